Context: an optimization exercise on an open-source flow, tuned for small area, a short achievable clock period and few clock cycles. The choices shown serve that exercise and are no tape-out recipe.
At most, simulation tests tie the RTL to the original design; equivalence was not proved.
Runs are listed by start time; runs that overlapped did not see each other's results, and the first one shown may already differ from the original design.
The series may have gaps, and a smaller design here may also do less where the tests do not look.
For runs 18, 19 and 25 to 27, only the layout was checked, not whether the RTL still works.

**design/flow/config.mk**
```make
export PLATFORM = sky130hd
export DESIGN_NAME = fmultiplier
export DESIGN_NICKNAME = fmultiplier
export VERILOG_FILES = /design/flow/design.v
export SDC_FILE = /design/flow/constraint.sdc
export NUM_CORES = 4
export LEC_CHECK = 0
export CAP_MARGIN = 20
export CORE_MARGIN = 2
export CORE_UTILIZATION = 40
export PLACE_DENSITY = 0.6
export SLEW_MARGIN = 20
```
**design/flow/design.v**
```verilog
`timescale 1ns / 1ps
module fmultiplier(
    input  wire        clk,
    input  wire        rst,
    input  wire        valid,       
    input  wire [31:0] a,
    input  wire [31:0] b,
    output reg  [31:0] z,
    output reg         out_valid    
);
    function automatic [4:0] lz24(input [23:0] x);
        integer i;
        reg found;
        begin
            lz24 = 5'd24;
            found = 1'b0;
            for (i = 23; i >= 0; i = i - 1)
                if (!found && x[i]) begin
                    lz24 = 5'd23 - i[4:0];
                    found = 1'b1;
                end
        end
    endfunction
    function automatic [4:0] tz24(input [23:0] x);
        integer i;
        reg found;
        begin
            tz24 = 5'd24;
            found = 1'b0;
            for (i = 0; i < 24; i = i + 1)
                if (!found && x[i]) begin
                    tz24 = i[4:0];
                    found = 1'b1;
                end
        end
    endfunction
    wire        sa = a[31], sb = b[31];
    wire [7:0]  ea = a[30:23], eb = b[30:23];
    wire [22:0] fa = a[22:0], fb = b[22:0];
    wire        sz = sa ^ sb;
    wire a_ez = (ea == 8'h00), b_ez = (eb == 8'h00);
    wire a_eo = (ea == 8'hFF), b_eo = (eb == 8'hFF);
    wire a_fz = (fa == 23'd0), b_fz = (fb == 23'd0);
    wire a_nan  = a_eo & ~a_fz, b_nan  = b_eo & ~b_fz;
    wire a_inf  = a_eo &  a_fz, b_inf  = b_eo &  b_fz;
    wire a_zero = a_ez &  a_fz, b_zero = b_ez &  b_fz;
    wire is_nan  = a_nan | b_nan | (a_inf & b_zero) | (b_inf & a_zero);
    wire is_inf  = a_inf | b_inf;
    wire is_zero = a_zero | b_zero;
    wire [23:0] ma = {~a_ez, fa};
    wire [23:0] mb = {~b_ez, fb};
    wire [7:0]  xa = {ea[7:1], ea[0] | a_ez};
    wire [7:0]  xb = {eb[7:1], eb[0] | b_ez};
    wire [47:0] p = ma * mb;
    wire [5:0] lzs = lz24(ma) + lz24(mb);           
    wire [5:0] tzs = tz24(ma) + tz24(mb);           
    wire signed [10:0] e0  = $signed({3'b000, xa}) + $signed({3'b000, xb}) - 11'sd127;
    wire signed [10:0] t1  = 11'sd23 - $signed({5'd0, lzs});
    wire signed [10:0] t2  = 11'sd24 - e0;
    wire signed [10:0] t   = (t1 > t2) ? t1 : t2;   
    wire [5:0]  tsh  = (t > 11'sd63) ? 6'd63 : t[5:0];
    wire signed [10:0] eadj = e0 - 11'sd24 + t;      
    wire        st1  = ({5'd0, tzs} < t);             
    wire        st0  = ({5'd0, tzs} < t - 11'sd1);    
    wire        ovf_hi = (eadj >= 11'sd254);
    wire        ovf_eq = (eadj == 11'sd253);
    wire [7:0]  e_0 = eadj[7:0];
    wire [7:0]  e_1 = eadj[7:0] + 8'd1;
    wire [7:0]  e_2 = eadj[7:0] + 8'd2;
    wire [70:0] x = {p, 23'd0};
    wire [70:0] qx = x >> tsh;
    wire [47:22] q = qx[47:22];
    wire [23:0] m  = q[47] ? q[47:24] : q[46:23];
    wire        g  = q[47] ? q[23] : q[22];
    wire        st = q[47] ? st1 : st0;
    wire [7:0]  ef = q[47] ? e_2 : (q[46] ? e_1 : e_0);
    wire        inc = g & (st | m[0]);
    wire [30:0] pk = {ef, m[22:0]} + {30'd0, inc};
    wire        ovf = ovf_hi | (ovf_eq & q[47]);
    reg [31:0] res;
    always @(*) begin
        if (is_nan)
            res = 32'h7FC0_0000;
        else if (is_inf | ovf)
            res = {sz, 8'hFF, 23'd0};
        else if (is_zero)
            res = {sz, 31'd0};
        else
            res = {sz, pk};
    end
    always @(posedge clk or posedge rst) begin
        if (rst)
            out_valid <= 1'b0;
        else
            out_valid <= valid;
    end
    always @(posedge clk) begin
        z <= res;
    end
endmodule
```
**design/flow/constraint.sdc**
```tcl
create_clock -name core_clock -period 10.0 [get_ports {clk}]
set_input_delay 2.0000 -clock core_clock [delete_from_list [all_inputs] [get_ports {clk}]]
set_output_delay 2.0000 -clock core_clock [all_outputs]
set_load 0.01 [all_outputs]
```
**design/flow/run.sh**
```bash
#!/bin/bash
# synth_recipe.tcl (not shown) runs the flow's synth.tcl, then flattens the netlist and writes it again
# the make line also repeats each setting of config.mk as NAME=value (left out here)
make -C /OpenROAD-flow-scripts/flow DESIGN_CONFIG=/design/flow/config.mk WORK_HOME=/design/flow/orfs CLKGATE_MAP_FILE= SYNTH_SCRIPT=/design/flow/synth_recipe.tcl finish
```
==> impl_metrics.toml, run 1 <==
[timing]
worst_pin_slew_ns = 0.934
relSlewSlack_pct = 36.9
setup_violations = 31
fmax_ghz = 0.0903
drv_slew = 0
worst_slack_ns = -1.07
hold_viol_final = 0
finalCriticalPeriod_ns = 11.07
fin_crit_sh_pct = 111
rsz0062_at_grt = "true"
fin_setup_tns_ns = -20.85

[grt]
busiest_layer = "met2"
grt_use_total_pct = 29.8
grt_max_degree = 46
gr-usage-met2_pct = 49.6
grtUsageMet1_pct = 41.0
grt_antenna_before_repair = 0
use_met3_pct = 2.04
overflow = 0
grt_pass1_wl_mm = 183
grt_pass1_vias = 32900

[finish]
antennaDiodeCount = 0
utilization_pct = 58.1
drive_gt1_share_pct = 33.1
instances_no_fill = 5714
final_area_mm2 = 0.0432
synthToLayoutAreaGrowth_pct = 43.8
final_nets = 5547

[critical_path]
startpoint_type = "primary input"
critical_path.most_common_cell = "fa_1"
critPathKind = "primary input to flop"
required_ns = 10.21
slowest_delay_ns = 0.55
path_delay_family = "adder cells"
critical_path_arrival_ns = 11.28
cp_num_buf_inv = 9
crit_path_max_fanout = 10
cp-end-kind = "flop"
critPathSlowestCell = "fa_1"

[hold_path]
hold_class = "primary input to asynchronous set/reset pin"

[synth]
synth_edf_count = 0
netlist_area_mm2 = 0.0300
synth_seq_cells = 33
ys_seq_area_share_pct = 2.22
yosys.area.top_type = "fa_1"
async_reset_ff_share_pct = 3.03
yosys_warnings = 1
synth_area_leaders = "fa_1 (32%), ha_1 (10%), and2_1 (9.0%)"
synth.distinct_cells = 111
synth_top_flop_cell = "dfxtp_1"
synth_top_area_share_pct = 32.4
synth_cells = 3791
avgSynthCellArea_um2 = 7.92

[clock_tree]
root_buffer = "clkbuf_16"
clock_tree.buffer_depth = 2
cts_tree = "done"
clkSinkCount = 33
cts_buffers = 5
cts_max_level = 2
path_clk_slew_ns = 0.06

[route]
viasPerCell = 5.55
drcViolationCount = 0
via_count = 31700
post_drt_wl_per_cell_um = 20.3
ant_nets = 0
first_pass_iters = 6
wl_mm = 116
drt-initial-drc-count = 2357

[placed_design]
port_buffers = 99
globalplace.congestion = 1.02
dpl_cell_area_mm2 = 0.0393
hpwl_mm = 93.7
dp.cells = 5584

[floorplan]
ios = 100
die_x_um = 278
num_rows = 100
initial_utilization_pct = 40.4
dieArea_mm2 = 0.0772
die_h_um = 278
core_mm2 = 0.0743

[status]
status = "failed layout checks"
check.faults = "negative setup slack"

[flow_run]
max_cap_violations = 0
-- repair_timing --
action / CTS / global route
gates cloned: 12 / 3
hold buffers: 0 / 0
setup buffers: 61 / 53
resized for setup: 420 / 265
pin swaps: 167 / 160
endpoints found under the setup margin: 31 / 31
-- cells in the mapped netlist (37+ instances only) --
master / n
fa_1: 486
a31oi_1: 37
inv_1: 590
nand2_1: 339
and2_1: 430
clkbuf_1: 188
ha_1: 250
xnor2_1: 62
o21ai_0: 117
nand3_1: 84
nor2_1: 208
nor3_1: 61
nand4_1: 41
a21oi_1: 164
-- how the worst max path moves through the flow --
stage / startpoint / to / depth (start not counted)
4_1_cts: a[30] / z[30] / 36
5_1_grt: b[29] / z[30] / 38
3_5_place_dp: b[25] / z[30] / 36
6_report: a[12] / z[30] / 37
2_1_floorplan: b[26] / z[30] / 33
3_3_place_gp: b[25] / z[28] / 36
-- cell families after synthesis --
kind of cell,count (synthesis),share of synthesized area (%)
flip-flops,33,2.22
buffers and inverters,827,10.6
adder cells (fa/ha/maj),736,42.8
AND/OR/NAND/NOR,1336,23.3
XOR/XNOR,89,2.60
multiplexers,43,1.48
AO/OA/AOI/OAI,727,17.0
-- cell usage in the layout, fill, tap and decap left out, types with 30 or more instances in the layout --
cell type	instances
and2_1	414
nor2_1	184
buf_4	923
nand4_1	41
ha_1	216
nand2_1	322
fa_1	460
clkdlybuf4s50_1	45
nand3_1	71
buf_6	86
buf_12	53
o211ai_1	34
inv_1	574
nor3_1	46
xnor2_1	53
o21ai_0	87
a21oi_2	30
a21oi_1	129
dfxtp_1	32
-- sequential cells by signal, summed over array words and instances (netlist names) --
name       count
out_valid      1
z             32
-- per-layer routing --
| metal | vias to the layer above | part of all wire, % |
|---|---|---|
| li1 | 14500 | - |
| met1 | 15800 | 43 |
| met2 | 1174 | 47 |
| met3 | 245 | 6.1 |
| met4 | 0 | 3.8 |
| met5 | - | 0 |
-- through the flow --
| stage | setup slack (ns) | hold WS [ns] |
|---|---|---|
| CTS | -0.855 | 1.83 |
| global placement | -1.74 | 2.14 |
| global route | -1.37 | 1.84 |
| floorplan | -0.904 | 1.73 |
| detailed placement | -1.84 | 2.14 |
| finish | -1.07 | 1.83 |
-- area by class of cell --
type	count	area, µm²
well taps	969	1210
multi-input cells	2932	28600
fillers	6728	31200
repair buffers	1174	10300
flip-flops and latches	33	666
clock buffers	5	125
inverters	598	2260
clock inverters	3	46.3
Testbench counts, summed over its fixed seeds: cycles 16,000.
Power of run 1 is left out: the tool's default activity adds up to more than one toggle a clock period on the data nets, which glitch-free logic cannot reach.
==> run 2, diff against run 1 <==
==> design/flow/design.v (replaced) <==
`timescale 1ns / 1ps
module fmultiplier(
    input  wire        clk,
    input  wire        rst,
    input  wire        valid,       
    input  wire [31:0] a,
    input  wire [31:0] b,
    output reg  [31:0] z,
    output reg         out_valid    
);
    function automatic [4:0] lz24(input [23:0] x);
        integer i;
        reg found;
        begin
            lz24 = 5'd24;
            found = 1'b0;
            for (i = 23; i >= 0; i = i - 1)
                if (!found && x[i]) begin
                    lz24 = 5'd23 - i[4:0];
                    found = 1'b1;
                end
        end
    endfunction
    function automatic [4:0] tz24(input [23:0] x);
        integer i;
        reg found;
        begin
            tz24 = 5'd24;
            found = 1'b0;
            for (i = 0; i < 24; i = i + 1)
                if (!found && x[i]) begin
                    tz24 = i[4:0];
                    found = 1'b1;
                end
        end
    endfunction
    wire        sa = a[31], sb = b[31];
    wire [7:0]  ea = a[30:23], eb = b[30:23];
    wire [22:0] fa = a[22:0], fb = b[22:0];
    wire a_ez = (ea == 8'h00), b_ez = (eb == 8'h00);
    wire a_eo = (ea == 8'hFF), b_eo = (eb == 8'hFF);
    wire a_fz = (fa == 23'd0), b_fz = (fb == 23'd0);
    wire a_nan  = a_eo & ~a_fz, b_nan  = b_eo & ~b_fz;
    wire a_inf  = a_eo &  a_fz, b_inf  = b_eo &  b_fz;
    wire a_zero = a_ez &  a_fz, b_zero = b_ez &  b_fz;
    wire is_nan  = a_nan | b_nan | (a_inf & b_zero) | (b_inf & a_zero);
    wire is_inf  = a_inf | b_inf;
    wire is_zero = a_zero | b_zero;
    wire [23:0] ma = {~a_ez, fa};
    wire [23:0] mb = {~b_ez, fb};
    wire [7:0]  xa = {ea[7:1], ea[0] | a_ez};
    wire [7:0]  xb = {eb[7:1], eb[0] | b_ez};
    wire [26:0] yb = {2'b00, mb, 1'b0};
    wire [12:0] bn;               
    wire [24:0] bm0, bm1, bm2, bm3, bm4, bm5, bm6, bm7, bm8, bm9, bm10, bm11, bm12;
    wire [24:0] bmx [0:12];
    genvar gi;
    generate
        for (gi = 0; gi < 13; gi = gi + 1) begin : g_booth
            wire d2 = yb[2*gi+2], d1 = yb[2*gi+1], d0 = yb[2*gi];
            wire one = d1 ^ d0;
            wire two = (d2 & ~d1 & ~d0) | (~d2 & d1 & d0);
            assign bn[gi] = d2 & ~(d1 & d0);
            assign bmx[gi] = (({25{one}} & {1'b0, ma}) | ({25{two}} & {ma, 1'b0})) ^ {25{bn[gi]}};
        end
    endgenerate
    assign bm0 = bmx[0];   assign bm1 = bmx[1];   assign bm2 = bmx[2];
    assign bm3 = bmx[3];   assign bm4 = bmx[4];   assign bm5 = bmx[5];
    assign bm6 = bmx[6];   assign bm7 = bmx[7];   assign bm8 = bmx[8];
    assign bm9 = bmx[9];   assign bm10 = bmx[10]; assign bm11 = bmx[11];
    assign bm12 = bmx[12];
    wire hs0 = bn[1] ^ bm0[2];
    wire hc0 = bn[1] & bm0[2];
    wire hs1 = bm0[3] ^ bm1[1];
    wire hc1 = bm0[3] & bm1[1];
    wire fs0 = bn[2] ^ bm0[4] ^ bm1[2];
    wire fc0 = (bn[2] & bm0[4]) | (bn[2] & bm1[2]) | (bm0[4] & bm1[2]);
    wire hs2 = bm2[0] ^ hc1;
    wire hc2 = bm2[0] & hc1;
    wire fs1 = bm0[5] ^ bm1[3] ^ bm2[1];
    wire fc1 = (bm0[5] & bm1[3]) | (bm0[5] & bm2[1]) | (bm1[3] & bm2[1]);
    wire hs3 = fc0 ^ fs1;
    wire hc3 = fc0 & fs1;
    wire fs2 = bn[3] ^ bm0[6] ^ bm1[4];
    wire fc2 = (bn[3] & bm0[6]) | (bn[3] & bm1[4]) | (bm0[6] & bm1[4]);
    wire fs3 = bm2[2] ^ bm3[0] ^ fc1;
    wire fc3 = (bm2[2] & bm3[0]) | (bm2[2] & fc1) | (bm3[0] & fc1);
    wire hs4 = fs2 ^ hc3;
    wire hc4 = fs2 & hc3;
    wire fs4 = bm0[7] ^ bm1[5] ^ bm2[3];
    wire fc4 = (bm0[7] & bm1[5]) | (bm0[7] & bm2[3]) | (bm1[5] & bm2[3]);
    wire fs5 = bm3[1] ^ fc2 ^ fs4;
    wire fc5 = (bm3[1] & fc2) | (bm3[1] & fs4) | (fc2 & fs4);
    wire hs5 = fc3 ^ fs5;
    wire hc5 = fc3 & fs5;
    wire fs6 = bn[4] ^ bm0[8] ^ bm1[6];
    wire fc6 = (bn[4] & bm0[8]) | (bn[4] & bm1[6]) | (bm0[8] & bm1[6]);
    wire fs7 = bm2[4] ^ bm3[2] ^ bm4[0];
    wire fc7 = (bm2[4] & bm3[2]) | (bm2[4] & bm4[0]) | (bm3[2] & bm4[0]);
    wire fs8 = fc4 ^ fs6 ^ fs7;
    wire fc8 = (fc4 & fs6) | (fc4 & fs7) | (fs6 & fs7);
    wire hs6 = fc5 ^ fs8;
    wire hc6 = fc5 & fs8;
    wire fs9 = bm0[9] ^ bm1[7] ^ bm2[5];
    wire fc9 = (bm0[9] & bm1[7]) | (bm0[9] & bm2[5]) | (bm1[7] & bm2[5]);
    wire fs10 = bm3[3] ^ bm4[1] ^ fc6;
    wire fc10 = (bm3[3] & bm4[1]) | (bm3[3] & fc6) | (bm4[1] & fc6);
    wire fs11 = fc7 ^ fs9 ^ fc8;
    wire fc11 = (fc7 & fs9) | (fc7 & fc8) | (fs9 & fc8);
    wire hs7 = fs10 ^ hc6;
    wire hc7 = fs10 & hc6;
    wire fs12 = bn[5] ^ bm0[10] ^ bm1[8];
    wire fc12 = (bn[5] & bm0[10]) | (bn[5] & bm1[8]) | (bm0[10] & bm1[8]);
    wire fs13 = bm2[6] ^ bm3[4] ^ bm4[2];
    wire fc13 = (bm2[6] & bm3[4]) | (bm2[6] & bm4[2]) | (bm3[4] & bm4[2]);
    wire fs14 = bm5[0] ^ fc9 ^ fs12;
    wire fc14 = (bm5[0] & fc9) | (bm5[0] & fs12) | (fc9 & fs12);
    wire fs15 = fs13 ^ fc10 ^ fs14;
    wire fc15 = (fs13 & fc10) | (fs13 & fs14) | (fc10 & fs14);
    wire hs8 = fc11 ^ fs15;
    wire hc8 = fc11 & fs15;
    wire fs16 = bm0[11] ^ bm1[9] ^ bm2[7];
    wire fc16 = (bm0[11] & bm1[9]) | (bm0[11] & bm2[7]) | (bm1[9] & bm2[7]);
    wire fs17 = bm3[5] ^ bm4[3] ^ bm5[1];
    wire fc17 = (bm3[5] & bm4[3]) | (bm3[5] & bm5[1]) | (bm4[3] & bm5[1]);
    wire fs18 = fc12 ^ fc13 ^ fs16;
    wire fc18 = (fc12 & fc13) | (fc12 & fs16) | (fc13 & fs16);
    wire fs19 = fs17 ^ fc14 ^ fs18;
    wire fc19 = (fs17 & fc14) | (fs17 & fs18) | (fc14 & fs18);
    wire hs9 = fc15 ^ fs19;
    wire hc9 = fc15 & fs19;
    wire fs20 = bn[6] ^ bm0[12] ^ bm1[10];
    wire fc20 = (bn[6] & bm0[12]) | (bn[6] & bm1[10]) | (bm0[12] & bm1[10]);
    wire fs21 = bm2[8] ^ bm3[6] ^ bm4[4];
    wire fc21 = (bm2[8] & bm3[6]) | (bm2[8] & bm4[4]) | (bm3[6] & bm4[4]);
    wire fs22 = bm5[2] ^ bm6[0] ^ fc16;
    wire fc22 = (bm5[2] & bm6[0]) | (bm5[2] & fc16) | (bm6[0] & fc16);
    wire fs23 = fc17 ^ fs20 ^ fs21;
    wire fc23 = (fc17 & fs20) | (fc17 & fs21) | (fs20 & fs21);
    wire fs24 = fc18 ^ fs22 ^ fs23;
    wire fc24 = (fc18 & fs22) | (fc18 & fs23) | (fs22 & fs23);
    wire hs10 = fc19 ^ fs24;
    wire hc10 = fc19 & fs24;
    wire fs25 = bm0[13] ^ bm1[11] ^ bm2[9];
    wire fc25 = (bm0[13] & bm1[11]) | (bm0[13] & bm2[9]) | (bm1[11] & bm2[9]);
    wire fs26 = bm3[7] ^ bm4[5] ^ bm5[3];
    wire fc26 = (bm3[7] & bm4[5]) | (bm3[7] & bm5[3]) | (bm4[5] & bm5[3]);
    wire fs27 = bm6[1] ^ fc20 ^ fc21;
    wire fc27 = (bm6[1] & fc20) | (bm6[1] & fc21) | (fc20 & fc21);
    wire fs28 = fs25 ^ fs26 ^ fc22;
    wire fc28 = (fs25 & fs26) | (fs25 & fc22) | (fs26 & fc22);
    wire fs29 = fc23 ^ fs27 ^ fs28;
    wire fc29 = (fc23 & fs27) | (fc23 & fs28) | (fs27 & fs28);
    wire hs11 = fc24 ^ hc10;
    wire hc11 = fc24 & hc10;
    wire fs30 = bn[7] ^ bm0[14] ^ bm1[12];
    wire fc30 = (bn[7] & bm0[14]) | (bn[7] & bm1[12]) | (bm0[14] & bm1[12]);
    wire fs31 = bm2[10] ^ bm3[8] ^ bm4[6];
    wire fc31 = (bm2[10] & bm3[8]) | (bm2[10] & bm4[6]) | (bm3[8] & bm4[6]);
    wire fs32 = bm5[4] ^ bm6[2] ^ bm7[0];
    wire fc32 = (bm5[4] & bm6[2]) | (bm5[4] & bm7[0]) | (bm6[2] & bm7[0]);
    wire fs33 = fc25 ^ fc26 ^ fs30;
    wire fc33 = (fc25 & fc26) | (fc25 & fs30) | (fc26 & fs30);
    wire fs34 = fs31 ^ fs32 ^ fc27;
    wire fc34 = (fs31 & fs32) | (fs31 & fc27) | (fs32 & fc27);
    wire fs35 = fs33 ^ fc28 ^ fs34;
    wire fc35 = (fs33 & fc28) | (fs33 & fs34) | (fc28 & fs34);
    wire hs12 = fc29 ^ fs35;
    wire hc12 = fc29 & fs35;
    wire fs36 = bm0[15] ^ bm1[13] ^ bm2[11];
    wire fc36 = (bm0[15] & bm1[13]) | (bm0[15] & bm2[11]) | (bm1[13] & bm2[11]);
    wire fs37 = bm3[9] ^ bm4[7] ^ bm5[5];
    wire fc37 = (bm3[9] & bm4[7]) | (bm3[9] & bm5[5]) | (bm4[7] & bm5[5]);
    wire fs38 = bm6[3] ^ bm7[1] ^ fc30;
    wire fc38 = (bm6[3] & bm7[1]) | (bm6[3] & fc30) | (bm7[1] & fc30);
    wire fs39 = fc31 ^ fc32 ^ fs36;
    wire fc39 = (fc31 & fc32) | (fc31 & fs36) | (fc32 & fs36);
    wire fs40 = fs37 ^ fc33 ^ fs38;
    wire fc40 = (fs37 & fc33) | (fs37 & fs38) | (fc33 & fs38);
    wire fs41 = fs39 ^ fc34 ^ fs40;
    wire fc41 = (fs39 & fc34) | (fs39 & fs40) | (fc34 & fs40);
    wire hs13 = fc35 ^ fs41;
    wire hc13 = fc35 & fs41;
    wire fs42 = bn[8] ^ bm0[16] ^ bm1[14];
    wire fc42 = (bn[8] & bm0[16]) | (bn[8] & bm1[14]) | (bm0[16] & bm1[14]);
    wire fs43 = bm2[12] ^ bm3[10] ^ bm4[8];
    wire fc43 = (bm2[12] & bm3[10]) | (bm2[12] & bm4[8]) | (bm3[10] & bm4[8]);
    wire fs44 = bm5[6] ^ bm6[4] ^ bm7[2];
    wire fc44 = (bm5[6] & bm6[4]) | (bm5[6] & bm7[2]) | (bm6[4] & bm7[2]);
    wire fs45 = bm8[0] ^ fc36 ^ fc37;
    wire fc45 = (bm8[0] & fc36) | (bm8[0] & fc37) | (fc36 & fc37);
    wire fs46 = fs42 ^ fs43 ^ fs44;
    wire fc46 = (fs42 & fs43) | (fs42 & fs44) | (fs43 & fs44);
    wire fs47 = fc38 ^ fc39 ^ fs45;
    wire fc47 = (fc38 & fc39) | (fc38 & fs45) | (fc39 & fs45);
    wire fs48 = fs46 ^ fc40 ^ fs47;
    wire fc48 = (fs46 & fc40) | (fs46 & fs47) | (fc40 & fs47);
    wire hs14 = fc41 ^ fs48;
    wire hc14 = fc41 & fs48;
    wire fs49 = bm0[17] ^ bm1[15] ^ bm2[13];
    wire fc49 = (bm0[17] & bm1[15]) | (bm0[17] & bm2[13]) | (bm1[15] & bm2[13]);
    wire fs50 = bm3[11] ^ bm4[9] ^ bm5[7];
    wire fc50 = (bm3[11] & bm4[9]) | (bm3[11] & bm5[7]) | (bm4[9] & bm5[7]);
    wire fs51 = bm6[5] ^ bm7[3] ^ bm8[1];
    wire fc51 = (bm6[5] & bm7[3]) | (bm6[5] & bm8[1]) | (bm7[3] & bm8[1]);
    wire fs52 = fc42 ^ fc43 ^ fc44;
    wire fc52 = (fc42 & fc43) | (fc42 & fc44) | (fc43 & fc44);
    wire fs53 = fs49 ^ fs50 ^ fs51;
    wire fc53 = (fs49 & fs50) | (fs49 & fs51) | (fs50 & fs51);
    wire fs54 = fc45 ^ fc46 ^ fs52;
    wire fc54 = (fc45 & fc46) | (fc45 & fs52) | (fc46 & fs52);
    wire fs55 = fs53 ^ fc47 ^ fs54;
    wire fc55 = (fs53 & fc47) | (fs53 & fs54) | (fc47 & fs54);
    wire hs15 = fc48 ^ fs55;
    wire hc15 = fc48 & fs55;
    wire fs56 = bn[9] ^ bm0[18] ^ bm1[16];
    wire fc56 = (bn[9] & bm0[18]) | (bn[9] & bm1[16]) | (bm0[18] & bm1[16]);
    wire fs57 = bm2[14] ^ bm3[12] ^ bm4[10];
    wire fc57 = (bm2[14] & bm3[12]) | (bm2[14] & bm4[10]) | (bm3[12] & bm4[10]);
    wire fs58 = bm5[8] ^ bm6[6] ^ bm7[4];
    wire fc58 = (bm5[8] & bm6[6]) | (bm5[8] & bm7[4]) | (bm6[6] & bm7[4]);
    wire fs59 = bm8[2] ^ bm9[0] ^ fc49;
    wire fc59 = (bm8[2] & bm9[0]) | (bm8[2] & fc49) | (bm9[0] & fc49);
    wire fs60 = fc50 ^ fc51 ^ fs56;
    wire fc60 = (fc50 & fc51) | (fc50 & fs56) | (fc51 & fs56);
    wire fs61 = fs57 ^ fs58 ^ fc52;
    wire fc61 = (fs57 & fs58) | (fs57 & fc52) | (fs58 & fc52);
    wire fs62 = fc53 ^ fs59 ^ fs60;
    wire fc62 = (fc53 & fs59) | (fc53 & fs60) | (fs59 & fs60);
    wire fs63 = fc54 ^ fs61 ^ fs62;
    wire fc63 = (fc54 & fs61) | (fc54 & fs62) | (fs61 & fs62);
    wire hs16 = fc55 ^ fs63;
    wire hc16 = fc55 & fs63;
    wire fs64 = bm0[19] ^ bm1[17] ^ bm2[15];
    wire fc64 = (bm0[19] & bm1[17]) | (bm0[19] & bm2[15]) | (bm1[17] & bm2[15]);
    wire fs65 = bm3[13] ^ bm4[11] ^ bm5[9];
    wire fc65 = (bm3[13] & bm4[11]) | (bm3[13] & bm5[9]) | (bm4[11] & bm5[9]);
    wire fs66 = bm6[7] ^ bm7[5] ^ bm8[3];
    wire fc66 = (bm6[7] & bm7[5]) | (bm6[7] & bm8[3]) | (bm7[5] & bm8[3]);
    wire fs67 = bm9[1] ^ fc56 ^ fc57;
    wire fc67 = (bm9[1] & fc56) | (bm9[1] & fc57) | (fc56 & fc57);
    wire fs68 = fc58 ^ fs64 ^ fs65;
    wire fc68 = (fc58 & fs64) | (fc58 & fs65) | (fs64 & fs65);
    wire fs69 = fs66 ^ fc59 ^ fc60;
    wire fc69 = (fs66 & fc59) | (fs66 & fc60) | (fc59 & fc60);
    wire fs70 = fs67 ^ fs68 ^ fc61;
    wire fc70 = (fs67 & fs68) | (fs67 & fc61) | (fs68 & fc61);
    wire fs71 = fc62 ^ fs69 ^ fs70;
    wire fc71 = (fc62 & fs69) | (fc62 & fs70) | (fs69 & fs70);
    wire hs17 = fc63 ^ hc16;
    wire hc17 = fc63 & hc16;
    wire fs72 = bn[10] ^ bm0[20] ^ bm1[18];
    wire fc72 = (bn[10] & bm0[20]) | (bn[10] & bm1[18]) | (bm0[20] & bm1[18]);
    wire fs73 = bm2[16] ^ bm3[14] ^ bm4[12];
    wire fc73 = (bm2[16] & bm3[14]) | (bm2[16] & bm4[12]) | (bm3[14] & bm4[12]);
    wire fs74 = bm5[10] ^ bm6[8] ^ bm7[6];
    wire fc74 = (bm5[10] & bm6[8]) | (bm5[10] & bm7[6]) | (bm6[8] & bm7[6]);
    wire fs75 = bm8[4] ^ bm9[2] ^ bm10[0];
    wire fc75 = (bm8[4] & bm9[2]) | (bm8[4] & bm10[0]) | (bm9[2] & bm10[0]);
    wire fs76 = fc64 ^ fc65 ^ fc66;
    wire fc76 = (fc64 & fc65) | (fc64 & fc66) | (fc65 & fc66);
    wire fs77 = fs72 ^ fs73 ^ fs74;
    wire fc77 = (fs72 & fs73) | (fs72 & fs74) | (fs73 & fs74);
    wire fs78 = fs75 ^ fc67 ^ fc68;
    wire fc78 = (fs75 & fc67) | (fs75 & fc68) | (fc67 & fc68);
    wire fs79 = fs76 ^ fs77 ^ fc69;
    wire fc79 = (fs76 & fs77) | (fs76 & fc69) | (fs77 & fc69);
    wire fs80 = fs78 ^ fc70 ^ fs79;
    wire fc80 = (fs78 & fc70) | (fs78 & fs79) | (fc70 & fs79);
    wire hs18 = fc71 ^ fs80;
    wire hc18 = fc71 & fs80;
    wire fs81 = bm0[21] ^ bm1[19] ^ bm2[17];
    wire fc81 = (bm0[21] & bm1[19]) | (bm0[21] & bm2[17]) | (bm1[19] & bm2[17]);
    wire fs82 = bm3[15] ^ bm4[13] ^ bm5[11];
    wire fc82 = (bm3[15] & bm4[13]) | (bm3[15] & bm5[11]) | (bm4[13] & bm5[11]);
    wire fs83 = bm6[9] ^ bm7[7] ^ bm8[5];
    wire fc83 = (bm6[9] & bm7[7]) | (bm6[9] & bm8[5]) | (bm7[7] & bm8[5]);
    wire fs84 = bm9[3] ^ bm10[1] ^ fc72;
    wire fc84 = (bm9[3] & bm10[1]) | (bm9[3] & fc72) | (bm10[1] & fc72);
    wire fs85 = fc73 ^ fc74 ^ fc75;
    wire fc85 = (fc73 & fc74) | (fc73 & fc75) | (fc74 & fc75);
    wire fs86 = fs81 ^ fs82 ^ fs83;
    wire fc86 = (fs81 & fs82) | (fs81 & fs83) | (fs82 & fs83);
    wire fs87 = fc76 ^ fc77 ^ fs84;
    wire fc87 = (fc76 & fc77) | (fc76 & fs84) | (fc77 & fs84);
    wire fs88 = fs85 ^ fs86 ^ fc78;
    wire fc88 = (fs85 & fs86) | (fs85 & fc78) | (fs86 & fc78);
    wire fs89 = fs87 ^ fc79 ^ fs88;
    wire fc89 = (fs87 & fc79) | (fs87 & fs88) | (fc79 & fs88);
    wire hs19 = fc80 ^ fs89;
    wire hc19 = fc80 & fs89;
    wire fs90 = bn[11] ^ bm0[22] ^ bm1[20];
    wire fc90 = (bn[11] & bm0[22]) | (bn[11] & bm1[20]) | (bm0[22] & bm1[20]);
    wire fs91 = bm2[18] ^ bm3[16] ^ bm4[14];
    wire fc91 = (bm2[18] & bm3[16]) | (bm2[18] & bm4[14]) | (bm3[16] & bm4[14]);
    wire fs92 = bm5[12] ^ bm6[10] ^ bm7[8];
    wire fc92 = (bm5[12] & bm6[10]) | (bm5[12] & bm7[8]) | (bm6[10] & bm7[8]);
    wire fs93 = bm8[6] ^ bm9[4] ^ bm10[2];
    wire fc93 = (bm8[6] & bm9[4]) | (bm8[6] & bm10[2]) | (bm9[4] & bm10[2]);
    wire fs94 = bm11[0] ^ fc81 ^ fc82;
    wire fc94 = (bm11[0] & fc81) | (bm11[0] & fc82) | (fc81 & fc82);
    wire fs95 = fc83 ^ fs90 ^ fs91;
    wire fc95 = (fc83 & fs90) | (fc83 & fs91) | (fs90 & fs91);
    wire fs96 = fs92 ^ fs93 ^ fc84;
    wire fc96 = (fs92 & fs93) | (fs92 & fc84) | (fs93 & fc84);
    wire fs97 = fc85 ^ fc86 ^ fs94;
    wire fc97 = (fc85 & fc86) | (fc85 & fs94) | (fc86 & fs94);
    wire fs98 = fs95 ^ fc87 ^ fs96;
    wire fc98 = (fs95 & fc87) | (fs95 & fs96) | (fc87 & fs96);
    wire fs99 = fs97 ^ fc88 ^ fs98;
    wire fc99 = (fs97 & fc88) | (fs97 & fs98) | (fc88 & fs98);
    wire hs20 = fc89 ^ fs99;
    wire hc20 = fc89 & fs99;
    wire fs100 = bm0[23] ^ bm1[21] ^ bm2[19];
    wire fc100 = (bm0[23] & bm1[21]) | (bm0[23] & bm2[19]) | (bm1[21] & bm2[19]);
    wire fs101 = bm3[17] ^ bm4[15] ^ bm5[13];
    wire fc101 = (bm3[17] & bm4[15]) | (bm3[17] & bm5[13]) | (bm4[15] & bm5[13]);
    wire fs102 = bm6[11] ^ bm7[9] ^ bm8[7];
    wire fc102 = (bm6[11] & bm7[9]) | (bm6[11] & bm8[7]) | (bm7[9] & bm8[7]);
    wire fs103 = bm9[5] ^ bm10[3] ^ bm11[1];
    wire fc103 = (bm9[5] & bm10[3]) | (bm9[5] & bm11[1]) | (bm10[3] & bm11[1]);
    wire fs104 = fc90 ^ fc91 ^ fc92;
    wire fc104 = (fc90 & fc91) | (fc90 & fc92) | (fc91 & fc92);
    wire fs105 = fc93 ^ fs100 ^ fs101;
    wire fc105 = (fc93 & fs100) | (fc93 & fs101) | (fs100 & fs101);
    wire fs106 = fs102 ^ fs103 ^ fc94;
    wire fc106 = (fs102 & fs103) | (fs102 & fc94) | (fs103 & fc94);
    wire fs107 = fc95 ^ fs104 ^ fs105;
    wire fc107 = (fc95 & fs104) | (fc95 & fs105) | (fs104 & fs105);
    wire fs108 = fc96 ^ fc97 ^ fs106;
    wire fc108 = (fc96 & fc97) | (fc96 & fs106) | (fc97 & fs106);
    wire fs109 = fs107 ^ fc98 ^ fs108;
    wire fc109 = (fs107 & fc98) | (fs107 & fs108) | (fc98 & fs108);
    wire hs21 = fc99 ^ fs109;
    wire hc21 = fc99 & fs109;
    wire fs110 = bn[12] ^ bm0[24] ^ bm1[22];
    wire fc110 = (bn[12] & bm0[24]) | (bn[12] & bm1[22]) | (bm0[24] & bm1[22]);
    wire fs111 = bm2[20] ^ bm3[18] ^ bm4[16];
    wire fc111 = (bm2[20] & bm3[18]) | (bm2[20] & bm4[16]) | (bm3[18] & bm4[16]);
    wire fs112 = bm5[14] ^ bm6[12] ^ bm7[10];
    wire fc112 = (bm5[14] & bm6[12]) | (bm5[14] & bm7[10]) | (bm6[12] & bm7[10]);
    wire fs113 = bm8[8] ^ bm9[6] ^ bm10[4];
    wire fc113 = (bm8[8] & bm9[6]) | (bm8[8] & bm10[4]) | (bm9[6] & bm10[4]);
    wire fs114 = bm11[2] ^ bm12[0] ^ fc100;
    wire fc114 = (bm11[2] & bm12[0]) | (bm11[2] & fc100) | (bm12[0] & fc100);
    wire fs115 = fc101 ^ fc102 ^ fc103;
    wire fc115 = (fc101 & fc102) | (fc101 & fc103) | (fc102 & fc103);
    wire fs116 = fs110 ^ fs111 ^ fs112;
    wire fc116 = (fs110 & fs111) | (fs110 & fs112) | (fs111 & fs112);
    wire fs117 = fs113 ^ fc104 ^ fc105;
    wire fc117 = (fs113 & fc104) | (fs113 & fc105) | (fc104 & fc105);
    wire fs118 = fs114 ^ fs115 ^ fs116;
    wire fc118 = (fs114 & fs115) | (fs114 & fs116) | (fs115 & fs116);
    wire fs119 = fc106 ^ fc107 ^ fs117;
    wire fc119 = (fc106 & fc107) | (fc106 & fs117) | (fc107 & fs117);
    wire fs120 = fs118 ^ fc108 ^ fs119;
    wire fc120 = (fs118 & fc108) | (fs118 & fs119) | (fc108 & fs119);
    wire hs22 = fc109 ^ fs120;
    wire hc22 = fc109 & fs120;
    wire fs121 = 1'b1 ^ ~bn[0] ^ bm1[23];
    wire fc121 = (1'b1 & ~bn[0]) | (1'b1 & bm1[23]) | (~bn[0] & bm1[23]);
    wire fs122 = bm2[21] ^ bm3[19] ^ bm4[17];
    wire fc122 = (bm2[21] & bm3[19]) | (bm2[21] & bm4[17]) | (bm3[19] & bm4[17]);
    wire fs123 = bm5[15] ^ bm6[13] ^ bm7[11];
    wire fc123 = (bm5[15] & bm6[13]) | (bm5[15] & bm7[11]) | (bm6[13] & bm7[11]);
    wire fs124 = bm8[9] ^ bm9[7] ^ bm10[5];
    wire fc124 = (bm8[9] & bm9[7]) | (bm8[9] & bm10[5]) | (bm9[7] & bm10[5]);
    wire fs125 = bm11[3] ^ bm12[1] ^ fc110;
    wire fc125 = (bm11[3] & bm12[1]) | (bm11[3] & fc110) | (bm12[1] & fc110);
    wire fs126 = fc111 ^ fc112 ^ fc113;
    wire fc126 = (fc111 & fc112) | (fc111 & fc113) | (fc112 & fc113);
    wire fs127 = fs121 ^ fs122 ^ fs123;
    wire fc127 = (fs121 & fs122) | (fs121 & fs123) | (fs122 & fs123);
    wire fs128 = fs124 ^ fc114 ^ fc115;
    wire fc128 = (fs124 & fc114) | (fs124 & fc115) | (fc114 & fc115);
    wire fs129 = fc116 ^ fs125 ^ fs126;
    wire fc129 = (fc116 & fs125) | (fc116 & fs126) | (fs125 & fs126);
    wire fs130 = fs127 ^ fc117 ^ fs128;
    wire fc130 = (fs127 & fc117) | (fs127 & fs128) | (fc117 & fs128);
    wire fs131 = fc118 ^ fs129 ^ fs130;
    wire fc131 = (fc118 & fs129) | (fc118 & fs130) | (fs129 & fs130);
    wire fs132 = fc119 ^ fs131 ^ fc120;
    wire fc132 = (fc119 & fs131) | (fc119 & fc120) | (fs131 & fc120);
    wire fs133 = 1'b1 ^ bm1[24] ^ bm2[22];
    wire fc133 = (1'b1 & bm1[24]) | (1'b1 & bm2[22]) | (bm1[24] & bm2[22]);
    wire fs134 = bm3[20] ^ bm4[18] ^ bm5[16];
    wire fc134 = (bm3[20] & bm4[18]) | (bm3[20] & bm5[16]) | (bm4[18] & bm5[16]);
    wire fs135 = bm6[14] ^ bm7[12] ^ bm8[10];
    wire fc135 = (bm6[14] & bm7[12]) | (bm6[14] & bm8[10]) | (bm7[12] & bm8[10]);
    wire fs136 = bm9[8] ^ bm10[6] ^ bm11[4];
    wire fc136 = (bm9[8] & bm10[6]) | (bm9[8] & bm11[4]) | (bm10[6] & bm11[4]);
    wire fs137 = bm12[2] ^ fc121 ^ fc122;
    wire fc137 = (bm12[2] & fc121) | (bm12[2] & fc122) | (fc121 & fc122);
    wire fs138 = fc123 ^ fc124 ^ fs133;
    wire fc138 = (fc123 & fc124) | (fc123 & fs133) | (fc124 & fs133);
    wire fs139 = fs134 ^ fs135 ^ fs136;
    wire fc139 = (fs134 & fs135) | (fs134 & fs136) | (fs135 & fs136);
    wire fs140 = fc125 ^ fc126 ^ fc127;
    wire fc140 = (fc125 & fc126) | (fc125 & fc127) | (fc126 & fc127);
    wire fs141 = fs137 ^ fs138 ^ fs139;
    wire fc141 = (fs137 & fs138) | (fs137 & fs139) | (fs138 & fs139);
    wire fs142 = fc128 ^ fc129 ^ fs140;
    wire fc142 = (fc128 & fc129) | (fc128 & fs140) | (fc129 & fs140);
    wire fs143 = fs141 ^ fc130 ^ fs142;
    wire fc143 = (fs141 & fc130) | (fs141 & fs142) | (fc130 & fs142);
    wire hs23 = fc131 ^ fs143;
    wire hc23 = fc131 & fs143;
    wire fs144 = ~bn[1] ^ bm2[23] ^ bm3[21];
    wire fc144 = (~bn[1] & bm2[23]) | (~bn[1] & bm3[21]) | (bm2[23] & bm3[21]);
    wire fs145 = bm4[19] ^ bm5[17] ^ bm6[15];
    wire fc145 = (bm4[19] & bm5[17]) | (bm4[19] & bm6[15]) | (bm5[17] & bm6[15]);
    wire fs146 = bm7[13] ^ bm8[11] ^ bm9[9];
    wire fc146 = (bm7[13] & bm8[11]) | (bm7[13] & bm9[9]) | (bm8[11] & bm9[9]);
    wire fs147 = bm10[7] ^ bm11[5] ^ bm12[3];
    wire fc147 = (bm10[7] & bm11[5]) | (bm10[7] & bm12[3]) | (bm11[5] & bm12[3]);
    wire fs148 = fc133 ^ fc134 ^ fc135;
    wire fc148 = (fc133 & fc134) | (fc133 & fc135) | (fc134 & fc135);
    wire fs149 = fc136 ^ fs144 ^ fs145;
    wire fc149 = (fc136 & fs144) | (fc136 & fs145) | (fs144 & fs145);
    wire fs150 = fs146 ^ fs147 ^ fc137;
    wire fc150 = (fs146 & fs147) | (fs146 & fc137) | (fs147 & fc137);
    wire fs151 = fc138 ^ fc139 ^ fs148;
    wire fc151 = (fc138 & fc139) | (fc138 & fs148) | (fc139 & fs148);
    wire fs152 = fs149 ^ fc140 ^ fs150;
    wire fc152 = (fs149 & fc140) | (fs149 & fs150) | (fc140 & fs150);
    wire fs153 = fc141 ^ fs151 ^ fs152;
    wire fc153 = (fc141 & fs151) | (fc141 & fs152) | (fs151 & fs152);
    wire fs154 = fc142 ^ fs153 ^ fc143;
    wire fc154 = (fc142 & fs153) | (fc142 & fc143) | (fs153 & fc143);
    wire fs155 = 1'b1 ^ bm2[24] ^ bm3[22];
    wire fc155 = (1'b1 & bm2[24]) | (1'b1 & bm3[22]) | (bm2[24] & bm3[22]);
    wire fs156 = bm4[20] ^ bm5[18] ^ bm6[16];
    wire fc156 = (bm4[20] & bm5[18]) | (bm4[20] & bm6[16]) | (bm5[18] & bm6[16]);
    wire fs157 = bm7[14] ^ bm8[12] ^ bm9[10];
    wire fc157 = (bm7[14] & bm8[12]) | (bm7[14] & bm9[10]) | (bm8[12] & bm9[10]);
    wire fs158 = bm10[8] ^ bm11[6] ^ bm12[4];
    wire fc158 = (bm10[8] & bm11[6]) | (bm10[8] & bm12[4]) | (bm11[6] & bm12[4]);
    wire fs159 = fc144 ^ fc145 ^ fc146;
    wire fc159 = (fc144 & fc145) | (fc144 & fc146) | (fc145 & fc146);
    wire fs160 = fc147 ^ fs155 ^ fs156;
    wire fc160 = (fc147 & fs155) | (fc147 & fs156) | (fs155 & fs156);
    wire fs161 = fs157 ^ fs158 ^ fc148;
    wire fc161 = (fs157 & fs158) | (fs157 & fc148) | (fs158 & fc148);
    wire fs162 = fc149 ^ fs159 ^ fs160;
    wire fc162 = (fc149 & fs159) | (fc149 & fs160) | (fs159 & fs160);
    wire fs163 = fc150 ^ fc151 ^ fs161;
    wire fc163 = (fc150 & fc151) | (fc150 & fs161) | (fc151 & fs161);
    wire fs164 = fs162 ^ fc152 ^ fs163;
    wire fc164 = (fs162 & fc152) | (fs162 & fs163) | (fc152 & fs163);
    wire hs24 = fc153 ^ fs164;
    wire hc24 = fc153 & fs164;
    wire fs165 = ~bn[2] ^ bm3[23] ^ bm4[21];
    wire fc165 = (~bn[2] & bm3[23]) | (~bn[2] & bm4[21]) | (bm3[23] & bm4[21]);
    wire fs166 = bm5[19] ^ bm6[17] ^ bm7[15];
    wire fc166 = (bm5[19] & bm6[17]) | (bm5[19] & bm7[15]) | (bm6[17] & bm7[15]);
    wire fs167 = bm8[13] ^ bm9[11] ^ bm10[9];
    wire fc167 = (bm8[13] & bm9[11]) | (bm8[13] & bm10[9]) | (bm9[11] & bm10[9]);
    wire fs168 = bm11[7] ^ bm12[5] ^ fc155;
    wire fc168 = (bm11[7] & bm12[5]) | (bm11[7] & fc155) | (bm12[5] & fc155);
    wire fs169 = fc156 ^ fc157 ^ fc158;
    wire fc169 = (fc156 & fc157) | (fc156 & fc158) | (fc157 & fc158);
    wire fs170 = fs165 ^ fs166 ^ fs167;
    wire fc170 = (fs165 & fs166) | (fs165 & fs167) | (fs166 & fs167);
    wire fs171 = fc159 ^ fc160 ^ fs168;
    wire fc171 = (fc159 & fc160) | (fc159 & fs168) | (fc160 & fs168);
    wire fs172 = fs169 ^ fs170 ^ fc161;
    wire fc172 = (fs169 & fs170) | (fs169 & fc161) | (fs170 & fc161);
    wire fs173 = fc162 ^ fs171 ^ fc163;
    wire fc173 = (fc162 & fs171) | (fc162 & fc163) | (fs171 & fc163);
    wire fs174 = fs172 ^ fc164 ^ fs173;
    wire fc174 = (fs172 & fc164) | (fs172 & fs173) | (fc164 & fs173);
    wire fs175 = 1'b1 ^ bm3[24] ^ bm4[22];
    wire fc175 = (1'b1 & bm3[24]) | (1'b1 & bm4[22]) | (bm3[24] & bm4[22]);
    wire fs176 = bm5[20] ^ bm6[18] ^ bm7[16];
    wire fc176 = (bm5[20] & bm6[18]) | (bm5[20] & bm7[16]) | (bm6[18] & bm7[16]);
    wire fs177 = bm8[14] ^ bm9[12] ^ bm10[10];
    wire fc177 = (bm8[14] & bm9[12]) | (bm8[14] & bm10[10]) | (bm9[12] & bm10[10]);
    wire fs178 = bm11[8] ^ bm12[6] ^ fc165;
    wire fc178 = (bm11[8] & bm12[6]) | (bm11[8] & fc165) | (bm12[6] & fc165);
    wire fs179 = fc166 ^ fc167 ^ fs175;
    wire fc179 = (fc166 & fc167) | (fc166 & fs175) | (fc167 & fs175);
    wire fs180 = fs176 ^ fs177 ^ fc168;
    wire fc180 = (fs176 & fs177) | (fs176 & fc168) | (fs177 & fc168);
    wire fs181 = fc169 ^ fc170 ^ fs178;
    wire fc181 = (fc169 & fc170) | (fc169 & fs178) | (fc170 & fs178);
    wire fs182 = fs179 ^ fc171 ^ fs180;
    wire fc182 = (fs179 & fc171) | (fs179 & fs180) | (fc171 & fs180);
    wire fs183 = fs181 ^ fc172 ^ fs182;
    wire fc183 = (fs181 & fc172) | (fs181 & fs182) | (fc172 & fs182);
    wire hs25 = fc173 ^ fs183;
    wire hc25 = fc173 & fs183;
    wire fs184 = ~bn[3] ^ bm4[23] ^ bm5[21];
    wire fc184 = (~bn[3] & bm4[23]) | (~bn[3] & bm5[21]) | (bm4[23] & bm5[21]);
    wire fs185 = bm6[19] ^ bm7[17] ^ bm8[15];
    wire fc185 = (bm6[19] & bm7[17]) | (bm6[19] & bm8[15]) | (bm7[17] & bm8[15]);
    wire fs186 = bm9[13] ^ bm10[11] ^ bm11[9];
    wire fc186 = (bm9[13] & bm10[11]) | (bm9[13] & bm11[9]) | (bm10[11] & bm11[9]);
    wire fs187 = bm12[7] ^ fc175 ^ fc176;
    wire fc187 = (bm12[7] & fc175) | (bm12[7] & fc176) | (fc175 & fc176);
    wire fs188 = fc177 ^ fs184 ^ fs185;
    wire fc188 = (fc177 & fs184) | (fc177 & fs185) | (fs184 & fs185);
    wire fs189 = fs186 ^ fc178 ^ fc179;
    wire fc189 = (fs186 & fc178) | (fs186 & fc179) | (fc178 & fc179);
    wire fs190 = fs187 ^ fs188 ^ fc180;
    wire fc190 = (fs187 & fs188) | (fs187 & fc180) | (fs188 & fc180);
    wire fs191 = fc181 ^ fs189 ^ fc182;
    wire fc191 = (fc181 & fs189) | (fc181 & fc182) | (fs189 & fc182);
    wire fs192 = fs190 ^ fc183 ^ fs191;
    wire fc192 = (fs190 & fc183) | (fs190 & fs191) | (fc183 & fs191);
    wire fs193 = 1'b1 ^ bm4[24] ^ bm5[22];
    wire fc193 = (1'b1 & bm4[24]) | (1'b1 & bm5[22]) | (bm4[24] & bm5[22]);
    wire fs194 = bm6[20] ^ bm7[18] ^ bm8[16];
    wire fc194 = (bm6[20] & bm7[18]) | (bm6[20] & bm8[16]) | (bm7[18] & bm8[16]);
    wire fs195 = bm9[14] ^ bm10[12] ^ bm11[10];
    wire fc195 = (bm9[14] & bm10[12]) | (bm9[14] & bm11[10]) | (bm10[12] & bm11[10]);
    wire fs196 = bm12[8] ^ fc184 ^ fc185;
    wire fc196 = (bm12[8] & fc184) | (bm12[8] & fc185) | (fc184 & fc185);
    wire fs197 = fc186 ^ fs193 ^ fs194;
    wire fc197 = (fc186 & fs193) | (fc186 & fs194) | (fs193 & fs194);
    wire fs198 = fs195 ^ fc187 ^ fc188;
    wire fc198 = (fs195 & fc187) | (fs195 & fc188) | (fc187 & fc188);
    wire fs199 = fs196 ^ fs197 ^ fc189;
    wire fc199 = (fs196 & fs197) | (fs196 & fc189) | (fs197 & fc189);
    wire fs200 = fs198 ^ fc190 ^ fs199;
    wire fc200 = (fs198 & fc190) | (fs198 & fs199) | (fc190 & fs199);
    wire hs26 = fc191 ^ fs200;
    wire hc26 = fc191 & fs200;
    wire fs201 = ~bn[4] ^ bm5[23] ^ bm6[21];
    wire fc201 = (~bn[4] & bm5[23]) | (~bn[4] & bm6[21]) | (bm5[23] & bm6[21]);
    wire fs202 = bm7[19] ^ bm8[17] ^ bm9[15];
    wire fc202 = (bm7[19] & bm8[17]) | (bm7[19] & bm9[15]) | (bm8[17] & bm9[15]);
    wire fs203 = bm10[13] ^ bm11[11] ^ bm12[9];
    wire fc203 = (bm10[13] & bm11[11]) | (bm10[13] & bm12[9]) | (bm11[11] & bm12[9]);
    wire fs204 = fc193 ^ fc194 ^ fc195;
    wire fc204 = (fc193 & fc194) | (fc193 & fc195) | (fc194 & fc195);
    wire fs205 = fs201 ^ fs202 ^ fs203;
    wire fc205 = (fs201 & fs202) | (fs201 & fs203) | (fs202 & fs203);
    wire fs206 = fc196 ^ fc197 ^ fs204;
    wire fc206 = (fc196 & fc197) | (fc196 & fs204) | (fc197 & fs204);
    wire fs207 = fs205 ^ fc198 ^ fs206;
    wire fc207 = (fs205 & fc198) | (fs205 & fs206) | (fc198 & fs206);
    wire fs208 = fc199 ^ fs207 ^ fc200;
    wire fc208 = (fc199 & fs207) | (fc199 & fc200) | (fs207 & fc200);
    wire fs209 = 1'b1 ^ bm5[24] ^ bm6[22];
    wire fc209 = (1'b1 & bm5[24]) | (1'b1 & bm6[22]) | (bm5[24] & bm6[22]);
    wire fs210 = bm7[20] ^ bm8[18] ^ bm9[16];
    wire fc210 = (bm7[20] & bm8[18]) | (bm7[20] & bm9[16]) | (bm8[18] & bm9[16]);
    wire fs211 = bm10[14] ^ bm11[12] ^ bm12[10];
    wire fc211 = (bm10[14] & bm11[12]) | (bm10[14] & bm12[10]) | (bm11[12] & bm12[10]);
    wire fs212 = fc201 ^ fc202 ^ fc203;
    wire fc212 = (fc201 & fc202) | (fc201 & fc203) | (fc202 & fc203);
    wire fs213 = fs209 ^ fs210 ^ fs211;
    wire fc213 = (fs209 & fs210) | (fs209 & fs211) | (fs210 & fs211);
    wire fs214 = fc204 ^ fc205 ^ fs212;
    wire fc214 = (fc204 & fc205) | (fc204 & fs212) | (fc205 & fs212);
    wire fs215 = fs213 ^ fc206 ^ fs214;
    wire fc215 = (fs213 & fc206) | (fs213 & fs214) | (fc206 & fs214);
    wire hs27 = fc207 ^ fs215;
    wire hc27 = fc207 & fs215;
    wire fs216 = ~bn[5] ^ bm6[23] ^ bm7[21];
    wire fc216 = (~bn[5] & bm6[23]) | (~bn[5] & bm7[21]) | (bm6[23] & bm7[21]);
    wire fs217 = bm8[19] ^ bm9[17] ^ bm10[15];
    wire fc217 = (bm8[19] & bm9[17]) | (bm8[19] & bm10[15]) | (bm9[17] & bm10[15]);
    wire fs218 = bm11[13] ^ bm12[11] ^ fc209;
    wire fc218 = (bm11[13] & bm12[11]) | (bm11[13] & fc209) | (bm12[11] & fc209);
    wire fs219 = fc210 ^ fc211 ^ fs216;
    wire fc219 = (fc210 & fc211) | (fc210 & fs216) | (fc211 & fs216);
    wire fs220 = fs217 ^ fc212 ^ fc213;
    wire fc220 = (fs217 & fc212) | (fs217 & fc213) | (fc212 & fc213);
    wire fs221 = fs218 ^ fs219 ^ fc214;
    wire fc221 = (fs218 & fs219) | (fs218 & fc214) | (fs219 & fc214);
    wire fs222 = fs220 ^ fs221 ^ fc215;
    wire fc222 = (fs220 & fs221) | (fs220 & fc215) | (fs221 & fc215);
    wire fs223 = 1'b1 ^ bm6[24] ^ bm7[22];
    wire fc223 = (1'b1 & bm6[24]) | (1'b1 & bm7[22]) | (bm6[24] & bm7[22]);
    wire fs224 = bm8[20] ^ bm9[18] ^ bm10[16];
    wire fc224 = (bm8[20] & bm9[18]) | (bm8[20] & bm10[16]) | (bm9[18] & bm10[16]);
    wire fs225 = bm11[14] ^ bm12[12] ^ fc216;
    wire fc225 = (bm11[14] & bm12[12]) | (bm11[14] & fc216) | (bm12[12] & fc216);
    wire fs226 = fc217 ^ fs223 ^ fs224;
    wire fc226 = (fc217 & fs223) | (fc217 & fs224) | (fs223 & fs224);
    wire fs227 = fc218 ^ fc219 ^ fs225;
    wire fc227 = (fc218 & fc219) | (fc218 & fs225) | (fc219 & fs225);
    wire fs228 = fs226 ^ fc220 ^ fs227;
    wire fc228 = (fs226 & fc220) | (fs226 & fs227) | (fc220 & fs227);
    wire hs28 = fc221 ^ fs228;
    wire hc28 = fc221 & fs228;
    wire fs229 = ~bn[6] ^ bm7[23] ^ bm8[21];
    wire fc229 = (~bn[6] & bm7[23]) | (~bn[6] & bm8[21]) | (bm7[23] & bm8[21]);
    wire fs230 = bm9[19] ^ bm10[17] ^ bm11[15];
    wire fc230 = (bm9[19] & bm10[17]) | (bm9[19] & bm11[15]) | (bm10[17] & bm11[15]);
    wire fs231 = bm12[13] ^ fc223 ^ fc224;
    wire fc231 = (bm12[13] & fc223) | (bm12[13] & fc224) | (fc223 & fc224);
    wire fs232 = fs229 ^ fs230 ^ fc225;
    wire fc232 = (fs229 & fs230) | (fs229 & fc225) | (fs230 & fc225);
    wire fs233 = fc226 ^ fs231 ^ fc227;
    wire fc233 = (fc226 & fs231) | (fc226 & fc227) | (fs231 & fc227);
    wire fs234 = fs232 ^ fs233 ^ fc228;
    wire fc234 = (fs232 & fs233) | (fs232 & fc228) | (fs233 & fc228);
    wire fs235 = 1'b1 ^ bm7[24] ^ bm8[22];
    wire fc235 = (1'b1 & bm7[24]) | (1'b1 & bm8[22]) | (bm7[24] & bm8[22]);
    wire fs236 = bm9[20] ^ bm10[18] ^ bm11[16];
    wire fc236 = (bm9[20] & bm10[18]) | (bm9[20] & bm11[16]) | (bm10[18] & bm11[16]);
    wire fs237 = bm12[14] ^ fc229 ^ fc230;
    wire fc237 = (bm12[14] & fc229) | (bm12[14] & fc230) | (fc229 & fc230);
    wire fs238 = fs235 ^ fs236 ^ fc231;
    wire fc238 = (fs235 & fs236) | (fs235 & fc231) | (fs236 & fc231);
    wire fs239 = fs237 ^ fc232 ^ fs238;
    wire fc239 = (fs237 & fc232) | (fs237 & fs238) | (fc232 & fs238);
    wire hs29 = fc233 ^ fs239;
    wire hc29 = fc233 & fs239;
    wire fs240 = ~bn[7] ^ bm8[23] ^ bm9[21];
    wire fc240 = (~bn[7] & bm8[23]) | (~bn[7] & bm9[21]) | (bm8[23] & bm9[21]);
    wire fs241 = bm10[19] ^ bm11[17] ^ bm12[15];
    wire fc241 = (bm10[19] & bm11[17]) | (bm10[19] & bm12[15]) | (bm11[17] & bm12[15]);
    wire fs242 = fc235 ^ fc236 ^ fs240;
    wire fc242 = (fc235 & fc236) | (fc235 & fs240) | (fc236 & fs240);
    wire fs243 = fs241 ^ fc237 ^ fs242;
    wire fc243 = (fs241 & fc237) | (fs241 & fs242) | (fc237 & fs242);
    wire fs244 = fc238 ^ fs243 ^ fc239;
    wire fc244 = (fc238 & fs243) | (fc238 & fc239) | (fs243 & fc239);
    wire fs245 = 1'b1 ^ bm8[24] ^ bm9[22];
    wire fc245 = (1'b1 & bm8[24]) | (1'b1 & bm9[22]) | (bm8[24] & bm9[22]);
    wire fs246 = bm10[20] ^ bm11[18] ^ bm12[16];
    wire fc246 = (bm10[20] & bm11[18]) | (bm10[20] & bm12[16]) | (bm11[18] & bm12[16]);
    wire fs247 = fc240 ^ fc241 ^ fs245;
    wire fc247 = (fc240 & fc241) | (fc240 & fs245) | (fc241 & fs245);
    wire fs248 = fs246 ^ fc242 ^ fs247;
    wire fc248 = (fs246 & fc242) | (fs246 & fs247) | (fc242 & fs247);
    wire hs30 = fc243 ^ fs248;
    wire hc30 = fc243 & fs248;
    wire fs249 = ~bn[8] ^ bm9[23] ^ bm10[21];
    wire fc249 = (~bn[8] & bm9[23]) | (~bn[8] & bm10[21]) | (bm9[23] & bm10[21]);
    wire fs250 = bm11[19] ^ bm12[17] ^ fc245;
    wire fc250 = (bm11[19] & bm12[17]) | (bm11[19] & fc245) | (bm12[17] & fc245);
    wire fs251 = fc246 ^ fs249 ^ fc247;
    wire fc251 = (fc246 & fs249) | (fc246 & fc247) | (fs249 & fc247);
    wire fs252 = fs250 ^ fc248 ^ fs251;
    wire fc252 = (fs250 & fc248) | (fs250 & fs251) | (fc248 & fs251);
    wire fs253 = 1'b1 ^ bm9[24] ^ bm10[22];
    wire fc253 = (1'b1 & bm9[24]) | (1'b1 & bm10[22]) | (bm9[24] & bm10[22]);
    wire fs254 = bm11[20] ^ bm12[18] ^ fc249;
    wire fc254 = (bm11[20] & bm12[18]) | (bm11[20] & fc249) | (bm12[18] & fc249);
    wire fs255 = fs253 ^ fc250 ^ fs254;
    wire fc255 = (fs253 & fc250) | (fs253 & fs254) | (fc250 & fs254);
    wire hs31 = fc251 ^ fs255;
    wire hc31 = fc251 & fs255;
    wire fs256 = ~bn[9] ^ bm10[23] ^ bm11[21];
    wire fc256 = (~bn[9] & bm10[23]) | (~bn[9] & bm11[21]) | (bm10[23] & bm11[21]);
    wire fs257 = bm12[19] ^ fc253 ^ fs256;
    wire fc257 = (bm12[19] & fc253) | (bm12[19] & fs256) | (fc253 & fs256);
    wire fs258 = fc254 ^ fs257 ^ fc255;
    wire fc258 = (fc254 & fs257) | (fc254 & fc255) | (fs257 & fc255);
    wire fs259 = 1'b1 ^ bm10[24] ^ bm11[22];
    wire fc259 = (1'b1 & bm10[24]) | (1'b1 & bm11[22]) | (bm10[24] & bm11[22]);
    wire fs260 = bm12[20] ^ fc256 ^ fs259;
    wire fc260 = (bm12[20] & fc256) | (bm12[20] & fs259) | (fc256 & fs259);
    wire hs32 = fc257 ^ fs260;
    wire hc32 = fc257 & fs260;
    wire fs261 = ~bn[10] ^ bm11[23] ^ bm12[21];
    wire fc261 = (~bn[10] & bm11[23]) | (~bn[10] & bm12[21]) | (bm11[23] & bm12[21]);
    wire fs262 = fc259 ^ fs261 ^ fc260;
    wire fc262 = (fc259 & fs261) | (fc259 & fc260) | (fs261 & fc260);
    wire fs263 = 1'b1 ^ bm11[24] ^ bm12[22];
    wire fc263 = (1'b1 & bm11[24]) | (1'b1 & bm12[22]) | (bm11[24] & bm12[22]);
    wire hs33 = fc261 ^ fs263;
    wire hc33 = fc261 & fs263;
    wire fs264 = ~bn[11] ^ bm12[23] ^ fc263;
    wire fc264 = (~bn[11] & bm12[23]) | (~bn[11] & fc263) | (bm12[23] & fc263);
    wire [47:0] s_row = {hc33, hs33, hc32, hs32, hc31, hs31, hc30, hs30, hc29, hs29, hc28, hs28, hc27, hs27, hc26, hs26, hc25, hs25, hc24, hs24, hc23, hs23, hc22, hc21, hc20, hc19, hc18, hc17, fs71, hc15, hc14, hc13, hc12, hc11, fs29, hc9, hc8, hc7, fs11, hc5, hc4, fs3, hc2, fs0, hc0, bm1[0], bm0[1], bn[0]};
    wire [47:0] c_row = {fs264, fc262, fs262, fc258, fs258, fc252, fs252, fc244, fs244, fc234, fs234, fc222, fs222, fc208, fs208, fc192, fs192, fc174, fs174, fc154, fs154, fc132, fs132, hs22, hs21, hs20, hs19, hs18, hs17, hs16, hs15, hs14, hs13, hs12, hs11, hs10, hs9, hs8, hs7, hs6, hs5, hs4, hs3, hs2, hs1, hs0, 1'b0, bm0[0]};
    wire [23:0] mn  = a_ez ? ma : mb;
    wire [4:0]  lzs = lz24(mn);                     
    wire [5:0]  tzs = tz24(ma) + tz24(mb);          
    wire [8:0]  xs  = {1'b0, xa} + {1'b0, xb};
    wire signed [10:0] u  = $signed({2'b00, xs}) - $signed({6'd0, lzs}) - 11'sd128;
    wire        nrm = ~u[10];                       
    wire [4:0]  t1  = 5'd23 - lzs;                  
    wire signed [10:0] t2 = 11'sd151 - $signed({2'b00, xs});    
    wire [5:0]  t2c = (t2 > 11'sd63) ? 6'd63 : t2[5:0];
    wire [5:0]  tsh = nrm ? {1'b0, t1} : t2c;       
    wire [7:0]  e_0 = nrm ? u[7:0] : 8'd0;          
    wire [5:0]  tzl = tzs + {1'b0, lzs};
    wire        st1 = nrm ? (tzl < 6'd23) : ($signed({5'd0, tzs}) < t2);
    wire        st0 = nrm ? (tzl < 6'd22) : ($signed({5'd0, tzs}) + 11'sd1 < t2);
    wire        ovf_hi = nrm & (u >= 11'sd254);
    wire        ovf_eq = nrm & (u == 11'sd253);
    reg [47:0] r_s, r_c;
    reg [5:0]  r_tsh;
    reg [7:0]  r_e0;
    reg        r_st1, r_st0, r_ovh, r_ove, r_sz, r_nan, r_inf, r_zero;
    always @(posedge clk) begin
        r_s    <= s_row;
        r_c    <= c_row;
        r_tsh  <= tsh;
        r_e0   <= e_0;
        r_st1  <= st1;
        r_st0  <= st0;
        r_ovh  <= ovf_hi & ~is_zero;
        r_ove  <= ovf_eq & ~is_zero;
        r_sz   <= sa ^ sb;
        r_nan  <= is_nan;
        r_inf  <= is_inf;
        r_zero <= is_zero;
    end
    always @(posedge clk or posedge rst) begin
        if (rst)
            out_valid <= 1'b0;
        else
            out_valid <= valid;
    end
    wire [47:0] p = r_s + r_c;
    wire [70:0] x  = {p, 23'd0};
    wire [70:0] qx = x >> r_tsh;
    wire [47:22] q = qx[47:22];
    wire [7:0]  e_1 = r_e0 + 8'd1;
    wire [7:0]  e_2 = r_e0 + 8'd2;
    wire [23:0] m  = q[47] ? q[47:24] : q[46:23];
    wire        g  = q[47] ? q[23] : q[22];
    wire        st = q[47] ? r_st1 : r_st0;
    wire [7:0]  ef = q[47] ? e_2 : (q[46] ? e_1 : r_e0);
    wire        inc = g & (st | m[0]);
    wire [30:0] pk0 = {ef, m[22:0]};
    wire [30:0] pk1 = pk0 + 31'd1;
    wire [30:0] pk  = inc ? pk1 : pk0;
    wire        ovf = r_ovh | (r_ove & q[47]);
    always @(*) begin
        if (r_nan)
            z = 32'h7FC0_0000;
        else if (r_inf | ovf)
            z = {r_sz, 8'hFF, 23'd0};
        else if (r_zero)
            z = {r_sz, 31'd0};
        else
            z = {r_sz, pk};
    end
endmodule
==> run 2 against run 1 <==
  * The run now finishes clean
  * Sequential cell count is 85 higher
  * Final area is 31% lower
  * Utilization is 14 points lower
  * Critical path depth is 20 lower
  * Worst hold slack worse by 0.13 ns
  * Sequential share of layout area is 6.4 points higher
==> impl_metrics.toml, run 2 <==
[hold_path]
hold_class = "primary input to asynchronous set/reset pin"

[synth]
synth.distinct_cells = 106
avgSynthCellArea_um2 = 7.83
synth_top_flop_cell = "dfxtp_1"
synth_most_common_cell = "inv_1"
ys_seq_area_share_pct = 8.60
yosys.area.top_type = "fa_1"
async_reset_ff_share_pct = 0.847
synth_area_leaders = "fa_1 (19%), dfxtp_1 (8.5%), a22oi_1 (7.5%)"
synth_cells = 3514
synth_edf_count = 0
synth_top_area_share_pct = 18.5
synth_seq_cells = 118
netlist_area_mm2 = 0.0275
synth_common_cells = "inv_1 (307), a22oi_1 (274), fa_1 (255)"
yosys_warnings = 1

[placed_design]
hpwl_mm = 81.6
dp.cells = 4306
port_buffers = 99
globalplace.congestion = 1.02

[clock_tree]
cts_max_level = 4
cts_tree = "done"
clkSinkCount = 118
path_clk_slew_ns = 0.06
root_buffer = "clkbuf_16"
cts_buffers = 17
clock_tree.buffer_depth = 2

[grt]
grt_pass1_wl_mm = 169
overflow = 0
grt_max_degree = 59
grt_use_total_pct = 30.9
grt_antenna_before_repair = 0
grt_pass1_vias = 27600

[floorplan]
dieArea_mm2 = 0.0709
num_rows = 96
die_x_um = 266
die_h_um = 266
ios = 100
initial_utilization_pct = 40.3
core_mm2 = 0.0683

[timing]
rsz0062_at_grt = "false"
relSlewSlack_pct = 18.1
hold_viol_final = 0
worst_pin_slew_ns = 1.23
fin_crit_sh_pct = 94.0
finalCriticalPeriod_ns = 9.40
setup_violations = 0
fmax_ghz = 0.106
fin_setup_tns_ns = 0
drv_slew = 0

[critical_path]
crit_path_max_fanout = 16
required_ns = 8.00
cp_num_buf_inv = 1
slowest_delay_ns = 0.61
path_delay_family = "simple AND/OR/NAND/NOR gates"
critical_path_arrival_ns = 7.40
critPathSlowestCell = "ha_1"
critPathKind = "flop to output pin"
critical_path.most_common_cell = "nor3_2"
startpoint_type = "flop"
worstPathCellList = "ha_1 -> nand4_1 -> or4_4 -> a21oi_2 -> nor3_2 -> nor2_1 -> o221ai_1 -> a2111oi_2 -> or4b_1 -> o221a_4 -> nor3b_1 -> nor3_2 -> nand3_1 -> nor4_1 -> mux2i_1 -> a211oi_1 -> clkdlybuf4s50_1"
cp-end-kind = "output pin"

[route]
drt-initial-drc-count = 3018
wl_mm = 111
post_drt_wl_per_cell_um = 25.6
first_pass_iters = 6
drcViolationCount = 0
viasPerCell = 6.42
ant_nets = 0
via_count = 27800

[finish]
largest_reg_flops = 48
antennaDiodeCount = 0
drive_gt1_share_pct = 6.74
regMostFlops = "r_s"
instances_no_fill = 4338
fillers = 6957
synthToLayoutAreaGrowth_pct = 8.78
final_nets = 3911
final_common_cell = "inv_1"
top_regs = "r_s (48), r_c (47), r_e0 (8)"
mostFrequentLayoutCells = "inv_1 (307), a22oi_1 (274), fa_1 (255)"

[flow_run]
max_cap_violations = 0

[status]
status = "complete, no violations"
run 2: cell count changes in the layout (fill, tap and decap cells not counted), sizes merged, moves of 35 or more:
cell           delta
inv             -283
xnor2           +150
buf             -979
nand2            -98
dfxtp            +85
clkdlybuf4s50    +49
nor3             +35
ha              -104
and2            -399
a22oi           +261
fa              -231
xor2            +144
run 2: per-stage QoR:
stage               setup slack [ns]  util, %  hold slack [ns]  cell area (µm²)
floorplan                       2.35        -             1.73            27500
detailed placement             0.913     42.9             2.15            29300
global route                  0.0188     43.8             1.71            29900
finish                         0.598     43.8             1.70            29900
CTS                            0.447     43.8             1.68            29900
global placement                1.05     42.9             2.14            29300
run 2: repair_timing:
item,CTS,global route
hold buffers,0,0
setup buffers,0,0
resized for setup,0,2
endpoints found under the setup margin,0,11
run 2: routing by layer:
metal | wire [µm] | up-vias | share of wire (%) | track usage, %
li1 | - | 12400 | - | -
met1 | 45500 | 13400 | 41 | 40.6
met2 | 48300 | 1633 | 44 | 47.9
met3 | 10400 | 371 | 9.3 | 5.55
met4 | 6770 | 0 | 6.1 | 17.3
met5 | 0 | - | 0 | 0
run 2: final cells by class:
class	count	area (µm²)	area share (%)
timing repair buffer	192	1660	5.56
tap	882	1100	3.69
multi-input combinational	2800	23000	76.8
clock inverter	11	148	0.493
clock buffer	21	470	1.57
sequential	118	2370	7.92
inverter	314	1180	3.94
run 2: worst max path at each step:
stage / cells after the start / from / to / slack (ns)
global route: 18 / r_s[22] / z[15] / 0.02
global placement: 20 / r_s[2] / z[30] / 1.05
finish: 17 / r_s[26] / z[15] / 0.60
detailed placement: 18 / r_c[7] / z[15] / 0.91
CTS: 18 / r_s[2] / z[15] / 0.45
floorplan: 24 / b[23] / r_tsh[0] / 2.35
run 2: cells by family after synthesis:
kind of cell / share of synthesized area (%)
buffers and inverters: 8.33
adders and majority gates: 25.2
AOI/OAI and AO/OA: 25.9
and+or+nand+nor: 17.0
muxes: 2.74
xor gates and xnor gates: 12.2
DFF: 8.60
Testbench counts for the RTL of run 2, summed over its fixed seeds: cycles 16,000.
Power of run 2 is not shown: the default activity estimate is doubtful for this run.
==> run 3, diff against run 2 <==
--- a/design/flow/design.v
+++ b/design/flow/design.v
@@ -686,11 +686,17 @@
     wire        ovf_hi = nrm & (u >= 11'sd254);
     wire        ovf_eq = nrm & (u == 11'sd253);
-    reg [47:0] r_s, r_c;
+    localparam K = 24;
+    wire [K:0]  p_lo = {1'b0, s_row[K-1:0]} + {1'b0, c_row[K-1:0]};
+    reg [47:K] r_s, r_c;
+    reg [K-1:0] r_plo;
+    reg        r_cy;
     reg [5:0]  r_tsh;
     reg [7:0]  r_e0;
     reg        r_st1, r_st0, r_ovh, r_ove, r_sz, r_nan, r_inf, r_zero;
     always @(posedge clk) begin
-        r_s    <= s_row;
-        r_c    <= c_row;
+        r_s    <= s_row[47:K];
+        r_c    <= c_row[47:K];
+        r_plo  <= p_lo[K-1:0];
+        r_cy   <= p_lo[K];
         r_tsh  <= tsh;
         r_e0   <= e_0;
@@ -710,5 +716,6 @@
             out_valid <= valid;
     end
-    wire [47:0] p = r_s + r_c;
+    wire [47:K] p_hi = r_s + r_c + {{(47-K){1'b0}}, r_cy};
+    wire [47:0] p = {p_hi, r_plo};
     wire [70:0] x  = {p, 23'd0};
     wire [70:0] qx = x >> r_tsh;
@@ -716,13 +723,14 @@
     wire [7:0]  e_1 = r_e0 + 8'd1;
     wire [7:0]  e_2 = r_e0 + 8'd2;
-    wire [23:0] m  = q[47] ? q[47:24] : q[46:23];
-    wire        g  = q[47] ? q[23] : q[22];
-    wire        st = q[47] ? r_st1 : r_st0;
-    wire [7:0]  ef = q[47] ? e_2 : (q[46] ? e_1 : r_e0);
-    wire        inc = g & (st | m[0]);
-    wire [30:0] pk0 = {ef, m[22:0]};
-    wire [30:0] pk1 = pk0 + 31'd1;
-    wire [30:0] pk  = inc ? pk1 : pk0;
-    wire        ovf = r_ovh | (r_ove & q[47]);
+    wire        inc_h = q[23] & (r_st1 | q[24]);
+    wire [30:0] pk_h0 = {e_2, q[46:24]};
+    wire [30:0] pk_h1 = pk_h0 + 31'd1;
+    wire [30:0] pk_h  = inc_h ? pk_h1 : pk_h0;
+    wire        inc_l = q[22] & (r_st0 | q[23]);
+    wire [30:0] pk_l0 = {(q[46] ? e_1 : r_e0), q[45:23]};
+    wire [30:0] pk_l1 = pk_l0 + 31'd1;
+    wire [30:0] pk_l  = inc_l ? pk_l1 : pk_l0;
+    wire [30:0] pk    = q[47] ? pk_h : pk_l;
+    wire        ovf   = r_ovh | (r_ove & q[47]);
     always @(*) begin
         if (r_nan)
==> run 3 against run 2 <==
  * First-iteration DRC count down 6.5%
  * Setup slack better by 0.60 ns
  * Wire length down 16%
  * Critical path type is now primary input to flop
  * Die area down 5.9%
  * Global-route usage down 3.4 points
  * Via count down 13%
  * Synthesized cell count down 8.9%
  * Sequential cell count down 22
==> impl_metrics.toml, run 3 <==
[status]
status = "complete, no violations"

[synth]
yosys.area.top_type = "fa_1"
synth_seq_cells = 96
synth_most_common_cell = "inv_1"
synth_top_area_share_pct = 19.9
synth_common_cells = "inv_1 (336), a22oi_1 (263), fa_1 (257)"
synth_area_leaders = "fa_1 (20%), xnor2_1 (8.6%), a22oi_1 (7.6%)"
synth_edf_count = 0
netlist_area_mm2 = 0.0259
yosys_warnings = 1
ys_seq_area_share_pct = 7.45
synth_top_flop_cell = "dfxtp_1"
avgSynthCellArea_um2 = 8.08
synth.distinct_cells = 114
async_reset_ff_share_pct = 1.04
synth_cells = 3202

[grt]
grt_use_total_pct = 27.5
overflow = 0
grt_pass1_wl_mm = 144
grt_max_degree = 54
grt_antenna_before_repair = 2
grt_pass1_vias = 23400

[timing]
hold_viol_final = 0
fin_setup_tns_ns = 0
finalCriticalPeriod_ns = 8.80
rsz0062_at_grt = "false"
drv_slew = 0
worst_pin_slew_ns = 1.06
relSlewSlack_pct = 29.2
fmax_ghz = 0.114
fin_crit_sh_pct = 88.0
setup_violations = 0

[clock_tree]
clkSinkCount = 96
cts_resized = 0
clock_tree.buffer_depth = 2
cts_buffers = 9
path_clk_slew_ns = 0.08
cts_tree = "done"
root_buffer = "clkbuf_16"
post-cts-setup-buffer-count = 0
cts_max_level = 3
hold_buffers = 0

[finish]
final_nets = 3627
top_regs = "r_c (24), r_plo (24), r_s (24)"
final_common_cell = "inv_1"
synthToLayoutAreaGrowth_pct = 8.22
mostFrequentLayoutCells = "inv_1 (336), a22oi_1 (263), fa_1 (257)"
drive_gt1_share_pct = 7.38

[route]
via_count = 24200
drt-initial-drc-count = 2821
first_pass_iters = 6
viasPerCell = 6.04
wl_mm = 93.2
drcViolationCount = 0
ant_nets = 0
post_drt_wl_per_cell_um = 23.2

[floorplan]
initial_utilization_pct = 40.3
die_h_um = 258
dieArea_mm2 = 0.0667
core_mm2 = 0.0642
ios = 100
num_rows = 93
die_x_um = 258

[placed_design]
globalplace.congestion = 1.02
hpwl_mm = 71.5
port_buffers = 99

[critical_path]
cp-end-kind = "flop"
critPathSlowestCell = "a22oi_1"
critPathKind = "primary input to flop"
required_ns = 10.27
slowest_delay_ns = 0.75
crit_path_max_fanout = 21
startpoint_type = "primary input"
critical_path.most_common_cell = "nor2_1"
critical_path_arrival_ns = 9.07

[hold_path]
hold_class = "primary input to asynchronous set/reset pin"

[flow_run]
max_cap_violations = 0
## run 3: cell count changes in the layout (fill, tap and decap cells not counted), moves of 21 or more
cell	previous run	this run
nand2_1	241	197
nor2_1	234	192
xnor2_1	211	253
a21oi_1	182	150
inv_1	307	336
o21ai_1	35	11
dfxtp_1	115	92
nand3_1	77	56
## run 3: stage by stage
stage / cell area [µm²] / util, % / worst slack [ns] / hold WS [ns] / std cells
after floorplan: 25900 / - / 2.46 / 1.73 / 3202
after CTS: 28000 / 43.6 / 1.34 / 1.76 / 4014
after detailed placement: 27700 / 43.1 / 0.992 / 2.15 / 3998
final: 28000 / 43.6 / 1.20 / 1.78 / 4016
after global placement: 27700 / 43.1 / 1.09 / 2.15 / 3998
after global routing: 28000 / 43.6 / 0.378 / 1.78 / 4016
## run 3: metal layers
layer,up-vias,GRT usage [%],part of all wire (%)
li1,11100,-,-
met1,11700,38.5,44
met2,1222,42.6,43
met3,246,3.69,7.9
met4,0,11.7,4.6
met5,-,0,0
## run 3: worst max path at each step
stage	from	endpoint	slack, ns	cells after the start
2_1_floorplan	b[15]	r_plo[23]	2.46	22
5_1_grt	a[27]	r_tsh[0]	0.38	25
6_report	a[27]	r_tsh[0]	1.20	25
4_1_cts	r_s[24]	z[26]	1.34	20
3_5_place_dp	a[27]	r_tsh[0]	0.99	25
3_3_place_gp	a[27]	r_tsh[0]	1.09	25
## run 3: area by class of cell
class,instances,area (µm²)
diodes,2,5.00
flip-flops and latches,96,1930
clock inverters,7,91.3
inverters,340,1280
well taps,855,1070
fillers,6576,36200
clock buffers,9,225
repair buffers,187,1660
multi-input cells,2520,21700
## run 3: critical path: cells and delay by family
family	cells	cell delay [ns]
adders and majority gates	1	0.46
buffers and inverters	2	0.66
and+or+nand+nor	11	2.82
AOI/OAI and AO/OA	10	2.94
xor gates and xnor gates	1	0.17
## run 3: logic make-up after synthesis
logic type | synth area share, %
AOI/OAI and AO/OA | 23.4
DFF | 7.45
muxes | 3.55
and+or+nand+nor | 15.6
buffers and inverters | 8.83
xor gates and xnor gates | 14.1
adders and majority gates | 27.1
Testbench counts for the RTL of run 3, summed over its fixed seeds: cycles 16,000.
Power of run 3 is not shown: the default activity estimate is doubtful for this run.
==> run 4, diff against run 3 <==
--- a/design/flow/design.v
+++ b/design/flow/design.v
@@ -9,15 +9,10 @@
     output reg         out_valid    
 );
-    function automatic [4:0] lz24(input [23:0] x);
+    function automatic [4:0] msb23(input [22:0] x);
         integer i;
-        reg found;
         begin
-            lz24 = 5'd24;
-            found = 1'b0;
-            for (i = 23; i >= 0; i = i - 1)
-                if (!found && x[i]) begin
-                    lz24 = 5'd23 - i[4:0];
-                    found = 1'b1;
-                end
+            msb23 = 5'd0;
+            for (i = 0; i < 23; i = i + 1)
+                if (x[i]) msb23 = i[4:0];
         end
     endfunction
@@ -670,18 +665,20 @@
     wire [47:0] s_row = {hc33, hs33, hc32, hs32, hc31, hs31, hc30, hs30, hc29, hs29, hc28, hs28, hc27, hs27, hc26, hs26, hc25, hs25, hc24, hs24, hc23, hs23, hc22, hc21, hc20, hc19, hc18, hc17, fs71, hc15, hc14, hc13, hc12, hc11, fs29, hc9, hc8, hc7, fs11, hc5, hc4, fs3, hc2, fs0, hc0, bm1[0], bm0[1], bn[0]};
     wire [47:0] c_row = {fs264, fc262, fs262, fc258, fs258, fc252, fs252, fc244, fs244, fc234, fs234, fc222, fs222, fc208, fs208, fc192, fs192, fc174, fs174, fc154, fs154, fc132, fs132, hs22, hs21, hs20, hs19, hs18, hs17, hs16, hs15, hs14, hs13, hs12, hs11, hs10, hs9, hs8, hs7, hs6, hs5, hs4, hs3, hs2, hs1, hs0, 1'b0, bm0[0]};
-    wire [23:0] mn  = a_ez ? ma : mb;
-    wire [4:0]  lzs = lz24(mn);                     
+    wire [4:0]  ka  = msb23(fa), kb = msb23(fb);    
     wire [5:0]  tzs = tz24(ma) + tz24(mb);          
     wire [8:0]  xs  = {1'b0, xa} + {1'b0, xb};
-    wire signed [10:0] u  = $signed({2'b00, xs}) - $signed({6'd0, lzs}) - 11'sd128;
+    wire signed [10:0] u_nn = $signed({2'b00, xs}) - 11'sd128;
+    wire signed [10:0] u_an = $signed({3'b000, xb}) + $signed({6'd0, ka}) - 11'sd150;
+    wire signed [10:0] u_bn = $signed({3'b000, xa}) + $signed({6'd0, kb}) - 11'sd150;
+    wire signed [10:0] u  = a_ez ? u_an : (b_ez ? u_bn : u_nn);
     wire        nrm = ~u[10];                       
-    wire [4:0]  t1  = 5'd23 - lzs;                  
+    wire [4:0]  t1  = a_ez ? ka : (b_ez ? kb : 5'd23);    
     wire signed [10:0] t2 = 11'sd151 - $signed({2'b00, xs});    
-    wire [5:0]  t2c = (t2 > 11'sd63) ? 6'd63 : t2[5:0];
+    wire        t2big = (xs < 9'd88);               
+    wire [5:0]  t2c = t2big ? 6'd63 : t2[5:0];
     wire [5:0]  tsh = nrm ? {1'b0, t1} : t2c;       
     wire [7:0]  e_0 = nrm ? u[7:0] : 8'd0;          
-    wire [5:0]  tzl = tzs + {1'b0, lzs};
-    wire        st1 = nrm ? (tzl < 6'd23) : ($signed({5'd0, tzs}) < t2);
-    wire        st0 = nrm ? (tzl < 6'd22) : ($signed({5'd0, tzs}) + 11'sd1 < t2);
+    wire        st1 = nrm ? (tzs < {1'b0, t1}) : (t2big | (tzs < t2[5:0]));
+    wire        st0 = nrm ? (tzs + 6'd1 < {1'b0, t1}) : (t2big | (tzs + 6'd1 < t2[5:0]));
     wire        ovf_hi = nrm & (u >= 11'sd254);
     wire        ovf_eq = nrm & (u == 11'sd253);
==> design/flow/flow/run.sh (new file) <==
#!/bin/bash
# Standard layout, with the ports buffered by buf cells instead of the delay
# buffer that buffer_ports picks by default.
export BUFFER_PORTS_ARGS="-buffer_cell sky130_fd_sc_hd__buf_2"
bash standard.sh > standard.log 2>&1
==> design/flow/standard.sh (new file) <==
#!/bin/bash
# synth_recipe.tcl (not shown) runs the flow's synth.tcl, then flattens the netlist and writes it again
# the make line also repeats each setting of config.mk as NAME=value (left out here)
make -C /OpenROAD-flow-scripts/flow DESIGN_CONFIG=/design/flow/config.mk WORK_HOME=/design/flow/orfs CLKGATE_MAP_FILE= SYNTH_SCRIPT=/design/flow/synth_recipe.tcl "${@:-finish}"
removed: design/flow/run.sh
==> run 4 against run 3 <==
  * Still clean on timing, DRC and antenna
  * Cell count is 3.0% higher
  * First-iteration DRC count shrank 9.3%
  * Non-clock buffer count shrank 11
  * Worst hold slack got worse by 0.33 ns
  * Sequential share of layout area hardly changed
  * Area after synthesis increased by 1.9%
  * Via count increased by 3.3%
  * Global-route usage decreased by 0.16 points
  * Maximum frequency up 8.2%
  * Wire length increased by 0.89%
  * Synthesized cell count rose by 3.9%
  * Critical path type is now flop to output pin
==> impl_metrics.toml, run 4 <==
[synth]
avgSynthCellArea_um2 = 7.92
synth_top_area_share_pct = 19.5
synth_most_common_cell = "inv_1"
yosys.area.top_type = "fa_1"
synth_area_leaders = "fa_1 (20%), ha_1 (8.2%), xnor2_1 (8.2%)"
synth_cells = 3328
synth.distinct_cells = 103
synth_edf_count = 0
ys_seq_area_share_pct = 7.31
synth_common_cells = "inv_1 (360), fa_1 (257), xnor2_1 (246)"
netlist_area_mm2 = 0.0264
yosys_warnings = 1
synth_seq_cells = 96
async_reset_ff_share_pct = 1.04
synth_top_flop_cell = "dfxtp_1"

[timing]
worst_pin_slew_ns = 1.18
relSlewSlack_pct = 20.7
drv_slew = 0
setup_violations = 0
hold_viol_final = 0
rsz0062_at_grt = "false"
whs_ns = 1.45
fin_crit_sh_pct = 81.4
fmax_ghz = 0.123
finalCriticalPeriod_ns = 8.14
fin_setup_tns_ns = 0

[status]
status = "complete, no violations"

[floorplan]
num_rows = 94
initial_utilization_pct = 40.2
core_mm2 = 0.0655
die_h_um = 261
die_x_um = 261
ios = 100
dieArea_mm2 = 0.0680

[finish]
synthToLayoutAreaGrowth_pct = 6.04
utilization_pct = 42.7
instances_no_fill = 4135
drive_gt1_share_pct = 9.17
final_nets = 3762
top_regs = "r_c (24), r_plo (24), r_s (24)"
mostFrequentLayoutCells = "inv_1 (360), fa_1 (257), xnor2_1 (246)"
final_common_cell = "inv_1"
fillers = 6628

[critical_path]
cp-end-kind = "output pin"
startpoint_type = "flop"
critical_path_arrival_ns = 6.14
crit_path_max_fanout = 10
required_ns = 8.00
critPathKind = "flop to output pin"

[grt]
grt_pass1_wl_mm = 145
overflow = 0
grt_max_degree = 57
grt_use_total_pct = 27.4
grt_pass1_vias = 24000
grt_antenna_before_repair = 0

[clock_tree]
cts_tree = "done"
clock_tree.buffer_depth = 2
post-cts-setup-buffer-count = 0
path_clk_slew_ns = 0.07
hold_buffers = 0
root_buffer = "clkbuf_16"
cts_max_level = 3
clkSinkCount = 96
cts_buffers = 9
cts_resized = 0

[route]
top_layer_used = "met4"
route.met2.wl_mm = 40.2
via_count = 25000
drcViolationCount = 0
drt-met1-wl_mm = 40.0
viasPerCell = 6.06
drt-initial-drc-count = 2560
wl_mm = 94.0
post_drt_wl_per_cell_um = 22.7
ant_nets = 0
wl_met3_mm = 8.68
first_pass_iters = 7

[placed_design]
globalplace.congestion = 0.997
port_buffers = 99
dp.cells = 4117
hpwl_mm = 70.9

[flow_run]
max_cap_violations = 0

[hold_path]
hold_class = "primary input to asynchronous set/reset pin"
## run 4: cell count changes after synthesis, moves of 21 or more
| cell | change |
|---|---|
| nor3_1 | -29 |
| inv_1 | +24 |
| ha_1 | +24 |
| nand2_1 | +24 |
| clkbuf_1 | +30 |
| a21oi_1 | +28 |
| nor2b_1 | +21 |
| a22oi_1 | -27 |
| o21ai_0 | +23 |
## run 4: worst max-delay path by stage
stage | from | endpoint | slack (ns) | cells past startpoint
finish | r_cy | z[24] | 1.86 | 20
detailed placement | b[3] | r_plo[23] | 2.28 | 19
global placement | b[3] | r_plo[23] | 2.32 | 19
floorplan | b[3] | r_plo[23] | 2.55 | 23
CTS | r_cy | z[26] | 2.09 | 20
global route | r_cy | z[26] | 1.43 | 19
## run 4: worst max-delay path: stages, from the launching register on
cell	delay, ns
dfxtp_1	0.35
fa_1	0.26
inv_1	0.07
fa_1	0.41
nand2b_1	0.21
a21o_1	0.22
o211ai_1	0.34
nand2_1	0.17
xnor2_1	0.44
o22ai_1	0.15
nor3_1	0.34
a2bb2oi_1	0.34
o211a_1	0.22
a21o_1	0.18
ha_1	0.23
o2111ai_2	0.33
nor4_1	0.71
nand3_1	0.18
xnor2_1	0.27
o221ai_1	0.16
buf_2	0.20
## run 4: area by class of cell
| cell class | instances | area [µm²] | share of cell area [%] |
|---|---|---|---|
| repair buffers | 176 | 1070 | 3.83 |
| multi-input cells | 2616 | 22200 | 79.4 |
| clock inverters | 7 | 86.3 | 0.309 |
| flip-flops and latches | 96 | 1930 | 6.91 |
| well taps | 864 | 1080 | 3.87 |
| diodes | 1 | 2.50 | 0.00895 |
| inverters | 366 | 1370 | 4.92 |
| clock buffers | 9 | 225 | 0.806 |
## run 4: kinds of logic after synthesis
group | share of synthesized area (%)
xor+xnor | 12.9
mux | 3.68
buf+inv | 8.89
compound gates | 23.6
fa+ha+maj | 27.7
simple gates | 15.8
flops | 7.31
## run 4: layer usage
| metal | global-route usage, % | vias up |
|---|---|---|
| met5 | 0 | - |
| met4 | 13.3 | 0 |
| met3 | 4.82 | 278 |
| met2 | 41.8 | 1313 |
| met1 | 37.3 | 12000 |
| li1 | - | 11500 |
## run 4: metrics by stage
stage                     setup slack, ns  area [µm²]
after global placement               2.32       27600
after floorplan                      2.55       26400
after detailed placement             2.28       27600
after CTS                            2.09       27900
after global routing                 1.43       27900
final                                1.86       27900
Testbench counts for the RTL of run 4, summed over its fixed seeds: cycles 16,000.
Power of run 4 is not shown: the default activity estimate is doubtful for this run.
==> run 5, diff against run 4 <==
==> design/flow/run.sh (new file) <==
#!/bin/bash
# synth_recipe.tcl (not shown) runs the flow's synth.tcl, then flattens the netlist and writes it again
# the make line also repeats each setting of config.mk as NAME=value (left out here)
make -C /OpenROAD-flow-scripts/flow DESIGN_CONFIG=/design/flow/config.mk WORK_HOME=/design/flow/orfs CLKGATE_MAP_FILE= SYNTH_SCRIPT=/design/flow/synth_recipe.tcl finish
removed: design/flow/flow/run.sh
removed: design/flow/standard.sh
==> run 5 against run 4 <==
  * Still clean on timing, DRC and antenna
  * Sequential cell count unchanged
  * Die area unchanged
  * First-iteration DRC count increased by 3.9%
  * Wire length decreased by 0.54%
  * Area after synthesis unchanged
  * Setup slack got worse by 0.34 ns
  * Critical path depth decreased by 5
  * Utilization increased by 0.85 points
  * Maximum frequency decreased by 4.0%
  * Final area increased by 2.0%
  * Non-clock buffer count increased by 8
  * Highest routed layer unchanged
==> impl_metrics.toml, run 5 <==
[timing]
fmax_ghz = 0.118
finalCriticalPeriod_ns = 8.48
hold_viol_final = 0
worst_pin_slew_ns = 1.21
setup_violations = 0
fin_crit_sh_pct = 84.8
drv_slew = 0
fin_setup_tns_ns = 0
rsz0062_at_grt = "false"
relSlewSlack_pct = 18.6

[synth]
synth_mux_area_share_pct = 3.68
ys_seq_area_share_pct = 7.31
synth_most_common_cell = "inv_1"
yosys_warnings = 1
synth_cells = 3328
synth_area_leaders = "fa_1 (20%), ha_1 (8.2%), xnor2_1 (8.2%)"
yosys.area.top_type = "fa_1"
synth_compound_area_share_pct = 23.6
synth_top_area_share_pct = 19.5
synth_seq_cells = 96
yosys.area_share.simple_pct = 15.8
synthXorXnorAreaFrac_pct = 12.9
netlist_area_mm2 = 0.0264
synth_top_flop_cell = "dfxtp_1"
synth.distinct_cells = 103
synth_common_cells = "inv_1 (360), fa_1 (257), xnor2_1 (246)"
yosys.area_share.adder_pct = 27.7
async_reset_ff_share_pct = 1.04
synth_top_family_by_area = "adder cells"
synth_edf_count = 0
avgSynthCellArea_um2 = 7.92

[floorplan]
die_x_um = 261
initial_utilization_pct = 40.2
dieArea_mm2 = 0.0680
ios = 100
die_h_um = 261
core_mm2 = 0.0655
num_rows = 94

[clock_tree]
cts_max_level = 3
cts_tree = "done"
post-cts-setup-buffer-count = 0
clkSinkCount = 96
clock_tree.buffer_depth = 2
root_buffer = "clkbuf_16"
cts_buffers = 9
cts_resized = 0
hold_buffers = 0
path_clk_slew_ns = 0.07

[finish]
synthToLayoutAreaGrowth_pct = 8.15
fillers = 6610
final_nets = 3770
mostFrequentLayoutCells = "inv_1 (360), fa_1 (257), xnor2_1 (246)"
drive_gt1_share_pct = 6.44
antennaDiodeCount = 0
final_common_cell = "inv_1"
top_regs = "r_c (24), r_plo (24), r_s (24)"

[hold_path]
hold_class = "primary input to asynchronous set/reset pin"

[status]
status = "complete, no violations"

[grt]
grt_pass1_vias = 23600
overflow = 0
grt_max_degree = 51
grt_use_total_pct = 27.3
grt_pass1_wl_mm = 144
grt_antenna_before_repair = 0

[placed_design]
globalplace.congestion = 0.984
port_buffers = 99
hpwl_mm = 72.3

[critical_path]
worstPathCellList = "clkinv_1 -> nand2_1 -> buf_4 -> nor4_1 -> nor4_1 -> o2111ai_1 -> a32oi_1 -> nor2_1 -> a211oi_1 -> nand2_1 -> nor4_1 -> nand4_1 -> xor2_1 -> o211ai_1 -> clkdlybuf4s50_1"
startpoint_type = "flop"
path_delay_family = "simple AND/OR/NAND/NOR gates"
slowest_delay_ns = 0.72
critical_path.most_common_cell = "nor4_1"
cp_num_buf_inv = 3
critPathKind = "flop to output pin"
crit_path_max_fanout = 27
cp-end-kind = "output pin"
critical_path_arrival_ns = 6.48
critPathSlowestCell = "clkinv_1"
required_ns = 8.00

[route]
wl_mm = 93.5
ant_nets = 0
first_pass_iters = 6
via_count = 24900
viasPerCell = 6.01
drcViolationCount = 0
drt-initial-drc-count = 2660
post_drt_wl_per_cell_um = 22.6

[flow_run]
max_cap_violations = 0
[run 5: cell counts after synthesis]
Identical to the previous run, type by type.
[run 5: layer usage]
metal	wire length [µm]	part of all wire, %	global-route usage [%]
met1	41200	44	38.5
met2	40700	43	41.8
met3	7410	7.9	3.12
met4	4210	4.5	11.8
met5	0	0	0
[run 5: area by class of cell]
type / instances / area [µm²] / share of cell area [%]
repair buffers: 184 / 1620 / 5.70
inverters: 366 / 1370 / 4.82
well taps: 864 / 1080 / 3.79
clock buffers: 9 / 225 / 0.790
clock inverters: 7 / 86.3 / 0.303
multi-input cells: 2616 / 22200 / 77.8
flip-flops and latches: 96 / 1930 / 6.77
[run 5: through the flow]
| stage | instances | cell area [µm²] | utilization (%) | setup slack [ns] | hold WS (ns) |
|---|---|---|---|---|---|
| floorplan | 3328 | 26400 | - | 2.55 | 1.73 |
| global placement | 4125 | 28200 | 43.0 | 1.73 | 2.14 |
| detailed placement | 4125 | 28200 | 43.0 | 1.77 | 2.15 |
| CTS | 4141 | 28500 | 43.5 | 1.69 | 1.75 |
| global route | 4142 | 28500 | 43.5 | 1.09 | 1.78 |
| finish | 4142 | 28500 | 43.5 | 1.52 | 1.77 |
[run 5: path summary, 6_finish.rpt]
kind / slack, ns / cells past startpoint / endpoint / from
setup / recovery: 1.52 / 15 / z[25] / r_tsh[1]
hold / removal: 1.77 / 2 / out_valid / rst
max in group asynchronous: 8.15 / 2 / out_valid / rst
min in group core_clock: 2.08 / 1 / out_valid / valid
[run 5: cells by family after synthesis]
| logic type | Yosys count |
|---|---|
| AO/OA/AOI/OAI | 892 |
| flip-flops | 96 |
| buffers and inverters | 616 |
| AND/OR/NAND/NOR | 827 |
| adder cells (fa/ha/maj) | 430 |
| multiplexers | 79 |
| XOR/XNOR | 388 |
Power of run 5 is not shown: the default activity estimate is doubtful for this run.
==> run 6, diff against run 5 <==
==> design/flow/flow/run.sh (new file) <==
#!/bin/bash
# Standard layout, with the ports buffered by buf cells instead of the delay
# buffer that buffer_ports picks by default.
export BUFFER_PORTS_ARGS="-buffer_cell sky130_fd_sc_hd__buf_2"
bash standard.sh > standard.log 2>&1
==> design/flow/standard.sh (new file) <==
#!/bin/bash
# synth_recipe.tcl (not shown) runs the flow's synth.tcl, then flattens the netlist and writes it again
# the make line also repeats each setting of config.mk as NAME=value (left out here)
make -C /OpenROAD-flow-scripts/flow DESIGN_CONFIG=/design/flow/config.mk WORK_HOME=/design/flow/orfs CLKGATE_MAP_FILE= SYNTH_SCRIPT=/design/flow/synth_recipe.tcl "${@:-finish}"
--- a/design/flow/config.mk
+++ b/design/flow/config.mk
@@ -8,5 +8,5 @@
 export CAP_MARGIN = 20
 export CORE_MARGIN = 2
-export CORE_UTILIZATION = 40
-export PLACE_DENSITY = 0.6
+export CORE_UTILIZATION = 60
+export PLACE_DENSITY = 0.75
 export SLEW_MARGIN = 20
removed: design/flow/run.sh
==> run 6 against run 5 <==
  * Sequential share of layout area is 0.25 points higher
  * Worst hold slack worse by 0.32 ns
  * Area after synthesis stayed put
  * Largest cell class unchanged
  * Highest routed layer unchanged
==> impl_metrics.toml, run 6 <==
[finish]
synthToLayoutAreaGrowth_pct = 4.23
final_common_cell = "inv_1"
mostFrequentLayoutCells = "inv_1 (360), fa_1 (257), xnor2_1 (246)"
final_nets = 3752
top_regs = "r_c (24), r_plo (24), r_s (24)"
drive_gt1_share_pct = 8.56
final_area_mm2 = 0.0275

[clock_tree]
clkSinkCount = 96
post-cts-setup-buffer-count = 0
root_buffer = "clkbuf_16"
cts_tree = "done"
path_clk_slew_ns = 0.07
cts_buffers = 9
clock_tree.buffer_depth = 2
hold_buffers = 0
cts_resized = 0
cts_max_level = 3

[timing]
hold_viol_final = 0
relSlewSlack_pct = 26.8
fin_crit_sh_pct = 82.6
drv_slew = 0
setup_violations = 0
fmax_ghz = 0.121
fin_setup_tns_ns = 0
finalCriticalPeriod_ns = 8.26
rsz0062_at_grt = "false"
worst_slack_ns = 1.74
worst_pin_slew_ns = 1.10

[hold_path]
hold_class = "primary input to asynchronous set/reset pin"

[critical_path]
cp-startpoint = "r_s[24]"
required_ns = 8.00
path_delay_family = "compound AO/OA/AOI/OAI gates"
cp_num_buf_inv = 1
cp.depth = 16
critical_path_arrival_ns = 6.26
startpoint_type = "flop"
setup.worst_path.end = "z[20]"
critPathSlowestCell = "o41ai_1"
worstPathCellList = "fa_1 -> a211oi_2 -> nor3_1 -> o21ai_1 -> o21ai_1 -> and4b_1 -> o41ai_1 -> mux4_2 -> nor2_1 -> a31oi_2 -> a21oi_1 -> nand4_1 -> nor3_1 -> xnor2_1 -> a211oi_1 -> buf_2"
critPathKind = "flop to output pin"
slowest_delay_ns = 0.88
crit_path_max_fanout = 13
cp-end-kind = "output pin"

[synth]
synth_top_flop_cell = "dfxtp_1"
synth_top_area_share_pct = 19.5
netlist_area_mm2 = 0.0264
async_reset_ff_share_pct = 1.04
avgSynthCellArea_um2 = 7.92
yosys_warnings = 1
synth_seq_cells = 96
synth_edf_count = 0
ys_seq_area_share_pct = 7.31
synth_area_leaders = "fa_1 (20%), ha_1 (8.2%), xnor2_1 (8.2%)"
synth.distinct_cells = 103
synth_common_cells = "inv_1 (360), fa_1 (257), xnor2_1 (246)"
synth_cells = 3328
yosys.area.top_type = "fa_1"
synth_most_common_cell = "inv_1"

[grt]
grt_antenna_before_repair = 2
grt_pass1_wl_mm = 148
grt_use_total_pct = 42.2
grt_pass1_vias = 25800
overflow = 0
grt_max_degree = 56

[floorplan]
num_rows = 76
die_x_um = 214
ios = 100
initial_utilization_pct = 61.0
die_h_um = 214
dieArea_mm2 = 0.0456
core_mm2 = 0.0432

[route]
wl_mm = 96.2
post_drt_wl_per_cell_um = 25.0
first_pass_iters = 9
drcViolationCount = 0
via_count = 26200
drt-initial-drc-count = 3305
ant_nets = 0
viasPerCell = 6.81

[placed_design]
dpl_cell_area_mm2 = 0.0272
hpwl_mm = 71.2
port_buffers = 99
pre_cts_ws_ns = 2.03
globalplace.congestion = 1.07

[flow_run]
max_cap_violations = 0

[status]
status = "complete, no violations"
[run 6: cell counts after synthesis]
Identical to the previous run, type by type.
[run 6: cell families (layout without fill, tap and decap cells)]
kind of cell	count (synthesis)	after routing	synth area share [%]
buffers and inverters	616	548	8.89
xor gates and xnor gates	388	388	12.9
muxes	79	79	3.68
other	0	1	0
and+or+nand+nor	827	827	15.8
DFF	96	96	7.31
adders and majority gates	430	430	27.7
AOI/OAI and AO/OA	892	892	23.6
[run 6: how the worst min path moves through the flow]
stage	from	end	slack [ns]	cells past startpoint
after floorplan	rst	out_valid	1.73	1
after global placement	rst	out_valid	1.83	2
after detailed placement	rst	out_valid	1.83	2
after CTS	rst	out_valid	1.43	2
after global routing	rst	out_valid	1.46	2
final	rst	out_valid	1.45	2
[run 6: per-stage QoR]
step | instances | utilization (%) | hold WS (ns)
final | 3846 | 63.6 | 1.45
after CTS | 3845 | 63.6 | 1.43
after global routing | 3845 | 63.6 | 1.46
after floorplan | 3328 | - | 1.73
after global placement | 3829 | 62.9 | 1.83
after detailed placement | 3829 | 62.9 | 1.83
[run 6: metal layers]
metal | vias to the layer above | global-route usage [%] | wire length (µm)
met5 | - | 0 | 0
met4 | 0 | 23.8 | 6360
met3 | 408 | 10.4 | 11800
met2 | 1878 | 64.2 | 41200
met1 | 12500 | 55.0 | 36900
li1 | 11400 | - | -
[run 6: cell type report]
type,count,area (µm²)
Sequential cell,96,1930
Antenna cell,1,2.50
Multi-Input combinational cell,2616,22100
Timing Repair Buffer,166,998
Clock buffer,10,229
Clock inverter,6,62.6
Tap cell,585,732
Inverter,366,1370
Fill cell,3845,15700
Power of run 6 is not shown: the default activity estimate is doubtful for this run.
==> run 7, diff against run 6 <==
--- a/design/flow/config.mk
+++ b/design/flow/config.mk
@@ -6,7 +6,8 @@
 export NUM_CORES = 4
 export LEC_CHECK = 0
+export ABC_AREA = 1
 export CAP_MARGIN = 20
 export CORE_MARGIN = 2
-export CORE_UTILIZATION = 60
-export PLACE_DENSITY = 0.75
+export CORE_UTILIZATION = 40
+export PLACE_DENSITY = 0.6
 export SLEW_MARGIN = 20
==> run 7 against run 6 <==
  * Still clean
  * Setup slack better by 0.82 ns
  * Die area grew 46%
  * Synthesized cell count grew 13%
  * Cell count up 20%
==> impl_metrics.toml, run 7 <==
[status]
status = "complete, no violations"

[timing]
fin_crit_sh_pct = 74.4
fmax_ghz = 0.134
relSlewSlack_pct = 37.5
worst_pin_slew_ns = 0.935
fin_setup_tns_ns = 0
finalCriticalPeriod_ns = 7.44
setup_violations = 0
drv_slew = 0
rsz0062_at_grt = "false"
hold_viol_final = 0

[synth]
synth_most_common_cell = "nand2_1"
synth_cells = 3763
synth_common_cells = "nand2_1 (623), inv_1 (620), xor2_1 (337)"
avgSynthCellArea_um2 = 6.87
yosys.area_share.simple_pct = 24.6
synth_edf_count = 0
synth_top_flop_cell = "dfxtp_1"
synth_top_family_by_area = "adder cells"
synthXorXnorAreaFrac_pct = 12.0
async_reset_ff_share_pct = 1.04
synth_area_leaders = "fa_1 (20%), xor2_1 (11%), nand2_1 (9.0%)"
synth.distinct_cells = 60
synth_mux_area_share_pct = 0.426
yosys.area_share.adder_pct = 28.3
yosys.area.top_type = "fa_1"
netlist_area_mm2 = 0.0259
yosys_warnings = 1
synth_compound_area_share_pct = 14.7
synth_seq_cells = 96
ys_seq_area_share_pct = 7.45
synth_top_area_share_pct = 19.9

[route]
wl_mm = 90.9
drt-initial-drc-count = 2572
viasPerCell = 5.54
ant_nets = 0
wl_met3_mm = 8.03
drcViolationCount = 0
post_drt_wl_per_cell_um = 19.6
route.met2.wl_mm = 39.5
first_pass_iters = 6
drt-met1-wl_mm = 39.4
via_count = 25600
top_layer_used = "met5"

[grt]
grt_pass1_wl_mm = 142
grt_antenna_before_repair = 5
grt_pass1_vias = 24700
overflow = 0
grt_max_degree = 58
grt_use_total_pct = 26.8

[floorplan]
dieArea_mm2 = 0.0667
num_rows = 93
ios = 100
core_mm2 = 0.0642
die_x_um = 258
initial_utilization_pct = 40.3
die_h_um = 258

[clock_tree]
path_clk_slew_ns = 0.07
cts_resized = 0
clock_tree.buffer_depth = 2
root_buffer = "clkbuf_16"
cts_tree = "done"
cts_max_level = 3
clkSinkCount = 96
hold_buffers = 0
cts_buffers = 9
post-cts-setup-buffer-count = 0

[critical_path]
worstPathCellList = "buf_2 -> nand2_1 -> o22ai_1 -> xor2_1 -> fa_1 -> inv_1 -> fa_1 -> inv_1 -> fa_1 -> inv_1 -> fa_1 -> inv_1 -> ha_1 -> ha_1 -> nand4_1 -> o221ai_1 -> a21boi_0 -> o21ai_0 -> nand3_1 -> nand2_1 -> xor2_1"
required_ns = 10.29
critPathSlowestCell = "nand2_1"
slowest_delay_ns = 0.73
path_delay_family = "adder cells"
critical_path_arrival_ns = 7.73
cp_num_buf_inv = 5
cp-end-kind = "flop"
startpoint_type = "primary input"
critPathKind = "primary input to flop"
cp-startpoint = "b[1]"
crit_path_max_fanout = 22

[finish]
synthToLayoutAreaGrowth_pct = 6.60
drive_gt1_share_pct = 9.81
utilization_pct = 42.9
final_nets = 4264
top_regs = "r_c (24), r_plo (24), r_s (24)"
final_common_cell = "nand2_1"
mostFrequentLayoutCells = "nand2_1 (623), inv_1 (620), xor2_1 (337)"

[flow_run]
max_cap_violations = 0

[placed_design]
hpwl_mm = 70.1
globalplace.congestion = 0.961
port_buffers = 99

[hold_path]
hold_class = "primary input to asynchronous set/reset pin"
-- run 7: cell count changes after synthesis, moves of 75 or more --
| cell | before | now |
|---|---|---|
| clkbuf_1 | 196 | 121 |
| a22oi_1 | 236 | 5 |
| nand2_1 | 222 | 623 |
| inv_1 | 360 | 620 |
| o22ai_1 | 19 | 280 |
| xnor2_1 | 246 | 16 |
| nand3_1 | 76 | 306 |
| xor2_1 | 142 | 337 |
-- run 7: cells by family after synthesis --
kind of cell               count (synthesis)
AOI/OAI and AO/OA                        638
xor gates and xnor gates                 353
adders and majority gates                430
buffers and inverters                    854
DFF                                       96
muxes                                     11
and+or+nand+nor                         1381
-- run 7: how the worst max path moves through the flow --
stage / to / slack (ns) / cells after the start
after floorplan: r_plo[22] / 2.85 / 20
after global placement: r_plo[22] / 2.34 / 21
after detailed placement: r_plo[22] / 2.31 / 21
after global routing: r_plo[22] / 2.17 / 21
after CTS: r_plo[22] / 2.67 / 21
final: r_plo[22] / 2.56 / 21
-- run 7: stage by stage --
stage	instances	hold WS, ns	worst slack [ns]	area [µm²]
3_5_place_dp	4611	1.83	2.31	27300
2_1_floorplan	3763	1.73	2.85	25900
3_3_place_gp	4611	1.83	2.34	27300
6_report	4628	1.46	2.56	27600
4_1_cts	4627	1.44	2.67	27600
5_1_grt	4628	1.45	2.17	27600
-- run 7: area by class of cell --
cell class | instances | area [µm²]
repair buffers | 172 | 1040
well taps | 855 | 1070
fillers | 6880 | 36700
multi-input cells | 2813 | 20700
inverters | 675 | 2530
diodes | 1 | 2.50
flip-flops and latches | 96 | 1930
clock inverters | 7 | 86.3
clock buffers | 9 | 225
-- run 7: metal layers --
layer | GRT usage (%) | up-vias
li1 | - | 12200
met1 | 36.5 | 12000
met2 | 41.9 | 1228
met3 | 4.76 | 225
met4 | 11.4 | 8
met5 | 0 | -
Power of run 7 is not shown: the default activity estimate is doubtful for this run.
==> run 8, diff against run 7 <==
==> design/flow/design.v (replaced) <==
`timescale 1ns / 1ps
module fmultiplier(
    input  wire        clk,
    input  wire        rst,
    input  wire        valid,       
    input  wire [31:0] a,
    input  wire [31:0] b,
    output reg  [31:0] z,
    output reg         out_valid    
);
    function automatic [4:0] msb23(input [22:0] x);
        integer i;
        begin
            msb23 = 5'd0;
            for (i = 0; i < 23; i = i + 1)
                if (x[i]) msb23 = i[4:0];
        end
    endfunction
    function automatic [4:0] tz24(input [23:0] x);
        integer i;
        reg found;
        begin
            tz24 = 5'd24;
            found = 1'b0;
            for (i = 0; i < 24; i = i + 1)
                if (!found && x[i]) begin
                    tz24 = i[4:0];
                    found = 1'b1;
                end
        end
    endfunction
    wire        sa = a[31], sb = b[31];
    wire [7:0]  ea = a[30:23], eb = b[30:23];
    wire [22:0] fa = a[22:0], fb = b[22:0];
    wire a_ez = (ea == 8'h00), b_ez = (eb == 8'h00);
    wire a_eo = (ea == 8'hFF), b_eo = (eb == 8'hFF);
    wire a_fz = (fa == 23'd0), b_fz = (fb == 23'd0);
    wire a_nan  = a_eo & ~a_fz, b_nan  = b_eo & ~b_fz;
    wire a_inf  = a_eo &  a_fz, b_inf  = b_eo &  b_fz;
    wire a_zero = a_ez &  a_fz, b_zero = b_ez &  b_fz;
    wire is_nan  = a_nan | b_nan | (a_inf & b_zero) | (b_inf & a_zero);
    wire is_inf  = a_inf | b_inf;
    wire is_zero = a_zero | b_zero;
    wire [23:0] ma = {~a_ez, fa};
    wire [23:0] mb = {~b_ez, fb};
    wire [7:0]  xa = {ea[7:1], ea[0] | a_ez};
    wire [7:0]  xb = {eb[7:1], eb[0] | b_ez};
    wire [26:0] yb = {2'b00, mb, 1'b0};
    wire [12:0] bn;               
    wire [24:0] bm0, bm1, bm2, bm3, bm4, bm5, bm6, bm7, bm8, bm9, bm10, bm11, bm12;
    wire [24:0] bmx [0:12];
    genvar gi;
    generate
        for (gi = 0; gi < 13; gi = gi + 1) begin : g_booth
            wire d2 = yb[2*gi+2], d1 = yb[2*gi+1], d0 = yb[2*gi];
            wire one = d1 ^ d0;
            wire two = (d2 & ~d1 & ~d0) | (~d2 & d1 & d0);
            assign bn[gi] = d2 & ~(d1 & d0);
            assign bmx[gi] = (({25{one}} & {1'b0, ma}) | ({25{two}} & {ma, 1'b0})) ^ {25{bn[gi]}};
        end
    endgenerate
    assign bm0 = bmx[0];   assign bm1 = bmx[1];   assign bm2 = bmx[2];
    assign bm3 = bmx[3];   assign bm4 = bmx[4];   assign bm5 = bmx[5];
    assign bm6 = bmx[6];   assign bm7 = bmx[7];   assign bm8 = bmx[8];
    assign bm9 = bmx[9];   assign bm10 = bmx[10]; assign bm11 = bmx[11];
    assign bm12 = bmx[12];
    wire hs0 = bn[8] ^ bm0[16];
    wire hc0 = bn[8] & bm0[16];
    wire hs1 = bm0[17] ^ bm1[15];
    wire hc1 = bm0[17] & bm1[15];
    wire fs0 = bn[9] ^ bm0[18] ^ bm1[16];
    wire fc0 = (bn[9] & bm0[18]) | (bn[9] & bm1[16]) | (bm0[18] & bm1[16]);
    wire hs2 = bm2[14] ^ bm3[12];
    wire hc2 = bm2[14] & bm3[12];
    wire fs1 = bm0[19] ^ bm1[17] ^ bm2[15];
    wire fc1 = (bm0[19] & bm1[17]) | (bm0[19] & bm2[15]) | (bm1[17] & bm2[15]);
    wire hs3 = bm3[13] ^ bm4[11];
    wire hc3 = bm3[13] & bm4[11];
    wire fs2 = bn[10] ^ bm0[20] ^ bm1[18];
    wire fc2 = (bn[10] & bm0[20]) | (bn[10] & bm1[18]) | (bm0[20] & bm1[18]);
    wire fs3 = bm2[16] ^ bm3[14] ^ bm4[12];
    wire fc3 = (bm2[16] & bm3[14]) | (bm2[16] & bm4[12]) | (bm3[14] & bm4[12]);
    wire hs4 = bm5[10] ^ bm6[8];
    wire hc4 = bm5[10] & bm6[8];
    wire fs4 = bm0[21] ^ bm1[19] ^ bm2[17];
    wire fc4 = (bm0[21] & bm1[19]) | (bm0[21] & bm2[17]) | (bm1[19] & bm2[17]);
    wire fs5 = bm3[15] ^ bm4[13] ^ bm5[11];
    wire fc5 = (bm3[15] & bm4[13]) | (bm3[15] & bm5[11]) | (bm4[13] & bm5[11]);
    wire hs5 = bm6[9] ^ bm7[7];
    wire hc5 = bm6[9] & bm7[7];
    wire fs6 = bn[11] ^ bm0[22] ^ bm1[20];
    wire fc6 = (bn[11] & bm0[22]) | (bn[11] & bm1[20]) | (bm0[22] & bm1[20]);
    wire fs7 = bm2[18] ^ bm3[16] ^ bm4[14];
    wire fc7 = (bm2[18] & bm3[16]) | (bm2[18] & bm4[14]) | (bm3[16] & bm4[14]);
    wire fs8 = bm5[12] ^ bm6[10] ^ bm7[8];
    wire fc8 = (bm5[12] & bm6[10]) | (bm5[12] & bm7[8]) | (bm6[10] & bm7[8]);
    wire hs6 = bm8[6] ^ bm9[4];
    wire hc6 = bm8[6] & bm9[4];
    wire fs9 = bm0[23] ^ bm1[21] ^ bm2[19];
    wire fc9 = (bm0[23] & bm1[21]) | (bm0[23] & bm2[19]) | (bm1[21] & bm2[19]);
    wire fs10 = bm3[17] ^ bm4[15] ^ bm5[13];
    wire fc10 = (bm3[17] & bm4[15]) | (bm3[17] & bm5[13]) | (bm4[15] & bm5[13]);
    wire fs11 = bm6[11] ^ bm7[9] ^ bm8[7];
    wire fc11 = (bm6[11] & bm7[9]) | (bm6[11] & bm8[7]) | (bm7[9] & bm8[7]);
    wire hs7 = bm9[5] ^ bm10[3];
    wire hc7 = bm9[5] & bm10[3];
    wire fs12 = bm0[24] ^ bm1[22] ^ bm2[20];
    wire fc12 = (bm0[24] & bm1[22]) | (bm0[24] & bm2[20]) | (bm1[22] & bm2[20]);
    wire fs13 = bm3[18] ^ bm4[16] ^ bm5[14];
    wire fc13 = (bm3[18] & bm4[16]) | (bm3[18] & bm5[14]) | (bm4[16] & bm5[14]);
    wire fs14 = bm6[12] ^ bm7[10] ^ bm8[8];
    wire fc14 = (bm6[12] & bm7[10]) | (bm6[12] & bm8[8]) | (bm7[10] & bm8[8]);
    wire fs15 = bm9[6] ^ bm10[4] ^ bm11[2];
    wire fc15 = (bm9[6] & bm10[4]) | (bm9[6] & bm11[2]) | (bm10[4] & bm11[2]);
    wire fs16 = bn[0] ^ bm1[23] ^ bm2[21];
    wire fc16 = (bn[0] & bm1[23]) | (bn[0] & bm2[21]) | (bm1[23] & bm2[21]);
    wire fs17 = bm3[19] ^ bm4[17] ^ bm5[15];
    wire fc17 = (bm3[19] & bm4[17]) | (bm3[19] & bm5[15]) | (bm4[17] & bm5[15]);
    wire fs18 = bm6[13] ^ bm7[11] ^ bm8[9];
    wire fc18 = (bm6[13] & bm7[11]) | (bm6[13] & bm8[9]) | (bm7[11] & bm8[9]);
    wire fs19 = bm9[7] ^ bm10[5] ^ bm11[3];
    wire fc19 = (bm9[7] & bm10[5]) | (bm9[7] & bm11[3]) | (bm10[5] & bm11[3]);
    wire fs20 = bn[0] ^ bm1[24] ^ bm2[22];
    wire fc20 = (bn[0] & bm1[24]) | (bn[0] & bm2[22]) | (bm1[24] & bm2[22]);
    wire fs21 = bm3[20] ^ bm4[18] ^ bm5[16];
    wire fc21 = (bm3[20] & bm4[18]) | (bm3[20] & bm5[16]) | (bm4[18] & bm5[16]);
    wire fs22 = bm6[14] ^ bm7[12] ^ bm8[10];
    wire fc22 = (bm6[14] & bm7[12]) | (bm6[14] & bm8[10]) | (bm7[12] & bm8[10]);
    wire fs23 = bm9[8] ^ bm10[6] ^ bm11[4];
    wire fc23 = (bm9[8] & bm10[6]) | (bm9[8] & bm11[4]) | (bm10[6] & bm11[4]);
    wire fs24 = ~bn[0] ^ ~bn[1] ^ bm2[23];
    wire fc24 = (~bn[0] & ~bn[1]) | (~bn[0] & bm2[23]) | (~bn[1] & bm2[23]);
    wire fs25 = bm3[21] ^ bm4[19] ^ bm5[17];
    wire fc25 = (bm3[21] & bm4[19]) | (bm3[21] & bm5[17]) | (bm4[19] & bm5[17]);
    wire fs26 = bm6[15] ^ bm7[13] ^ bm8[11];
    wire fc26 = (bm6[15] & bm7[13]) | (bm6[15] & bm8[11]) | (bm7[13] & bm8[11]);
    wire fs27 = bm9[9] ^ bm10[7] ^ bm11[5];
    wire fc27 = (bm9[9] & bm10[7]) | (bm9[9] & bm11[5]) | (bm10[7] & bm11[5]);
    wire fs28 = 1'b1 ^ bm2[24] ^ bm3[22];
    wire fc28 = (1'b1 & bm2[24]) | (1'b1 & bm3[22]) | (bm2[24] & bm3[22]);
    wire fs29 = bm4[20] ^ bm5[18] ^ bm6[16];
    wire fc29 = (bm4[20] & bm5[18]) | (bm4[20] & bm6[16]) | (bm5[18] & bm6[16]);
    wire fs30 = bm7[14] ^ bm8[12] ^ bm9[10];
    wire fc30 = (bm7[14] & bm8[12]) | (bm7[14] & bm9[10]) | (bm8[12] & bm9[10]);
    wire hs8 = bm10[8] ^ bm11[6];
    wire hc8 = bm10[8] & bm11[6];
    wire fs31 = ~bn[2] ^ bm3[23] ^ bm4[21];
    wire fc31 = (~bn[2] & bm3[23]) | (~bn[2] & bm4[21]) | (bm3[23] & bm4[21]);
    wire fs32 = bm5[19] ^ bm6[17] ^ bm7[15];
    wire fc32 = (bm5[19] & bm6[17]) | (bm5[19] & bm7[15]) | (bm6[17] & bm7[15]);
    wire fs33 = bm8[13] ^ bm9[11] ^ bm10[9];
    wire fc33 = (bm8[13] & bm9[11]) | (bm8[13] & bm10[9]) | (bm9[11] & bm10[9]);
    wire fs34 = 1'b1 ^ bm3[24] ^ bm4[22];
    wire fc34 = (1'b1 & bm3[24]) | (1'b1 & bm4[22]) | (bm3[24] & bm4[22]);
    wire fs35 = bm5[20] ^ bm6[18] ^ bm7[16];
    wire fc35 = (bm5[20] & bm6[18]) | (bm5[20] & bm7[16]) | (bm6[18] & bm7[16]);
    wire hs9 = bm8[14] ^ bm9[12];
    wire hc9 = bm8[14] & bm9[12];
    wire fs36 = ~bn[3] ^ bm4[23] ^ bm5[21];
    wire fc36 = (~bn[3] & bm4[23]) | (~bn[3] & bm5[21]) | (bm4[23] & bm5[21]);
    wire fs37 = bm6[19] ^ bm7[17] ^ bm8[15];
    wire fc37 = (bm6[19] & bm7[17]) | (bm6[19] & bm8[15]) | (bm7[17] & bm8[15]);
    wire fs38 = 1'b1 ^ bm4[24] ^ bm5[22];
    wire fc38 = (1'b1 & bm4[24]) | (1'b1 & bm5[22]) | (bm4[24] & bm5[22]);
    wire hs10 = bm6[20] ^ bm7[18];
    wire hc10 = bm6[20] & bm7[18];
    wire fs39 = ~bn[4] ^ bm5[23] ^ bm6[21];
    wire fc39 = (~bn[4] & bm5[23]) | (~bn[4] & bm6[21]) | (bm5[23] & bm6[21]);
    wire hs11 = 1'b1 ^ bm5[24];
    wire hc11 = 1'b1 & bm5[24];
    wire hs12 = bn[5] ^ bm0[10];
    wire hc12 = bn[5] & bm0[10];
    wire hs13 = bm0[11] ^ bm1[9];
    wire hc13 = bm0[11] & bm1[9];
    wire fs40 = bn[6] ^ bm0[12] ^ bm1[10];
    wire fc40 = (bn[6] & bm0[12]) | (bn[6] & bm1[10]) | (bm0[12] & bm1[10]);
    wire hs14 = bm2[8] ^ bm3[6];
    wire hc14 = bm2[8] & bm3[6];
    wire fs41 = bm0[13] ^ bm1[11] ^ bm2[9];
    wire fc41 = (bm0[13] & bm1[11]) | (bm0[13] & bm2[9]) | (bm1[11] & bm2[9]);
    wire hs15 = bm3[7] ^ bm4[5];
    wire hc15 = bm3[7] & bm4[5];
    wire fs42 = bn[7] ^ bm0[14] ^ bm1[12];
    wire fc42 = (bn[7] & bm0[14]) | (bn[7] & bm1[12]) | (bm0[14] & bm1[12]);
    wire fs43 = bm2[10] ^ bm3[8] ^ bm4[6];
    wire fc43 = (bm2[10] & bm3[8]) | (bm2[10] & bm4[6]) | (bm3[8] & bm4[6]);
    wire hs16 = bm5[4] ^ bm6[2];
    wire hc16 = bm5[4] & bm6[2];
    wire fs44 = bm0[15] ^ bm1[13] ^ bm2[11];
    wire fc44 = (bm0[15] & bm1[13]) | (bm0[15] & bm2[11]) | (bm1[13] & bm2[11]);
    wire fs45 = bm3[9] ^ bm4[7] ^ bm5[5];
    wire fc45 = (bm3[9] & bm4[7]) | (bm3[9] & bm5[5]) | (bm4[7] & bm5[5]);
    wire hs17 = bm6[3] ^ bm7[1];
    wire hc17 = bm6[3] & bm7[1];
    wire fs46 = bm1[14] ^ bm2[12] ^ bm3[10];
    wire fc46 = (bm1[14] & bm2[12]) | (bm1[14] & bm3[10]) | (bm2[12] & bm3[10]);
    wire fs47 = bm4[8] ^ bm5[6] ^ bm6[4];
    wire fc47 = (bm4[8] & bm5[6]) | (bm4[8] & bm6[4]) | (bm5[6] & bm6[4]);
    wire fs48 = bm7[2] ^ bm8[0] ^ hs0;
    wire fc48 = (bm7[2] & bm8[0]) | (bm7[2] & hs0) | (bm8[0] & hs0);
    wire fs49 = bm2[13] ^ bm3[11] ^ bm4[9];
    wire fc49 = (bm2[13] & bm3[11]) | (bm2[13] & bm4[9]) | (bm3[11] & bm4[9]);
    wire fs50 = bm5[7] ^ bm6[5] ^ bm7[3];
    wire fc50 = (bm5[7] & bm6[5]) | (bm5[7] & bm7[3]) | (bm6[5] & bm7[3]);
    wire fs51 = bm8[1] ^ hc0 ^ hs1;
    wire fc51 = (bm8[1] & hc0) | (bm8[1] & hs1) | (hc0 & hs1);
    wire fs52 = bm4[10] ^ bm5[8] ^ bm6[6];
    wire fc52 = (bm4[10] & bm5[8]) | (bm4[10] & bm6[6]) | (bm5[8] & bm6[6]);
    wire fs53 = bm7[4] ^ bm8[2] ^ bm9[0];
    wire fc53 = (bm7[4] & bm8[2]) | (bm7[4] & bm9[0]) | (bm8[2] & bm9[0]);
    wire fs54 = hc1 ^ hs2 ^ fs0;
    wire fc54 = (hc1 & hs2) | (hc1 & fs0) | (hs2 & fs0);
    wire fs55 = bm5[9] ^ bm6[7] ^ bm7[5];
    wire fc55 = (bm5[9] & bm6[7]) | (bm5[9] & bm7[5]) | (bm6[7] & bm7[5]);
    wire fs56 = bm8[3] ^ bm9[1] ^ hc2;
    wire fc56 = (bm8[3] & bm9[1]) | (bm8[3] & hc2) | (bm9[1] & hc2);
    wire fs57 = hs3 ^ fc0 ^ fs1;
    wire fc57 = (hs3 & fc0) | (hs3 & fs1) | (fc0 & fs1);
    wire fs58 = bm7[6] ^ bm8[4] ^ bm9[2];
    wire fc58 = (bm7[6] & bm8[4]) | (bm7[6] & bm9[2]) | (bm8[4] & bm9[2]);
    wire fs59 = bm10[0] ^ hc3 ^ hs4;
    wire fc59 = (bm10[0] & hc3) | (bm10[0] & hs4) | (hc3 & hs4);
    wire fs60 = fc1 ^ fs2 ^ fs3;
    wire fc60 = (fc1 & fs2) | (fc1 & fs3) | (fs2 & fs3);
    wire fs61 = bm8[5] ^ bm9[3] ^ bm10[1];
    wire fc61 = (bm8[5] & bm9[3]) | (bm8[5] & bm10[1]) | (bm9[3] & bm10[1]);
    wire fs62 = hc4 ^ hs5 ^ fc2;
    wire fc62 = (hc4 & hs5) | (hc4 & fc2) | (hs5 & fc2);
    wire fs63 = fc3 ^ fs4 ^ fs5;
    wire fc63 = (fc3 & fs4) | (fc3 & fs5) | (fs4 & fs5);
    wire fs64 = bm10[2] ^ bm11[0] ^ hc5;
    wire fc64 = (bm10[2] & bm11[0]) | (bm10[2] & hc5) | (bm11[0] & hc5);
    wire fs65 = hs6 ^ fc4 ^ fc5;
    wire fc65 = (hs6 & fc4) | (hs6 & fc5) | (fc4 & fc5);
    wire fs66 = fs6 ^ fs7 ^ fs8;
    wire fc66 = (fs6 & fs7) | (fs6 & fs8) | (fs7 & fs8);
    wire fs67 = bm11[1] ^ hc6 ^ hs7;
    wire fc67 = (bm11[1] & hc6) | (bm11[1] & hs7) | (hc6 & hs7);
    wire fs68 = fc6 ^ fc7 ^ fc8;
    wire fc68 = (fc6 & fc7) | (fc6 & fc8) | (fc7 & fc8);
    wire fs69 = fs9 ^ fs10 ^ fs11;
    wire fc69 = (fs9 & fs10) | (fs9 & fs11) | (fs10 & fs11);
    wire fs70 = bm12[0] ^ hc7 ^ fc9;
    wire fc70 = (bm12[0] & hc7) | (bm12[0] & fc9) | (hc7 & fc9);
    wire fs71 = fc10 ^ fc11 ^ fs12;
    wire fc71 = (fc10 & fc11) | (fc10 & fs12) | (fc11 & fs12);
    wire fs72 = fs13 ^ fs14 ^ fs15;
    wire fc72 = (fs13 & fs14) | (fs13 & fs15) | (fs14 & fs15);
    wire fs73 = bm12[1] ^ fc12 ^ fc13;
    wire fc73 = (bm12[1] & fc12) | (bm12[1] & fc13) | (fc12 & fc13);
    wire fs74 = fc14 ^ fc15 ^ fs16;
    wire fc74 = (fc14 & fc15) | (fc14 & fs16) | (fc15 & fs16);
    wire fs75 = fs17 ^ fs18 ^ fs19;
    wire fc75 = (fs17 & fs18) | (fs17 & fs19) | (fs18 & fs19);
    wire fs76 = bm12[2] ^ fc16 ^ fc17;
    wire fc76 = (bm12[2] & fc16) | (bm12[2] & fc17) | (fc16 & fc17);
    wire fs77 = fc18 ^ fc19 ^ fs20;
    wire fc77 = (fc18 & fc19) | (fc18 & fs20) | (fc19 & fs20);
    wire fs78 = fs21 ^ fs22 ^ fs23;
    wire fc78 = (fs21 & fs22) | (fs21 & fs23) | (fs22 & fs23);
    wire fs79 = bm12[3] ^ fc20 ^ fc21;
    wire fc79 = (bm12[3] & fc20) | (bm12[3] & fc21) | (fc20 & fc21);
    wire fs80 = fc22 ^ fc23 ^ fs24;
    wire fc80 = (fc22 & fc23) | (fc22 & fs24) | (fc23 & fs24);
    wire fs81 = fs25 ^ fs26 ^ fs27;
    wire fc81 = (fs25 & fs26) | (fs25 & fs27) | (fs26 & fs27);
    wire fs82 = bm12[4] ^ hs8 ^ fc24;
    wire fc82 = (bm12[4] & hs8) | (bm12[4] & fc24) | (hs8 & fc24);
    wire fs83 = fc25 ^ fc26 ^ fc27;
    wire fc83 = (fc25 & fc26) | (fc25 & fc27) | (fc26 & fc27);
    wire fs84 = fs28 ^ fs29 ^ fs30;
    wire fc84 = (fs28 & fs29) | (fs28 & fs30) | (fs29 & fs30);
    wire fs85 = bm11[7] ^ bm12[5] ^ hc8;
    wire fc85 = (bm11[7] & bm12[5]) | (bm11[7] & hc8) | (bm12[5] & hc8);
    wire fs86 = fc28 ^ fc29 ^ fc30;
    wire fc86 = (fc28 & fc29) | (fc28 & fc30) | (fc29 & fc30);
    wire fs87 = fs31 ^ fs32 ^ fs33;
    wire fc87 = (fs31 & fs32) | (fs31 & fs33) | (fs32 & fs33);
    wire fs88 = bm10[10] ^ bm11[8] ^ bm12[6];
    wire fc88 = (bm10[10] & bm11[8]) | (bm10[10] & bm12[6]) | (bm11[8] & bm12[6]);
    wire fs89 = hs9 ^ fc31 ^ fc32;
    wire fc89 = (hs9 & fc31) | (hs9 & fc32) | (fc31 & fc32);
    wire fs90 = fc33 ^ fs34 ^ fs35;
    wire fc90 = (fc33 & fs34) | (fc33 & fs35) | (fs34 & fs35);
    wire fs91 = bm9[13] ^ bm10[11] ^ bm11[9];
    wire fc91 = (bm9[13] & bm10[11]) | (bm9[13] & bm11[9]) | (bm10[11] & bm11[9]);
    wire fs92 = bm12[7] ^ hc9 ^ fc34;
    wire fc92 = (bm12[7] & hc9) | (bm12[7] & fc34) | (hc9 & fc34);
    wire fs93 = fc35 ^ fs36 ^ fs37;
    wire fc93 = (fc35 & fs36) | (fc35 & fs37) | (fs36 & fs37);
    wire fs94 = bm8[16] ^ bm9[14] ^ bm10[12];
    wire fc94 = (bm8[16] & bm9[14]) | (bm8[16] & bm10[12]) | (bm9[14] & bm10[12]);
    wire fs95 = bm11[10] ^ bm12[8] ^ hs10;
    wire fc95 = (bm11[10] & bm12[8]) | (bm11[10] & hs10) | (bm12[8] & hs10);
    wire fs96 = fc36 ^ fc37 ^ fs38;
    wire fc96 = (fc36 & fc37) | (fc36 & fs38) | (fc37 & fs38);
    wire fs97 = bm7[19] ^ bm8[17] ^ bm9[15];
    wire fc97 = (bm7[19] & bm8[17]) | (bm7[19] & bm9[15]) | (bm8[17] & bm9[15]);
    wire fs98 = bm10[13] ^ bm11[11] ^ bm12[9];
    wire fc98 = (bm10[13] & bm11[11]) | (bm10[13] & bm12[9]) | (bm11[11] & bm12[9]);
    wire fs99 = hc10 ^ fc38 ^ fs39;
    wire fc99 = (hc10 & fc38) | (hc10 & fs39) | (fc38 & fs39);
    wire fs100 = bm6[22] ^ bm7[20] ^ bm8[18];
    wire fc100 = (bm6[22] & bm7[20]) | (bm6[22] & bm8[18]) | (bm7[20] & bm8[18]);
    wire fs101 = bm9[16] ^ bm10[14] ^ bm11[12];
    wire fc101 = (bm9[16] & bm10[14]) | (bm9[16] & bm11[12]) | (bm10[14] & bm11[12]);
    wire fs102 = bm12[10] ^ hs11 ^ fc39;
    wire fc102 = (bm12[10] & hs11) | (bm12[10] & fc39) | (hs11 & fc39);
    wire fs103 = ~bn[5] ^ bm6[23] ^ bm7[21];
    wire fc103 = (~bn[5] & bm6[23]) | (~bn[5] & bm7[21]) | (bm6[23] & bm7[21]);
    wire fs104 = bm8[19] ^ bm9[17] ^ bm10[15];
    wire fc104 = (bm8[19] & bm9[17]) | (bm8[19] & bm10[15]) | (bm9[17] & bm10[15]);
    wire fs105 = bm11[13] ^ bm12[11] ^ hc11;
    wire fc105 = (bm11[13] & bm12[11]) | (bm11[13] & hc11) | (bm12[11] & hc11);
    wire fs106 = 1'b1 ^ bm6[24] ^ bm7[22];
    wire fc106 = (1'b1 & bm6[24]) | (1'b1 & bm7[22]) | (bm6[24] & bm7[22]);
    wire fs107 = bm8[20] ^ bm9[18] ^ bm10[16];
    wire fc107 = (bm8[20] & bm9[18]) | (bm8[20] & bm10[16]) | (bm9[18] & bm10[16]);
    wire hs18 = bm11[14] ^ bm12[12];
    wire hc18 = bm11[14] & bm12[12];
    wire fs108 = ~bn[6] ^ bm7[23] ^ bm8[21];
    wire fc108 = (~bn[6] & bm7[23]) | (~bn[6] & bm8[21]) | (bm7[23] & bm8[21]);
    wire fs109 = bm9[19] ^ bm10[17] ^ bm11[15];
    wire fc109 = (bm9[19] & bm10[17]) | (bm9[19] & bm11[15]) | (bm10[17] & bm11[15]);
    wire fs110 = 1'b1 ^ bm7[24] ^ bm8[22];
    wire fc110 = (1'b1 & bm7[24]) | (1'b1 & bm8[22]) | (bm7[24] & bm8[22]);
    wire hs19 = bm9[20] ^ bm10[18];
    wire hc19 = bm9[20] & bm10[18];
    wire fs111 = ~bn[7] ^ bm8[23] ^ bm9[21];
    wire fc111 = (~bn[7] & bm8[23]) | (~bn[7] & bm9[21]) | (bm8[23] & bm9[21]);
    wire hs20 = 1'b1 ^ bm8[24];
    wire hc20 = 1'b1 & bm8[24];
    wire hs21 = bn[3] ^ bm0[6];
    wire hc21 = bn[3] & bm0[6];
    wire hs22 = bm0[7] ^ bm1[5];
    wire hc22 = bm0[7] & bm1[5];
    wire fs112 = bn[4] ^ bm0[8] ^ bm1[6];
    wire fc112 = (bn[4] & bm0[8]) | (bn[4] & bm1[6]) | (bm0[8] & bm1[6]);
    wire hs23 = bm2[4] ^ bm3[2];
    wire hc23 = bm2[4] & bm3[2];
    wire fs113 = bm0[9] ^ bm1[7] ^ bm2[5];
    wire fc113 = (bm0[9] & bm1[7]) | (bm0[9] & bm2[5]) | (bm1[7] & bm2[5]);
    wire hs24 = bm3[3] ^ bm4[1];
    wire hc24 = bm3[3] & bm4[1];
    wire fs114 = bm1[8] ^ bm2[6] ^ bm3[4];
    wire fc114 = (bm1[8] & bm2[6]) | (bm1[8] & bm3[4]) | (bm2[6] & bm3[4]);
    wire fs115 = bm4[2] ^ bm5[0] ^ hs12;
    wire fc115 = (bm4[2] & bm5[0]) | (bm4[2] & hs12) | (bm5[0] & hs12);
    wire fs116 = bm2[7] ^ bm3[5] ^ bm4[3];
    wire fc116 = (bm2[7] & bm3[5]) | (bm2[7] & bm4[3]) | (bm3[5] & bm4[3]);
    wire fs117 = bm5[1] ^ hc12 ^ hs13;
    wire fc117 = (bm5[1] & hc12) | (bm5[1] & hs13) | (hc12 & hs13);
    wire fs118 = bm4[4] ^ bm5[2] ^ bm6[0];
    wire fc118 = (bm4[4] & bm5[2]) | (bm4[4] & bm6[0]) | (bm5[2] & bm6[0]);
    wire fs119 = hc13 ^ hs14 ^ fs40;
    wire fc119 = (hc13 & hs14) | (hc13 & fs40) | (hs14 & fs40);
    wire fs120 = bm5[3] ^ bm6[1] ^ hc14;
    wire fc120 = (bm5[3] & bm6[1]) | (bm5[3] & hc14) | (bm6[1] & hc14);
    wire fs121 = hs15 ^ fc40 ^ fs41;
    wire fc121 = (hs15 & fc40) | (hs15 & fs41) | (fc40 & fs41);
    wire fs122 = bm7[0] ^ hc15 ^ hs16;
    wire fc122 = (bm7[0] & hc15) | (bm7[0] & hs16) | (hc15 & hs16);
    wire fs123 = fc41 ^ fs42 ^ fs43;
    wire fc123 = (fc41 & fs42) | (fc41 & fs43) | (fs42 & fs43);
    wire fs124 = hc16 ^ hs17 ^ fc42;
    wire fc124 = (hc16 & hs17) | (hc16 & fc42) | (hs17 & fc42);
    wire fs125 = fc43 ^ fs44 ^ fs45;
    wire fc125 = (fc43 & fs44) | (fc43 & fs45) | (fs44 & fs45);
    wire fs126 = hc17 ^ fc44 ^ fc45;
    wire fc126 = (hc17 & fc44) | (hc17 & fc45) | (fc44 & fc45);
    wire fs127 = fs46 ^ fs47 ^ fs48;
    wire fc127 = (fs46 & fs47) | (fs46 & fs48) | (fs47 & fs48);
    wire fs128 = fc46 ^ fc47 ^ fs49;
    wire fc128 = (fc46 & fc47) | (fc46 & fs49) | (fc47 & fs49);
    wire fs129 = fs50 ^ fc48 ^ fs51;
    wire fc129 = (fs50 & fc48) | (fs50 & fs51) | (fc48 & fs51);
    wire fs130 = fc49 ^ fc50 ^ fs52;
    wire fc130 = (fc49 & fc50) | (fc49 & fs52) | (fc50 & fs52);
    wire fs131 = fs53 ^ fc51 ^ fs54;
    wire fc131 = (fs53 & fc51) | (fs53 & fs54) | (fc51 & fs54);
    wire fs132 = fc52 ^ fc53 ^ fs55;
    wire fc132 = (fc52 & fc53) | (fc52 & fs55) | (fc53 & fs55);
    wire fs133 = fs56 ^ fc54 ^ fs57;
    wire fc133 = (fs56 & fc54) | (fs56 & fs57) | (fc54 & fs57);
    wire fs134 = fc55 ^ fs58 ^ fc56;
    wire fc134 = (fc55 & fs58) | (fc55 & fc56) | (fs58 & fc56);
    wire fs135 = fs59 ^ fc57 ^ fs60;
    wire fc135 = (fs59 & fc57) | (fs59 & fs60) | (fc57 & fs60);
    wire fs136 = fc58 ^ fs61 ^ fc59;
    wire fc136 = (fc58 & fs61) | (fc58 & fc59) | (fs61 & fc59);
    wire fs137 = fc60 ^ fs62 ^ fs63;
    wire fc137 = (fc60 & fs62) | (fc60 & fs63) | (fs62 & fs63);
    wire fs138 = fc61 ^ fs64 ^ fc62;
    wire fc138 = (fc61 & fs64) | (fc61 & fc62) | (fs64 & fc62);
    wire fs139 = fc63 ^ fs65 ^ fs66;
    wire fc139 = (fc63 & fs65) | (fc63 & fs66) | (fs65 & fs66);
    wire fs140 = fc64 ^ fs67 ^ fc65;
    wire fc140 = (fc64 & fs67) | (fc64 & fc65) | (fs67 & fc65);
    wire fs141 = fc66 ^ fs68 ^ fs69;
    wire fc141 = (fc66 & fs68) | (fc66 & fs69) | (fs68 & fs69);
    wire fs142 = fc67 ^ fc68 ^ fc69;
    wire fc142 = (fc67 & fc68) | (fc67 & fc69) | (fc68 & fc69);
    wire fs143 = fs70 ^ fs71 ^ fs72;
    wire fc143 = (fs70 & fs71) | (fs70 & fs72) | (fs71 & fs72);
    wire fs144 = fc70 ^ fc71 ^ fc72;
    wire fc144 = (fc70 & fc71) | (fc70 & fc72) | (fc71 & fc72);
    wire fs145 = fs73 ^ fs74 ^ fs75;
    wire fc145 = (fs73 & fs74) | (fs73 & fs75) | (fs74 & fs75);
    wire fs146 = fc73 ^ fc74 ^ fc75;
    wire fc146 = (fc73 & fc74) | (fc73 & fc75) | (fc74 & fc75);
    wire fs147 = fs76 ^ fs77 ^ fs78;
    wire fc147 = (fs76 & fs77) | (fs76 & fs78) | (fs77 & fs78);
    wire fs148 = fc76 ^ fc77 ^ fc78;
    wire fc148 = (fc76 & fc77) | (fc76 & fc78) | (fc77 & fc78);
    wire fs149 = fs79 ^ fs80 ^ fs81;
    wire fc149 = (fs79 & fs80) | (fs79 & fs81) | (fs80 & fs81);
    wire fs150 = fc79 ^ fc80 ^ fc81;
    wire fc150 = (fc79 & fc80) | (fc79 & fc81) | (fc80 & fc81);
    wire fs151 = fs82 ^ fs83 ^ fs84;
    wire fc151 = (fs82 & fs83) | (fs82 & fs84) | (fs83 & fs84);
    wire fs152 = fs85 ^ fc82 ^ fc83;
    wire fc152 = (fs85 & fc82) | (fs85 & fc83) | (fc82 & fc83);
    wire fs153 = fc84 ^ fs86 ^ fs87;
    wire fc153 = (fc84 & fs86) | (fc84 & fs87) | (fs86 & fs87);
    wire fs154 = fs88 ^ fc85 ^ fc86;
    wire fc154 = (fs88 & fc85) | (fs88 & fc86) | (fc85 & fc86);
    wire fs155 = fc87 ^ fs89 ^ fs90;
    wire fc155 = (fc87 & fs89) | (fc87 & fs90) | (fs89 & fs90);
    wire fs156 = fc88 ^ fs91 ^ fc89;
    wire fc156 = (fc88 & fs91) | (fc88 & fc89) | (fs91 & fc89);
    wire fs157 = fc90 ^ fs92 ^ fs93;
    wire fc157 = (fc90 & fs92) | (fc90 & fs93) | (fs92 & fs93);
    wire fs158 = fc91 ^ fs94 ^ fs95;
    wire fc158 = (fc91 & fs94) | (fc91 & fs95) | (fs94 & fs95);
    wire fs159 = fc92 ^ fc93 ^ fs96;
    wire fc159 = (fc92 & fc93) | (fc92 & fs96) | (fc93 & fs96);
    wire fs160 = fc94 ^ fs97 ^ fs98;
    wire fc160 = (fc94 & fs97) | (fc94 & fs98) | (fs97 & fs98);
    wire fs161 = fc95 ^ fc96 ^ fs99;
    wire fc161 = (fc95 & fc96) | (fc95 & fs99) | (fc96 & fs99);
    wire fs162 = fc97 ^ fc98 ^ fs100;
    wire fc162 = (fc97 & fc98) | (fc97 & fs100) | (fc98 & fs100);
    wire fs163 = fs101 ^ fc99 ^ fs102;
    wire fc163 = (fs101 & fc99) | (fs101 & fs102) | (fc99 & fs102);
    wire fs164 = fc100 ^ fc101 ^ fs103;
    wire fc164 = (fc100 & fc101) | (fc100 & fs103) | (fc101 & fs103);
    wire fs165 = fs104 ^ fs105 ^ fc102;
    wire fc165 = (fs104 & fs105) | (fs104 & fc102) | (fs105 & fc102);
    wire fs166 = hs18 ^ fc103 ^ fc104;
    wire fc166 = (hs18 & fc103) | (hs18 & fc104) | (fc103 & fc104);
    wire fs167 = fs106 ^ fs107 ^ fc105;
    wire fc167 = (fs106 & fs107) | (fs106 & fc105) | (fs107 & fc105);
    wire fs168 = bm12[13] ^ hc18 ^ fc106;
    wire fc168 = (bm12[13] & hc18) | (bm12[13] & fc106) | (hc18 & fc106);
    wire fs169 = fc107 ^ fs108 ^ fs109;
    wire fc169 = (fc107 & fs108) | (fc107 & fs109) | (fs108 & fs109);
    wire fs170 = bm11[16] ^ bm12[14] ^ hs19;
    wire fc170 = (bm11[16] & bm12[14]) | (bm11[16] & hs19) | (bm12[14] & hs19);
    wire fs171 = fc108 ^ fc109 ^ fs110;
    wire fc171 = (fc108 & fc109) | (fc108 & fs110) | (fc109 & fs110);
    wire fs172 = bm10[19] ^ bm11[17] ^ bm12[15];
    wire fc172 = (bm10[19] & bm11[17]) | (bm10[19] & bm12[15]) | (bm11[17] & bm12[15]);
    wire fs173 = hc19 ^ fc110 ^ fs111;
    wire fc173 = (hc19 & fc110) | (hc19 & fs111) | (fc110 & fs111);
    wire fs174 = bm9[22] ^ bm10[20] ^ bm11[18];
    wire fc174 = (bm9[22] & bm10[20]) | (bm9[22] & bm11[18]) | (bm10[20] & bm11[18]);
    wire fs175 = bm12[16] ^ hs20 ^ fc111;
    wire fc175 = (bm12[16] & hs20) | (bm12[16] & fc111) | (hs20 & fc111);
    wire fs176 = ~bn[8] ^ bm9[23] ^ bm10[21];
    wire fc176 = (~bn[8] & bm9[23]) | (~bn[8] & bm10[21]) | (bm9[23] & bm10[21]);
    wire fs177 = bm11[19] ^ bm12[17] ^ hc20;
    wire fc177 = (bm11[19] & bm12[17]) | (bm11[19] & hc20) | (bm12[17] & hc20);
    wire fs178 = 1'b1 ^ bm9[24] ^ bm10[22];
    wire fc178 = (1'b1 & bm9[24]) | (1'b1 & bm10[22]) | (bm9[24] & bm10[22]);
    wire hs25 = bm11[20] ^ bm12[18];
    wire hc25 = bm11[20] & bm12[18];
    wire fs179 = ~bn[9] ^ bm10[23] ^ bm11[21];
    wire fc179 = (~bn[9] & bm10[23]) | (~bn[9] & bm11[21]) | (bm10[23] & bm11[21]);
    wire hs26 = 1'b1 ^ bm10[24];
    wire hc26 = 1'b1 & bm10[24];
    wire hs27 = bn[2] ^ bm0[4];
    wire hc27 = bn[2] & bm0[4];
    wire hs28 = bm0[5] ^ bm1[3];
    wire hc28 = bm0[5] & bm1[3];
    wire fs180 = bm1[4] ^ bm2[2] ^ bm3[0];
    wire fc180 = (bm1[4] & bm2[2]) | (bm1[4] & bm3[0]) | (bm2[2] & bm3[0]);
    wire fs181 = bm2[3] ^ bm3[1] ^ hc21;
    wire fc181 = (bm2[3] & bm3[1]) | (bm2[3] & hc21) | (bm3[1] & hc21);
    wire fs182 = bm4[0] ^ hc22 ^ hs23;
    wire fc182 = (bm4[0] & hc22) | (bm4[0] & hs23) | (hc22 & hs23);
    wire fs183 = hc23 ^ hs24 ^ fc112;
    wire fc183 = (hc23 & hs24) | (hc23 & fc112) | (hs24 & fc112);
    wire fs184 = hc24 ^ fc113 ^ fs114;
    wire fc184 = (hc24 & fc113) | (hc24 & fs114) | (fc113 & fs114);
    wire fs185 = fc114 ^ fs116 ^ fc115;
    wire fc185 = (fc114 & fs116) | (fc114 & fc115) | (fs116 & fc115);
    wire fs186 = fc116 ^ fs118 ^ fc117;
    wire fc186 = (fc116 & fs118) | (fc116 & fc117) | (fs118 & fc117);
    wire fs187 = fc118 ^ fs120 ^ fc119;
    wire fc187 = (fc118 & fs120) | (fc118 & fc119) | (fs120 & fc119);
    wire fs188 = fc120 ^ fs122 ^ fc121;
    wire fc188 = (fc120 & fs122) | (fc120 & fc121) | (fs122 & fc121);
    wire fs189 = fc122 ^ fc123 ^ fs124;
    wire fc189 = (fc122 & fc123) | (fc122 & fs124) | (fc123 & fs124);
    wire fs190 = fc124 ^ fc125 ^ fs126;
    wire fc190 = (fc124 & fc125) | (fc124 & fs126) | (fc125 & fs126);
    wire fs191 = fc126 ^ fs128 ^ fc127;
    wire fc191 = (fc126 & fs128) | (fc126 & fc127) | (fs128 & fc127);
    wire fs192 = fc128 ^ fs130 ^ fc129;
    wire fc192 = (fc128 & fs130) | (fc128 & fc129) | (fs130 & fc129);
    wire fs193 = fc130 ^ fs132 ^ fc131;
    wire fc193 = (fc130 & fs132) | (fc130 & fc131) | (fs132 & fc131);
    wire fs194 = fc132 ^ fs134 ^ fc133;
    wire fc194 = (fc132 & fs134) | (fc132 & fc133) | (fs134 & fc133);
    wire fs195 = fc134 ^ fs136 ^ fc135;
    wire fc195 = (fc134 & fs136) | (fc134 & fc135) | (fs136 & fc135);
    wire fs196 = fc136 ^ fs138 ^ fc137;
    wire fc196 = (fc136 & fs138) | (fc136 & fc137) | (fs138 & fc137);
    wire fs197 = fc138 ^ fs140 ^ fc139;
    wire fc197 = (fc138 & fs140) | (fc138 & fc139) | (fs140 & fc139);
    wire fs198 = fc140 ^ fc141 ^ fs142;
    wire fc198 = (fc140 & fc141) | (fc140 & fs142) | (fc141 & fs142);
    wire fs199 = fc142 ^ fc143 ^ fs144;
    wire fc199 = (fc142 & fc143) | (fc142 & fs144) | (fc143 & fs144);
    wire fs200 = fc144 ^ fc145 ^ fs146;
    wire fc200 = (fc144 & fc145) | (fc144 & fs146) | (fc145 & fs146);
    wire fs201 = fc146 ^ fc147 ^ fs148;
    wire fc201 = (fc146 & fc147) | (fc146 & fs148) | (fc147 & fs148);
    wire fs202 = fc148 ^ fc149 ^ fs150;
    wire fc202 = (fc148 & fc149) | (fc148 & fs150) | (fc149 & fs150);
    wire fs203 = fc150 ^ fs152 ^ fc151;
    wire fc203 = (fc150 & fs152) | (fc150 & fc151) | (fs152 & fc151);
    wire fs204 = fc152 ^ fs154 ^ fc153;
    wire fc204 = (fc152 & fs154) | (fc152 & fc153) | (fs154 & fc153);
    wire fs205 = fc154 ^ fs156 ^ fc155;
    wire fc205 = (fc154 & fs156) | (fc154 & fc155) | (fs156 & fc155);
    wire fs206 = fs158 ^ fc156 ^ fc157;
    wire fc206 = (fs158 & fc156) | (fs158 & fc157) | (fc156 & fc157);
    wire fs207 = fs160 ^ fc158 ^ fc159;
    wire fc207 = (fs160 & fc158) | (fs160 & fc159) | (fc158 & fc159);
    wire fs208 = fc160 ^ fs162 ^ fc161;
    wire fc208 = (fc160 & fs162) | (fc160 & fc161) | (fs162 & fc161);
    wire fs209 = fc162 ^ fs164 ^ fc163;
    wire fc209 = (fc162 & fs164) | (fc162 & fc163) | (fs164 & fc163);
    wire fs210 = fc164 ^ fs166 ^ fs167;
    wire fc210 = (fc164 & fs166) | (fc164 & fs167) | (fs166 & fs167);
    wire fs211 = fc166 ^ fs168 ^ fs169;
    wire fc211 = (fc166 & fs168) | (fc166 & fs169) | (fs168 & fs169);
    wire fs212 = fs170 ^ fc168 ^ fc169;
    wire fc212 = (fs170 & fc168) | (fs170 & fc169) | (fc168 & fc169);
    wire fs213 = fs172 ^ fc170 ^ fc171;
    wire fc213 = (fs172 & fc170) | (fs172 & fc171) | (fc170 & fc171);
    wire fs214 = fc172 ^ fs174 ^ fc173;
    wire fc214 = (fc172 & fs174) | (fc172 & fc173) | (fs174 & fc173);
    wire fs215 = fc174 ^ fs176 ^ fs177;
    wire fc215 = (fc174 & fs176) | (fc174 & fs177) | (fs176 & fs177);
    wire fs216 = hs25 ^ fc176 ^ fs178;
    wire fc216 = (hs25 & fc176) | (hs25 & fs178) | (fc176 & fs178);
    wire fs217 = bm12[19] ^ hc25 ^ fc178;
    wire fc217 = (bm12[19] & hc25) | (bm12[19] & fc178) | (hc25 & fc178);
    wire fs218 = bm11[22] ^ bm12[20] ^ hs26;
    wire fc218 = (bm11[22] & bm12[20]) | (bm11[22] & hs26) | (bm12[20] & hs26);
    wire fs219 = ~bn[10] ^ bm11[23] ^ bm12[21];
    wire fc219 = (~bn[10] & bm11[23]) | (~bn[10] & bm12[21]) | (bm11[23] & bm12[21]);
    wire hs29 = 1'b1 ^ bm11[24];
    wire hc29 = 1'b1 & bm11[24];
    wire hs30 = bn[1] ^ bm0[2];
    wire hc30 = bn[1] & bm0[2];
    wire hs31 = bm0[3] ^ bm1[1];
    wire hc31 = bm0[3] & bm1[1];
    wire fs220 = bm1[2] ^ bm2[0] ^ hs27;
    wire fc220 = (bm1[2] & bm2[0]) | (bm1[2] & hs27) | (bm2[0] & hs27);
    wire fs221 = bm2[1] ^ hc27 ^ hs28;
    wire fc221 = (bm2[1] & hc27) | (bm2[1] & hs28) | (hc27 & hs28);
    wire fs222 = hc28 ^ hs21 ^ fs180;
    wire fc222 = (hc28 & hs21) | (hc28 & fs180) | (hs21 & fs180);
    wire fs223 = hs22 ^ fc180 ^ fs181;
    wire fc223 = (hs22 & fc180) | (hs22 & fs181) | (fc180 & fs181);
    wire fs224 = fs112 ^ fc181 ^ fs182;
    wire fc224 = (fs112 & fc181) | (fs112 & fs182) | (fc181 & fs182);
    wire fs225 = fs113 ^ fc182 ^ fs183;
    wire fc225 = (fs113 & fc182) | (fs113 & fs183) | (fc182 & fs183);
    wire fs226 = fs115 ^ fc183 ^ fs184;
    wire fc226 = (fs115 & fc183) | (fs115 & fs184) | (fc183 & fs184);
    wire fs227 = fs117 ^ fc184 ^ fs185;
    wire fc227 = (fs117 & fc184) | (fs117 & fs185) | (fc184 & fs185);
    wire fs228 = fs119 ^ fc185 ^ fs186;
    wire fc228 = (fs119 & fc185) | (fs119 & fs186) | (fc185 & fs186);
    wire fs229 = fs121 ^ fc186 ^ fs187;
    wire fc229 = (fs121 & fc186) | (fs121 & fs187) | (fc186 & fs187);
    wire fs230 = fs123 ^ fc187 ^ fs188;
    wire fc230 = (fs123 & fc187) | (fs123 & fs188) | (fc187 & fs188);
    wire fs231 = fs125 ^ fc188 ^ fs189;
    wire fc231 = (fs125 & fc188) | (fs125 & fs189) | (fc188 & fs189);
    wire fs232 = fs127 ^ fc189 ^ fs190;
    wire fc232 = (fs127 & fc189) | (fs127 & fs190) | (fc189 & fs190);
    wire fs233 = fs129 ^ fc190 ^ fs191;
    wire fc233 = (fs129 & fc190) | (fs129 & fs191) | (fc190 & fs191);
    wire fs234 = fs131 ^ fc191 ^ fs192;
    wire fc234 = (fs131 & fc191) | (fs131 & fs192) | (fc191 & fs192);
    wire fs235 = fs133 ^ fc192 ^ fs193;
    wire fc235 = (fs133 & fc192) | (fs133 & fs193) | (fc192 & fs193);
    wire fs236 = fs135 ^ fc193 ^ fs194;
    wire fc236 = (fs135 & fc193) | (fs135 & fs194) | (fc193 & fs194);
    wire fs237 = fs137 ^ fc194 ^ fs195;
    wire fc237 = (fs137 & fc194) | (fs137 & fs195) | (fc194 & fs195);
    wire fs238 = fs139 ^ fc195 ^ fs196;
    wire fc238 = (fs139 & fc195) | (fs139 & fs196) | (fc195 & fs196);
    wire fs239 = fs141 ^ fc196 ^ fs197;
    wire fc239 = (fs141 & fc196) | (fs141 & fs197) | (fc196 & fs197);
    wire fs240 = fs143 ^ fc197 ^ fs198;
    wire fc240 = (fs143 & fc197) | (fs143 & fs198) | (fc197 & fs198);
    wire fs241 = fs145 ^ fc198 ^ fs199;
    wire fc241 = (fs145 & fc198) | (fs145 & fs199) | (fc198 & fs199);
    wire fs242 = fs147 ^ fc199 ^ fs200;
    wire fc242 = (fs147 & fc199) | (fs147 & fs200) | (fc199 & fs200);
    wire fs243 = fs149 ^ fc200 ^ fs201;
    wire fc243 = (fs149 & fc200) | (fs149 & fs201) | (fc200 & fs201);
    wire fs244 = fs151 ^ fc201 ^ fs202;
    wire fc244 = (fs151 & fc201) | (fs151 & fs202) | (fc201 & fs202);
    wire fs245 = fs153 ^ fc202 ^ fs203;
    wire fc245 = (fs153 & fc202) | (fs153 & fs203) | (fc202 & fs203);
    wire fs246 = fs155 ^ fc203 ^ fs204;
    wire fc246 = (fs155 & fc203) | (fs155 & fs204) | (fc203 & fs204);
    wire fs247 = fs157 ^ fc204 ^ fs205;
    wire fc247 = (fs157 & fc204) | (fs157 & fs205) | (fc204 & fs205);
    wire fs248 = fs159 ^ fc205 ^ fs206;
    wire fc248 = (fs159 & fc205) | (fs159 & fs206) | (fc205 & fs206);
    wire fs249 = fs161 ^ fc206 ^ fs207;
    wire fc249 = (fs161 & fc206) | (fs161 & fs207) | (fc206 & fs207);
    wire fs250 = fs163 ^ fc207 ^ fs208;
    wire fc250 = (fs163 & fc207) | (fs163 & fs208) | (fc207 & fs208);
    wire fs251 = fs165 ^ fs209 ^ fc208;
    wire fc251 = (fs165 & fs209) | (fs165 & fc208) | (fs209 & fc208);
    wire fs252 = fc165 ^ fs210 ^ fc209;
    wire fc252 = (fc165 & fs210) | (fc165 & fc209) | (fs210 & fc209);
    wire fs253 = fc167 ^ fs211 ^ fc210;
    wire fc253 = (fc167 & fs211) | (fc167 & fc210) | (fs211 & fc210);
    wire fs254 = fs171 ^ fc211 ^ fs212;
    wire fc254 = (fs171 & fc211) | (fs171 & fs212) | (fc211 & fs212);
    wire fs255 = fs173 ^ fc212 ^ fs213;
    wire fc255 = (fs173 & fc212) | (fs173 & fs213) | (fc212 & fs213);
    wire fs256 = fs175 ^ fc213 ^ fs214;
    wire fc256 = (fs175 & fc213) | (fs175 & fs214) | (fc213 & fs214);
    wire fs257 = fc175 ^ fs215 ^ fc214;
    wire fc257 = (fc175 & fs215) | (fc175 & fc214) | (fs215 & fc214);
    wire fs258 = fc177 ^ fs216 ^ fc215;
    wire fc258 = (fc177 & fs216) | (fc177 & fc215) | (fs216 & fc215);
    wire fs259 = fs179 ^ fc216 ^ fs217;
    wire fc259 = (fs179 & fc216) | (fs179 & fs217) | (fc216 & fs217);
    wire fs260 = fc179 ^ fs218 ^ fc217;
    wire fc260 = (fc179 & fs218) | (fc179 & fc217) | (fs218 & fc217);
    wire fs261 = hc26 ^ fs219 ^ fc218;
    wire fc261 = (hc26 & fs219) | (hc26 & fc218) | (fs219 & fc218);
    wire fs262 = bm12[22] ^ hs29 ^ fc219;
    wire fc262 = (bm12[22] & hs29) | (bm12[22] & fc219) | (hs29 & fc219);
    wire fs263 = ~bn[11] ^ bm12[23] ^ hc29;
    wire fc263 = (~bn[11] & bm12[23]) | (~bn[11] & hc29) | (bm12[23] & hc29);
    wire [47:0] s_row = {fs263, fs262, fs261, fc259, fs259, fs258, fs257, fc255, fc254, fs254, fs253, fs252, fc250, fc249, fc248, fc247, fc246, fc245, fc244, fc243, fc242, fc241, fc240, fc239, fc238, fc237, fc236, fc235, fc234, fc233, fc232, fc231, fc230, fc229, fc228, fc227, fc226, fc225, fc224, fc223, fc222, fc221, fc220, hc31, hc30, bm1[0], bm0[1], bn[0]};
    wire [47:0] c_row = {fc262, fc261, fc260, fs260, fc258, fc257, fc256, fs256, fs255, fc253, fc252, fc251, fs251, fs250, fs249, fs248, fs247, fs246, fs245, fs244, fs243, fs242, fs241, fs240, fs239, fs238, fs237, fs236, fs235, fs234, fs233, fs232, fs231, fs230, fs229, fs228, fs227, fs226, fs225, fs224, fs223, fs222, fs221, fs220, hs31, hs30, 1'b0, bm0[0]};
    wire [4:0]  ka  = msb23(fa), kb = msb23(fb);    
    wire [5:0]  tzs = tz24(ma) + tz24(mb);          
    wire [8:0]  xs  = {1'b0, xa} + {1'b0, xb};
    wire signed [10:0] u_nn = $signed({2'b00, xs}) - 11'sd128;
    wire signed [10:0] u_an = $signed({3'b000, xb}) + $signed({6'd0, ka}) - 11'sd150;
    wire signed [10:0] u_bn = $signed({3'b000, xa}) + $signed({6'd0, kb}) - 11'sd150;
    wire signed [10:0] u  = a_ez ? u_an : (b_ez ? u_bn : u_nn);
    wire        nrm = ~u[10];                       
    wire [4:0]  t1  = a_ez ? ka : (b_ez ? kb : 5'd23);    
    wire signed [10:0] t2 = 11'sd151 - $signed({2'b00, xs});    
    wire        t2big = (xs < 9'd88);               
    wire [5:0]  t2c = t2big ? 6'd63 : t2[5:0];
    wire [5:0]  tsh = nrm ? {1'b0, t1} : t2c;       
    wire [7:0]  e_0 = nrm ? u[7:0] : 8'd0;          
    wire        st1 = nrm ? (tzs < {1'b0, t1}) : (t2big | (tzs < t2[5:0]));
    wire        st0 = nrm ? (tzs + 6'd1 < {1'b0, t1}) : (t2big | (tzs + 6'd1 < t2[5:0]));
    wire        ovf_hi = nrm & (u >= 11'sd254);
    wire        ovf_eq = nrm & (u == 11'sd253);
    wire        special = is_nan | is_inf | is_zero;
    wire        slow = ~special & (a_ez | b_ez | u_nn[10]);
    localparam K = 16;
    wire [K:0]  p_lo = {1'b0, s_row[K-1:0]} + {1'b0, c_row[K-1:0]};
    reg [47:K] r_s, r_c;
    reg [K-1:0] r_plo;
    reg        r_cy;
    reg [5:0]  r_tsh;
    reg [7:0]  r_e0;
    reg        r_st1, r_st0, r_ovh, r_ove, r_sz, r_nan, r_inf, r_zero, r_slow;
    reg        r_v1;              
    reg        r_v2;              
    reg [47:22] r_q;              
    wire        hold = r_v1 & r_slow;
    always @(posedge clk) begin
        r_s    <= s_row[47:K];
        r_c    <= c_row[47:K];
        r_plo  <= p_lo[K-1:0];
        r_cy   <= p_lo[K];
        r_tsh  <= tsh;
    end
    always @(posedge clk) begin
        if (!hold) begin
            r_e0   <= e_0;
            r_st1  <= st1;
            r_st0  <= st0;
            r_ovh  <= ovf_hi & ~is_zero;
            r_ove  <= ovf_eq & ~is_zero;
            r_sz   <= sa ^ sb;
            r_nan  <= is_nan;
            r_inf  <= is_inf;
            r_zero <= is_zero;
            r_slow <= slow;
        end
    end
    always @(posedge clk or posedge rst) begin
        if (rst) begin
            r_v1 <= 1'b0;
            r_v2 <= 1'b0;
        end else begin
            r_v1 <= valid;
            r_v2 <= r_v1 & r_slow;
        end
    end
    wire [47:K] p_hi = r_s + r_c + {{(47-K){1'b0}}, r_cy};
    wire [47:0] p = {p_hi, r_plo};
    wire [70:0] x  = {p, 23'd0};
    wire [70:0] qx = x >> r_tsh;
    always @(posedge clk) r_q <= qx[47:22];
    wire [47:22] q = r_v2 ? r_q : p[47:22];
    wire [7:0]  e_1 = r_e0 + 8'd1;
    wire [7:0]  e_2 = r_e0 + 8'd2;
    wire        inc_h = q[23] & (r_st1 | q[24]);
    wire [30:0] pk_h0 = {e_2, q[46:24]};
    wire [30:0] pk_h1 = pk_h0 + 31'd1;
    wire [30:0] pk_h  = inc_h ? pk_h1 : pk_h0;
    wire        inc_l = q[22] & (r_st0 | q[23]);
    wire [30:0] pk_l0 = {(q[46] ? e_1 : r_e0), q[45:23]};
    wire [30:0] pk_l1 = pk_l0 + 31'd1;
    wire [30:0] pk_l  = inc_l ? pk_l1 : pk_l0;
    wire [30:0] pk    = q[47] ? pk_h : pk_l;
    wire        ovf   = r_ovh | (r_ove & q[47]);
    always @(*) out_valid = (r_v1 & ~r_slow) | r_v2;
    always @(*) begin
        if (r_nan)
            z = 32'h7FC0_0000;
        else if (r_inf | ovf)
            z = {r_sz, 8'hFF, 23'd0};
        else if (r_zero)
            z = {r_sz, 31'd0};
        else
            z = {r_sz, pk};
    end
endmodule
==> run 8 against run 7 <==
  * Synthesized cell count increased by 4.3%
  * Wire length up 6.0%
  * Critical path depth down 2
  * Worst hold slack worse by 0.81 ns
  * Critical endpoint is now r_plo[15]
==> impl_metrics.toml, run 8 <==
[timing]
fmax_ghz = 0.149
setup_violations = 0
clock_skew_ns = 0.0177
rsz0062_at_grt = "false"
whs_ns = 0.645
finalCriticalPeriod_ns = 6.71
relSlewSlack_pct = 21.2
hold_viol_final = 0
fin_setup_tns_ns = 0
drv_slew = 0
fin_crit_sh_pct = 67.1
worst_pin_slew_ns = 1.18

[synth]
synth_top_family_by_area = "adder cells"
synth_cells = 3925
synth_area_leaders = "fa_1 (19%), xor2_1 (11%), nand2_1 (11%)"
yosys.area_share.simple_pct = 25.6
yosys.area.top_type = "fa_1"
synth_common_cells = "nand2_1 (770), inv_1 (595), xor2_1 (333)"
async_reset_ff_share_pct = 1.52
netlist_area_mm2 = 0.0272
synthXorXnorAreaFrac_pct = 11.4
synth_compound_area_share_pct = 14.0
synth_most_common_cell = "nand2_1"
synth_top_flop_cell = "dfxtp_1"
synth_mux_area_share_pct = 0.335
yosys.area_share.adder_pct = 26.7
synth_seq_cells = 132
avgSynthCellArea_um2 = 6.94
yosys_warnings = 1
ys_seq_area_share_pct = 10.4
synth.distinct_cells = 66
synth_top_area_share_pct = 19.3
synth_edf_count = 17

[route]
viasPerCell = 5.54
drt-initial-drc-count = 2859
drcViolationCount = 0
first_pass_iters = 6
post_drt_wl_per_cell_um = 20.1
via_count = 26500
wl_mm = 96.3
ant_nets = 0

[finish]
final_area_mm2 = 0.0291
mostFrequentLayoutCells = "nand2_1 (770), inv_1 (594), xor2_1 (333)"
synthToLayoutAreaGrowth_pct = 6.75
drive_gt1_share_pct = 9.48
fillers = 7086
final_nets = 4390
antennaDiodeCount = 0
utilization_pct = 43.2
final_common_cell = "nand2_1"
top_regs = "r_c (32), r_s (32), r_q (26)"

[clock_tree]
cts_buffers = 17
clkSinkCount = 132
cts_max_level = 4
cts_tree = "done"
clock_tree.buffer_depth = 2
post-cts-setup-buffer-count = 0
path_clk_slew_ns = 0.07
root_buffer = "clkbuf_16"
clk_latency_ns = 0.44
cts_resized = 0
hold_buffers = 0

[critical_path]
required_ns = 10.33
critical_path_arrival_ns = 7.04
critPathKind = "primary input to flop"
crit_path_max_fanout = 30
startpoint_type = "primary input"
cp-end-kind = "flop"

[grt]
grt_antenna_before_repair = 1
grtUsageMet1_pct = 37.5
grt_pass1_vias = 25100
use_met3_pct = 5.11
grt_pass1_wl_mm = 147
grt_max_degree = 56
busiest_layer = "met2"
grt_use_total_pct = 27.0
gr-usage-met2_pct = 41.5
overflow = 0

[floorplan]
die_x_um = 265
die_h_um = 265
num_rows = 95
core_mm2 = 0.0673
dieArea_mm2 = 0.0702
ios = 100
initial_utilization_pct = 40.5

[status]
status = "complete, no violations"

[placed_design]
port_buffers = 99
hpwl_mm = 74.5
dpl_cell_area_mm2 = 0.0285
globalplace.congestion = 0.958

[hold_path]
hold_class = "flop to flop"

[flow_run]
max_cap_violations = 0
-- run 8: final timing paths --
check / slack, ns / depth (start not counted) / endpoint / from
max reg2reg: 6.28 / 17 / r_q[46] / r_cy
min: 0.64 / 2 / r_q[22] / r_tsh[5]
max in group asynchronous: 8.50 / 2 / r_v2 / rst
max: 3.29 / 19 / r_plo[15] / b[1]
min in group asynchronous: 1.39 / 2 / r_v1 / rst
min reg2reg: 0.64 / 2 / r_q[22] / r_tsh[5]
-- run 8: cell families after synthesis --
family | after synthesis
AND/OR/NAND/NOR | 1533
buffers and inverters | 841
AO/OA/AOI/OAI | 634
adder cells (fa/ha/maj) | 423
XOR/XNOR | 353
flip-flops | 132
multiplexers | 9
-- run 8: layer usage --
layer | up-vias | share of wire [%]
met2 | 1220 | 43
met1 | 12500 | 44
met4 | 0 | 4.0
li1 | 12600 | -
met3 | 193 | 8.8
met5 | - | 0
-- run 8: layout make-up --
| type | count | area [µm²] | area share, % |
|---|---|---|---|
| clock buffers | 17 | 425 | 1.46 |
| clock inverters | 15 | 189 | 0.649 |
| inverters | 652 | 2450 | 8.42 |
| multi-input cells | 2952 | 21300 | 73.1 |
| flip-flops and latches | 132 | 2820 | 9.71 |
| well taps | 873 | 1090 | 3.76 |
| repair buffers | 145 | 841 | 2.89 |
-- run 8: critical path: stages --
cell      delay, ns
buf_2          0.61
inv_2          0.24
o21ai_0        0.17
nand2_1        0.58
o22ai_1        0.37
xor2_1         0.14
fa_1           0.54
inv_1          0.05
fa_1           0.40
inv_1          0.08
fa_1           0.41
fa_1           0.50
ha_1           0.36
nand2_1        0.09
nor2_1         0.05
a211oi_1       0.23
nand2_1        0.09
nand2_1        0.06
nand2_1        0.06
-- run 8: per-stage QoR --
step	cells	worst slack, ns
finish	4786	3.29
global route	4786	2.94
CTS	4786	3.36
detailed placement	4754	2.90
global placement	4754	2.96
floorplan	3925	3.76
Testbench counts for the RTL of run 8, summed over its fixed seeds: cycles 16,137.
Power of run 8 is not shown: the default activity estimate is doubtful for this run.
==> run 9, diff against run 8 <==
--- a/design/flow/design.v
+++ b/design/flow/design.v
@@ -679,5 +679,5 @@
     wire        special = is_nan | is_inf | is_zero;
     wire        slow = ~special & (a_ez | b_ez | u_nn[10]);
-    localparam K = 16;
+    localparam K = 24;
     wire [K:0]  p_lo = {1'b0, s_row[K-1:0]} + {1'b0, c_row[K-1:0]};
     reg [47:K] r_s, r_c;
==> run 9 against run 8 <==
  * Still clean on timing, DRC and antenna
  * Final area fell by 4.4%
  * Non-clock buffer count grew 15
  * Die area down 4.9%
  * Maximum frequency down 11%
  * Wire length is 7.5% lower
  * Worst hold slack got worse by 0.027 ns
  * Cell count shrank 6.5%
  * Synthesized cell count is 7.9% lower
  * Setup slack worse by 0.83 ns
  * Clock skew down 0.0047 ns
  * Utilization increased by 0.057 points
==> impl_metrics.toml, run 9 <==
[clock_tree]
path_clk_slew_ns = 0.06
cts_resized = 0
root_buffer = "clkbuf_16"
clk_latency_ns = 0.44
hold_buffers = 0
clock_tree.buffer_depth = 2
post-cts-setup-buffer-count = 0
cts_tree = "done"
cts_buffers = 17
cts_max_level = 4
clkSinkCount = 124

[timing]
hold_viol_final = 0
worst_pin_slew_ns = 1.09
relSlewSlack_pct = 26.6
fin_setup_tns_ns = 0
drv_slew = 0
setup_violations = 0
rsz0062_at_grt = "false"
finalCriticalPeriod_ns = 7.53
fmax_ghz = 0.133
fin_crit_sh_pct = 75.3
clock_skew_ns = 0.0131

[hold_path]
hold_class = "flop to flop"

[floorplan]
dieArea_mm2 = 0.0668
die_h_um = 258
num_rows = 93
ios = 100
core_mm2 = 0.0642
die_x_um = 258
initial_utilization_pct = 40.3

[critical_path]
cp_num_buf_inv = 4
reg2reg_depth = 23
timing.rr.start = "r_s[24]"
critPathSlowestCell = "buf_2"
critPathKind = "primary input to flop"
startpoint_type = "primary input"
reg2reg_slack_ns = 6.55
required_ns = 10.32
setup.worst_path.end = "r_plo[22]"
rr_endpoint = "r_q[39]"
cp.depth = 21
cp-startpoint = "b[1]"
slowest_delay_ns = 0.65
cp-end-kind = "flop"
crit_path_max_fanout = 29
critical_path.most_common_cell = "fa_1"
critical_path_arrival_ns = 7.85
worstPathCellList = "buf_2 -> inv_2 -> o21ai_0 -> nand2_1 -> o22ai_1 -> xor2_1 -> fa_1 -> inv_1 -> fa_1 -> inv_1 -> fa_1 -> fa_1 -> ha_1 -> nand3_1 -> o221ai_1 -> a21oi_1 -> nor3_1 -> nor2_1 -> o21ai_0 -> a31oi_1 -> xor2_1"
path_delay_family = "adder cells"

[route]
first_pass_iters = 6
drcViolationCount = 0
post_drt_wl_per_cell_um = 19.9
viasPerCell = 5.52
drt-initial-drc-count = 2250
wl_mm = 89.1
ant_nets = 0
via_count = 24700

[placed_design]
globalplace.congestion = 0.972
port_buffers = 99
hpwl_mm = 67.9

[finish]
drive_gt1_share_pct = 9.83
final_nets = 4098
synthToLayoutAreaGrowth_pct = 7.43
largest_reg_flops = 26
regMostFlops = "r_q"
antennaDiodeCount = 0
mostFrequentLayoutCells = "nand2_1 (616), inv_1 (526), xor2_1 (348)"
fillers = 6695
final_common_cell = "nand2_1"

[synth]
synth_top_flop_cell = "dfxtp_1"
async_reset_ff_share_pct = 1.61
synth_common_cells = "nand2_1 (616), inv_1 (526), xor2_1 (348)"
synth_edf_count = 17
netlist_area_mm2 = 0.0259
ys_seq_area_share_pct = 10.3
synth_cells = 3616
synth_top_area_share_pct = 20.3
synth_area_leaders = "fa_1 (20%), xor2_1 (12%), nand2_1 (8.9%)"
synth_most_common_cell = "nand2_1"
yosys.area.top_type = "fa_1"
avgSynthCellArea_um2 = 7.16
synth.distinct_cells = 68
synth_seq_cells = 124
yosys_warnings = 1

[grt]
grt_antenna_before_repair = 0
grt_pass1_wl_mm = 139
grt_use_total_pct = 26.6
grt_pass1_vias = 24400
grt_max_degree = 55
overflow = 0

[flow_run]
max_cap_violations = 0

[status]
status = "complete, no violations"
## run 9: cell count changes after synthesis, sizes merged, moves of 14 or more
| cell | delta |
|---|---|
| buf | -14 |
| inv | -64 |
| nand2 | -195 |
| nand3 | -96 |
| nor2 | -31 |
| o21ai | +48 |
## run 9: area by class of cell
class                      instances  area (µm²)  area share (%)
sequential                       124        2660            9.58
multi-input combinational       2721       20300            73.1
timing repair buffer             160         953            3.43
tap                              855        1070            3.85
clock buffer                      17         425            1.53
inverter                         584        2190            7.89
clock inverter                    15         178           0.639
## run 9: how the worst min path moves through the flow
stage,start,endpoint,slack [ns],depth (start not counted)
2_1_floorplan,r_tsh[5],r_q[47],0.42,1
3_3_place_gp,r_tsh[5],r_q[25],0.61,1
3_5_place_dp,r_tsh[5],r_q[25],0.62,1
4_1_cts,r_tsh[5],r_q[25],0.63,1
5_1_grt,r_tsh[5],r_q[25],0.63,1
6_report,r_tsh[5],r_q[25],0.62,1
## run 9: through the flow
step	setup WS [ns]	instance area, µm²	cells	hold slack [ns]	util, %
final	2.47	27800	4476	0.618	43.3
after global placement	2.13	27200	4444	0.608	42.4
after detailed placement	2.11	27200	4444	0.616	42.4
after CTS	2.56	27800	4476	0.627	43.3
after floorplan	2.96	25900	3616	0.418	-
after global routing	2.07	27800	4476	0.627	43.3
## run 9: kinds of logic (layout without fill, tap and decap cells)
logic type,Yosys count,count (layout),synth area share (%)
buffers and inverters,771,776,11.3
XOR/XNOR,372,372,12.6
multiplexers,5,5,0.193
AO/OA/AOI/OAI,712,712,16.5
flip-flops,124,124,10.3
adder cells (fa/ha/maj),423,423,28.1
AND/OR/NAND/NOR,1209,1209,21.0
## run 9: worst register-to-register path, delay by kind of cell, from the launching register on
family | cells | cell delay [ns]
AO/OA/AOI/OAI | 6 | 0.97
AND/OR/NAND/NOR | 10 | 0.96
adder cells (fa/ha/maj) | 2 | 0.66
buffers and inverters | 5 | 0.43
flip-flops | 1 | 0.30
## run 9: per-layer routing
layer	part of all wire [%]	routed length (µm)	GRT usage, %	vias to the layer above
met1	43	38400	35.6	11600
met2	43	38600	41.3	1148
met5	0	0	0	-
met3	9.6	8510	5.96	220
li1	-	-	-	11700
met4	4.1	3620	11.0	0
Testbench counts for the RTL of run 9, summed over its fixed seeds: cycles 16,137.
Power of run 9 is not shown: the default activity estimate is doubtful for this run.
==> run 10, diff against run 9 <==
--- a/design/flow/design.v
+++ b/design/flow/design.v
@@ -679,5 +679,5 @@
     wire        special = is_nan | is_inf | is_zero;
     wire        slow = ~special & (a_ez | b_ez | u_nn[10]);
-    localparam K = 24;
+    localparam K = 16;
     wire [K:0]  p_lo = {1'b0, s_row[K-1:0]} + {1'b0, c_row[K-1:0]};
     reg [47:K] r_s, r_c;
--- a/design/flow/config.mk
+++ b/design/flow/config.mk
@@ -11,3 +11,4 @@
 export CORE_UTILIZATION = 40
 export PLACE_DENSITY = 0.6
+export SETUP_SLACK_MARGIN = 4.5
 export SLEW_MARGIN = 20
==> run 10 against run 9 <==
  * Final area grew 24%
  * Synthesized cell count rose by 8.5%
  * Still clean on timing, DRC and antenna
  * Via count grew 17%
  * Global-route usage up 3.1 points
  * Sequential cell count rose by 8
  * Maximum frequency is 31% higher
==> impl_metrics.toml, run 10 <==
[floorplan]
num_rows = 95
initial_utilization_pct = 40.5
ios = 100
die_x_um = 265
core_mm2 = 0.0673
die_h_um = 265
dieArea_mm2 = 0.0702

[placed_design]
dp.cells = 4761
hpwl_mm = 75.4
port_buffers = 99
dpl_cell_area_mm2 = 0.0289
globalplace.congestion = 0.956

[synth]
synthXorXnorAreaFrac_pct = 11.4
synth_cells = 3925
async_reset_ff_share_pct = 1.52
synth_area_leaders = "fa_1 (19%), xor2_1 (11%), nand2_1 (11%)"
synth_top_flop_cell = "dfxtp_1"
yosys.area_share.adder_pct = 26.7
yosys.area.top_type = "fa_1"
synth.distinct_cells = 66
synth_compound_area_share_pct = 14.0
synth_mux_area_share_pct = 0.335
synth_most_common_cell = "nand2_1"
synth_edf_count = 17
yosys_warnings = 1
synth_top_area_share_pct = 19.3
netlist_area_mm2 = 0.0272
synth_top_family_by_area = "adder cells"
synth_seq_cells = 132
yosys.area_share.simple_pct = 25.6
avgSynthCellArea_um2 = 6.94
ys_seq_area_share_pct = 10.4
synth_common_cells = "nand2_1 (770), inv_1 (595), xor2_1 (333)"

[grt]
grt_pass1_vias = 27300
grt_use_total_pct = 29.6
grt_pass1_wl_mm = 161
overflow = 0
grt_antenna_before_repair = 3
grt_max_degree = 56

[clock_tree]
cts_buffers = 17
cts_max_level = 4
root_buffer = "clkbuf_16"
path_clk_slew_ns = 0.07
cts_tree = "done"
clk_latency_ns = 0.45
clock_tree.buffer_depth = 2
clkSinkCount = 132
hold_buffers = 0

[hold_path]
hold_class = "flop to flop"
hold_depth = 2
whs_endpoint = "r_q[22]"
min_from = "r_tsh[5]"

[critical_path]
critical_path_arrival_ns = 3.76
cp-end-kind = "output pin"
cp_num_buf_inv = 6
required_ns = 8.00
cp.depth = 20
path_delay_family = "buffers and inverters"
worstPathCellList = "inv_2 -> fa_2 -> inv_2 -> fa_2 -> nand2_2 -> nand2_4 -> nand3_4 -> nand2_4 -> nand2_4 -> a31oi_4 -> buf_6 -> ha_4 -> nand3_4 -> nor2_4 -> nand3_4 -> buf_4 -> buf_4 -> xor2_1 -> a211oi_2 -> buf_2"
slowest_delay_ns = 0.36
reg2reg_slack_ns = 4.56
startpoint_type = "flop"
reg2reg_depth = 43
timing.rr.start = "r_cy"
crit_path_max_fanout = 3
rr_endpoint = "r_q[36]"
critPathKind = "flop to output pin"
critPathSlowestCell = "fa_2"

[finish]
top_regs = "r_c (32), r_s (32), r_q (26)"
final_nets = 4658
instances_no_fill = 5058
drive_gt1_share_pct = 25.8
utilization_pct = 51.3
final_area_mm2 = 0.0345
synthToLayoutAreaGrowth_pct = 26.6
final_common_cell = "nand2_1"
mostFrequentLayoutCells = "nand2_1 (705), inv_1 (524), xor2_1 (322)"

[timing]
fin_setup_tns_ns = 0
drv_slew = 0
finalCriticalPeriod_ns = 5.76
rsz0062_at_grt = "true"
fin_crit_sh_pct = 57.6
worst_pin_slew_ns = 0.799
setup_violations = 0
fmax_ghz = 0.174
clock_skew_ns = 0.0122
hold_viol_final = 0
relSlewSlack_pct = 46.5

[status]
status = "complete, no violations"

[route]
drcViolationCount = 0
viasPerCell = 5.70
wl_mm = 110
ant_nets = 0
first_pass_iters = 9
via_count = 28800
drt-initial-drc-count = 3392
post_drt_wl_per_cell_um = 21.7

[flow_run]
max_cap_violations = 0
run 10: what timing repair did:
action | CTS | global route
setup buffers | 158 | 77
pin swaps | 153 | 180
gates cloned | 16 | 10
gates resized for setup | 373 | 316
endpoints found under the setup margin | 111 | 91
run 10: logic make-up after synthesis:
family          Yosys count
fa+ha+maj               423
compound gates          634
xor+xnor                353
buf+inv                 841
flops                   132
simple gates           1533
mux                       9
run 10: worst max path at each step:
stage,start,to
after floorplan,b[29],r_c[25]
after global placement,b[1],r_st0
after detailed placement,b[1],r_st0
after CTS,r_s[16],z[26]
after global routing,r_c[16],z[28]
final,r_cy,z[8]
run 10: tightest hold or removal path, stage by stage (launching register included):
cell	delay (ns)
dfxtp_1	0.40
nand3_1	0.13
nand2_1	0.05
run 10: through the flow:
| stage | hold slack, ns | setup WS [ns] |
|---|---|---|
| after detailed placement | 0.601 | 2.90 |
| after floorplan | 0.459 | 4.29 |
| after global placement | 0.624 | 3.07 |
| after global routing | 0.624 | 4.08 |
| after CTS | 0.606 | 4.21 |
| final | 0.612 | 4.24 |
run 10: final cells by class:
cell class              count  area, µm²
inverters                 652       2650
repair inverters            9       67.6
clock buffers              18        429
fillers                  6464      32800
diodes                      4       10.0
flip-flops and latches    132       2830
clock inverters            14        145
multi-input cells        2954      23600
well taps                 873       1090
repair buffers            402       3630
run 10: routing by layer:
layer  wire [µm]  vias up  GRT usage, %
met5         110        -             0
met4        6260        2          13.2
met3       11900      420          6.10
met2       47000     1744          45.5
met1       44500    13500          40.2
li1            -    13200             -
Testbench counts for the RTL of run 10, summed over its fixed seeds: cycles 16,137.
Power of run 10 is not shown: the default activity estimate is doubtful for this run.
==> run 11, diff against run 10 <==
--- a/design/flow/config.mk
+++ b/design/flow/config.mk
@@ -11,4 +11,4 @@
 export CORE_UTILIZATION = 40
 export PLACE_DENSITY = 0.6
-export SETUP_SLACK_MARGIN = 4.5
+export SETUP_SLACK_MARGIN = 3.5
 export SLEW_MARGIN = 20
==> run 11 against run 10 <==
  * Critical path depth decreased by 1
  * Non-clock buffer count decreased by 249
  * Sequential share of layout area increased by 1.5 points
  * Wire length decreased by 12%
  * Die area unchanged
  * Clock skew increased by 0.0035 ns
  * Synthesized cell count unchanged
==> impl_metrics.toml, run 11 <==
[route]
top_layer_used = "met4"
wl_met3_mm = 8.64
route.met2.wl_mm = 41.5
drcViolationCount = 0
drt-initial-drc-count = 2870
ant_nets = 0
drt-met1-wl_mm = 42.4
via_count = 26600
viasPerCell = 5.54
wl_mm = 96.5
first_pass_iters = 7
post_drt_wl_per_cell_um = 20.1

[critical_path]
critPathKind = "primary input to flop"
path_delay_family = "adder cells"
reg2reg_slack_ns = 6.38
cp_num_buf_inv = 8
rr_endpoint = "r_q[46]"
crit_path_max_fanout = 26
worstPathCellList = "buf_2 -> inv_1 -> ha_1 -> inv_1 -> nor4_4 -> buf_4 -> nand3_1 -> nand2_1 -> clkinvlp_4 -> o22ai_1 -> xor2_1 -> fa_1 -> fa_1 -> inv_1 -> fa_1 -> inv_1 -> fa_1 -> inv_1 -> fa_1"
timing.rr.start = "r_cy"
slowest_delay_ns = 0.52
critPathSlowestCell = "fa_1"
cp-end-kind = "flop"
required_ns = 10.31
reg2reg_depth = 21
startpoint_type = "primary input"
critical_path_arrival_ns = 6.61

[timing]
fin_crit_sh_pct = 62.9
relSlewSlack_pct = 20.6
rsz0062_at_grt = "false"
drv_slew = 0
finalCriticalPeriod_ns = 6.29
hold_viol_final = 0
fin_setup_tns_ns = 0
worst_pin_slew_ns = 1.19
clock_skew_ns = 0.0158
fmax_ghz = 0.159
setup_violations = 0

[grt]
grt_max_degree = 56
grt_antenna_before_repair = 1
overflow = 0
grt_use_total_pct = 27.0
grt_pass1_vias = 25100
grt_pass1_wl_mm = 147

[flow_run]
max_cap_violations = 0

[floorplan]
num_rows = 95
initial_utilization_pct = 40.5
core_mm2 = 0.0673
dieArea_mm2 = 0.0702
ios = 100
die_h_um = 265
die_x_um = 265

[clock_tree]
clk_latency_ns = 0.44
hold_buffers = 0
path_clk_slew_ns = 0.07
clkSinkCount = 132
cts_max_level = 4
root_buffer = "clkbuf_16"
clock_tree.buffer_depth = 2
cts_buffers = 17
cts_tree = "done"

[finish]
final_common_cell = "nand2_1"
mostFrequentLayoutCells = "nand2_1 (768), inv_1 (591), xor2_1 (333)"
synthToLayoutAreaGrowth_pct = 7.36
drive_gt1_share_pct = 10.1
top_regs = "r_c (32), r_s (32), r_q (26)"
antennaDiodeCount = 0
final_nets = 4400

[placed_design]
port_buffers = 99
hpwl_mm = 74.5
globalplace.congestion = 0.958

[synth]
async_reset_ff_share_pct = 1.52
synth.distinct_cells = 66
avgSynthCellArea_um2 = 6.94
synth_seq_cells = 132
synth_area_leaders = "fa_1 (19%), xor2_1 (11%), nand2_1 (11%)"
synth_most_common_cell = "nand2_1"
ys_seq_area_share_pct = 10.4
synth_common_cells = "nand2_1 (770), inv_1 (595), xor2_1 (333)"
synth_edf_count = 17
synth_cells = 3925
yosys.area.top_type = "fa_1"
synth_top_area_share_pct = 19.3
yosys_warnings = 1
synth_top_flop_cell = "dfxtp_1"
netlist_area_mm2 = 0.0272

[hold_path]
hold_depth = 2
hold_class = "flop to flop"
min_from = "r_tsh[5]"
whs_endpoint = "r_q[22]"

[status]
status = "complete, no violations"
==> run 11: cell counts after synthesis <==
No cell type changed its count.
==> run 11: per-stage QoR <==
stage	hold slack (ns)	cell area (µm²)	setup slack (ns)	instances	util (%)
finish	0.646	29300	3.71	4796	43.5
global route	0.673	29300	3.51	4796	43.5
CTS	0.657	29100	3.50	4786	43.2
detailed placement	0.636	28500	2.90	4754	42.3
global placement	0.643	28500	2.96	4754	42.3
floorplan	0.459	27200	3.76	3925	-
==> run 11: per-layer routing <==
layer	up-vias	track usage, %
met5	-	0
met2	1264	41.5
met3	194	5.11
li1	12600	-
met4	0	10.2
met1	12500	37.5
==> run 11: worst max path at each step <==
stage           from        end  slack (ns)  depth (start not counted)
2_1_floorplan   b[1]  r_plo[15]        3.76                         17
3_3_place_gp    b[1]  r_plo[15]        2.96                         19
3_5_place_dp    b[1]  r_plo[15]        2.90                         19
4_1_cts         r_cy      z[17]        3.50                         20
5_1_grt        b[29]    r_c[27]        3.51                         19
6_report       b[29]    r_c[26]        3.71                         19
==> run 11: worst reg2reg max path, stage by stage, from the launching register on <==
cell and delay [ns]:
dfxtp_1 0.36, inv_1 0.09, fa_1 0.38, inv_2 0.13, fa_2 0.25, nand2_1 0.06, nand2_1 0.11, nand3_1 0.13
nand2_2 0.13, nand2_2 0.08, nand2_2 0.10, nand2_1 0.07, nand2_1 0.06, inv_1 0.06, nand2_1 0.05, o21ai_0 0.21
or2_2 0.37, nand3_1 0.09, nand3_1 0.11, nand3_1 0.09, nand2_1 0.07, a31oi_1 0.44
==> run 11: repair_timing <==
| item | 4_1_cts | 5_1_grt |
|---|---|---|
| pin swaps | 1 | 5 |
| buffers inserted | 0 | 8 |
| setup endpoints to repair | 8 | 38 |
| cloned | 0 | 2 |
| endpoints found under the hold margin | 0 | 0 |
| gates resized for setup | 3 | 23 |
==> run 11: cells by family after synthesis <==
family / count (synthesis) / synth area share (%)
buffers and inverters: 841 / 11.7
AND/OR/NAND/NOR: 1533 / 25.6
flip-flops: 132 / 10.4
AO/OA/AOI/OAI: 634 / 14.0
adder cells (fa/ha/maj): 423 / 26.7
XOR/XNOR: 353 / 11.4
multiplexers: 9 / 0.335
==> run 11: cell type report <==
type,instances,area (µm²)
clock buffers,17,425
clock inverters,15,189
fillers,7076,38000
inverters,652,2460
multi-input cells,2953,21400
flip-flops and latches,132,2820
well taps,873,1090
repair buffers,153,907
repair inverters,1,5.00
Power of run 11 is not shown: the default activity estimate is doubtful for this run.
==> run 12, diff against run 11 <==
==> design/flow/design.v (replaced) <==
`timescale 1ns / 1ps
module fmultiplier(
    input  wire        clk,
    input  wire        rst,
    input  wire        valid,       
    input  wire [31:0] a,
    input  wire [31:0] b,
    output reg  [31:0] z,
    output reg         out_valid    
);
    function automatic [4:0] msb23(input [22:0] x);
        integer i;
        begin
            msb23 = 5'd0;
            for (i = 0; i < 23; i = i + 1)
                if (x[i]) msb23 = i[4:0];
        end
    endfunction
    function automatic [4:0] tz24(input [23:0] x);
        integer i;
        reg found;
        begin
            tz24 = 5'd24;
            found = 1'b0;
            for (i = 0; i < 24; i = i + 1)
                if (!found && x[i]) begin
                    tz24 = i[4:0];
                    found = 1'b1;
                end
        end
    endfunction
    wire        sa = a[31], sb = b[31];
    wire [7:0]  ea = a[30:23], eb = b[30:23];
    wire [22:0] fa = a[22:0], fb = b[22:0];
    wire a_ez = (ea == 8'h00), b_ez = (eb == 8'h00);
    wire a_eo = (ea == 8'hFF), b_eo = (eb == 8'hFF);
    wire a_fz = (fa == 23'd0), b_fz = (fb == 23'd0);
    wire a_nan  = a_eo & ~a_fz, b_nan  = b_eo & ~b_fz;
    wire a_inf  = a_eo &  a_fz, b_inf  = b_eo &  b_fz;
    wire a_zero = a_ez &  a_fz, b_zero = b_ez &  b_fz;
    wire is_nan  = a_nan | b_nan | (a_inf & b_zero) | (b_inf & a_zero);
    wire is_inf  = a_inf | b_inf;
    wire is_zero = a_zero | b_zero;
    wire [23:0] ma = {~a_ez, fa};
    wire [23:0] mb = {~b_ez, fb};
    wire [7:0]  xa = {ea[7:1], ea[0] | a_ez};
    wire [7:0]  xb = {eb[7:1], eb[0] | b_ez};
    wire [26:0] yb = {2'b00, mb, 1'b0};
    wire [12:0] bn;               
    wire [24:0] bm0, bm1, bm2, bm3, bm4, bm5, bm6, bm7, bm8, bm9, bm10, bm11, bm12;
    wire [24:0] bmx [0:12];
    genvar gi;
    generate
        for (gi = 0; gi < 13; gi = gi + 1) begin : g_booth
            wire d2 = yb[2*gi+2], d1 = yb[2*gi+1], d0 = yb[2*gi];
            wire one = d1 ^ d0;
            wire two = (d2 & ~d1 & ~d0) | (~d2 & d1 & d0);
            assign bn[gi] = d2 & ~(d1 & d0);
            assign bmx[gi] = (({25{one}} & {1'b0, ma}) | ({25{two}} & {ma, 1'b0})) ^ {25{bn[gi]}};
        end
    endgenerate
    assign bm0 = bmx[0];   assign bm1 = bmx[1];   assign bm2 = bmx[2];
    assign bm3 = bmx[3];   assign bm4 = bmx[4];   assign bm5 = bmx[5];
    assign bm6 = bmx[6];   assign bm7 = bmx[7];   assign bm8 = bmx[8];
    assign bm9 = bmx[9];   assign bm10 = bmx[10]; assign bm11 = bmx[11];
    assign bm12 = bmx[12];
    wire hs0, hc0;
    fmul_ha u_ha0 (.a(bn[8]), .b(bm0[16]), .s(hs0), .co(hc0));
    wire hs1, hc1;
    fmul_ha u_ha1 (.a(bm0[17]), .b(bm1[15]), .s(hs1), .co(hc1));
    wire fs0, fc0;
    fmul_fa u_fa0 (.a(bn[9]), .b(bm0[18]), .c(bm1[16]), .s(fs0), .co(fc0));
    wire hs2, hc2;
    fmul_ha u_ha2 (.a(bm2[14]), .b(bm3[12]), .s(hs2), .co(hc2));
    wire fs1, fc1;
    fmul_fa u_fa1 (.a(bm0[19]), .b(bm1[17]), .c(bm2[15]), .s(fs1), .co(fc1));
    wire hs3, hc3;
    fmul_ha u_ha3 (.a(bm3[13]), .b(bm4[11]), .s(hs3), .co(hc3));
    wire fs2, fc2;
    fmul_fa u_fa2 (.a(bn[10]), .b(bm0[20]), .c(bm1[18]), .s(fs2), .co(fc2));
    wire fs3, fc3;
    fmul_fa u_fa3 (.a(bm2[16]), .b(bm3[14]), .c(bm4[12]), .s(fs3), .co(fc3));
    wire hs4, hc4;
    fmul_ha u_ha4 (.a(bm5[10]), .b(bm6[8]), .s(hs4), .co(hc4));
    wire fs4, fc4;
    fmul_fa u_fa4 (.a(bm0[21]), .b(bm1[19]), .c(bm2[17]), .s(fs4), .co(fc4));
    wire fs5, fc5;
    fmul_fa u_fa5 (.a(bm3[15]), .b(bm4[13]), .c(bm5[11]), .s(fs5), .co(fc5));
    wire hs5, hc5;
    fmul_ha u_ha5 (.a(bm6[9]), .b(bm7[7]), .s(hs5), .co(hc5));
    wire fs6, fc6;
    fmul_fa u_fa6 (.a(bn[11]), .b(bm0[22]), .c(bm1[20]), .s(fs6), .co(fc6));
    wire fs7, fc7;
    fmul_fa u_fa7 (.a(bm2[18]), .b(bm3[16]), .c(bm4[14]), .s(fs7), .co(fc7));
    wire fs8, fc8;
    fmul_fa u_fa8 (.a(bm5[12]), .b(bm6[10]), .c(bm7[8]), .s(fs8), .co(fc8));
    wire hs6, hc6;
    fmul_ha u_ha6 (.a(bm8[6]), .b(bm9[4]), .s(hs6), .co(hc6));
    wire fs9, fc9;
    fmul_fa u_fa9 (.a(bm0[23]), .b(bm1[21]), .c(bm2[19]), .s(fs9), .co(fc9));
    wire fs10, fc10;
    fmul_fa u_fa10 (.a(bm3[17]), .b(bm4[15]), .c(bm5[13]), .s(fs10), .co(fc10));
    wire fs11, fc11;
    fmul_fa u_fa11 (.a(bm6[11]), .b(bm7[9]), .c(bm8[7]), .s(fs11), .co(fc11));
    wire hs7, hc7;
    fmul_ha u_ha7 (.a(bm9[5]), .b(bm10[3]), .s(hs7), .co(hc7));
    wire fs12, fc12;
    fmul_fa u_fa12 (.a(bm0[24]), .b(bm1[22]), .c(bm2[20]), .s(fs12), .co(fc12));
    wire fs13, fc13;
    fmul_fa u_fa13 (.a(bm3[18]), .b(bm4[16]), .c(bm5[14]), .s(fs13), .co(fc13));
    wire fs14, fc14;
    fmul_fa u_fa14 (.a(bm6[12]), .b(bm7[10]), .c(bm8[8]), .s(fs14), .co(fc14));
    wire fs15, fc15;
    fmul_fa u_fa15 (.a(bm9[6]), .b(bm10[4]), .c(bm11[2]), .s(fs15), .co(fc15));
    wire fs16, fc16;
    fmul_fa u_fa16 (.a(bn[0]), .b(bm1[23]), .c(bm2[21]), .s(fs16), .co(fc16));
    wire fs17, fc17;
    fmul_fa u_fa17 (.a(bm3[19]), .b(bm4[17]), .c(bm5[15]), .s(fs17), .co(fc17));
    wire fs18, fc18;
    fmul_fa u_fa18 (.a(bm6[13]), .b(bm7[11]), .c(bm8[9]), .s(fs18), .co(fc18));
    wire fs19, fc19;
    fmul_fa u_fa19 (.a(bm9[7]), .b(bm10[5]), .c(bm11[3]), .s(fs19), .co(fc19));
    wire fs20, fc20;
    fmul_fa u_fa20 (.a(bn[0]), .b(bm1[24]), .c(bm2[22]), .s(fs20), .co(fc20));
    wire fs21, fc21;
    fmul_fa u_fa21 (.a(bm3[20]), .b(bm4[18]), .c(bm5[16]), .s(fs21), .co(fc21));
    wire fs22, fc22;
    fmul_fa u_fa22 (.a(bm6[14]), .b(bm7[12]), .c(bm8[10]), .s(fs22), .co(fc22));
    wire fs23, fc23;
    fmul_fa u_fa23 (.a(bm9[8]), .b(bm10[6]), .c(bm11[4]), .s(fs23), .co(fc23));
    wire fs24, fc24;
    fmul_fa u_fa24 (.a(~bn[0]), .b(~bn[1]), .c(bm2[23]), .s(fs24), .co(fc24));
    wire fs25, fc25;
    fmul_fa u_fa25 (.a(bm3[21]), .b(bm4[19]), .c(bm5[17]), .s(fs25), .co(fc25));
    wire fs26, fc26;
    fmul_fa u_fa26 (.a(bm6[15]), .b(bm7[13]), .c(bm8[11]), .s(fs26), .co(fc26));
    wire fs27, fc27;
    fmul_fa u_fa27 (.a(bm9[9]), .b(bm10[7]), .c(bm11[5]), .s(fs27), .co(fc27));
    wire fs28, fc28;
    fmul_fa u_fa28 (.a(1'b1), .b(bm2[24]), .c(bm3[22]), .s(fs28), .co(fc28));
    wire fs29, fc29;
    fmul_fa u_fa29 (.a(bm4[20]), .b(bm5[18]), .c(bm6[16]), .s(fs29), .co(fc29));
    wire fs30, fc30;
    fmul_fa u_fa30 (.a(bm7[14]), .b(bm8[12]), .c(bm9[10]), .s(fs30), .co(fc30));
    wire hs8, hc8;
    fmul_ha u_ha8 (.a(bm10[8]), .b(bm11[6]), .s(hs8), .co(hc8));
    wire fs31, fc31;
    fmul_fa u_fa31 (.a(~bn[2]), .b(bm3[23]), .c(bm4[21]), .s(fs31), .co(fc31));
    wire fs32, fc32;
    fmul_fa u_fa32 (.a(bm5[19]), .b(bm6[17]), .c(bm7[15]), .s(fs32), .co(fc32));
    wire fs33, fc33;
    fmul_fa u_fa33 (.a(bm8[13]), .b(bm9[11]), .c(bm10[9]), .s(fs33), .co(fc33));
    wire fs34, fc34;
    fmul_fa u_fa34 (.a(1'b1), .b(bm3[24]), .c(bm4[22]), .s(fs34), .co(fc34));
    wire fs35, fc35;
    fmul_fa u_fa35 (.a(bm5[20]), .b(bm6[18]), .c(bm7[16]), .s(fs35), .co(fc35));
    wire hs9, hc9;
    fmul_ha u_ha9 (.a(bm8[14]), .b(bm9[12]), .s(hs9), .co(hc9));
    wire fs36, fc36;
    fmul_fa u_fa36 (.a(~bn[3]), .b(bm4[23]), .c(bm5[21]), .s(fs36), .co(fc36));
    wire fs37, fc37;
    fmul_fa u_fa37 (.a(bm6[19]), .b(bm7[17]), .c(bm8[15]), .s(fs37), .co(fc37));
    wire fs38, fc38;
    fmul_fa u_fa38 (.a(1'b1), .b(bm4[24]), .c(bm5[22]), .s(fs38), .co(fc38));
    wire hs10, hc10;
    fmul_ha u_ha10 (.a(bm6[20]), .b(bm7[18]), .s(hs10), .co(hc10));
    wire fs39, fc39;
    fmul_fa u_fa39 (.a(~bn[4]), .b(bm5[23]), .c(bm6[21]), .s(fs39), .co(fc39));
    wire hs11, hc11;
    fmul_ha u_ha11 (.a(1'b1), .b(bm5[24]), .s(hs11), .co(hc11));
    wire hs12, hc12;
    fmul_ha u_ha12 (.a(bn[5]), .b(bm0[10]), .s(hs12), .co(hc12));
    wire hs13, hc13;
    fmul_ha u_ha13 (.a(bm0[11]), .b(bm1[9]), .s(hs13), .co(hc13));
    wire fs40, fc40;
    fmul_fa u_fa40 (.a(bn[6]), .b(bm0[12]), .c(bm1[10]), .s(fs40), .co(fc40));
    wire hs14, hc14;
    fmul_ha u_ha14 (.a(bm2[8]), .b(bm3[6]), .s(hs14), .co(hc14));
    wire fs41, fc41;
    fmul_fa u_fa41 (.a(bm0[13]), .b(bm1[11]), .c(bm2[9]), .s(fs41), .co(fc41));
    wire hs15, hc15;
    fmul_ha u_ha15 (.a(bm3[7]), .b(bm4[5]), .s(hs15), .co(hc15));
    wire fs42, fc42;
    fmul_fa u_fa42 (.a(bn[7]), .b(bm0[14]), .c(bm1[12]), .s(fs42), .co(fc42));
    wire fs43, fc43;
    fmul_fa u_fa43 (.a(bm2[10]), .b(bm3[8]), .c(bm4[6]), .s(fs43), .co(fc43));
    wire hs16, hc16;
    fmul_ha u_ha16 (.a(bm5[4]), .b(bm6[2]), .s(hs16), .co(hc16));
    wire fs44, fc44;
    fmul_fa u_fa44 (.a(bm0[15]), .b(bm1[13]), .c(bm2[11]), .s(fs44), .co(fc44));
    wire fs45, fc45;
    fmul_fa u_fa45 (.a(bm3[9]), .b(bm4[7]), .c(bm5[5]), .s(fs45), .co(fc45));
    wire hs17, hc17;
    fmul_ha u_ha17 (.a(bm6[3]), .b(bm7[1]), .s(hs17), .co(hc17));
    wire fs46, fc46;
    fmul_fa u_fa46 (.a(bm1[14]), .b(bm2[12]), .c(bm3[10]), .s(fs46), .co(fc46));
    wire fs47, fc47;
    fmul_fa u_fa47 (.a(bm4[8]), .b(bm5[6]), .c(bm6[4]), .s(fs47), .co(fc47));
    wire fs48, fc48;
    fmul_fa u_fa48 (.a(bm7[2]), .b(bm8[0]), .c(hs0), .s(fs48), .co(fc48));
    wire fs49, fc49;
    fmul_fa u_fa49 (.a(bm2[13]), .b(bm3[11]), .c(bm4[9]), .s(fs49), .co(fc49));
    wire fs50, fc50;
    fmul_fa u_fa50 (.a(bm5[7]), .b(bm6[5]), .c(bm7[3]), .s(fs50), .co(fc50));
    wire fs51, fc51;
    fmul_fa u_fa51 (.a(bm8[1]), .b(hc0), .c(hs1), .s(fs51), .co(fc51));
    wire fs52, fc52;
    fmul_fa u_fa52 (.a(bm4[10]), .b(bm5[8]), .c(bm6[6]), .s(fs52), .co(fc52));
    wire fs53, fc53;
    fmul_fa u_fa53 (.a(bm7[4]), .b(bm8[2]), .c(bm9[0]), .s(fs53), .co(fc53));
    wire fs54, fc54;
    fmul_fa u_fa54 (.a(hc1), .b(hs2), .c(fs0), .s(fs54), .co(fc54));
    wire fs55, fc55;
    fmul_fa u_fa55 (.a(bm5[9]), .b(bm6[7]), .c(bm7[5]), .s(fs55), .co(fc55));
    wire fs56, fc56;
    fmul_fa u_fa56 (.a(bm8[3]), .b(bm9[1]), .c(hc2), .s(fs56), .co(fc56));
    wire fs57, fc57;
    fmul_fa u_fa57 (.a(hs3), .b(fc0), .c(fs1), .s(fs57), .co(fc57));
    wire fs58, fc58;
    fmul_fa u_fa58 (.a(bm7[6]), .b(bm8[4]), .c(bm9[2]), .s(fs58), .co(fc58));
    wire fs59, fc59;
    fmul_fa u_fa59 (.a(bm10[0]), .b(hc3), .c(hs4), .s(fs59), .co(fc59));
    wire fs60, fc60;
    fmul_fa u_fa60 (.a(fc1), .b(fs2), .c(fs3), .s(fs60), .co(fc60));
    wire fs61, fc61;
    fmul_fa u_fa61 (.a(bm8[5]), .b(bm9[3]), .c(bm10[1]), .s(fs61), .co(fc61));
    wire fs62, fc62;
    fmul_fa u_fa62 (.a(hc4), .b(hs5), .c(fc2), .s(fs62), .co(fc62));
    wire fs63, fc63;
    fmul_fa u_fa63 (.a(fc3), .b(fs4), .c(fs5), .s(fs63), .co(fc63));
    wire fs64, fc64;
    fmul_fa u_fa64 (.a(bm10[2]), .b(bm11[0]), .c(hc5), .s(fs64), .co(fc64));
    wire fs65, fc65;
    fmul_fa u_fa65 (.a(hs6), .b(fc4), .c(fc5), .s(fs65), .co(fc65));
    wire fs66, fc66;
    fmul_fa u_fa66 (.a(fs6), .b(fs7), .c(fs8), .s(fs66), .co(fc66));
    wire fs67, fc67;
    fmul_fa u_fa67 (.a(bm11[1]), .b(hc6), .c(hs7), .s(fs67), .co(fc67));
    wire fs68, fc68;
    fmul_fa u_fa68 (.a(fc6), .b(fc7), .c(fc8), .s(fs68), .co(fc68));
    wire fs69, fc69;
    fmul_fa u_fa69 (.a(fs9), .b(fs10), .c(fs11), .s(fs69), .co(fc69));
    wire fs70, fc70;
    fmul_fa u_fa70 (.a(bm12[0]), .b(hc7), .c(fc9), .s(fs70), .co(fc70));
    wire fs71, fc71;
    fmul_fa u_fa71 (.a(fc10), .b(fc11), .c(fs12), .s(fs71), .co(fc71));
    wire fs72, fc72;
    fmul_fa u_fa72 (.a(fs13), .b(fs14), .c(fs15), .s(fs72), .co(fc72));
    wire fs73, fc73;
    fmul_fa u_fa73 (.a(bm12[1]), .b(fc12), .c(fc13), .s(fs73), .co(fc73));
    wire fs74, fc74;
    fmul_fa u_fa74 (.a(fc14), .b(fc15), .c(fs16), .s(fs74), .co(fc74));
    wire fs75, fc75;
    fmul_fa u_fa75 (.a(fs17), .b(fs18), .c(fs19), .s(fs75), .co(fc75));
    wire fs76, fc76;
    fmul_fa u_fa76 (.a(bm12[2]), .b(fc16), .c(fc17), .s(fs76), .co(fc76));
    wire fs77, fc77;
    fmul_fa u_fa77 (.a(fc18), .b(fc19), .c(fs20), .s(fs77), .co(fc77));
    wire fs78, fc78;
    fmul_fa u_fa78 (.a(fs21), .b(fs22), .c(fs23), .s(fs78), .co(fc78));
    wire fs79, fc79;
    fmul_fa u_fa79 (.a(bm12[3]), .b(fc20), .c(fc21), .s(fs79), .co(fc79));
    wire fs80, fc80;
    fmul_fa u_fa80 (.a(fc22), .b(fc23), .c(fs24), .s(fs80), .co(fc80));
    wire fs81, fc81;
    fmul_fa u_fa81 (.a(fs25), .b(fs26), .c(fs27), .s(fs81), .co(fc81));
    wire fs82, fc82;
    fmul_fa u_fa82 (.a(bm12[4]), .b(hs8), .c(fc24), .s(fs82), .co(fc82));
    wire fs83, fc83;
    fmul_fa u_fa83 (.a(fc25), .b(fc26), .c(fc27), .s(fs83), .co(fc83));
    wire fs84, fc84;
    fmul_fa u_fa84 (.a(fs28), .b(fs29), .c(fs30), .s(fs84), .co(fc84));
    wire fs85, fc85;
    fmul_fa u_fa85 (.a(bm11[7]), .b(bm12[5]), .c(hc8), .s(fs85), .co(fc85));
    wire fs86, fc86;
    fmul_fa u_fa86 (.a(fc28), .b(fc29), .c(fc30), .s(fs86), .co(fc86));
    wire fs87, fc87;
    fmul_fa u_fa87 (.a(fs31), .b(fs32), .c(fs33), .s(fs87), .co(fc87));
    wire fs88, fc88;
    fmul_fa u_fa88 (.a(bm10[10]), .b(bm11[8]), .c(bm12[6]), .s(fs88), .co(fc88));
    wire fs89, fc89;
    fmul_fa u_fa89 (.a(hs9), .b(fc31), .c(fc32), .s(fs89), .co(fc89));
    wire fs90, fc90;
    fmul_fa u_fa90 (.a(fc33), .b(fs34), .c(fs35), .s(fs90), .co(fc90));
    wire fs91, fc91;
    fmul_fa u_fa91 (.a(bm9[13]), .b(bm10[11]), .c(bm11[9]), .s(fs91), .co(fc91));
    wire fs92, fc92;
    fmul_fa u_fa92 (.a(bm12[7]), .b(hc9), .c(fc34), .s(fs92), .co(fc92));
    wire fs93, fc93;
    fmul_fa u_fa93 (.a(fc35), .b(fs36), .c(fs37), .s(fs93), .co(fc93));
    wire fs94, fc94;
    fmul_fa u_fa94 (.a(bm8[16]), .b(bm9[14]), .c(bm10[12]), .s(fs94), .co(fc94));
    wire fs95, fc95;
    fmul_fa u_fa95 (.a(bm11[10]), .b(bm12[8]), .c(hs10), .s(fs95), .co(fc95));
    wire fs96, fc96;
    fmul_fa u_fa96 (.a(fc36), .b(fc37), .c(fs38), .s(fs96), .co(fc96));
    wire fs97, fc97;
    fmul_fa u_fa97 (.a(bm7[19]), .b(bm8[17]), .c(bm9[15]), .s(fs97), .co(fc97));
    wire fs98, fc98;
    fmul_fa u_fa98 (.a(bm10[13]), .b(bm11[11]), .c(bm12[9]), .s(fs98), .co(fc98));
    wire fs99, fc99;
    fmul_fa u_fa99 (.a(hc10), .b(fc38), .c(fs39), .s(fs99), .co(fc99));
    wire fs100, fc100;
    fmul_fa u_fa100 (.a(bm6[22]), .b(bm7[20]), .c(bm8[18]), .s(fs100), .co(fc100));
    wire fs101, fc101;
    fmul_fa u_fa101 (.a(bm9[16]), .b(bm10[14]), .c(bm11[12]), .s(fs101), .co(fc101));
    wire fs102, fc102;
    fmul_fa u_fa102 (.a(bm12[10]), .b(hs11), .c(fc39), .s(fs102), .co(fc102));
    wire fs103, fc103;
    fmul_fa u_fa103 (.a(~bn[5]), .b(bm6[23]), .c(bm7[21]), .s(fs103), .co(fc103));
    wire fs104, fc104;
    fmul_fa u_fa104 (.a(bm8[19]), .b(bm9[17]), .c(bm10[15]), .s(fs104), .co(fc104));
    wire fs105, fc105;
    fmul_fa u_fa105 (.a(bm11[13]), .b(bm12[11]), .c(hc11), .s(fs105), .co(fc105));
    wire fs106, fc106;
    fmul_fa u_fa106 (.a(1'b1), .b(bm6[24]), .c(bm7[22]), .s(fs106), .co(fc106));
    wire fs107, fc107;
    fmul_fa u_fa107 (.a(bm8[20]), .b(bm9[18]), .c(bm10[16]), .s(fs107), .co(fc107));
    wire hs18, hc18;
    fmul_ha u_ha18 (.a(bm11[14]), .b(bm12[12]), .s(hs18), .co(hc18));
    wire fs108, fc108;
    fmul_fa u_fa108 (.a(~bn[6]), .b(bm7[23]), .c(bm8[21]), .s(fs108), .co(fc108));
    wire fs109, fc109;
    fmul_fa u_fa109 (.a(bm9[19]), .b(bm10[17]), .c(bm11[15]), .s(fs109), .co(fc109));
    wire fs110, fc110;
    fmul_fa u_fa110 (.a(1'b1), .b(bm7[24]), .c(bm8[22]), .s(fs110), .co(fc110));
    wire hs19, hc19;
    fmul_ha u_ha19 (.a(bm9[20]), .b(bm10[18]), .s(hs19), .co(hc19));
    wire fs111, fc111;
    fmul_fa u_fa111 (.a(~bn[7]), .b(bm8[23]), .c(bm9[21]), .s(fs111), .co(fc111));
    wire hs20, hc20;
    fmul_ha u_ha20 (.a(1'b1), .b(bm8[24]), .s(hs20), .co(hc20));
    wire hs21, hc21;
    fmul_ha u_ha21 (.a(bn[3]), .b(bm0[6]), .s(hs21), .co(hc21));
    wire hs22, hc22;
    fmul_ha u_ha22 (.a(bm0[7]), .b(bm1[5]), .s(hs22), .co(hc22));
    wire fs112, fc112;
    fmul_fa u_fa112 (.a(bn[4]), .b(bm0[8]), .c(bm1[6]), .s(fs112), .co(fc112));
    wire hs23, hc23;
    fmul_ha u_ha23 (.a(bm2[4]), .b(bm3[2]), .s(hs23), .co(hc23));
    wire fs113, fc113;
    fmul_fa u_fa113 (.a(bm0[9]), .b(bm1[7]), .c(bm2[5]), .s(fs113), .co(fc113));
    wire hs24, hc24;
    fmul_ha u_ha24 (.a(bm3[3]), .b(bm4[1]), .s(hs24), .co(hc24));
    wire fs114, fc114;
    fmul_fa u_fa114 (.a(bm1[8]), .b(bm2[6]), .c(bm3[4]), .s(fs114), .co(fc114));
    wire fs115, fc115;
    fmul_fa u_fa115 (.a(bm4[2]), .b(bm5[0]), .c(hs12), .s(fs115), .co(fc115));
    wire fs116, fc116;
    fmul_fa u_fa116 (.a(bm2[7]), .b(bm3[5]), .c(bm4[3]), .s(fs116), .co(fc116));
    wire fs117, fc117;
    fmul_fa u_fa117 (.a(bm5[1]), .b(hc12), .c(hs13), .s(fs117), .co(fc117));
    wire fs118, fc118;
    fmul_fa u_fa118 (.a(bm4[4]), .b(bm5[2]), .c(bm6[0]), .s(fs118), .co(fc118));
    wire fs119, fc119;
    fmul_fa u_fa119 (.a(hc13), .b(hs14), .c(fs40), .s(fs119), .co(fc119));
    wire fs120, fc120;
    fmul_fa u_fa120 (.a(bm5[3]), .b(bm6[1]), .c(hc14), .s(fs120), .co(fc120));
    wire fs121, fc121;
    fmul_fa u_fa121 (.a(hs15), .b(fc40), .c(fs41), .s(fs121), .co(fc121));
    wire fs122, fc122;
    fmul_fa u_fa122 (.a(bm7[0]), .b(hc15), .c(hs16), .s(fs122), .co(fc122));
    wire fs123, fc123;
    fmul_fa u_fa123 (.a(fc41), .b(fs42), .c(fs43), .s(fs123), .co(fc123));
    wire fs124, fc124;
    fmul_fa u_fa124 (.a(hc16), .b(hs17), .c(fc42), .s(fs124), .co(fc124));
    wire fs125, fc125;
    fmul_fa u_fa125 (.a(fc43), .b(fs44), .c(fs45), .s(fs125), .co(fc125));
    wire fs126, fc126;
    fmul_fa u_fa126 (.a(hc17), .b(fc44), .c(fc45), .s(fs126), .co(fc126));
    wire fs127, fc127;
    fmul_fa u_fa127 (.a(fs46), .b(fs47), .c(fs48), .s(fs127), .co(fc127));
    wire fs128, fc128;
    fmul_fa u_fa128 (.a(fc46), .b(fc47), .c(fs49), .s(fs128), .co(fc128));
    wire fs129, fc129;
    fmul_fa u_fa129 (.a(fs50), .b(fc48), .c(fs51), .s(fs129), .co(fc129));
    wire fs130, fc130;
    fmul_fa u_fa130 (.a(fc49), .b(fc50), .c(fs52), .s(fs130), .co(fc130));
    wire fs131, fc131;
    fmul_fa u_fa131 (.a(fs53), .b(fc51), .c(fs54), .s(fs131), .co(fc131));
    wire fs132, fc132;
    fmul_fa u_fa132 (.a(fc52), .b(fc53), .c(fs55), .s(fs132), .co(fc132));
    wire fs133, fc133;
    fmul_fa u_fa133 (.a(fs56), .b(fc54), .c(fs57), .s(fs133), .co(fc133));
    wire fs134, fc134;
    fmul_fa u_fa134 (.a(fc55), .b(fs58), .c(fc56), .s(fs134), .co(fc134));
    wire fs135, fc135;
    fmul_fa u_fa135 (.a(fs59), .b(fc57), .c(fs60), .s(fs135), .co(fc135));
    wire fs136, fc136;
    fmul_fa u_fa136 (.a(fc58), .b(fs61), .c(fc59), .s(fs136), .co(fc136));
    wire fs137, fc137;
    fmul_fa u_fa137 (.a(fc60), .b(fs62), .c(fs63), .s(fs137), .co(fc137));
    wire fs138, fc138;
    fmul_fa u_fa138 (.a(fc61), .b(fs64), .c(fc62), .s(fs138), .co(fc138));
    wire fs139, fc139;
    fmul_fa u_fa139 (.a(fc63), .b(fs65), .c(fs66), .s(fs139), .co(fc139));
    wire fs140, fc140;
    fmul_fa u_fa140 (.a(fc64), .b(fs67), .c(fc65), .s(fs140), .co(fc140));
    wire fs141, fc141;
    fmul_fa u_fa141 (.a(fc66), .b(fs68), .c(fs69), .s(fs141), .co(fc141));
    wire fs142, fc142;
    fmul_fa u_fa142 (.a(fc67), .b(fc68), .c(fc69), .s(fs142), .co(fc142));
    wire fs143, fc143;
    fmul_fa u_fa143 (.a(fs70), .b(fs71), .c(fs72), .s(fs143), .co(fc143));
    wire fs144, fc144;
    fmul_fa u_fa144 (.a(fc70), .b(fc71), .c(fc72), .s(fs144), .co(fc144));
    wire fs145, fc145;
    fmul_fa u_fa145 (.a(fs73), .b(fs74), .c(fs75), .s(fs145), .co(fc145));
    wire fs146, fc146;
    fmul_fa u_fa146 (.a(fc73), .b(fc74), .c(fc75), .s(fs146), .co(fc146));
    wire fs147, fc147;
    fmul_fa u_fa147 (.a(fs76), .b(fs77), .c(fs78), .s(fs147), .co(fc147));
    wire fs148, fc148;
    fmul_fa u_fa148 (.a(fc76), .b(fc77), .c(fc78), .s(fs148), .co(fc148));
    wire fs149, fc149;
    fmul_fa u_fa149 (.a(fs79), .b(fs80), .c(fs81), .s(fs149), .co(fc149));
    wire fs150, fc150;
    fmul_fa u_fa150 (.a(fc79), .b(fc80), .c(fc81), .s(fs150), .co(fc150));
    wire fs151, fc151;
    fmul_fa u_fa151 (.a(fs82), .b(fs83), .c(fs84), .s(fs151), .co(fc151));
    wire fs152, fc152;
    fmul_fa u_fa152 (.a(fs85), .b(fc82), .c(fc83), .s(fs152), .co(fc152));
    wire fs153, fc153;
    fmul_fa u_fa153 (.a(fc84), .b(fs86), .c(fs87), .s(fs153), .co(fc153));
    wire fs154, fc154;
    fmul_fa u_fa154 (.a(fs88), .b(fc85), .c(fc86), .s(fs154), .co(fc154));
    wire fs155, fc155;
    fmul_fa u_fa155 (.a(fc87), .b(fs89), .c(fs90), .s(fs155), .co(fc155));
    wire fs156, fc156;
    fmul_fa u_fa156 (.a(fc88), .b(fs91), .c(fc89), .s(fs156), .co(fc156));
    wire fs157, fc157;
    fmul_fa u_fa157 (.a(fc90), .b(fs92), .c(fs93), .s(fs157), .co(fc157));
    wire fs158, fc158;
    fmul_fa u_fa158 (.a(fc91), .b(fs94), .c(fs95), .s(fs158), .co(fc158));
    wire fs159, fc159;
    fmul_fa u_fa159 (.a(fc92), .b(fc93), .c(fs96), .s(fs159), .co(fc159));
    wire fs160, fc160;
    fmul_fa u_fa160 (.a(fc94), .b(fs97), .c(fs98), .s(fs160), .co(fc160));
    wire fs161, fc161;
    fmul_fa u_fa161 (.a(fc95), .b(fc96), .c(fs99), .s(fs161), .co(fc161));
    wire fs162, fc162;
    fmul_fa u_fa162 (.a(fc97), .b(fc98), .c(fs100), .s(fs162), .co(fc162));
    wire fs163, fc163;
    fmul_fa u_fa163 (.a(fs101), .b(fc99), .c(fs102), .s(fs163), .co(fc163));
    wire fs164, fc164;
    fmul_fa u_fa164 (.a(fc100), .b(fc101), .c(fs103), .s(fs164), .co(fc164));
    wire fs165, fc165;
    fmul_fa u_fa165 (.a(fs104), .b(fs105), .c(fc102), .s(fs165), .co(fc165));
    wire fs166, fc166;
    fmul_fa u_fa166 (.a(hs18), .b(fc103), .c(fc104), .s(fs166), .co(fc166));
    wire fs167, fc167;
    fmul_fa u_fa167 (.a(fs106), .b(fs107), .c(fc105), .s(fs167), .co(fc167));
    wire fs168, fc168;
    fmul_fa u_fa168 (.a(bm12[13]), .b(hc18), .c(fc106), .s(fs168), .co(fc168));
    wire fs169, fc169;
    fmul_fa u_fa169 (.a(fc107), .b(fs108), .c(fs109), .s(fs169), .co(fc169));
    wire fs170, fc170;
    fmul_fa u_fa170 (.a(bm11[16]), .b(bm12[14]), .c(hs19), .s(fs170), .co(fc170));
    wire fs171, fc171;
    fmul_fa u_fa171 (.a(fc108), .b(fc109), .c(fs110), .s(fs171), .co(fc171));
    wire fs172, fc172;
    fmul_fa u_fa172 (.a(bm10[19]), .b(bm11[17]), .c(bm12[15]), .s(fs172), .co(fc172));
    wire fs173, fc173;
    fmul_fa u_fa173 (.a(hc19), .b(fc110), .c(fs111), .s(fs173), .co(fc173));
    wire fs174, fc174;
    fmul_fa u_fa174 (.a(bm9[22]), .b(bm10[20]), .c(bm11[18]), .s(fs174), .co(fc174));
    wire fs175, fc175;
    fmul_fa u_fa175 (.a(bm12[16]), .b(hs20), .c(fc111), .s(fs175), .co(fc175));
    wire fs176, fc176;
    fmul_fa u_fa176 (.a(~bn[8]), .b(bm9[23]), .c(bm10[21]), .s(fs176), .co(fc176));
    wire fs177, fc177;
    fmul_fa u_fa177 (.a(bm11[19]), .b(bm12[17]), .c(hc20), .s(fs177), .co(fc177));
    wire fs178, fc178;
    fmul_fa u_fa178 (.a(1'b1), .b(bm9[24]), .c(bm10[22]), .s(fs178), .co(fc178));
    wire hs25, hc25;
    fmul_ha u_ha25 (.a(bm11[20]), .b(bm12[18]), .s(hs25), .co(hc25));
    wire fs179, fc179;
    fmul_fa u_fa179 (.a(~bn[9]), .b(bm10[23]), .c(bm11[21]), .s(fs179), .co(fc179));
    wire hs26, hc26;
    fmul_ha u_ha26 (.a(1'b1), .b(bm10[24]), .s(hs26), .co(hc26));
    wire hs27, hc27;
    fmul_ha u_ha27 (.a(bn[2]), .b(bm0[4]), .s(hs27), .co(hc27));
    wire hs28, hc28;
    fmul_ha u_ha28 (.a(bm0[5]), .b(bm1[3]), .s(hs28), .co(hc28));
    wire fs180, fc180;
    fmul_fa u_fa180 (.a(bm1[4]), .b(bm2[2]), .c(bm3[0]), .s(fs180), .co(fc180));
    wire fs181, fc181;
    fmul_fa u_fa181 (.a(bm2[3]), .b(bm3[1]), .c(hc21), .s(fs181), .co(fc181));
    wire fs182, fc182;
    fmul_fa u_fa182 (.a(bm4[0]), .b(hc22), .c(hs23), .s(fs182), .co(fc182));
    wire fs183, fc183;
    fmul_fa u_fa183 (.a(hc23), .b(hs24), .c(fc112), .s(fs183), .co(fc183));
    wire fs184, fc184;
    fmul_fa u_fa184 (.a(hc24), .b(fc113), .c(fs114), .s(fs184), .co(fc184));
    wire fs185, fc185;
    fmul_fa u_fa185 (.a(fc114), .b(fs116), .c(fc115), .s(fs185), .co(fc185));
    wire fs186, fc186;
    fmul_fa u_fa186 (.a(fc116), .b(fs118), .c(fc117), .s(fs186), .co(fc186));
    wire fs187, fc187;
    fmul_fa u_fa187 (.a(fc118), .b(fs120), .c(fc119), .s(fs187), .co(fc187));
    wire fs188, fc188;
    fmul_fa u_fa188 (.a(fc120), .b(fs122), .c(fc121), .s(fs188), .co(fc188));
    wire fs189, fc189;
    fmul_fa u_fa189 (.a(fc122), .b(fc123), .c(fs124), .s(fs189), .co(fc189));
    wire fs190, fc190;
    fmul_fa u_fa190 (.a(fc124), .b(fc125), .c(fs126), .s(fs190), .co(fc190));
    wire fs191, fc191;
    fmul_fa u_fa191 (.a(fc126), .b(fs128), .c(fc127), .s(fs191), .co(fc191));
    wire fs192, fc192;
    fmul_fa u_fa192 (.a(fc128), .b(fs130), .c(fc129), .s(fs192), .co(fc192));
    wire fs193, fc193;
    fmul_fa u_fa193 (.a(fc130), .b(fs132), .c(fc131), .s(fs193), .co(fc193));
    wire fs194, fc194;
    fmul_fa u_fa194 (.a(fc132), .b(fs134), .c(fc133), .s(fs194), .co(fc194));
    wire fs195, fc195;
    fmul_fa u_fa195 (.a(fc134), .b(fs136), .c(fc135), .s(fs195), .co(fc195));
    wire fs196, fc196;
    fmul_fa u_fa196 (.a(fc136), .b(fs138), .c(fc137), .s(fs196), .co(fc196));
    wire fs197, fc197;
    fmul_fa u_fa197 (.a(fc138), .b(fs140), .c(fc139), .s(fs197), .co(fc197));
    wire fs198, fc198;
    fmul_fa u_fa198 (.a(fc140), .b(fc141), .c(fs142), .s(fs198), .co(fc198));
    wire fs199, fc199;
    fmul_fa u_fa199 (.a(fc142), .b(fc143), .c(fs144), .s(fs199), .co(fc199));
    wire fs200, fc200;
    fmul_fa u_fa200 (.a(fc144), .b(fc145), .c(fs146), .s(fs200), .co(fc200));
    wire fs201, fc201;
    fmul_fa u_fa201 (.a(fc146), .b(fc147), .c(fs148), .s(fs201), .co(fc201));
    wire fs202, fc202;
    fmul_fa u_fa202 (.a(fc148), .b(fc149), .c(fs150), .s(fs202), .co(fc202));
    wire fs203, fc203;
    fmul_fa u_fa203 (.a(fc150), .b(fs152), .c(fc151), .s(fs203), .co(fc203));
    wire fs204, fc204;
    fmul_fa u_fa204 (.a(fc152), .b(fs154), .c(fc153), .s(fs204), .co(fc204));
    wire fs205, fc205;
    fmul_fa u_fa205 (.a(fc154), .b(fs156), .c(fc155), .s(fs205), .co(fc205));
    wire fs206, fc206;
    fmul_fa u_fa206 (.a(fs158), .b(fc156), .c(fc157), .s(fs206), .co(fc206));
    wire fs207, fc207;
    fmul_fa u_fa207 (.a(fs160), .b(fc158), .c(fc159), .s(fs207), .co(fc207));
    wire fs208, fc208;
    fmul_fa u_fa208 (.a(fc160), .b(fs162), .c(fc161), .s(fs208), .co(fc208));
    wire fs209, fc209;
    fmul_fa u_fa209 (.a(fc162), .b(fs164), .c(fc163), .s(fs209), .co(fc209));
    wire fs210, fc210;
    fmul_fa u_fa210 (.a(fc164), .b(fs166), .c(fs167), .s(fs210), .co(fc210));
    wire fs211, fc211;
    fmul_fa u_fa211 (.a(fc166), .b(fs168), .c(fs169), .s(fs211), .co(fc211));
    wire fs212, fc212;
    fmul_fa u_fa212 (.a(fs170), .b(fc168), .c(fc169), .s(fs212), .co(fc212));
    wire fs213, fc213;
    fmul_fa u_fa213 (.a(fs172), .b(fc170), .c(fc171), .s(fs213), .co(fc213));
    wire fs214, fc214;
    fmul_fa u_fa214 (.a(fc172), .b(fs174), .c(fc173), .s(fs214), .co(fc214));
    wire fs215, fc215;
    fmul_fa u_fa215 (.a(fc174), .b(fs176), .c(fs177), .s(fs215), .co(fc215));
    wire fs216, fc216;
    fmul_fa u_fa216 (.a(hs25), .b(fc176), .c(fs178), .s(fs216), .co(fc216));
    wire fs217, fc217;
    fmul_fa u_fa217 (.a(bm12[19]), .b(hc25), .c(fc178), .s(fs217), .co(fc217));
    wire fs218, fc218;
    fmul_fa u_fa218 (.a(bm11[22]), .b(bm12[20]), .c(hs26), .s(fs218), .co(fc218));
    wire fs219, fc219;
    fmul_fa u_fa219 (.a(~bn[10]), .b(bm11[23]), .c(bm12[21]), .s(fs219), .co(fc219));
    wire hs29, hc29;
    fmul_ha u_ha29 (.a(1'b1), .b(bm11[24]), .s(hs29), .co(hc29));
    wire hs30, hc30;
    fmul_ha u_ha30 (.a(bn[1]), .b(bm0[2]), .s(hs30), .co(hc30));
    wire hs31, hc31;
    fmul_ha u_ha31 (.a(bm0[3]), .b(bm1[1]), .s(hs31), .co(hc31));
    wire fs220, fc220;
    fmul_fa u_fa220 (.a(bm1[2]), .b(bm2[0]), .c(hs27), .s(fs220), .co(fc220));
    wire fs221, fc221;
    fmul_fa u_fa221 (.a(bm2[1]), .b(hc27), .c(hs28), .s(fs221), .co(fc221));
    wire fs222, fc222;
    fmul_fa u_fa222 (.a(hc28), .b(hs21), .c(fs180), .s(fs222), .co(fc222));
    wire fs223, fc223;
    fmul_fa u_fa223 (.a(hs22), .b(fc180), .c(fs181), .s(fs223), .co(fc223));
    wire fs224, fc224;
    fmul_fa u_fa224 (.a(fs112), .b(fc181), .c(fs182), .s(fs224), .co(fc224));
    wire fs225, fc225;
    fmul_fa u_fa225 (.a(fs113), .b(fc182), .c(fs183), .s(fs225), .co(fc225));
    wire fs226, fc226;
    fmul_fa u_fa226 (.a(fs115), .b(fc183), .c(fs184), .s(fs226), .co(fc226));
    wire fs227, fc227;
    fmul_fa u_fa227 (.a(fs117), .b(fc184), .c(fs185), .s(fs227), .co(fc227));
    wire fs228, fc228;
    fmul_fa u_fa228 (.a(fs119), .b(fc185), .c(fs186), .s(fs228), .co(fc228));
    wire fs229, fc229;
    fmul_fa u_fa229 (.a(fs121), .b(fc186), .c(fs187), .s(fs229), .co(fc229));
    wire fs230, fc230;
    fmul_fa u_fa230 (.a(fs123), .b(fc187), .c(fs188), .s(fs230), .co(fc230));
    wire fs231, fc231;
    fmul_fa u_fa231 (.a(fs125), .b(fc188), .c(fs189), .s(fs231), .co(fc231));
    wire fs232, fc232;
    fmul_fa u_fa232 (.a(fs127), .b(fc189), .c(fs190), .s(fs232), .co(fc232));
    wire fs233, fc233;
    fmul_fa u_fa233 (.a(fs129), .b(fc190), .c(fs191), .s(fs233), .co(fc233));
    wire fs234, fc234;
    fmul_fa u_fa234 (.a(fs131), .b(fc191), .c(fs192), .s(fs234), .co(fc234));
    wire fs235, fc235;
    fmul_fa u_fa235 (.a(fs133), .b(fc192), .c(fs193), .s(fs235), .co(fc235));
    wire fs236, fc236;
    fmul_fa u_fa236 (.a(fs135), .b(fc193), .c(fs194), .s(fs236), .co(fc236));
    wire fs237, fc237;
    fmul_fa u_fa237 (.a(fs137), .b(fc194), .c(fs195), .s(fs237), .co(fc237));
    wire fs238, fc238;
    fmul_fa u_fa238 (.a(fs139), .b(fc195), .c(fs196), .s(fs238), .co(fc238));
    wire fs239, fc239;
    fmul_fa u_fa239 (.a(fs141), .b(fc196), .c(fs197), .s(fs239), .co(fc239));
    wire fs240, fc240;
    fmul_fa u_fa240 (.a(fs143), .b(fc197), .c(fs198), .s(fs240), .co(fc240));
    wire fs241, fc241;
    fmul_fa u_fa241 (.a(fs145), .b(fc198), .c(fs199), .s(fs241), .co(fc241));
    wire fs242, fc242;
    fmul_fa u_fa242 (.a(fs147), .b(fc199), .c(fs200), .s(fs242), .co(fc242));
    wire fs243, fc243;
    fmul_fa u_fa243 (.a(fs149), .b(fc200), .c(fs201), .s(fs243), .co(fc243));
    wire fs244, fc244;
    fmul_fa u_fa244 (.a(fs151), .b(fc201), .c(fs202), .s(fs244), .co(fc244));
    wire fs245, fc245;
    fmul_fa u_fa245 (.a(fs153), .b(fc202), .c(fs203), .s(fs245), .co(fc245));
    wire fs246, fc246;
    fmul_fa u_fa246 (.a(fs155), .b(fc203), .c(fs204), .s(fs246), .co(fc246));
    wire fs247, fc247;
    fmul_fa u_fa247 (.a(fs157), .b(fc204), .c(fs205), .s(fs247), .co(fc247));
    wire fs248, fc248;
    fmul_fa u_fa248 (.a(fs159), .b(fc205), .c(fs206), .s(fs248), .co(fc248));
    wire fs249, fc249;
    fmul_fa u_fa249 (.a(fs161), .b(fc206), .c(fs207), .s(fs249), .co(fc249));
    wire fs250, fc250;
    fmul_fa u_fa250 (.a(fs163), .b(fc207), .c(fs208), .s(fs250), .co(fc250));
    wire fs251, fc251;
    fmul_fa u_fa251 (.a(fs165), .b(fs209), .c(fc208), .s(fs251), .co(fc251));
    wire fs252, fc252;
    fmul_fa u_fa252 (.a(fc165), .b(fs210), .c(fc209), .s(fs252), .co(fc252));
    wire fs253, fc253;
    fmul_fa u_fa253 (.a(fc167), .b(fs211), .c(fc210), .s(fs253), .co(fc253));
    wire fs254, fc254;
    fmul_fa u_fa254 (.a(fs171), .b(fc211), .c(fs212), .s(fs254), .co(fc254));
    wire fs255, fc255;
    fmul_fa u_fa255 (.a(fs173), .b(fc212), .c(fs213), .s(fs255), .co(fc255));
    wire fs256, fc256;
    fmul_fa u_fa256 (.a(fs175), .b(fc213), .c(fs214), .s(fs256), .co(fc256));
    wire fs257, fc257;
    fmul_fa u_fa257 (.a(fc175), .b(fs215), .c(fc214), .s(fs257), .co(fc257));
    wire fs258, fc258;
    fmul_fa u_fa258 (.a(fc177), .b(fs216), .c(fc215), .s(fs258), .co(fc258));
    wire fs259, fc259;
    fmul_fa u_fa259 (.a(fs179), .b(fc216), .c(fs217), .s(fs259), .co(fc259));
    wire fs260, fc260;
    fmul_fa u_fa260 (.a(fc179), .b(fs218), .c(fc217), .s(fs260), .co(fc260));
    wire fs261, fc261;
    fmul_fa u_fa261 (.a(hc26), .b(fs219), .c(fc218), .s(fs261), .co(fc261));
    wire fs262, fc262;
    fmul_fa u_fa262 (.a(bm12[22]), .b(hs29), .c(fc219), .s(fs262), .co(fc262));
    wire fs263, fc263;
    fmul_fa u_fa263 (.a(~bn[11]), .b(bm12[23]), .c(hc29), .s(fs263), .co(fc263));
    wire [47:0] s_row = {fs263, fs262, fs261, fc259, fs259, fs258, fs257, fc255, fc254, fs254, fs253, fs252, fc250, fc249, fc248, fc247, fc246, fc245, fc244, fc243, fc242, fc241, fc240, fc239, fc238, fc237, fc236, fc235, fc234, fc233, fc232, fc231, fc230, fc229, fc228, fc227, fc226, fc225, fc224, fc223, fc222, fc221, fc220, hc31, hc30, bm1[0], bm0[1], bn[0]};
    wire [47:0] c_row = {fc262, fc261, fc260, fs260, fc258, fc257, fc256, fs256, fs255, fc253, fc252, fc251, fs251, fs250, fs249, fs248, fs247, fs246, fs245, fs244, fs243, fs242, fs241, fs240, fs239, fs238, fs237, fs236, fs235, fs234, fs233, fs232, fs231, fs230, fs229, fs228, fs227, fs226, fs225, fs224, fs223, fs222, fs221, fs220, hs31, hs30, 1'b0, bm0[0]};
    wire [4:0]  ka  = msb23(fa), kb = msb23(fb);    
    wire [5:0]  tzs = tz24(ma) + tz24(mb);          
    wire [8:0]  xs  = {1'b0, xa} + {1'b0, xb};
    wire signed [10:0] u_nn = $signed({2'b00, xs}) - 11'sd128;
    wire signed [10:0] u_an = $signed({3'b000, xb}) + $signed({6'd0, ka}) - 11'sd150;
    wire signed [10:0] u_bn = $signed({3'b000, xa}) + $signed({6'd0, kb}) - 11'sd150;
    wire signed [10:0] u  = a_ez ? u_an : (b_ez ? u_bn : u_nn);
    wire        nrm = ~u[10];                       
    wire [4:0]  t1  = a_ez ? ka : (b_ez ? kb : 5'd23);    
    wire signed [10:0] t2 = 11'sd151 - $signed({2'b00, xs});    
    wire        t2big = (xs < 9'd88);               
    wire [5:0]  t2c = t2big ? 6'd63 : t2[5:0];
    wire [5:0]  tsh = nrm ? {1'b0, t1} : t2c;       
    wire [7:0]  e_0 = nrm ? u[7:0] : 8'd0;          
    wire        st1 = nrm ? (tzs < {1'b0, t1}) : (t2big | (tzs < t2[5:0]));
    wire        st0 = nrm ? (tzs + 6'd1 < {1'b0, t1}) : (t2big | (tzs + 6'd1 < t2[5:0]));
    wire        ovf_hi = nrm & (u >= 11'sd254);
    wire        ovf_eq = nrm & (u == 11'sd253);
    wire        special = is_nan | is_inf | is_zero;
    wire        slow = ~special & (a_ez | b_ez | u_nn[10]);
    localparam K = 16;
    wire [K:0]  p_lo = {1'b0, s_row[K-1:0]} + {1'b0, c_row[K-1:0]};
    reg [47:K] r_s, r_c;
    reg [K-1:0] r_plo;
    reg        r_cy;
    reg [5:0]  r_tsh;
    reg [7:0]  r_e0;
    reg        r_st1, r_st0, r_ovh, r_ove, r_sz, r_nan, r_inf, r_zero, r_slow;
    reg        r_v1;              
    reg        r_v2;              
    reg [47:22] r_q;              
    wire        hold = r_v1 & r_slow;
    always @(posedge clk) begin
        r_s    <= s_row[47:K];
        r_c    <= c_row[47:K];
        r_plo  <= p_lo[K-1:0];
        r_cy   <= p_lo[K];
        r_tsh  <= tsh;
    end
    always @(posedge clk) begin
        if (!hold) begin
            r_e0   <= e_0;
            r_st1  <= st1;
            r_st0  <= st0;
            r_ovh  <= ovf_hi & ~is_zero;
            r_ove  <= ovf_eq & ~is_zero;
            r_sz   <= sa ^ sb;
            r_nan  <= is_nan;
            r_inf  <= is_inf;
            r_zero <= is_zero;
            r_slow <= slow;
        end
    end
    always @(posedge clk or posedge rst) begin
        if (rst) begin
            r_v1 <= 1'b0;
            r_v2 <= 1'b0;
        end else begin
            r_v1 <= valid;
            r_v2 <= r_v1 & r_slow;
        end
    end
    wire [47:K] p_hi = r_s + r_c + {{(47-K){1'b0}}, r_cy};
    wire [47:0] p = {p_hi, r_plo};
    wire [70:0] x  = {p, 23'd0};
    wire [70:0] qx = x >> r_tsh;
    always @(posedge clk) r_q <= qx[47:22];
    wire [47:22] q = r_v2 ? r_q : p[47:22];
    wire [7:0]  e_1 = r_e0 + 8'd1;
    wire [7:0]  e_2 = r_e0 + 8'd2;
    wire        inc_h = q[23] & (r_st1 | q[24]);
    wire [30:0] pk_h0 = {e_2, q[46:24]};
    wire [30:0] pk_h1 = pk_h0 + 31'd1;
    wire [30:0] pk_h  = inc_h ? pk_h1 : pk_h0;
    wire        inc_l = q[22] & (r_st0 | q[23]);
    wire [30:0] pk_l0 = {(q[46] ? e_1 : r_e0), q[45:23]};
    wire [30:0] pk_l1 = pk_l0 + 31'd1;
    wire [30:0] pk_l  = inc_l ? pk_l1 : pk_l0;
    wire [30:0] pk    = q[47] ? pk_h : pk_l;
    wire        ovf   = r_ovh | (r_ove & q[47]);
    always @(*) out_valid = (r_v1 & ~r_slow) | r_v2;
    always @(*) begin
        if (r_nan)
            z = 32'h7FC0_0000;
        else if (r_inf | ovf)
            z = {r_sz, 8'hFF, 23'd0};
        else if (r_zero)
            z = {r_sz, 31'd0};
        else
            z = {r_sz, pk};
    end
endmodule
module fmul_fa(input wire a, input wire b, input wire c, output wire s, output wire co);
    assign s  = a ^ b ^ c;
    assign co = (a & b) | (a & c) | (b & c);
endmodule
module fmul_ha(input wire a, input wire b, output wire s, output wire co);
    assign s  = a ^ b;
    assign co = a & b;
endmodule
--- a/design/flow/config.mk
+++ b/design/flow/config.mk
@@ -13,2 +13,3 @@
 export SETUP_SLACK_MARGIN = 3.5
 export SLEW_MARGIN = 20
+export SYNTH_HIERARCHICAL = 1
==> run 12 against run 11 <==
  * Still clean on timing, DRC and antenna
  * Area after synthesis decreased by 5.6%
  * First-iteration DRC count decreased by 9.1%
  * Worst hold slack improved by 0.12 ns
  * Cell count down 7.4%
  * Via count shrank 5.3%
  * Final area down 4.6%
  * Critical path depth grew 5
  * Non-clock buffer count up 9
  * Sequential cell count is the same
  * Utilization rose by 0.61 points
  * Die area decreased by 5.5%
  * Global-route usage is 0.63 points higher
  * Critical endpoint is now z[10]
==> impl_metrics.toml, run 12 <==
[synth]
synth_seq_cells = 132
synth_cells = 3572
yosys.area.top_type = "fa_1"
avgSynthCellArea_um2 = 7.20
synth.distinct_cells = 63
yosys.area_share.simple_pct = 23.6
synth_top_area_share_pct = 21.0
synth_top_flop_cell = "dfxtp_1"
synth_common_cells = "nand2_1 (664), xor2_1 (337), inv_1 (323)"
netlist_area_mm2 = 0.0257
synth_top_family_by_area = "adder cells"
synthXorXnorAreaFrac_pct = 12.1
ys_seq_area_share_pct = 11.0
synth_compound_area_share_pct = 16.0
yosys_warnings = 7
synth_mux_area_share_pct = 0.394
synth_edf_count = 17
synth_most_common_cell = "nand2_1"
async_reset_ff_share_pct = 1.52
synth_area_leaders = "fa_1 (21%), xor2_1 (11%), nand2_1 (9.7%)"
yosys.area_share.adder_pct = 28.7

[status]
status = "complete, no violations"

[route]
wl_mm = 92.8
via_count = 25100
drt-met1-wl_mm = 40.3
ant_nets = 0
wl_met3_mm = 7.80
viasPerCell = 5.66
top_layer_used = "met4"
drt-initial-drc-count = 2608
route.met2.wl_mm = 41.0
first_pass_iters = 6
drcViolationCount = 0
post_drt_wl_per_cell_um = 20.9

[grt]
grt_antenna_before_repair = 3
overflow = 0
grt_pass1_vias = 24500
grt_use_total_pct = 27.6
grt_pass1_wl_mm = 143
grt_max_degree = 55

[finish]
final_common_cell = "nand2_1"
mostFrequentLayoutCells = "nand2_1 (662), xor2_1 (337), inv_1 (319)"
drive_gt1_share_pct = 10.6
fillers = 6624
synthToLayoutAreaGrowth_pct = 8.56
final_nets = 4073
top_regs = "r_c (32), r_s (32), r_q (26)"

[clock_tree]
cts_tree = "done"
cts_buffers = 17
hold_buffers = 0
clk_latency_ns = 0.46
clkSinkCount = 132
clock_tree.buffer_depth = 2
cts_max_level = 4
path_clk_slew_ns = 0.07
root_buffer = "clkbuf_16"

[critical_path]
cp-end-kind = "output pin"
worstPathCellList = "inv_1 -> fa_1 -> inv_2 -> fa_2 -> nand2_1 -> o21ai_2 -> nand2_1 -> nand2_2 -> nand2_1 -> nand3_2 -> o21ai_4 -> inv_2 -> ha_2 -> inv_1 -> nor2_1 -> inv_2 -> a21oi_4 -> nand2_4 -> nor2_2 -> a21oi_1 -> o21ai_0 -> o21ai_0 -> nor2_1 -> buf_2"
critPathKind = "flop to output pin"
critical_path_arrival_ns = 4.25
required_ns = 8.00
slowest_delay_ns = 0.39
reg2reg_depth = 22
timing.rr.start = "r_cy"
reg2reg_slack_ns = 6.45
crit_path_max_fanout = 5
rr_endpoint = "r_q[41]"
startpoint_type = "flop"
critPathSlowestCell = "fa_1"

[hold_path]
min_from = "r_tsh[5]"
hold_depth = 1
whs_endpoint = "r_q[23]"
hold_class = "flop to flop"

[timing]
fin_crit_sh_pct = 62.5
rsz0062_at_grt = "true"
setup_violations = 0
fmax_ghz = 0.160
clock_skew_ns = 0.0161
whs_ns = 0.763
drv_slew = 0
worst_pin_slew_ns = 1.16
fin_setup_tns_ns = 0
hold_viol_final = 0
finalCriticalPeriod_ns = 6.25
relSlewSlack_pct = 22.2

[placed_design]
hpwl_mm = 68.9
port_buffers = 99
globalplace.congestion = 0.963

[flow_run]
max_cap_violations = 0

[floorplan]
initial_utilization_pct = 40.6
die_x_um = 258
num_rows = 92
dieArea_mm2 = 0.0663
die_h_um = 258
ios = 100
core_mm2 = 0.0633
-- run 12: cell count changes in the layout (fill, tap and decap cells not counted), sizes merged, moves of 10 or more --
cell   change
a21oi     +21
o21ai     +37
conb      +10
inv      -277
nor2      +41
nand3     -37
nand2    -136
-- run 12: final cells by class --
| type | count | area [µm²] | area share [%] |
|---|---|---|---|
| multi-input combinational | 2891 | 21000 | 75.3 |
| sequential | 132 | 2830 | 10.1 |
| inverter | 371 | 1420 | 5.09 |
| tap | 846 | 1060 | 3.79 |
| timing repair buffer | 162 | 1000 | 3.59 |
| clock buffer | 17 | 425 | 1.52 |
| clock inverter | 15 | 156 | 0.560 |
| timing repair inverter | 3 | 15.0 | 0.0538 |
| antenna | 2 | 5.00 | 0.0179 |
-- run 12: worst max path at each step --
stage,depth (start not counted),end,slack [ns],start
after global routing,24,r_st0,3.45,a[8]
after global placement,37,r_st0,2.89,a[2]
after CTS,27,z[24],3.49,r_cy
after detailed placement,37,r_st0,2.85,a[2]
after floorplan,13,r_cy,4.05,b[1]
final,24,z[10],3.75,r_cy
-- run 12: cells by family (layout without fill, tap and decap cells) --
family	Yosys count	count (layout)
adder cells (fa/ha/maj)	428	428
XOR/XNOR	355	355
buffers and inverters	558	568
multiplexers	10	10
AO/OA/AOI/OAI	696	696
flip-flops	132	132
other	1	12
AND/OR/NAND/NOR	1392	1392
-- run 12: per-stage QoR --
stage               setup slack, ns  cell area (µm²)  instances  util (%)
CTS                            3.49            27600       4420      43.6
finish                         3.75            27900       4439      44.1
global placement               2.89            27000       4385      42.6
floorplan                      4.05            25800       3581         -
global route                   3.45            27900       4439      44.1
detailed placement             2.85            27000       4385      42.6
-- run 12: worst max-delay path, delay by kind of cell, from the launching register on --
family | cells | cell delay [ns]
flip-flops | 1 | 0.35
AND/OR/NAND/NOR | 9 | 1.10
buffers and inverters | 6 | 0.55
AO/OA/AOI/OAI | 6 | 0.96
adder cells (fa/ha/maj) | 3 | 0.82
-- run 12: Yosys stat by module, one instance, submodules excluded --
module | copies in the design | flops+latches | cells inside | cell area [µm²]
fmul_fa | 264 | 0 | 1 | 20.0
fmultiplier | 1 | 132 | 3276 | 20000
fmul_ha | 32 | 0 | 1 | 12.5
-- run 12: repair_timing --
item                       in CTS  in global routing
resized for setup               9                 36
buffers inserted                3                 12
pin swaps                       0                  5
setup endpoints to repair      23                 49
gates cloned                    0                  3
-- run 12: metal layers --
metal / global-route usage [%] / vias up
met4: 11.7 / 0
met1: 37.7 / 11900
li1: - / 11900
met5: 0 / -
met3: 4.85 / 205
met2: 43.1 / 1210
Testbench counts for the RTL of run 12, summed over its fixed seeds: cycles 16,137.
Power of run 12 is not shown: the default activity estimate is doubtful for this run.
==> run 13, diff against run 12 <==
==> design/flow/design.v: back to that of run 8 <==
--- a/design/flow/config.mk
+++ b/design/flow/config.mk
@@ -11,5 +11,4 @@
 export CORE_UTILIZATION = 40
 export PLACE_DENSITY = 0.6
-export SETUP_SLACK_MARGIN = 3.5
+export SETUP_SLACK_MARGIN = 4.0
 export SLEW_MARGIN = 20
-export SYNTH_HIERARCHICAL = 1
==> run 13 against run 12 <==
  * Still clean on timing, DRC and antenna
  * Maximum frequency up 5.2%
  * Global-route usage up 0.19 points
  * Die area up 5.9%
  * Cell count up 9.5%
  * Largest cell class unchanged
==> impl_metrics.toml, run 13 <==
[route]
post_drt_wl_per_cell_um = 20.5
first_pass_iters = 6
ant_nets = 0
wl_mm = 99.6
drcViolationCount = 0
viasPerCell = 5.56
via_count = 27000
drt-initial-drc-count = 3205

[clock_tree]
clk_latency_ns = 0.45
cts_buffers = 17
clock_tree.buffer_depth = 2
root_buffer = "clkbuf_16"
path_clk_slew_ns = 0.07
cts_max_level = 4
clkSinkCount = 132
cts_tree = "done"

[timing]
rsz0062_at_grt = "true"
fin_setup_tns_ns = 0
drv_slew = 0
worst_pin_slew_ns = 1.08
finalCriticalPeriod_ns = 5.93
hold_viol_final = 0
fin_crit_sh_pct = 59.3
setup_violations = 0
clock_skew_ns = 0.0118
fmax_ghz = 0.169
relSlewSlack_pct = 28.1

[critical_path]
cp-end-kind = "flop"
startpoint_type = "primary input"
critPathKind = "primary input to flop"
critical_path_arrival_ns = 6.26
required_ns = 10.33
crit_path_max_fanout = 11

[synth]
ys_seq_area_share_pct = 10.4
synth_area_leaders = "fa_1 (19%), xor2_1 (11%), nand2_1 (11%)"
netlist_area_mm2 = 0.0272
synth_seq_cells = 132
synth_top_flop_cell = "dfxtp_1"
async_reset_ff_share_pct = 1.52
avgSynthCellArea_um2 = 6.94
yosys.area.top_type = "fa_1"
synth_cells = 3925
yosys_warnings = 1
synth.distinct_cells = 66
synth_edf_count = 17
synth_most_common_cell = "nand2_1"
synth_top_area_share_pct = 19.3
synth_common_cells = "nand2_1 (770), inv_1 (595), xor2_1 (333)"

[grt]
overflow = 0
grt_antenna_before_repair = 2
grt_max_degree = 56
grt_use_total_pct = 27.8
grt_pass1_wl_mm = 151
grt_pass1_vias = 25500

[finish]
top_regs = "r_c (32), r_s (32), r_q (26)"
synthToLayoutAreaGrowth_pct = 11.4
drive_gt1_share_pct = 13.9
multiInputGateArea_mm2 = 0.0218
mostFrequentLayoutCells = "nand2_1 (753), inv_1 (577), xor2_1 (332)"
seq_area_mm2 = 0.00283
final_area_mm2 = 0.0303
final_common_cell = "nand2_1"
final_nets = 4463
utilization_pct = 45.1
fillers = 7054

[floorplan]
core_mm2 = 0.0673
initial_utilization_pct = 40.5
num_rows = 95
die_h_um = 265
die_x_um = 265
dieArea_mm2 = 0.0702
ios = 100

[placed_design]
hpwl_mm = 74.2
dpl_cell_area_mm2 = 0.0285
port_buffers = 99
globalplace.congestion = 0.946

[flow_run]
max_cap_violations = 0

[hold_path]
hold_class = "flop to flop"

[status]
status = "complete, no violations"
==> run 13: layout make-up <==
class / count / area share (%)
multi-input cells: 2953 / 71.8
flip-flops and latches: 132 / 9.31
inverters: 652 / 8.34
repair buffers: 208 / 4.82
well taps: 873 / 3.60
clock buffers: 18 / 1.41
clock inverters: 14 / 0.466
repair inverters: 9 / 0.190
diodes: 1 / 0.00825
==> run 13: cell families after synthesis <==
logic type | Yosys count | synth area share (%)
compound gates | 634 | 14.0
flops | 132 | 10.4
mux | 9 | 0.335
xor+xnor | 353 | 11.4
buf+inv | 841 | 11.7
fa+ha+maj | 423 | 26.7
simple gates | 1533 | 25.6
==> run 13: through the flow <==
step	cells	setup slack, ns	hold WS, ns
finish	4860	4.07	0.637
global route	4860	3.93	0.648
CTS	4813	3.99	0.625
detailed placement	4754	2.95	0.609
global placement	4754	2.98	0.630
floorplan	3925	3.98	0.459
==> run 13: metal layers <==
| metal | global-route usage [%] | vias to the layer above | share of wire [%] |
|---|---|---|---|
| li1 | - | 12800 | - |
| met1 | 38.6 | 12700 | 43 |
| met2 | 42.3 | 1346 | 43 |
| met3 | 5.46 | 206 | 9.9 |
| met4 | 11.1 | 0 | 3.9 |
| met5 | 0 | - | 0 |
==> run 13: final timing paths <==
check,startpoint,end,slack [ns],cells past startpoint
max,b[3],r_c[25],4.07,13
min,r_tsh[5],r_q[22],0.64,2
max reg2reg,r_cy,r_q[46],6.58,18
min reg2reg,r_tsh[5],r_q[22],0.64,2
max in group asynchronous,rst,r_v2,8.51,2
min in group asynchronous,rst,r_v1,1.38,2
==> run 13: worst max-delay path, cell delays in order <==
cell        delay, ns
clkbuf_4         0.17
ha_2             0.47
clkinvlp_2       0.59
o22ai_1          0.42
xor2_1           0.22
fa_1             0.43
inv_1            0.10
fa_1             0.46
fa_1             0.40
inv_1            0.09
fa_1             0.42
inv_1            0.08
fa_1             0.40
==> run 13: repair_timing <==
action / in CTS / in global routing
buffers inserted: 19 / 42
gates cloned: 8 / 4
endpoints found under the hold margin: 0 / 0
endpoints found under the setup margin: 84 / 67
pin swaps: 8 / 25
hold buffers: 0 / 0
resized for setup: 55 / 130
Testbench counts for the RTL of run 13, summed over its fixed seeds: cycles 16,137.
Power of run 13 is not shown: the default activity estimate is doubtful for this run.
==> run 14, diff against run 13 <==
==> design/flow/design.v: back to that of run 12 <==
--- a/design/flow/config.mk
+++ b/design/flow/config.mk
@@ -13,2 +13,3 @@
 export SETUP_SLACK_MARGIN = 4.0
 export SLEW_MARGIN = 20
+export SYNTH_HIERARCHICAL = 1
==> run 14 against run 13 <==
  * Register-to-register slack gained 0.02 ns
  * Worst hold slack better by 0.12 ns
  * Setup slack worse by 0.068 ns
  * Critical path type unchanged
  * Critical endpoint is now r_c[28]
  * Largest cell class unchanged
==> impl_metrics.toml, run 14 <==
[floorplan]
die_x_um = 258
dieArea_mm2 = 0.0663
num_rows = 92
initial_utilization_pct = 40.6
core_mm2 = 0.0633
ios = 100
die_h_um = 258

[critical_path]
critical_path_arrival_ns = 6.31
crit_path_max_fanout = 11
cp-end-kind = "flop"
reg2reg_depth = 22
startpoint_type = "primary input"
critPathKind = "primary input to flop"
required_ns = 10.31
rr_endpoint = "r_q[41]"
timing.rr.start = "r_cy"
reg2reg_slack_ns = 6.60

[timing]
hold_viol_final = 0
finalCriticalPeriod_ns = 6.00
worst_slack_ns = 4.00
setup_violations = 0
relSlewSlack_pct = 25.5
worst_pin_slew_ns = 1.12
fmax_ghz = 0.167
fin_setup_tns_ns = 0
clock_skew_ns = 0.0156
fin_crit_sh_pct = 60.0
rsz0062_at_grt = "true"
drv_slew = 0

[route]
route.met2.wl_mm = 41.6
wl_mm = 95.7
post_drt_wl_per_cell_um = 21.3
drcViolationCount = 0
via_count = 25600
first_pass_iters = 6
top_layer_used = "met4"
ant_nets = 0
drt-initial-drc-count = 2743
drt-met1-wl_mm = 40.7
viasPerCell = 5.71
wl_met3_mm = 9.07

[placed_design]
port_buffers = 99
hpwl_mm = 68.9
pre_cts_ws_ns = 2.85
globalplace.congestion = 0.963

[grt]
grt_pass1_vias = 24600
grt_antenna_before_repair = 3
grt_pass1_wl_mm = 143
overflow = 0
grt_use_total_pct = 27.7
grt_max_degree = 55

[hold_path]
whs_endpoint = "r_q[23]"
min_from = "r_tsh[5]"
hold_depth = 1
hold_class = "flop to flop"

[clock_tree]
cts_max_level = 4
path_clk_slew_ns = 0.07
cts_buffers = 17
root_buffer = "clkbuf_16"
clk_latency_ns = 0.46
clkSinkCount = 132
clock_tree.buffer_depth = 2
cts_tree = "done"

[finish]
drive_gt1_share_pct = 14.8
seq_area_mm2 = 0.00283
multiInputGateArea_mm2 = 0.0215
top_regs = "r_c (32), r_s (32), r_q (26)"
fillers = 6535
final_nets = 4127
mostFrequentLayoutCells = "nand2_1 (639), xor2_1 (336), inv_1 (301)"
synthToLayoutAreaGrowth_pct = 12.6
final_common_cell = "nand2_1"

[synth]
synth_area_leaders = "fa_1 (21%), xor2_1 (11%), nand2_1 (9.7%)"
synth_most_common_cell = "nand2_1"
synth_top_flop_cell = "dfxtp_1"
yosys.area.top_type = "fa_1"
yosys_warnings = 7
avgSynthCellArea_um2 = 7.20
synth_cells = 3572
synth_top_area_share_pct = 21.0
synth_common_cells = "nand2_1 (664), xor2_1 (337), inv_1 (323)"
async_reset_ff_share_pct = 1.52
netlist_area_mm2 = 0.0257
synth.distinct_cells = 63
synth_edf_count = 17
ys_seq_area_share_pct = 11.0
synth_seq_cells = 132

[status]
status = "complete, no violations"

[flow_run]
max_cap_violations = 0
[run 14: area by class of cell]
| class | instances | share of cell area [%] |
|---|---|---|
| repair inverters | 8 | 0.173 |
| diodes | 2 | 0.0173 |
| flip-flops and latches | 132 | 9.76 |
| clock inverters | 15 | 0.540 |
| clock buffers | 17 | 1.47 |
| inverters | 371 | 5.02 |
| well taps | 846 | 3.66 |
| multi-input cells | 2893 | 74.4 |
| repair buffers | 209 | 4.92 |
[run 14: worst max path at each step]
stage / start / to / slack (ns) / cells past startpoint
global placement: a[2] / r_st0 / 2.89 / 37
CTS: r_cy / z[20] / 3.95 / 21
global route: r_s[16] / z[30] / 3.88 / 27
floorplan: b[1] / r_cy / 4.05 / 13
finish: b[3] / r_c[28] / 4.00 / 10
detailed placement: a[2] / r_st0 / 2.85 / 37
[run 14: critical path, stage by stage]
cell	delay, ns
buf_2	0.16
ha_1	0.47
clkinvlp_2	0.67
o22ai_1	0.43
xor2_1	0.20
fa_1	0.45
fa_1	0.43
fa_1	0.45
fa_1	0.57
fa_1	0.48
[run 14: cell families (layout without fill, tap and decap cells)]
logic type,count (synthesis),in the layout,share of synthesized area [%]
DFF,132,132,11.0
other,1,12,0.0146
adders and majority gates,428,428,28.7
buffers and inverters,558,620,8.26
muxes,10,10,0.394
and+or+nand+nor,1392,1394,23.6
AOI/OAI and AO/OA,696,696,16.0
xor gates and xnor gates,355,355,12.1
[run 14: Yosys stat by module (local to each module, per instance)]
module / times used / cells / cell area, µm² / flops+latches
fmul_fa: 264 / 1 / 20.0 / 0
fmul_ha: 32 / 1 / 12.5 / 0
fmultiplier: 1 / 3276 / 20000 / 132
[run 14: through the flow]
step	hold WS [ns]	std cells	utilization, %	instance area [µm²]
2_1_floorplan	0.490	3581	-	25800
3_5_place_dp	0.750	4385	42.6	27000
3_3_place_gp	0.750	4385	42.6	27000
5_1_grt	0.798	4493	45.7	28900
6_report	0.754	4493	45.7	28900
4_1_cts	0.758	4438	44.1	27900
[run 14: per-layer routing]
layer | track usage (%) | vias to the layer above
met1 | 37.7 | 12100
li1 | - | 12000
met4 | 11.5 | 0
met5 | 0 | -
met2 | 43.4 | 1319
met3 | 5.05 | 251
[run 14: what timing repair did]
action                                  CTS  global route
buffers inserted                         21            40
gates resized for setup                  55           172
endpoints found under the hold margin     0             0
hold buffers                              0             0
pin swaps                                11            47
gates cloned                              0            11
endpoints found under the setup margin   72            66
Testbench counts for the RTL of run 14, summed over its fixed seeds: cycles 16,137.
Power of run 14 is not shown: the default activity estimate is doubtful for this run.
==> run 15, diff against run 14 <==
--- a/design/flow/config.mk
+++ b/design/flow/config.mk
@@ -14,2 +14,3 @@
 export SLEW_MARGIN = 20
 export SYNTH_HIERARCHICAL = 1
+export TNS_END_PERCENT = 100
==> run 15 against run 14 <==
  * Utilization is the same
  * Cell count stayed put
  * Non-clock buffer count did not move
  * Die area is the same
  * Maximum frequency is the same
  * Global-route usage unchanged
  * Largest cell class unchanged
  * Still clean
  * Final area is the same
  * Area after synthesis stayed put
  * Sequential cell count is the same
  * Register-to-register slack is essentially flat
==> impl_metrics.toml, run 15 <==
[finish]
final_nets = 4127
top_regs = "r_c (32), r_s (32), r_q (26)"
final_common_cell = "nand2_1"
synthToLayoutAreaGrowth_pct = 12.6
drive_gt1_share_pct = 14.8
mostFrequentLayoutCells = "nand2_1 (639), xor2_1 (336), inv_1 (301)"

[clock_tree]
root_buffer = "clkbuf_16"
path_clk_slew_ns = 0.07
cts_tree = "done"
cts_max_level = 4
cts_buffers = 17
hold_buffers = 0
clk_latency_ns = 0.46
clkSinkCount = 132
clock_tree.buffer_depth = 2

[route]
via_count = 25600
first_pass_iters = 6
drt-initial-drc-count = 2743
viasPerCell = 5.71
wl_mm = 95.7
ant_nets = 0
drcViolationCount = 0
post_drt_wl_per_cell_um = 21.3

[status]
status = "complete, no violations"

[floorplan]
die_x_um = 258
dieArea_mm2 = 0.0663
die_h_um = 258
initial_utilization_pct = 40.6
num_rows = 92
core_mm2 = 0.0633
ios = 100

[timing]
fmax_ghz = 0.167
relSlewSlack_pct = 25.5
finalCriticalPeriod_ns = 6.00
clock_skew_ns = 0.0156
hold_viol_final = 0
rsz0062_at_grt = "true"
worst_pin_slew_ns = 1.12
fin_setup_tns_ns = 0
fin_crit_sh_pct = 60.0
drv_slew = 0
setup_violations = 0

[synth]
async_reset_ff_share_pct = 1.52
synth_most_common_cell = "nand2_1"
ys_seq_area_share_pct = 11.0
synth_seq_cells = 132
avgSynthCellArea_um2 = 7.20
yosys_warnings = 7
netlist_area_mm2 = 0.0257
synth_cells = 3572
synth_top_area_share_pct = 21.0
synth_top_flop_cell = "dfxtp_1"
synth_edf_count = 17
synth_area_leaders = "fa_1 (21%), xor2_1 (11%), nand2_1 (9.7%)"
yosys.area.top_type = "fa_1"
synth.distinct_cells = 63
synth_common_cells = "nand2_1 (664), xor2_1 (337), inv_1 (323)"

[placed_design]
hpwl_mm = 68.9
globalplace.congestion = 0.963
port_buffers = 99

[grt]
grt_use_total_pct = 27.7
grt_antenna_before_repair = 3
grt_max_degree = 55
overflow = 0
grt_pass1_vias = 24600
grt_pass1_wl_mm = 143

[critical_path]
cp-end-kind = "flop"
cp-startpoint = "b[3]"
timing.rr.start = "r_cy"
critical_path_arrival_ns = 6.31
critPathKind = "primary input to flop"
required_ns = 10.31
startpoint_type = "primary input"
crit_path_max_fanout = 11

[hold_path]
hold_class = "flop to flop"
min_from = "r_tsh[5]"

[flow_run]
max_cap_violations = 0
==> run 15: Yosys stat by module, one instance, submodules excluded <==
module	cells	cell area (µm²)
fmul_ha	1	12.5
fmultiplier	3276	20000
fmul_fa	1	20.0
==> run 15: cell type report <==
cell class                      instances  area, µm²
Timing Repair Buffer                  209       1420
Sequential cell                       132       2830
Clock buffer                           17        425
Inverter                              371       1450
Fill cell                            6535      34400
Tap cell                              846       1060
Antenna cell                            2       5.00
Multi-Input combinational cell       2893      21500
Clock inverter                         15        156
Timing Repair inverter                  8       50.0
==> run 15: timing repair <==
item | CTS | global route
pin swaps | 11 | 47
cloned | 0 | 11
resized for setup | 55 | 172
setup buffers | 21 | 40
endpoints found under the setup margin | 72 | 66
==> run 15: logic make-up (layout without fill, tap and decap cells) <==
family / after synthesis / in the layout / share of synthesized area (%)
xor gates and xnor gates: 355 / 355 / 12.1
muxes: 10 / 10 / 0.394
and+or+nand+nor: 1392 / 1394 / 23.6
other: 1 / 12 / 0.0146
AOI/OAI and AO/OA: 696 / 696 / 16.0
buffers and inverters: 558 / 620 / 8.26
adders and majority gates: 428 / 428 / 28.7
DFF: 132 / 132 / 11.0
==> run 15: path summary, 6_finish.rpt <==
| check | slack, ns | to | cells past startpoint |
|---|---|---|---|
| min | 0.75 | r_q[23] | 1 |
| min in group asynchronous | 1.38 | r_v2 | 2 |
| min reg2reg | 0.75 | r_q[23] | 1 |
| max in group asynchronous | 8.51 | r_v1 | 2 |
| max reg2reg | 6.60 | r_q[41] | 22 |
| max | 4.00 | r_c[28] | 10 |
==> run 15: worst max-delay path: stages <==
cell and delay, ns:
buf_2 0.16, ha_1 0.47, clkinvlp_2 0.67, o22ai_1 0.43, xor2_1 0.20, fa_1 0.45, fa_1 0.43, fa_1 0.45
fa_1 0.57, fa_1 0.48
==> run 15: per-stage QoR <==
step / hold slack (ns) / util (%) / cells / setup WS (ns) / area (µm²)
global route: 0.798 / 45.7 / 4493 / 3.88 / 28900
finish: 0.754 / 45.7 / 4493 / 4.00 / 28900
CTS: 0.758 / 44.1 / 4438 / 3.95 / 27900
floorplan: 0.490 / - / 3581 / 4.05 / 25800
detailed placement: 0.750 / 42.6 / 4385 / 2.85 / 27000
global placement: 0.750 / 42.6 / 4385 / 2.89 / 27000
==> run 15: layer usage <==
metal	part of all wire [%]	vias up	GRT usage (%)	wire length, µm
met3	9.5	251	5.05	9070
met5	0	-	0	0
met1	43	12100	37.7	40700
met4	4.5	0	11.5	4270
met2	44	1319	43.4	41600
li1	-	12000	-	-
Power of run 15 is not shown: the default activity estimate is doubtful for this run.
==> run 16, diff against run 15 <==
--- a/design/flow/design.v
+++ b/design/flow/design.v
@@ -673,6 +673,4 @@
     wire [5:0]  tsh = nrm ? {1'b0, t1} : t2c;       
     wire [7:0]  e_0 = nrm ? u[7:0] : 8'd0;          
-    wire        st1 = nrm ? (tzs < {1'b0, t1}) : (t2big | (tzs < t2[5:0]));
-    wire        st0 = nrm ? (tzs + 6'd1 < {1'b0, t1}) : (t2big | (tzs + 6'd1 < t2[5:0]));
     wire        ovf_hi = nrm & (u >= 11'sd254);
     wire        ovf_eq = nrm & (u == 11'sd253);
@@ -685,6 +683,7 @@
     reg        r_cy;
     reg [5:0]  r_tsh;
+    reg [5:0]  r_tzs;
     reg [7:0]  r_e0;
-    reg        r_st1, r_st0, r_ovh, r_ove, r_sz, r_nan, r_inf, r_zero, r_slow;
+    reg        r_ovh, r_ove, r_sz, r_nan, r_inf, r_zero, r_slow;
     reg        r_v1;              
     reg        r_v2;              
@@ -696,11 +695,10 @@
         r_plo  <= p_lo[K-1:0];
         r_cy   <= p_lo[K];
-        r_tsh  <= tsh;
     end
     always @(posedge clk) begin
         if (!hold) begin
             r_e0   <= e_0;
-            r_st1  <= st1;
-            r_st0  <= st0;
+            r_tsh  <= tsh;
+            r_tzs  <= tzs;
             r_ovh  <= ovf_hi & ~is_zero;
             r_ove  <= ovf_eq & ~is_zero;
@@ -729,9 +727,11 @@
     wire [7:0]  e_1 = r_e0 + 8'd1;
     wire [7:0]  e_2 = r_e0 + 8'd2;
-    wire        inc_h = q[23] & (r_st1 | q[24]);
+    wire        st1 = (r_tzs < r_tsh);
+    wire        st0 = (r_tzs + 6'd1 < r_tsh);
+    wire        inc_h = q[23] & (st1 | q[24]);
     wire [30:0] pk_h0 = {e_2, q[46:24]};
     wire [30:0] pk_h1 = pk_h0 + 31'd1;
     wire [30:0] pk_h  = inc_h ? pk_h1 : pk_h0;
-    wire        inc_l = q[22] & (r_st0 | q[23]);
+    wire        inc_l = q[22] & (st0 | q[23]);
     wire [30:0] pk_l0 = {(q[46] ? e_1 : r_e0), q[45:23]};
     wire [30:0] pk_l1 = pk_l0 + 31'd1;
--- a/design/flow/config.mk
+++ b/design/flow/config.mk
@@ -14,3 +14,2 @@
 export SLEW_MARGIN = 20
 export SYNTH_HIERARCHICAL = 1
-export TNS_END_PERCENT = 100
==> run 16 against run 15 <==
  * Via count increased by 1.8%
  * Clock skew increased by 0.0020 ns
  * Non-clock buffer count unchanged
  * Critical path type unchanged
  * Largest cell class unchanged
  * Highest routed layer is now met5
==> impl_metrics.toml, run 16 <==
[status]
status = "complete, no violations"

[flow_run]
max_cap_violations = 0

[clock_tree]
clkSinkCount = 136
root_buffer = "clkbuf_16"
cts_buffers = 17
clk_latency_ns = 0.45
cts_tree = "done"
clock_tree.buffer_depth = 2
cts_max_level = 4
path_clk_slew_ns = 0.07

[grt]
grt_pass1_wl_mm = 146
grt_pass1_vias = 24800
overflow = 0
grt_max_degree = 54
grt_antenna_before_repair = 4
grt_use_total_pct = 28.1

[synth]
ys_seq_area_share_pct = 11.5
netlist_area_mm2 = 0.0262
synth.distinct_cells = 60
synth_cells = 3663
synth_area_leaders = "fa_1 (21%), xor2_1 (11%), nand2_1 (11%)"
avgSynthCellArea_um2 = 7.14
synth_mux_area_share_pct = 0.306
synthXorXnorAreaFrac_pct = 11.9
yosys_warnings = 7
yosys.area_share.adder_pct = 27.8
synth_common_cells = "nand2_1 (740), inv_1 (370), xor2_1 (331)"
synth_top_area_share_pct = 20.7
synth_seq_cells = 136
synth_top_family_by_area = "adder cells"
yosys.area_share.simple_pct = 25.7
async_reset_ff_share_pct = 1.47
synth_top_flop_cell = "dfxtp_1"
synth_edf_count = 27
synth_most_common_cell = "nand2_1"
synth_compound_area_share_pct = 13.9
yosys.area.top_type = "fa_1"

[route]
first_pass_iters = 6
via_count = 26100
ant_nets = 0
drcViolationCount = 0
wl_mm = 97.5
viasPerCell = 5.68
drt-initial-drc-count = 2832
post_drt_wl_per_cell_um = 21.2

[floorplan]
initial_utilization_pct = 40.5
num_rows = 93
core_mm2 = 0.0646
die_x_um = 260
dieArea_mm2 = 0.0675
die_h_um = 260
ios = 100

[finish]
drive_gt1_share_pct = 13.6
top_regs = "r_c (32), r_s (32), r_q (26)"
final_nets = 4211
final_common_cell = "nand2_1"
fillers = 6636
mostFrequentLayoutCells = "nand2_1 (712), inv_1 (357), xor2_1 (330)"
synthToLayoutAreaGrowth_pct = 11.9

[timing]
fin_setup_tns_ns = 0
worst_pin_slew_ns = 1.18
fin_crit_sh_pct = 59.5
relSlewSlack_pct = 21.0
rsz0062_at_grt = "true"
finalCriticalPeriod_ns = 5.95
clock_skew_ns = 0.0176
setup_violations = 0
drv_slew = 0
fmax_ghz = 0.168
hold_viol_final = 0

[critical_path]
slowest_delay_ns = 0.67
critPathSlowestCell = "clkinvlp_2"
worstPathCellList = "buf_2 -> ha_1 -> clkinvlp_2 -> o22ai_1 -> xor2_1 -> fa_1 -> fa_1 -> fa_1 -> fa_1 -> fa_1"
cp-end-kind = "flop"
critical_path.most_common_cell = "fa_1"
critical_path_arrival_ns = 6.27
critPathKind = "primary input to flop"
startpoint_type = "primary input"
required_ns = 10.32
crit_path_max_fanout = 11

[placed_design]
globalplace.congestion = 0.956
hpwl_mm = 71.6
port_buffers = 99

[hold_path]
hold_class = "flop to flop"
-- run 16: cell count changes after synthesis, moves of 17 or more --
cell	before	now
a21oi_1	127	103
nor3_1	32	15
nand3_1	268	327
nor2_1	285	260
nand2_1	664	740
o211ai_1	7	25
o21ai_0	171	142
inv_1	323	370
-- run 16: through the flow --
stage | instances | hold WS [ns] | setup slack [ns] | util, % | instance area [µm²]
floorplan | 3672 | 0.459 | 4.00 | - | 26200
global placement | 4495 | 0.776 | 2.75 | 42.6 | 27500
detailed placement | 4495 | 0.781 | 2.67 | 42.6 | 27500
CTS | 4538 | 0.796 | 3.96 | 43.9 | 28300
global route | 4592 | 0.803 | 3.95 | 45.3 | 29300
finish | 4593 | 0.807 | 4.05 | 45.3 | 29300
-- run 16: repair_timing --
item	4_1_cts	5_1_grt
pin swaps	9	29
cloned	1	12
resized for setup	41	131
setup endpoints to repair	56	72
setup buffers	10	42
hold buffers	0	0
-- run 16: worst max-delay path, delay by kind of cell --
kind,cells,cell delay [ns]
buf+inv,2,0.80
compound gates,1,0.41
fa+ha+maj,6,2.84
xor+xnor,1,0.22
-- run 16: cell type report --
type,count,area (µm²),share of cell area (%)
clock buffer,17,425,1.45
clock inverter,15,195,0.667
tap,855,1070,3.65
antenna,1,2.50,0.00855
timing repair buffer,209,1440,4.92
multi-input combinational,2925,21400,73.2
sequential,136,3000,10.3
timing repair inverter,8,52.6,0.180
inverter,427,1660,5.68
-- run 16: worst paths after layout --
path	startpoint	to	slack (ns)	cells after the start
setup / recovery	b[11]	r_c[34]	4.05	10
hold / removal	r_tsh[5]	r_q[47]	0.81	1
setup reg to reg	r_s[16]	r_q[38]	6.80	19
hold reg to reg	r_tsh[5]	r_q[47]	0.81	1
max in group asynchronous	rst	r_v1	8.46	2
min in group asynchronous	rst	r_v2	1.40	2
-- run 16: kinds of logic after synthesis --
family | count (synthesis)
AOI/OAI and AO/OA | 615
xor gates and xnor gates | 354
adders and majority gates | 420
buffers and inverters | 614
DFF | 136
muxes | 8
other | 1
and+or+nand+nor | 1515
-- run 16: per-module statistics from Yosys, one instance, submodules excluded --
module | area [µm²] | cells
fmul_ha | 12.5 | 1
fmul_fa | 20.0 | 1
fmultiplier | 20500 | 3367
-- run 16: routing by layer --
layer / GRT usage (%) / share of wire (%) / vias to the layer above / wire, µm
met3: 5.87 / 9.4 / 257 / 9190
li1: - / - / 12200 / -
met5: 0 / 0.013 / - / 13
met2: 44.5 / 44 / 1331 / 43100
met1: 37.6 / 42 / 12300 / 40800
met4: 10.2 / 4.5 / 2 / 4380
Testbench counts for the RTL of run 16, summed over its fixed seeds: cycles 16,137.
Power of run 16 is not shown: the default activity estimate is doubtful for this run.
==> run 17, diff against run 16 <==
--- a/design/flow/config.mk
+++ b/design/flow/config.mk
@@ -9,6 +9,6 @@
 export CAP_MARGIN = 20
 export CORE_MARGIN = 2
-export CORE_UTILIZATION = 40
-export PLACE_DENSITY = 0.6
+export CORE_UTILIZATION = 55
+export PLACE_DENSITY = 0.7
 export SETUP_SLACK_MARGIN = 4.0
 export SLEW_MARGIN = 20
==> run 17 against run 16 <==
  * Global-route usage rose by 11 points
  * Synthesized cell count stayed put
  * Register-to-register slack lost 0.31 ns
  * Wire length grew 3.7%
  * Worst hold slack got worse by 0.097 ns
  * Sequential share of layout area rose by 0.11 points
  * Cell count decreased by 5.2%
  * Die area fell by 27%
  * Clock-buffer cell count grew 1
==> impl_metrics.toml, run 17 <==
[status]
status = "complete, no violations"

[timing]
fin_setup_tns_ns = 0
worst_pin_slew_ns = 1.16
setup_violations = 0
drv_slew = 0
fmax_ghz = 0.168
whs_ns = 0.710
relSlewSlack_pct = 22.2
hold_viol_final = 0
finalCriticalPeriod_ns = 5.97
fin_crit_sh_pct = 59.7
clock_skew_ns = 0.0201
rsz0062_at_grt = "true"

[floorplan]
initial_utilization_pct = 55.9
ios = 100
die_h_um = 222
core_mm2 = 0.0468
die_x_um = 222
dieArea_mm2 = 0.0493
num_rows = 79

[critical_path]
slowest_delay_ns = 0.71
cp-end-kind = "flop"
cp-startpoint = "b[19]"
path_delay_family = "adder cells"
cp_num_buf_inv = 4
required_ns = 10.32
critical_path_arrival_ns = 6.29
startpoint_type = "primary input"
crit_path_max_fanout = 11
critPathSlowestCell = "clkinvlp_2"
critPathKind = "primary input to flop"
critical_path.most_common_cell = "fa_1"
timing.rr.start = "r_cy"
worstPathCellList = "buf_2 -> inv_1 -> nor2_1 -> inv_1 -> o21ai_1 -> clkinvlp_2 -> o22ai_1 -> xor2_1 -> fa_1 -> fa_1 -> fa_1 -> fa_1"

[grt]
grt_max_degree = 54
grt_use_total_pct = 39.3
grt_pass1_vias = 25400
overflow = 0
grt_antenna_before_repair = 5
grt_pass1_wl_mm = 149

[synth]
ys_seq_area_share_pct = 11.5
synth_top_flop_cell = "dfxtp_1"
synth_common_cells = "nand2_1 (740), inv_1 (370), xor2_1 (331)"
yosys.area.top_type = "fa_1"
async_reset_ff_share_pct = 1.47
yosys.area_share.simple_pct = 25.7
synth_compound_area_share_pct = 13.9
netlist_area_mm2 = 0.0262
synth_most_common_cell = "nand2_1"
synth_mux_area_share_pct = 0.306
synth_seq_cells = 136
synth_top_family_by_area = "adder cells"
synth_edf_count = 27
synth_area_leaders = "fa_1 (21%), xor2_1 (11%), nand2_1 (11%)"
yosys.area_share.adder_pct = 27.8
synthXorXnorAreaFrac_pct = 11.9
avgSynthCellArea_um2 = 7.14
synth_top_area_share_pct = 20.7
yosys_warnings = 7
synth.distinct_cells = 60
synth_cells = 3663

[clock_tree]
clk_latency_ns = 0.46
clkSinkCount = 136
cts_max_level = 4
path_clk_slew_ns = 0.06
root_buffer = "clkbuf_16"
clock_tree.buffer_depth = 2
cts_buffers = 17
hold_buffers = 0
cts_tree = "done"

[route]
wl_met3_mm = 11.9
top_layer_used = "met5"
post_drt_wl_per_cell_um = 23.2
first_pass_iters = 8
drt-initial-drc-count = 3247
wl_mm = 101
ant_nets = 0
via_count = 27300
viasPerCell = 6.28
drt-met1-wl_mm = 38.9
drcViolationCount = 0
route.met2.wl_mm = 44.2

[finish]
drive_gt1_share_pct = 14.3
mostFrequentLayoutCells = "nand2_1 (708), inv_1 (355), xor2_1 (331)"
utilization_pct = 62.0
top_regs = "r_c (32), r_s (32), r_q (26)"
multiInputGateArea_mm2 = 0.0214
seq_area_mm2 = 0.00301
fillers = 4376
final_nets = 4218
synthToLayoutAreaGrowth_pct = 10.9
final_common_cell = "nand2_1"

[hold_path]
hold_class = "flop to flop"
min_from = "r_tsh[5]"

[placed_design]
globalplace.congestion = 0.998
port_buffers = 99
hpwl_mm = 73.4

[flow_run]
max_cap_violations = 0
[run 17: cell counts after synthesis]
No cell type changed its count.
[run 17: path summary, 6_finish.rpt]
check / to / slack, ns / cells after the start
max reg2reg: r_q[38] / 6.49 / 19
min: r_q[47] / 0.71 / 2
max: r_c[22] / 4.03 / 12
max in group asynchronous: r_v2 / 8.50 / 2
min in group asynchronous: r_v1 / 1.38 / 2
min reg2reg: r_q[47] / 0.71 / 2
[run 17: logic make-up after synthesis]
| group | count (synthesis) |
|---|---|
| DFF | 136 |
| adders and majority gates | 420 |
| and+or+nand+nor | 1515 |
| AOI/OAI and AO/OA | 615 |
| other | 1 |
| muxes | 8 |
| xor gates and xnor gates | 354 |
| buffers and inverters | 614 |
[run 17: metrics by stage]
stage	instances	setup WS, ns	cell area, µm²
2_1_floorplan	3672	4.00	26200
3_3_place_gp	4233	2.71	27100
3_5_place_dp	4233	2.61	27100
4_1_cts	4274	3.96	27900
5_1_grt	4351	3.91	29000
6_report	4352	4.03	29000
[run 17: final cells by class]
type                    instances  area share (%)
diodes                          1         0.00863
clock buffers                  18            1.55
clock inverters                14           0.462
inverters                     427            5.78
multi-input cells            2925            73.9
flip-flops and latches        136            10.4
well taps                     607            2.62
repair buffers                214            5.13
repair inverters               10           0.216
[run 17: timing repair]
action	CTS	global route
buffers inserted	8	62
pin swaps	9	32
gates cloned	1	14
endpoints found under the setup margin	80	71
resized for setup	39	148
[run 17: worst reg2reg max path, delay by kind of cell, from the launching register on]
kind / cells / cell delay [ns]
compound gates: 6 / 1.23
fa+ha+maj: 2 / 0.54
buf+inv: 3 / 0.30
flops: 1 / 0.34
simple gates: 8 / 0.88
[run 17: modules after synthesis (local to each module, per instance)]
module       cells inside  flip-flops and latches  times used
fmul_ha                 1                       0          32
fmul_fa                 1                       0         264
fmultiplier          3367                     136           1
[run 17: routing by layer]
metal  vias up  GRT usage (%)
li1      12200              -
met1     12900           52.0
met2      1810           61.7
met3       410           9.33
met4         2           16.6
met5         -              0
Power of run 17 is not shown: the default activity estimate is doubtful for this run.
==> run 18, diff against run 17 <==
--- a/design/flow/design.v
+++ b/design/flow/design.v
@@ -55,6 +55,6 @@
             wire d2 = yb[2*gi+2], d1 = yb[2*gi+1], d0 = yb[2*gi];
             wire one = d1 ^ d0;
-            wire two = (d2 & ~d1 & ~d0) | (~d2 & d1 & d0);
-            assign bn[gi] = d2 & ~(d1 & d0);
+            wire two = ~one & (d2 ^ d1);
+            assign bn[gi] = d2;
             assign bmx[gi] = (({25{one}} & {1'b0, ma}) | ({25{two}} & {ma, 1'b0})) ^ {25{bn[gi]}};
         end
--- a/design/flow/config.mk
+++ b/design/flow/config.mk
@@ -9,6 +9,6 @@
 export CAP_MARGIN = 20
 export CORE_MARGIN = 2
-export CORE_UTILIZATION = 55
-export PLACE_DENSITY = 0.7
+export CORE_UTILIZATION = 40
+export PLACE_DENSITY = 0.6
 export SETUP_SLACK_MARGIN = 4.0
 export SLEW_MARGIN = 20
==> run 18 against run 17 <==
  * Final area barely moved
  * Critical path depth rose by 5
  * Clock-buffer cell count rose by 1
  * Sequential cell count did not move
  * Die area rose by 35%
  * Area after synthesis fell by 1.3%
  * Maximum frequency rose by 1.0%
  * Via count fell by 5.8%
  * Global-route usage fell by 11 points
  * First-iteration DRC count fell by 17%
  * Register-to-register slack improved by 0.34 ns
  * Highest routed layer unchanged
==> impl_metrics.toml, run 18 <==
[finish]
final_area_mm2 = 0.0290
mostFrequentLayoutCells = "nand2_1 (775), xor2_1 (340), inv_1 (334)"
final_nets = 4146
fillers = 6501
top_regs = "r_c (32), r_s (32), r_q (26)"
final_common_cell = "nand2_1"
synthToLayoutAreaGrowth_pct = 12.2
utilization_pct = 45.2
drive_gt1_share_pct = 12.1

[timing]
rsz0062_at_grt = "true"
fmax_ghz = 0.169
whs_ns = 0.829
relSlewSlack_pct = 23.2
drv_slew = 0
finalCriticalPeriod_ns = 5.91
clock_skew_ns = 0.0177
hold_viol_final = 0
fin_setup_tns_ns = 0
fin_crit_sh_pct = 59.1
worst_pin_slew_ns = 1.14
setup_violations = 0

[synth]
synth_edf_count = 27
synth_cells = 3618
synth_common_cells = "nand2_1 (807), inv_1 (342), xor2_1 (341)"
synth_most_common_cell = "nand2_1"
synth.distinct_cells = 59
yosys_warnings = 7
yosys.area.top_type = "fa_1"
synth_top_flop_cell = "dfxtp_1"
synth_top_area_share_pct = 20.9
avgSynthCellArea_um2 = 7.13
async_reset_ff_share_pct = 1.47
synth_seq_cells = 136
synth_area_leaders = "fa_1 (21%), nand2_1 (12%), xor2_1 (12%)"
netlist_area_mm2 = 0.0258
ys_seq_area_share_pct = 11.6

[clock_tree]
cts_buffers = 17
clkSinkCount = 136
cts_tree = "done"
path_clk_slew_ns = 0.06
cts_max_level = 4
root_buffer = "clkbuf_16"
clk_latency_ns = 0.47
clock_tree.buffer_depth = 2

[grt]
grt_antenna_before_repair = 2
grt_pass1_wl_mm = 146
grt_pass1_vias = 24500
grt_max_degree = 57
grt_use_total_pct = 28.6
overflow = 0

[route]
first_pass_iters = 6
viasPerCell = 5.69
ant_nets = 0
via_count = 25700
drcViolationCount = 0
post_drt_wl_per_cell_um = 21.3
drt-initial-drc-count = 2707
wl_mm = 96.4

[hold_path]
hold_class = "flop to flop"

[placed_design]
port_buffers = 99
dpl_cell_area_mm2 = 0.0272
globalplace.congestion = 1.00
hpwl_mm = 72.2

[floorplan]
die_h_um = 258
die_x_um = 258
num_rows = 93
ios = 100
initial_utilization_pct = 40.3
dieArea_mm2 = 0.0666
core_mm2 = 0.0641

[critical_path]
required_ns = 10.34
critical_path_arrival_ns = 6.25
crit_path_max_fanout = 16
reg2reg_slack_ns = 6.83
cp-end-kind = "flop"
critPathKind = "primary input to flop"
startpoint_type = "primary input"

[status]
status = "complete, no violations"

[flow_run]
max_cap_violations = 0
## run 18: worst paths after layout
check,from,to,depth (start not counted)
setup reg to reg,r_s[24],r_q[44],19
max in group asynchronous,rst,r_v2,2
hold reg to reg,r_tsh[4],r_q[47],2
setup / recovery,b[9],r_plo[15],17
min in group asynchronous,rst,r_v1,2
hold / removal,r_tsh[4],r_q[47],2
## run 18: cell families after synthesis
| group | share of synthesized area [%] |
|---|---|
| other | 0.0145 |
| adders and majority gates | 28.2 |
| xor gates and xnor gates | 12.2 |
| muxes | 0.504 |
| DFF | 11.6 |
| AOI/OAI and AO/OA | 13.8 |
| and+or+nand+nor | 25.1 |
| buffers and inverters | 8.51 |
## run 18: metal layers
| metal | share of wire, % | up-vias | GRT usage [%] |
|---|---|---|---|
| li1 | - | 12000 | - |
| met4 | 5.5 | 2 | 13.7 |
| met1 | 42 | 12200 | 38.3 |
| met3 | 8.7 | 263 | 4.87 |
| met5 | 0.013 | - | 0 |
| met2 | 44 | 1283 | 44.8 |
## run 18: what timing repair did
action                                 in CTS  in global routing
buffers inserted                            5                 35
gates cloned                                0                  6
hold buffers                                0                  0
pin swaps                                   6                 27
resized for setup                          59                152
endpoints found under the hold margin       0                  0
setup endpoints to repair                  95                 66
## run 18: area by class of cell
| type | instances | area, µm² | area share, % |
|---|---|---|---|
| Inverter | 377 | 1460 | 5.04 |
| Clock inverter | 13 | 136 | 0.471 |
| Clock buffer | 19 | 443 | 1.53 |
| Timing Repair Buffer | 212 | 1610 | 5.54 |
| Timing Repair inverter | 1 | 5.00 | 0.0173 |
| Tap cell | 855 | 1070 | 3.69 |
| Sequential cell | 136 | 3000 | 10.4 |
| Antenna cell | 1 | 2.50 | 0.00864 |
| Multi-Input combinational cell | 2914 | 21300 | 73.3 |
## run 18: per-module statistics from Yosys, one instance, submodules excluded
module / cells inside / flops+latches
fmul_fa: 1 / 0
fmul_ha: 1 / 0
fmultiplier: 3322 / 136
## run 18: stage by stage
stage | cells | worst slack [ns]
3_3_place_gp | 4449 | 2.62
2_1_floorplan | 3627 | 4.02
4_1_cts | 4486 | 3.97
3_5_place_dp | 4449 | 2.60
5_1_grt | 4527 | 3.96
6_report | 4528 | 4.09
## run 18: worst max-delay path: stages
cell and delay, ns:
clkbuf_4 0.27, inv_1 0.22, ha_1 0.33, nand2_2 0.22, buf_6 0.24, o22ai_1 0.10, xor2_1 0.17, ha_1 0.34
fa_1 0.45, fa_1 0.51, fa_1 0.44, ha_1 0.35, nand2_1 0.10, nor2_1 0.05, a211oi_1 0.15, o21ai_0 0.13
xor2_1 0.16
Power of run 18 is not shown: the default activity estimate is doubtful for this run.
==> run 19, diff against run 18 <==
--- a/design/flow/design.v
+++ b/design/flow/design.v
@@ -55,6 +55,6 @@
             wire d2 = yb[2*gi+2], d1 = yb[2*gi+1], d0 = yb[2*gi];
             wire one = d1 ^ d0;
-            wire two = ~one & (d2 ^ d1);
-            assign bn[gi] = d2;
+            wire two = (d2 & ~d1 & ~d0) | (~d2 & d1 & d0);
+            assign bn[gi] = d2 & ~(d1 & d0);
             assign bmx[gi] = (({25{one}} & {1'b0, ma}) | ({25{two}} & {ma, 1'b0})) ^ {25{bn[gi]}};
         end
@@ -677,5 +677,5 @@
     wire        special = is_nan | is_inf | is_zero;
     wire        slow = ~special & (a_ez | b_ez | u_nn[10]);
-    localparam K = 16;
+    localparam K = 12;
     wire [K:0]  p_lo = {1'b0, s_row[K-1:0]} + {1'b0, c_row[K-1:0]};
     reg [47:K] r_s, r_c;
==> run 19 against run 18 <==
  * Still clean
  * Clock skew decreased by 0.0049 ns
  * First-iteration DRC count grew 2.3%
  * Critical path depth is 7 lower
  * Setup slack improved by 0.039 ns
  * Area after synthesis up 2.8%
  * Highest routed layer is now met4
==> impl_metrics.toml, run 19 <==
[route]
ant_nets = 0
drt-met1-wl_mm = 42.6
via_count = 26300
viasPerCell = 5.66
wl_met3_mm = 8.45
route.met2.wl_mm = 43.0
drt-initial-drc-count = 2768
wl_mm = 99.4
drcViolationCount = 0
first_pass_iters = 5
top_layer_used = "met4"
post_drt_wl_per_cell_um = 21.4

[synth]
synth_top_area_share_pct = 20.4
synth_common_cells = "nand2_1 (807), inv_1 (355), xor2_1 (331)"
synth_cells = 3723
synth_top_flop_cell = "dfxtp_1"
yosys_warnings = 7
synth_edf_count = 27
ys_seq_area_share_pct = 11.6
netlist_area_mm2 = 0.0265
yosys.area.top_type = "fa_1"
synth_seq_cells = 140
async_reset_ff_share_pct = 1.43
synth_most_common_cell = "nand2_1"
synth_area_leaders = "fa_1 (20%), nand2_1 (11%), xor2_1 (11%)"
avgSynthCellArea_um2 = 7.13
synth.distinct_cells = 64

[clock_tree]
cts_tree = "done"
clk_latency_ns = 0.48
cts_buffers = 17
hold_buffers = 0
cts_max_level = 4
clkSinkCount = 140
path_clk_slew_ns = 0.07
clock_tree.buffer_depth = 2
root_buffer = "clkbuf_16"

[finish]
mostFrequentLayoutCells = "nand2_1 (777), inv_1 (348), xor2_1 (331)"
multiInputGateArea_mm2 = 0.0218
final_nets = 4255
final_area_mm2 = 0.0296
fillers = 6712
top_regs = "r_c (36), r_s (36), r_q (26)"
final_common_cell = "nand2_1"
drive_gt1_share_pct = 14.0
seq_area_mm2 = 0.00309
synthToLayoutAreaGrowth_pct = 11.5

[timing]
fin_setup_tns_ns = 0
fin_crit_sh_pct = 58.7
setup_violations = 0
fmax_ghz = 0.170
drv_slew = 0
clock_skew_ns = 0.0128
rsz0062_at_grt = "true"
relSlewSlack_pct = 21.3
finalCriticalPeriod_ns = 5.87
worst_pin_slew_ns = 1.18
hold_viol_final = 0

[critical_path]
critPathKind = "primary input to flop"
cp_num_buf_inv = 2
crit_path_max_fanout = 23
required_ns = 10.36
slowest_delay_ns = 0.84
critPathSlowestCell = "inv_1"
startpoint_type = "primary input"
critical_path_arrival_ns = 6.23
critical_path.most_common_cell = "fa_1"
worstPathCellList = "buf_2 -> ha_1 -> inv_1 -> o22ai_1 -> xor2_1 -> fa_1 -> fa_1 -> fa_1 -> fa_1 -> fa_1"
cp-end-kind = "flop"
path_delay_family = "adder cells"

[floorplan]
ios = 100
core_mm2 = 0.0657
dieArea_mm2 = 0.0684
num_rows = 94
die_h_um = 262
initial_utilization_pct = 40.4
die_x_um = 262

[hold_path]
hold_class = "flop to flop"

[flow_run]
max_cap_violations = 0

[grt]
grt_use_total_pct = 28.8
grt_pass1_wl_mm = 150
overflow = 0
grt_antenna_before_repair = 6
grt_pass1_vias = 25100
grt_max_degree = 59

[placed_design]
port_buffers = 99
hpwl_mm = 73.9
dpl_cell_area_mm2 = 0.0279
globalplace.congestion = 0.946

[status]
status = "complete, no violations"
-- run 19: cell types whose count changed after synthesis, sizes merged, moves of 4 or more --
cell	delta
inv	+40
xor2	-10
nand3b	-5
o21ai	+31
dfxtp	+4
clkbuf	-12
nor2	+24
nand2	+28
or2	+9
xnor2	+4
mux2i	-5
nand3	+8
-- run 19: area by class of cell --
type | instances | share of cell area [%]
Inverter | 420 | 5.46
Clock buffer | 17 | 1.44
Timing Repair Buffer | 205 | 4.84
Tap cell | 864 | 3.65
Antenna cell | 2 | 0.0169
Sequential cell | 140 | 10.4
Multi-Input combinational cell | 2984 | 73.6
Clock inverter | 15 | 0.609
-- run 19: path summary, 6_finish.rpt --
kind,start,end,cells past startpoint,slack [ns]
setup / recovery,b[13],r_c[28],10,4.13
hold / removal,r_v1,r_v2,2,0.61
setup reg to reg,r_cy,r_q[24],15,6.66
hold reg to reg,r_v1,r_v2,2,0.61
max in group asynchronous,rst,r_v2,2,8.49
min in group asynchronous,rst,r_v1,2,1.36
-- run 19: worst min-delay path, cell delays in order, from the launching register on --
cell	delay [ns]
dfrtp_1	0.35
nand2_1	0.13
inv_1	0.09
-- run 19: what timing repair did --
item                                   CTS  global route
pin swaps                               19            51
setup endpoints to repair               54            48
resized for setup                       46           131
gates cloned                             0             3
setup buffers                           13            35
endpoints found under the hold margin    0             0
-- run 19: through the flow --
step,hold slack [ns],setup WS [ns],std cells,utilization (%)
floorplan,0.522,4.00,3732,-
global placement,0.562,3.01,4562,42.5
detailed placement,0.564,2.91,4562,42.5
CTS,0.597,4.00,4607,43.8
global route,0.641,3.94,4647,45.0
finish,0.612,4.13,4647,45.0
-- run 19: kinds of logic (layout without fill, tap and decap cells) --
family / Yosys count / after routing / synth area share (%)
compound gates: 624 / 624 / 13.9
xor+xnor: 353 / 353 / 11.7
fa+ha+maj: 420 / 420 / 27.4
buf+inv: 608 / 657 / 8.71
flops: 140 / 140 / 11.6
mux: 8 / 8 / 0.302
other cells: 1 / 12 / 0.0141
simple gates: 1569 / 1569 / 26.4
-- run 19: layer usage --
metal | track usage [%] | vias up
met4 | 14.0 | 0
met3 | 6.14 | 271
met2 | 43.9 | 1307
met1 | 38.8 | 12400
li1 | - | 12300
met5 | 0 | -
-- run 19: per-module statistics from Yosys (local to each module, per instance) --
module / flip-flops and latches / times used / cell area, µm²
fmultiplier: 140 / 1 / 20900
fmul_fa: 0 / 264 / 20.0
fmul_ha: 0 / 32 / 12.5
Power of run 19 is not shown: the default activity estimate is doubtful for this run.
==> run 20, diff against run 19 <==
--- a/design/flow/design.v
+++ b/design/flow/design.v
@@ -55,6 +55,6 @@
             wire d2 = yb[2*gi+2], d1 = yb[2*gi+1], d0 = yb[2*gi];
             wire one = d1 ^ d0;
-            wire two = (d2 & ~d1 & ~d0) | (~d2 & d1 & d0);
-            assign bn[gi] = d2 & ~(d1 & d0);
+            wire two = ~one & (d2 ^ d1);
+            assign bn[gi] = d2;
             assign bmx[gi] = (({25{one}} & {1'b0, ma}) | ({25{two}} & {ma, 1'b0})) ^ {25{bn[gi]}};
         end
@@ -676,6 +676,7 @@
     wire        ovf_eq = nrm & (u == 11'sd253);
     wire        special = is_nan | is_inf | is_zero;
-    wire        slow = ~special & (a_ez | b_ez | u_nn[10]);
-    localparam K = 12;
+    wire        uf = (xs < 9'd103);                 
+    wire        slow = ~special & ~uf & (a_ez | b_ez | u_nn[10]);
+    localparam K = 16;
     wire [K:0]  p_lo = {1'b0, s_row[K-1:0]} + {1'b0, c_row[K-1:0]};
     reg [47:K] r_s, r_c;
@@ -706,5 +707,5 @@
             r_nan  <= is_nan;
             r_inf  <= is_inf;
-            r_zero <= is_zero;
+            r_zero <= is_zero | uf;
             r_slow <= slow;
         end
==> run 20 against run 19 <==
  * Clock-buffer cell count increased by 1
  * Cell count decreased by 1.4%
  * Die area decreased by 1.3%
  * Non-clock buffer count increased by 18
  * First-iteration DRC count increased by 9.0%
  * Via count decreased by 0.22%
  * Setup slack got worse by 0.046 ns
==> impl_metrics.toml, run 20 <==
[synth]
yosys.area.top_type = "fa_1"
netlist_area_mm2 = 0.0262
synth_cells = 3663
synth_area_leaders = "fa_1 (21%), xor2_1 (11%), nand2_1 (11%)"
async_reset_ff_share_pct = 1.47
ys_seq_area_share_pct = 11.5
avgSynthCellArea_um2 = 7.15
yosys_warnings = 7
synth_seq_cells = 136
synth_common_cells = "nand2_1 (796), inv_1 (347), xor2_1 (342)"
synth_top_flop_cell = "dfxtp_1"
synth_edf_count = 27
synth_most_common_cell = "nand2_1"
synth.distinct_cells = 67
synth_top_area_share_pct = 20.6

[grt]
overflow = 0
grtUsageMet1_pct = 38.9
use_met3_pct = 6.42
grt_max_degree = 60
grt_pass1_vias = 25000
busiest_layer = "met2"
grt_pass1_wl_mm = 149
grt_antenna_before_repair = 4
gr-usage-met2_pct = 43.4
grt_use_total_pct = 29.0

[route]
drcViolationCount = 0
drt-initial-drc-count = 3016
wl_mm = 99.5
viasPerCell = 5.73
ant_nets = 0
via_count = 26200
post_drt_wl_per_cell_um = 21.7
first_pass_iters = 6

[clock_tree]
cts_max_level = 4
clock_tree.buffer_depth = 2
cts_buffers = 17
root_buffer = "clkbuf_16"
clkSinkCount = 136
cts_tree = "done"
clk_latency_ns = 0.48
path_clk_slew_ns = 0.07

[floorplan]
core_mm2 = 0.0646
num_rows = 93
ios = 100
dieArea_mm2 = 0.0675
die_x_um = 260
initial_utilization_pct = 40.6
die_h_um = 260

[critical_path]
critPathKind = "primary input to flop"
cp-end-kind = "flop"
crit_path_max_fanout = 4
reg2reg_depth = 21
startpoint_type = "primary input"
timing.rr.start = "r_s[16]"
required_ns = 10.26
critical_path_arrival_ns = 6.17
cp-startpoint = "a[1]"

[timing]
worst_pin_slew_ns = 0.941
clock_skew_ns = 0.0206
hold_viol_final = 0
setup_violations = 0
rsz0062_at_grt = "true"
fin_crit_sh_pct = 59.1
fmax_ghz = 0.169
fin_setup_tns_ns = 0
relSlewSlack_pct = 36.9
drv_slew = 0
finalCriticalPeriod_ns = 5.91

[finish]
top_regs = "r_c (32), r_s (32), r_q (26)"
antennaDiodeCount = 0
synthToLayoutAreaGrowth_pct = 12.4
final_nets = 4201
final_common_cell = "nand2_1"
mostFrequentLayoutCells = "nand2_1 (763), xor2_1 (342), inv_1 (340)"
drive_gt1_share_pct = 13.3
instances_no_fill = 4580

[status]
status = "complete, no violations"

[hold_path]
min_from = "r_v1"
hold_depth = 2
hold_class = "flop to flop"

[placed_design]
dp.cells = 4494
globalplace.congestion = 1.01
hpwl_mm = 72.6
port_buffers = 99

[flow_run]
max_cap_violations = 0
## run 20: final cells by class
type,count,area (µm²)
Timing Repair Buffer,223,1780
Multi-Input combinational cell,2941,21500
Sequential cell,136,3010
Clock buffer,18,429
Clock inverter,14,164
Tap cell,855,1070
Fill cell,6634,35100
Inverter,393,1510
## run 20: cells by family after synthesis
family | count (synthesis) | synth area share [%]
other | 1 | 0.0143
xor gates and xnor gates | 362 | 12.1
adders and majority gates | 422 | 27.9
DFF | 136 | 11.5
AOI/OAI and AO/OA | 619 | 14.1
buffers and inverters | 596 | 8.66
muxes | 9 | 0.344
and+or+nand+nor | 1518 | 25.4
## run 20: Yosys stat by module (local to each module, per instance)
module	flops+latches	copies in the design	cell area (µm²)
fmultiplier	136	1	20500
fmul_ha	0	32	12.5
fmul_fa	0	264	20.0
## run 20: worst max-delay path: stages
cell      delay, ns
buf_2          0.16
nor2_1         0.43
inv_1          0.08
nor2_1         0.14
nand4_1        0.08
nor2_1         0.41
inv_1          0.13
nor2_1         0.28
nand2_1        0.22
o31ai_1        0.70
nor3_1         0.13
o211ai_1       0.18
ha_1           0.19
inv_1          0.06
fa_1           0.40
o21ai_0        0.24
xor2_1         0.33
## run 20: per-layer routing
metal	up-vias	routed length [µm]	share of wire, %
met4	2	5530	5.6
met2	1390	42600	43
met1	12400	41800	42
met5	-	13	0.013
li1	12200	-	-
met3	292	9550	9.6
## run 20: timing repair
action / in CTS / in global routing
gates resized for setup: 55 / 151
hold buffers: 0 / 0
endpoints found under the setup margin: 83 / 76
pin swaps: 6 / 25
gates cloned: 1 / 7
buffers inserted: 6 / 40
## run 20: path summary, 6_finish.rpt
kind                       slack [ns]        to
max                              4.09  r_tzs[4]
min in group asynchronous        1.38      r_v1
max reg2reg                      6.74   r_q[46]
max in group asynchronous        8.48      r_v2
min                              0.55      r_v2
min reg2reg                      0.55      r_v2
## run 20: per-stage QoR
stage	cell area [µm²]	worst slack, ns	hold slack [ns]	util, %
final	29400	4.09	0.554	45.6
after global routing	29400	3.95	0.604	45.6
after CTS	28400	3.94	0.568	44.0
after detailed placement	27600	2.97	0.536	42.7
after global placement	27600	3.04	0.550	42.7
after floorplan	26200	4.00	0.609	-
Testbench counts for the RTL of run 20, summed over its fixed seeds: cycles 16,082.
Power of run 20 is not shown: the default activity estimate is doubtful for this run.
==> run 21, diff against run 20 <==
--- a/design/flow/config.mk
+++ b/design/flow/config.mk
@@ -11,5 +11,5 @@
 export CORE_UTILIZATION = 40
 export PLACE_DENSITY = 0.6
-export SETUP_SLACK_MARGIN = 4.0
+export SETUP_SLACK_MARGIN = 3.7
 export SLEW_MARGIN = 20
 export SYNTH_HIERARCHICAL = 1
==> run 21 against run 20 <==
  * Highest routed layer is now met4
  * Register-to-register slack lost 0.12 ns
  * Utilization shrank 1.4 points
  * Via count shrank 1.2%
  * Non-clock buffer count shrank 42
  * First-iteration DRC count shrank 5.1%
  * Die area is the same
  * Synthesized cell count is the same
  * Critical endpoint is now r_plo[15]
  * Global-route usage grew 0.14 points
  * Wire length shrank 0.39%
  * Area after synthesis is the same
  * Maximum frequency shrank 5.1%
  * Clock skew shrank 0.0029 ns
==> impl_metrics.toml, run 21 <==
[critical_path]
path_delay_family = "adder cells"
setup.worst_path.end = "r_plo[15]"
cp-end-kind = "flop"
required_ns = 10.34
reg2reg_slack_ns = 6.62
worstPathCellList = "clkbuf_4 -> inv_1 -> ha_1 -> nand2_1 -> buf_4 -> o22ai_1 -> xor2_1 -> ha_1 -> fa_1 -> fa_1 -> fa_1 -> ha_1 -> nand2_1 -> nor2_1 -> a211oi_1 -> o21ai_0 -> xor2_1"
cp_num_buf_inv = 3
critPathKind = "primary input to flop"
critPathSlowestCell = "fa_1"
startpoint_type = "primary input"
critical_path_arrival_ns = 6.57
crit_path_max_fanout = 24
cp.depth = 17
timing.rr.start = "r_s[16]"
slowest_delay_ns = 0.53
cp-startpoint = "b[11]"
reg2reg_depth = 21
rr_endpoint = "r_q[46]"

[synth]
synth_common_cells = "nand2_1 (796), inv_1 (347), xor2_1 (342)"
synth_top_flop_cell = "dfxtp_1"
netlist_area_mm2 = 0.0262
synth_cells = 3663
yosys.area.top_type = "fa_1"
synth.distinct_cells = 67
synth_top_area_share_pct = 20.6
synth_area_leaders = "fa_1 (21%), xor2_1 (11%), nand2_1 (11%)"
async_reset_ff_share_pct = 1.47
avgSynthCellArea_um2 = 7.15
ys_seq_area_share_pct = 11.5
synth_seq_cells = 136
synth_edf_count = 27
synth_most_common_cell = "nand2_1"
yosys_warnings = 7

[route]
drcViolationCount = 0
route.met2.wl_mm = 42.6
wl_mm = 99.1
first_pass_iters = 6
drt-initial-drc-count = 2861
viasPerCell = 5.71
top_layer_used = "met4"
wl_met3_mm = 9.13
via_count = 25900
drt-met1-wl_mm = 41.8
post_drt_wl_per_cell_um = 21.8
ant_nets = 0

[clock_tree]
cts_tree = "done"
path_clk_slew_ns = 0.08
cts_buffers = 17
hold_buffers = 0
cts_max_level = 4
clk_latency_ns = 0.46
clock_tree.buffer_depth = 2
clkSinkCount = 136
root_buffer = "clkbuf_16"

[timing]
rsz0062_at_grt = "true"
finalCriticalPeriod_ns = 6.24
setup_violations = 0
relSlewSlack_pct = 27.6
whs_ns = 0.609
fin_setup_tns_ns = 0
drv_slew = 0
fin_crit_sh_pct = 62.4
worst_pin_slew_ns = 1.09
fmax_ghz = 0.160
hold_viol_final = 0
clock_skew_ns = 0.0176

[grt]
grt_max_degree = 60
grt_pass1_vias = 24800
grt_use_total_pct = 29.2
grt_pass1_wl_mm = 150
grt_antenna_before_repair = 1
overflow = 0

[finish]
drive_gt1_share_pct = 10.2
top_regs = "r_c (32), r_s (32), r_q (26)"
final_area_mm2 = 0.0285
utilization_pct = 44.2
mostFrequentLayoutCells = "nand2_1 (786), inv_1 (344), xor2_1 (342)"
final_nets = 4160
synthToLayoutAreaGrowth_pct = 8.98
final_common_cell = "nand2_1"

[floorplan]
ios = 100
initial_utilization_pct = 40.6
die_x_um = 260
dieArea_mm2 = 0.0675
num_rows = 93
core_mm2 = 0.0646
die_h_um = 260

[placed_design]
dpl_cell_area_mm2 = 0.0276
globalplace.congestion = 0.989
port_buffers = 99
hpwl_mm = 73.5

[status]
status = "complete, no violations"

[hold_path]
hold_class = "flop to flop"
min_from = "r_v1"

[flow_run]
max_cap_violations = 0
[run 21: cell counts after synthesis]
Identical to the previous run, type by type.
[run 21: Yosys stat by module (local to each module, per instance)]
module       copies in the design  cells inside  cell area (µm²)
fmul_ha                        32             1             12.5
fmul_fa                       264             1             20.0
fmultiplier                     1          3367            20500
[run 21: cell families after synthesis]
logic type | count (synthesis) | share of synthesized area [%]
multiplexers | 9 | 0.344
flip-flops | 136 | 11.5
other | 1 | 0.0143
adder cells (fa/ha/maj) | 422 | 27.9
AND/OR/NAND/NOR | 1518 | 25.4
XOR/XNOR | 362 | 12.1
AO/OA/AOI/OAI | 619 | 14.1
buffers and inverters | 596 | 8.66
[run 21: layout make-up]
class	count	area, µm²
clock buffers	17	425
clock inverters	15	179
fillers	6745	36000
multi-input cells	2941	21200
repair buffers	181	1210
well taps	855	1070
flip-flops and latches	136	3000
inverters	393	1500
repair inverters	1	5.00
diodes	1	2.50
[run 21: how the worst min path moves through the flow]
stage / slack (ns) / depth (start not counted) / end
final: 0.61 / 2 / r_v2
after global routing: 0.63 / 2 / r_v2
after CTS: 0.61 / 2 / r_v2
after detailed placement: 0.57 / 2 / r_v2
after global placement: 0.57 / 2 / r_v2
after floorplan: 0.61 / 3 / r_q[23]
[run 21: worst reg2reg max path, stage by stage, from the launching register on]
cell and delay [ns]:
dfxtp_1 0.32, inv_1 0.05, fa_1 0.42, inv_2 0.10
fa_2 0.22, nand2_1 0.08, nand2_1 0.12, nand3_1 0.09
nand2_2 0.13, nand2_1 0.08, nand2_1 0.12, nand2_1 0.08
nand2_1 0.14, inv_1 0.06, nand2_1 0.05, o21ai_0 0.10
or2_2 0.33, nand3_1 0.10, nand3_1 0.11, nand3_1 0.10
nand2_1 0.05, nor2_1 0.38
[run 21: what timing repair did]
action | in CTS | in global routing
endpoints found under the setup margin | 59 | 63
cloned | 2 | 0
setup buffers | 3 | 12
gates resized for setup | 17 | 52
pin swaps | 3 | 5
[run 21: metal layers]
metal	up-vias	global-route usage [%]
li1	12100	-
met1	12200	39.3
met2	1339	44.3
met3	312	5.51
met4	0	15.0
met5	-	0
[run 21: metrics by stage]
stage	setup slack [ns]	cells
global placement	2.65	4489
floorplan	3.76	3672
global route	3.61	4539
finish	3.76	4540
detailed placement	2.52	4489
CTS	3.70	4526
Power of run 21 is not shown: the default activity estimate is doubtful for this run.
==> run 22, diff against run 21 <==
--- a/design/flow/config.mk
+++ b/design/flow/config.mk
@@ -11,5 +11,5 @@
 export CORE_UTILIZATION = 40
 export PLACE_DENSITY = 0.6
-export SETUP_SLACK_MARGIN = 3.7
+export SETUP_SLACK_MARGIN = 4.3
 export SLEW_MARGIN = 20
 export SYNTH_HIERARCHICAL = 1
==> run 22 against run 21 <==
  * Die area stayed put
  * Sequential cell count stayed put
  * Largest cell class unchanged
  * Via count is 5.7% higher
  * Synthesized cell count stayed put
  * Clock skew hardly changed
  * Utilization is 5.5 points higher
  * Still clean on timing, DRC and antenna
  * Sequential share of layout area is 1.1 points lower
==> impl_metrics.toml, run 22 <==
[status]
status = "complete, no violations"

[critical_path]
worstPathCellList = "inv_2 -> fa_2 -> inv_4 -> fa_2 -> nand2_4 -> nand2_4 -> nand3_4 -> nand3b_1 -> nand3_4 -> nand2_4 -> ha_4 -> inv_4 -> nor2_4 -> buf_4 -> nand4_1 -> buf_4 -> inv_1 -> nand2_2 -> o21ai_2 -> nand2_1 -> nor2_1 -> buf_2"
cp_num_buf_inv = 7
critical_path.most_common_cell = "nand2_4"
required_ns = 8.00
cp-end-kind = "output pin"
crit_path_max_fanout = 5
reg2reg_depth = 17
cp.depth = 22
critPathKind = "flop to output pin"
critPathSlowestCell = "fa_2"
critical_path_arrival_ns = 3.73
path_delay_family = "simple AND/OR/NAND/NOR gates"
startpoint_type = "flop"
slowest_delay_ns = 0.39

[timing]
clock_skew_ns = 0.0180
fin_setup_tns_ns = 0
hold_viol_final = 0
worst_pin_slew_ns = 0.988
relSlewSlack_pct = 33.8
rsz0062_at_grt = "true"
whs_ns = 0.600
worst_slack_ns = 4.27
finalCriticalPeriod_ns = 5.73
fin_crit_sh_pct = 57.3
drv_slew = 0
setup_violations = 0
fmax_ghz = 0.175

[grt]
grt_use_total_pct = 29.3
grt_pass1_wl_mm = 151
grt_pass1_vias = 25200
grt_max_degree = 60
overflow = 0
grt_antenna_before_repair = 1

[route]
ant_nets = 0
viasPerCell = 5.82
drcViolationCount = 0
drt-initial-drc-count = 3105
wl_mm = 106
via_count = 27400
post_drt_wl_per_cell_um = 22.6
first_pass_iters = 6

[synth]
yosys.area_share.adder_pct = 27.9
synth_most_common_cell = "nand2_1"
synth_seq_cells = 136
synth_top_family_by_area = "adder cells"
async_reset_ff_share_pct = 1.47
ys_seq_area_share_pct = 11.5
synth_top_area_share_pct = 20.6
synth_compound_area_share_pct = 14.1
synth_edf_count = 27
synth_mux_area_share_pct = 0.344
netlist_area_mm2 = 0.0262
yosys.area.top_type = "fa_1"
yosys_warnings = 7
synthXorXnorAreaFrac_pct = 12.1
synth.distinct_cells = 67
synth_top_flop_cell = "dfxtp_1"
synth_area_leaders = "fa_1 (21%), xor2_1 (11%), nand2_1 (11%)"
avgSynthCellArea_um2 = 7.15
synth_cells = 3663
yosys.area_share.simple_pct = 25.4
synth_common_cells = "nand2_1 (796), inv_1 (347), xor2_1 (342)"

[clock_tree]
clkSinkCount = 136
clk_latency_ns = 0.46
root_buffer = "clkbuf_16"
cts_tree = "done"
cts_max_level = 4
path_clk_slew_ns = 0.07
clock_tree.buffer_depth = 2
cts_buffers = 17
hold_buffers = 0

[floorplan]
dieArea_mm2 = 0.0675
core_mm2 = 0.0646
die_h_um = 260
die_x_um = 260
initial_utilization_pct = 40.6
ios = 100
num_rows = 93

[hold_path]
hold_class = "flop to flop"
hold_depth = 2

[finish]
top_regs = "r_c (32), r_s (32), r_q (26)"
final_nets = 4329
drive_gt1_share_pct = 20.6
synthToLayoutAreaGrowth_pct = 22.5
mostFrequentLayoutCells = "nand2_1 (724), xor2_1 (339), inv_1 (324)"
final_common_cell = "nand2_1"

[placed_design]
globalplace.congestion = 0.973
hpwl_mm = 72.5
pre_cts_ws_ns = 2.35
port_buffers = 99

[flow_run]
max_cap_violations = 0
## run 22: cell counts after synthesis
Identical to the previous run, type by type.
## run 22: worst register-to-register path, stage by stage, from the launching register on
cell	delay [ns]
dfxtp_2	0.33
inv_2	0.04
fa_2	0.39
inv_4	0.08
fa_2	0.23
nand2_4	0.08
nand2_4	0.09
nand3_4	0.07
nand3b_1	0.18
nand2_1	0.10
o21ai_0	0.21
nand2_1	0.07
o21ai_0	0.09
or2_0	0.15
o21ai_0	0.18
o21ai_0	0.38
nor2_1	0.07
o21ai_0	0.31
## run 22: modules after synthesis, one instance, submodules excluded
module / times used / cells inside
fmultiplier: 1 / 3367
fmul_fa: 264 / 1
fmul_ha: 32 / 1
## run 22: layer usage
layer  GRT usage, %  share of wire [%]  vias to the layer above
li1               -                  -                    12400
met1           39.3                 41                    13000
met2           44.1                 43                     1612
met3           5.54                 10                      388
met4           16.5                6.6                        0
met5              0                  0                        -
## run 22: metrics by stage
stage | instances | cell area, µm² | utilization (%)
final | 4709 | 32100 | 49.7
after global routing | 4708 | 32100 | 49.7
after CTS | 4572 | 29400 | 45.6
after detailed placement | 4490 | 27600 | 42.7
after global placement | 4490 | 27600 | 42.7
after floorplan | 3672 | 26300 | -
## run 22: logic make-up after synthesis
kind of cell | Yosys count
buffers and inverters | 596
AO/OA/AOI/OAI | 619
other | 1
adder cells (fa/ha/maj) | 422
flip-flops | 136
XOR/XNOR | 362
AND/OR/NAND/NOR | 1518
multiplexers | 9
## run 22: path summary, 6_finish.rpt
path	start	to	slack, ns
worst max-delay path	r_cy	z[19]	4.27
worst min register to register	r_v1	r_v2	0.60
min in group asynchronous	rst	r_v1	1.39
max in group asynchronous	rst	r_v2	8.47
worst max register to register	r_cy	r_q[29]	6.82
worst min-delay path	r_v1	r_v2	0.60
## run 22: area by class of cell
cell class                      count  area [µm²]
Fill cell                        6294       32500
Multi-Input combinational cell   2942       22700
Timing Repair Buffer              347        3160
Sequential cell                   136        3020
Inverter                          393        1560
Tap cell                          855        1070
Clock buffer                       17         425
Clock inverter                     15         159
Timing Repair inverter              3        22.5
Antenna cell                        1        2.50
## run 22: repair_timing
item                       CTS  global route
pin swaps                   51           112
cloned                       9            17
setup endpoints to repair  109            77
setup buffers               41           119
gates resized for setup    197           313
Power of run 22 is not shown: the default activity estimate is doubtful for this run.
==> run 23, diff against run 22 <==
--- a/design/flow/config.mk
+++ b/design/flow/config.mk
@@ -6,10 +6,10 @@
 export NUM_CORES = 4
 export LEC_CHECK = 0
-export ABC_AREA = 1
+export ABC_AREA = 0
 export CAP_MARGIN = 20
 export CORE_MARGIN = 2
 export CORE_UTILIZATION = 40
 export PLACE_DENSITY = 0.6
-export SETUP_SLACK_MARGIN = 4.3
+export SETUP_SLACK_MARGIN = 4.0
 export SLEW_MARGIN = 20
 export SYNTH_HIERARCHICAL = 1
==> run 23 against run 22 <==
  * Still clean
  * Area after synthesis increased by 3.1%
  * Final area fell by 1.1%
  * Clock skew fell by 0.00081 ns
  * Register-to-register slack lost 1.2 ns
  * Critical path type unchanged
==> impl_metrics.toml, run 23 <==
[status]
status = "complete, no violations"

[critical_path]
critPathSlowestCell = "fa_2"
cp-end-kind = "output pin"
critical_path_arrival_ns = 4.38
slowest_delay_ns = 0.38
worstPathCellList = "inv_2 -> fa_2 -> inv_2 -> fa_2 -> a211oi_4 -> o21ai_4 -> a221oi_4 -> buf_12 -> buf_6 -> a2111oi_4 -> a211oi_2 -> xor2_2 -> a21oi_4 -> nand4_1 -> buf_6 -> buf_4 -> nor2_2 -> xor2_1 -> nor4_1 -> a211o_1 -> buf_2"
cp_num_buf_inv = 7
startpoint_type = "flop"
critPathKind = "flop to output pin"
crit_path_max_fanout = 7
required_ns = 8.00
path_delay_family = "compound AO/OA/AOI/OAI gates"

[hold_path]
hold_class = "flop to flop"

[timing]
fmax_ghz = 0.157
rsz0062_at_grt = "true"
clock_skew_ns = 0.0171
hold_viol_final = 0
drv_slew = 0
fin_setup_tns_ns = 0
setup_violations = 0
relSlewSlack_pct = 30.9
worst_pin_slew_ns = 1.03
finalCriticalPeriod_ns = 6.38
fin_crit_sh_pct = 63.8

[clock_tree]
hold_buffers = 0
root_buffer = "clkbuf_16"
clk_latency_ns = 0.45
cts_tree = "done"
cts_buffers = 17
cts_max_level = 4
clkSinkCount = 136
path_clk_slew_ns = 0.06
clock_tree.buffer_depth = 2

[finish]
synthToLayoutAreaGrowth_pct = 17.5
final_nets = 3818
final_common_cell = "xnor2_1"
instances_no_fill = 4216
utilization_pct = 47.3
mostFrequentLayoutCells = "xnor2_1 (325), a21oi_1 (305), nor2_1 (272)"
top_regs = "r_c (32), r_s (32), r_q (26)"
drive_gt1_share_pct = 19.5

[synth]
synth_area_leaders = "fa_1 (20%), xnor2_1 (11%), dfxtp_1 (7.9%)"
yosys_warnings = 7
synth_seq_cells = 136
synth_common_cells = "xnor2_1 (338), a21oi_1 (332), nor2_1 (295)"
synth_top_area_share_pct = 20.0
synth_cells = 3280
yosys.area.top_type = "fa_1"
synth.distinct_cells = 107
avgSynthCellArea_um2 = 8.23
async_reset_ff_share_pct = 1.47
synth_edf_count = 27
synth_most_common_cell = "xnor2_1"
ys_seq_area_share_pct = 11.1
netlist_area_mm2 = 0.0270
synth_top_flop_cell = "dfxtp_1"

[route]
drt-initial-drc-count = 3247
via_count = 26200
viasPerCell = 6.20
drcViolationCount = 0
ant_nets = 0
post_drt_wl_per_cell_um = 25.1
wl_mm = 106
first_pass_iters = 8

[grt]
grt_pass1_wl_mm = 157
grt_pass1_vias = 24700
overflow = 0
grt_antenna_before_repair = 3
grt_max_degree = 54
grt_use_total_pct = 29.5

[placed_design]
dp.cells = 4036
globalplace.congestion = 0.942
port_buffers = 99
hpwl_mm = 73.0

[floorplan]
initial_utilization_pct = 40.3
die_x_um = 264
die_h_um = 264
dieArea_mm2 = 0.0696
num_rows = 95
core_mm2 = 0.0670
ios = 100

[flow_run]
max_cap_violations = 0
-- run 23: cell types whose count changed in the layout (fill, tap and decap cells not counted), sizes merged, moves of 125 or more --
cell	previous run	this run
nand3	307	83
nand2	835	186
xor2	342	68
o22ai	281	19
xnor2	22	341
and3	1	126
inv	367	101
a21oi	106	336
-- run 23: worst register-to-register path: stages (launching register included) --
cell and delay, ns:
dfxtp_1 0.30, inv_2 0.05, fa_2 0.21, inv_2 0.04
fa_2 0.38, a211oi_4 0.29, o21ai_4 0.14, a221oi_4 0.33
buf_12 0.17, buf_6 0.10, a2111oi_4 0.07, a211oi_2 0.25
xor2_2 0.17, buf_4 0.18, mux4_2 0.54, mux4_2 0.54
o21ai_1 0.42
-- run 23: area by class of cell --
| cell class | instances | area, µm² |
|---|---|---|
| tap | 873 | 1090 |
| fill | 6492 | 35300 |
| clock inverter | 15 | 163 |
| sequential | 136 | 3010 |
| timing repair buffer | 301 | 2420 |
| clock buffer | 17 | 425 |
| antenna | 1 | 2.50 |
| inverter | 103 | 442 |
| multi-input combinational | 2770 | 24200 |
-- run 23: path summary, 6_finish.rpt --
check	startpoint	to	slack, ns	depth (start not counted)
max	r_cy	z[22]	3.62	21
min	r_tsh[4]	r_q[45]	0.88	3
max reg2reg	r_cy	r_q[39]	5.67	16
min reg2reg	r_tsh[4]	r_q[45]	0.88	3
max in group asynchronous	rst	r_v2	8.47	2
min in group asynchronous	rst	r_v1	1.40	2
-- run 23: per-module statistics from Yosys, one instance, submodules excluded --
module / cell area [µm²] / flip-flops and latches / times used / cells inside
fmul_fa: 20.0 / 0 / 264 / 1
fmul_ha: 12.5 / 0 / 32 / 1
fmultiplier: 21300 / 136 / 1 / 2984
-- run 23: what timing repair did --
item / 4_1_cts / 5_1_grt
gates resized for setup: 197 / 166
cloned: 5 / 5
setup buffers: 69 / 68
setup endpoints to repair: 91 / 72
pin swaps: 60 / 85
-- run 23: cell families (layout without fill, tap and decap cells) --
logic type / after synthesis / count (layout) / synth area share (%)
other cells: 1 / 11 / 0.0139
xor+xnor: 406 / 409 / 13.2
fa+ha+maj: 430 / 430 / 27.3
buf+inv: 390 / 436 / 5.53
simple gates: 920 / 923 / 16.7
compound gates: 883 / 884 / 20.5
flops: 136 / 136 / 11.1
mux: 114 / 114 / 5.53
-- run 23: metrics by stage --
stage / hold WS, ns / setup slack [ns] / area (µm²)
6_report: 0.876 / 3.62 / 31700
5_1_grt: 0.906 / 3.41 / 31700
4_1_cts: 0.862 / 3.58 / 30400
3_5_place_dp: 0.849 / 2.57 / 28200
3_3_place_gp: 0.851 / 2.62 / 28200
2_1_floorplan: 0.705 / 4.01 / 27100
-- run 23: routing by layer --
layer	global-route usage (%)	wire length [µm]
met3	6.18	10600
met1	39.3	43000
met2	45.6	46700
met4	13.9	5320
met5	0	27
Power of run 23 is not shown: the default activity estimate is doubtful for this run.
==> run 24, diff against run 23 <==
--- a/design/flow/design.v
+++ b/design/flow/design.v
@@ -17,17 +17,4 @@
         end
     endfunction
-    function automatic [4:0] tz24(input [23:0] x);
-        integer i;
-        reg found;
-        begin
-            tz24 = 5'd24;
-            found = 1'b0;
-            for (i = 0; i < 24; i = i + 1)
-                if (!found && x[i]) begin
-                    tz24 = i[4:0];
-                    found = 1'b1;
-                end
-        end
-    endfunction
     wire        sa = a[31], sb = b[31];
     wire [7:0]  ea = a[30:23], eb = b[30:23];
@@ -660,5 +647,4 @@
     wire [47:0] c_row = {fc262, fc261, fc260, fs260, fc258, fc257, fc256, fs256, fs255, fc253, fc252, fc251, fs251, fs250, fs249, fs248, fs247, fs246, fs245, fs244, fs243, fs242, fs241, fs240, fs239, fs238, fs237, fs236, fs235, fs234, fs233, fs232, fs231, fs230, fs229, fs228, fs227, fs226, fs225, fs224, fs223, fs222, fs221, fs220, hs31, hs30, 1'b0, bm0[0]};
     wire [4:0]  ka  = msb23(fa), kb = msb23(fb);    
-    wire [5:0]  tzs = tz24(ma) + tz24(mb);          
     wire [8:0]  xs  = {1'b0, xa} + {1'b0, xb};
     wire signed [10:0] u_nn = $signed({2'b00, xs}) - 11'sd128;
@@ -684,5 +670,4 @@
     reg        r_cy;
     reg [5:0]  r_tsh;
-    reg [5:0]  r_tzs;
     reg [7:0]  r_e0;
     reg        r_ovh, r_ove, r_sz, r_nan, r_inf, r_zero, r_slow;
@@ -690,4 +675,5 @@
     reg        r_v2;              
     reg [47:22] r_q;              
+    reg         r_sst1, r_sst0;   
     wire        hold = r_v1 & r_slow;
     always @(posedge clk) begin
@@ -696,10 +682,9 @@
         r_plo  <= p_lo[K-1:0];
         r_cy   <= p_lo[K];
+        r_tsh  <= tsh;
     end
     always @(posedge clk) begin
         if (!hold) begin
             r_e0   <= e_0;
-            r_tsh  <= tsh;
-            r_tzs  <= tzs;
             r_ovh  <= ovf_hi & ~is_zero;
             r_ove  <= ovf_eq & ~is_zero;
@@ -724,10 +709,24 @@
     wire [70:0] x  = {p, 23'd0};
     wire [70:0] qx = x >> r_tsh;
-    always @(posedge clk) r_q <= qx[47:22];
+    reg [47:0] lo1, lo0;
+    integer k;
+    always @(*) begin
+        for (k = 0; k < 48; k = k + 1) begin
+            lo1[k] = (k < r_tsh);
+            lo0[k] = (k + 1 < r_tsh);
+        end
+    end
+    wire        sst1 = |(p & lo1);
+    wire        sst0 = |(p & lo0);
+    always @(posedge clk) begin
+        r_q    <= qx[47:22];
+        r_sst1 <= sst1;
+        r_sst0 <= sst0;
+    end
     wire [47:22] q = r_v2 ? r_q : p[47:22];
     wire [7:0]  e_1 = r_e0 + 8'd1;
     wire [7:0]  e_2 = r_e0 + 8'd2;
-    wire        st1 = (r_tzs < r_tsh);
-    wire        st0 = (r_tzs + 6'd1 < r_tsh);
+    wire        st1 = r_v2 ? r_sst1 : sst1;
+    wire        st0 = r_v2 ? r_sst0 : sst0;
     wire        inc_h = q[23] & (st1 | q[24]);
     wire [30:0] pk_h0 = {e_2, q[46:24]};
--- a/design/flow/config.mk
+++ b/design/flow/config.mk
@@ -6,5 +6,5 @@
 export NUM_CORES = 4
 export LEC_CHECK = 0
-export ABC_AREA = 0
+export ABC_AREA = 1
 export CAP_MARGIN = 20
 export CORE_MARGIN = 2
==> run 24 against run 23 <==
  * Die area fell by 3.2%
  * Wire length fell by 3.0%
  * Largest cell class unchanged
  * Via count grew 4.3%
  * Still clean
==> impl_metrics.toml, run 24 <==
[hold_path]
hold_class = "flop to flop"
min_from = "r_slow"

[clock_tree]
clk_latency_ns = 0.48
path_clk_slew_ns = 0.07
cts_max_level = 4
clkSinkCount = 132
cts_tree = "done"
root_buffer = "clkbuf_16"
clock_tree.buffer_depth = 2
cts_buffers = 17

[finish]
mostFrequentLayoutCells = "nand2_1 (775), inv_1 (356), xor2_1 (332)"
final_common_cell = "nand2_1"
fillers = 6585
utilization_pct = 47.5
final_area_mm2 = 0.0307
top_regs = "r_c (32), r_s (32), r_q (26)"
synthToLayoutAreaGrowth_pct = 17.3
drive_gt1_share_pct = 16.5
final_nets = 4313

[flow_run]
max_cap_violations = 0

[timing]
finalCriticalPeriod_ns = 5.96
fmax_ghz = 0.168
fin_setup_tns_ns = 0
worst_pin_slew_ns = 1.18
rsz0062_at_grt = "true"
hold_viol_final = 0
clock_skew_ns = 0.0155
relSlewSlack_pct = 20.6
drv_slew = 0
setup_violations = 0
fin_crit_sh_pct = 59.6

[grt]
grt_antenna_before_repair = 1
grt_pass1_vias = 26000
grt_use_total_pct = 29.7
grt_max_degree = 56
grt_pass1_wl_mm = 154
overflow = 0

[critical_path]
critical_path_arrival_ns = 3.96
critical_path.most_common_cell = "nand2_1"
cp-startpoint = "r_cy"
worstPathCellList = "inv_2 -> fa_2 -> inv_2 -> fa_2 -> nand3_4 -> nand3_4 -> nand3_4 -> nand4_1 -> nand2_4 -> nand2_1 -> nand4_1 -> nor2_1 -> nand3_2 -> o21ai_4 -> nand2_8 -> buf_4 -> nand2_1 -> xor2_1 -> nand2_1 -> nand2_1 -> nor2_1 -> buf_2"
cp_num_buf_inv = 4
path_delay_family = "simple AND/OR/NAND/NOR gates"
crit_path_max_fanout = 5
cp-end-kind = "output pin"
timing.rr.start = "r_cy"
startpoint_type = "flop"
required_ns = 8.00
slowest_delay_ns = 0.37
critPathKind = "flop to output pin"
critPathSlowestCell = "fa_2"

[route]
ant_nets = 0
drcViolationCount = 0
viasPerCell = 5.79
via_count = 27300
wl_mm = 103
post_drt_wl_per_cell_um = 21.8
drt-initial-drc-count = 2728
first_pass_iters = 6

[floorplan]
num_rows = 93
ios = 100
initial_utilization_pct = 40.5
dieArea_mm2 = 0.0674
die_x_um = 260
core_mm2 = 0.0646
die_h_um = 260

[placed_design]
port_buffers = 99
dpl_cell_area_mm2 = 0.0275
globalplace.congestion = 0.990
hpwl_mm = 73.4

[synth]
synth.distinct_cells = 62
synth_area_leaders = "fa_1 (21%), nand2_1 (12%), xor2_1 (11%)"
async_reset_ff_share_pct = 1.52
avgSynthCellArea_um2 = 6.97
synth_common_cells = "nand2_1 (858), inv_1 (374), xor2_1 (332)"
synth_most_common_cell = "nand2_1"
yosys_warnings = 7
synth_seq_cells = 132
synth_top_flop_cell = "dfxtp_1"
synth_edf_count = 15
yosys.area.top_type = "fa_1"
ys_seq_area_share_pct = 10.7
synth_cells = 3752
synth_top_area_share_pct = 20.6
netlist_area_mm2 = 0.0261

[status]
status = "complete, no violations"
## run 24: kinds of logic after synthesis
group	Yosys count	share of synthesized area (%)
other	1	0.0143
AO/OA/AOI/OAI	679	15.3
flip-flops	132	10.7
multiplexers	12	0.460
AND/OR/NAND/NOR	1560	25.6
XOR/XNOR	349	11.7
adder cells (fa/ha/maj)	405	27.1
buffers and inverters	614	9.14
## run 24: worst paths after layout
kind | end | cells after the start | slack, ns
max reg2reg | r_q[46] | 21 | 6.62
max | z[18] | 22 | 4.04
min | r_v2 | 2 | 0.88
min reg2reg | r_v2 | 2 | 0.88
max in group asynchronous | r_v2 | 2 | 8.54
min in group asynchronous | r_v1 | 2 | 1.35
## run 24: layout make-up
| cell class | instances | area, µm² | share of cell area, % |
|---|---|---|---|
| Multi-Input combinational cell | 3019 | 22400 | 73.2 |
| Sequential cell | 132 | 2810 | 9.16 |
| Timing Repair Buffer | 258 | 2120 | 6.93 |
| Inverter | 412 | 1640 | 5.34 |
| Tap cell | 855 | 1070 | 3.49 |
| Clock buffer | 17 | 425 | 1.39 |
| Clock inverter | 15 | 129 | 0.420 |
| Timing Repair inverter | 1 | 8.76 | 0.0286 |
| Antenna cell | 2 | 5.00 | 0.0163 |
## run 24: worst min-delay path, stage by stage, from the launching register on
cell	delay, ns
edfxtp_1	0.35
nand2_1	0.36
inv_1	0.14
## run 24: per-layer routing
metal / global-route usage (%) / vias up / wire length, µm
met4: 12.9 / 0 / 4970
met5: 0 / - / 0
li1: - / 12600 / -
met2: 46.7 / 1426 / 45500
met1: 39.3 / 13000 / 42400
met3: 6.50 / 307 / 9690
## run 24: timing repair
action	CTS	global route
gates cloned	2	11
buffers inserted	34	49
setup endpoints to repair	97	64
pin swaps	26	100
resized for setup	126	314
hold buffers	0	0
## run 24: stage by stage
| stage | std cells | hold WS (ns) | worst slack (ns) |
|---|---|---|---|
| floorplan | 3761 | 0.672 | 4.02 |
| finish | 4711 | 0.882 | 4.04 |
| CTS | 4649 | 0.890 | 3.99 |
| global route | 4709 | 0.948 | 3.85 |
| detailed placement | 4581 | 0.892 | 2.19 |
| global placement | 4580 | 0.880 | 2.24 |
## run 24: per-module statistics from Yosys (local to each module, per instance)
module | copies in the design | cells inside | flops+latches | area (µm²)
fmul_ha | 32 | 1 | 0 | 12.5
fmultiplier | 1 | 3456 | 132 | 20500
fmul_fa | 264 | 1 | 0 | 20.0
Testbench counts for the RTL of run 24, summed over its fixed seeds: cycles 16,082.
Power of run 24 is not shown: the default activity estimate is doubtful for this run.
==> run 25, diff against run 24 <==
--- a/design/flow/design.v
+++ b/design/flow/design.v
@@ -17,4 +17,17 @@
         end
     endfunction
+    function automatic [4:0] tz24(input [23:0] x);
+        integer n, j;
+        reg [23:0] low;           
+        begin
+            for (n = 0; n < 24; n = n + 1)
+                low[n] = x[n] & ((x & ((24'd1 << n) - 24'd1)) == 24'd0);
+            for (j = 0; j < 5; j = j + 1) begin
+                tz24[j] = 1'b0;
+                for (n = 0; n < 24; n = n + 1)
+                    if ((n >> j) & 1) tz24[j] = tz24[j] | low[n];
+            end
+        end
+    endfunction
     wire        sa = a[31], sb = b[31];
     wire [7:0]  ea = a[30:23], eb = b[30:23];
@@ -647,4 +660,5 @@
     wire [47:0] c_row = {fc262, fc261, fc260, fs260, fc258, fc257, fc256, fs256, fs255, fc253, fc252, fc251, fs251, fs250, fs249, fs248, fs247, fs246, fs245, fs244, fs243, fs242, fs241, fs240, fs239, fs238, fs237, fs236, fs235, fs234, fs233, fs232, fs231, fs230, fs229, fs228, fs227, fs226, fs225, fs224, fs223, fs222, fs221, fs220, hs31, hs30, 1'b0, bm0[0]};
     wire [4:0]  ka  = msb23(fa), kb = msb23(fb);    
+    wire [4:0]  tza = tz24(ma), tzb = tz24(mb);     
     wire [8:0]  xs  = {1'b0, xa} + {1'b0, xb};
     wire signed [10:0] u_nn = $signed({2'b00, xs}) - 11'sd128;
@@ -670,4 +684,5 @@
     reg        r_cy;
     reg [5:0]  r_tsh;
+    reg [4:0]  r_tza, r_tzb;
     reg [7:0]  r_e0;
     reg        r_ovh, r_ove, r_sz, r_nan, r_inf, r_zero, r_slow;
@@ -675,5 +690,4 @@
     reg        r_v2;              
     reg [47:22] r_q;              
-    reg         r_sst1, r_sst0;   
     wire        hold = r_v1 & r_slow;
     always @(posedge clk) begin
@@ -682,9 +696,11 @@
         r_plo  <= p_lo[K-1:0];
         r_cy   <= p_lo[K];
-        r_tsh  <= tsh;
     end
     always @(posedge clk) begin
         if (!hold) begin
             r_e0   <= e_0;
+            r_tsh  <= tsh;
+            r_tza  <= tza;
+            r_tzb  <= tzb;
             r_ovh  <= ovf_hi & ~is_zero;
             r_ove  <= ovf_eq & ~is_zero;
@@ -709,24 +725,11 @@
     wire [70:0] x  = {p, 23'd0};
     wire [70:0] qx = x >> r_tsh;
-    reg [47:0] lo1, lo0;
-    integer k;
-    always @(*) begin
-        for (k = 0; k < 48; k = k + 1) begin
-            lo1[k] = (k < r_tsh);
-            lo0[k] = (k + 1 < r_tsh);
-        end
-    end
-    wire        sst1 = |(p & lo1);
-    wire        sst0 = |(p & lo0);
-    always @(posedge clk) begin
-        r_q    <= qx[47:22];
-        r_sst1 <= sst1;
-        r_sst0 <= sst0;
-    end
+    always @(posedge clk) r_q <= qx[47:22];
     wire [47:22] q = r_v2 ? r_q : p[47:22];
     wire [7:0]  e_1 = r_e0 + 8'd1;
     wire [7:0]  e_2 = r_e0 + 8'd2;
-    wire        st1 = r_v2 ? r_sst1 : sst1;
-    wire        st0 = r_v2 ? r_sst0 : sst0;
+    wire [5:0]  tzs = {1'b0, r_tza} + {1'b0, r_tzb};    
+    wire        st1 = (tzs < r_tsh);
+    wire        st0 = (tzs + 6'd1 < r_tsh);
     wire        inc_h = q[23] & (st1 | q[24]);
     wire [30:0] pk_h0 = {e_2, q[46:24]};
==> run 25 against run 24 <==
  * The layout now fails its checks (antenna violations)
  * Synthesized cell count fell by 2.3%
  * Utilization decreased by 1.6 points
  * Cell count down 2.0%
  * Die area is 0.97% higher
  * First-iteration DRC count is 11% lower
  * Via count fell by 4.3%
  * Register-to-register slack improved by 0.17 ns
==> impl_metrics.toml, run 25 <==
[critical_path]
required_ns = 8.00
startpoint_type = "flop"
setup.worst_path.end = "z[20]"
cp-startpoint = "r_tza[1]"
rr_endpoint = "r_q[43]"
crit_path_max_fanout = 4
timing.rr.start = "r_s[34]"
critical_path_arrival_ns = 4.19
cp-end-kind = "output pin"
critPathKind = "flop to output pin"
reg2reg_depth = 18
reg2reg_slack_ns = 6.79

[clock_tree]
clkSinkCount = 140
root_buffer = "clkbuf_16"
cts_tree = "done"
path_clk_slew_ns = 0.07
clock_tree.buffer_depth = 2
clk_latency_ns = 0.48
cts_buffers = 17
cts_max_level = 4

[timing]
rsz0062_at_grt = "true"
finalCriticalPeriod_ns = 6.19
worst_pin_slew_ns = 1.04
hold_viol_final = 0
drv_slew = 0
fin_crit_sh_pct = 61.9
fmax_ghz = 0.162
clock_skew_ns = 0.0176
setup_violations = 0
relSlewSlack_pct = 30.3
fin_setup_tns_ns = 0

[synth]
yosys_warnings = 7
yosys.area_share.adder_pct = 27.7
ys_seq_area_share_pct = 11.8
synth_seq_cells = 140
synth_most_common_cell = "nand2_1"
async_reset_ff_share_pct = 1.43
synth_top_area_share_pct = 20.5
synthXorXnorAreaFrac_pct = 11.9
synth_edf_count = 31
yosys.area.top_type = "fa_1"
synth_top_family_by_area = "adder cells"
synth_top_flop_cell = "dfxtp_1"
synth_compound_area_share_pct = 13.9
netlist_area_mm2 = 0.0264
synth_area_leaders = "fa_1 (20%), xor2_1 (11%), nand2_1 (11%)"
synth_common_cells = "nand2_1 (790), xor2_1 (340), inv_1 (336)"
synth.distinct_cells = 68
yosys.area_share.simple_pct = 25.6
avgSynthCellArea_um2 = 7.20
synth_cells = 3665
synth_mux_area_share_pct = 0.455

[finish]
final_common_cell = "nand2_1"
seq_area_mm2 = 0.00312
mostFrequentLayoutCells = "nand2_1 (762), xor2_1 (337), inv_1 (325)"
utilization_pct = 45.8
drive_gt1_share_pct = 15.0
instances_no_fill = 4615
synthToLayoutAreaGrowth_pct = 13.7
top_regs = "r_c (32), r_s (32), r_q (26)"
fillers = 6648
multiInputGateArea_mm2 = 0.0219
final_nets = 4221

[grt]
grt_pass1_wl_mm = 146
busiest_layer = "met2"
gr-usage-met2_pct = 43.6
grt_max_degree = 55
grt_pass1_vias = 24900
overflow = 0
grt_use_total_pct = 27.9
use_met3_pct = 5.26
grt_antenna_before_repair = 1
grtUsageMet1_pct = 37.2

[route]
post_drt_wl_per_cell_um = 20.8
via_count = 26100
ant_nets = 1
drt-initial-drc-count = 2422
wl_mm = 96.2
viasPerCell = 5.66
first_pass_iters = 6
drcViolationCount = 0

[floorplan]
ios = 100
die_x_um = 261
dieArea_mm2 = 0.0681
core_mm2 = 0.0655
initial_utilization_pct = 40.3
die_h_um = 261
num_rows = 94

[placed_design]
dp.cells = 4504
port_buffers = 99
hpwl_mm = 71.4
globalplace.congestion = 0.956

[status]
status = "failed layout checks"
check.faults = "antenna violations"

[flow_run]
max_cap_violations = 0

[hold_path]
hold_class = "flop to flop"
hold_depth = 3
[run 25: cell count changes after synthesis, moves of 21 or more]
cell and change:
nand3_1 +21, nand4_1 -29, o21ai_0 -59, nand2_1 -68
nand2_2 +29, inv_1 -38
[run 25: how the worst min path moves through the flow]
stage | from | end | slack [ns]
after global routing | r_slow | r_v2 | 0.86
after floorplan | r_tsh[5] | r_q[22] | 0.56
after global placement | r_v1 | r_v2 | 0.78
after CTS | r_v1 | r_v2 | 0.80
final | r_v1 | r_v2 | 0.79
after detailed placement | r_v1 | r_v2 | 0.78
[run 25: what timing repair did]
item	4_1_cts	5_1_grt
setup endpoints to repair	84	76
hold buffers	0	0
resized for setup	86	169
gates cloned	2	6
buffers inserted	19	46
pin swaps	47	78
endpoints found under the hold margin	0	0
[run 25: cell families (layout without fill, tap and decap cells)]
kind of cell    after synthesis  after routing
compound gates              611            611
xor+xnor                    359            360
fa+ha+maj                   422            422
buf+inv                     595            665
flops                       140            140
mux                          12             12
other cells                   1             16
simple gates               1525           1525
[run 25: cell type report]
| class | count | share of cell area [%] |
|---|---|---|
| multi-input combinational | 2940 | 72.8 |
| sequential | 140 | 10.4 |
| timing repair buffer | 238 | 6.13 |
| inverter | 394 | 5.04 |
| tap | 864 | 3.60 |
| clock buffer | 18 | 1.43 |
| clock inverter | 14 | 0.529 |
| antenna | 6 | 0.0500 |
| timing repair inverter | 1 | 0.0167 |
[run 25: per-module statistics from Yosys, one instance, submodules excluded]
| module | cells inside | flops+latches |
|---|---|---|
| fmultiplier | 3369 | 140 |
| fmul_fa | 1 | 0 |
| fmul_ha | 1 | 0 |
[run 25: worst max-delay path: stages, from the launching register on]
cell and delay, ns:
edfxtp_1 0.40, buf_4 0.16, fa_2 0.44, a21oi_2 0.17, o21ai_2 0.09, xnor2_2 0.14, buf_6 0.14, inv_6 0.06
nand3_4 0.06, xor2_2 0.21, ha_4 0.23, a21oi_2 0.14, o221ai_2 0.16, nand2_2 0.15, nand3_4 0.09, nor2_4 0.15
nand3_2 0.17, nor2_4 0.17, o21ai_0 0.09, o21ai_1 0.24, nor2_1 0.07, buf_2 0.14
[run 25: per-stage QoR]
step,setup WS [ns],cell area (µm²),hold WS [ns]
after floorplan,4.01,26400,0.560
after global placement,2.94,27800,0.784
after detailed placement,2.91,27800,0.776
after CTS,3.70,28900,0.796
after global routing,3.66,30000,0.862
final,3.81,30000,0.785
[run 25: layer usage]
metal	wire length, µm	vias to the layer above
met2	42600	1259
met1	40100	12400
met4	5280	0
li1	-	12200
met3	8170	278
met5	0	-
Power of run 25 is not shown: the default activity estimate is doubtful for this run.
==> run 26, diff against run 25 <==
--- a/design/flow/design.v
+++ b/design/flow/design.v
@@ -18,14 +18,14 @@
     endfunction
     function automatic [4:0] tz24(input [23:0] x);
-        integer n, j;
-        reg [23:0] low;           
+        integer i;
+        reg found;
         begin
-            for (n = 0; n < 24; n = n + 1)
-                low[n] = x[n] & ((x & ((24'd1 << n) - 24'd1)) == 24'd0);
-            for (j = 0; j < 5; j = j + 1) begin
-                tz24[j] = 1'b0;
-                for (n = 0; n < 24; n = n + 1)
-                    if ((n >> j) & 1) tz24[j] = tz24[j] | low[n];
-            end
+            tz24 = 5'd24;
+            found = 1'b0;
+            for (i = 0; i < 24; i = i + 1)
+                if (!found && x[i]) begin
+                    tz24 = i[4:0];
+                    found = 1'b1;
+                end
         end
     endfunction
@@ -660,5 +660,5 @@
     wire [47:0] c_row = {fc262, fc261, fc260, fs260, fc258, fc257, fc256, fs256, fs255, fc253, fc252, fc251, fs251, fs250, fs249, fs248, fs247, fs246, fs245, fs244, fs243, fs242, fs241, fs240, fs239, fs238, fs237, fs236, fs235, fs234, fs233, fs232, fs231, fs230, fs229, fs228, fs227, fs226, fs225, fs224, fs223, fs222, fs221, fs220, hs31, hs30, 1'b0, bm0[0]};
     wire [4:0]  ka  = msb23(fa), kb = msb23(fb);    
-    wire [4:0]  tza = tz24(ma), tzb = tz24(mb);     
+    wire [5:0]  tzs = tz24(ma) + tz24(mb);          
     wire [8:0]  xs  = {1'b0, xa} + {1'b0, xb};
     wire signed [10:0] u_nn = $signed({2'b00, xs}) - 11'sd128;
@@ -684,5 +684,5 @@
     reg        r_cy;
     reg [5:0]  r_tsh;
-    reg [4:0]  r_tza, r_tzb;
+    reg [5:0]  r_tzs;
     reg [7:0]  r_e0;
     reg        r_ovh, r_ove, r_sz, r_nan, r_inf, r_zero, r_slow;
@@ -701,6 +701,5 @@
             r_e0   <= e_0;
             r_tsh  <= tsh;
-            r_tza  <= tza;
-            r_tzb  <= tzb;
+            r_tzs  <= tzs;
             r_ovh  <= ovf_hi & ~is_zero;
             r_ove  <= ovf_eq & ~is_zero;
@@ -721,5 +720,6 @@
         end
     end
-    wire [47:K] p_hi = r_s + r_c + {{(47-K){1'b0}}, r_cy};
+    wire [48:K] p_hc = {r_s, 1'b1} + {r_c, r_cy};
+    wire [47:K] p_hi = p_hc[48:K+1];
     wire [47:0] p = {p_hi, r_plo};
     wire [70:0] x  = {p, 23'd0};
@@ -729,7 +729,6 @@
     wire [7:0]  e_1 = r_e0 + 8'd1;
     wire [7:0]  e_2 = r_e0 + 8'd2;
-    wire [5:0]  tzs = {1'b0, r_tza} + {1'b0, r_tzb};    
-    wire        st1 = (tzs < r_tsh);
-    wire        st0 = (tzs + 6'd1 < r_tsh);
+    wire        st1 = (r_tzs < r_tsh);
+    wire        st0 = (r_tzs + 6'd1 < r_tsh);
     wire        inc_h = q[23] & (st1 | q[24]);
     wire [30:0] pk_h0 = {e_2, q[46:24]};
==> run 26 against run 25 <==
  * The run now finishes clean
  * Maximum frequency up 4.6%
  * Wire length increased by 2.4%
  * Area after synthesis is 0.61% lower
  * Sequential cell count fell by 4
  * Utilization shrank 0.35 points
  * Via count rose by 0.80%
  * Critical path depth is 4 lower
  * Critical path type is now primary input to flop
  * Clock-buffer cell count fell by 1
  * First-iteration DRC count up 19%
  * Final area shrank 2.0%
  * Global-route usage rose by 0.92 points
==> impl_metrics.toml, run 26 <==
[hold_path]
hold_class = "flop to flop"

[placed_design]
pre_cts_ws_ns = 2.39
dp.cells = 4519
hpwl_mm = 72.8
globalplace.congestion = 0.971
port_buffers = 99

[timing]
worst_slack_ns = 4.08
finalCriticalPeriod_ns = 5.92
drv_slew = 0
fin_crit_sh_pct = 59.2
fin_setup_tns_ns = 0
setup_violations = 0
fmax_ghz = 0.169
relSlewSlack_pct = 31.7
worst_pin_slew_ns = 1.02
hold_viol_final = 0
clock_skew_ns = 0.0149
rsz0062_at_grt = "true"

[finish]
top_regs = "r_c (32), r_s (32), r_q (26)"
antennaDiodeCount = 0
drive_gt1_share_pct = 12.4
mostFrequentLayoutCells = "nand2_1 (802), inv_1 (353), xor2_1 (336)"
synthToLayoutAreaGrowth_pct = 12.1
final_common_cell = "nand2_1"
final_nets = 4234
instances_no_fill = 4613

[grt]
grt_use_total_pct = 28.9
grt_max_degree = 57
grt_antenna_before_repair = 0
grt_pass1_vias = 24900
use_met3_pct = 5.63
gr-usage-met2_pct = 44.2
overflow = 0
grt_pass1_wl_mm = 149
grtUsageMet1_pct = 38.5
busiest_layer = "met2"

[clock_tree]
clkSinkCount = 136
hold_buffers = 0
cts_buffers = 17
clock_tree.buffer_depth = 2
root_buffer = "clkbuf_16"
clk_latency_ns = 0.48
path_clk_slew_ns = 0.07
cts_tree = "done"
cts_max_level = 4

[floorplan]
num_rows = 93
die_x_um = 260
initial_utilization_pct = 40.6
core_mm2 = 0.0647
die_h_um = 260
dieArea_mm2 = 0.0677
ios = 100

[critical_path]
crit_path_max_fanout = 30
critPathKind = "primary input to flop"
cp-end-kind = "flop"
startpoint_type = "primary input"
required_ns = 10.36
critical_path_arrival_ns = 6.28

[route]
wl_mm = 98.6
via_count = 26300
viasPerCell = 5.71
ant_nets = 0
post_drt_wl_per_cell_um = 21.4
drt-initial-drc-count = 2874
drcViolationCount = 0
first_pass_iters = 6

[synth]
netlist_area_mm2 = 0.0262
synth_most_common_cell = "nand2_1"
yosys_warnings = 7
yosys.area.top_type = "fa_1"
synth_seq_cells = 136
avgSynthCellArea_um2 = 7.09
synth_top_area_share_pct = 20.5
synth_area_leaders = "fa_1 (21%), nand2_1 (12%), xor2_1 (11%)"
synth_top_flop_cell = "dfxtp_1"
synth_common_cells = "nand2_1 (829), inv_1 (364), xor2_1 (336)"
async_reset_ff_share_pct = 1.47
synth.distinct_cells = 63
synth_cells = 3703
synth_edf_count = 27
ys_seq_area_share_pct = 11.4

[status]
status = "complete, no violations"

[flow_run]
max_cap_violations = 0
-- run 26: cell types whose count changed in the layout (fill, tap and decap cells not counted), sizes merged, moves of 7 or more --
cell    before  now
o21ai      144  160
nand3      300  291
nand2      836  860
clkinv      33   21
nand3b       4   11
buf        227  203
nand4       24   36
mux2i       12    4
a21oi      104  124
inv        367  381
-- run 26: cell type report --
type,instances,area (µm²)
clock inverters,15,178
inverters,398,1550
multi-input cells,2979,21600
fillers,6771,35300
well taps,855,1070
clock buffers,17,425
repair inverters,4,27.5
repair buffers,209,1540
flip-flops and latches,136,3010
-- run 26: stage by stage --
step	hold WS, ns	area [µm²]	util, %
after floorplan	0.585	26300	-
after global placement	0.866	27500	42.5
after detailed placement	0.862	27500	42.5
after CTS	0.868	28500	44.1
after global routing	0.910	29400	45.5
final	0.855	29400	45.5
-- run 26: worst paths after layout --
path	depth (start not counted)	from	end	slack (ns)
max	17	b[13]	r_plo[15]	4.08
min	3	r_tsh[5]	r_q[22]	0.85
max reg2reg	20	r_cy	r_q[37]	7.00
min reg2reg	3	r_tsh[5]	r_q[22]	0.85
max in group asynchronous	2	rst	r_v2	8.54
min in group asynchronous	2	rst	r_v1	1.35
-- run 26: layer usage --
layer  up-vias  share of wire (%)
met5         -                  0
li1      12300                  -
met1     12500                 42
met3       238                9.2
met4         0                5.4
met2      1335                 43
-- run 26: modules after synthesis, one instance, submodules excluded --
module | area (µm²) | flip-flops and latches
fmul_fa | 20.0 | 0
fmul_ha | 12.5 | 0
fmultiplier | 20600 | 136
-- run 26: kinds of logic after synthesis --
family / share of synthesized area, %
adder cells (fa/ha/maj): 27.8
flip-flops: 11.4
XOR/XNOR: 11.8
other: 0.0143
buffers and inverters: 8.75
AND/OR/NAND/NOR: 25.8
AO/OA/AOI/OAI: 14.2
multiplexers: 0.153
-- run 26: what timing repair did --
item	CTS	global route
endpoints found under the setup margin	102	83
pin swaps	2	19
endpoints found under the hold margin	0	0
resized for setup	60	132
buffers inserted	21	30
gates cloned	4	7
-- run 26: critical path: stages --
cell,delay [ns]
buf_2,0.11
buf_12,0.22
inv_1,0.22
ha_1,0.36
nand2_4,0.28
o22ai_2,0.12
xor2_1,0.17
ha_1,0.30
fa_1,0.49
fa_1,0.56
fa_1,0.44
ha_1,0.36
nand2_1,0.09
nor2_1,0.04
a211oi_1,0.17
o21ai_0,0.14
xor2_1,0.16
Power of run 26 is not shown: the default activity estimate is doubtful for this run.
==> run 27, diff against run 26 <==
--- a/design/flow/design.v
+++ b/design/flow/design.v
@@ -54,7 +54,6 @@
         for (gi = 0; gi < 13; gi = gi + 1) begin : g_booth
             wire d2 = yb[2*gi+2], d1 = yb[2*gi+1], d0 = yb[2*gi];
-            wire one = d1 ^ d0;
-            wire two = ~one & (d2 ^ d1);
-            assign bn[gi] = d2;
+            wire one, two;
+            fmul_benc u_benc (.d({d2, d1, d0}), .one(one), .two(two), .neg(bn[gi]));
             assign bmx[gi] = (({25{one}} & {1'b0, ma}) | ({25{two}} & {ma, 1'b0})) ^ {25{bn[gi]}};
         end
@@ -761,2 +760,7 @@
     assign co = a & b;
 endmodule
+module fmul_benc(input wire [2:0] d, output wire one, output wire two, output wire neg);
+    assign one = d[1] ^ d[0];
+    assign two = ~one & (d[2] ^ d[1]);
+    assign neg = d[2];
+endmodule
==> run 27 against run 26 <==
  * Global-route usage decreased by 0.87 points
  * Utilization shrank 1.1 points
  * First-iteration DRC count is 9.5% lower
==> impl_metrics.toml, run 27 <==
[grt]
grt_max_degree = 51
overflow = 0
grt_pass1_vias = 25200
use_met3_pct = 5.09
grt_use_total_pct = 28.0
grt_pass1_wl_mm = 151
grtUsageMet1_pct = 37.7
gr-usage-met2_pct = 43.1
busiest_layer = "met2"
grt_antenna_before_repair = 1

[synth]
synth_common_cells = "nand2_1 (834), inv_1 (406), xor2_1 (377)"
synth_edf_count = 27
avgSynthCellArea_um2 = 7.04
synth.distinct_cells = 62
ys_seq_area_share_pct = 11.2
synth_cells = 3819
async_reset_ff_share_pct = 1.47
synth_area_leaders = "fa_1 (20%), xor2_1 (12%), nand2_1 (12%)"
yosys.area.top_type = "fa_1"
yosys_warnings = 7
synth_top_area_share_pct = 20.0
synth_seq_cells = 136
synth_top_flop_cell = "dfxtp_1"
netlist_area_mm2 = 0.0269
synth_most_common_cell = "nand2_1"

[clock_tree]
path_clk_slew_ns = 0.08
root_buffer = "clkbuf_16"
clkSinkCount = 136
cts_tree = "done"
cts_max_level = 4
clk_latency_ns = 0.47
hold_buffers = 0
cts_buffers = 17
clock_tree.buffer_depth = 2

[finish]
antennaDiodeCount = 0
drive_gt1_share_pct = 12.4
seq_area_mm2 = 0.00300
final_nets = 4314
synthToLayoutAreaGrowth_pct = 10.3
top_regs = "r_c (32), r_s (32), r_q (26)"
final_common_cell = "nand2_1"
instances_no_fill = 4723
mostFrequentLayoutCells = "nand2_1 (818), inv_1 (384), xor2_1 (369)"
fillers = 6918
multiInputGateArea_mm2 = 0.0218

[floorplan]
core_mm2 = 0.0668
die_x_um = 263
initial_utilization_pct = 40.2
ios = 100
num_rows = 95
die_h_um = 263
dieArea_mm2 = 0.0693

[route]
via_count = 26800
ant_nets = 0
first_pass_iters = 7
viasPerCell = 5.67
drt-initial-drc-count = 2600
drcViolationCount = 0
wl_mm = 99.0
post_drt_wl_per_cell_um = 21.0

[critical_path]
crit_path_max_fanout = 35
critical_path.most_common_cell = "fa_1"
critPathKind = "primary input to flop"
cp-end-kind = "flop"
reg2reg_depth = 18
critPathSlowestCell = "clkinvlp_2"
rr_endpoint = "r_q[46]"
slowest_delay_ns = 0.67
startpoint_type = "primary input"
timing.rr.start = "r_s[16]"
reg2reg_slack_ns = 6.81
worstPathCellList = "buf_2 -> buf_12 -> xor2_2 -> clkinvlp_2 -> o22ai_1 -> xor2_1 -> fa_1 -> fa_1 -> fa_1 -> fa_1 -> fa_1"
required_ns = 10.33
critical_path_arrival_ns = 6.42

[timing]
worst_pin_slew_ns = 1.14
rsz0062_at_grt = "true"
fin_crit_sh_pct = 60.9
drv_slew = 0
hold_viol_final = 0
relSlewSlack_pct = 24.2
setup_violations = 0
clock_skew_ns = 0.0185
finalCriticalPeriod_ns = 6.09
fmax_ghz = 0.164
fin_setup_tns_ns = 0

[flow_run]
max_cap_violations = 0

[hold_path]
hold_depth = 2
hold_class = "flop to flop"
whs_endpoint = "r_q[47]"
min_from = "r_tsh[4]"

[placed_design]
dp.cells = 4624
hpwl_mm = 72.7
globalplace.congestion = 0.965
port_buffers = 99

[status]
status = "complete, no violations"
[run 27: worst max path at each step]
| stage | slack [ns] | cells past startpoint | from | end |
|---|---|---|---|---|
| floorplan | 4.00 | 14 | b[29] | r_c[27] |
| global placement | 2.80 | 36 | a[2] | r_tsh[0] |
| detailed placement | 2.80 | 36 | a[2] | r_tsh[0] |
| CTS | 4.00 | 18 | b[7] | r_plo[15] |
| global route | 3.98 | 20 | r_s[16] | z[15] |
| finish | 3.91 | 11 | b[3] | r_c[26] |
[run 27: timing repair]
item,in CTS,in global routing
buffers inserted,18,29
setup endpoints to repair,70,89
pin swaps,0,9
cloned,11,8
resized for setup,51,140
[run 27: critical path, delay by kind of cell]
family,cells,cell delay [ns]
AO/OA/AOI/OAI,1,0.35
XOR/XNOR,2,0.64
adder cells (fa/ha/maj),5,2.38
buffers and inverters,3,1.04
[run 27: stage by stage]
step	utilization (%)	setup WS (ns)	area, µm²	hold slack, ns
6_report	44.4	3.91	29600	0.836
5_1_grt	44.4	3.98	29600	0.855
3_3_place_gp	41.8	2.80	27900	0.913
3_5_place_dp	41.8	2.80	27900	0.904
4_1_cts	43.1	4.00	28800	0.903
2_1_floorplan	-	4.00	26900	0.548
[run 27: logic make-up (layout without fill, tap and decap cells)]
| family | count (synthesis) | count (layout) | share of synthesized area, % |
|---|---|---|---|
| AND/OR/NAND/NOR | 1558 | 1558 | 25.5 |
| buffers and inverters | 674 | 688 | 9.70 |
| AO/OA/AOI/OAI | 641 | 641 | 14.0 |
| adder cells (fa/ha/maj) | 410 | 410 | 26.6 |
| XOR/XNOR | 392 | 392 | 12.8 |
| flip-flops | 136 | 136 | 11.2 |
| multiplexers | 6 | 6 | 0.223 |
| other | 2 | 19 | 0.0279 |
[run 27: modules after synthesis, one instance, submodules excluded]
module | cell area, µm² | flip-flops and latches | cells | copies in the design
fmul_fa | 20.0 | 0 | 1 | 264
fmul_ha | 12.5 | 0 | 1 | 32
fmul_benc | 36.3 | 0 | 7 | 13
fmultiplier | 20700 | 136 | 3432 | 1
[run 27: layer usage]
layer  routed length, µm  up-vias  part of all wire (%)
met5                   7        -                0.0071
met4                5760        2                   5.8
met3                9040      294                   9.1
met2               42700     1345                    43
met1               41500    12700                    42
li1                    -    12500                     -
[run 27: layout make-up]
| cell class | count | share of cell area [%] |
|---|---|---|
| inverter | 455 | 6.17 |
| timing repair inverter | 18 | 0.397 |
| tap | 873 | 3.68 |
| timing repair buffer | 183 | 4.25 |
| clock inverter | 15 | 0.549 |
| multi-input combinational | 3026 | 73.4 |
| clock buffer | 17 | 1.43 |
| sequential | 136 | 10.1 |
Power of run 27 is not shown: the default activity estimate is doubtful for this run.
==> run 28, diff against run 27 <==
--- a/design/flow/design.v
+++ b/design/flow/design.v
@@ -54,6 +54,7 @@
         for (gi = 0; gi < 13; gi = gi + 1) begin : g_booth
             wire d2 = yb[2*gi+2], d1 = yb[2*gi+1], d0 = yb[2*gi];
-            wire one, two;
-            fmul_benc u_benc (.d({d2, d1, d0}), .one(one), .two(two), .neg(bn[gi]));
+            wire one = d1 ^ d0;
+            wire two = ~one & (d2 ^ d1);
+            assign bn[gi] = d2;
             assign bmx[gi] = (({25{one}} & {1'b0, ma}) | ({25{two}} & {ma, 1'b0})) ^ {25{bn[gi]}};
         end
@@ -731,12 +732,8 @@
     wire        st0 = (r_tzs + 6'd1 < r_tsh);
     wire        inc_h = q[23] & (st1 | q[24]);
-    wire [30:0] pk_h0 = {e_2, q[46:24]};
-    wire [30:0] pk_h1 = pk_h0 + 31'd1;
-    wire [30:0] pk_h  = inc_h ? pk_h1 : pk_h0;
     wire        inc_l = q[22] & (st0 | q[23]);
-    wire [30:0] pk_l0 = {(q[46] ? e_1 : r_e0), q[45:23]};
-    wire [30:0] pk_l1 = pk_l0 + 31'd1;
-    wire [30:0] pk_l  = inc_l ? pk_l1 : pk_l0;
-    wire [30:0] pk    = q[47] ? pk_h : pk_l;
+    wire        inc   = q[47] ? inc_h : inc_l;
+    wire [30:0] pk0   = q[47] ? {e_2, q[46:24]} : {(q[46] ? e_1 : r_e0), q[45:23]};
+    wire [30:0] pk    = pk0 + {30'd0, inc};
     wire        ovf   = r_ovh | (r_ove & q[47]);
     always @(*) out_valid = (r_v1 & ~r_slow) | r_v2;
@@ -760,7 +757,2 @@
     assign co = a & b;
 endmodule
-module fmul_benc(input wire [2:0] d, output wire one, output wire two, output wire neg);
-    assign one = d[1] ^ d[0];
-    assign two = ~one & (d[2] ^ d[1]);
-    assign neg = d[2];
-endmodule
==> run 28 against run 27 <==
  * Still clean on timing, DRC and antenna
  * Wire length fell by 4.9%
  * Sequential cell count did not move
  * Non-clock buffer count rose by 35
  * Critical path depth rose by 2
  * Synthesized cell count fell by 9.2%
  * Register-to-register slack got worse by 0.20 ns
  * Area after synthesis fell by 6.3%
==> impl_metrics.toml, run 28 <==
[timing]
hold_viol_final = 0
worst_pin_slew_ns = 1.14
fin_setup_tns_ns = 0
setup_violations = 0
relSlewSlack_pct = 23.1
fmax_ghz = 0.169
drv_slew = 0
fin_crit_sh_pct = 59.2
finalCriticalPeriod_ns = 5.92
rsz0062_at_grt = "true"
whs_ns = 0.832
clock_skew_ns = 0.0145

[grt]
overflow = 0
grt_pass1_wl_mm = 141
grtUsageMet1_pct = 37.3
grt_pass1_vias = 23700
busiest_layer = "met2"
grt_antenna_before_repair = 0
use_met3_pct = 5.99
gr-usage-met2_pct = 43.9
grt_use_total_pct = 28.6
grt_max_degree = 54

[synth]
synth_top_area_share_pct = 21.4
synth_common_cells = "nand2_1 (768), xor2_1 (335), inv_1 (317)"
ys_seq_area_share_pct = 11.9
yosys.area.top_type = "fa_1"
yosys.area_share.simple_pct = 22.6
synth_top_family_by_area = "adder cells"
synth_area_leaders = "fa_1 (21%), xor2_1 (12%), nand2_1 (11%)"
avgSynthCellArea_um2 = 7.26
synth_most_common_cell = "nand2_1"
synth.distinct_cells = 67
synth_mux_area_share_pct = 0.437
netlist_area_mm2 = 0.0252
async_reset_ff_share_pct = 1.47
synth_edf_count = 27
synth_cells = 3466
synth_seq_cells = 136
synthXorXnorAreaFrac_pct = 12.5
synth_top_flop_cell = "dfxtp_1"
yosys_warnings = 7
synth_compound_area_share_pct = 15.2
yosys.area_share.adder_pct = 28.8

[critical_path]
required_ns = 10.31
cp-startpoint = "b[21]"
slowest_delay_ns = 0.50
worstPathCellList = "buf_2 -> clkbuf_8 -> clkinvlp_4 -> ha_1 -> nand2_2 -> buf_4 -> o22ai_1 -> xor2_1 -> fa_1 -> fa_1 -> fa_1 -> fa_1 -> fa_1"
timing.rr.start = "r_c[25]"
critPathSlowestCell = "fa_1"
critPathKind = "primary input to flop"
cp.depth = 13
cp_num_buf_inv = 4
cp-end-kind = "flop"
startpoint_type = "primary input"
rr_endpoint = "r_q[39]"
path_delay_family = "adder cells"
critical_path_arrival_ns = 6.23
setup.worst_path.end = "r_s[33]"
reg2reg_slack_ns = 6.61
crit_path_max_fanout = 29
reg2reg_depth = 17
critical_path.most_common_cell = "fa_1"

[finish]
final_nets = 4001
antennaDiodeCount = 0
mostFrequentLayoutCells = "nand2_1 (742), xor2_1 (334), inv_1 (310)"
synthToLayoutAreaGrowth_pct = 13.6
drive_gt1_share_pct = 13.4
final_common_cell = "nand2_1"
fillers = 6392
final_area_mm2 = 0.0286
top_regs = "r_c (32), r_s (32), r_q (26)"

[status]
status = "complete, no violations"

[clock_tree]
cts_max_level = 4
clk_latency_ns = 0.47
root_buffer = "clkbuf_16"
clkSinkCount = 136
cts_buffers = 17
path_clk_slew_ns = 0.07
clock_tree.buffer_depth = 2
cts_tree = "done"
hold_buffers = 0

[floorplan]
num_rows = 91
dieArea_mm2 = 0.0650
core_mm2 = 0.0619
die_x_um = 255
ios = 100
initial_utilization_pct = 40.7
die_h_um = 255

[route]
drt-initial-drc-count = 2660
first_pass_iters = 6
viasPerCell = 5.68
wl_mm = 94.2
post_drt_wl_per_cell_um = 21.6
ant_nets = 0
via_count = 24800
drcViolationCount = 0

[placed_design]
dpl_cell_area_mm2 = 0.0264
globalplace.congestion = 0.939
hpwl_mm = 67.9
port_buffers = 99

[hold_path]
hold_class = "flop to flop"
min_from = "r_tsh[4]"

[flow_run]
max_cap_violations = 0
==> run 28: changes by cell type after synthesis, sizes merged, moves of 12 or more <==
cell | previous run | this run
nand3 | 309 | 188
inv | 434 | 327
buf | 118 | 53
nand2 | 862 | 801
clkbuf | 101 | 149
xor2 | 377 | 335
nor2 | 286 | 256
o22ai | 306 | 280
a21oi | 125 | 105
o21ai | 148 | 168
o21bai | 8 | 20
==> run 28: final cells by class <==
class	count	area (µm²)	area share (%)
clock buffers	17	425	1.49
clock inverters	15	204	0.713
inverters	354	1390	4.85
multi-input cells	2786	20700	72.4
flip-flops and latches	136	3010	10.5
well taps	837	1050	3.66
repair buffers	218	1790	6.26
repair inverters	2	13.8	0.0481
==> run 28: kinds of logic (layout without fill, tap and decap cells) <==
kind of cell               Yosys count  after routing
and+or+nand+nor                   1338           1341
DFF                                136            136
AOI/OAI and AO/OA                  647            647
muxes                               11             11
buffers and inverters              556            606
xor gates and xnor gates           358            358
adders and majority gates          419            419
other                                1             10
==> run 28: worst register-to-register path, stage by stage, from the launching register on <==
cell and delay [ns]:
dfxtp_1 0.31, ha_1 0.39, nand2_1 0.14, nor2_1 0.16, inv_1 0.09, nor3_1 0.26
nand2_1 0.12, nand2_1 0.13, nand2_1 0.07, nand3_1 0.06, nand2_1 0.13, o21ai_0 0.31
o21ai_0 0.18, or2_2 0.32, nand3_1 0.07, nand2_1 0.07, o211ai_1 0.39, inv_1 0.09
==> run 28: stage by stage <==
stage	utilization [%]	setup WS (ns)	cells
final	46.2	4.08	4365
after global routing	46.2	3.91	4365
after CTS	44.5	3.81	4320
after detailed placement	42.7	2.27	4268
after global placement	42.7	2.29	4268
after floorplan	-	3.93	3475
==> run 28: per-module statistics from Yosys (local to each module, per instance) <==
module       cells inside  cell area [µm²]  copies in the design
fmul_fa                 1             20.0                   264
fmul_ha                 1             12.5                    32
fmultiplier          3170            19500                     1
==> run 28: worst min-delay path by stage <==
stage	slack, ns	endpoint	depth (start not counted)
4_1_cts	0.85	r_q[37]	4
6_report	0.83	r_q[47]	2
2_1_floorplan	0.58	r_q[26]	3
5_1_grt	0.83	r_q[40]	2
3_5_place_dp	0.85	r_q[25]	3
3_3_place_gp	0.86	r_q[25]	3
==> run 28: repair_timing <==
action	4_1_cts	5_1_grt
pin swaps	11	43
endpoints found under the setup margin	98	71
resized for setup	80	174
setup buffers	15	37
cloned	5	7
==> run 28: metal layers <==
layer  vias to the layer above  part of all wire [%]
met5                         -                     0
met4                         0                   6.0
met3                       274                   9.5
met2                      1303                    44
met1                     11700                    41
li1                      11500                     -
Testbench counts for the RTL of run 28, summed over its fixed seeds: cycles 16,082.
Power of run 28 is not shown: the default activity estimate is doubtful for this run.
==> run 29, diff against run 28 <==
--- a/design/flow/config.mk
+++ b/design/flow/config.mk
@@ -11,5 +11,5 @@
 export CORE_UTILIZATION = 40
 export PLACE_DENSITY = 0.6
-export SETUP_SLACK_MARGIN = 4.0
+export SETUP_SLACK_MARGIN = 4.2
 export SLEW_MARGIN = 20
 export SYNTH_HIERARCHICAL = 1
==> run 29 against run 28 <==
  * Die area did not move
  * Sequential share of layout area decreased by 0.49 points
  * Maximum frequency increased by 2.3%
==> impl_metrics.toml, run 29 <==
[clock_tree]
root_buffer = "clkbuf_16"
path_clk_slew_ns = 0.07
cts_max_level = 4
clkSinkCount = 136
cts_tree = "done"
clk_latency_ns = 0.46
cts_buffers = 17
clock_tree.buffer_depth = 2
hold_buffers = 0

[critical_path]
rr_endpoint = "r_q[41]"
worstPathCellList = "buf_2 -> clkbuf_8 -> xnor2_2 -> buf_6 -> nand2_1 -> buf_4 -> o22ai_1 -> xor2_1 -> fa_1 -> fa_1 -> fa_1 -> fa_1 -> fa_1"
cp-end-kind = "flop"
setup.worst_path.end = "r_s[32]"
cp_num_buf_inv = 4
critPathKind = "primary input to flop"
cp.depth = 13
critical_path_arrival_ns = 6.08
startpoint_type = "primary input"
crit_path_max_fanout = 31
path_delay_family = "adder cells"
cp-startpoint = "b[17]"
critPathSlowestCell = "fa_1"
required_ns = 10.28
reg2reg_depth = 18
reg2reg_slack_ns = 6.75
slowest_delay_ns = 0.49
critical_path.most_common_cell = "fa_1"
timing.rr.start = "r_s[21]"

[route]
drcViolationCount = 0
first_pass_iters = 7
wl_mm = 97.4
ant_nets = 0
drt-initial-drc-count = 2728
via_count = 25400
viasPerCell = 5.74
post_drt_wl_per_cell_um = 22.0

[hold_path]
hold_class = "flop to flop"

[grt]
grt_pass1_vias = 24000
grt_use_total_pct = 28.9
grt_pass1_wl_mm = 143
overflow = 0
grt_max_degree = 45
grt_antenna_before_repair = 3

[synth]
synth_seq_cells = 136
synth_top_area_share_pct = 21.4
yosys.area.top_type = "fa_1"
synth_edf_count = 27
synth_common_cells = "nand2_1 (768), xor2_1 (335), inv_1 (317)"
synth_area_leaders = "fa_1 (21%), xor2_1 (12%), nand2_1 (11%)"
synth_cells = 3466
avgSynthCellArea_um2 = 7.26
yosys_warnings = 7
async_reset_ff_share_pct = 1.47
synth.distinct_cells = 67
ys_seq_area_share_pct = 11.9
netlist_area_mm2 = 0.0252
synth_top_flop_cell = "dfxtp_1"
synth_most_common_cell = "nand2_1"

[timing]
worst_pin_slew_ns = 1.04
setup_violations = 0
rsz0062_at_grt = "true"
clock_skew_ns = 0.0143
fmax_ghz = 0.173
fin_setup_tns_ns = 0
finalCriticalPeriod_ns = 5.79
fin_crit_sh_pct = 57.9
drv_slew = 0
hold_viol_final = 0
relSlewSlack_pct = 30.6

[finish]
top_regs = "r_c (32), r_s (32), r_q (26)"
final_common_cell = "nand2_1"
mostFrequentLayoutCells = "nand2_1 (718), xor2_1 (334), inv_1 (304)"
synthToLayoutAreaGrowth_pct = 19.2
fillers = 6207
instances_no_fill = 4428
drive_gt1_share_pct = 17.2
final_nets = 4063

[floorplan]
dieArea_mm2 = 0.0650
initial_utilization_pct = 40.7
die_h_um = 255
ios = 100
core_mm2 = 0.0619
num_rows = 91
die_x_um = 255

[status]
status = "complete, no violations"

[placed_design]
dp.cells = 4276
globalplace.congestion = 0.962
hpwl_mm = 67.5
port_buffers = 99

[flow_run]
max_cap_violations = 0
-- run 29: final cells by class --
class | count | area [µm²] | share of cell area, %
Timing Repair Buffer | 275 | 2580 | 8.60
Timing Repair inverter | 5 | 38.8 | 0.129
Antenna cell | 1 | 2.50 | 0.00834
Sequential cell | 136 | 3010 | 10.0
Multi-Input combinational cell | 2788 | 21300 | 71.0
Clock inverter | 15 | 154 | 0.513
Clock buffer | 17 | 425 | 1.42
Inverter | 354 | 1430 | 4.78
Tap cell | 837 | 1050 | 3.49
-- run 29: worst min-delay path by stage --
stage	start	end	slack (ns)	cells past startpoint
3_3_place_gp	r_tsh[5]	r_q[25]	0.87	3
5_1_grt	r_tsh[4]	r_q[40]	0.85	2
4_1_cts	r_tsh[4]	r_q[40]	0.88	2
3_5_place_dp	r_tsh[5]	r_q[25]	0.85	3
6_report	r_tsh[4]	r_q[40]	0.84	2
2_1_floorplan	r_tsh[4]	r_q[26]	0.58	3
-- run 29: per-stage QoR --
step                      utilization [%]  setup slack [ns]  hold WS (ns)  instance area [µm²]
after floorplan                         -              4.07         0.575                25300
after global placement               42.8              2.70         0.868                26500
after detailed placement             42.8              2.66         0.846                26500
after CTS                            45.8              4.18         0.878                28400
after global routing                 48.5              4.09         0.849                30000
final                                48.5              4.21         0.836                30000
-- run 29: routing by layer --
metal / global-route usage, % / up-vias / wire length [µm]
met1: 37.7 / 12000 / 39100
li1: - / 11600 / -
met3: 5.91 / 344 / 9580
met4: 15.4 / 4 / 6300
met2: 45.1 / 1436 / 42300
met5: 0 / - / 34
-- run 29: tightest hold or removal path, stage by stage, from the launching register on --
cell      delay [ns]
edfxtp_1        0.35
buf_6           0.26
a21oi_1         0.14
-- run 29: per-module statistics from Yosys (local to each module, per instance) --
module	flip-flops and latches	cells	area, µm²	times used
fmul_fa	0	1	20.0	264
fmul_ha	0	1	12.5	32
fmultiplier	136	3170	19500	1
-- run 29: cell families (layout without fill, tap and decap cells) --
| group | count (synthesis) | after routing | share of synthesized area, % |
|---|---|---|---|
| simple gates | 1338 | 1343 | 22.6 |
| other cells | 1 | 11 | 0.0149 |
| buf+inv | 556 | 666 | 8.50 |
| xor+xnor | 358 | 358 | 12.5 |
| flops | 136 | 136 | 11.9 |
| fa+ha+maj | 419 | 419 | 28.8 |
| compound gates | 647 | 647 | 15.2 |
| mux | 11 | 11 | 0.437 |
-- run 29: timing repair --
| action | in CTS | in global routing |
|---|---|---|
| cloned | 14 | 13 |
| buffers inserted | 35 | 57 |
| setup endpoints to repair | 95 | 79 |
| pin swaps | 28 | 95 |
| gates resized for setup | 163 | 258 |
Power of run 29 is not shown: the default activity estimate is doubtful for this run.
==> run 30, diff against run 29 <==
--- a/design/flow/design.v
+++ b/design/flow/design.v
@@ -17,17 +17,4 @@
         end
     endfunction
-    function automatic [4:0] tz24(input [23:0] x);
-        integer i;
-        reg found;
-        begin
-            tz24 = 5'd24;
-            found = 1'b0;
-            for (i = 0; i < 24; i = i + 1)
-                if (!found && x[i]) begin
-                    tz24 = i[4:0];
-                    found = 1'b1;
-                end
-        end
-    endfunction
     wire        sa = a[31], sb = b[31];
     wire [7:0]  ea = a[30:23], eb = b[30:23];
@@ -660,5 +647,4 @@
     wire [47:0] c_row = {fc262, fc261, fc260, fs260, fc258, fc257, fc256, fs256, fs255, fc253, fc252, fc251, fs251, fs250, fs249, fs248, fs247, fs246, fs245, fs244, fs243, fs242, fs241, fs240, fs239, fs238, fs237, fs236, fs235, fs234, fs233, fs232, fs231, fs230, fs229, fs228, fs227, fs226, fs225, fs224, fs223, fs222, fs221, fs220, hs31, hs30, 1'b0, bm0[0]};
     wire [4:0]  ka  = msb23(fa), kb = msb23(fb);    
-    wire [5:0]  tzs = tz24(ma) + tz24(mb);          
     wire [8:0]  xs  = {1'b0, xa} + {1'b0, xb};
     wire signed [10:0] u_nn = $signed({2'b00, xs}) - 11'sd128;
@@ -684,5 +670,4 @@
     reg        r_cy;
     reg [5:0]  r_tsh;
-    reg [5:0]  r_tzs;
     reg [7:0]  r_e0;
     reg        r_ovh, r_ove, r_sz, r_nan, r_inf, r_zero, r_slow;
@@ -690,4 +675,5 @@
     reg        r_v2;              
     reg [47:22] r_q;              
+    reg         r_sst1, r_sst0;   
     wire        hold = r_v1 & r_slow;
     always @(posedge clk) begin
@@ -696,10 +682,9 @@
         r_plo  <= p_lo[K-1:0];
         r_cy   <= p_lo[K];
+        r_tsh  <= tsh;
     end
     always @(posedge clk) begin
         if (!hold) begin
             r_e0   <= e_0;
-            r_tsh  <= tsh;
-            r_tzs  <= tzs;
             r_ovh  <= ovf_hi & ~is_zero;
             r_ove  <= ovf_eq & ~is_zero;
@@ -725,10 +710,22 @@
     wire [70:0] x  = {p, 23'd0};
     wire [70:0] qx = x >> r_tsh;
-    always @(posedge clk) r_q <= qx[47:22];
+    reg [47:0] lo1, lo0;
+    integer k;
+    always @(*) begin
+        for (k = 0; k < 48; k = k + 1) begin
+            lo1[k] = (k < r_tsh);
+            lo0[k] = (k + 1 < r_tsh);
+        end
+    end
+    always @(posedge clk) begin
+        r_q    <= qx[47:22];
+        r_sst1 <= |(p & lo1);
+        r_sst0 <= |(p & lo0);
+    end
     wire [47:22] q = r_v2 ? r_q : p[47:22];
     wire [7:0]  e_1 = r_e0 + 8'd1;
     wire [7:0]  e_2 = r_e0 + 8'd2;
-    wire        st1 = (r_tzs < r_tsh);
-    wire        st0 = (r_tzs + 6'd1 < r_tsh);
+    wire        st1 = r_v2 ? r_sst1 : (p[22:0] != 23'd0);
+    wire        st0 = r_v2 ? r_sst0 : (p[21:0] != 22'd0);
     wire        inc_h = q[23] & (st1 | q[24]);
     wire        inc_l = q[22] & (st0 | q[23]);
--- a/design/flow/config.mk
+++ b/design/flow/config.mk
@@ -11,5 +11,5 @@
 export CORE_UTILIZATION = 40
 export PLACE_DENSITY = 0.6
-export SETUP_SLACK_MARGIN = 4.2
+export SETUP_SLACK_MARGIN = 4.0
 export SLEW_MARGIN = 20
 export SYNTH_HIERARCHICAL = 1
==> run 30 against run 29 <==
  * Maximum frequency is 4.8% lower
  * Critical path depth is 12 higher
  * First-iteration DRC count rose by 3.5%
  * Wire length shrank 2.1%
  * Register-to-register slack lost 2.7 ns
==> impl_metrics.toml, run 30 <==
[status]
status = "complete, no violations"

[grt]
grt_use_total_pct = 29.6
grt_pass1_vias = 24300
overflow = 0
grt_antenna_before_repair = 3
grt_pass1_wl_mm = 144
grt_max_degree = 80

[synth]
synth_top_flop_cell = "dfxtp_1"
netlist_area_mm2 = 0.0248
synth_most_common_cell = "nand2_1"
avgSynthCellArea_um2 = 7.16
synth.distinct_cells = 65
synth_top_area_share_pct = 21.7
yosys_warnings = 7
synth_edf_count = 15
yosys.area.top_type = "fa_1"
synth_area_leaders = "fa_1 (22%), nand2_1 (12%), xor2_1 (12%)"
synth_seq_cells = 132
synth_common_cells = "nand2_1 (793), xor2_1 (326), inv_1 (323)"
synth_cells = 3458
async_reset_ff_share_pct = 1.52
ys_seq_area_share_pct = 11.3

[finish]
final_common_cell = "nand2_1"
fillers = 6229
final_nets = 4012
synthToLayoutAreaGrowth_pct = 14.0
drive_gt1_share_pct = 13.9
antennaDiodeCount = 0
top_regs = "r_c (32), r_s (32), r_q (26)"
mostFrequentLayoutCells = "nand2_1 (763), xor2_1 (325), inv_1 (313)"
final_area_mm2 = 0.0282

[placed_design]
port_buffers = 99
globalplace.congestion = 0.961
dpl_cell_area_mm2 = 0.0261
hpwl_mm = 67.7

[critical_path]
critPathKind = "flop to output pin"
required_ns = 8.00
reg2reg_depth = 40
timing.rr.start = "r_cy"
critical_path_arrival_ns = 4.08
rr_endpoint = "r_q[37]"
startpoint_type = "flop"
cp-end-kind = "output pin"
crit_path_max_fanout = 4
reg2reg_slack_ns = 4.02

[route]
drt-initial-drc-count = 2824
viasPerCell = 5.82
drcViolationCount = 0
post_drt_wl_per_cell_um = 21.9
ant_nets = 0
wl_mm = 95.3
first_pass_iters = 6
via_count = 25300

[floorplan]
initial_utilization_pct = 40.3
num_rows = 91
die_x_um = 253
core_mm2 = 0.0615
ios = 100
die_h_um = 253
dieArea_mm2 = 0.0639

[hold_path]
hold_class = "flop to flop"
whs_endpoint = "r_q[28]"
hold_depth = 4
min_from = "r_tsh[3]"

[clock_tree]
clkSinkCount = 132
path_clk_slew_ns = 0.07
clock_tree.buffer_depth = 2
root_buffer = "clkbuf_16"
cts_tree = "done"
cts_buffers = 17
cts_max_level = 4
clk_latency_ns = 0.49

[timing]
hold_viol_final = 0
clock_skew_ns = 0.0222
fin_setup_tns_ns = 0
fmax_ghz = 0.164
relSlewSlack_pct = 19.7
finalCriticalPeriod_ns = 6.08
rsz0062_at_grt = "true"
worst_pin_slew_ns = 1.19
setup_violations = 0
drv_slew = 0
fin_crit_sh_pct = 60.8

[flow_run]
max_cap_violations = 0
run 30: timing repair:
action,CTS,global route
resized for setup,95,143
hold buffers,0,0
gates cloned,6,4
pin swaps,27,38
endpoints found under the setup margin,102,83
buffers inserted,48,32
run 30: critical path, cell delays in order (launching register included):
cell,delay [ns]
dfxtp_4,0.38
inv_2,0.04
fa_2,0.55
inv_2,0.05
nor4_2,0.13
nand4_1,0.17
nor3_2,0.17
nand4_1,0.18
nor3_4,0.21
a31oi_4,0.16
a21oi_2,0.13
nand3_1,0.11
nand3_2,0.10
o21ai_2,0.05
ha_2,0.21
ha_4,0.17
nand3_4,0.07
inv_4,0.06
nand3_2,0.09
nor2_2,0.05
buf_4,0.13
nand3_2,0.05
nand2_1,0.04
nand3_1,0.08
nand2_1,0.06
buf_2,0.13
run 30: how the worst max path moves through the flow:
stage	from	to	slack, ns	cells past startpoint
finish	r_cy	z[26]	3.92	25
global placement	b[11]	r_plo[15]	2.80	16
global route	r_cy	z[20]	3.68	26
CTS	r_cy	z[20]	3.89	25
detailed placement	b[11]	r_plo[15]	2.67	16
floorplan	a[29]	r_c[31]	4.00	13
run 30: cell type report:
class	instances	area, µm²	share of cell area [%]
inverter	360	1390	4.93
tap	790	988	3.50
sequential	132	2820	9.98
timing repair inverter	1	7.51	0.0266
clock buffer	19	433	1.53
multi-input combinational	2786	20600	73.1
timing repair buffer	245	1830	6.50
clock inverter	13	111	0.394
run 30: per-layer routing:
layer	routed length, µm	vias up	global-route usage, %
met1	38500	11900	38.4
met2	41900	1394	46.1
li1	-	11600	-
met3	9290	355	6.66
met5	13	-	0.0772
met4	5640	2	15.3
run 30: per-module statistics from Yosys (local to each module, per instance):
module	cells	area [µm²]
fmul_fa	1	20.0
fmultiplier	3162	19100
fmul_ha	1	12.5
run 30: logic make-up (layout without fill, tap and decap cells):
logic type,after synthesis,after routing,synth area share [%]
and+or+nand+nor,1338,1341,22.8
xor gates and xnor gates,344,345,12.2
adders and majority gates,402,402,28.4
muxes,6,6,0.242
AOI/OAI and AO/OA,682,682,16.5
other,1,10,0.0151
DFF,132,132,11.3
buffers and inverters,553,638,8.57
run 30: through the flow:
stage,worst slack (ns),cells,hold slack (ns),utilization (%)
floorplan,4.00,3467,0.612,-
global placement,2.80,4224,0.848,42.4
detailed placement,2.67,4224,0.841,42.4
CTS,3.89,4310,0.852,44.6
global route,3.68,4346,0.901,45.9
finish,3.92,4346,0.867,45.9
Testbench counts for the RTL of run 30, summed over its fixed seeds: cycles 16,082.
Power of run 30 is not shown: the default activity estimate is doubtful for this run.
==> run 31, diff against run 30 <==
--- a/design/flow/design.v
+++ b/design/flow/design.v
@@ -17,4 +17,17 @@
         end
     endfunction
+    function automatic [4:0] tz24(input [23:0] x);
+        integer i;
+        reg found;
+        begin
+            tz24 = 5'd24;
+            found = 1'b0;
+            for (i = 0; i < 24; i = i + 1)
+                if (!found && x[i]) begin
+                    tz24 = i[4:0];
+                    found = 1'b1;
+                end
+        end
+    endfunction
     wire        sa = a[31], sb = b[31];
     wire [7:0]  ea = a[30:23], eb = b[30:23];
@@ -646,12 +659,14 @@
     wire [47:0] s_row = {fs263, fs262, fs261, fc259, fs259, fs258, fs257, fc255, fc254, fs254, fs253, fs252, fc250, fc249, fc248, fc247, fc246, fc245, fc244, fc243, fc242, fc241, fc240, fc239, fc238, fc237, fc236, fc235, fc234, fc233, fc232, fc231, fc230, fc229, fc228, fc227, fc226, fc225, fc224, fc223, fc222, fc221, fc220, hc31, hc30, bm1[0], bm0[1], bn[0]};
     wire [47:0] c_row = {fc262, fc261, fc260, fs260, fc258, fc257, fc256, fs256, fs255, fc253, fc252, fc251, fs251, fs250, fs249, fs248, fs247, fs246, fs245, fs244, fs243, fs242, fs241, fs240, fs239, fs238, fs237, fs236, fs235, fs234, fs233, fs232, fs231, fs230, fs229, fs228, fs227, fs226, fs225, fs224, fs223, fs222, fs221, fs220, hs31, hs30, 1'b0, bm0[0]};
-    wire [4:0]  ka  = msb23(fa), kb = msb23(fb);    
+    wire        sub = a_ez | b_ez;                  
+    wire [4:0]  kn  = msb23(a_ez ? fa : fb);        
+    wire [7:0]  xo  = a_ez ? xb : xa;               
+    wire [5:0]  tzs = tz24(ma) + tz24(mb);          
     wire [8:0]  xs  = {1'b0, xa} + {1'b0, xb};
     wire signed [10:0] u_nn = $signed({2'b00, xs}) - 11'sd128;
-    wire signed [10:0] u_an = $signed({3'b000, xb}) + $signed({6'd0, ka}) - 11'sd150;
-    wire signed [10:0] u_bn = $signed({3'b000, xa}) + $signed({6'd0, kb}) - 11'sd150;
-    wire signed [10:0] u  = a_ez ? u_an : (b_ez ? u_bn : u_nn);
+    wire signed [10:0] u_sn = $signed({3'b000, xo}) + $signed({6'd0, kn}) - 11'sd150;
+    wire signed [10:0] u  = sub ? u_sn : u_nn;
     wire        nrm = ~u[10];                       
-    wire [4:0]  t1  = a_ez ? ka : (b_ez ? kb : 5'd23);    
+    wire [4:0]  t1  = sub ? kn : 5'd23;             
     wire signed [10:0] t2 = 11'sd151 - $signed({2'b00, xs});    
     wire        t2big = (xs < 9'd88);               
@@ -670,4 +685,5 @@
     reg        r_cy;
     reg [5:0]  r_tsh;
+    reg [5:0]  r_tzs;
     reg [7:0]  r_e0;
     reg        r_ovh, r_ove, r_sz, r_nan, r_inf, r_zero, r_slow;
@@ -675,5 +691,4 @@
     reg        r_v2;              
     reg [47:22] r_q;              
-    reg         r_sst1, r_sst0;   
     wire        hold = r_v1 & r_slow;
     always @(posedge clk) begin
@@ -682,9 +697,10 @@
         r_plo  <= p_lo[K-1:0];
         r_cy   <= p_lo[K];
-        r_tsh  <= tsh;
     end
     always @(posedge clk) begin
         if (!hold) begin
             r_e0   <= e_0;
+            r_tsh  <= tsh;
+            r_tzs  <= tzs;
             r_ovh  <= ovf_hi & ~is_zero;
             r_ove  <= ovf_eq & ~is_zero;
@@ -710,22 +726,10 @@
     wire [70:0] x  = {p, 23'd0};
     wire [70:0] qx = x >> r_tsh;
-    reg [47:0] lo1, lo0;
-    integer k;
-    always @(*) begin
-        for (k = 0; k < 48; k = k + 1) begin
-            lo1[k] = (k < r_tsh);
-            lo0[k] = (k + 1 < r_tsh);
-        end
-    end
-    always @(posedge clk) begin
-        r_q    <= qx[47:22];
-        r_sst1 <= |(p & lo1);
-        r_sst0 <= |(p & lo0);
-    end
+    always @(posedge clk) r_q <= qx[47:22];
     wire [47:22] q = r_v2 ? r_q : p[47:22];
     wire [7:0]  e_1 = r_e0 + 8'd1;
     wire [7:0]  e_2 = r_e0 + 8'd2;
-    wire        st1 = r_v2 ? r_sst1 : (p[22:0] != 23'd0);
-    wire        st0 = r_v2 ? r_sst0 : (p[21:0] != 22'd0);
+    wire        st1 = (r_tzs < r_tsh);
+    wire        st0 = (r_tzs + 6'd1 < r_tsh);
     wire        inc_h = q[23] & (st1 | q[24]);
     wire        inc_l = q[22] & (st0 | q[23]);
==> run 31 against run 30 <==
  * Final area up 0.71%
  * First-iteration DRC count down 24%
  * Worst hold slack lost 0.039 ns
  * Non-clock buffer count is 9 lower
  * Utilization up 1.2 points
  * Clock-buffer cell count is 2 lower
  * Sequential share of layout area rose by 0.60 points
  * Wire length fell by 6.4%
  * Setup slack better by 0.13 ns
  * Die area fell by 1.4%
  * Largest cell class unchanged
==> impl_metrics.toml, run 31 <==
[timing]
finalCriticalPeriod_ns = 5.96
drv_slew = 0
fin_crit_sh_pct = 59.6
clock_skew_ns = 0.0198
relSlewSlack_pct = 22.5
fmax_ghz = 0.168
worst_pin_slew_ns = 1.14
setup_violations = 0
rsz0062_at_grt = "true"
fin_setup_tns_ns = 0
hold_viol_final = 0

[hold_path]
hold_class = "flop to flop"

[placed_design]
port_buffers = 99
hpwl_mm = 63.1
globalplace.congestion = 0.944

[critical_path]
critical_path_arrival_ns = 6.31
required_ns = 10.35
startpoint_type = "primary input"
crit_path_max_fanout = 26
cp-end-kind = "flop"
critPathKind = "primary input to flop"

[finish]
mostFrequentLayoutCells = "nand2_1 (590), xor2_1 (332), o22ai_1 (277)"
final_nets = 3806
synthToLayoutAreaGrowth_pct = 16.4
drive_gt1_share_pct = 16.3
final_common_cell = "nand2_1"
top_regs = "r_c (32), r_s (32), r_q (26)"

[grt]
grt_pass1_vias = 23300
grt_use_total_pct = 28.0
grt_max_degree = 61
overflow = 0
grt_antenna_before_repair = 1
grt_pass1_wl_mm = 136

[synth]
avgSynthCellArea_um2 = 7.48
synth_seq_cells = 136
ys_seq_area_share_pct = 12.3
synth.distinct_cells = 73
synth_top_area_share_pct = 22.0
synth_cells = 3267
async_reset_ff_share_pct = 1.47
netlist_area_mm2 = 0.0244
synth_edf_count = 27
synth_common_cells = "nand2_1 (622), xor2_1 (335), o22ai_1 (277)"
synth_most_common_cell = "nand2_1"
yosys.area.top_type = "fa_1"
synth_area_leaders = "fa_1 (22%), xor2_1 (12%), nand2_1 (9.6%)"
synth_top_flop_cell = "dfxtp_1"
yosys_warnings = 7

[status]
status = "complete, no violations"

[floorplan]
die_h_um = 251
dieArea_mm2 = 0.0630
initial_utilization_pct = 40.5
ios = 100
num_rows = 90
core_mm2 = 0.0604
die_x_um = 251

[route]
first_pass_iters = 6
drcViolationCount = 0
drt-initial-drc-count = 2141
viasPerCell = 5.79
route.met2.wl_mm = 39.8
drt-met1-wl_mm = 36.8
post_drt_wl_per_cell_um = 21.6
wl_met3_mm = 6.82
via_count = 23900
ant_nets = 0
top_layer_used = "met4"
wl_mm = 89.2

[clock_tree]
cts_tree = "done"
cts_max_level = 4
clock_tree.buffer_depth = 2
cts_buffers = 17
clk_latency_ns = 0.49
root_buffer = "clkbuf_16"
clkSinkCount = 136
path_clk_slew_ns = 0.08

[flow_run]
max_cap_violations = 0
run 31: kinds of logic (layout without fill, tap and decap cells):
group	after synthesis	after routing	share of synthesized area (%)
simple gates	1150	1155	20.5
compound gates	719	719	17.5
buf+inv	500	569	8.00
fa+ha+maj	402	402	28.8
xor+xnor	353	353	12.7
flops	136	136	12.3
mux	6	6	0.246
other cells	1	11	0.0154
run 31: metrics by stage:
step	instances	cell area [µm²]	hold WS, ns	setup WS, ns	utilization (%)
floorplan	3276	24500	0.625	4.02	-
global placement	4004	25500	0.784	2.39	42.3
detailed placement	4005	25500	0.780	2.38	42.3
CTS	4072	27000	0.790	3.89	44.7
global route	4133	28400	0.827	3.78	47.1
finish	4133	28400	0.828	4.04	47.1
run 31: worst max-delay path, cell delays in order:
cell,delay (ns)
buf_2,0.25
clkinv_1,0.95
o22ai_1,0.51
xor2_1,0.25
fa_1,0.50
fa_1,0.49
fa_1,0.42
fa_1,0.53
fa_1,0.40
run 31: layout make-up:
class                           count  area (µm²)
Clock buffer                       17         425
Antenna cell                        1        2.50
Sequential cell                   136        3010
Timing Repair Buffer              236        2060
Clock inverter                     15         181
Tap cell                          782         978
Fill cell                        6046       31900
Inverter                          297        1180
Multi-Input combinational cell   2645       20600
Timing Repair inverter              4        23.8
run 31: what timing repair did:
| item | 4_1_cts | 5_1_grt |
|---|---|---|
| setup buffers | 22 | 54 |
| resized for setup | 112 | 239 |
| cloned | 13 | 5 |
| pin swaps | 18 | 79 |
| setup endpoints to repair | 111 | 80 |
| hold buffers | 0 | 0 |
run 31: layer usage:
| layer | vias up | global-route usage [%] |
|---|---|---|
| met1 | 11400 | 36.5 |
| met5 | - | 0 |
| met3 | 280 | 4.30 |
| li1 | 11000 | - |
| met2 | 1151 | 44.3 |
| met4 | 0 | 15.9 |
run 31: worst paths after layout:
path	startpoint	end	slack, ns	cells after the start
min reg2reg	r_tsh[5]	r_q[47]	0.83	2
max	a[15]	r_c[24]	4.04	9
max reg2reg	r_s[17]	r_q[31]	6.74	18
max in group asynchronous	rst	r_v2	8.52	2
min in group asynchronous	rst	r_v1	1.37	2
min	r_tsh[5]	r_q[47]	0.83	2
run 31: per-module statistics from Yosys, one instance, submodules excluded:
| module | area (µm²) | flops+latches | times used | cells |
|---|---|---|---|---|
| fmul_fa | 20.0 | 0 | 264 | 1 |
| fmul_ha | 12.5 | 0 | 32 | 1 |
| fmultiplier | 18700 | 136 | 1 | 2971 |
Testbench counts for the RTL of run 31, summed over its fixed seeds: cycles 16,082.
Power of run 31 is not shown: the default activity estimate is doubtful for this run.
==> run 32, diff against run 31 <==
--- a/design/flow/design.v
+++ b/design/flow/design.v
@@ -17,17 +17,4 @@
         end
     endfunction
-    function automatic [4:0] tz24(input [23:0] x);
-        integer i;
-        reg found;
-        begin
-            tz24 = 5'd24;
-            found = 1'b0;
-            for (i = 0; i < 24; i = i + 1)
-                if (!found && x[i]) begin
-                    tz24 = i[4:0];
-                    found = 1'b1;
-                end
-        end
-    endfunction
     wire        sa = a[31], sb = b[31];
     wire [7:0]  ea = a[30:23], eb = b[30:23];
@@ -662,5 +649,4 @@
     wire [4:0]  kn  = msb23(a_ez ? fa : fb);        
     wire [7:0]  xo  = a_ez ? xb : xa;               
-    wire [5:0]  tzs = tz24(ma) + tz24(mb);          
     wire [8:0]  xs  = {1'b0, xa} + {1'b0, xb};
     wire signed [10:0] u_nn = $signed({2'b00, xs}) - 11'sd128;
@@ -685,5 +671,4 @@
     reg        r_cy;
     reg [5:0]  r_tsh;
-    reg [5:0]  r_tzs;
     reg [7:0]  r_e0;
     reg        r_ovh, r_ove, r_sz, r_nan, r_inf, r_zero, r_slow;
@@ -691,4 +676,5 @@
     reg        r_v2;              
     reg [47:22] r_q;              
+    reg         r_sst1, r_sst0;   
     wire        hold = r_v1 & r_slow;
     always @(posedge clk) begin
@@ -697,10 +683,9 @@
         r_plo  <= p_lo[K-1:0];
         r_cy   <= p_lo[K];
+        r_tsh  <= tsh;
     end
     always @(posedge clk) begin
         if (!hold) begin
             r_e0   <= e_0;
-            r_tsh  <= tsh;
-            r_tzs  <= tzs;
             r_ovh  <= ovf_hi & ~is_zero;
             r_ove  <= ovf_eq & ~is_zero;
@@ -726,10 +711,22 @@
     wire [70:0] x  = {p, 23'd0};
     wire [70:0] qx = x >> r_tsh;
-    always @(posedge clk) r_q <= qx[47:22];
+    reg [47:0] lo1, lo0;
+    integer k;
+    always @(*) begin
+        for (k = 0; k < 48; k = k + 1) begin
+            lo1[k] = (k < r_tsh);
+            lo0[k] = (k + 1 < r_tsh);
+        end
+    end
+    always @(posedge clk) begin
+        r_q    <= qx[47:22];
+        r_sst1 <= |(p & lo1);
+        r_sst0 <= |(p & lo0);
+    end
     wire [47:22] q = r_v2 ? r_q : p[47:22];
     wire [7:0]  e_1 = r_e0 + 8'd1;
     wire [7:0]  e_2 = r_e0 + 8'd2;
-    wire        st1 = (r_tzs < r_tsh);
-    wire        st0 = (r_tzs + 6'd1 < r_tsh);
+    wire        st1 = r_v2 ? r_sst1 : (p[22:0] != 23'd0);
+    wire        st0 = r_v2 ? r_sst0 : (p[21:0] != 22'd0);
     wire        inc_h = q[23] & (st1 | q[24]);
     wire        inc_l = q[22] & (st0 | q[23]);
==> run 32 against run 31 <==
  * Area after synthesis shrank 3.2%
  * Synthesized cell count shrank 2.4%
  * Global-route usage grew 0.12 points
  * Cell count shrank 2.0%
  * Via count shrank 1.1%
  * Setup slack lost 0.20 ns
  * Worst hold slack gained 0.0015 ns
  * Final area shrank 4.1%
  * First-iteration DRC count grew 12%
  * Sequential share of layout area shrank 0.28 points
  * Clock-buffer cell count grew 3
  * Non-clock buffer count grew 5
  * Critical path type is now flop to output pin
  * Largest cell class unchanged
==> impl_metrics.toml, run 32 <==
[critical_path]
critPathKind = "flop to output pin"
path_delay_family = "compound AO/OA/AOI/OAI gates"
critPathSlowestCell = "o21ai_0"
worstPathCellList = "inv_2 -> fa_2 -> inv_2 -> nand2_2 -> o21ai_2 -> nand2_1 -> nand2_2 -> buf_4 -> xor2_2 -> o21ai_0 -> o21ai_0 -> ha_4 -> ha_4 -> nand3_4 -> nor2_4 -> buf_4 -> buf_6 -> nand3_1 -> o21ai_1 -> a21oi_2 -> buf_2"
required_ns = 8.00
cp-startpoint = "r_s[16]"
slowest_delay_ns = 0.43
timing.rr.start = "r_tsh[5]"
cp_num_buf_inv = 6
startpoint_type = "flop"
critical_path_arrival_ns = 4.16
cp-end-kind = "output pin"
crit_path_max_fanout = 5

[synth]
synth.distinct_cells = 62
synth_edf_count = 15
async_reset_ff_share_pct = 1.52
netlist_area_mm2 = 0.0237
synth_cells = 3189
synth_area_leaders = "fa_1 (23%), xor2_1 (12%), nand2_1 (9.8%)"
avgSynthCellArea_um2 = 7.42
synth_top_flop_cell = "dfxtp_1"
yosys.area.top_type = "fa_1"
ys_seq_area_share_pct = 11.8
synth_top_area_share_pct = 22.6
synth_most_common_cell = "nand2_1"
synth_common_cells = "nand2_1 (620), xor2_1 (329), o22ai_1 (283)"
yosys_warnings = 7
synth_seq_cells = 132

[finish]
final_nets = 3718
mostFrequentLayoutCells = "nand2_1 (588), xor2_1 (321), o22ai_1 (282)"
final_area_mm2 = 0.0273
antennaDiodeCount = 0
synthToLayoutAreaGrowth_pct = 15.3
final_common_cell = "nand2_1"
top_regs = "r_c (32), r_s (32), r_q (26)"
instances_no_fill = 4052
drive_gt1_share_pct = 15.1

[route]
drcViolationCount = 0
ant_nets = 0
first_pass_iters = 5
post_drt_wl_per_cell_um = 21.5
drt-initial-drc-count = 2396
wl_mm = 87.1
viasPerCell = 5.84
via_count = 23700

[grt]
grt_use_total_pct = 28.1
grt_pass1_vias = 22900
grt_max_degree = 60
grt_antenna_before_repair = 0
grt_pass1_wl_mm = 132
overflow = 0

[timing]
whs_ns = 0.829
fin_setup_tns_ns = 0
fmax_ghz = 0.162
drv_slew = 0
rsz0062_at_grt = "true"
worst_pin_slew_ns = 1.11
hold_viol_final = 0
relSlewSlack_pct = 25.4
setup_violations = 0
fin_crit_sh_pct = 61.6
clock_skew_ns = 0.0221
finalCriticalPeriod_ns = 6.16

[placed_design]
hpwl_mm = 61.9
dpl_cell_area_mm2 = 0.0250
dp.cells = 3939
globalplace.congestion = 0.966
port_buffers = 99

[floorplan]
die_x_um = 247
core_mm2 = 0.0587
initial_utilization_pct = 40.3
dieArea_mm2 = 0.0611
num_rows = 89
ios = 100
die_h_um = 247

[clock_tree]
cts_tree = "done"
clock_tree.buffer_depth = 2
path_clk_slew_ns = 0.06
clk_latency_ns = 0.46
cts_buffers = 17
clkSinkCount = 132
root_buffer = "clkbuf_16"
cts_max_level = 4

[flow_run]
max_cap_violations = 0

[hold_path]
min_from = "r_tsh[3]"
hold_class = "flop to flop"

[status]
status = "complete, no violations"
-- run 32: repair_timing --
item,in CTS,in global routing
hold buffers,0,0
endpoints found under the setup margin,92,67
resized for setup,98,179
cloned,5,3
pin swaps,24,71
setup buffers,28,44
-- run 32: area by class of cell --
| cell class | count | area [µm²] |
|---|---|---|
| Fill cell | 5841 | 31400 |
| Multi-Input combinational cell | 2593 | 19900 |
| Sequential cell | 132 | 2810 |
| Timing Repair Buffer | 241 | 1860 |
| Inverter | 280 | 1070 |
| Tap cell | 773 | 967 |
| Clock buffer | 20 | 457 |
| Clock inverter | 12 | 168 |
| Timing Repair inverter | 1 | 7.51 |
-- run 32: metal layers --
metal,up-vias,routed length (µm),global-route usage (%)
met3,255,7220,4.50
li1,10800,-,-
met4,0,4080,11.8
met5,-,0,0
met1,11300,36000,36.7
met2,1227,39800,46.1
-- run 32: kinds of logic after synthesis --
kind of cell | Yosys count | share of synthesized area, %
and+or+nand+nor | 1093 | 19.4
AOI/OAI and AO/OA | 743 | 18.8
buffers and inverters | 478 | 7.80
adders and majority gates | 385 | 28.8
xor gates and xnor gates | 349 | 13.0
DFF | 132 | 11.8
muxes | 8 | 0.339
other | 1 | 0.0159
-- run 32: modules after synthesis (local to each module, per instance) --
module | flops+latches | area, µm² | times used
fmultiplier | 132 | 18000 | 1
fmul_ha | 0 | 12.5 | 32
fmul_fa | 0 | 20.0 | 264
-- run 32: worst paths after layout --
check                           endpoint  slack [ns]  depth (start not counted)
worst max register to register    r_sst0        6.42                         10
worst max-delay path               z[16]        3.84                         21
min in group asynchronous           r_v2        1.38                          2
worst min register to register   r_q[33]        0.83                          4
max in group asynchronous           r_v1        8.51                          2
worst min-delay path             r_q[33]        0.83                          4
-- run 32: worst register-to-register path, stage by stage (launching register included) --
cell,delay [ns]
dfxtp_1,0.39
nor2_1,0.13
buf_4,0.27
inv_1,0.29
nor2_1,0.51
inv_1,0.39
a21oi_1,0.30
nor2_1,0.07
a2111oi_0,0.54
nand4_1,0.31
nand3b_1,0.24
-- run 32: stage by stage --
| step | util (%) | setup slack (ns) |
|---|---|---|
| 3_5_place_dp | 42.5 | 2.77 |
| 3_3_place_gp | 42.5 | 2.90 |
| 5_1_grt | 46.5 | 3.55 |
| 4_1_cts | 44.8 | 3.82 |
| 6_report | 46.5 | 3.84 |
| 2_1_floorplan | - | 3.99 |
Testbench counts for the RTL of run 32, summed over its fixed seeds: cycles 16,082.
Power of run 32 is not shown: the default activity estimate is doubtful for this run.
==> run 33, diff against run 32 <==
--- a/design/flow/config.mk
+++ b/design/flow/config.mk
@@ -11,5 +11,5 @@
 export CORE_UTILIZATION = 40
 export PLACE_DENSITY = 0.6
-export SETUP_SLACK_MARGIN = 4.0
+export SETUP_SLACK_MARGIN = 4.2
 export SLEW_MARGIN = 20
 export SYNTH_HIERARCHICAL = 1
==> run 33 against run 32 <==
  * Setup slack worse by 0.12 ns
  * First-iteration DRC count fell by 0.42%
  * Wire length grew 3.2%
  * Die area stayed put
  * Sequential cell count unchanged
  * Global-route usage grew 0.77 points
  * Sequential share of layout area down 0.35 points
  * Critical path depth up 2
==> impl_metrics.toml, run 33 <==
[timing]
finalCriticalPeriod_ns = 6.27
hold_viol_final = 0
fin_setup_tns_ns = 0
fin_crit_sh_pct = 62.7
worst_pin_slew_ns = 0.895
fmax_ghz = 0.159
worst_slack_ns = 3.73
drv_slew = 0
setup_violations = 0
relSlewSlack_pct = 40.1
clock_skew_ns = 0.0143
rsz0062_at_grt = "true"

[clock_tree]
root_buffer = "clkbuf_16"
cts_max_level = 4
clkSinkCount = 132
clock_tree.buffer_depth = 2
path_clk_slew_ns = 0.07
hold_buffers = 0
cts_tree = "done"
clk_latency_ns = 0.48
cts_buffers = 17

[grt]
grt_antenna_before_repair = 0
overflow = 0
grt_max_degree = 60
grt_use_total_pct = 28.9
grt_pass1_wl_mm = 135
grt_pass1_vias = 23200

[synth]
synth_common_cells = "nand2_1 (620), xor2_1 (329), o22ai_1 (283)"
yosys.area.top_type = "fa_1"
synth_seq_cells = 132
synthXorXnorAreaFrac_pct = 13.0
yosys_warnings = 7
synth_mux_area_share_pct = 0.339
yosys.area_share.adder_pct = 28.8
synth_most_common_cell = "nand2_1"
async_reset_ff_share_pct = 1.52
ys_seq_area_share_pct = 11.8
synth.distinct_cells = 62
synth_cells = 3189
synth_compound_area_share_pct = 18.8
synth_top_family_by_area = "adder cells"
netlist_area_mm2 = 0.0237
synth_top_area_share_pct = 22.6
synth_area_leaders = "fa_1 (23%), xor2_1 (12%), nand2_1 (9.8%)"
yosys.area_share.simple_pct = 19.4
synth_top_flop_cell = "dfxtp_1"
synth_edf_count = 15
avgSynthCellArea_um2 = 7.42

[critical_path]
cp-end-kind = "output pin"
crit_path_max_fanout = 5
required_ns = 8.00
startpoint_type = "flop"
critical_path_arrival_ns = 4.27
rr_endpoint = "r_sst1"
critPathKind = "flop to output pin"
reg2reg_slack_ns = 6.41
timing.rr.start = "r_tsh[1]"
reg2reg_depth = 11

[hold_path]
hold_class = "flop to flop"
hold_depth = 4
whs_endpoint = "r_q[40]"
min_from = "r_tsh[3]"

[placed_design]
globalplace.congestion = 0.956
port_buffers = 99
pre_cts_ws_ns = 3.04
dp.cells = 3936
hpwl_mm = 62.0

[finish]
top_regs = "r_c (32), r_s (32), r_q (26)"
synthToLayoutAreaGrowth_pct = 19.5
final_nets = 3762
drive_gt1_share_pct = 17.7
antennaDiodeCount = 0
instances_no_fill = 4096
utilization_pct = 48.2
mostFrequentLayoutCells = "nand2_1 (576), xor2_1 (320), o22ai_1 (275)"
final_common_cell = "nand2_1"

[route]
viasPerCell = 5.86
drt-initial-drc-count = 2386
wl_mm = 89.9
post_drt_wl_per_cell_um = 21.9
drcViolationCount = 0
via_count = 24000
first_pass_iters = 8
ant_nets = 0

[status]
status = "complete, no violations"

[floorplan]
die_x_um = 247
initial_utilization_pct = 40.3
die_h_um = 247
dieArea_mm2 = 0.0611
num_rows = 89
core_mm2 = 0.0587
ios = 100

[flow_run]
max_cap_violations = 0
run 33: worst max-delay path by stage:
stage / startpoint / end / slack, ns / depth (start not counted)
floorplan: b[3] / r_plo[15] / 4.16 / 18
global placement: a[27] / r_ovh / 3.10 / 30
detailed placement: a[27] / r_ovh / 3.04 / 30
CTS: r_s[16] / z[26] / 3.79 / 28
global route: r_s[16] / z[26] / 3.55 / 28
finish: r_s[16] / z[18] / 3.73 / 23
run 33: layout make-up:
type / instances / area [µm²]
timing repair buffer: 282 / 2450
tap: 773 / 967
multi-input combinational: 2596 / 20400
fill: 5692 / 30400
sequential: 132 / 2810
timing repair inverter: 1 / 7.51
inverter: 280 / 1070
clock inverter: 14 / 176
clock buffer: 18 / 429
run 33: critical path, stage by stage, from the launching register on:
cell       delay (ns)
dfxtp_2          0.35
inv_2            0.05
fa_2             0.37
inv_2            0.08
nand2_4          0.05
o21ai_4          0.18
nand2_2          0.07
nand2_2          0.09
buf_4            0.12
buf_4            0.10
xor2_2           0.35
o21ai_0          0.23
nor2_2           0.15
a2bb2oi_2        0.20
ha_4             0.20
ha_4             0.15
nand3_4          0.12
nor2_4           0.23
nand3_4          0.11
nor2_4           0.15
buf_4            0.13
a21oi_1          0.05
o21a_1           0.11
buf_2            0.13
run 33: cell families (layout without fill, tap and decap cells):
family                     count (synthesis)  count (layout)
and+or+nand+nor                         1093            1098
AOI/OAI and AO/OA                        743             745
buffers and inverters                    478             595
adders and majority gates                385             385
xor gates and xnor gates                 349             350
DFF                                      132             132
muxes                                      8               8
other                                      1              10
run 33: metrics by stage:
step / cell area (µm²) / hold slack (ns)
4_1_cts: 27000 / 0.813
3_3_place_gp: 25000 / 0.808
5_1_grt: 28300 / 0.869
6_report: 28300 / 0.826
2_1_floorplan: 23800 / 0.618
3_5_place_dp: 25000 / 0.803
run 33: what timing repair did:
item / 4_1_cts / 5_1_grt
gates cloned: 9 / 7
resized for setup: 183 / 191
setup endpoints to repair: 95 / 70
setup buffers: 59 / 52
pin swaps: 55 / 91
run 33: metal layers:
metal / GRT usage [%] / vias to the layer above / share of wire [%]
met5: 0 / - / 0
met1: 37.6 / 11600 / 40
met2: 46.7 / 1254 / 46
met3: 5.80 / 229 / 9.3
met4: 12.1 / 0 / 4.3
li1: - / 10900 / -
run 33: modules after synthesis (local to each module, per instance):
module,times used,flip-flops and latches,cells inside
fmul_fa,264,0,1
fmultiplier,1,132,2893
fmul_ha,32,0,1
Power of run 33 is not shown: the default activity estimate is doubtful for this run.

## re-timing with driven ports
The flow's constraints put no driver on any port. The routed layouts listed below were extracted and timed again, unchanged, in two steps.
Step 1 assumes that a clkbuf_16 drives the clock port and a buf_2 every other input.
Step 2 times the ports against the registers' clock, not the clock port: input delays grow and output delays shrink by t, the midpoint of the rising clock arrivals with the driver on.
a / b / c = ideal / step 1 / step 2; a / b = the first two.
| run | t, ns | setup slack, ns | worst setup path after step 2 | latest minus earliest clock arrival (ns) | worst slew at a driven data input, ns |
|---|---|---|---|---|---|
| run 1 | 0.328 | -1.074 / -1.064 / -1.392 | input to register | 0.006 / 0.006 | 0.05 |
| run 2 | 0.465 | 0.598 / 0.550 / 0.965 | input to register | 0.019 / 0.019 | 0.04 |
| run 3 | 0.406 | 1.200 / 1.224 / 0.818 | input to register | 0.014 / 0.014 | 0.12 |
| run 4 | 0.407 | 1.865 / 1.814 / 2.222 | register to output | 0.010 / 0.011 | 0.05 |
| run 5 | 0.408 | 1.522 / 1.471 / 1.721 | input to register | 0.008 / 0.008 | 0.04 |
| run 6 | 0.411 | 1.743 / 1.694 / 1.913 | input to register | 0.010 / 0.010 | 0.04 |
| run 7 | 0.401 | 2.561 / 2.586 / 2.185 | input to register | 0.013 / 0.013 | 0.07 |
| run 8 | 0.494 | 3.294 / 3.307 / 2.813 | input to register | 0.018 / 0.018 | 0.06 |
| run 9 | 0.488 | 2.467 / 2.496 / 2.008 | input to register | 0.014 / 0.013 | 0.06 |
| run 10 | 0.504 | 4.238 / 4.179 / 3.936 | input to register | 0.012 / 0.012 | 0.20 |
| run 11 | 0.492 | 3.705 / 3.695 / 3.247 | input to register | 0.016 / 0.015 | 0.06 |
| run 12 | 0.513 | 3.754 / 3.695 / 3.287 | input to register | 0.016 / 0.016 | 0.08 |
| run 13 | 0.508 | 4.065 / 4.104 / 3.596 | input to register | 0.013 / 0.013 | 0.10 |
| run 14 | 0.514 | 3.997 / 4.001 / 3.525 | input to register | 0.016 / 0.015 | 0.08 |
| run 15 | 0.514 | 3.997 / 4.001 / 3.525 | input to register | 0.016 / 0.015 | 0.08 |
| run 16 | 0.504 | 4.053 / 4.094 / 3.590 | input to register | 0.018 / 0.018 | 0.11 |
| run 17 | 0.517 | 4.033 / 4.030 / 3.513 | input to register | 0.020 / 0.020 | 0.12 |
| run 18 | 0.527 | 4.092 / 4.111 / 3.584 | input to register | 0.018 / 0.018 | 0.08 |
| run 19 | 0.542 | 4.131 / 4.085 / 3.608 | input to register | 0.018 / 0.018 | 0.14 |
| run 20 | 0.534 | 4.086 / 4.073 / 3.595 | input to register | 0.021 / 0.021 | 0.08 |
| run 21 | 0.514 | 3.765 / 3.767 / 3.283 | input to register | 0.020 / 0.020 | 0.07 |
| run 22 | 0.512 | 4.270 / 4.210 / 3.836 | input to register | 0.021 / 0.021 | 0.08 |
| run 23 | 0.499 | 3.617 / 3.560 / 3.529 | input to register | 0.021 / 0.022 | 0.08 |
| run 24 | 0.539 | 4.044 / 3.982 / 3.569 | input to register | 0.017 / 0.016 | 0.05 |
| run 25 | 0.536 | 3.810 / 3.748 / 3.526 | input to register | 0.017 / 0.018 | 0.07 |
| run 26 | 0.538 | 4.080 / 4.091 / 3.568 | input to register | 0.015 / 0.015 | 0.07 |
| run 27 | 0.528 | 3.909 / 3.951 / 3.423 | input to register | 0.018 / 0.019 | 0.08 |
| run 28 | 0.520 | 4.076 / 4.082 / 3.595 | input to register | 0.014 / 0.014 | 0.08 |
| run 29 | 0.510 | 4.209 / 4.164 / 3.739 | input to register | 0.016 / 0.016 | 0.06 |
| run 30 | 0.539 | 3.915 / 3.856 / 3.489 | input to register | 0.023 / 0.022 | 0.06 |
| run 31 | 0.539 | 4.041 / 4.011 / 3.531 | input to register | 0.020 / 0.020 | 0.07 |
| run 32 | 0.513 | 3.843 / 3.783 / 3.485 | input to register | 0.023 / 0.022 | 0.06 |
| run 33 | 0.534 | 3.725 / 3.667 / 3.546 | input to register | 0.015 / 0.015 | 0.06 |
For run 19, which loses most, drivers alone change the setup slack by -0.046 ns; drivers and shift together by -0.523 ns.
